Background: an optimization exercise with open tools, aiming at small area. Do not read the settings as production practice. Where RTL was checked, it was by simulation tests only, not by an equivalence proof against the original. The runs stand in the order in which they began. Some may have run side by side, so a run need not build on the results above it, and the first need not be the original design. The series may have gaps, and a smaller design here may also do less where the tests do not look. Only the layout flow was run in run 1; the RTL was not checked for function there.

==> flow/design.v <==
typedef struct packed {
    logic          valid          ;
    logic          pending        ;
    logic          flushed        ;
    logic          valid_dest     ;
    logic [ 5 : 0] lreg           ;
    logic [ 5 : 0] preg           ;
    logic [ 5 : 0] ppreg          ;
    logic [ 4 : 0] microoperation ;
    logic          valid_exception;  
    logic [ 3 : 0] cause          ;  
    logic          is_store       ;
    logic [31 : 0] address        ;
} rob_entry;
typedef struct packed {
    logic         valid_request_1 ;
    logic         valid_dest_1    ;
    logic [5 : 0] lreg_1         ;
    logic [5 : 0] preg_1         ;
    logic [5 : 0] ppreg_1        ;
    logic [4 : 0] microoperation_1;
    logic         valid_request_2 ;
    logic         valid_dest_2    ;
    logic [5 : 0] lreg_2          ;
    logic [5 : 0] preg_2          ;
    logic [5 : 0] ppreg_2         ;
    logic [4 : 0] microoperation_2;
    } new_entries;
typedef struct packed {
    logic          valid_commit;
    logic          valid_write ;
    logic          flushed     ;
    logic [ 5 : 0] ldst        ;
    logic [ 5 : 0] pdst        ;
    logic [ 5 : 0] ppdst       ;
    logic [31 : 0] data        ;
    logic [ 2 : 0] ticket      ;
} writeback_toARF;
typedef struct packed {
    logic          valid          ;
    logic [ 5 : 0] destination    ;
    logic [ 2 : 0] ticket         ;
    logic [31 : 0] data           ;
    logic          valid_exception;
    logic [ 3 : 0] cause          ;
} ex_update;
typedef struct packed {
    logic         is_full  ;
    logic         two_empty;
    logic [2 : 0] ticket   ;
} to_issue;
typedef struct packed {
    logic [31 : 0] pc               ;
    logic [ 5 : 0] source1          ;
    logic          source1_pc       ;
    logic [ 5 : 0] source2          ;
    logic          source2_immediate;
    logic [31 : 0] immediate        ;
    logic [ 5 : 0] source3          ;
    logic [ 5 : 0] destination      ;
    logic [ 1 : 0] functional_unit  ;
    logic [ 4 : 0] microoperation   ;
    logic [ 2 : 0] rm               ;
    logic          is_branch        ;
    logic          is_valid         ;
} decoded_instr;
typedef struct packed {
    logic [31 : 0] pc               ;
    logic [ 5 : 0] source1          ;
    logic          source1_pc       ;
    logic [ 5 : 0] source2          ;
    logic          source2_immediate;
    logic [31 : 0] immediate        ;
    logic [ 5 : 0] source3          ;
    logic [ 5 : 0] destination      ;
    logic [ 1 : 0] functional_unit  ;
    logic [ 4 : 0] microoperation   ;
    logic [ 3 : 0] ticket           ;
    logic [ 2 : 0] rm               ;
    logic [ 1 : 0] rat_id           ;
    logic          is_valid         ;
} renamed_instr;
typedef struct packed {
    logic         pending;
    logic [1 : 0] fu     ;
    logic [2 : 0] ticket ;
    logic         in_rob ;
}scoreboard_entry;
typedef struct packed {
    logic busy;
}fu_entry;
typedef struct packed {
    logic          valid          ;
    logic [31 : 0] pc             ;
    logic [ 5 : 0] destination    ;
    logic [31 : 0] data1          ;
    logic [31 : 0] data2          ;
    logic [31 : 0] immediate      ;
    logic [ 1 : 0] functional_unit;
    logic [ 4 : 0] microoperation ;
    logic [ 2 : 0] rm             ;
    logic [ 1 : 0] rat_id         ;
    logic [ 2 : 0] ticket         ;
    }to_execution;
typedef struct packed {
    logic          valid_jump  ;
    logic          jump_taken  ;
    logic          is_comp     ;
    logic [ 1 : 0] rat_id      ;
    logic [31 : 0] orig_pc     ;
    logic [31 : 0] jump_address;
    logic [ 2 : 0] ticket      ;
} predictor_update;
module division #(
    parameter DATA_WIDTH  = 32,
    parameter CALC_CYCLES = 4
) (
    input  logic                    clk          ,
    input  logic                    rst_n        ,
    input  logic                    enable       ,
    input  logic                    sign         ,
    input  logic [  DATA_WIDTH-1:0] dividend     ,
    input  logic [  DATA_WIDTH-1:0] divider      ,
    output logic                    ready        ,
    output logic [2*DATA_WIDTH-1:0] result       ,
    output logic [  DATA_WIDTH-1:0] remainder_out
);
    localparam BIT_GROUPS = DATA_WIDTH/CALC_CYCLES;
    logic [$clog2(CALC_CYCLES)-1:0] counter        ;
    logic [         DATA_WIDTH-1:0] remainder_saved, quotient_saved;
    logic [         DATA_WIDTH-1:0] quotient,divider_copy, remainder;
    logic [           DATA_WIDTH:0] diff           ;
    logic                           result_sign, saved_sign;
    always_comb begin : Division
        remainder = {remainder_saved[DATA_WIDTH-2:0],quotient_saved[DATA_WIDTH-1]};
        quotient  = quotient_saved << 1 ;
        diff      = remainder - divider_copy;
        if(diff[DATA_WIDTH]) begin
            quotient[0] = 1'b0;
        end else begin
            quotient[0] = 1'b1;
            remainder   = remainder - divider_copy;
        end
        for(int i = 0; i < BIT_GROUPS-1; i++)    begin
            remainder = {remainder[DATA_WIDTH-2:0],quotient[DATA_WIDTH-1]};
            quotient  = quotient << 1 ;
            diff      = remainder - divider_copy;
            if(diff[DATA_WIDTH]) begin
                quotient[0] = 1'b0;
            end else begin
                quotient[0] = 1'b1;
                remainder   = remainder - divider_copy;
            end
        end
    end
    always_ff @(posedge clk or negedge rst_n) begin : CaptureData
        if(!rst_n) begin
            counter <= 0;
        end else begin
            if(enable && counter==0) begin
                counter        <= CALC_CYCLES-1;
                result_sign    <= sign & (dividend[31]^divider[31]);
                saved_sign     <= sign & dividend[31];
                quotient_saved <= (!sign || !dividend[31]) ? dividend : ~dividend + 1'b1;
                divider_copy   <= (!sign || !divider[31]) ? divider : ~divider + 1'b1;
                remainder_saved    <= 0;
            end else if(counter!=0) begin
                counter         <= counter -1;
                remainder_saved <= remainder;
                quotient_saved  <= quotient;
            end
        end
    end
    always_ff @(posedge clk or negedge rst_n) begin : Ready
        if(!rst_n) begin
            ready <= 0;
        end else begin
            if(counter==1 && !ready) begin
                ready <= 1;
            end else if(ready) begin
                ready <= 0;
            end
        end
    end
    assign remainder_out = (!saved_sign) ? remainder : ~remainder + 1'b1;
    assign result        = (!result_sign) ? quotient : ~quotient + 1'b1;
endmodule
module multiply #(parameter DATA_SIZE=32) (
    input  logic                   clk      ,
    input  logic                   rst_n    ,
    input  logic                   enable   ,
    input  logic                   sign     ,
    input  logic                   diff_type,
    input  logic [  DATA_SIZE-1:0] data_1   ,
    input  logic [  DATA_SIZE-1:0] data_2   ,
    output logic                   ready    ,
    output logic [2*DATA_SIZE-1:0] result
);
    logic [DATA_SIZE-1+8:0] part_1, part_2, part_3, part_4;
    logic [2*DATA_SIZE-1:0] extended_1,extended_2,extended_3,extended_4;
    logic [2*DATA_SIZE-1:0] result_i   ;
    logic [  DATA_SIZE-1:0] data_1_i, data_2_i;
    logic [            2:0] saved_ready, saved_sign;
    logic [  DATA_SIZE-1:0] saved_data_1, saved_data_2;
	assign ready = saved_ready[2];
	always_comb begin : data
		data_1_i = (!sign || !data_1[31]) ?  data_1 : ~data_1 + 1'b1;
        data_2_i = (!sign || diff_type || !data_2[31]) ?  data_2 : ~data_2 + 1'b1;
	end
	always_ff @(posedge clk) begin : Multiplication
        saved_data_1 <= data_1_i;
        saved_data_2 <= data_2_i;
		part_1 <= saved_data_1 * saved_data_2[7:0];
		part_2 <= saved_data_1 * saved_data_2[15:8];
		part_3 <= saved_data_1 * saved_data_2[23:16];
		part_4 <= saved_data_1 * saved_data_2[31:24];
		result_i <= extended_1+extended_2+extended_3+extended_4;
	end    
    assign extended_1 = {24'b0,part_1};
    assign extended_2 = {16'b0,part_2,8'b0};
    assign extended_3 = {8'b0,part_3,16'b0};
    assign extended_4 = {part_4,24'b0};
	assign result   = !saved_sign[2] ? result_i : ~result_i + 1'b1;
	always_ff @(posedge clk) begin : TempStorage
        saved_ready[2] <= saved_ready[1];
		saved_ready[1] <= saved_ready[0];
		saved_ready[0] <= enable;
        saved_sign[2]  <= saved_sign[1];
		saved_sign[1]  <= saved_sign[0];
		saved_sign[0]  <= diff_type? data_1[31] : sign && data_1[31]^data_2[31];
	end
endmodule
module int_alu #(
    parameter INSTR_BITS     = 32,
    parameter DATA_WIDTH     = 32,
    parameter R_ADDR         = 6 ,
    parameter ROB_INDEX_BITS = 3
) (
    input  logic        clk       ,
    input  logic        rst_n     ,
    input  logic        valid     ,
    input  to_execution input_data,
    output ex_update    fu_update ,
    output logic        busy_fu
);
    localparam DIV_CYCLES = 16;
    typedef enum logic[1:0] {NORMAL, MUL, DIV} alu_state;
    logic unsigned [DATA_WIDTH-1 : 0] data_1_u,data_2_u;
    logic signed [DATA_WIDTH-1 : 0]   data_1_s,data_2_s;
    logic [DIV_CYCLES-1:0][ROB_INDEX_BITS-1:0]  storage_ticket;
    logic [DATA_WIDTH-1 : 0]          result_comb;
    logic [DIV_CYCLES-1:0][R_ADDR-1:0]          storage_destination;
    logic [DIV_CYCLES-1:0][4 : 0]               storage_microop;
	logic [4 : 0]                     microoperation;
    logic [DIV_CYCLES:0]                      busy_vector;
    alu_state                         next_state;
    logic                             operation_enable;
    logic [2*DATA_WIDTH-1 : 0] result_div, result_mul;
    logic [DATA_WIDTH-1 : 0]   remainder;
    logic                      sign, diff_type, enable_div, enable_mul;
    logic                      div_ready, mul_ready, exc_valid;
    division #(DATA_WIDTH,DIV_CYCLES)
    division(.clk      (clk),
             .rst_n    (rst_n),
             .enable   (enable_div),
             .sign     (sign),
             .dividend (input_data.data1),
             .divider  (input_data.data2),
             .ready         (div_ready),
             .result        (result_div),
             .remainder_out (remainder));
    multiply #(DATA_WIDTH)
    multiply(.clk      (clk),
             .rst_n    (rst_n),
             .enable   (enable_mul),
             .sign     (sign),
             .diff_type(diff_type),
             .data_1   (input_data.data1),
             .data_2   (input_data.data2),
             .ready     (mul_ready),
             .result    (result_mul));
	assign microoperation = input_data.microoperation;
    assign data_1_u = $unsigned(input_data.data1);
    assign data_2_u = $unsigned(input_data.data2);
    assign data_1_s = $signed(input_data.data1);
    assign data_2_s = $signed(input_data.data2);
    assign operation_enable = valid & input_data.valid;
	assign fu_update.valid_exception = (mul_ready | div_ready)? 1'b0 : exc_valid;			 
	assign fu_update.cause           = 2;					 
    assign fu_update.valid           = (valid & input_data.valid & (next_state==NORMAL)) | mul_ready | div_ready;
    always_comb begin : Outputs
        if(mul_ready) begin
            fu_update.destination = storage_destination[2];
            fu_update.ticket      = storage_ticket[2];
            if(storage_microop[2]==5'b00010) begin
                fu_update.data        = result_mul[DATA_WIDTH-1:0];
            end else begin
                fu_update.data        = result_mul[2*DATA_WIDTH-1:DATA_WIDTH];
            end
        end else if(div_ready) begin
            fu_update.destination = storage_destination[DIV_CYCLES-1];
            fu_update.ticket      = storage_ticket[DIV_CYCLES-1];
            if(storage_microop[DIV_CYCLES-1]==5'b00110 || storage_microop[DIV_CYCLES-1]==5'b00111) begin
                fu_update.data        = result_div[DATA_WIDTH-1:0];
            end else if(storage_microop[DIV_CYCLES-1]==5'b01000 || storage_microop[DIV_CYCLES-1]==5'b01001) begin
                fu_update.data        = remainder[DATA_WIDTH-1:0];
            end else begin
                fu_update.data        = result_div[DATA_WIDTH-1:0];
            end
        end else begin
            fu_update.destination = input_data.destination;
            fu_update.ticket      = input_data.ticket;
            fu_update.data        = result_comb;
        end
    end
always_comb begin : Operations
    case (microoperation)
        5'b00000: begin
            enable_mul = 0;
            enable_div = 0;
            sign       = 0;
            diff_type  = 0;
            next_state = NORMAL;
            result_comb = data_1_u + data_2_u;
            exc_valid  = 0;
        end
        5'b00001: begin
            enable_mul = 0;
            enable_div = 0;
            sign       = 0;
            diff_type  = 0;
            next_state = NORMAL;
            result_comb = data_1_u - data_2_u;
            exc_valid  = 0;
        end
        5'b00010: begin
            sign       = 1;
            enable_mul = operation_enable;
            enable_div = 0;
            diff_type  = 0;
            next_state = MUL;
            result_comb = 0;
            exc_valid  = 0;
        end
        5'b00011: begin
            sign       = 1;
            enable_mul = operation_enable;
            enable_div = 0;
            diff_type  = 0;
            next_state = MUL;
            result_comb = 0;
            exc_valid  = 0;
        end
        5'b00100: begin
            sign       = 0;
            enable_mul = operation_enable;
            enable_div = 0;
            diff_type  = 0;
            next_state = MUL;
            result_comb = 0;
            exc_valid  = 0;
        end
        5'b00101: begin
            sign       = 1;
            enable_mul = operation_enable;
            enable_div = 0;
            diff_type  = 1;
            next_state = MUL;
            result_comb = 0;
            exc_valid  = 0;
        end
        5'b00110: begin
            if(input_data.data2==0) begin             
                next_state = NORMAL;
                result_comb = -1;
                enable_div = 0;
            end else if(input_data.data1==32'h80000000 && input_data.data2==32'hffffffff) begin  
                next_state = NORMAL;
                result_comb = input_data.data1;
                enable_div = 0;
            end else begin
                next_state = DIV;
                enable_div = operation_enable;
                result_comb = 0;
            end
            sign       = 1;
            enable_mul = 0;
            diff_type  = 0;
            exc_valid  = 0;
        end
        5'b00111: begin
            if(input_data.data2==0) begin             
                next_state = NORMAL;
                enable_div = 0;
                result_comb = '1;
            end else begin
                next_state = DIV;
                enable_div = operation_enable;
                result_comb = 0;
            end
            sign       = 0;
            enable_mul = 0;
            diff_type  = 0;
            exc_valid  = 0;
        end
        5'b01000: begin
            if(input_data.data2==0) begin             
                next_state = NORMAL;
                enable_div = 0;
                result_comb = input_data.data1;
            end else if(input_data.data1==32'h80000000 && input_data.data2==32'hffffffff) begin  
                next_state = NORMAL;
                result_comb = 'b0;
                enable_div = 0;
            end else begin
                next_state = DIV;
                enable_div = operation_enable;
                result_comb = 0;
            end
            sign       = 1;
            enable_mul = 0;
            diff_type  = 0;
            exc_valid  = 0;
        end
        5'b01001: begin
            if(input_data.data2==0) begin             
                next_state = NORMAL;
                enable_div = 0;
                result_comb = input_data.data1;
            end else begin
                next_state = DIV;
                enable_div = operation_enable;
                result_comb = 0;
            end
            sign       = 0;
            enable_mul = 0;
            diff_type  = 0;
            exc_valid  = 0;
        end
        5'b01010: begin
            enable_mul = 0;
            enable_div = 0;
            sign       = 0;
            diff_type  = 0;
            next_state = NORMAL;
            result_comb = data_1_u & data_2_u;
            exc_valid  = 0;
        end
        5'b01011: begin
            enable_mul = 0;
            enable_div = 0;
            sign       = 0;
            diff_type  = 0;
            next_state = NORMAL;
            result_comb = data_1_u | data_2_u;
            exc_valid  = 0;
        end
        5'b01100: begin
            enable_mul = 0;
            enable_div = 0;
            sign       = 0;
            diff_type  = 0;
            next_state = NORMAL;
            result_comb = data_1_u ^ data_2_u;
            exc_valid  = 0;
        end
        default: begin
            sign       = 0;
            enable_mul = 0;
            enable_div = 0;
            result_comb = 0;
            diff_type  = 0;
            next_state = NORMAL;
            exc_valid  = 1;
        end
    endcase
end
logic [DIV_CYCLES:0] busy_vector_shifted;
assign busy_vector_shifted = busy_vector <<1;
always_ff @(posedge clk or negedge rst_n) begin : BusyVector
    if(!rst_n) begin
        busy_vector <= 'b0;
    end else begin
        if(next_state==MUL & operation_enable) begin
            busy_vector <= busy_vector_shifted | 17'b00100000000000000;
        end else if(next_state==DIV & operation_enable) begin
            busy_vector <= busy_vector_shifted | 17'b01111111111111110;
        end else begin
            busy_vector <= busy_vector_shifted;
        end
    end
end
assign busy_fu = busy_vector[DIV_CYCLES-1] | (next_state == DIV & operation_enable);
always_ff @(posedge clk) begin : Storage
    for (int i = DIV_CYCLES-1; i > 0; i--) begin
        storage_destination[i] <= storage_destination[i-1];
        storage_ticket[i]      <= storage_ticket[i-1];
        storage_microop[i]     <= storage_microop[i-1];
    end
    storage_destination[0] <= input_data.destination;
    storage_ticket[0]      <= input_data.ticket;
    storage_microop[0]     <= input_data.microoperation;
end
endmodule
module int_alu_top (
    input  logic        clk          ,
    input  logic        rst_n        ,
    input  logic        in_valid     ,
    input  logic [ 4:0] in_microop   ,
    input  logic [31:0] in_data1     ,
    input  logic [31:0] in_data2     ,
    input  logic [ 5:0] in_dest      ,
    input  logic [ 2:0] in_ticket    ,
    output logic        out_valid    ,
    output logic [ 5:0] out_dest     ,
    output logic [ 2:0] out_ticket   ,
    output logic [31:0] out_data     ,
    output logic        out_exception,
    output logic [ 3:0] out_cause    ,
    output logic        busy
);
    logic [149:0] input_data;
    logic [ 46:0] fu_update;
    assign input_data = {in_valid, 32'b0, in_dest, in_data1, in_data2,
                         32'b0, 2'b10, in_microop, 3'b0, 2'b0, in_ticket};
    int_alu #(
        .INSTR_BITS    (32),
        .DATA_WIDTH    (32),
        .R_ADDR        (6 ),
        .ROB_INDEX_BITS(3 )
    ) int_alu (
        .clk       (clk       ),
        .rst_n     (rst_n     ),
        .valid     (in_valid  ),
        .input_data(input_data),
        .fu_update (fu_update ),
        .busy_fu   (busy      )
    );
    assign {out_valid, out_dest, out_ticket, out_data, out_exception, out_cause} = fu_update;
endmodule
==> flow/run.sh <==
#!/bin/bash
# synth_recipe.tcl (not shown) runs the flow's synth.tcl, then flattens the netlist and writes it again
# the make line also repeats each setting of config.mk as NAME=value (left out here)
make -C /OpenROAD-flow-scripts/flow DESIGN_CONFIG=/design/flow/config.mk WORK_HOME=/design/flow/orfs CLKGATE_MAP_FILE= SYNTH_SCRIPT=/design/flow/synth_recipe.tcl finish
==> flow/config.mk <==
export PLATFORM = sky130hd
export DESIGN_NAME = int_alu_top
export DESIGN_NICKNAME = int_alu_top
export VERILOG_FILES = /design/flow/design.v
export SDC_FILE = /design/flow/constraint.sdc
export NUM_CORES = 4
export LEC_CHECK = 0
export CAP_MARGIN = 20
export CORE_MARGIN = 2
export CORE_UTILIZATION = 40
export SLEW_MARGIN = 20
==> flow/constraint.sdc <==
create_clock -name core_clock -period 10.0 [get_ports {clk}]
set_input_delay 2.0000 -clock core_clock [delete_from_list [all_inputs] [get_ports {clk}]]
set_output_delay 2.0000 -clock core_clock [all_outputs]
set_load 0.01 [all_outputs]
==> flow_summary.yaml, run 1 <==
status:
  outcome: "timing/DRC/antenna clean"
floorplanning:
  ios: 129
  floorplan.rows: 145
  die_h_um: 401.5
  start_util: 0.4036
  dieArea_um2: 161200
  core_area_um2: 156600
  fp.dieW_um: 401.5
layout:
  area_delta_synth_final_pct: 12.93
  drive_above_1_share: 0.08941
  final_cell_mix: "nand2_1 (920), inv_1 (772), fa_1 (771), ha_1 (499), dfxtp_1 (484)"
  final_common_cell: "nand2_1"
  final_util: 0.4558
  nNetsFinal: 8567
  fillerInstances: 15100
setup_path:
  cp.required_ps: 8000
  crit_fanout: 4
  cp-start-kind: "input port"
  r2r_cells: 20
  rr_startpoint: "int_alu.multiply.saved_data_1[3]"
  crit_type: "in2out"
  r2r-end: "int_alu.multiply.part_2[39]"
  worst-r2r-setup-slack_ps: 2910
  cp.arrival_ps: 7780
  end_kind: "primary output"
synth:
  ys_types: 88
  yosysSeqAreaShare: 0.2140
  avgSynthCellArea_um2: 9.017
  synth-edff-count: 97
  synthArstFlopShare: 0.03215
  ys.flop_type: "dfxtp_1"
  synthTopCellsByArea: "fa_1 (24%), dfxtp_1 (16%), ha_1 (10%)"
  syn_inst: 7008
  yosysWarnings: 3
  netlist.area_leader.share: 0.2446
  ys_seq_elements: 622
  netlist_area_um2: 63190
  synth_top_area_cell: "fa_1"
clocking:
  postCtsHoldBufs: 0
  clkTransAtPathRegs_ps: 60
  htree_num_levels: 3
  cts_tree: "built"
  cts_buffers: 72
  clk_latency_ps: 710
  clockBufferDepth: 3
  cts_root_buf: "clkbuf_16"
  cts_num_sinks: 622
timing:
  min_period_ps: 9776
  rsz0062_at_grt: "false"
  tightest_slew_ps: 1151
  fin_skew_ps: 42.14
  period_share: 0.9776
  slew_headroom: 0.2297
  clock.fmax_mhz: 102.3
  setup_viol: 0
  hold_violations: 0
  report.final.slew_viol_count: 0
min_path:
  hp-class: "reg2reg"
  worstHoldStart: "int_alu.storage_microop[2]"
  min_path_cells: 0
  min_to: "int_alu.storage_microop[7]"
job:
  drv_cap: 0
routing:
  viasPerCell: 5.554
  first_iter_violations: 4647
  drc: 0
  drtAntennaViolNets: 0
  wl_um: 210400
  dr.pass1.iters: 6
  vias: 51820
  wl_per_cell_um: 22.55
global_routing:
  grt_pass1_vias: 52700
  grt_max_degree: 75
  grt_pass1_wl_um: 321400
  overflow: 0
  grt_usage: 0.2605
  antenna_found_initial: 12
placement:
  dp_hpwl_um: 161900
  gp_congestion: 1.018
  numPortBuffers: 124
-- final cells by class --
type / count / area [um2] / share of cell area
Multi-Input combinational cell: 5288 / 46020 / 0.6448
Sequential cell: 622 / 13550 / 0.1899
Timing Repair Buffer: 453 / 3775 / 0.05290
Inverter: 774 / 2905 / 0.04071
Tap cell: 2058 / 2575 / 0.03608
Clock buffer: 91 / 2016 / 0.02825
Clock inverter: 42 / 518.0 / 0.007259
Antenna cell: 3 / 7.507 / 0.0001052
-- per-layer routing --
layer / GRT usage / up-vias / part of all wire
met5: 0 / - / 0.00023
met3: 0.04186 / 431 / 0.072
li1: - / 23480 / -
met2: 0.4161 / 1933 / 0.45
met4: 0.1061 / 6 / 0.047
met1: 0.3512 / 25970 / 0.43
-- per-stage QoR --
stage          setup TNS [ps]  setup WS [ps]  hold WS, ps  instance area [um2]  instances
6_report                    0          223.9        305.2                71360       9331
5_1_grt                     0          4.157        298.1                71360       9329
4_1_cts                     0          2.985        286.0                71080       9324
3_5_place_dp            -4455         -821.9        312.1                68300       9187
3_3_place_gp            -4567         -844.1        309.5                68300       9187
2_1_floorplan               0          280.7        309.6                63200       7010
-- registers in the layout, indices dropped and copies added, names as in the netlist --
| register | count |
|---|---|
| int_alu.multiply.part_2 | 40 |
| int_alu.multiply.part_1 | 40 |
| int_alu.division.result_sign | 1 |
| int_alu.busy_vector | 15 |
| int_alu.division.saved_sign | 1 |
| int_alu.multiply.saved_data_2 | 32 |
| int_alu.multiply.part_3 | 40 |
| int_alu.division.remainder_saved | 31 |
| int_alu.storage_ticket | 48 |
| int_alu.division.counter | 4 |
| int_alu.division.ready | 1 |
| int_alu.multiply.saved_sign | 3 |
| int_alu.multiply.part_4 | 40 |
| int_alu.multiply.result_i | 64 |
| int_alu.multiply.saved_ready | 3 |
| int_alu.division.quotient_saved | 32 |
| int_alu.multiply.saved_data_1 | 32 |
| int_alu.division.divider_copy | 32 |
| int_alu.storage_microop | 67 |
| int_alu.storage_destination | 96 |
-- worst max-delay path by stage --
stage | end | start | depth (start not counted) | slack, ps
after detailed placement | out_data[29] | in_data2[0] | 25 | -820
after CTS | out_data[24] | int_alu.division.quotient_saved[31] | 30 | 3
after floorplan | out_data[30] | int_alu.division.quotient_saved[31] | 36 | 280
after global routing | out_data[8] | int_alu.division.quotient_saved[31] | 33 | 4
final | out_data[25] | in_data2[1] | 27 | 220
after global placement | out_data[29] | in_data2[0] | 25 | -840
-- Yosys cell counts (48+ instances only) --
cell	instances
nand2_1	922
fa_1	772
inv_1	772
dfxtp_1	505
ha_1	503
and2_1	458
nor2_1	352
xnor2_1	351
a21oi_1	326
clkbuf_1	304
o21ai_0	238
a21o_1	142
xor2_1	116
nor3_1	98
edfxtp_1	97
nand3_1	77
o31ai_1	59
nand2b_1	57
mux2_2	51
or3_1	50
mux2i_1	48
o21a_1	48
-- kinds of logic (layout without fill, tap and decap cells) --
group | after synthesis | after routing | synth area share
buffers and inverters | 1100 | 1360 | 0.06574
adder cells (fa/ha/maj) | 1275 | 1275 | 0.3442
AO/OA/AOI/OAI | 1192 | 1192 | 0.1234
flip-flops | 622 | 622 | 0.2140
XOR/XNOR | 467 | 467 | 0.06473
AND/OR/NAND/NOR | 2251 | 2251 | 0.1712
other | 2 | 7 | 0.0001188
multiplexers | 99 | 99 | 0.01669
-- worst max-delay path: stages --
cell and delay (ps):
clkdlybuf4s50_1 430, inv_1 90, ha_1 170, or3b_2 470
or4_4 470, nor4_4 190, buf_4 170, nand2_2 100
buf_6 200, nor2_2 100, nor2_1 60, xnor2_1 130
ha_1 330, nand4_1 150, nor4_2 230, buf_4 160
or4b_4 490, a31oi_4 260, buf_4 140, buf_4 90
nor2_1 40, xnor2_1 180, a221oi_2 90, nor2_1 190
a211oi_2 70, a32oi_2 450, clkdlybuf4s15_1 310
-- what timing repair did --
| item | 4_1_cts | 5_1_grt |
|---|---|---|
| pin swaps | 20 | 17 |
| setup buffers | 4 | 4 |
| setup endpoints to repair | 30 | 30 |
| gates cloned | 0 | 0 |
| resized for setup | 63 | 52 |
| hold endpoints to repair | 0 | 0 |
Power of run 1 is not shown: the default activity estimate is doubtful for this run.
==> run 2: too many edits to list; what changed since run 1 <==
flow/design.v: 540 -> 2666 lines; modules unchanged: 0
  div_unit: new, 60 lines
  mul_unit: new, 19 lines
  booth33: new, 2375 lines, shown in part
  int_alu_top: edited, 36 -> 99 lines
  removed: division, multiply, int_alu
==> module div_unit as of run 2 <==
module div_unit (
    input  logic        clk   ,
    input  logic        rst_n ,
    input  logic        start ,
    input  logic [ 4:0] op    ,
    input  logic [31:0] a     ,
    input  logic [31:0] b     ,
    input  logic [ 8:0] tag_in,
    output logic        done  ,
    output logic        busy  ,
    output logic [31:0] res   ,
    output logic [ 8:0] tag
);
    logic [ 3:0] cnt;
    logic        act;
    logic [31:0] rem_q, quo_q, dvs_q;
    logic        neg_q, sel_rem;
    logic        sgn;
    logic [31:0] r1, q1, r2, q2;
    logic [32:0] d1, d2;
    assign sgn  = ~op[0];
    assign done = act & (cnt == 4'd0);
    assign busy = act & (cnt != 4'd0);
    always_comb begin
        d1 = {rem_q, quo_q[31]} - {1'b0, dvs_q};
        r1 = d1[32] ? {rem_q[30:0], quo_q[31]} : d1[31:0];
        q1 = {quo_q[30:0], ~d1[32]};
        d2 = {r1, q1[31]} - {1'b0, dvs_q};
        r2 = d2[32] ? {r1[30:0], q1[31]} : d2[31:0];
        q2 = {q1[30:0], ~d2[32]};
    end
    logic [31:0] sel;
    assign sel = sel_rem ? r2 : q2;
    assign res = neg_q ? -sel : sel;
    always_ff @(posedge clk or negedge rst_n) begin
        if (!rst_n) begin
            act <= 1'b0;
            cnt <= 4'd0;
        end else if (start) begin
            act <= 1'b1;
            cnt <= 4'd15;
        end else if (act) begin
            act <= (cnt != 4'd0);
            cnt <= cnt - 4'd1;
        end
    end
    always_ff @(posedge clk) begin
        if (start) begin
            rem_q   <= 32'd0;
            quo_q   <= (sgn & a[31]) ? -a : a;
            dvs_q   <= (sgn & b[31]) ? -b : b;
            sel_rem <= op[3];
            neg_q   <= op[3] ? (sgn & a[31]) : (sgn & (a[31] ^ b[31]));
            tag     <= tag_in;
        end else begin
            rem_q   <= r2;
            quo_q   <= q2;
        end
    end
endmodule
==> module mul_unit as of run 2 <==
module mul_unit (
    input  logic [ 4:0] op ,
    input  logic [31:0] a  ,
    input  logic [31:0] b  ,
    output logic [31:0] res
);
    logic        sa, sb;
    logic [63:0] s, c, p;
    assign sa  = op[0];
    assign sb  = op[0] & op[1];
    booth33 booth33 (
        .a ({sa & a[31], a}),
        .b ({sb & b[31], b}),
        .s (s),
        .c (c)
    );
    assign p   = s + c;
    assign res = (op[2:0] == 3'b010) ? p[31:0] : p[63:32];
endmodule
==> module booth33 as of run 2, first 31 of 2375 lines <==
module booth33 (input logic [32:0] a, input logic [32:0] b,
    output logic [63:0] s, output logic [63:0] c);
    logic one0, two0, neg0;
    assign one0 = b[0] ^ 1'b0;
    assign two0 = (b[1] & ~b[0] & ~1'b0) | (~b[1] & b[0] & 1'b0);
    assign neg0 = b[1];
    logic [33:0] pp0;
    assign pp0[0] = ((a[0] & one0) | (1'b0 & two0)) ^ neg0;
    assign pp0[1] = ((a[1] & one0) | (a[0] & two0)) ^ neg0;
    assign pp0[2] = ((a[2] & one0) | (a[1] & two0)) ^ neg0;
    assign pp0[3] = ((a[3] & one0) | (a[2] & two0)) ^ neg0;
    assign pp0[4] = ((a[4] & one0) | (a[3] & two0)) ^ neg0;
    assign pp0[5] = ((a[5] & one0) | (a[4] & two0)) ^ neg0;
    assign pp0[6] = ((a[6] & one0) | (a[5] & two0)) ^ neg0;
    assign pp0[7] = ((a[7] & one0) | (a[6] & two0)) ^ neg0;
    assign pp0[8] = ((a[8] & one0) | (a[7] & two0)) ^ neg0;
    assign pp0[9] = ((a[9] & one0) | (a[8] & two0)) ^ neg0;
    assign pp0[10] = ((a[10] & one0) | (a[9] & two0)) ^ neg0;
    assign pp0[11] = ((a[11] & one0) | (a[10] & two0)) ^ neg0;
    assign pp0[12] = ((a[12] & one0) | (a[11] & two0)) ^ neg0;
    assign pp0[13] = ((a[13] & one0) | (a[12] & two0)) ^ neg0;
    assign pp0[14] = ((a[14] & one0) | (a[13] & two0)) ^ neg0;
    assign pp0[15] = ((a[15] & one0) | (a[14] & two0)) ^ neg0;
    assign pp0[16] = ((a[16] & one0) | (a[15] & two0)) ^ neg0;
    assign pp0[17] = ((a[17] & one0) | (a[16] & two0)) ^ neg0;
    assign pp0[18] = ((a[18] & one0) | (a[17] & two0)) ^ neg0;
    assign pp0[19] = ((a[19] & one0) | (a[18] & two0)) ^ neg0;
    assign pp0[20] = ((a[20] & one0) | (a[19] & two0)) ^ neg0;
    assign pp0[21] = ((a[21] & one0) | (a[20] & two0)) ^ neg0;
    assign pp0[22] = ((a[22] & one0) | (a[21] & two0)) ^ neg0;
    assign pp0[23] = ((a[23] & one0) | (a[22] & two0)) ^ neg0;
==> module int_alu_top as of run 2 <==
module int_alu_top (
    input  logic        clk          ,
    input  logic        rst_n        ,
    input  logic        in_valid     ,
    input  logic [ 4:0] in_microop   ,
    input  logic [31:0] in_data1     ,
    input  logic [31:0] in_data2     ,
    input  logic [ 5:0] in_dest      ,
    input  logic [ 2:0] in_ticket    ,
    output logic        out_valid    ,
    output logic [ 5:0] out_dest     ,
    output logic [ 2:0] out_ticket   ,
    output logic [31:0] out_data     ,
    output logic        out_exception,
    output logic [ 3:0] out_cause    ,
    output logic        busy
);
    logic [4:0] op;
    assign op = in_microop;
    logic is_mul, is_div, d2zero, ovf, div_triv, div_start, mul_start;
    assign is_mul    = (op == 5'd2) | (op == 5'd3) | (op == 5'd4) | (op == 5'd5);
    assign is_div    = (op == 5'd6) | (op == 5'd7) | (op == 5'd8) | (op == 5'd9);
    assign d2zero    = (in_data2 == 32'd0);
    assign ovf       = (in_data1 == 32'h8000_0000) & (in_data2 == 32'hffff_ffff) & ~op[0];
    assign div_triv  = d2zero | ovf;
    assign div_start = in_valid & is_div & ~div_triv;
    assign mul_start = in_valid & is_mul;
    logic [31:0] comb;
    always_comb begin
        case (op)
            5'd0:    comb = in_data1 + in_data2;
            5'd1:    comb = in_data1 - in_data2;
            5'd6:    comb = d2zero ? 32'hffff_ffff : 32'h8000_0000;
            5'd7:    comb = 32'hffff_ffff;
            5'd8:    comb = d2zero ? in_data1 : 32'd0;
            5'd9:    comb = in_data1;
            5'd10:   comb = in_data1 & in_data2;
            5'd11:   comb = in_data1 | in_data2;
            5'd12:   comb = in_data1 ^ in_data2;
            default: comb = 32'd0;
        endcase
    end
    logic        m_hi;
    logic [31:0] mres;
    mul_unit mul_unit (
        .op  (op      ),
        .a   (in_data1),
        .b   (in_data2),
        .res (mres    )
    );
    logic        mv1, mv2, mv3;
    logic [31:0] ms1, ms2, ms3;
    logic [ 8:0] mt1, mt2, mt3;
    always_ff @(posedge clk) begin
        mv1 <= mul_start;
        mv2 <= mv1;
        mv3 <= mv2;
        ms1 <= mres;
        ms2 <= ms1;
        ms3 <= ms2;
        mt1 <= {in_dest, in_ticket};
        mt2 <= mt1;
        mt3 <= mt2;
    end
    logic        d_done, d_busy;
    logic [31:0] dres;
    logic [ 8:0] dtag;
    div_unit div_unit (
        .clk    (clk      ),
        .rst_n  (rst_n    ),
        .start  (div_start),
        .op     (op       ),
        .a      (in_data1 ),
        .b      (in_data2 ),
        .tag_in ({in_dest, in_ticket}),
        .done   (d_done   ),
        .busy   (d_busy   ),
        .res    (dres     ),
        .tag    (dtag     )
    );
    assign busy      = mv2 | div_start | d_busy;
    assign out_valid = (in_valid & ~is_mul & ~(is_div & ~div_triv)) | mv3 | d_done;
    assign out_cause = 4'd2;
    always_comb begin
        if (mv3) begin
            {out_dest, out_ticket} = mt3;
            out_data               = ms3;
            out_exception          = 1'b0;
        end else if (d_done) begin
            {out_dest, out_ticket} = dtag;
            out_data               = dres;
            out_exception          = 1'b0;
        end else begin
            {out_dest, out_ticket} = {in_dest, in_ticket};
            out_data               = comb;
            out_exception          = (op > 5'd12);
        end
    end
endmodule
==> flow_summary.yaml, run 2 <==
routing:
  drtAntennaViolNets: 0
  vias: 42120
  dr.pass1.iters: 13
  drc: 0
  first_iter_violations: 5010
  viasPerCell: 6.074
  wl_um: 197100
  wl_per_cell_um: 28.42
global_routing:
  grt_usage: 0.3561
  antenna_found_initial: 14
  grt_pass1_wl_um: 285800
  grt_max_degree: 74
  overflow: 0
  grt_pass1_vias: 42350
timing:
  setup_viol: 1
  clock.fmax_mhz: 99.41
  setup_ws_ps: -59.77
  rsz0062_at_grt: "true"
  report.final.slew_viol_count: 0
  fin_skew_ps: 25.70
  tightest_slew_ps: 1158
  min_period_ps: 10060
  period_share: 1.006
  hold_violations: 0
  slew_headroom: 0.2280
setup_path:
  crit_type: "reg2out"
  cp-start-kind: "flip-flop"
  slowest_stage: "a221o_1"
  cp.arrival_ps: 8060
  slowest_delay_ps: 420
  crit_fanout: 6
  crit_top_cell: "buf_4"
  end_kind: "primary output"
  cp.required_ps: 8000
floorplanning:
  start_util: 0.4043
  fp.dieW_um: 330.4
  ios: 129
  floorplan.rows: 119
  die_h_um: 330.4
  core_area_um2: 105400
  dieArea_um2: 109200
placement:
  dpl_cell_area_um2: 50030
  gp_congestion: 1.029
  numPortBuffers: 124
  dp_hpwl_um: 154600
min_path:
  hp-class: "reg2reg"
synth:
  syn_inst: 4997
  ys_types: 96
  synthTopCellsByArea: "fa_1 (22%), xnor2_1 (15%), a22oi_1 (9.1%)"
  yosysSeqAreaShare: 0.1225
  netlist.area_leader.share: 0.2156
  synth_top_area_cell: "fa_1"
  yosysWarnings: 2
  synthArstFlopShare: 0.02101
  avgSynthCellArea_um2: 8.530
  ys_seq_elements: 238
  netlist_area_um2: 42620
  synth-edff-count: 43
  ys.flop_type: "dfxtp_1"
  synth_most_common_cell: "xnor2_1"
  yosys-top-cells-count: "xnor2_1 (734), a22oi_1 (516), fa_1 (459), inv_1 (406), clkbuf_1 (333)"
layout:
  final_cell_mix: "buf_4 (761), xnor2_1 (733), a22oi_1 (515), fa_1 (457), inv_1 (397)"
  final_common_cell: "buf_4"
  stdcell_area_um2: 51790
  nNetsFinal: 6362
  area_delta_synth_final_pct: 21.51
  fillerInstances: 10170
  drive_above_1_share: 0.1933
clocking:
  clkTransAtPathRegs_ps: 70
  clk_latency_ps: 590
  cts_tree: "built"
  cts_num_sinks: 238
  postCtsHoldBufs: 0
  cts_buffers: 28
  htree_num_levels: 1
  clockBufferDepth: 3
  cts_root_buf: "clkbuf_16"
status:
  so_faults: "negative setup slack"
  outcome: "failed layout checks"
job:
  drv_cap: 0
## run 2: kinds of logic after synthesis
family,after synthesis,share of synthesized area
flops,238,0.1225
buf+inv,850,0.07588
compound gates,1422,0.2257
fa+ha+maj,761,0.3042
other cells,2,0.0001762
mux,51,0.01256
simple gates,875,0.09497
xor+xnor,798,0.1640
## run 2: cell type report
class                   count  area [um2]  share of cell area
clock buffers              36       770.7             0.01488
repair buffers            925        7467              0.1442
flip-flops and latches    238        5223              0.1008
diodes                      2       5.005          0.00009663
clock inverters            16       147.6            0.002851
inverters                 416        1562             0.03015
multi-input cells        3911       34880              0.6734
well taps                1391        1740             0.03360
## run 2: worst paths after layout
kind | to | slack [ps] | start | cells past startpoint
max | out_data[27] | -60 | div_unit.dvs_q[25] | 32
min | ms3[23] | 320 | ms2[23] | 0
max reg2reg | div_unit.rem_q[27] | 3800 | div_unit.dvs_q[25] | 26
min reg2reg | ms3[23] | 320 | ms2[23] | 0
max in group asynchronous | div_unit.cnt[1] | 8160 | rst_n | 1
min in group asynchronous | div_unit.act | 1630 | rst_n | 1
## run 2: timing repair
| action | in CTS | in global routing |
|---|---|---|
| endpoints found under the setup margin | 31 | 30 |
| pin swaps | 44 | 59 |
| gates resized for setup | 129 | 97 |
| cloned | 0 | 0 |
| setup buffers | 20 | 15 |
## run 2: metal layers
layer  vias up  global-route usage  part of all wire
li1      18310                   -                 -
met2      2562              0.5607              0.44
met1     20630              0.4573              0.39
met5         -                   0           0.00060
met3       606             0.07270              0.10
met4        16              0.1962             0.068
## run 2: critical path: cells and delay by family, from the launching register on
family | cells | cell delay (ps)
DFF | 1 | 380
adders and majority gates | 2 | 540
xor gates and xnor gates | 1 | 110
AOI/OAI and AO/OA | 12 | 3180
and+or+nand+nor | 8 | 1450
buffers and inverters | 8 | 1410
muxes | 1 | 360
## run 2: through the flow
step / setup WS, ps / utilization / setup TNS [ps] / cells / hold slack, ps
after floorplan: 30.90 / - / 0 / 4999 / 309.6
after global placement: -729.0 / 0.4746 / -8568 / 6848 / 309.7
after detailed placement: -808.1 / 0.4746 / -8813 / 6848 / 312.1
after CTS: -22.41 / 0.4872 / -26.47 / 6919 / 325.3
after global routing: -358.8 / 0.4913 / -2598 / 6933 / 326.5
final: -59.77 / 0.4913 / -59.77 / 6935 / 322.3
Power of run 2 is left out: the tool's default activity adds up to more than one toggle a clock period on the data nets, which glitch-free logic cannot reach.
==> inputs of run 3 (changes only) <==
==> flow/design.v (replaced) <==
typedef struct packed {
    logic          valid          ;
    logic          pending        ;
    logic          flushed        ;
    logic          valid_dest     ;
    logic [ 5 : 0] lreg           ;
    logic [ 5 : 0] preg           ;
    logic [ 5 : 0] ppreg          ;
    logic [ 4 : 0] microoperation ;
    logic          valid_exception;  
    logic [ 3 : 0] cause          ;  
    logic          is_store       ;
    logic [31 : 0] address        ;
} rob_entry;
typedef struct packed {
    logic         valid_request_1 ;
    logic         valid_dest_1    ;
    logic [5 : 0] lreg_1         ;
    logic [5 : 0] preg_1         ;
    logic [5 : 0] ppreg_1        ;
    logic [4 : 0] microoperation_1;
    logic         valid_request_2 ;
    logic         valid_dest_2    ;
    logic [5 : 0] lreg_2          ;
    logic [5 : 0] preg_2          ;
    logic [5 : 0] ppreg_2         ;
    logic [4 : 0] microoperation_2;
    } new_entries;
typedef struct packed {
    logic          valid_commit;
    logic          valid_write ;
    logic          flushed     ;
    logic [ 5 : 0] ldst        ;
    logic [ 5 : 0] pdst        ;
    logic [ 5 : 0] ppdst       ;
    logic [31 : 0] data        ;
    logic [ 2 : 0] ticket      ;
} writeback_toARF;
typedef struct packed {
    logic          valid          ;
    logic [ 5 : 0] destination    ;
    logic [ 2 : 0] ticket         ;
    logic [31 : 0] data           ;
    logic          valid_exception;
    logic [ 3 : 0] cause          ;
} ex_update;
typedef struct packed {
    logic         is_full  ;
    logic         two_empty;
    logic [2 : 0] ticket   ;
} to_issue;
typedef struct packed {
    logic [31 : 0] pc               ;
    logic [ 5 : 0] source1          ;
    logic          source1_pc       ;
    logic [ 5 : 0] source2          ;
    logic          source2_immediate;
    logic [31 : 0] immediate        ;
    logic [ 5 : 0] source3          ;
    logic [ 5 : 0] destination      ;
    logic [ 1 : 0] functional_unit  ;
    logic [ 4 : 0] microoperation   ;
    logic [ 2 : 0] rm               ;
    logic          is_branch        ;
    logic          is_valid         ;
} decoded_instr;
typedef struct packed {
    logic [31 : 0] pc               ;
    logic [ 5 : 0] source1          ;
    logic          source1_pc       ;
    logic [ 5 : 0] source2          ;
    logic          source2_immediate;
    logic [31 : 0] immediate        ;
    logic [ 5 : 0] source3          ;
    logic [ 5 : 0] destination      ;
    logic [ 1 : 0] functional_unit  ;
    logic [ 4 : 0] microoperation   ;
    logic [ 3 : 0] ticket           ;
    logic [ 2 : 0] rm               ;
    logic [ 1 : 0] rat_id           ;
    logic          is_valid         ;
} renamed_instr;
typedef struct packed {
    logic         pending;
    logic [1 : 0] fu     ;
    logic [2 : 0] ticket ;
    logic         in_rob ;
}scoreboard_entry;
typedef struct packed {
    logic busy;
}fu_entry;
typedef struct packed {
    logic          valid          ;
    logic [31 : 0] pc             ;
    logic [ 5 : 0] destination    ;
    logic [31 : 0] data1          ;
    logic [31 : 0] data2          ;
    logic [31 : 0] immediate      ;
    logic [ 1 : 0] functional_unit;
    logic [ 4 : 0] microoperation ;
    logic [ 2 : 0] rm             ;
    logic [ 1 : 0] rat_id         ;
    logic [ 2 : 0] ticket         ;
    }to_execution;
typedef struct packed {
    logic          valid_jump  ;
    logic          jump_taken  ;
    logic          is_comp     ;
    logic [ 1 : 0] rat_id      ;
    logic [31 : 0] orig_pc     ;
    logic [31 : 0] jump_address;
    logic [ 2 : 0] ticket      ;
} predictor_update;
module div_unit (
    input  logic        clk   ,
    input  logic        rst_n ,
    input  logic        start ,
    input  logic [ 4:0] op    ,
    input  logic [31:0] a     ,
    input  logic [31:0] b     ,
    input  logic [ 8:0] tag_in,
    output logic        done  ,
    output logic        busy  ,
    output logic [31:0] res   ,
    output logic [ 8:0] tag
);
    logic [ 3:0] cnt;
    logic        act;
    logic [31:0] rem_q, quo_q, dvs_q;
    logic        neg_q, sel_rem;
    logic        sgn;
    logic [31:0] r1, q1, r2, q2;
    logic [32:0] d1, d2;
    assign sgn  = ~op[0];
    assign done = act & (cnt == 4'd0);
    assign busy = act & (cnt != 4'd0);
    always_comb begin
        d1 = {rem_q, quo_q[31]} - {1'b0, dvs_q};
        r1 = d1[32] ? {rem_q[30:0], quo_q[31]} : d1[31:0];
        q1 = {quo_q[30:0], ~d1[32]};
        d2 = {r1, q1[31]} - {1'b0, dvs_q};
        r2 = d2[32] ? {r1[30:0], q1[31]} : d2[31:0];
        q2 = {q1[30:0], ~d2[32]};
    end
    logic [31:0] sel;
    assign sel = sel_rem ? r2 : q2;
    assign res = neg_q ? -sel : sel;
    always_ff @(posedge clk or negedge rst_n) begin
        if (!rst_n) begin
            act <= 1'b0;
            cnt <= 4'd0;
        end else if (start) begin
            act <= 1'b1;
            cnt <= 4'd15;
        end else if (act) begin
            act <= (cnt != 4'd0);
            cnt <= cnt - 4'd1;
        end
    end
    always_ff @(posedge clk) begin
        if (start) begin
            rem_q   <= 32'd0;
            quo_q   <= (sgn & a[31]) ? -a : a;
            dvs_q   <= (sgn & b[31]) ? -b : b;
            sel_rem <= op[3];
            neg_q   <= op[3] ? (sgn & a[31]) : (sgn & (a[31] ^ b[31]));
            tag     <= tag_in;
        end else begin
            rem_q   <= r2;
            quo_q   <= q2;
        end
    end
endmodule
module mul_unit (
    input  logic        clk     ,
    input  logic        out_pass,    
    input  logic [ 4:0] op      ,
    input  logic [31:0] a       ,
    input  logic [31:0] b       ,
    output logic [31:0] res
);
    logic        sa, sb, lo;
    assign sa = op[0];
    assign sb = op[0] & op[1];
    assign lo = (op[2:0] == 3'b010);
    logic [32:0] w1, w2, w3;
    logic [32:0] x1, x2, x3;
    logic [16:0] y1, y2, y3;
    logic        l1, l2, l3;
    logic [32:0] xa, acc;
    logic [16:0] yb;
    logic [48:0] s, c, r;
    assign xa  = out_pass ? x3 : {sa & a[31], a};
    assign yb  = out_pass ? y3 : {1'b0, b[15:0]};
    assign acc = out_pass ? w3 : 33'd0;
    mulhalf mulhalf (
        .a   (xa ),
        .b   (yb ),
        .acc (acc),
        .s   (s  ),
        .c   (c  )
    );
    assign r = s + c;
    always_ff @(posedge clk) begin
        w1 <= {(lo ? {1'b0, r[15:0]} : r[48:32]), r[31:16]};
        x1 <= {sa & a[31], a};
        y1 <= {sb & b[31], b[31:16]};
        l1 <= lo;
        w2 <= w1; x2 <= x1; y2 <= y1; l2 <= l1;
        w3 <= w2; x3 <= x2; y3 <= y2; l3 <= l2;
    end
    assign res = l3 ? {r[15:0], w3[31:16]} : r[47:16];
endmodule
module mulhalf (input logic [32:0] a, input logic [16:0] b, input logic [32:0] acc,
    output logic [48:0] s, output logic [48:0] c);
    logic one0, two0, neg0;
    assign one0 = b[0] ^ 1'b0;
    assign two0 = (b[1] & ~b[0] & ~1'b0) | (~b[1] & b[0] & 1'b0);
    assign neg0 = b[1];
    logic [33:0] pp0;
    assign pp0[0] = ((a[0] & one0) | (1'b0 & two0)) ^ neg0;
    assign pp0[1] = ((a[1] & one0) | (a[0] & two0)) ^ neg0;
    assign pp0[2] = ((a[2] & one0) | (a[1] & two0)) ^ neg0;
    assign pp0[3] = ((a[3] & one0) | (a[2] & two0)) ^ neg0;
    assign pp0[4] = ((a[4] & one0) | (a[3] & two0)) ^ neg0;
    assign pp0[5] = ((a[5] & one0) | (a[4] & two0)) ^ neg0;
    assign pp0[6] = ((a[6] & one0) | (a[5] & two0)) ^ neg0;
    assign pp0[7] = ((a[7] & one0) | (a[6] & two0)) ^ neg0;
    assign pp0[8] = ((a[8] & one0) | (a[7] & two0)) ^ neg0;
    assign pp0[9] = ((a[9] & one0) | (a[8] & two0)) ^ neg0;
    assign pp0[10] = ((a[10] & one0) | (a[9] & two0)) ^ neg0;
    assign pp0[11] = ((a[11] & one0) | (a[10] & two0)) ^ neg0;
    assign pp0[12] = ((a[12] & one0) | (a[11] & two0)) ^ neg0;
    assign pp0[13] = ((a[13] & one0) | (a[12] & two0)) ^ neg0;
    assign pp0[14] = ((a[14] & one0) | (a[13] & two0)) ^ neg0;
    assign pp0[15] = ((a[15] & one0) | (a[14] & two0)) ^ neg0;
    assign pp0[16] = ((a[16] & one0) | (a[15] & two0)) ^ neg0;
    assign pp0[17] = ((a[17] & one0) | (a[16] & two0)) ^ neg0;
    assign pp0[18] = ((a[18] & one0) | (a[17] & two0)) ^ neg0;
    assign pp0[19] = ((a[19] & one0) | (a[18] & two0)) ^ neg0;
    assign pp0[20] = ((a[20] & one0) | (a[19] & two0)) ^ neg0;
    assign pp0[21] = ((a[21] & one0) | (a[20] & two0)) ^ neg0;
    assign pp0[22] = ((a[22] & one0) | (a[21] & two0)) ^ neg0;
    assign pp0[23] = ((a[23] & one0) | (a[22] & two0)) ^ neg0;
    assign pp0[24] = ((a[24] & one0) | (a[23] & two0)) ^ neg0;
    assign pp0[25] = ((a[25] & one0) | (a[24] & two0)) ^ neg0;
    assign pp0[26] = ((a[26] & one0) | (a[25] & two0)) ^ neg0;
    assign pp0[27] = ((a[27] & one0) | (a[26] & two0)) ^ neg0;
    assign pp0[28] = ((a[28] & one0) | (a[27] & two0)) ^ neg0;
    assign pp0[29] = ((a[29] & one0) | (a[28] & two0)) ^ neg0;
    assign pp0[30] = ((a[30] & one0) | (a[29] & two0)) ^ neg0;
    assign pp0[31] = ((a[31] & one0) | (a[30] & two0)) ^ neg0;
    assign pp0[32] = ((a[32] & one0) | (a[31] & two0)) ^ neg0;
    assign pp0[33] = ((a[32] & one0) | (a[32] & two0)) ^ neg0;
    logic one1, two1, neg1;
    assign one1 = b[2] ^ b[1];
    assign two1 = (b[3] & ~b[2] & ~b[1]) | (~b[3] & b[2] & b[1]);
    assign neg1 = b[3];
    logic [33:0] pp1;
    assign pp1[0] = ((a[0] & one1) | (1'b0 & two1)) ^ neg1;
    assign pp1[1] = ((a[1] & one1) | (a[0] & two1)) ^ neg1;
    assign pp1[2] = ((a[2] & one1) | (a[1] & two1)) ^ neg1;
    assign pp1[3] = ((a[3] & one1) | (a[2] & two1)) ^ neg1;
    assign pp1[4] = ((a[4] & one1) | (a[3] & two1)) ^ neg1;
    assign pp1[5] = ((a[5] & one1) | (a[4] & two1)) ^ neg1;
    assign pp1[6] = ((a[6] & one1) | (a[5] & two1)) ^ neg1;
    assign pp1[7] = ((a[7] & one1) | (a[6] & two1)) ^ neg1;
    assign pp1[8] = ((a[8] & one1) | (a[7] & two1)) ^ neg1;
    assign pp1[9] = ((a[9] & one1) | (a[8] & two1)) ^ neg1;
    assign pp1[10] = ((a[10] & one1) | (a[9] & two1)) ^ neg1;
    assign pp1[11] = ((a[11] & one1) | (a[10] & two1)) ^ neg1;
    assign pp1[12] = ((a[12] & one1) | (a[11] & two1)) ^ neg1;
    assign pp1[13] = ((a[13] & one1) | (a[12] & two1)) ^ neg1;
    assign pp1[14] = ((a[14] & one1) | (a[13] & two1)) ^ neg1;
    assign pp1[15] = ((a[15] & one1) | (a[14] & two1)) ^ neg1;
    assign pp1[16] = ((a[16] & one1) | (a[15] & two1)) ^ neg1;
    assign pp1[17] = ((a[17] & one1) | (a[16] & two1)) ^ neg1;
    assign pp1[18] = ((a[18] & one1) | (a[17] & two1)) ^ neg1;
    assign pp1[19] = ((a[19] & one1) | (a[18] & two1)) ^ neg1;
    assign pp1[20] = ((a[20] & one1) | (a[19] & two1)) ^ neg1;
    assign pp1[21] = ((a[21] & one1) | (a[20] & two1)) ^ neg1;
    assign pp1[22] = ((a[22] & one1) | (a[21] & two1)) ^ neg1;
    assign pp1[23] = ((a[23] & one1) | (a[22] & two1)) ^ neg1;
    assign pp1[24] = ((a[24] & one1) | (a[23] & two1)) ^ neg1;
    assign pp1[25] = ((a[25] & one1) | (a[24] & two1)) ^ neg1;
    assign pp1[26] = ((a[26] & one1) | (a[25] & two1)) ^ neg1;
    assign pp1[27] = ((a[27] & one1) | (a[26] & two1)) ^ neg1;
    assign pp1[28] = ((a[28] & one1) | (a[27] & two1)) ^ neg1;
    assign pp1[29] = ((a[29] & one1) | (a[28] & two1)) ^ neg1;
    assign pp1[30] = ((a[30] & one1) | (a[29] & two1)) ^ neg1;
    assign pp1[31] = ((a[31] & one1) | (a[30] & two1)) ^ neg1;
    assign pp1[32] = ((a[32] & one1) | (a[31] & two1)) ^ neg1;
    assign pp1[33] = ((a[32] & one1) | (a[32] & two1)) ^ neg1;
    logic one2, two2, neg2;
    assign one2 = b[4] ^ b[3];
    assign two2 = (b[5] & ~b[4] & ~b[3]) | (~b[5] & b[4] & b[3]);
    assign neg2 = b[5];
    logic [33:0] pp2;
    assign pp2[0] = ((a[0] & one2) | (1'b0 & two2)) ^ neg2;
    assign pp2[1] = ((a[1] & one2) | (a[0] & two2)) ^ neg2;
    assign pp2[2] = ((a[2] & one2) | (a[1] & two2)) ^ neg2;
    assign pp2[3] = ((a[3] & one2) | (a[2] & two2)) ^ neg2;
    assign pp2[4] = ((a[4] & one2) | (a[3] & two2)) ^ neg2;
    assign pp2[5] = ((a[5] & one2) | (a[4] & two2)) ^ neg2;
    assign pp2[6] = ((a[6] & one2) | (a[5] & two2)) ^ neg2;
    assign pp2[7] = ((a[7] & one2) | (a[6] & two2)) ^ neg2;
    assign pp2[8] = ((a[8] & one2) | (a[7] & two2)) ^ neg2;
    assign pp2[9] = ((a[9] & one2) | (a[8] & two2)) ^ neg2;
    assign pp2[10] = ((a[10] & one2) | (a[9] & two2)) ^ neg2;
    assign pp2[11] = ((a[11] & one2) | (a[10] & two2)) ^ neg2;
    assign pp2[12] = ((a[12] & one2) | (a[11] & two2)) ^ neg2;
    assign pp2[13] = ((a[13] & one2) | (a[12] & two2)) ^ neg2;
    assign pp2[14] = ((a[14] & one2) | (a[13] & two2)) ^ neg2;
    assign pp2[15] = ((a[15] & one2) | (a[14] & two2)) ^ neg2;
    assign pp2[16] = ((a[16] & one2) | (a[15] & two2)) ^ neg2;
    assign pp2[17] = ((a[17] & one2) | (a[16] & two2)) ^ neg2;
    assign pp2[18] = ((a[18] & one2) | (a[17] & two2)) ^ neg2;
    assign pp2[19] = ((a[19] & one2) | (a[18] & two2)) ^ neg2;
    assign pp2[20] = ((a[20] & one2) | (a[19] & two2)) ^ neg2;
    assign pp2[21] = ((a[21] & one2) | (a[20] & two2)) ^ neg2;
    assign pp2[22] = ((a[22] & one2) | (a[21] & two2)) ^ neg2;
    assign pp2[23] = ((a[23] & one2) | (a[22] & two2)) ^ neg2;
    assign pp2[24] = ((a[24] & one2) | (a[23] & two2)) ^ neg2;
    assign pp2[25] = ((a[25] & one2) | (a[24] & two2)) ^ neg2;
    assign pp2[26] = ((a[26] & one2) | (a[25] & two2)) ^ neg2;
    assign pp2[27] = ((a[27] & one2) | (a[26] & two2)) ^ neg2;
    assign pp2[28] = ((a[28] & one2) | (a[27] & two2)) ^ neg2;
    assign pp2[29] = ((a[29] & one2) | (a[28] & two2)) ^ neg2;
    assign pp2[30] = ((a[30] & one2) | (a[29] & two2)) ^ neg2;
    assign pp2[31] = ((a[31] & one2) | (a[30] & two2)) ^ neg2;
    assign pp2[32] = ((a[32] & one2) | (a[31] & two2)) ^ neg2;
    assign pp2[33] = ((a[32] & one2) | (a[32] & two2)) ^ neg2;
    logic one3, two3, neg3;
    assign one3 = b[6] ^ b[5];
    assign two3 = (b[7] & ~b[6] & ~b[5]) | (~b[7] & b[6] & b[5]);
    assign neg3 = b[7];
    logic [33:0] pp3;
    assign pp3[0] = ((a[0] & one3) | (1'b0 & two3)) ^ neg3;
    assign pp3[1] = ((a[1] & one3) | (a[0] & two3)) ^ neg3;
    assign pp3[2] = ((a[2] & one3) | (a[1] & two3)) ^ neg3;
    assign pp3[3] = ((a[3] & one3) | (a[2] & two3)) ^ neg3;
    assign pp3[4] = ((a[4] & one3) | (a[3] & two3)) ^ neg3;
    assign pp3[5] = ((a[5] & one3) | (a[4] & two3)) ^ neg3;
    assign pp3[6] = ((a[6] & one3) | (a[5] & two3)) ^ neg3;
    assign pp3[7] = ((a[7] & one3) | (a[6] & two3)) ^ neg3;
    assign pp3[8] = ((a[8] & one3) | (a[7] & two3)) ^ neg3;
    assign pp3[9] = ((a[9] & one3) | (a[8] & two3)) ^ neg3;
    assign pp3[10] = ((a[10] & one3) | (a[9] & two3)) ^ neg3;
    assign pp3[11] = ((a[11] & one3) | (a[10] & two3)) ^ neg3;
    assign pp3[12] = ((a[12] & one3) | (a[11] & two3)) ^ neg3;
    assign pp3[13] = ((a[13] & one3) | (a[12] & two3)) ^ neg3;
    assign pp3[14] = ((a[14] & one3) | (a[13] & two3)) ^ neg3;
    assign pp3[15] = ((a[15] & one3) | (a[14] & two3)) ^ neg3;
    assign pp3[16] = ((a[16] & one3) | (a[15] & two3)) ^ neg3;
    assign pp3[17] = ((a[17] & one3) | (a[16] & two3)) ^ neg3;
    assign pp3[18] = ((a[18] & one3) | (a[17] & two3)) ^ neg3;
    assign pp3[19] = ((a[19] & one3) | (a[18] & two3)) ^ neg3;
    assign pp3[20] = ((a[20] & one3) | (a[19] & two3)) ^ neg3;
    assign pp3[21] = ((a[21] & one3) | (a[20] & two3)) ^ neg3;
    assign pp3[22] = ((a[22] & one3) | (a[21] & two3)) ^ neg3;
    assign pp3[23] = ((a[23] & one3) | (a[22] & two3)) ^ neg3;
    assign pp3[24] = ((a[24] & one3) | (a[23] & two3)) ^ neg3;
    assign pp3[25] = ((a[25] & one3) | (a[24] & two3)) ^ neg3;
    assign pp3[26] = ((a[26] & one3) | (a[25] & two3)) ^ neg3;
    assign pp3[27] = ((a[27] & one3) | (a[26] & two3)) ^ neg3;
    assign pp3[28] = ((a[28] & one3) | (a[27] & two3)) ^ neg3;
    assign pp3[29] = ((a[29] & one3) | (a[28] & two3)) ^ neg3;
    assign pp3[30] = ((a[30] & one3) | (a[29] & two3)) ^ neg3;
    assign pp3[31] = ((a[31] & one3) | (a[30] & two3)) ^ neg3;
    assign pp3[32] = ((a[32] & one3) | (a[31] & two3)) ^ neg3;
    assign pp3[33] = ((a[32] & one3) | (a[32] & two3)) ^ neg3;
    logic one4, two4, neg4;
    assign one4 = b[8] ^ b[7];
    assign two4 = (b[9] & ~b[8] & ~b[7]) | (~b[9] & b[8] & b[7]);
    assign neg4 = b[9];
    logic [33:0] pp4;
    assign pp4[0] = ((a[0] & one4) | (1'b0 & two4)) ^ neg4;
    assign pp4[1] = ((a[1] & one4) | (a[0] & two4)) ^ neg4;
    assign pp4[2] = ((a[2] & one4) | (a[1] & two4)) ^ neg4;
    assign pp4[3] = ((a[3] & one4) | (a[2] & two4)) ^ neg4;
    assign pp4[4] = ((a[4] & one4) | (a[3] & two4)) ^ neg4;
    assign pp4[5] = ((a[5] & one4) | (a[4] & two4)) ^ neg4;
    assign pp4[6] = ((a[6] & one4) | (a[5] & two4)) ^ neg4;
    assign pp4[7] = ((a[7] & one4) | (a[6] & two4)) ^ neg4;
    assign pp4[8] = ((a[8] & one4) | (a[7] & two4)) ^ neg4;
    assign pp4[9] = ((a[9] & one4) | (a[8] & two4)) ^ neg4;
    assign pp4[10] = ((a[10] & one4) | (a[9] & two4)) ^ neg4;
    assign pp4[11] = ((a[11] & one4) | (a[10] & two4)) ^ neg4;
    assign pp4[12] = ((a[12] & one4) | (a[11] & two4)) ^ neg4;
    assign pp4[13] = ((a[13] & one4) | (a[12] & two4)) ^ neg4;
    assign pp4[14] = ((a[14] & one4) | (a[13] & two4)) ^ neg4;
    assign pp4[15] = ((a[15] & one4) | (a[14] & two4)) ^ neg4;
    assign pp4[16] = ((a[16] & one4) | (a[15] & two4)) ^ neg4;
    assign pp4[17] = ((a[17] & one4) | (a[16] & two4)) ^ neg4;
    assign pp4[18] = ((a[18] & one4) | (a[17] & two4)) ^ neg4;
    assign pp4[19] = ((a[19] & one4) | (a[18] & two4)) ^ neg4;
    assign pp4[20] = ((a[20] & one4) | (a[19] & two4)) ^ neg4;
    assign pp4[21] = ((a[21] & one4) | (a[20] & two4)) ^ neg4;
    assign pp4[22] = ((a[22] & one4) | (a[21] & two4)) ^ neg4;
    assign pp4[23] = ((a[23] & one4) | (a[22] & two4)) ^ neg4;
    assign pp4[24] = ((a[24] & one4) | (a[23] & two4)) ^ neg4;
    assign pp4[25] = ((a[25] & one4) | (a[24] & two4)) ^ neg4;
    assign pp4[26] = ((a[26] & one4) | (a[25] & two4)) ^ neg4;
    assign pp4[27] = ((a[27] & one4) | (a[26] & two4)) ^ neg4;
    assign pp4[28] = ((a[28] & one4) | (a[27] & two4)) ^ neg4;
    assign pp4[29] = ((a[29] & one4) | (a[28] & two4)) ^ neg4;
    assign pp4[30] = ((a[30] & one4) | (a[29] & two4)) ^ neg4;
    assign pp4[31] = ((a[31] & one4) | (a[30] & two4)) ^ neg4;
    assign pp4[32] = ((a[32] & one4) | (a[31] & two4)) ^ neg4;
    assign pp4[33] = ((a[32] & one4) | (a[32] & two4)) ^ neg4;
    logic one5, two5, neg5;
    assign one5 = b[10] ^ b[9];
    assign two5 = (b[11] & ~b[10] & ~b[9]) | (~b[11] & b[10] & b[9]);
    assign neg5 = b[11];
    logic [33:0] pp5;
    assign pp5[0] = ((a[0] & one5) | (1'b0 & two5)) ^ neg5;
    assign pp5[1] = ((a[1] & one5) | (a[0] & two5)) ^ neg5;
    assign pp5[2] = ((a[2] & one5) | (a[1] & two5)) ^ neg5;
    assign pp5[3] = ((a[3] & one5) | (a[2] & two5)) ^ neg5;
    assign pp5[4] = ((a[4] & one5) | (a[3] & two5)) ^ neg5;
    assign pp5[5] = ((a[5] & one5) | (a[4] & two5)) ^ neg5;
    assign pp5[6] = ((a[6] & one5) | (a[5] & two5)) ^ neg5;
    assign pp5[7] = ((a[7] & one5) | (a[6] & two5)) ^ neg5;
    assign pp5[8] = ((a[8] & one5) | (a[7] & two5)) ^ neg5;
    assign pp5[9] = ((a[9] & one5) | (a[8] & two5)) ^ neg5;
    assign pp5[10] = ((a[10] & one5) | (a[9] & two5)) ^ neg5;
    assign pp5[11] = ((a[11] & one5) | (a[10] & two5)) ^ neg5;
    assign pp5[12] = ((a[12] & one5) | (a[11] & two5)) ^ neg5;
    assign pp5[13] = ((a[13] & one5) | (a[12] & two5)) ^ neg5;
    assign pp5[14] = ((a[14] & one5) | (a[13] & two5)) ^ neg5;
    assign pp5[15] = ((a[15] & one5) | (a[14] & two5)) ^ neg5;
    assign pp5[16] = ((a[16] & one5) | (a[15] & two5)) ^ neg5;
    assign pp5[17] = ((a[17] & one5) | (a[16] & two5)) ^ neg5;
    assign pp5[18] = ((a[18] & one5) | (a[17] & two5)) ^ neg5;
    assign pp5[19] = ((a[19] & one5) | (a[18] & two5)) ^ neg5;
    assign pp5[20] = ((a[20] & one5) | (a[19] & two5)) ^ neg5;
    assign pp5[21] = ((a[21] & one5) | (a[20] & two5)) ^ neg5;
    assign pp5[22] = ((a[22] & one5) | (a[21] & two5)) ^ neg5;
    assign pp5[23] = ((a[23] & one5) | (a[22] & two5)) ^ neg5;
    assign pp5[24] = ((a[24] & one5) | (a[23] & two5)) ^ neg5;
    assign pp5[25] = ((a[25] & one5) | (a[24] & two5)) ^ neg5;
    assign pp5[26] = ((a[26] & one5) | (a[25] & two5)) ^ neg5;
    assign pp5[27] = ((a[27] & one5) | (a[26] & two5)) ^ neg5;
    assign pp5[28] = ((a[28] & one5) | (a[27] & two5)) ^ neg5;
    assign pp5[29] = ((a[29] & one5) | (a[28] & two5)) ^ neg5;
    assign pp5[30] = ((a[30] & one5) | (a[29] & two5)) ^ neg5;
    assign pp5[31] = ((a[31] & one5) | (a[30] & two5)) ^ neg5;
    assign pp5[32] = ((a[32] & one5) | (a[31] & two5)) ^ neg5;
    assign pp5[33] = ((a[32] & one5) | (a[32] & two5)) ^ neg5;
    logic one6, two6, neg6;
    assign one6 = b[12] ^ b[11];
    assign two6 = (b[13] & ~b[12] & ~b[11]) | (~b[13] & b[12] & b[11]);
    assign neg6 = b[13];
    logic [33:0] pp6;
    assign pp6[0] = ((a[0] & one6) | (1'b0 & two6)) ^ neg6;
    assign pp6[1] = ((a[1] & one6) | (a[0] & two6)) ^ neg6;
    assign pp6[2] = ((a[2] & one6) | (a[1] & two6)) ^ neg6;
    assign pp6[3] = ((a[3] & one6) | (a[2] & two6)) ^ neg6;
    assign pp6[4] = ((a[4] & one6) | (a[3] & two6)) ^ neg6;
    assign pp6[5] = ((a[5] & one6) | (a[4] & two6)) ^ neg6;
    assign pp6[6] = ((a[6] & one6) | (a[5] & two6)) ^ neg6;
    assign pp6[7] = ((a[7] & one6) | (a[6] & two6)) ^ neg6;
    assign pp6[8] = ((a[8] & one6) | (a[7] & two6)) ^ neg6;
    assign pp6[9] = ((a[9] & one6) | (a[8] & two6)) ^ neg6;
    assign pp6[10] = ((a[10] & one6) | (a[9] & two6)) ^ neg6;
    assign pp6[11] = ((a[11] & one6) | (a[10] & two6)) ^ neg6;
    assign pp6[12] = ((a[12] & one6) | (a[11] & two6)) ^ neg6;
    assign pp6[13] = ((a[13] & one6) | (a[12] & two6)) ^ neg6;
    assign pp6[14] = ((a[14] & one6) | (a[13] & two6)) ^ neg6;
    assign pp6[15] = ((a[15] & one6) | (a[14] & two6)) ^ neg6;
    assign pp6[16] = ((a[16] & one6) | (a[15] & two6)) ^ neg6;
    assign pp6[17] = ((a[17] & one6) | (a[16] & two6)) ^ neg6;
    assign pp6[18] = ((a[18] & one6) | (a[17] & two6)) ^ neg6;
    assign pp6[19] = ((a[19] & one6) | (a[18] & two6)) ^ neg6;
    assign pp6[20] = ((a[20] & one6) | (a[19] & two6)) ^ neg6;
    assign pp6[21] = ((a[21] & one6) | (a[20] & two6)) ^ neg6;
    assign pp6[22] = ((a[22] & one6) | (a[21] & two6)) ^ neg6;
    assign pp6[23] = ((a[23] & one6) | (a[22] & two6)) ^ neg6;
    assign pp6[24] = ((a[24] & one6) | (a[23] & two6)) ^ neg6;
    assign pp6[25] = ((a[25] & one6) | (a[24] & two6)) ^ neg6;
    assign pp6[26] = ((a[26] & one6) | (a[25] & two6)) ^ neg6;
    assign pp6[27] = ((a[27] & one6) | (a[26] & two6)) ^ neg6;
    assign pp6[28] = ((a[28] & one6) | (a[27] & two6)) ^ neg6;
    assign pp6[29] = ((a[29] & one6) | (a[28] & two6)) ^ neg6;
    assign pp6[30] = ((a[30] & one6) | (a[29] & two6)) ^ neg6;
    assign pp6[31] = ((a[31] & one6) | (a[30] & two6)) ^ neg6;
    assign pp6[32] = ((a[32] & one6) | (a[31] & two6)) ^ neg6;
    assign pp6[33] = ((a[32] & one6) | (a[32] & two6)) ^ neg6;
    logic one7, two7, neg7;
    assign one7 = b[14] ^ b[13];
    assign two7 = (b[15] & ~b[14] & ~b[13]) | (~b[15] & b[14] & b[13]);
    assign neg7 = b[15];
    logic [33:0] pp7;
    assign pp7[0] = ((a[0] & one7) | (1'b0 & two7)) ^ neg7;
    assign pp7[1] = ((a[1] & one7) | (a[0] & two7)) ^ neg7;
    assign pp7[2] = ((a[2] & one7) | (a[1] & two7)) ^ neg7;
    assign pp7[3] = ((a[3] & one7) | (a[2] & two7)) ^ neg7;
    assign pp7[4] = ((a[4] & one7) | (a[3] & two7)) ^ neg7;
    assign pp7[5] = ((a[5] & one7) | (a[4] & two7)) ^ neg7;
    assign pp7[6] = ((a[6] & one7) | (a[5] & two7)) ^ neg7;
    assign pp7[7] = ((a[7] & one7) | (a[6] & two7)) ^ neg7;
    assign pp7[8] = ((a[8] & one7) | (a[7] & two7)) ^ neg7;
    assign pp7[9] = ((a[9] & one7) | (a[8] & two7)) ^ neg7;
    assign pp7[10] = ((a[10] & one7) | (a[9] & two7)) ^ neg7;
    assign pp7[11] = ((a[11] & one7) | (a[10] & two7)) ^ neg7;
    assign pp7[12] = ((a[12] & one7) | (a[11] & two7)) ^ neg7;
    assign pp7[13] = ((a[13] & one7) | (a[12] & two7)) ^ neg7;
    assign pp7[14] = ((a[14] & one7) | (a[13] & two7)) ^ neg7;
    assign pp7[15] = ((a[15] & one7) | (a[14] & two7)) ^ neg7;
    assign pp7[16] = ((a[16] & one7) | (a[15] & two7)) ^ neg7;
    assign pp7[17] = ((a[17] & one7) | (a[16] & two7)) ^ neg7;
    assign pp7[18] = ((a[18] & one7) | (a[17] & two7)) ^ neg7;
    assign pp7[19] = ((a[19] & one7) | (a[18] & two7)) ^ neg7;
    assign pp7[20] = ((a[20] & one7) | (a[19] & two7)) ^ neg7;
    assign pp7[21] = ((a[21] & one7) | (a[20] & two7)) ^ neg7;
    assign pp7[22] = ((a[22] & one7) | (a[21] & two7)) ^ neg7;
    assign pp7[23] = ((a[23] & one7) | (a[22] & two7)) ^ neg7;
    assign pp7[24] = ((a[24] & one7) | (a[23] & two7)) ^ neg7;
    assign pp7[25] = ((a[25] & one7) | (a[24] & two7)) ^ neg7;
    assign pp7[26] = ((a[26] & one7) | (a[25] & two7)) ^ neg7;
    assign pp7[27] = ((a[27] & one7) | (a[26] & two7)) ^ neg7;
    assign pp7[28] = ((a[28] & one7) | (a[27] & two7)) ^ neg7;
    assign pp7[29] = ((a[29] & one7) | (a[28] & two7)) ^ neg7;
    assign pp7[30] = ((a[30] & one7) | (a[29] & two7)) ^ neg7;
    assign pp7[31] = ((a[31] & one7) | (a[30] & two7)) ^ neg7;
    assign pp7[32] = ((a[32] & one7) | (a[31] & two7)) ^ neg7;
    assign pp7[33] = ((a[32] & one7) | (a[32] & two7)) ^ neg7;
    logic one8, two8, neg8;
    assign one8 = b[16] ^ b[15];
    assign two8 = (b[16] & ~b[16] & ~b[15]) | (~b[16] & b[16] & b[15]);
    assign neg8 = b[16];
    logic [33:0] pp8;
    assign pp8[0] = ((a[0] & one8) | (1'b0 & two8)) ^ neg8;
    assign pp8[1] = ((a[1] & one8) | (a[0] & two8)) ^ neg8;
    assign pp8[2] = ((a[2] & one8) | (a[1] & two8)) ^ neg8;
    assign pp8[3] = ((a[3] & one8) | (a[2] & two8)) ^ neg8;
    assign pp8[4] = ((a[4] & one8) | (a[3] & two8)) ^ neg8;
    assign pp8[5] = ((a[5] & one8) | (a[4] & two8)) ^ neg8;
    assign pp8[6] = ((a[6] & one8) | (a[5] & two8)) ^ neg8;
    assign pp8[7] = ((a[7] & one8) | (a[6] & two8)) ^ neg8;
    assign pp8[8] = ((a[8] & one8) | (a[7] & two8)) ^ neg8;
    assign pp8[9] = ((a[9] & one8) | (a[8] & two8)) ^ neg8;
    assign pp8[10] = ((a[10] & one8) | (a[9] & two8)) ^ neg8;
    assign pp8[11] = ((a[11] & one8) | (a[10] & two8)) ^ neg8;
    assign pp8[12] = ((a[12] & one8) | (a[11] & two8)) ^ neg8;
    assign pp8[13] = ((a[13] & one8) | (a[12] & two8)) ^ neg8;
    assign pp8[14] = ((a[14] & one8) | (a[13] & two8)) ^ neg8;
    assign pp8[15] = ((a[15] & one8) | (a[14] & two8)) ^ neg8;
    assign pp8[16] = ((a[16] & one8) | (a[15] & two8)) ^ neg8;
    assign pp8[17] = ((a[17] & one8) | (a[16] & two8)) ^ neg8;
    assign pp8[18] = ((a[18] & one8) | (a[17] & two8)) ^ neg8;
    assign pp8[19] = ((a[19] & one8) | (a[18] & two8)) ^ neg8;
    assign pp8[20] = ((a[20] & one8) | (a[19] & two8)) ^ neg8;
    assign pp8[21] = ((a[21] & one8) | (a[20] & two8)) ^ neg8;
    assign pp8[22] = ((a[22] & one8) | (a[21] & two8)) ^ neg8;
    assign pp8[23] = ((a[23] & one8) | (a[22] & two8)) ^ neg8;
    assign pp8[24] = ((a[24] & one8) | (a[23] & two8)) ^ neg8;
    assign pp8[25] = ((a[25] & one8) | (a[24] & two8)) ^ neg8;
    assign pp8[26] = ((a[26] & one8) | (a[25] & two8)) ^ neg8;
    assign pp8[27] = ((a[27] & one8) | (a[26] & two8)) ^ neg8;
    assign pp8[28] = ((a[28] & one8) | (a[27] & two8)) ^ neg8;
    assign pp8[29] = ((a[29] & one8) | (a[28] & two8)) ^ neg8;
    assign pp8[30] = ((a[30] & one8) | (a[29] & two8)) ^ neg8;
    assign pp8[31] = ((a[31] & one8) | (a[30] & two8)) ^ neg8;
    assign pp8[32] = ((a[32] & one8) | (a[31] & two8)) ^ neg8;
    assign pp8[33] = ((a[32] & one8) | (a[32] & two8)) ^ neg8;
    logic hs0, hc0;
    assign hs0 = pp0[14] ^ pp1[12];
    assign hc0 = pp0[14] & pp1[12];
    logic hs1, hc1;
    assign hs1 = pp0[15] ^ pp1[13];
    assign hc1 = pp0[15] & pp1[13];
    logic fs2, fc2;
    logic ft2;
    assign ft2 = pp0[16] ^ pp1[14];
    assign fs2 = ft2 ^ pp2[12];
    assign fc2 = (pp0[16] & pp1[14]) | (ft2 & pp2[12]);
    logic hs3, hc3;
    assign hs3 = pp3[10] ^ pp4[8];
    assign hc3 = pp3[10] & pp4[8];
    logic fs4, fc4;
    logic ft4;
    assign ft4 = pp0[17] ^ pp1[15];
    assign fs4 = ft4 ^ pp2[13];
    assign fc4 = (pp0[17] & pp1[15]) | (ft4 & pp2[13]);
    logic hs5, hc5;
    assign hs5 = pp3[11] ^ pp4[9];
    assign hc5 = pp3[11] & pp4[9];
    logic fs6, fc6;
    logic ft6;
    assign ft6 = pp0[18] ^ pp1[16];
    assign fs6 = ft6 ^ pp2[14];
    assign fc6 = (pp0[18] & pp1[16]) | (ft6 & pp2[14]);
    logic hs7, hc7;
    assign hs7 = pp3[12] ^ pp4[10];
    assign hc7 = pp3[12] & pp4[10];
    logic fs8, fc8;
    logic ft8;
    assign ft8 = pp0[19] ^ pp1[17];
    assign fs8 = ft8 ^ pp2[15];
    assign fc8 = (pp0[19] & pp1[17]) | (ft8 & pp2[15]);
    logic hs9, hc9;
    assign hs9 = pp3[13] ^ pp4[11];
    assign hc9 = pp3[13] & pp4[11];
    logic fs10, fc10;
    logic ft10;
    assign ft10 = pp0[20] ^ pp1[18];
    assign fs10 = ft10 ^ pp2[16];
    assign fc10 = (pp0[20] & pp1[18]) | (ft10 & pp2[16]);
    logic hs11, hc11;
    assign hs11 = pp3[14] ^ pp4[12];
    assign hc11 = pp3[14] & pp4[12];
    logic fs12, fc12;
    logic ft12;
    assign ft12 = pp0[21] ^ pp1[19];
    assign fs12 = ft12 ^ pp2[17];
    assign fc12 = (pp0[21] & pp1[19]) | (ft12 & pp2[17]);
    logic hs13, hc13;
    assign hs13 = pp3[15] ^ pp4[13];
    assign hc13 = pp3[15] & pp4[13];
    logic fs14, fc14;
    logic ft14;
    assign ft14 = pp0[22] ^ pp1[20];
    assign fs14 = ft14 ^ pp2[18];
    assign fc14 = (pp0[22] & pp1[20]) | (ft14 & pp2[18]);
    logic hs15, hc15;
    assign hs15 = pp3[16] ^ pp4[14];
    assign hc15 = pp3[16] & pp4[14];
    logic fs16, fc16;
    logic ft16;
    assign ft16 = pp0[23] ^ pp1[21];
    assign fs16 = ft16 ^ pp2[19];
    assign fc16 = (pp0[23] & pp1[21]) | (ft16 & pp2[19]);
    logic hs17, hc17;
    assign hs17 = pp3[17] ^ pp4[15];
    assign hc17 = pp3[17] & pp4[15];
    logic fs18, fc18;
    logic ft18;
    assign ft18 = pp0[24] ^ pp1[22];
    assign fs18 = ft18 ^ pp2[20];
    assign fc18 = (pp0[24] & pp1[22]) | (ft18 & pp2[20]);
    logic hs19, hc19;
    assign hs19 = pp3[18] ^ pp4[16];
    assign hc19 = pp3[18] & pp4[16];
    logic fs20, fc20;
    logic ft20;
    assign ft20 = pp0[25] ^ pp1[23];
    assign fs20 = ft20 ^ pp2[21];
    assign fc20 = (pp0[25] & pp1[23]) | (ft20 & pp2[21]);
    logic hs21, hc21;
    assign hs21 = pp3[19] ^ pp4[17];
    assign hc21 = pp3[19] & pp4[17];
    logic fs22, fc22;
    logic ft22;
    assign ft22 = pp0[26] ^ pp1[24];
    assign fs22 = ft22 ^ pp2[22];
    assign fc22 = (pp0[26] & pp1[24]) | (ft22 & pp2[22]);
    logic hs23, hc23;
    assign hs23 = pp3[20] ^ pp4[18];
    assign hc23 = pp3[20] & pp4[18];
    logic fs24, fc24;
    logic ft24;
    assign ft24 = pp0[27] ^ pp1[25];
    assign fs24 = ft24 ^ pp2[23];
    assign fc24 = (pp0[27] & pp1[25]) | (ft24 & pp2[23]);
    logic hs25, hc25;
    assign hs25 = pp3[21] ^ pp4[19];
    assign hc25 = pp3[21] & pp4[19];
    logic fs26, fc26;
    logic ft26;
    assign ft26 = pp0[28] ^ pp1[26];
    assign fs26 = ft26 ^ pp2[24];
    assign fc26 = (pp0[28] & pp1[26]) | (ft26 & pp2[24]);
    logic hs27, hc27;
    assign hs27 = pp3[22] ^ pp4[20];
    assign hc27 = pp3[22] & pp4[20];
    logic fs28, fc28;
    logic ft28;
    assign ft28 = pp0[29] ^ pp1[27];
    assign fs28 = ft28 ^ pp2[25];
    assign fc28 = (pp0[29] & pp1[27]) | (ft28 & pp2[25]);
    logic hs29, hc29;
    assign hs29 = pp3[23] ^ pp4[21];
    assign hc29 = pp3[23] & pp4[21];
    logic fs30, fc30;
    logic ft30;
    assign ft30 = pp0[30] ^ pp1[28];
    assign fs30 = ft30 ^ pp2[26];
    assign fc30 = (pp0[30] & pp1[28]) | (ft30 & pp2[26]);
    logic hs31, hc31;
    assign hs31 = pp3[24] ^ pp4[22];
    assign hc31 = pp3[24] & pp4[22];
    logic fs32, fc32;
    logic ft32;
    assign ft32 = pp0[31] ^ pp1[29];
    assign fs32 = ft32 ^ pp2[27];
    assign fc32 = (pp0[31] & pp1[29]) | (ft32 & pp2[27]);
    logic hs33, hc33;
    assign hs33 = pp3[25] ^ pp4[23];
    assign hc33 = pp3[25] & pp4[23];
    logic fs34, fc34;
    logic ft34;
    assign ft34 = pp0[32] ^ pp1[30];
    assign fs34 = ft34 ^ pp2[28];
    assign fc34 = (pp0[32] & pp1[30]) | (ft34 & pp2[28]);
    logic fs35, fc35;
    logic ft35;
    assign ft35 = pp3[26] ^ pp4[24];
    assign fs35 = ft35 ^ pp5[22];
    assign fc35 = (pp3[26] & pp4[24]) | (ft35 & pp5[22]);
    logic fs36, fc36;
    logic ft36;
    assign ft36 = ~pp0[33] ^ pp1[31];
    assign fs36 = ft36 ^ pp2[29];
    assign fc36 = (~pp0[33] & pp1[31]) | (ft36 & pp2[29]);
    logic hs37, hc37;
    assign hs37 = pp1[32] ^ pp2[30];
    assign hc37 = pp1[32] & pp2[30];
    logic hs38, hc38;
    assign hs38 = pp0[8] ^ pp1[6];
    assign hc38 = pp0[8] & pp1[6];
    logic hs39, hc39;
    assign hs39 = pp0[9] ^ pp1[7];
    assign hc39 = pp0[9] & pp1[7];
    logic fs40, fc40;
    logic ft40;
    assign ft40 = pp0[10] ^ pp1[8];
    assign fs40 = ft40 ^ pp2[6];
    assign fc40 = (pp0[10] & pp1[8]) | (ft40 & pp2[6]);
    logic hs41, hc41;
    assign hs41 = pp3[4] ^ pp4[2];
    assign hc41 = pp3[4] & pp4[2];
    logic fs42, fc42;
    logic ft42;
    assign ft42 = pp0[11] ^ pp1[9];
    assign fs42 = ft42 ^ pp2[7];
    assign fc42 = (pp0[11] & pp1[9]) | (ft42 & pp2[7]);
    logic hs43, hc43;
    assign hs43 = pp3[5] ^ pp4[3];
    assign hc43 = pp3[5] & pp4[3];
    logic fs44, fc44;
    logic ft44;
    assign ft44 = pp0[12] ^ pp1[10];
    assign fs44 = ft44 ^ pp2[8];
    assign fc44 = (pp0[12] & pp1[10]) | (ft44 & pp2[8]);
    logic fs45, fc45;
    logic ft45;
    assign ft45 = pp3[6] ^ pp4[4];
    assign fs45 = ft45 ^ pp5[2];
    assign fc45 = (pp3[6] & pp4[4]) | (ft45 & pp5[2]);
    logic hs46, hc46;
    assign hs46 = pp6[0] ^ neg6;
    assign hc46 = pp6[0] & neg6;
    logic fs47, fc47;
    logic ft47;
    assign ft47 = pp0[13] ^ pp1[11];
    assign fs47 = ft47 ^ pp2[9];
    assign fc47 = (pp0[13] & pp1[11]) | (ft47 & pp2[9]);
    logic fs48, fc48;
    logic ft48;
    assign ft48 = pp3[7] ^ pp4[5];
    assign fs48 = ft48 ^ pp5[3];
    assign fc48 = (pp3[7] & pp4[5]) | (ft48 & pp5[3]);
    logic hs49, hc49;
    assign hs49 = pp6[1] ^ acc[13];
    assign hc49 = pp6[1] & acc[13];
    logic fs50, fc50;
    logic ft50;
    assign ft50 = pp2[10] ^ pp3[8];
    assign fs50 = ft50 ^ pp4[6];
    assign fc50 = (pp2[10] & pp3[8]) | (ft50 & pp4[6]);
    logic fs51, fc51;
    logic ft51;
    assign ft51 = pp5[4] ^ pp6[2];
    assign fs51 = ft51 ^ pp7[0];
    assign fc51 = (pp5[4] & pp6[2]) | (ft51 & pp7[0]);
    logic fs52, fc52;
    logic ft52;
    assign ft52 = neg7 ^ acc[14];
    assign fs52 = ft52 ^ hs0;
    assign fc52 = (neg7 & acc[14]) | (ft52 & hs0);
    logic fs53, fc53;
    logic ft53;
    assign ft53 = pp2[11] ^ pp3[9];
    assign fs53 = ft53 ^ pp4[7];
    assign fc53 = (pp2[11] & pp3[9]) | (ft53 & pp4[7]);
    logic fs54, fc54;
    logic ft54;
    assign ft54 = pp5[5] ^ pp6[3];
    assign fs54 = ft54 ^ pp7[1];
    assign fc54 = (pp5[5] & pp6[3]) | (ft54 & pp7[1]);
    logic fs55, fc55;
    logic ft55;
    assign ft55 = acc[15] ^ hc0;
    assign fs55 = ft55 ^ hs1;
    assign fc55 = (acc[15] & hc0) | (ft55 & hs1);
    logic fs56, fc56;
    logic ft56;
    assign ft56 = pp5[6] ^ pp6[4];
    assign fs56 = ft56 ^ pp7[2];
    assign fc56 = (pp5[6] & pp6[4]) | (ft56 & pp7[2]);
    logic fs57, fc57;
    logic ft57;
    assign ft57 = pp8[0] ^ neg8;
    assign fs57 = ft57 ^ acc[16];
    assign fc57 = (pp8[0] & neg8) | (ft57 & acc[16]);
    logic fs58, fc58;
    logic ft58;
    assign ft58 = hc1 ^ fs2;
    assign fs58 = ft58 ^ hs3;
    assign fc58 = (hc1 & fs2) | (ft58 & hs3);
    logic fs59, fc59;
    logic ft59;
    assign ft59 = pp5[7] ^ pp6[5];
    assign fs59 = ft59 ^ pp7[3];
    assign fc59 = (pp5[7] & pp6[5]) | (ft59 & pp7[3]);
    logic fs60, fc60;
    logic ft60;
    assign ft60 = pp8[1] ^ acc[17];
    assign fs60 = ft60 ^ fc2;
    assign fc60 = (pp8[1] & acc[17]) | (ft60 & fc2);
    logic fs61, fc61;
    logic ft61;
    assign ft61 = hc3 ^ fs4;
    assign fs61 = ft61 ^ hs5;
    assign fc61 = (hc3 & fs4) | (ft61 & hs5);
    logic fs62, fc62;
    logic ft62;
    assign ft62 = pp5[8] ^ pp6[6];
    assign fs62 = ft62 ^ pp7[4];
    assign fc62 = (pp5[8] & pp6[6]) | (ft62 & pp7[4]);
    logic fs63, fc63;
    logic ft63;
    assign ft63 = pp8[2] ^ acc[18];
    assign fs63 = ft63 ^ fc4;
    assign fc63 = (pp8[2] & acc[18]) | (ft63 & fc4);
    logic fs64, fc64;
    logic ft64;
    assign ft64 = hc5 ^ fs6;
    assign fs64 = ft64 ^ hs7;
    assign fc64 = (hc5 & fs6) | (ft64 & hs7);
    logic fs65, fc65;
    logic ft65;
    assign ft65 = pp5[9] ^ pp6[7];
    assign fs65 = ft65 ^ pp7[5];
    assign fc65 = (pp5[9] & pp6[7]) | (ft65 & pp7[5]);
    logic fs66, fc66;
    logic ft66;
    assign ft66 = pp8[3] ^ acc[19];
    assign fs66 = ft66 ^ fc6;
    assign fc66 = (pp8[3] & acc[19]) | (ft66 & fc6);
    logic fs67, fc67;
    logic ft67;
    assign ft67 = hc7 ^ fs8;
    assign fs67 = ft67 ^ hs9;
    assign fc67 = (hc7 & fs8) | (ft67 & hs9);
    logic fs68, fc68;
    logic ft68;
    assign ft68 = pp5[10] ^ pp6[8];
    assign fs68 = ft68 ^ pp7[6];
    assign fc68 = (pp5[10] & pp6[8]) | (ft68 & pp7[6]);
    logic fs69, fc69;
    logic ft69;
    assign ft69 = pp8[4] ^ acc[20];
    assign fs69 = ft69 ^ fc8;
    assign fc69 = (pp8[4] & acc[20]) | (ft69 & fc8);
    logic fs70, fc70;
    logic ft70;
    assign ft70 = hc9 ^ fs10;
    assign fs70 = ft70 ^ hs11;
    assign fc70 = (hc9 & fs10) | (ft70 & hs11);
    logic fs71, fc71;
    logic ft71;
    assign ft71 = pp5[11] ^ pp6[9];
    assign fs71 = ft71 ^ pp7[7];
    assign fc71 = (pp5[11] & pp6[9]) | (ft71 & pp7[7]);
    logic fs72, fc72;
    logic ft72;
    assign ft72 = pp8[5] ^ acc[21];
    assign fs72 = ft72 ^ fc10;
    assign fc72 = (pp8[5] & acc[21]) | (ft72 & fc10);
    logic fs73, fc73;
    logic ft73;
    assign ft73 = hc11 ^ fs12;
    assign fs73 = ft73 ^ hs13;
    assign fc73 = (hc11 & fs12) | (ft73 & hs13);
    logic fs74, fc74;
    logic ft74;
    assign ft74 = pp5[12] ^ pp6[10];
    assign fs74 = ft74 ^ pp7[8];
    assign fc74 = (pp5[12] & pp6[10]) | (ft74 & pp7[8]);
    logic fs75, fc75;
    logic ft75;
    assign ft75 = pp8[6] ^ acc[22];
    assign fs75 = ft75 ^ fc12;
    assign fc75 = (pp8[6] & acc[22]) | (ft75 & fc12);
    logic fs76, fc76;
    logic ft76;
    assign ft76 = hc13 ^ fs14;
    assign fs76 = ft76 ^ hs15;
    assign fc76 = (hc13 & fs14) | (ft76 & hs15);
    logic fs77, fc77;
    logic ft77;
    assign ft77 = pp5[13] ^ pp6[11];
    assign fs77 = ft77 ^ pp7[9];
    assign fc77 = (pp5[13] & pp6[11]) | (ft77 & pp7[9]);
    logic fs78, fc78;
    logic ft78;
    assign ft78 = pp8[7] ^ acc[23];
    assign fs78 = ft78 ^ fc14;
    assign fc78 = (pp8[7] & acc[23]) | (ft78 & fc14);
    logic fs79, fc79;
    logic ft79;
    assign ft79 = hc15 ^ fs16;
    assign fs79 = ft79 ^ hs17;
    assign fc79 = (hc15 & fs16) | (ft79 & hs17);
    logic fs80, fc80;
    logic ft80;
    assign ft80 = pp5[14] ^ pp6[12];
    assign fs80 = ft80 ^ pp7[10];
    assign fc80 = (pp5[14] & pp6[12]) | (ft80 & pp7[10]);
    logic fs81, fc81;
    logic ft81;
    assign ft81 = pp8[8] ^ acc[24];
    assign fs81 = ft81 ^ fc16;
    assign fc81 = (pp8[8] & acc[24]) | (ft81 & fc16);
    logic fs82, fc82;
    logic ft82;
    assign ft82 = hc17 ^ fs18;
    assign fs82 = ft82 ^ hs19;
    assign fc82 = (hc17 & fs18) | (ft82 & hs19);
    logic fs83, fc83;
    logic ft83;
    assign ft83 = pp5[15] ^ pp6[13];
    assign fs83 = ft83 ^ pp7[11];
    assign fc83 = (pp5[15] & pp6[13]) | (ft83 & pp7[11]);
    logic fs84, fc84;
    logic ft84;
    assign ft84 = pp8[9] ^ acc[25];
    assign fs84 = ft84 ^ fc18;
    assign fc84 = (pp8[9] & acc[25]) | (ft84 & fc18);
    logic fs85, fc85;
    logic ft85;
    assign ft85 = hc19 ^ fs20;
    assign fs85 = ft85 ^ hs21;
    assign fc85 = (hc19 & fs20) | (ft85 & hs21);
    logic fs86, fc86;
    logic ft86;
    assign ft86 = pp5[16] ^ pp6[14];
    assign fs86 = ft86 ^ pp7[12];
    assign fc86 = (pp5[16] & pp6[14]) | (ft86 & pp7[12]);
    logic fs87, fc87;
    logic ft87;
    assign ft87 = pp8[10] ^ acc[26];
    assign fs87 = ft87 ^ fc20;
    assign fc87 = (pp8[10] & acc[26]) | (ft87 & fc20);
    logic fs88, fc88;
    logic ft88;
    assign ft88 = hc21 ^ fs22;
    assign fs88 = ft88 ^ hs23;
    assign fc88 = (hc21 & fs22) | (ft88 & hs23);
    logic fs89, fc89;
    logic ft89;
    assign ft89 = pp5[17] ^ pp6[15];
    assign fs89 = ft89 ^ pp7[13];
    assign fc89 = (pp5[17] & pp6[15]) | (ft89 & pp7[13]);
    logic fs90, fc90;
    logic ft90;
    assign ft90 = pp8[11] ^ acc[27];
    assign fs90 = ft90 ^ fc22;
    assign fc90 = (pp8[11] & acc[27]) | (ft90 & fc22);
    logic fs91, fc91;
    logic ft91;
    assign ft91 = hc23 ^ fs24;
    assign fs91 = ft91 ^ hs25;
    assign fc91 = (hc23 & fs24) | (ft91 & hs25);
    logic fs92, fc92;
    logic ft92;
    assign ft92 = pp5[18] ^ pp6[16];
    assign fs92 = ft92 ^ pp7[14];
    assign fc92 = (pp5[18] & pp6[16]) | (ft92 & pp7[14]);
    logic fs93, fc93;
    logic ft93;
    assign ft93 = pp8[12] ^ acc[28];
    assign fs93 = ft93 ^ fc24;
    assign fc93 = (pp8[12] & acc[28]) | (ft93 & fc24);
    logic fs94, fc94;
    logic ft94;
    assign ft94 = hc25 ^ fs26;
    assign fs94 = ft94 ^ hs27;
    assign fc94 = (hc25 & fs26) | (ft94 & hs27);
    logic fs95, fc95;
    logic ft95;
    assign ft95 = pp5[19] ^ pp6[17];
    assign fs95 = ft95 ^ pp7[15];
    assign fc95 = (pp5[19] & pp6[17]) | (ft95 & pp7[15]);
    logic fs96, fc96;
    logic ft96;
    assign ft96 = pp8[13] ^ acc[29];
    assign fs96 = ft96 ^ fc26;
    assign fc96 = (pp8[13] & acc[29]) | (ft96 & fc26);
    logic fs97, fc97;
    logic ft97;
    assign ft97 = hc27 ^ fs28;
    assign fs97 = ft97 ^ hs29;
    assign fc97 = (hc27 & fs28) | (ft97 & hs29);
    logic fs98, fc98;
    logic ft98;
    assign ft98 = pp5[20] ^ pp6[18];
    assign fs98 = ft98 ^ pp7[16];
    assign fc98 = (pp5[20] & pp6[18]) | (ft98 & pp7[16]);
    logic fs99, fc99;
    logic ft99;
    assign ft99 = pp8[14] ^ acc[30];
    assign fs99 = ft99 ^ fc28;
    assign fc99 = (pp8[14] & acc[30]) | (ft99 & fc28);
    logic fs100, fc100;
    logic ft100;
    assign ft100 = hc29 ^ fs30;
    assign fs100 = ft100 ^ hs31;
    assign fc100 = (hc29 & fs30) | (ft100 & hs31);
    logic fs101, fc101;
    logic ft101;
    assign ft101 = pp5[21] ^ pp6[19];
    assign fs101 = ft101 ^ pp7[17];
    assign fc101 = (pp5[21] & pp6[19]) | (ft101 & pp7[17]);
    logic fs102, fc102;
    logic ft102;
    assign ft102 = pp8[15] ^ acc[31];
    assign fs102 = ft102 ^ fc30;
    assign fc102 = (pp8[15] & acc[31]) | (ft102 & fc30);
    logic fs103, fc103;
    logic ft103;
    assign ft103 = hc31 ^ fs32;
    assign fs103 = ft103 ^ hs33;
    assign fc103 = (hc31 & fs32) | (ft103 & hs33);
    logic fs104, fc104;
    logic ft104;
    assign ft104 = pp6[20] ^ pp7[18];
    assign fs104 = ft104 ^ pp8[16];
    assign fc104 = (pp6[20] & pp7[18]) | (ft104 & pp8[16]);
    logic fs105, fc105;
    logic ft105;
    assign ft105 = ~acc[32] ^ 1'b1;
    assign fs105 = ft105 ^ fc32;
    assign fc105 = (~acc[32] & 1'b1) | (ft105 & fc32);
    logic fs106, fc106;
    logic ft106;
    assign ft106 = hc33 ^ fs34;
    assign fs106 = ft106 ^ fs35;
    assign fc106 = (hc33 & fs34) | (ft106 & fs35);
    logic fs107, fc107;
    logic ft107;
    assign ft107 = pp3[27] ^ pp4[25];
    assign fs107 = ft107 ^ pp5[23];
    assign fc107 = (pp3[27] & pp4[25]) | (ft107 & pp5[23]);
    logic fs108, fc108;
    logic ft108;
    assign ft108 = pp6[21] ^ pp7[19];
    assign fs108 = ft108 ^ pp8[17];
    assign fc108 = (pp6[21] & pp7[19]) | (ft108 & pp8[17]);
    logic fs109, fc109;
    logic ft109;
    assign ft109 = fc34 ^ fc35;
    assign fs109 = ft109 ^ fs36;
    assign fc109 = (fc34 & fc35) | (ft109 & fs36);
    logic fs110, fc110;
    logic ft110;
    assign ft110 = pp3[28] ^ pp4[26];
    assign fs110 = ft110 ^ pp5[24];
    assign fc110 = (pp3[28] & pp4[26]) | (ft110 & pp5[24]);
    logic fs111, fc111;
    logic ft111;
    assign ft111 = pp6[22] ^ pp7[20];
    assign fs111 = ft111 ^ pp8[18];
    assign fc111 = (pp6[22] & pp7[20]) | (ft111 & pp8[18]);
    logic fs112, fc112;
    logic ft112;
    assign ft112 = 1'b1 ^ fc36;
    assign fs112 = ft112 ^ hs37;
    assign fc112 = (1'b1 & fc36) | (ft112 & hs37);
    logic fs113, fc113;
    logic ft113;
    assign ft113 = ~pp1[33] ^ pp2[31];
    assign fs113 = ft113 ^ pp3[29];
    assign fc113 = (~pp1[33] & pp2[31]) | (ft113 & pp3[29]);
    logic fs114, fc114;
    logic ft114;
    assign ft114 = pp4[27] ^ pp5[25];
    assign fs114 = ft114 ^ pp6[23];
    assign fc114 = (pp4[27] & pp5[25]) | (ft114 & pp6[23]);
    logic fs115, fc115;
    logic ft115;
    assign ft115 = pp7[21] ^ pp8[19];
    assign fs115 = ft115 ^ hc37;
    assign fc115 = (pp7[21] & pp8[19]) | (ft115 & hc37);
    logic fs116, fc116;
    logic ft116;
    assign ft116 = pp2[32] ^ pp3[30];
    assign fs116 = ft116 ^ pp4[28];
    assign fc116 = (pp2[32] & pp3[30]) | (ft116 & pp4[28]);
    logic fs117, fc117;
    logic ft117;
    assign ft117 = pp5[26] ^ pp6[24];
    assign fs117 = ft117 ^ pp7[22];
    assign fc117 = (pp5[26] & pp6[24]) | (ft117 & pp7[22]);
    logic hs118, hc118;
    assign hs118 = pp8[20] ^ 1'b1;
    assign hc118 = pp8[20] & 1'b1;
    logic fs119, fc119;
    logic ft119;
    assign ft119 = ~pp2[33] ^ pp3[31];
    assign fs119 = ft119 ^ pp4[29];
    assign fc119 = (~pp2[33] & pp3[31]) | (ft119 & pp4[29]);
    logic fs120, fc120;
    logic ft120;
    assign ft120 = pp5[27] ^ pp6[25];
    assign fs120 = ft120 ^ pp7[23];
    assign fc120 = (pp5[27] & pp6[25]) | (ft120 & pp7[23]);
    logic fs121, fc121;
    logic ft121;
    assign ft121 = pp3[32] ^ pp4[30];
    assign fs121 = ft121 ^ pp5[28];
    assign fc121 = (pp3[32] & pp4[30]) | (ft121 & pp5[28]);
    logic hs122, hc122;
    assign hs122 = pp6[26] ^ pp7[24];
    assign hc122 = pp6[26] & pp7[24];
    logic fs123, fc123;
    logic ft123;
    assign ft123 = ~pp3[33] ^ pp4[31];
    assign fs123 = ft123 ^ pp5[29];
    assign fc123 = (~pp3[33] & pp4[31]) | (ft123 & pp5[29]);
    logic hs124, hc124;
    assign hs124 = pp4[32] ^ pp5[30];
    assign hc124 = pp4[32] & pp5[30];
    logic hs125, hc125;
    assign hs125 = pp0[4] ^ pp1[2];
    assign hc125 = pp0[4] & pp1[2];
    logic hs126, hc126;
    assign hs126 = pp0[5] ^ pp1[3];
    assign hc126 = pp0[5] & pp1[3];
    logic fs127, fc127;
    logic ft127;
    assign ft127 = pp0[6] ^ pp1[4];
    assign fs127 = ft127 ^ pp2[2];
    assign fc127 = (pp0[6] & pp1[4]) | (ft127 & pp2[2]);
    logic hs128, hc128;
    assign hs128 = pp3[0] ^ neg3;
    assign hc128 = pp3[0] & neg3;
    logic fs129, fc129;
    logic ft129;
    assign ft129 = pp0[7] ^ pp1[5];
    assign fs129 = ft129 ^ pp2[3];
    assign fc129 = (pp0[7] & pp1[5]) | (ft129 & pp2[3]);
    logic hs130, hc130;
    assign hs130 = pp3[1] ^ acc[7];
    assign hc130 = pp3[1] & acc[7];
    logic fs131, fc131;
    logic ft131;
    assign ft131 = pp2[4] ^ pp3[2];
    assign fs131 = ft131 ^ pp4[0];
    assign fc131 = (pp2[4] & pp3[2]) | (ft131 & pp4[0]);
    logic fs132, fc132;
    logic ft132;
    assign ft132 = neg4 ^ acc[8];
    assign fs132 = ft132 ^ hs38;
    assign fc132 = (neg4 & acc[8]) | (ft132 & hs38);
    logic fs133, fc133;
    logic ft133;
    assign ft133 = pp2[5] ^ pp3[3];
    assign fs133 = ft133 ^ pp4[1];
    assign fc133 = (pp2[5] & pp3[3]) | (ft133 & pp4[1]);
    logic fs134, fc134;
    logic ft134;
    assign ft134 = acc[9] ^ hc38;
    assign fs134 = ft134 ^ hs39;
    assign fc134 = (acc[9] & hc38) | (ft134 & hs39);
    logic fs135, fc135;
    logic ft135;
    assign ft135 = pp5[0] ^ neg5;
    assign fs135 = ft135 ^ acc[10];
    assign fc135 = (pp5[0] & neg5) | (ft135 & acc[10]);
    logic fs136, fc136;
    logic ft136;
    assign ft136 = hc39 ^ fs40;
    assign fs136 = ft136 ^ hs41;
    assign fc136 = (hc39 & fs40) | (ft136 & hs41);
    logic fs137, fc137;
    logic ft137;
    assign ft137 = pp5[1] ^ acc[11];
    assign fs137 = ft137 ^ fc40;
    assign fc137 = (pp5[1] & acc[11]) | (ft137 & fc40);
    logic fs138, fc138;
    logic ft138;
    assign ft138 = hc41 ^ fs42;
    assign fs138 = ft138 ^ hs43;
    assign fc138 = (hc41 & fs42) | (ft138 & hs43);
    logic fs139, fc139;
    logic ft139;
    assign ft139 = acc[12] ^ fc42;
    assign fs139 = ft139 ^ hc43;
    assign fc139 = (acc[12] & fc42) | (ft139 & hc43);
    logic fs140, fc140;
    logic ft140;
    assign ft140 = fs44 ^ fs45;
    assign fs140 = ft140 ^ hs46;
    assign fc140 = (fs44 & fs45) | (ft140 & hs46);
    logic fs141, fc141;
    logic ft141;
    assign ft141 = fc44 ^ fc45;
    assign fs141 = ft141 ^ hc46;
    assign fc141 = (fc44 & fc45) | (ft141 & hc46);
    logic fs142, fc142;
    logic ft142;
    assign ft142 = fs47 ^ fs48;
    assign fs142 = ft142 ^ hs49;
    assign fc142 = (fs47 & fs48) | (ft142 & hs49);
    logic fs143, fc143;
    logic ft143;
    assign ft143 = fc47 ^ fc48;
    assign fs143 = ft143 ^ hc49;
    assign fc143 = (fc47 & fc48) | (ft143 & hc49);
    logic fs144, fc144;
    logic ft144;
    assign ft144 = fs50 ^ fs51;
    assign fs144 = ft144 ^ fs52;
    assign fc144 = (fs50 & fs51) | (ft144 & fs52);
    logic fs145, fc145;
    logic ft145;
    assign ft145 = fc50 ^ fc51;
    assign fs145 = ft145 ^ fc52;
    assign fc145 = (fc50 & fc51) | (ft145 & fc52);
    logic fs146, fc146;
    logic ft146;
    assign ft146 = fs53 ^ fs54;
    assign fs146 = ft146 ^ fs55;
    assign fc146 = (fs53 & fs54) | (ft146 & fs55);
    logic fs147, fc147;
    logic ft147;
    assign ft147 = fc53 ^ fc54;
    assign fs147 = ft147 ^ fc55;
    assign fc147 = (fc53 & fc54) | (ft147 & fc55);
    logic fs148, fc148;
    logic ft148;
    assign ft148 = fs56 ^ fs57;
    assign fs148 = ft148 ^ fs58;
    assign fc148 = (fs56 & fs57) | (ft148 & fs58);
    logic fs149, fc149;
    logic ft149;
    assign ft149 = fc56 ^ fc57;
    assign fs149 = ft149 ^ fc58;
    assign fc149 = (fc56 & fc57) | (ft149 & fc58);
    logic fs150, fc150;
    logic ft150;
    assign ft150 = fs59 ^ fs60;
    assign fs150 = ft150 ^ fs61;
    assign fc150 = (fs59 & fs60) | (ft150 & fs61);
    logic fs151, fc151;
    logic ft151;
    assign ft151 = fc59 ^ fc60;
    assign fs151 = ft151 ^ fc61;
    assign fc151 = (fc59 & fc60) | (ft151 & fc61);
    logic fs152, fc152;
    logic ft152;
    assign ft152 = fs62 ^ fs63;
    assign fs152 = ft152 ^ fs64;
    assign fc152 = (fs62 & fs63) | (ft152 & fs64);
    logic fs153, fc153;
    logic ft153;
    assign ft153 = fc62 ^ fc63;
    assign fs153 = ft153 ^ fc64;
    assign fc153 = (fc62 & fc63) | (ft153 & fc64);
    logic fs154, fc154;
    logic ft154;
    assign ft154 = fs65 ^ fs66;
    assign fs154 = ft154 ^ fs67;
    assign fc154 = (fs65 & fs66) | (ft154 & fs67);
    logic fs155, fc155;
    logic ft155;
    assign ft155 = fc65 ^ fc66;
    assign fs155 = ft155 ^ fc67;
    assign fc155 = (fc65 & fc66) | (ft155 & fc67);
    logic fs156, fc156;
    logic ft156;
    assign ft156 = fs68 ^ fs69;
    assign fs156 = ft156 ^ fs70;
    assign fc156 = (fs68 & fs69) | (ft156 & fs70);
    logic fs157, fc157;
    logic ft157;
    assign ft157 = fc68 ^ fc69;
    assign fs157 = ft157 ^ fc70;
    assign fc157 = (fc68 & fc69) | (ft157 & fc70);
    logic fs158, fc158;
    logic ft158;
    assign ft158 = fs71 ^ fs72;
    assign fs158 = ft158 ^ fs73;
    assign fc158 = (fs71 & fs72) | (ft158 & fs73);
    logic fs159, fc159;
    logic ft159;
    assign ft159 = fc71 ^ fc72;
    assign fs159 = ft159 ^ fc73;
    assign fc159 = (fc71 & fc72) | (ft159 & fc73);
    logic fs160, fc160;
    logic ft160;
    assign ft160 = fs74 ^ fs75;
    assign fs160 = ft160 ^ fs76;
    assign fc160 = (fs74 & fs75) | (ft160 & fs76);
    logic fs161, fc161;
    logic ft161;
    assign ft161 = fc74 ^ fc75;
    assign fs161 = ft161 ^ fc76;
    assign fc161 = (fc74 & fc75) | (ft161 & fc76);
    logic fs162, fc162;
    logic ft162;
    assign ft162 = fs77 ^ fs78;
    assign fs162 = ft162 ^ fs79;
    assign fc162 = (fs77 & fs78) | (ft162 & fs79);
    logic fs163, fc163;
    logic ft163;
    assign ft163 = fc77 ^ fc78;
    assign fs163 = ft163 ^ fc79;
    assign fc163 = (fc77 & fc78) | (ft163 & fc79);
    logic fs164, fc164;
    logic ft164;
    assign ft164 = fs80 ^ fs81;
    assign fs164 = ft164 ^ fs82;
    assign fc164 = (fs80 & fs81) | (ft164 & fs82);
    logic fs165, fc165;
    logic ft165;
    assign ft165 = fc80 ^ fc81;
    assign fs165 = ft165 ^ fc82;
    assign fc165 = (fc80 & fc81) | (ft165 & fc82);
    logic fs166, fc166;
    logic ft166;
    assign ft166 = fs83 ^ fs84;
    assign fs166 = ft166 ^ fs85;
    assign fc166 = (fs83 & fs84) | (ft166 & fs85);
    logic fs167, fc167;
    logic ft167;
    assign ft167 = fc83 ^ fc84;
    assign fs167 = ft167 ^ fc85;
    assign fc167 = (fc83 & fc84) | (ft167 & fc85);
    logic fs168, fc168;
    logic ft168;
    assign ft168 = fs86 ^ fs87;
    assign fs168 = ft168 ^ fs88;
    assign fc168 = (fs86 & fs87) | (ft168 & fs88);
    logic fs169, fc169;
    logic ft169;
    assign ft169 = fc86 ^ fc87;
    assign fs169 = ft169 ^ fc88;
    assign fc169 = (fc86 & fc87) | (ft169 & fc88);
    logic fs170, fc170;
    logic ft170;
    assign ft170 = fs89 ^ fs90;
    assign fs170 = ft170 ^ fs91;
    assign fc170 = (fs89 & fs90) | (ft170 & fs91);
    logic fs171, fc171;
    logic ft171;
    assign ft171 = fc89 ^ fc90;
    assign fs171 = ft171 ^ fc91;
    assign fc171 = (fc89 & fc90) | (ft171 & fc91);
    logic fs172, fc172;
    logic ft172;
    assign ft172 = fs92 ^ fs93;
    assign fs172 = ft172 ^ fs94;
    assign fc172 = (fs92 & fs93) | (ft172 & fs94);
    logic fs173, fc173;
    logic ft173;
    assign ft173 = fc92 ^ fc93;
    assign fs173 = ft173 ^ fc94;
    assign fc173 = (fc92 & fc93) | (ft173 & fc94);
    logic fs174, fc174;
    logic ft174;
    assign ft174 = fs95 ^ fs96;
    assign fs174 = ft174 ^ fs97;
    assign fc174 = (fs95 & fs96) | (ft174 & fs97);
    logic fs175, fc175;
    logic ft175;
    assign ft175 = fc95 ^ fc96;
    assign fs175 = ft175 ^ fc97;
    assign fc175 = (fc95 & fc96) | (ft175 & fc97);
    logic fs176, fc176;
    logic ft176;
    assign ft176 = fs98 ^ fs99;
    assign fs176 = ft176 ^ fs100;
    assign fc176 = (fs98 & fs99) | (ft176 & fs100);
    logic fs177, fc177;
    logic ft177;
    assign ft177 = fc98 ^ fc99;
    assign fs177 = ft177 ^ fc100;
    assign fc177 = (fc98 & fc99) | (ft177 & fc100);
    logic fs178, fc178;
    logic ft178;
    assign ft178 = fs101 ^ fs102;
    assign fs178 = ft178 ^ fs103;
    assign fc178 = (fs101 & fs102) | (ft178 & fs103);
    logic fs179, fc179;
    logic ft179;
    assign ft179 = fc101 ^ fc102;
    assign fs179 = ft179 ^ fc103;
    assign fc179 = (fc101 & fc102) | (ft179 & fc103);
    logic fs180, fc180;
    logic ft180;
    assign ft180 = fs104 ^ fs105;
    assign fs180 = ft180 ^ fs106;
    assign fc180 = (fs104 & fs105) | (ft180 & fs106);
    logic fs181, fc181;
    logic ft181;
    assign ft181 = fc104 ^ fc105;
    assign fs181 = ft181 ^ fc106;
    assign fc181 = (fc104 & fc105) | (ft181 & fc106);
    logic fs182, fc182;
    logic ft182;
    assign ft182 = fs107 ^ fs108;
    assign fs182 = ft182 ^ fs109;
    assign fc182 = (fs107 & fs108) | (ft182 & fs109);
    logic fs183, fc183;
    logic ft183;
    assign ft183 = fc107 ^ fc108;
    assign fs183 = ft183 ^ fc109;
    assign fc183 = (fc107 & fc108) | (ft183 & fc109);
    logic fs184, fc184;
    logic ft184;
    assign ft184 = fs110 ^ fs111;
    assign fs184 = ft184 ^ fs112;
    assign fc184 = (fs110 & fs111) | (ft184 & fs112);
    logic fs185, fc185;
    logic ft185;
    assign ft185 = fc110 ^ fc111;
    assign fs185 = ft185 ^ fc112;
    assign fc185 = (fc110 & fc111) | (ft185 & fc112);
    logic fs186, fc186;
    logic ft186;
    assign ft186 = fs113 ^ fs114;
    assign fs186 = ft186 ^ fs115;
    assign fc186 = (fs113 & fs114) | (ft186 & fs115);
    logic fs187, fc187;
    logic ft187;
    assign ft187 = fc113 ^ fc114;
    assign fs187 = ft187 ^ fc115;
    assign fc187 = (fc113 & fc114) | (ft187 & fc115);
    logic fs188, fc188;
    logic ft188;
    assign ft188 = fs116 ^ fs117;
    assign fs188 = ft188 ^ hs118;
    assign fc188 = (fs116 & fs117) | (ft188 & hs118);
    logic fs189, fc189;
    logic ft189;
    assign ft189 = pp8[21] ^ fc116;
    assign fs189 = ft189 ^ fc117;
    assign fc189 = (pp8[21] & fc116) | (ft189 & fc117);
    logic fs190, fc190;
    logic ft190;
    assign ft190 = hc118 ^ fs119;
    assign fs190 = ft190 ^ fs120;
    assign fc190 = (hc118 & fs119) | (ft190 & fs120);
    logic fs191, fc191;
    logic ft191;
    assign ft191 = pp8[22] ^ 1'b1;
    assign fs191 = ft191 ^ fc119;
    assign fc191 = (pp8[22] & 1'b1) | (ft191 & fc119);
    logic fs192, fc192;
    logic ft192;
    assign ft192 = fc120 ^ fs121;
    assign fs192 = ft192 ^ hs122;
    assign fc192 = (fc120 & fs121) | (ft192 & hs122);
    logic fs193, fc193;
    logic ft193;
    assign ft193 = pp6[27] ^ pp7[25];
    assign fs193 = ft193 ^ pp8[23];
    assign fc193 = (pp6[27] & pp7[25]) | (ft193 & pp8[23]);
    logic fs194, fc194;
    logic ft194;
    assign ft194 = fc121 ^ hc122;
    assign fs194 = ft194 ^ fs123;
    assign fc194 = (fc121 & hc122) | (ft194 & fs123);
    logic fs195, fc195;
    logic ft195;
    assign ft195 = pp6[28] ^ pp7[26];
    assign fs195 = ft195 ^ pp8[24];
    assign fc195 = (pp6[28] & pp7[26]) | (ft195 & pp8[24]);
    logic fs196, fc196;
    logic ft196;
    assign ft196 = 1'b1 ^ fc123;
    assign fs196 = ft196 ^ hs124;
    assign fc196 = (1'b1 & fc123) | (ft196 & hs124);
    logic fs197, fc197;
    logic ft197;
    assign ft197 = ~pp4[33] ^ pp5[31];
    assign fs197 = ft197 ^ pp6[29];
    assign fc197 = (~pp4[33] & pp5[31]) | (ft197 & pp6[29]);
    logic fs198, fc198;
    logic ft198;
    assign ft198 = pp7[27] ^ pp8[25];
    assign fs198 = ft198 ^ hc124;
    assign fc198 = (pp7[27] & pp8[25]) | (ft198 & hc124);
    logic fs199, fc199;
    logic ft199;
    assign ft199 = pp5[32] ^ pp6[30];
    assign fs199 = ft199 ^ pp7[28];
    assign fc199 = (pp5[32] & pp6[30]) | (ft199 & pp7[28]);
    logic hs200, hc200;
    assign hs200 = pp8[26] ^ 1'b1;
    assign hc200 = pp8[26] & 1'b1;
    logic fs201, fc201;
    logic ft201;
    assign ft201 = ~pp5[33] ^ pp6[31];
    assign fs201 = ft201 ^ pp7[29];
    assign fc201 = (~pp5[33] & pp6[31]) | (ft201 & pp7[29]);
    logic hs202, hc202;
    assign hs202 = pp6[32] ^ pp7[30];
    assign hc202 = pp6[32] & pp7[30];
    logic hs203, hc203;
    assign hs203 = pp0[2] ^ pp1[0];
    assign hc203 = pp0[2] & pp1[0];
    logic hs204, hc204;
    assign hs204 = pp0[3] ^ pp1[1];
    assign hc204 = pp0[3] & pp1[1];
    logic fs205, fc205;
    logic ft205;
    assign ft205 = pp2[0] ^ neg2;
    assign fs205 = ft205 ^ acc[4];
    assign fc205 = (pp2[0] & neg2) | (ft205 & acc[4]);
    logic fs206, fc206;
    logic ft206;
    assign ft206 = pp2[1] ^ acc[5];
    assign fs206 = ft206 ^ hc125;
    assign fc206 = (pp2[1] & acc[5]) | (ft206 & hc125);
    logic fs207, fc207;
    logic ft207;
    assign ft207 = acc[6] ^ hc126;
    assign fs207 = ft207 ^ fs127;
    assign fc207 = (acc[6] & hc126) | (ft207 & fs127);
    logic fs208, fc208;
    logic ft208;
    assign ft208 = fc127 ^ hc128;
    assign fs208 = ft208 ^ fs129;
    assign fc208 = (fc127 & hc128) | (ft208 & fs129);
    logic fs209, fc209;
    logic ft209;
    assign ft209 = fc129 ^ hc130;
    assign fs209 = ft209 ^ fs131;
    assign fc209 = (fc129 & hc130) | (ft209 & fs131);
    logic fs210, fc210;
    logic ft210;
    assign ft210 = fc131 ^ fc132;
    assign fs210 = ft210 ^ fs133;
    assign fc210 = (fc131 & fc132) | (ft210 & fs133);
    logic fs211, fc211;
    logic ft211;
    assign ft211 = fc133 ^ fc134;
    assign fs211 = ft211 ^ fs135;
    assign fc211 = (fc133 & fc134) | (ft211 & fs135);
    logic fs212, fc212;
    logic ft212;
    assign ft212 = fc135 ^ fc136;
    assign fs212 = ft212 ^ fs137;
    assign fc212 = (fc135 & fc136) | (ft212 & fs137);
    logic fs213, fc213;
    logic ft213;
    assign ft213 = fc137 ^ fc138;
    assign fs213 = ft213 ^ fs139;
    assign fc213 = (fc137 & fc138) | (ft213 & fs139);
    logic fs214, fc214;
    logic ft214;
    assign ft214 = fc139 ^ fc140;
    assign fs214 = ft214 ^ fs141;
    assign fc214 = (fc139 & fc140) | (ft214 & fs141);
    logic fs215, fc215;
    logic ft215;
    assign ft215 = fc141 ^ fc142;
    assign fs215 = ft215 ^ fs143;
    assign fc215 = (fc141 & fc142) | (ft215 & fs143);
    logic fs216, fc216;
    logic ft216;
    assign ft216 = fc143 ^ fc144;
    assign fs216 = ft216 ^ fs145;
    assign fc216 = (fc143 & fc144) | (ft216 & fs145);
    logic fs217, fc217;
    logic ft217;
    assign ft217 = fc145 ^ fc146;
    assign fs217 = ft217 ^ fs147;
    assign fc217 = (fc145 & fc146) | (ft217 & fs147);
    logic fs218, fc218;
    logic ft218;
    assign ft218 = fc147 ^ fc148;
    assign fs218 = ft218 ^ fs149;
    assign fc218 = (fc147 & fc148) | (ft218 & fs149);
    logic fs219, fc219;
    logic ft219;
    assign ft219 = fc149 ^ fc150;
    assign fs219 = ft219 ^ fs151;
    assign fc219 = (fc149 & fc150) | (ft219 & fs151);
    logic fs220, fc220;
    logic ft220;
    assign ft220 = fc151 ^ fc152;
    assign fs220 = ft220 ^ fs153;
    assign fc220 = (fc151 & fc152) | (ft220 & fs153);
    logic fs221, fc221;
    logic ft221;
    assign ft221 = fc153 ^ fc154;
    assign fs221 = ft221 ^ fs155;
    assign fc221 = (fc153 & fc154) | (ft221 & fs155);
    logic fs222, fc222;
    logic ft222;
    assign ft222 = fc155 ^ fc156;
    assign fs222 = ft222 ^ fs157;
    assign fc222 = (fc155 & fc156) | (ft222 & fs157);
    logic fs223, fc223;
    logic ft223;
    assign ft223 = fc157 ^ fc158;
    assign fs223 = ft223 ^ fs159;
    assign fc223 = (fc157 & fc158) | (ft223 & fs159);
    logic fs224, fc224;
    logic ft224;
    assign ft224 = fc159 ^ fc160;
    assign fs224 = ft224 ^ fs161;
    assign fc224 = (fc159 & fc160) | (ft224 & fs161);
    logic fs225, fc225;
    logic ft225;
    assign ft225 = fc161 ^ fc162;
    assign fs225 = ft225 ^ fs163;
    assign fc225 = (fc161 & fc162) | (ft225 & fs163);
    logic fs226, fc226;
    logic ft226;
    assign ft226 = fc163 ^ fc164;
    assign fs226 = ft226 ^ fs165;
    assign fc226 = (fc163 & fc164) | (ft226 & fs165);
    logic fs227, fc227;
    logic ft227;
    assign ft227 = fc165 ^ fc166;
    assign fs227 = ft227 ^ fs167;
    assign fc227 = (fc165 & fc166) | (ft227 & fs167);
    logic fs228, fc228;
    logic ft228;
    assign ft228 = fc167 ^ fc168;
    assign fs228 = ft228 ^ fs169;
    assign fc228 = (fc167 & fc168) | (ft228 & fs169);
    logic fs229, fc229;
    logic ft229;
    assign ft229 = fc169 ^ fc170;
    assign fs229 = ft229 ^ fs171;
    assign fc229 = (fc169 & fc170) | (ft229 & fs171);
    logic fs230, fc230;
    logic ft230;
    assign ft230 = fc171 ^ fc172;
    assign fs230 = ft230 ^ fs173;
    assign fc230 = (fc171 & fc172) | (ft230 & fs173);
    logic fs231, fc231;
    logic ft231;
    assign ft231 = fc173 ^ fc174;
    assign fs231 = ft231 ^ fs175;
    assign fc231 = (fc173 & fc174) | (ft231 & fs175);
    logic fs232, fc232;
    logic ft232;
    assign ft232 = fc175 ^ fc176;
    assign fs232 = ft232 ^ fs177;
    assign fc232 = (fc175 & fc176) | (ft232 & fs177);
    logic fs233, fc233;
    logic ft233;
    assign ft233 = fc177 ^ fc178;
    assign fs233 = ft233 ^ fs179;
    assign fc233 = (fc177 & fc178) | (ft233 & fs179);
    logic fs234, fc234;
    logic ft234;
    assign ft234 = fc179 ^ fc180;
    assign fs234 = ft234 ^ fs181;
    assign fc234 = (fc179 & fc180) | (ft234 & fs181);
    logic fs235, fc235;
    logic ft235;
    assign ft235 = fc181 ^ fc182;
    assign fs235 = ft235 ^ fs183;
    assign fc235 = (fc181 & fc182) | (ft235 & fs183);
    logic fs236, fc236;
    logic ft236;
    assign ft236 = fc183 ^ fc184;
    assign fs236 = ft236 ^ fs185;
    assign fc236 = (fc183 & fc184) | (ft236 & fs185);
    logic fs237, fc237;
    logic ft237;
    assign ft237 = fc185 ^ fc186;
    assign fs237 = ft237 ^ fs187;
    assign fc237 = (fc185 & fc186) | (ft237 & fs187);
    logic fs238, fc238;
    logic ft238;
    assign ft238 = fc187 ^ fc188;
    assign fs238 = ft238 ^ fs189;
    assign fc238 = (fc187 & fc188) | (ft238 & fs189);
    logic fs239, fc239;
    logic ft239;
    assign ft239 = fc189 ^ fc190;
    assign fs239 = ft239 ^ fs191;
    assign fc239 = (fc189 & fc190) | (ft239 & fs191);
    logic fs240, fc240;
    logic ft240;
    assign ft240 = fc191 ^ fc192;
    assign fs240 = ft240 ^ fs193;
    assign fc240 = (fc191 & fc192) | (ft240 & fs193);
    logic fs241, fc241;
    logic ft241;
    assign ft241 = fc193 ^ fc194;
    assign fs241 = ft241 ^ fs195;
    assign fc241 = (fc193 & fc194) | (ft241 & fs195);
    logic fs242, fc242;
    logic ft242;
    assign ft242 = fc195 ^ fc196;
    assign fs242 = ft242 ^ fs197;
    assign fc242 = (fc195 & fc196) | (ft242 & fs197);
    logic fs243, fc243;
    logic ft243;
    assign ft243 = fc197 ^ fc198;
    assign fs243 = ft243 ^ fs199;
    assign fc243 = (fc197 & fc198) | (ft243 & fs199);
    logic fs244, fc244;
    logic ft244;
    assign ft244 = pp8[27] ^ fc199;
    assign fs244 = ft244 ^ hc200;
    assign fc244 = (pp8[27] & fc199) | (ft244 & hc200);
    logic fs245, fc245;
    logic ft245;
    assign ft245 = pp8[28] ^ 1'b1;
    assign fs245 = ft245 ^ fc201;
    assign fc245 = (pp8[28] & 1'b1) | (ft245 & fc201);
    logic fs246, fc246;
    logic ft246;
    assign ft246 = ~pp6[33] ^ pp7[31];
    assign fs246 = ft246 ^ pp8[29];
    assign fc246 = (~pp6[33] & pp7[31]) | (ft246 & pp8[29]);
    logic hs247, hc247;
    assign hs247 = pp7[32] ^ pp8[30];
    assign hc247 = pp7[32] & pp8[30];
    logic hs248, hc248;
    assign hs248 = pp0[0] ^ neg0;
    assign hc248 = pp0[0] & neg0;
    logic hs249, hc249;
    assign hs249 = pp0[1] ^ acc[1];
    assign hc249 = pp0[1] & acc[1];
    logic fs250, fc250;
    logic ft250;
    assign ft250 = neg1 ^ acc[2];
    assign fs250 = ft250 ^ hs203;
    assign fc250 = (neg1 & acc[2]) | (ft250 & hs203);
    logic fs251, fc251;
    logic ft251;
    assign ft251 = acc[3] ^ hc203;
    assign fs251 = ft251 ^ hs204;
    assign fc251 = (acc[3] & hc203) | (ft251 & hs204);
    logic fs252, fc252;
    logic ft252;
    assign ft252 = hs125 ^ hc204;
    assign fs252 = ft252 ^ fs205;
    assign fc252 = (hs125 & hc204) | (ft252 & fs205);
    logic fs253, fc253;
    logic ft253;
    assign ft253 = hs126 ^ fc205;
    assign fs253 = ft253 ^ fs206;
    assign fc253 = (hs126 & fc205) | (ft253 & fs206);
    logic fs254, fc254;
    logic ft254;
    assign ft254 = hs128 ^ fc206;
    assign fs254 = ft254 ^ fs207;
    assign fc254 = (hs128 & fc206) | (ft254 & fs207);
    logic fs255, fc255;
    logic ft255;
    assign ft255 = hs130 ^ fc207;
    assign fs255 = ft255 ^ fs208;
    assign fc255 = (hs130 & fc207) | (ft255 & fs208);
    logic fs256, fc256;
    logic ft256;
    assign ft256 = fs132 ^ fc208;
    assign fs256 = ft256 ^ fs209;
    assign fc256 = (fs132 & fc208) | (ft256 & fs209);
    logic fs257, fc257;
    logic ft257;
    assign ft257 = fs134 ^ fc209;
    assign fs257 = ft257 ^ fs210;
    assign fc257 = (fs134 & fc209) | (ft257 & fs210);
    logic fs258, fc258;
    logic ft258;
    assign ft258 = fs136 ^ fc210;
    assign fs258 = ft258 ^ fs211;
    assign fc258 = (fs136 & fc210) | (ft258 & fs211);
    logic fs259, fc259;
    logic ft259;
    assign ft259 = fs138 ^ fc211;
    assign fs259 = ft259 ^ fs212;
    assign fc259 = (fs138 & fc211) | (ft259 & fs212);
    logic fs260, fc260;
    logic ft260;
    assign ft260 = fs140 ^ fc212;
    assign fs260 = ft260 ^ fs213;
    assign fc260 = (fs140 & fc212) | (ft260 & fs213);
    logic fs261, fc261;
    logic ft261;
    assign ft261 = fs142 ^ fc213;
    assign fs261 = ft261 ^ fs214;
    assign fc261 = (fs142 & fc213) | (ft261 & fs214);
    logic fs262, fc262;
    logic ft262;
    assign ft262 = fs144 ^ fc214;
    assign fs262 = ft262 ^ fs215;
    assign fc262 = (fs144 & fc214) | (ft262 & fs215);
    logic fs263, fc263;
    logic ft263;
    assign ft263 = fs146 ^ fc215;
    assign fs263 = ft263 ^ fs216;
    assign fc263 = (fs146 & fc215) | (ft263 & fs216);
    logic fs264, fc264;
    logic ft264;
    assign ft264 = fs148 ^ fc216;
    assign fs264 = ft264 ^ fs217;
    assign fc264 = (fs148 & fc216) | (ft264 & fs217);
    logic fs265, fc265;
    logic ft265;
    assign ft265 = fs150 ^ fc217;
    assign fs265 = ft265 ^ fs218;
    assign fc265 = (fs150 & fc217) | (ft265 & fs218);
    logic fs266, fc266;
    logic ft266;
    assign ft266 = fs152 ^ fc218;
    assign fs266 = ft266 ^ fs219;
    assign fc266 = (fs152 & fc218) | (ft266 & fs219);
    logic fs267, fc267;
    logic ft267;
    assign ft267 = fs154 ^ fc219;
    assign fs267 = ft267 ^ fs220;
    assign fc267 = (fs154 & fc219) | (ft267 & fs220);
    logic fs268, fc268;
    logic ft268;
    assign ft268 = fs156 ^ fc220;
    assign fs268 = ft268 ^ fs221;
    assign fc268 = (fs156 & fc220) | (ft268 & fs221);
    logic fs269, fc269;
    logic ft269;
    assign ft269 = fs158 ^ fc221;
    assign fs269 = ft269 ^ fs222;
    assign fc269 = (fs158 & fc221) | (ft269 & fs222);
    logic fs270, fc270;
    logic ft270;
    assign ft270 = fs160 ^ fc222;
    assign fs270 = ft270 ^ fs223;
    assign fc270 = (fs160 & fc222) | (ft270 & fs223);
    logic fs271, fc271;
    logic ft271;
    assign ft271 = fs162 ^ fc223;
    assign fs271 = ft271 ^ fs224;
    assign fc271 = (fs162 & fc223) | (ft271 & fs224);
    logic fs272, fc272;
    logic ft272;
    assign ft272 = fs164 ^ fc224;
    assign fs272 = ft272 ^ fs225;
    assign fc272 = (fs164 & fc224) | (ft272 & fs225);
    logic fs273, fc273;
    logic ft273;
    assign ft273 = fs166 ^ fc225;
    assign fs273 = ft273 ^ fs226;
    assign fc273 = (fs166 & fc225) | (ft273 & fs226);
    logic fs274, fc274;
    logic ft274;
    assign ft274 = fs168 ^ fc226;
    assign fs274 = ft274 ^ fs227;
    assign fc274 = (fs168 & fc226) | (ft274 & fs227);
    logic fs275, fc275;
    logic ft275;
    assign ft275 = fs170 ^ fc227;
    assign fs275 = ft275 ^ fs228;
    assign fc275 = (fs170 & fc227) | (ft275 & fs228);
    logic fs276, fc276;
    logic ft276;
    assign ft276 = fs172 ^ fc228;
    assign fs276 = ft276 ^ fs229;
    assign fc276 = (fs172 & fc228) | (ft276 & fs229);
    logic fs277, fc277;
    logic ft277;
    assign ft277 = fs174 ^ fc229;
    assign fs277 = ft277 ^ fs230;
    assign fc277 = (fs174 & fc229) | (ft277 & fs230);
    logic fs278, fc278;
    logic ft278;
    assign ft278 = fs176 ^ fc230;
    assign fs278 = ft278 ^ fs231;
    assign fc278 = (fs176 & fc230) | (ft278 & fs231);
    logic fs279, fc279;
    logic ft279;
    assign ft279 = fs178 ^ fc231;
    assign fs279 = ft279 ^ fs232;
    assign fc279 = (fs178 & fc231) | (ft279 & fs232);
    logic fs280, fc280;
    logic ft280;
    assign ft280 = fs180 ^ fc232;
    assign fs280 = ft280 ^ fs233;
    assign fc280 = (fs180 & fc232) | (ft280 & fs233);
    logic fs281, fc281;
    logic ft281;
    assign ft281 = fs182 ^ fc233;
    assign fs281 = ft281 ^ fs234;
    assign fc281 = (fs182 & fc233) | (ft281 & fs234);
    logic fs282, fc282;
    logic ft282;
    assign ft282 = fs184 ^ fc234;
    assign fs282 = ft282 ^ fs235;
    assign fc282 = (fs184 & fc234) | (ft282 & fs235);
    logic fs283, fc283;
    logic ft283;
    assign ft283 = fs186 ^ fc235;
    assign fs283 = ft283 ^ fs236;
    assign fc283 = (fs186 & fc235) | (ft283 & fs236);
    logic fs284, fc284;
    logic ft284;
    assign ft284 = fs188 ^ fc236;
    assign fs284 = ft284 ^ fs237;
    assign fc284 = (fs188 & fc236) | (ft284 & fs237);
    logic fs285, fc285;
    logic ft285;
    assign ft285 = fs190 ^ fc237;
    assign fs285 = ft285 ^ fs238;
    assign fc285 = (fs190 & fc237) | (ft285 & fs238);
    logic fs286, fc286;
    logic ft286;
    assign ft286 = fs192 ^ fc238;
    assign fs286 = ft286 ^ fs239;
    assign fc286 = (fs192 & fc238) | (ft286 & fs239);
    logic fs287, fc287;
    logic ft287;
    assign ft287 = fs194 ^ fc239;
    assign fs287 = ft287 ^ fs240;
    assign fc287 = (fs194 & fc239) | (ft287 & fs240);
    logic fs288, fc288;
    logic ft288;
    assign ft288 = fs196 ^ fc240;
    assign fs288 = ft288 ^ fs241;
    assign fc288 = (fs196 & fc240) | (ft288 & fs241);
    logic fs289, fc289;
    logic ft289;
    assign ft289 = fs198 ^ fc241;
    assign fs289 = ft289 ^ fs242;
    assign fc289 = (fs198 & fc241) | (ft289 & fs242);
    logic fs290, fc290;
    logic ft290;
    assign ft290 = hs200 ^ fc242;
    assign fs290 = ft290 ^ fs243;
    assign fc290 = (hs200 & fc242) | (ft290 & fs243);
    logic fs291, fc291;
    logic ft291;
    assign ft291 = fs201 ^ fc243;
    assign fs291 = ft291 ^ fs244;
    assign fc291 = (fs201 & fc243) | (ft291 & fs244);
    logic fs292, fc292;
    logic ft292;
    assign ft292 = hs202 ^ fc244;
    assign fs292 = ft292 ^ fs245;
    assign fc292 = (hs202 & fc244) | (ft292 & fs245);
    logic fs293, fc293;
    logic ft293;
    assign ft293 = hc202 ^ fc245;
    assign fs293 = ft293 ^ fs246;
    assign fc293 = (hc202 & fc245) | (ft293 & fs246);
    logic fs294, fc294;
    logic ft294;
    assign ft294 = 1'b1 ^ fc246;
    assign fs294 = ft294 ^ hs247;
    assign fc294 = (1'b1 & fc246) | (ft294 & hs247);
    logic fs295, fc295;
    logic ft295;
    assign ft295 = ~pp7[33] ^ pp8[31];
    assign fs295 = ft295 ^ hc247;
    assign fc295 = (~pp7[33] & pp8[31]) | (ft295 & hc247);
    logic hs296, hc296;
    assign hs296 = pp8[32] ^ 1'b1;
    assign hc296 = pp8[32] & 1'b1;
    assign s[0] = acc[0];
    assign c[0] = hs248;
    assign s[1] = hc248;
    assign c[1] = hs249;
    assign s[2] = hc249;
    assign c[2] = fs250;
    assign s[3] = fc250;
    assign c[3] = fs251;
    assign s[4] = fc251;
    assign c[4] = fs252;
    assign s[5] = fc252;
    assign c[5] = fs253;
    assign s[6] = fc253;
    assign c[6] = fs254;
    assign s[7] = fc254;
    assign c[7] = fs255;
    assign s[8] = fc255;
    assign c[8] = fs256;
    assign s[9] = fc256;
    assign c[9] = fs257;
    assign s[10] = fc257;
    assign c[10] = fs258;
    assign s[11] = fc258;
    assign c[11] = fs259;
    assign s[12] = fc259;
    assign c[12] = fs260;
    assign s[13] = fc260;
    assign c[13] = fs261;
    assign s[14] = fc261;
    assign c[14] = fs262;
    assign s[15] = fc262;
    assign c[15] = fs263;
    assign s[16] = fc263;
    assign c[16] = fs264;
    assign s[17] = fc264;
    assign c[17] = fs265;
    assign s[18] = fc265;
    assign c[18] = fs266;
    assign s[19] = fc266;
    assign c[19] = fs267;
    assign s[20] = fc267;
    assign c[20] = fs268;
    assign s[21] = fc268;
    assign c[21] = fs269;
    assign s[22] = fc269;
    assign c[22] = fs270;
    assign s[23] = fc270;
    assign c[23] = fs271;
    assign s[24] = fc271;
    assign c[24] = fs272;
    assign s[25] = fc272;
    assign c[25] = fs273;
    assign s[26] = fc273;
    assign c[26] = fs274;
    assign s[27] = fc274;
    assign c[27] = fs275;
    assign s[28] = fc275;
    assign c[28] = fs276;
    assign s[29] = fc276;
    assign c[29] = fs277;
    assign s[30] = fc277;
    assign c[30] = fs278;
    assign s[31] = fc278;
    assign c[31] = fs279;
    assign s[32] = fc279;
    assign c[32] = fs280;
    assign s[33] = fc280;
    assign c[33] = fs281;
    assign s[34] = fc281;
    assign c[34] = fs282;
    assign s[35] = fc282;
    assign c[35] = fs283;
    assign s[36] = fc283;
    assign c[36] = fs284;
    assign s[37] = fc284;
    assign c[37] = fs285;
    assign s[38] = fc285;
    assign c[38] = fs286;
    assign s[39] = fc286;
    assign c[39] = fs287;
    assign s[40] = fc287;
    assign c[40] = fs288;
    assign s[41] = fc288;
    assign c[41] = fs289;
    assign s[42] = fc289;
    assign c[42] = fs290;
    assign s[43] = fc290;
    assign c[43] = fs291;
    assign s[44] = fc291;
    assign c[44] = fs292;
    assign s[45] = fc292;
    assign c[45] = fs293;
    assign s[46] = fc293;
    assign c[46] = fs294;
    assign s[47] = fc294;
    assign c[47] = fs295;
    assign s[48] = fc295;
    assign c[48] = hs296;
endmodule
module int_alu_top (
    input  logic        clk          ,
    input  logic        rst_n        ,
    input  logic        in_valid     ,
    input  logic [ 4:0] in_microop   ,
    input  logic [31:0] in_data1     ,
    input  logic [31:0] in_data2     ,
    input  logic [ 5:0] in_dest      ,
    input  logic [ 2:0] in_ticket    ,
    output logic        out_valid    ,
    output logic [ 5:0] out_dest     ,
    output logic [ 2:0] out_ticket   ,
    output logic [31:0] out_data     ,
    output logic        out_exception,
    output logic [ 3:0] out_cause    ,
    output logic        busy
);
    logic [4:0] op;
    assign op = in_microop;
    logic is_mul, is_div, d2zero, ovf, div_triv, div_start, mul_start;
    assign is_mul    = (op == 5'd2) | (op == 5'd3) | (op == 5'd4) | (op == 5'd5);
    assign is_div    = (op == 5'd6) | (op == 5'd7) | (op == 5'd8) | (op == 5'd9);
    assign d2zero    = (in_data2 == 32'd0);
    assign ovf       = (in_data1 == 32'h8000_0000) & (in_data2 == 32'hffff_ffff) & ~op[0];
    assign div_triv  = d2zero | ovf;
    assign div_start = in_valid & is_div & ~div_triv;
    assign mul_start = in_valid & is_mul;
    logic [31:0] comb;
    always_comb begin
        case (op)
            5'd0:    comb = in_data1 + in_data2;
            5'd1:    comb = in_data1 - in_data2;
            5'd6:    comb = d2zero ? 32'hffff_ffff : 32'h8000_0000;
            5'd7:    comb = 32'hffff_ffff;
            5'd8:    comb = d2zero ? in_data1 : 32'd0;
            5'd9:    comb = in_data1;
            5'd10:   comb = in_data1 & in_data2;
            5'd11:   comb = in_data1 | in_data2;
            5'd12:   comb = in_data1 ^ in_data2;
            default: comb = 32'd0;
        endcase
    end
    logic        m_hi;
    logic [31:0] mres;
    mul_unit mul_unit (
        .clk      (clk     ),
        .out_pass (mv3     ),
        .op       (op      ),
        .a        (in_data1),
        .b        (in_data2),
        .res      (mres    )
    );
    logic        mv1, mv2, mv3;
    logic [ 8:0] mt1, mt2, mt3;
    always_ff @(posedge clk) begin
        mv1 <= mul_start;
        mv2 <= mv1;
        mv3 <= mv2;
        mt1 <= {in_dest, in_ticket};
        mt2 <= mt1;
        mt3 <= mt2;
    end
    logic        d_done, d_busy;
    logic [31:0] dres;
    logic [ 8:0] dtag;
    div_unit div_unit (
        .clk    (clk      ),
        .rst_n  (rst_n    ),
        .start  (div_start),
        .op     (op       ),
        .a      (in_data1 ),
        .b      (in_data2 ),
        .tag_in ({in_dest, in_ticket}),
        .done   (d_done   ),
        .busy   (d_busy   ),
        .res    (dres     ),
        .tag    (dtag     )
    );
    assign busy      = mv2 | div_start | d_busy;
    assign out_valid = (in_valid & ~is_mul & ~(is_div & ~div_triv)) | mv3 | d_done;
    assign out_cause = 4'd2;
    always_comb begin
        if (mv3) begin
            {out_dest, out_ticket} = mt3;
            out_data               = mres;
            out_exception          = 1'b0;
        end else if (d_done) begin
            {out_dest, out_ticket} = dtag;
            out_data               = dres;
            out_exception          = 1'b0;
        end else begin
            {out_dest, out_ticket} = {in_dest, in_ticket};
            out_data               = comb;
            out_exception          = (op > 5'd12);
        end
    end
endmodule
--- a/flow/config.mk
+++ b/flow/config.mk
@@ -7,2 +7,3 @@
 export LEC_CHECK = 0
+export ABC_AREA = 1
 export CAP_MARGIN = 20
==> flow_summary.yaml, run 3 <==
status:
  outcome: "failed layout checks"
  so_faults: "negative setup slack"
min_path:
  hp-class: "reg2reg"
setup_path:
  end_kind: "primary output"
  crit_family: "adder cells"
  crit_fanout: 6
  crit_type: "in2out"
  cp.arrival_ps: 8300
  critical_path_buf_inv_count: 11
  crit_top_cell: "buf_6"
  cp.required_ps: 8000
  slowest_delay_ps: 510
  slowest_stage: "fa_1"
  cp-start-kind: "input port"
timing:
  min_period_ps: 10300
  setup_viol: 9
  clock.fmax_mhz: 97.13
  period_share: 1.030
  rsz0062_at_grt: "true"
  slew_headroom: 0.1861
  fin_skew_ps: 39.12
  setup_ws_ps: -295.3
  report.final.slew_viol_count: 0
  hold_violations: 0
  tightest_slew_ps: 1208
  finalSetupTns_ps: -1238
routing:
  wl_per_cell_um: 23.68
  routed.top_layer: "met5"
  vias: 39090
  wl_met3_um: 19100
  viasPerCell: 5.503
  wl_um: 168200
  drtAntennaViolNets: 0
  wl_met1_um: 77830
  dr.pass1.iters: 8
  first_iter_violations: 4274
  dr_wl_met2_um: 65930
  drc: 0
floorplanning:
  core_area_um2: 93470
  dieArea_um2: 97060
  start_util: 0.4048
  ios: 129
  floorplan.rows: 112
  fp.dieW_um: 311.5
  die_h_um: 311.5
global_routing:
  grt_usage: 0.3359
  grt_pass1_wl_um: 244600
  grt_max_degree: 74
  overflow: 0
  grt_pass1_vias: 37250
  antenna_found_initial: 8
synth:
  yosysSeqAreaShare: 0.2205
  muxShareOfSynthArea: 0.0002646
  ys_seq_elements: 394
  netlist.area_leader.share: 0.1831
  synthAdderAreaFrac: 0.2185
  synth-edff-count: 43
  synth_top_area_cell: "dfxtp_1"
  ys_types: 76
  yosys-top-cells-count: "nand2_1 (1104), inv_1 (586), xor2_1 (359), dfxtp_1 (346), nor2_1 (339)"
  synthArstFlopShare: 0.01269
  avgSynthCellArea_um2: 7.409
  synth_compound_area_frac: 0.1664
  netlist_area_um2: 37830
  synth_most_common_cell: "nand2_1"
  synth_xor_area_frac: 0.09353
  yosysWarnings: 3
  ys.flop_type: "dfxtp_1"
  synth-simple-area-share: 0.2134
  synthTopCellsByArea: "dfxtp_1 (18%), fa_1 (13%), nand2_1 (11%)"
  synth_top_family_by_area: "adder cells"
  syn_inst: 5106
clocking:
  clockBufferDepth: 3
  cts_num_sinks: 394
  cts_tree: "built"
  cts_buffers: 46
  htree_num_levels: 2
  cts_root_buf: "clkbuf_16"
  clk_latency_ps: 620
  postCtsHoldBufs: 0
  clkTransAtPathRegs_ps: 60
layout:
  drive_above_1_share: 0.2624
  multi_input_area_um2: 28780
  final_cell_mix: "nand2_1 (1049), buf_4 (679), inv_1 (543), dfxtp_1 (345), xor2_1 (322)"
  register_area_um2: 8347
  area_delta_synth_final_pct: 32.72
  fillerInstances: 8956
  nNetsFinal: 6397
  final_common_cell: "nand2_1"
job:
  drv_cap: 0
placement:
  numPortBuffers: 124
  dp_hpwl_um: 135500
  gp_congestion: 1.019
run 3: worst reg2reg max path, delay by kind of cell (launching register included):
family | cells | cell delay [ps]
buffers and inverters | 33 | 4710
adders and majority gates | 6 | 2580
AOI/OAI and AO/OA | 11 | 1500
xor gates and xnor gates | 2 | 430
DFF | 1 | 370
and+or+nand+nor | 2 | 130
run 3: path summary, 6_finish.rpt:
| check | startpoint | endpoint | slack, ps | cells past startpoint |
|---|---|---|---|---|
| worst max-delay path | in_data2[2] | out_data[23] | -300 | 35 |
| worst min-delay path | mul_unit.x2[15] | mul_unit.x3[15] | 310 | 0 |
| worst max register to register | mv3 | mul_unit.w1[29] | 140 | 54 |
| worst min register to register | mul_unit.x2[15] | mul_unit.x3[15] | 310 | 0 |
| max in group asynchronous | rst_n | div_unit.cnt[0] | 8220 | 1 |
| min in group asynchronous | rst_n | div_unit.cnt[2] | 1600 | 1 |
run 3: through the flow:
stage | instance area [um2] | util | hold slack [ps] | std cells | setup WS, ps
CTS | 48110 | 0.5147 | 305.7 | 7057 | -386.3
detailed placement | 45060 | 0.4820 | 312.1 | 6917 | -1494
floorplan | 37840 | - | 309.6 | 5108 | 48.71
global route | 50210 | 0.5371 | 319.4 | 7101 | -476.0
finish | 50210 | 0.5372 | 311.8 | 7103 | -295.3
global placement | 45060 | 0.4820 | 309.6 | 6917 | -1592
run 3: area by class of cell:
class                      count  area share
sequential                   394      0.1662
timing repair buffer         884      0.1493
antenna                        4   0.0001993
tap                         1254     0.03125
clock buffer                  65     0.02826
multi-input combinational   3869      0.5731
inverter                     612     0.04667
clock inverter                21    0.004959
run 3: metal layers:
| layer | up-vias | global-route usage |
|---|---|---|
| met2 | 1922 | 0.4646 |
| met4 | 4 | 0.09014 |
| li1 | 18190 | - |
| met3 | 286 | 0.09177 |
| met1 | 18690 | 0.5051 |
| met5 | - | 0 |
run 3: timing repair:
| item | 4_1_cts | 5_1_grt |
|---|---|---|
| cloned | 1 | 2 |
| pin swaps | 89 | 199 |
| gates resized for setup | 390 | 474 |
| setup endpoints to repair | 32 | 33 |
| buffers inserted | 53 | 41 |
run 3: kinds of logic (layout without fill, tap and decap cells):
logic type | count (synthesis) | after routing
AND/OR/NAND/NOR | 1879 | 1879
AO/OA/AOI/OAI | 1072 | 1072
buffers and inverters | 845 | 1582
adder cells (fa/ha/maj) | 509 | 509
XOR/XNOR | 404 | 404
flip-flops | 394 | 394
other | 2 | 8
multiplexers | 1 | 1
Power of run 3 is left out for the same reason.
==> run 4: too many edits to list; what changed since run 3 <==
flow/design.v: 2167 -> 2683 lines; modules unchanged: 0
  div_unit: edited, 60 -> 77 lines
  mul_unit: edited, 40 -> 19 lines
  booth33: new, 2375 lines, shown in part
  int_alu_top: edited, 97 -> 99 lines
  removed: mulhalf
==> module div_unit as of run 4 <==
module div_unit (
    input  logic        clk   ,
    input  logic        rst_n ,
    input  logic        start ,
    input  logic [ 4:0] op    ,
    input  logic [31:0] a     ,
    input  logic [31:0] b     ,
    input  logic [ 8:0] tag_in,
    output logic        done  ,
    output logic        busy  ,
    output logic [31:0] res   ,
    output logic [ 8:0] tag
);
    logic [ 3:0] cnt;
    logic        act;
    logic [31:0] rem_q, quo_q, dx_q;
    logic        cin_q, neg_q, sel_rem;
    assign done = act & (cnt == 4'd0);
    assign busy = act & (cnt != 4'd0);
    logic        sgn, an, bn;
    logic [31:0] neg_in, neg_out, amag;
    assign sgn     = ~op[0];
    assign an      = sgn & a[31];
    assign bn      = sgn & b[31];
    assign neg_in  = done ? (sel_rem ? rem_q : quo_q) : a;
    assign neg_out = (done ? neg_q : an) ? (32'd0 - neg_in) : neg_in;
    assign amag    = neg_out;
    assign res     = neg_out;
    logic       dsmall;
    logic [1:0] dlow, r1, r2;
    logic       q1, q0;
    assign dsmall = bn ? ((&b[31:2]) & (b[1:0] != 2'd0)) : (b[31:2] == 30'd0);
    assign dlow  = bn ? (2'd0 - b[1:0]) : b[1:0];
    always_comb begin
        q1 = amag[31] & dsmall & (dlow == 2'd1);
        r1 = {1'b0, amag[31] & ~q1};
        r2 = {r1[0], amag[30]};
        q0 = dsmall & (dlow <= r2);
        if (q0) r2 = r2 - dlow;
    end
    logic [33:0] d1, d2;
    logic [31:0] r1s, q1s, r2s, q2s;
    always_comb begin
        d1  = {rem_q, quo_q[31], 1'b1} + {1'b1, dx_q, cin_q};
        r1s = d1[33] ? {rem_q[30:0], quo_q[31]} : d1[32:1];
        q1s = {quo_q[30:0], ~d1[33]};
        d2  = {r1s, q1s[31], 1'b1} + {1'b1, dx_q, cin_q};
        r2s = d2[33] ? {r1s[30:0], q1s[31]} : d2[32:1];
        q2s = {q1s[30:0], ~d2[33]};
    end
    always_ff @(posedge clk or negedge rst_n) begin
        if (!rst_n) begin
            act <= 1'b0;
            cnt <= 4'd0;
        end else if (start) begin
            act <= 1'b1;
            cnt <= 4'd15;
        end else if (act) begin
            act <= (cnt != 4'd0);
            cnt <= cnt - 4'd1;
        end
    end
    always_ff @(posedge clk) begin
        if (act) begin
            rem_q   <= r2s;
            quo_q   <= q2s;
        end else begin
            rem_q   <= {30'd0, r2};
            quo_q   <= {amag[29:0], q1, q0};
            dx_q    <= bn ? b : ~b;
            cin_q   <= ~bn;
            sel_rem <= op[3];
            neg_q   <= op[3] ? an : (an ^ bn);
            tag     <= tag_in;
        end
    end
endmodule
==> module mul_unit as of run 4 <==
module mul_unit (
    input  logic [ 4:0] op ,
    input  logic [31:0] a  ,
    input  logic [31:0] b  ,
    output logic [31:0] res
);
    logic        sa, sb;
    logic [63:0] s, c, p;
    assign sa  = op[0];
    assign sb  = op[0] & op[1];
    booth33 booth33 (
        .a ({sa & a[31], a}),
        .b ({sb & b[31], b}),
        .s (s),
        .c (c)
    );
    assign p   = s + c;
    assign res = (op[2:0] == 3'b010) ? p[31:0] : p[63:32];
endmodule
==> module booth33 as of run 4, first 31 of 2375 lines <==
module booth33 (input logic [32:0] a, input logic [32:0] b,
    output logic [63:0] s, output logic [63:0] c);
    logic one0, two0, neg0;
    assign one0 = b[0] ^ 1'b0;
    assign two0 = (b[1] & ~b[0] & ~1'b0) | (~b[1] & b[0] & 1'b0);
    assign neg0 = b[1];
    logic [33:0] pp0;
    assign pp0[0] = ((a[0] & one0) | (1'b0 & two0)) ^ neg0;
    assign pp0[1] = ((a[1] & one0) | (a[0] & two0)) ^ neg0;
    assign pp0[2] = ((a[2] & one0) | (a[1] & two0)) ^ neg0;
    assign pp0[3] = ((a[3] & one0) | (a[2] & two0)) ^ neg0;
    assign pp0[4] = ((a[4] & one0) | (a[3] & two0)) ^ neg0;
    assign pp0[5] = ((a[5] & one0) | (a[4] & two0)) ^ neg0;
    assign pp0[6] = ((a[6] & one0) | (a[5] & two0)) ^ neg0;
    assign pp0[7] = ((a[7] & one0) | (a[6] & two0)) ^ neg0;
    assign pp0[8] = ((a[8] & one0) | (a[7] & two0)) ^ neg0;
    assign pp0[9] = ((a[9] & one0) | (a[8] & two0)) ^ neg0;
    assign pp0[10] = ((a[10] & one0) | (a[9] & two0)) ^ neg0;
    assign pp0[11] = ((a[11] & one0) | (a[10] & two0)) ^ neg0;
    assign pp0[12] = ((a[12] & one0) | (a[11] & two0)) ^ neg0;
    assign pp0[13] = ((a[13] & one0) | (a[12] & two0)) ^ neg0;
    assign pp0[14] = ((a[14] & one0) | (a[13] & two0)) ^ neg0;
    assign pp0[15] = ((a[15] & one0) | (a[14] & two0)) ^ neg0;
    assign pp0[16] = ((a[16] & one0) | (a[15] & two0)) ^ neg0;
    assign pp0[17] = ((a[17] & one0) | (a[16] & two0)) ^ neg0;
    assign pp0[18] = ((a[18] & one0) | (a[17] & two0)) ^ neg0;
    assign pp0[19] = ((a[19] & one0) | (a[18] & two0)) ^ neg0;
    assign pp0[20] = ((a[20] & one0) | (a[19] & two0)) ^ neg0;
    assign pp0[21] = ((a[21] & one0) | (a[20] & two0)) ^ neg0;
    assign pp0[22] = ((a[22] & one0) | (a[21] & two0)) ^ neg0;
    assign pp0[23] = ((a[23] & one0) | (a[22] & two0)) ^ neg0;
==> module int_alu_top, changes in run 4 <==
@@ -45,10 +45,9 @@
     mul_unit mul_unit (
-        .clk      (clk     ),
-        .out_pass (mv3     ),
-        .op       (op      ),
-        .a        (in_data1),
-        .b        (in_data2),
-        .res      (mres    )
+        .op  (op      ),
+        .a   (in_data1),
+        .b   (in_data2),
+        .res (mres    )
     );
     logic        mv1, mv2, mv3;
+    logic [31:0] ms1, ms2, ms3;
     logic [ 8:0] mt1, mt2, mt3;
@@ -58,2 +57,5 @@
         mv3 <= mv2;
+        ms1 <= mres;
+        ms2 <= ms1;
+        ms3 <= ms2;
         mt1 <= {in_dest, in_ticket};
@@ -84,3 +86,3 @@
             {out_dest, out_ticket} = mt3;
-            out_data               = mres;
+            out_data               = ms3;
             out_exception          = 1'b0;
==> flow_summary.yaml, run 4 <==
status:
  outcome: "timing/DRC/antenna clean"
timing:
  min_period_ps: 9764
  report.final.slew_viol_count: 0
  finalSetupTns_ps: 0
  period_share: 0.9764
  fin_skew_ps: 33.03
  clock.fmax_mhz: 102.4
  hold_violations: 0
  rsz0062_at_grt: "false"
  slew_headroom: 0.2459
  setup_viol: 0
  tightest_slew_ps: 1119
placement:
  dp_hpwl_um: 165700
  numPortBuffers: 124
  gp_congestion: 1.042
clocking:
  cts_buffers: 29
  post_cts_buffers: 0
  cts_num_sinks: 239
  post_cts_resized: 0
  postCtsHoldBufs: 0
  cts_root_buf: "clkbuf_16"
  htree_num_levels: 1
  clk_latency_ps: 610
  clkTransAtPathRegs_ps: 60
  cts_tree: "built"
  clockBufferDepth: 3
routing:
  drc: 0
  dr.pass1.iters: 6
  wl_um: 211200
  drtAntennaViolNets: 0
  viasPerCell: 5.917
  vias: 45040
  wl_per_cell_um: 27.75
  first_iter_violations: 4994
synth:
  synthArstFlopShare: 0.02092
  synth-edff-count: 44
  yosysWarnings: 2
  synthTopCellsByArea: "fa_1 (21%), xor2_1 (13%), nand2_1 (10%)"
  avgSynthCellArea_um2: 7.264
  netlist_area_um2: 44360
  ys.flop_type: "dfxtp_1"
  synth_most_common_cell: "nand2_1"
  synth_top_area_cell: "fa_1"
  yosysSeqAreaShare: 0.1184
  ys_seq_elements: 239
  ys_types: 63
  yosys-top-cells-count: "nand2_1 (1227), inv_1 (704), xor2_1 (653), o22ai_1 (514), fa_1 (460)"
  syn_inst: 6106
  netlist.area_leader.share: 0.2076
global_routing:
  overflow: 0
  grt_pass1_wl_um: 305900
  grt_usage: 0.3674
  grt_pass1_vias: 44280
  antenna_found_initial: 6
  grt_max_degree: 82
layout:
  area_delta_synth_final_pct: 9.610
  final_common_cell: "nand2_1"
  multi_input_area_um2: 34850
  fillerInstances: 11540
  nNetsFinal: 6941
  final_cell_mix: "nand2_1 (1227), inv_1 (699), xor2_1 (653), o22ai_1 (514), fa_1 (460)"
  drive_above_1_share: 0.05376
  register_area_um2: 5250
min_path:
  hp-class: "reg2reg"
setup_path:
  end_kind: "primary output"
  cp-start-kind: "input port"
  crit_type: "in2out"
  cp.arrival_ps: 7760
  worst-r2r-setup-slack_ps: 3560
  cp.required_ps: 8000
  crit_fanout: 25
floorplanning:
  floorplan.rows: 122
  start_util: 0.4019
  fp.dieW_um: 337
  dieArea_um2: 113600
  die_h_um: 337
  ios: 129
  core_area_um2: 110400
job:
  drv_cap: 0
==> run 4: cell count changes after synthesis, moves of 118 or more <==
cell,before,now
o22ai_1,261,514
nand2_1,1104,1227
inv_1,586,704
dfxtp_1,346,190
xor2_1,359,653
fa_1,253,460
==> run 4: critical path, stage by stage <==
cell	delay, ps
clkdlybuf4s50_1	740
inv_2	180
nor2_1	290
inv_1	450
o21ai_0	620
inv_1	120
ha_1	300
nand2_1	60
o21ai_0	410
a21oi_1	180
o21ai_0	470
nand2_1	140
nand3b_1	120
nand3_1	160
nand2_1	420
nand2_1	140
nand2_1	150
nand2_1	80
nand2_1	150
clkdlybuf4s50_1	580
==> run 4: final timing paths <==
path                              startpoint                  to  cells past startpoint
hold / removal                        mt2[3]              mt3[3]                      0
max in group asynchronous              rst_n     div_unit.cnt[3]                      1
hold reg to reg                       mt2[3]              mt3[3]                      0
setup / recovery               in_microop[0]        out_data[21]                     20
min in group asynchronous              rst_n     div_unit.cnt[2]                      1
setup reg to reg           div_unit.dx_q[14]  div_unit.rem_q[18]                     26
==> run 4: logic make-up after synthesis <==
group                      count (synthesis)  share of synthesized area
and+or+nand+nor                         1988                     0.1839
AOI/OAI and AO/OA                       1316                     0.1730
buffers and inverters                   1114                    0.09661
adders and majority gates                761                     0.2925
xor gates and xnor gates                 685                     0.1353
DFF                                      239                     0.1184
other                                      2                  0.0001693
muxes                                      1                  0.0002539
==> run 4: area by class of cell <==
| cell class | instances | share of cell area |
|---|---|---|
| Timing Repair Buffer | 314 | 0.05667 |
| Clock buffer | 38 | 0.01740 |
| Sequential cell | 239 | 0.1080 |
| Multi-Input combinational cell | 4755 | 0.7167 |
| Inverter | 760 | 0.05870 |
| Tap cell | 1488 | 0.03829 |
| Clock inverter | 14 | 0.004092 |
| Antenna cell | 3 | 0.0001544 |
==> run 4: routing by layer <==
metal	routed length [um]	GRT usage
met5	37	0
met3	20160	0.07966
met4	15730	0.2273
met2	93530	0.5779
met1	81760	0.4588
==> run 4: stage by stage <==
stage | cells | utilization | hold slack, ps | worst slack [ps] | area (um2)
2_1_floorplan | 6108 | - | 309.6 | 1580 | 44360
3_3_place_gp | 7556 | 0.4310 | 310.2 | 243.1 | 47570
3_5_place_dp | 7556 | 0.4310 | 312.1 | 255.7 | 47570
4_1_cts | 7608 | 0.4405 | 324.4 | 443.5 | 48610
5_1_grt | 7609 | 0.4405 | 328.8 | 130.7 | 48610
6_report | 7611 | 0.4405 | 322.9 | 236.2 | 48620
Power of run 4 is left out for the same reason.
==> inputs of run 5 (changes only) <==
--- a/flow/design.v
+++ b/flow/design.v
@@ -138,3 +138,11 @@
     assign neg_in  = done ? (sel_rem ? rem_q : quo_q) : a;
-    assign neg_out = (done ? neg_q : an) ? (32'd0 - neg_in) : neg_in;
+    logic        ngate, nco;
+    assign ngate   = done ? neg_q : an;
+    add_bk32 negator (
+        .a    (neg_in ^ {32{ngate}}),
+        .b    (32'd0  ),
+        .cin  (ngate  ),
+        .s    (neg_out),
+        .cout (nco    )
+    );
     assign amag    = neg_out;
@@ -153,11 +161,24 @@
     end
-    logic [33:0] d1, d2;
+    logic [32:0] d1, d2;
+    logic        c1, c2;
+    add_bk33 step1 (
+        .a    ({rem_q, quo_q[31]}),
+        .b    ({1'b1, dx_q}),
+        .cin  (cin_q),
+        .s    (d1   ),
+        .cout (c1   )
+    );
+    add_bk33 step2 (
+        .a    ({r1s, q1s[31]}),
+        .b    ({1'b1, dx_q}),
+        .cin  (cin_q),
+        .s    (d2   ),
+        .cout (c2   )
+    );
     logic [31:0] r1s, q1s, r2s, q2s;
     always_comb begin
-        d1  = {rem_q, quo_q[31], 1'b1} + {1'b1, dx_q, cin_q};
-        r1s = d1[33] ? {rem_q[30:0], quo_q[31]} : d1[32:1];
-        q1s = {quo_q[30:0], ~d1[33]};
-        d2  = {r1s, q1s[31], 1'b1} + {1'b1, dx_q, cin_q};
-        r2s = d2[33] ? {r1s[30:0], q1s[31]} : d2[32:1];
-        q2s = {q1s[30:0], ~d2[33]};
+        r1s = d1[32] ? {rem_q[30:0], quo_q[31]} : d1[31:0];
+        q1s = {quo_q[30:0], ~d1[32]};
+        r2s = d2[32] ? {r1s[30:0], q1s[31]} : d2[31:0];
+        q2s = {q1s[30:0], ~d2[32]};
     end
@@ -190,2 +211,423 @@
 endmodule
+module add_bk32 (input logic [31:0] a, input logic [31:0] b, input logic cin,
+    output logic [31:0] s, output logic cout);
+    logic [31:0] p, g;
+    assign p = a ^ b;
+    assign g = a & b;
+    logic gg0;
+    assign gg0 = g[0] | (p[0] & cin);
+    logic gg1;
+    assign gg1 = g[2] | (p[2] & g[1]);
+    logic pp1;
+    assign pp1 = p[2] & p[1];
+    logic gg2;
+    assign gg2 = g[4] | (p[4] & g[3]);
+    logic pp2;
+    assign pp2 = p[4] & p[3];
+    logic gg3;
+    assign gg3 = g[6] | (p[6] & g[5]);
+    logic pp3;
+    assign pp3 = p[6] & p[5];
+    logic gg4;
+    assign gg4 = g[8] | (p[8] & g[7]);
+    logic pp4;
+    assign pp4 = p[8] & p[7];
+    logic gg5;
+    assign gg5 = g[10] | (p[10] & g[9]);
+    logic pp5;
+    assign pp5 = p[10] & p[9];
+    logic gg6;
+    assign gg6 = g[12] | (p[12] & g[11]);
+    logic pp6;
+    assign pp6 = p[12] & p[11];
+    logic gg7;
+    assign gg7 = g[14] | (p[14] & g[13]);
+    logic pp7;
+    assign pp7 = p[14] & p[13];
+    logic gg8;
+    assign gg8 = g[16] | (p[16] & g[15]);
+    logic pp8;
+    assign pp8 = p[16] & p[15];
+    logic gg9;
+    assign gg9 = g[18] | (p[18] & g[17]);
+    logic pp9;
+    assign pp9 = p[18] & p[17];
+    logic gg10;
+    assign gg10 = g[20] | (p[20] & g[19]);
+    logic pp10;
+    assign pp10 = p[20] & p[19];
+    logic gg11;
+    assign gg11 = g[22] | (p[22] & g[21]);
+    logic pp11;
+    assign pp11 = p[22] & p[21];
+    logic gg12;
+    assign gg12 = g[24] | (p[24] & g[23]);
+    logic pp12;
+    assign pp12 = p[24] & p[23];
+    logic gg13;
+    assign gg13 = g[26] | (p[26] & g[25]);
+    logic pp13;
+    assign pp13 = p[26] & p[25];
+    logic gg14;
+    assign gg14 = g[28] | (p[28] & g[27]);
+    logic pp14;
+    assign pp14 = p[28] & p[27];
+    logic gg15;
+    assign gg15 = g[30] | (p[30] & g[29]);
+    logic pp15;
+    assign pp15 = p[30] & p[29];
+    logic gg16;
+    assign gg16 = gg1 | (pp1 & gg0);
+    logic gg17;
+    assign gg17 = gg3 | (pp3 & gg2);
+    logic pp17;
+    assign pp17 = pp3 & pp2;
+    logic gg18;
+    assign gg18 = gg5 | (pp5 & gg4);
+    logic pp18;
+    assign pp18 = pp5 & pp4;
+    logic gg19;
+    assign gg19 = gg7 | (pp7 & gg6);
+    logic pp19;
+    assign pp19 = pp7 & pp6;
+    logic gg20;
+    assign gg20 = gg9 | (pp9 & gg8);
+    logic pp20;
+    assign pp20 = pp9 & pp8;
+    logic gg21;
+    assign gg21 = gg11 | (pp11 & gg10);
+    logic pp21;
+    assign pp21 = pp11 & pp10;
+    logic gg22;
+    assign gg22 = gg13 | (pp13 & gg12);
+    logic pp22;
+    assign pp22 = pp13 & pp12;
+    logic gg23;
+    assign gg23 = gg15 | (pp15 & gg14);
+    logic pp23;
+    assign pp23 = pp15 & pp14;
+    logic gg24;
+    assign gg24 = gg17 | (pp17 & gg16);
+    logic gg25;
+    assign gg25 = gg19 | (pp19 & gg18);
+    logic pp25;
+    assign pp25 = pp19 & pp18;
+    logic gg26;
+    assign gg26 = gg21 | (pp21 & gg20);
+    logic pp26;
+    assign pp26 = pp21 & pp20;
+    logic gg27;
+    assign gg27 = gg23 | (pp23 & gg22);
+    logic pp27;
+    assign pp27 = pp23 & pp22;
+    logic gg28;
+    assign gg28 = gg25 | (pp25 & gg24);
+    logic gg29;
+    assign gg29 = gg27 | (pp27 & gg26);
+    logic pp29;
+    assign pp29 = pp27 & pp26;
+    logic gg30;
+    assign gg30 = gg29 | (pp29 & gg28);
+    logic gg31;
+    assign gg31 = gg26 | (pp26 & gg28);
+    logic gg32;
+    assign gg32 = gg18 | (pp18 & gg24);
+    logic gg33;
+    assign gg33 = gg20 | (pp20 & gg28);
+    logic gg34;
+    assign gg34 = gg22 | (pp22 & gg31);
+    logic gg35;
+    assign gg35 = gg2 | (pp2 & gg16);
+    logic gg36;
+    assign gg36 = gg4 | (pp4 & gg24);
+    logic gg37;
+    assign gg37 = gg6 | (pp6 & gg32);
+    logic gg38;
+    assign gg38 = gg8 | (pp8 & gg28);
+    logic gg39;
+    assign gg39 = gg10 | (pp10 & gg33);
+    logic gg40;
+    assign gg40 = gg12 | (pp12 & gg31);
+    logic gg41;
+    assign gg41 = gg14 | (pp14 & gg34);
+    logic gg42;
+    assign gg42 = g[1] | (p[1] & gg0);
+    logic gg43;
+    assign gg43 = g[3] | (p[3] & gg16);
+    logic gg44;
+    assign gg44 = g[5] | (p[5] & gg35);
+    logic gg45;
+    assign gg45 = g[7] | (p[7] & gg24);
+    logic gg46;
+    assign gg46 = g[9] | (p[9] & gg36);
+    logic gg47;
+    assign gg47 = g[11] | (p[11] & gg32);
+    logic gg48;
+    assign gg48 = g[13] | (p[13] & gg37);
+    logic gg49;
+    assign gg49 = g[15] | (p[15] & gg28);
+    logic gg50;
+    assign gg50 = g[17] | (p[17] & gg38);
+    logic gg51;
+    assign gg51 = g[19] | (p[19] & gg33);
+    logic gg52;
+    assign gg52 = g[21] | (p[21] & gg39);
+    logic gg53;
+    assign gg53 = g[23] | (p[23] & gg31);
+    logic gg54;
+    assign gg54 = g[25] | (p[25] & gg40);
+    logic gg55;
+    assign gg55 = g[27] | (p[27] & gg34);
+    logic gg56;
+    assign gg56 = g[29] | (p[29] & gg41);
+    logic gg57;
+    assign gg57 = g[31] | (p[31] & gg30);
+    assign s[0] = p[0] ^ cin;
+    assign s[1] = p[1] ^ gg0;
+    assign s[2] = p[2] ^ gg42;
+    assign s[3] = p[3] ^ gg16;
+    assign s[4] = p[4] ^ gg43;
+    assign s[5] = p[5] ^ gg35;
+    assign s[6] = p[6] ^ gg44;
+    assign s[7] = p[7] ^ gg24;
+    assign s[8] = p[8] ^ gg45;
+    assign s[9] = p[9] ^ gg36;
+    assign s[10] = p[10] ^ gg46;
+    assign s[11] = p[11] ^ gg32;
+    assign s[12] = p[12] ^ gg47;
+    assign s[13] = p[13] ^ gg37;
+    assign s[14] = p[14] ^ gg48;
+    assign s[15] = p[15] ^ gg28;
+    assign s[16] = p[16] ^ gg49;
+    assign s[17] = p[17] ^ gg38;
+    assign s[18] = p[18] ^ gg50;
+    assign s[19] = p[19] ^ gg33;
+    assign s[20] = p[20] ^ gg51;
+    assign s[21] = p[21] ^ gg39;
+    assign s[22] = p[22] ^ gg52;
+    assign s[23] = p[23] ^ gg31;
+    assign s[24] = p[24] ^ gg53;
+    assign s[25] = p[25] ^ gg40;
+    assign s[26] = p[26] ^ gg54;
+    assign s[27] = p[27] ^ gg34;
+    assign s[28] = p[28] ^ gg55;
+    assign s[29] = p[29] ^ gg41;
+    assign s[30] = p[30] ^ gg56;
+    assign s[31] = p[31] ^ gg30;
+    assign cout = gg57;
+endmodule
+module add_bk33 (input logic [32:0] a, input logic [32:0] b, input logic cin,
+    output logic [32:0] s, output logic cout);
+    logic [32:0] p, g;
+    assign p = a ^ b;
+    assign g = a & b;
+    logic gg0;
+    assign gg0 = g[0] | (p[0] & cin);
+    logic gg1;
+    assign gg1 = g[2] | (p[2] & g[1]);
+    logic pp1;
+    assign pp1 = p[2] & p[1];
+    logic gg2;
+    assign gg2 = g[4] | (p[4] & g[3]);
+    logic pp2;
+    assign pp2 = p[4] & p[3];
+    logic gg3;
+    assign gg3 = g[6] | (p[6] & g[5]);
+    logic pp3;
+    assign pp3 = p[6] & p[5];
+    logic gg4;
+    assign gg4 = g[8] | (p[8] & g[7]);
+    logic pp4;
+    assign pp4 = p[8] & p[7];
+    logic gg5;
+    assign gg5 = g[10] | (p[10] & g[9]);
+    logic pp5;
+    assign pp5 = p[10] & p[9];
+    logic gg6;
+    assign gg6 = g[12] | (p[12] & g[11]);
+    logic pp6;
+    assign pp6 = p[12] & p[11];
+    logic gg7;
+    assign gg7 = g[14] | (p[14] & g[13]);
+    logic pp7;
+    assign pp7 = p[14] & p[13];
+    logic gg8;
+    assign gg8 = g[16] | (p[16] & g[15]);
+    logic pp8;
+    assign pp8 = p[16] & p[15];
+    logic gg9;
+    assign gg9 = g[18] | (p[18] & g[17]);
+    logic pp9;
+    assign pp9 = p[18] & p[17];
+    logic gg10;
+    assign gg10 = g[20] | (p[20] & g[19]);
+    logic pp10;
+    assign pp10 = p[20] & p[19];
+    logic gg11;
+    assign gg11 = g[22] | (p[22] & g[21]);
+    logic pp11;
+    assign pp11 = p[22] & p[21];
+    logic gg12;
+    assign gg12 = g[24] | (p[24] & g[23]);
+    logic pp12;
+    assign pp12 = p[24] & p[23];
+    logic gg13;
+    assign gg13 = g[26] | (p[26] & g[25]);
+    logic pp13;
+    assign pp13 = p[26] & p[25];
+    logic gg14;
+    assign gg14 = g[28] | (p[28] & g[27]);
+    logic pp14;
+    assign pp14 = p[28] & p[27];
+    logic gg15;
+    assign gg15 = g[30] | (p[30] & g[29]);
+    logic pp15;
+    assign pp15 = p[30] & p[29];
+    logic gg16;
+    assign gg16 = g[32] | (p[32] & g[31]);
+    logic pp16;
+    assign pp16 = p[32] & p[31];
+    logic gg17;
+    assign gg17 = gg1 | (pp1 & gg0);
+    logic gg18;
+    assign gg18 = gg3 | (pp3 & gg2);
+    logic pp18;
+    assign pp18 = pp3 & pp2;
+    logic gg19;
+    assign gg19 = gg5 | (pp5 & gg4);
+    logic pp19;
+    assign pp19 = pp5 & pp4;
+    logic gg20;
+    assign gg20 = gg7 | (pp7 & gg6);
+    logic pp20;
+    assign pp20 = pp7 & pp6;
+    logic gg21;
+    assign gg21 = gg9 | (pp9 & gg8);
+    logic pp21;
+    assign pp21 = pp9 & pp8;
+    logic gg22;
+    assign gg22 = gg11 | (pp11 & gg10);
+    logic pp22;
+    assign pp22 = pp11 & pp10;
+    logic gg23;
+    assign gg23 = gg13 | (pp13 & gg12);
+    logic pp23;
+    assign pp23 = pp13 & pp12;
+    logic gg24;
+    assign gg24 = gg15 | (pp15 & gg14);
+    logic pp24;
+    assign pp24 = pp15 & pp14;
+    logic gg25;
+    assign gg25 = gg18 | (pp18 & gg17);
+    logic gg26;
+    assign gg26 = gg20 | (pp20 & gg19);
+    logic pp26;
+    assign pp26 = pp20 & pp19;
+    logic gg27;
+    assign gg27 = gg22 | (pp22 & gg21);
+    logic pp27;
+    assign pp27 = pp22 & pp21;
+    logic gg28;
+    assign gg28 = gg24 | (pp24 & gg23);
+    logic pp28;
+    assign pp28 = pp24 & pp23;
+    logic gg29;
+    assign gg29 = gg26 | (pp26 & gg25);
+    logic gg30;
+    assign gg30 = gg28 | (pp28 & gg27);
+    logic pp30;
+    assign pp30 = pp28 & pp27;
+    logic gg31;
+    assign gg31 = gg30 | (pp30 & gg29);
+    logic gg32;
+    assign gg32 = gg27 | (pp27 & gg29);
+    logic gg33;
+    assign gg33 = gg19 | (pp19 & gg25);
+    logic gg34;
+    assign gg34 = gg21 | (pp21 & gg29);
+    logic gg35;
+    assign gg35 = gg23 | (pp23 & gg32);
+    logic gg36;
+    assign gg36 = gg2 | (pp2 & gg17);
+    logic gg37;
+    assign gg37 = gg4 | (pp4 & gg25);
+    logic gg38;
+    assign gg38 = gg6 | (pp6 & gg33);
+    logic gg39;
+    assign gg39 = gg8 | (pp8 & gg29);
+    logic gg40;
+    assign gg40 = gg10 | (pp10 & gg34);
+    logic gg41;
+    assign gg41 = gg12 | (pp12 & gg32);
+    logic gg42;
+    assign gg42 = gg14 | (pp14 & gg35);
+    logic gg43;
+    assign gg43 = gg16 | (pp16 & gg31);
+    logic gg44;
+    assign gg44 = g[1] | (p[1] & gg0);
+    logic gg45;
+    assign gg45 = g[3] | (p[3] & gg17);
+    logic gg46;
+    assign gg46 = g[5] | (p[5] & gg36);
+    logic gg47;
+    assign gg47 = g[7] | (p[7] & gg25);
+    logic gg48;
+    assign gg48 = g[9] | (p[9] & gg37);
+    logic gg49;
+    assign gg49 = g[11] | (p[11] & gg33);
+    logic gg50;
+    assign gg50 = g[13] | (p[13] & gg38);
+    logic gg51;
+    assign gg51 = g[15] | (p[15] & gg29);
+    logic gg52;
+    assign gg52 = g[17] | (p[17] & gg39);
+    logic gg53;
+    assign gg53 = g[19] | (p[19] & gg34);
+    logic gg54;
+    assign gg54 = g[21] | (p[21] & gg40);
+    logic gg55;
+    assign gg55 = g[23] | (p[23] & gg32);
+    logic gg56;
+    assign gg56 = g[25] | (p[25] & gg41);
+    logic gg57;
+    assign gg57 = g[27] | (p[27] & gg35);
+    logic gg58;
+    assign gg58 = g[29] | (p[29] & gg42);
+    logic gg59;
+    assign gg59 = g[31] | (p[31] & gg31);
+    assign s[0] = p[0] ^ cin;
+    assign s[1] = p[1] ^ gg0;
+    assign s[2] = p[2] ^ gg44;
+    assign s[3] = p[3] ^ gg17;
+    assign s[4] = p[4] ^ gg45;
+    assign s[5] = p[5] ^ gg36;
+    assign s[6] = p[6] ^ gg46;
+    assign s[7] = p[7] ^ gg25;
+    assign s[8] = p[8] ^ gg47;
+    assign s[9] = p[9] ^ gg37;
+    assign s[10] = p[10] ^ gg48;
+    assign s[11] = p[11] ^ gg33;
+    assign s[12] = p[12] ^ gg49;
+    assign s[13] = p[13] ^ gg38;
+    assign s[14] = p[14] ^ gg50;
+    assign s[15] = p[15] ^ gg29;
+    assign s[16] = p[16] ^ gg51;
+    assign s[17] = p[17] ^ gg39;
+    assign s[18] = p[18] ^ gg52;
+    assign s[19] = p[19] ^ gg34;
+    assign s[20] = p[20] ^ gg53;
+    assign s[21] = p[21] ^ gg40;
+    assign s[22] = p[22] ^ gg54;
+    assign s[23] = p[23] ^ gg32;
+    assign s[24] = p[24] ^ gg55;
+    assign s[25] = p[25] ^ gg41;
+    assign s[26] = p[26] ^ gg56;
+    assign s[27] = p[27] ^ gg35;
+    assign s[28] = p[28] ^ gg57;
+    assign s[29] = p[29] ^ gg42;
+    assign s[30] = p[30] ^ gg58;
+    assign s[31] = p[31] ^ gg31;
+    assign s[32] = p[32] ^ gg59;
+    assign cout = gg43;
+endmodule
 module mul_unit (
@@ -206,3 +648,10 @@
     );
-    assign p   = s + c;
+    logic pco;
+    add_bk64 cpa (
+        .a    (s   ),
+        .b    (c   ),
+        .cin  (1'b0),
+        .s    (p   ),
+        .cout (pco )
+    );
     assign res = (op[2:0] == 3'b010) ? p[31:0] : p[63:32];
@@ -2584,2 +3033,429 @@
 endmodule
+module add_bk64 (input logic [63:0] a, input logic [63:0] b, input logic cin,
+    output logic [63:0] s, output logic cout);
+    logic [63:0] p, g;
+    assign p = a ^ b;
+    assign g = a & b;
+    logic gg0;
+    assign gg0 = g[0] | (p[0] & cin);
+    logic gg1;
+    assign gg1 = g[2] | (p[2] & g[1]);
+    logic pp1;
+    assign pp1 = p[2] & p[1];
+    logic gg2;
+    assign gg2 = g[4] | (p[4] & g[3]);
+    logic pp2;
+    assign pp2 = p[4] & p[3];
+    logic gg3;
+    assign gg3 = g[6] | (p[6] & g[5]);
+    logic pp3;
+    assign pp3 = p[6] & p[5];
+    logic gg4;
+    assign gg4 = g[8] | (p[8] & g[7]);
+    logic pp4;
+    assign pp4 = p[8] & p[7];
+    logic gg5;
+    assign gg5 = g[10] | (p[10] & g[9]);
+    logic pp5;
+    assign pp5 = p[10] & p[9];
+    logic gg6;
+    assign gg6 = g[12] | (p[12] & g[11]);
+    logic pp6;
+    assign pp6 = p[12] & p[11];
+    logic gg7;
+    assign gg7 = g[14] | (p[14] & g[13]);
+    logic pp7;
+    assign pp7 = p[14] & p[13];
+    logic gg8;
+    assign gg8 = g[16] | (p[16] & g[15]);
+    logic pp8;
+    assign pp8 = p[16] & p[15];
+    logic gg9;
+    assign gg9 = g[18] | (p[18] & g[17]);
+    logic pp9;
+    assign pp9 = p[18] & p[17];
+    logic gg10;
+    assign gg10 = g[20] | (p[20] & g[19]);
+    logic pp10;
+    assign pp10 = p[20] & p[19];
+    logic gg11;
+    assign gg11 = g[22] | (p[22] & g[21]);
+    logic pp11;
+    assign pp11 = p[22] & p[21];
+    logic gg12;
+    assign gg12 = g[24] | (p[24] & g[23]);
+    logic pp12;
+    assign pp12 = p[24] & p[23];
+    logic gg13;
+    assign gg13 = g[26] | (p[26] & g[25]);
+    logic pp13;
+    assign pp13 = p[26] & p[25];
+    logic gg14;
+    assign gg14 = g[28] | (p[28] & g[27]);
+    logic pp14;
+    assign pp14 = p[28] & p[27];
+    logic gg15;
+    assign gg15 = g[30] | (p[30] & g[29]);
+    logic pp15;
+    assign pp15 = p[30] & p[29];
+    logic gg16;
+    assign gg16 = g[32] | (p[32] & g[31]);
+    logic pp16;
+    assign pp16 = p[32] & p[31];
+    logic gg17;
+    assign gg17 = g[34] | (p[34] & g[33]);
+    logic pp17;
+    assign pp17 = p[34] & p[33];
+    logic gg18;
+    assign gg18 = g[36] | (p[36] & g[35]);
+    logic pp18;
+    assign pp18 = p[36] & p[35];
+    logic gg19;
+    assign gg19 = g[38] | (p[38] & g[37]);
+    logic pp19;
+    assign pp19 = p[38] & p[37];
+    logic gg20;
+    assign gg20 = g[40] | (p[40] & g[39]);
+    logic pp20;
+    assign pp20 = p[40] & p[39];
+    logic gg21;
+    assign gg21 = g[42] | (p[42] & g[41]);
+    logic pp21;
+    assign pp21 = p[42] & p[41];
+    logic gg22;
+    assign gg22 = g[44] | (p[44] & g[43]);
+    logic pp22;
+    assign pp22 = p[44] & p[43];
+    logic gg23;
+    assign gg23 = g[46] | (p[46] & g[45]);
+    logic pp23;
+    assign pp23 = p[46] & p[45];
+    logic gg24;
+    assign gg24 = g[48] | (p[48] & g[47]);
+    logic pp24;
+    assign pp24 = p[48] & p[47];
+    logic gg25;
+    assign gg25 = g[50] | (p[50] & g[49]);
+    logic pp25;
+    assign pp25 = p[50] & p[49];
+    logic gg26;
+    assign gg26 = g[52] | (p[52] & g[51]);
+    logic pp26;
+    assign pp26 = p[52] & p[51];
+    logic gg27;
+    assign gg27 = g[54] | (p[54] & g[53]);
+    logic pp27;
+    assign pp27 = p[54] & p[53];
+    logic gg28;
+    assign gg28 = g[56] | (p[56] & g[55]);
+    logic pp28;
+    assign pp28 = p[56] & p[55];
+    logic gg29;
+    assign gg29 = g[58] | (p[58] & g[57]);
+    logic pp29;
+    assign pp29 = p[58] & p[57];
+    logic gg30;
+    assign gg30 = g[60] | (p[60] & g[59]);
+    logic pp30;
+    assign pp30 = p[60] & p[59];
+    logic gg31;
+    assign gg31 = g[62] | (p[62] & g[61]);
+    logic pp31;
+    assign pp31 = p[62] & p[61];
+    logic gg32;
+    assign gg32 = gg1 | (pp1 & gg0);
+    logic gg33;
+    assign gg33 = gg3 | (pp3 & gg2);
+    logic pp33;
+    assign pp33 = pp3 & pp2;
+    logic gg34;
+    assign gg34 = gg5 | (pp5 & gg4);
+    logic pp34;
+    assign pp34 = pp5 & pp4;
+    logic gg35;
+    assign gg35 = gg7 | (pp7 & gg6);
+    logic pp35;
+    assign pp35 = pp7 & pp6;
+    logic gg36;
+    assign gg36 = gg9 | (pp9 & gg8);
+    logic pp36;
+    assign pp36 = pp9 & pp8;
+    logic gg37;
+    assign gg37 = gg11 | (pp11 & gg10);
+    logic pp37;
+    assign pp37 = pp11 & pp10;
+    logic gg38;
+    assign gg38 = gg13 | (pp13 & gg12);
+    logic pp38;
+    assign pp38 = pp13 & pp12;
+    logic gg39;
+    assign gg39 = gg15 | (pp15 & gg14);
+    logic pp39;
+    assign pp39 = pp15 & pp14;
+    logic gg40;
+    assign gg40 = gg17 | (pp17 & gg16);
+    logic pp40;
+    assign pp40 = pp17 & pp16;
+    logic gg41;
+    assign gg41 = gg19 | (pp19 & gg18);
+    logic pp41;
+    assign pp41 = pp19 & pp18;
+    logic gg42;
+    assign gg42 = gg21 | (pp21 & gg20);
+    logic pp42;
+    assign pp42 = pp21 & pp20;
+    logic gg43;
+    assign gg43 = gg23 | (pp23 & gg22);
+    logic pp43;
+    assign pp43 = pp23 & pp22;
+    logic gg44;
+    assign gg44 = gg25 | (pp25 & gg24);
+    logic pp44;
+    assign pp44 = pp25 & pp24;
+    logic gg45;
+    assign gg45 = gg27 | (pp27 & gg26);
+    logic pp45;
+    assign pp45 = pp27 & pp26;
+    logic gg46;
+    assign gg46 = gg29 | (pp29 & gg28);
+    logic pp46;
+    assign pp46 = pp29 & pp28;
+    logic gg47;
+    assign gg47 = gg31 | (pp31 & gg30);
+    logic pp47;
+    assign pp47 = pp31 & pp30;
+    logic gg48;
+    assign gg48 = gg33 | (pp33 & gg32);
+    logic gg49;
+    assign gg49 = gg35 | (pp35 & gg34);
+    logic pp49;
+    assign pp49 = pp35 & pp34;
+    logic gg50;
+    assign gg50 = gg37 | (pp37 & gg36);
+    logic pp50;
+    assign pp50 = pp37 & pp36;
+    logic gg51;
+    assign gg51 = gg39 | (pp39 & gg38);
+    logic pp51;
+    assign pp51 = pp39 & pp38;
+    logic gg52;
+    assign gg52 = gg41 | (pp41 & gg40);
+    logic pp52;
+    assign pp52 = pp41 & pp40;
+    logic gg53;
+    assign gg53 = gg43 | (pp43 & gg42);
+    logic pp53;
+    assign pp53 = pp43 & pp42;
+    logic gg54;
+    assign gg54 = gg45 | (pp45 & gg44);
+    logic pp54;
+    assign pp54 = pp45 & pp44;
+    logic gg55;
+    assign gg55 = gg47 | (pp47 & gg46);
+    logic pp55;
+    assign pp55 = pp47 & pp46;
+    logic gg56;
+    assign gg56 = gg49 | (pp49 & gg48);
+    logic gg57;
+    assign gg57 = gg51 | (pp51 & gg50);
+    logic pp57;
+    assign pp57 = pp51 & pp50;
+    logic gg58;
+    assign gg58 = gg53 | (pp53 & gg52);
+    logic pp58;
+    assign pp58 = pp53 & pp52;
+    logic gg59;
+    assign gg59 = gg55 | (pp55 & gg54);
+    logic pp59;
+    assign pp59 = pp55 & pp54;
+    logic gg60;
+    assign gg60 = gg57 | (pp57 & gg56);
+    logic gg61;
+    assign gg61 = gg59 | (pp59 & gg58);
+    logic pp61;
+    assign pp61 = pp59 & pp58;
+    logic gg62;
+    assign gg62 = gg61 | (pp61 & gg60);
+    logic gg63;
+    assign gg63 = gg58 | (pp58 & gg60);
+    logic gg64;
+    assign gg64 = gg50 | (pp50 & gg56);
+    logic gg65;
+    assign gg65 = gg52 | (pp52 & gg60);
+    logic gg66;
+    assign gg66 = gg54 | (pp54 & gg63);
+    logic gg67;
+    assign gg67 = gg34 | (pp34 & gg48);
+    logic gg68;
+    assign gg68 = gg36 | (pp36 & gg56);
+    logic gg69;
+    assign gg69 = gg38 | (pp38 & gg64);
+    logic gg70;
+    assign gg70 = gg40 | (pp40 & gg60);
+    logic gg71;
+    assign gg71 = gg42 | (pp42 & gg65);
+    logic gg72;
+    assign gg72 = gg44 | (pp44 & gg63);
+    logic gg73;
+    assign gg73 = gg46 | (pp46 & gg66);
+    logic gg74;
+    assign gg74 = gg2 | (pp2 & gg32);
+    logic gg75;
+    assign gg75 = gg4 | (pp4 & gg48);
+    logic gg76;
+    assign gg76 = gg6 | (pp6 & gg67);
+    logic gg77;
+    assign gg77 = gg8 | (pp8 & gg56);
+    logic gg78;
+    assign gg78 = gg10 | (pp10 & gg68);
+    logic gg79;
+    assign gg79 = gg12 | (pp12 & gg64);
+    logic gg80;
+    assign gg80 = gg14 | (pp14 & gg69);
+    logic gg81;
+    assign gg81 = gg16 | (pp16 & gg60);
+    logic gg82;
+    assign gg82 = gg18 | (pp18 & gg70);
+    logic gg83;
+    assign gg83 = gg20 | (pp20 & gg65);
+    logic gg84;
+    assign gg84 = gg22 | (pp22 & gg71);
+    logic gg85;
+    assign gg85 = gg24 | (pp24 & gg63);
+    logic gg86;
+    assign gg86 = gg26 | (pp26 & gg72);
+    logic gg87;
+    assign gg87 = gg28 | (pp28 & gg66);
+    logic gg88;
+    assign gg88 = gg30 | (pp30 & gg73);
+    logic gg89;
+    assign gg89 = g[1] | (p[1] & gg0);
+    logic gg90;
+    assign gg90 = g[3] | (p[3] & gg32);
+    logic gg91;
+    assign gg91 = g[5] | (p[5] & gg74);
+    logic gg92;
+    assign gg92 = g[7] | (p[7] & gg48);
+    logic gg93;
+    assign gg93 = g[9] | (p[9] & gg75);
+    logic gg94;
+    assign gg94 = g[11] | (p[11] & gg67);
+    logic gg95;
+    assign gg95 = g[13] | (p[13] & gg76);
+    logic gg96;
+    assign gg96 = g[15] | (p[15] & gg56);
+    logic gg97;
+    assign gg97 = g[17] | (p[17] & gg77);
+    logic gg98;
+    assign gg98 = g[19] | (p[19] & gg68);
+    logic gg99;
+    assign gg99 = g[21] | (p[21] & gg78);
+    logic gg100;
+    assign gg100 = g[23] | (p[23] & gg64);
+    logic gg101;
+    assign gg101 = g[25] | (p[25] & gg79);
+    logic gg102;
+    assign gg102 = g[27] | (p[27] & gg69);
+    logic gg103;
+    assign gg103 = g[29] | (p[29] & gg80);
+    logic gg104;
+    assign gg104 = g[31] | (p[31] & gg60);
+    logic gg105;
+    assign gg105 = g[33] | (p[33] & gg81);
+    logic gg106;
+    assign gg106 = g[35] | (p[35] & gg70);
+    logic gg107;
+    assign gg107 = g[37] | (p[37] & gg82);
+    logic gg108;
+    assign gg108 = g[39] | (p[39] & gg65);
+    logic gg109;
+    assign gg109 = g[41] | (p[41] & gg83);
+    logic gg110;
+    assign gg110 = g[43] | (p[43] & gg71);
+    logic gg111;
+    assign gg111 = g[45] | (p[45] & gg84);
+    logic gg112;
+    assign gg112 = g[47] | (p[47] & gg63);
+    logic gg113;
+    assign gg113 = g[49] | (p[49] & gg85);
+    logic gg114;
+    assign gg114 = g[51] | (p[51] & gg72);
+    logic gg115;
+    assign gg115 = g[53] | (p[53] & gg86);
+    logic gg116;
+    assign gg116 = g[55] | (p[55] & gg66);
+    logic gg117;
+    assign gg117 = g[57] | (p[57] & gg87);
+    logic gg118;
+    assign gg118 = g[59] | (p[59] & gg73);
+    logic gg119;
+    assign gg119 = g[61] | (p[61] & gg88);
+    logic gg120;
+    assign gg120 = g[63] | (p[63] & gg62);
+    assign s[0] = p[0] ^ cin;
+    assign s[1] = p[1] ^ gg0;
+    assign s[2] = p[2] ^ gg89;
+    assign s[3] = p[3] ^ gg32;
+    assign s[4] = p[4] ^ gg90;
+    assign s[5] = p[5] ^ gg74;
+    assign s[6] = p[6] ^ gg91;
+    assign s[7] = p[7] ^ gg48;
+    assign s[8] = p[8] ^ gg92;
+    assign s[9] = p[9] ^ gg75;
+    assign s[10] = p[10] ^ gg93;
+    assign s[11] = p[11] ^ gg67;
+    assign s[12] = p[12] ^ gg94;
+    assign s[13] = p[13] ^ gg76;
+    assign s[14] = p[14] ^ gg95;
+    assign s[15] = p[15] ^ gg56;
+    assign s[16] = p[16] ^ gg96;
+    assign s[17] = p[17] ^ gg77;
+    assign s[18] = p[18] ^ gg97;
+    assign s[19] = p[19] ^ gg68;
+    assign s[20] = p[20] ^ gg98;
+    assign s[21] = p[21] ^ gg78;
+    assign s[22] = p[22] ^ gg99;
+    assign s[23] = p[23] ^ gg64;
+    assign s[24] = p[24] ^ gg100;
+    assign s[25] = p[25] ^ gg79;
+    assign s[26] = p[26] ^ gg101;
+    assign s[27] = p[27] ^ gg69;
+    assign s[28] = p[28] ^ gg102;
+    assign s[29] = p[29] ^ gg80;
+    assign s[30] = p[30] ^ gg103;
+    assign s[31] = p[31] ^ gg60;
+    assign s[32] = p[32] ^ gg104;
+    assign s[33] = p[33] ^ gg81;
+    assign s[34] = p[34] ^ gg105;
+    assign s[35] = p[35] ^ gg70;
+    assign s[36] = p[36] ^ gg106;
+    assign s[37] = p[37] ^ gg82;
+    assign s[38] = p[38] ^ gg107;
+    assign s[39] = p[39] ^ gg65;
+    assign s[40] = p[40] ^ gg108;
+    assign s[41] = p[41] ^ gg83;
+    assign s[42] = p[42] ^ gg109;
+    assign s[43] = p[43] ^ gg71;
+    assign s[44] = p[44] ^ gg110;
+    assign s[45] = p[45] ^ gg84;
+    assign s[46] = p[46] ^ gg111;
+    assign s[47] = p[47] ^ gg63;
+    assign s[48] = p[48] ^ gg112;
+    assign s[49] = p[49] ^ gg85;
+    assign s[50] = p[50] ^ gg113;
+    assign s[51] = p[51] ^ gg72;
+    assign s[52] = p[52] ^ gg114;
+    assign s[53] = p[53] ^ gg86;
+    assign s[54] = p[54] ^ gg115;
+    assign s[55] = p[55] ^ gg66;
+    assign s[56] = p[56] ^ gg116;
+    assign s[57] = p[57] ^ gg87;
+    assign s[58] = p[58] ^ gg117;
+    assign s[59] = p[59] ^ gg73;
+    assign s[60] = p[60] ^ gg118;
+    assign s[61] = p[61] ^ gg88;
+    assign s[62] = p[62] ^ gg119;
+    assign s[63] = p[63] ^ gg62;
+    assign cout = gg120;
+endmodule
 module int_alu_top (
@@ -2611,7 +3487,15 @@
     assign mul_start = in_valid & is_mul;
-    logic [31:0] comb;
+    logic [31:0] comb, addsub;
+    logic        asco;
+    add_bk32 alu_add (
+        .a    (in_data1),
+        .b    (in_data2 ^ {32{op[0]}}),
+        .cin  (op[0]   ),
+        .s    (addsub  ),
+        .cout (asco    )
+    );
     always_comb begin
         case (op)
-            5'd0:    comb = in_data1 + in_data2;
-            5'd1:    comb = in_data1 - in_data2;
+            5'd0:    comb = addsub;
+            5'd1:    comb = addsub;
             5'd6:    comb = d2zero ? 32'hffff_ffff : 32'h8000_0000;
==> flow_summary.yaml, run 5 <==
floorplanning:
  start_util: 0.4037
  fp.dieW_um: 321.7
  dieArea_um2: 103500
  ios: 129
  die_h_um: 321.7
  floorplan.rows: 116
  core_area_um2: 100000
synth:
  avgSynthCellArea_um2: 8.293
  yosysSeqAreaShare: 0.1300
  ys_types: 55
  netlist_area_um2: 40370
  syn_inst: 4868
  yosysWarnings: 2
  synth-edff-count: 44
  synth_most_common_cell: "nand2_1"
  netlist.area_leader.share: 0.2658
  synthArstFlopShare: 0.02092
  yosys-top-cells-count: "nand2_1 (664), xor2_1 (602), inv_1 (542), fa_1 (536), o22ai_1 (518)"
  synthTopCellsByArea: "fa_1 (27%), xor2_1 (13%), dfxtp_1 (9.4%)"
  ys_seq_elements: 239
  ys.flop_type: "dfxtp_1"
  synth_top_area_cell: "fa_1"
setup_path:
  end_kind: "flip-flop"
  worst-r2r-setup-slack_ps: 1240
  rr_startpoint: "div_unit.dx_q[2]"
  crit_type: "in2reg"
  cp.arrival_ps: 9830
  r2r_cells: 37
  crit_family: "adder cells"
  slowest_delay_ps: 580
  crit_top_cell: "fa_1"
  crit_fanout: 17
  cp-start-kind: "input port"
  cp.required_ps: 10480
  critical_path_buf_inv_count: 7
  r2r-end: "div_unit.rem_q[8]"
  slowest_stage: "clkdlybuf4s50_1"
clocking:
  htree_num_levels: 1
  cts_buffers: 31
  post_cts_resized: 0
  post_cts_buffers: 0
  clk_latency_ps: 640
  cts_root_buf: "clkbuf_16"
  cts_num_sinks: 239
  clockBufferDepth: 3
  clkTransAtPathRegs_ps: 60
  cts_tree: "built"
  postCtsHoldBufs: 0
layout:
  nNetsFinal: 5795
  area_delta_synth_final_pct: 11.00
  fillerInstances: 9971
  final_common_cell: "nand2_1"
  final_cell_mix: "nand2_1 (664), xor2_1 (602), inv_1 (539), fa_1 (536), o22ai_1 (518)"
  drive_above_1_share: 0.07951
  final_util: 0.4481
min_path:
  worstHoldStart: "ms2[30]"
  hp-class: "reg2reg"
  min_path_cells: 0
  min_to: "ms3[30]"
timing:
  clock.fmax_mhz: 106.9
  hold_violations: 0
  min_period_ps: 9351
  finalSetupTns_ps: 0
  rsz0062_at_grt: "false"
  setup_viol: 0
  fin_skew_ps: 15.31
  report.final.slew_viol_count: 0
  slew_headroom: 0.2568
  period_share: 0.9351
  tightest_slew_ps: 1103
placement:
  gp_congestion: 1.013
  dp_hpwl_um: 132100
  numPortBuffers: 124
routing:
  first_iter_violations: 4117
  wl_um: 168100
  dr.pass1.iters: 6
  drtAntennaViolNets: 0
  viasPerCell: 5.933
  vias: 36830
  wl_per_cell_um: 27.08
  drc: 0
global_routing:
  grt_usage: 0.3257
  overflow: 0
  antenna_found_initial: 10
  grt_pass1_wl_um: 249600
  grt_pass1_vias: 36570
  grt_max_degree: 75
job:
  drv_cap: 0
status:
  outcome: "timing/DRC/antenna clean"
-- run 5: cell count changes after synthesis, sizes merged, moves of 19 or more --
| cell | previous run | this run |
|---|---|---|
| a21oi | 297 | 169 |
| nand2 | 1236 | 672 |
| xor2 | 653 | 602 |
| nor3 | 50 | 24 |
| nor2 | 401 | 167 |
| fa | 460 | 536 |
| inv | 738 | 562 |
| o21ai | 352 | 244 |
| o21bai | 23 | 4 |
| nand3 | 189 | 96 |
| clkbuf | 216 | 265 |
| xnor2 | 32 | 82 |
-- run 5: layout make-up --
class	count	area, um2	area share
antenna	5	12.51	0.0002792
clock buffer	43	934.6	0.02086
clock inverter	15	148.9	0.003323
inverter	572	2151	0.04800
multi-input combinational	3662	31460	0.7020
sequential	239	5250	0.1172
tap	1298	1624	0.03624
timing repair buffer	374	3231	0.07210
-- run 5: per-layer routing --
layer / GRT usage / routed length (um) / vias to the layer above
li1: - / - / 16120
met1: 0.4283 / 66520 / 18150
met2: 0.5070 / 74210 / 2143
met3: 0.07313 / 18060 / 404
met4: 0.1540 / 9278 / 10
met5: 0 / 65 / -
-- run 5: worst max-delay path by stage --
stage | start | to | cells after the start
finish | in_data2[23] | ms1[12] | 28
global route | in_data2[14] | ms1[12] | 29
CTS | in_data2[1] | out_data[29] | 22
detailed placement | in_data2[23] | ms1[12] | 28
global placement | in_data2[23] | ms1[29] | 31
floorplan | in_data2[15] | ms1[30] | 33
-- run 5: logic make-up after synthesis --
kind of cell / count (synthesis) / synth area share
AND/OR/NAND/NOR: 1047 / 0.1095
other: 2 / 0.0001860
flip-flops: 239 / 0.1300
adder cells (fa/ha/maj): 834 / 0.3582
XOR/XNOR: 684 / 0.1484
buffers and inverters: 969 / 0.09230
multiplexers: 4 / 0.0009918
AO/OA/AOI/OAI: 1089 / 0.1605
-- run 5: stage by stage --
| stage | cells | setup WS (ps) | instance area [um2] | hold WS, ps |
|---|---|---|---|---|
| global route | 6205 | 415.7 | 44800 | 331.1 |
| CTS | 6203 | 659.6 | 44800 | 326.6 |
| finish | 6208 | 649.1 | 44810 | 316.8 |
| detailed placement | 6145 | 300.6 | 43710 | 312.1 |
| floorplan | 4870 | 1629 | 40380 | 309.6 |
| global placement | 6144 | 237.7 | 43710 | 309.9 |
Power of run 5 is left out for the same reason.
==> inputs of run 6 (changes only) <==
--- a/flow/config.mk
+++ b/flow/config.mk
@@ -10,3 +10,3 @@
 export CORE_MARGIN = 2
-export CORE_UTILIZATION = 40
+export CORE_UTILIZATION = 70
 export SLEW_MARGIN = 20
==> flow_summary.yaml, run 6 <==
clocking:
  clkTransAtPathRegs_ps: 60
  clk_latency_ps: 610
  clockBufferDepth: 3
  post_cts_buffers: 0
  postCtsHoldBufs: 0
  cts_buffers: 28
  cts_num_sinks: 239
  cts_root_buf: "clkbuf_16"
  post_cts_resized: 0
  cts_tree: "built"
  htree_num_levels: 1
synth:
  syn_inst: 4868
  synthArstFlopShare: 0.02092
  avgSynthCellArea_um2: 8.293
  synthTopCellsByArea: "fa_1 (27%), xor2_1 (13%), dfxtp_1 (9.4%)"
  muxShareOfSynthArea: 0.0009918
  synth_xor_area_frac: 0.1484
  synth-edff-count: 44
  yosysWarnings: 2
  synth_top_area_cell: "fa_1"
  synth_top_family_by_area: "adder cells"
  ys_types: 55
  ys.flop_type: "dfxtp_1"
  synth_compound_area_frac: 0.1605
  synthAdderAreaFrac: 0.3582
  netlist.area_leader.share: 0.2658
  yosys-top-cells-count: "nand2_1 (664), xor2_1 (602), inv_1 (542), fa_1 (536), o22ai_1 (518)"
  yosysSeqAreaShare: 0.1300
  synth_most_common_cell: "nand2_1"
  ys_seq_elements: 239
  synth-simple-area-share: 0.1095
  netlist_area_um2: 40370
setup_path:
  slowest_delay_ps: 670
  cp.arrival_ps: 10140
  critPathLaunch: "in_data2[10]"
  crit_type: "in2reg"
  crit_fanout: 18
  end_kind: "flip-flop"
  rr_startpoint: "div_unit.dx_q[2]"
  slowest_stage: "clkdlybuf4s50_1"
  cp-start-kind: "input port"
  crit_top_cell: "nand2_1"
  cp.required_ps: 10460
routing:
  dr.pass1.iters: 10
  drc: 0
  viasPerCell: 7.034
  wl_per_cell_um: 29.70
  wl_um: 167200
  drtAntennaViolNets: 0
  first_iter_violations: 6698
  vias: 39600
timing:
  min_period_ps: 9681
  setup_viol: 0
  period_share: 0.9681
  slew_headroom: 0.1717
  rsz0062_at_grt: "false"
  tightest_slew_ps: 1237
  fin_skew_ps: 15.15
  hold_violations: 0
  report.final.slew_viol_count: 0
  clock.fmax_mhz: 103.3
  finalSetupTns_ps: 0
layout:
  fillerInstances: 4070
  multi_input_area_um2: 31460
  drive_above_1_share: 0.07075
  final_common_cell: "nand2_1"
  final_cell_mix: "nand2_1 (664), xor2_1 (602), inv_1 (540), fa_1 (536), o22ai_1 (518)"
  register_area_um2: 5250
  area_delta_synth_final_pct: 8.275
  nNetsFinal: 5755
floorplanning:
  fp.dieW_um: 244.2
  core_area_um2: 57370
  die_h_um: 244.2
  floorplan.rows: 88
  dieArea_um2: 59610
  start_util: 0.7037
  ios: 129
placement:
  numPortBuffers: 124
  gp_congestion: 1.103
  dp_hpwl_um: 123500
global_routing:
  grt_pass1_vias: 40110
  grt_usage: 0.5619
  grt_pass1_wl_um: 248300
  grt_max_degree: 81
  antenna_found_initial: 6
  overflow: 0
min_path:
  hp-class: "reg2reg"
  worstHoldStart: "mt1[1]"
status:
  outcome: "timing/DRC/antenna clean"
job:
  drv_cap: 0
run 6: cell counts after synthesis:
No cell type changed its count.
run 6: per-stage QoR:
step	setup WS [ps]	area, um2	hold slack [ps]	utilization	std cells
2_1_floorplan	1629	40380	309.6	-	4870
3_3_place_gp	394.7	42720	309.5	0.7447	5574
3_5_place_dp	299.8	42720	312.1	0.7447	5574
4_1_cts	710.5	43700	323.7	0.7618	5626
5_1_grt	158.1	43710	325.9	0.7619	5627
6_report	319.4	43710	324.0	0.7620	5629
run 6: critical path: cells and delay by family:
family	cells	cell delay, ps
and+or+nand+nor	16	2080
adders and majority gates	7	3310
AOI/OAI and AO/OA	4	670
buffers and inverters	4	1690
xor gates and xnor gates	2	340
run 6: metal layers:
metal	global-route usage	part of all wire
met4	0.5082	0.13
met3	0.2135	0.16
met5	0	0.00016
met2	0.8061	0.40
met1	0.6518	0.32
run 6: worst paths after layout:
kind | to | cells past startpoint | slack (ps)
min in group asynchronous | div_unit.cnt[0] | 1 | 1630
max | ms1[30] | 33 | 320
max reg2reg | div_unit.rem_q[8] | 35 | 1090
min | mt2[1] | 0 | 320
min reg2reg | mt2[1] | 0 | 320
max in group asynchronous | div_unit.cnt[2] | 1 | 8170
run 6: cell type report:
type | instances | share of cell area
inverter | 572 | 0.04918
antenna | 2 | 0.0001145
multi-input combinational | 3662 | 0.7197
clock inverter | 14 | 0.004380
sequential | 239 | 0.1201
clock buffer | 38 | 0.01806
timing repair buffer | 337 | 0.06658
tap | 765 | 0.02190
run 6: logic make-up (layout without fill, tap and decap cells):
logic type               after synthesis  in the layout
AO/OA/AOI/OAI                       1089           1089
XOR/XNOR                             684            684
adder cells (fa/ha/maj)              834            834
buffers and inverters                969            961
flip-flops                           239            239
multiplexers                           4              4
other                                  2              6
AND/OR/NAND/NOR                     1047           1047
Power of run 6 is left out for the same reason.
==> inputs of run 7 (changes only) <==
--- a/flow/design.v
+++ b/flow/design.v
@@ -120,13 +120,14 @@
     input  logic [31:0] b     ,
-    input  logic [ 8:0] tag_in,
+    input  logic [31:0] dx_q  ,    
+    output logic        act   ,
+    output logic [31:0] dx_new,    
     output logic        done  ,
     output logic        busy  ,
-    output logic [31:0] res   ,
-    output logic [ 8:0] tag
+    output logic [31:0] res
 );
     logic [ 3:0] cnt;
-    logic        act;
-    logic [31:0] rem_q, quo_q, dx_q;
+    logic [31:0] rem_q, quo_q;
     logic        cin_q, neg_q, sel_rem;
-    assign done = act & (cnt == 4'd0);
+    assign done   = act & (cnt == 4'd0);
+    assign dx_new = bn ? b : ~b;
     assign busy = act & (cnt != 4'd0);
@@ -203,3 +204,2 @@
             quo_q   <= {amag[29:0], q1, q0};
-            dx_q    <= bn ? b : ~b;
             cin_q   <= ~bn;
@@ -207,3 +207,2 @@
             neg_q   <= op[3] ? an : (an ^ bn);
-            tag     <= tag_in;
         end
@@ -3510,3 +3509,4 @@
     end
-    logic        m_hi;
+    logic        d_act;
+    logic [31:0] dx_new;
     logic [31:0] mres;
@@ -3525,6 +3525,8 @@
         mv3 <= mv2;
-        ms1 <= mres;
+        if (!d_act) begin
+            ms1 <= is_mul ? mres : dx_new;
+            mt1 <= {in_dest, in_ticket};
+        end
         ms2 <= ms1;
         ms3 <= ms2;
-        mt1 <= {in_dest, in_ticket};
         mt2 <= mt1;
@@ -3534,3 +3536,2 @@
     logic [31:0] dres;
-    logic [ 8:0] dtag;
     div_unit div_unit (
@@ -3542,7 +3543,8 @@
         .b      (in_data2 ),
-        .tag_in ({in_dest, in_ticket}),
+        .dx_q   (ms1      ),
+        .act    (d_act    ),
+        .dx_new (dx_new   ),
         .done   (d_done   ),
         .busy   (d_busy   ),
-        .res    (dres     ),
-        .tag    (dtag     )
+        .res    (dres     )
     );
@@ -3557,3 +3559,3 @@
         end else if (d_done) begin
-            {out_dest, out_ticket} = dtag;
+            {out_dest, out_ticket} = mt1;
             out_data               = dres;
--- a/flow/config.mk
+++ b/flow/config.mk
@@ -10,3 +10,3 @@
 export CORE_MARGIN = 2
-export CORE_UTILIZATION = 70
+export CORE_UTILIZATION = 40
 export SLEW_MARGIN = 20
==> flow_summary.yaml, run 7 <==
placement:
  numPortBuffers: 124
  dp_hpwl_um: 131200
  gp_congestion: 1.016
floorplanning:
  floorplan.rows: 115
  ios: 129
  fp.dieW_um: 318.1
  core_area_um2: 98130
  dieArea_um2: 101200
  start_util: 0.4022
  die_h_um: 318.1
setup_path:
  cp-start-kind: "input port"
  cp.arrival_ps: 9730
  slowest_delay_ps: 600
  end_kind: "flip-flop"
  crit_fanout: 7
  slowest_stage: "clkdlybuf4s50_1"
  crit_top_cell: "nand2_1"
  cp.required_ps: 10220
  crit_type: "in2reg"
routing:
  drc: 0
  wl_um: 173800
  dr.pass1.iters: 6
  drtAntennaViolNets: 0
  vias: 37280
  wl_per_cell_um: 28.36
  viasPerCell: 6.084
  first_iter_violations: 4589
clocking:
  cts_buffers: 17
  clk_latency_ps: 510
  clockBufferDepth: 2
  cts_root_buf: "clkbuf_16"
  clkTransAtPathRegs_ps: 90
  post_cts_resized: 0
  cts_tree: "built"
  htree_num_levels: 4
  post_cts_buffers: 0
  cts_num_sinks: 198
  postCtsHoldBufs: 0
min_path:
  hp-class: "reg2reg"
job:
  drv_cap: 0
synth:
  ys_types: 54
  synth_top_area_cell: "fa_1"
  ys.flop_type: "dfxtp_1"
  avgSynthCellArea_um2: 8.253
  ys_seq_elements: 198
  yosys-top-cells-count: "xor2_1 (637), nand2_1 (626), inv_1 (540), fa_1 (536), o22ai_1 (524)"
  synth_most_common_cell: "xor2_1"
  syn_inst: 4783
  synthTopCellsByArea: "fa_1 (27%), xor2_1 (14%), ha_1 (9.5%)"
  synthArstFlopShare: 0.02525
  yosysWarnings: 2
  yosysSeqAreaShare: 0.1122
  synth-edff-count: 44
  netlist_area_um2: 39470
  netlist.area_leader.share: 0.2718
timing:
  slew_headroom: 0.1946
  holdWs_ps: 328.4
  fin_skew_ps: 23.04
  period_share: 0.9516
  clock.fmax_mhz: 105.1
  report.final.slew_viol_count: 0
  hold_violations: 0
  min_period_ps: 9516
  tightest_slew_ps: 1208
  rsz0062_at_grt: "false"
  setup_viol: 0
layout:
  drive_above_1_share: 0.08036
  diodes: 0
  area_delta_synth_final_pct: 11.40
  fillerInstances: 9803
  final_cell_mix: "xor2_1 (637), nand2_1 (626), fa_1 (536), inv_1 (532), o22ai_1 (524)"
  final_common_cell: "xor2_1"
  nNetsFinal: 5744
global_routing:
  antenna_found_initial: 2
  overflow: 0
  grt_pass1_wl_um: 253900
  grt_max_degree: 74
  grt_usage: 0.3393
  grt_pass1_vias: 37070
status:
  outcome: "timing/DRC/antenna clean"
[run 7: area by class of cell]
| cell class | count | area [um2] | area share |
|---|---|---|---|
| timing repair buffer | 396 | 3724 | 0.08468 |
| multi-input combinational | 3631 | 31440 | 0.7151 |
| inverter | 584 | 2193 | 0.04988 |
| sequential | 198 | 4431 | 0.1008 |
| clock inverter | 13 | 137.6 | 0.003130 |
| clock buffer | 19 | 432.9 | 0.009845 |
| tap | 1287 | 1610 | 0.03662 |
[run 7: through the flow]
| step | std cells | cell area [um2] | TNS (ps) | util | setup slack, ps |
|---|---|---|---|---|---|
| floorplan | 4785 | 39480 | 0 | - | 1400 |
| global placement | 6095 | 43370 | -1902 | 0.4419 | -240.7 |
| detailed placement | 6096 | 43400 | 0 | 0.4423 | 141.1 |
| CTS | 6128 | 43970 | 0 | 0.4481 | 656.8 |
| global route | 6128 | 43970 | 0 | 0.4481 | 212.0 |
| finish | 6128 | 43970 | 0 | 0.4481 | 484.3 |
[run 7: kinds of logic after synthesis]
group	after synthesis	share of synthesized area
multiplexers	8	0.002155
AO/OA/AOI/OAI	1101	0.1685
buffers and inverters	956	0.09300
adder cells (fa/ha/maj)	835	0.3666
flip-flops	198	0.1122
AND/OR/NAND/NOR	1007	0.1073
XOR/XNOR	676	0.1500
other	2	0.0001903
[run 7: critical path: cells and delay by family]
kind / cells / cell delay (ps)
adder cells (fa/ha/maj): 8 / 3480
AO/OA/AOI/OAI: 5 / 1370
AND/OR/NAND/NOR: 11 / 980
XOR/XNOR: 2 / 410
buffers and inverters: 7 / 1470
[run 7: worst paths after layout]
check / cells after the start / slack (ps) / startpoint / end
worst max-delay path: 33 / 480 / in_data2[18] / ms1[30]
max in group asynchronous: 1 / 8040 / rst_n / div_unit.act
worst min-delay path: 0 / 330 / mt2[1] / mt3[1]
worst min register to register: 0 / 330 / mt2[1] / mt3[1]
min in group asynchronous: 1 / 1740 / rst_n / div_unit.cnt[0]
worst max register to register: 32 / 1750 / ms1[2] / div_unit.rem_q[10]
[run 7: layer usage]
layer / GRT usage / share of wire
met5: 0 / 0.000086
met4: 0.1663 / 0.060
met3: 0.08528 / 0.12
met2: 0.5102 / 0.43
met1: 0.4545 / 0.40
Power of run 7 is left out for the same reason.
## Run 8: large edit since run 7, in outline
flow/design.v: 3569 -> 4528 lines; modules unchanged: 3
  div_unit: edited, 97 -> 88 lines
  mul_unit: edited, 26 -> 27 lines
  booth32t: new, 3325 lines, shown in part
  int_alu_top: edited, 110 -> 127 lines
  removed: booth33
==> module div_unit, changes in run 8 <==
@@ -12,3 +12,6 @@
     output logic        busy  ,
-    output logic [31:0] res
+    input  logic [31:0] amag  ,    
+    output logic        an    ,    
+    output logic [31:0] rsel  ,    
+    output logic        neg_q      
 );
@@ -16,3 +19,3 @@
     logic [31:0] rem_q, quo_q;
-    logic        cin_q, neg_q, sel_rem;
+    logic        cin_q, sel_rem;
     assign done   = act & (cnt == 4'd0);
@@ -20,4 +23,3 @@
     assign busy = act & (cnt != 4'd0);
-    logic        sgn, an, bn;
-    logic [31:0] neg_in, neg_out, amag;
+    logic        sgn, bn;
     assign sgn     = ~op[0];
@@ -25,14 +27,3 @@
     assign bn      = sgn & b[31];
-    assign neg_in  = done ? (sel_rem ? rem_q : quo_q) : a;
-    logic        ngate, nco;
-    assign ngate   = done ? neg_q : an;
-    add_bk32 negator (
-        .a    (neg_in ^ {32{ngate}}),
-        .b    (32'd0  ),
-        .cin  (ngate  ),
-        .s    (neg_out),
-        .cout (nco    )
-    );
-    assign amag    = neg_out;
-    assign res     = neg_out;
+    assign rsel    = sel_rem ? rem_q : quo_q;
     logic       dsmall;
==> module mul_unit, changes in run 8 <==
@@ -10,5 +10,6 @@
     assign sb  = op[0] & op[1];
-    booth33 booth33 (
-        .a ({sa & a[31], a}),
-        .b ({sb & b[31], b}),
+    booth32t booth32t (
+        .a  ({sa & a[31], a}),
+        .b  (b),
+        .bt (~sb & b[31]),
         .s (s),
==> module booth32t as of run 8, first 31 of 3325 lines <==
module booth32t (input logic [32:0] a, input logic [31:0] b, input logic bt,
    output logic [63:0] s, output logic [63:0] c);
    logic one0, two0, neg0;
    assign one0 = b[0] ^ 1'b0;
    assign two0 = (b[1] & ~b[0] & ~1'b0) | (~b[1] & b[0] & 1'b0);
    assign neg0 = b[1];
    logic [33:0] pp0;
    assign pp0[0] = ((a[0] & one0) | (1'b0 & two0)) ^ neg0;
    assign pp0[1] = ((a[1] & one0) | (a[0] & two0)) ^ neg0;
    assign pp0[2] = ((a[2] & one0) | (a[1] & two0)) ^ neg0;
    assign pp0[3] = ((a[3] & one0) | (a[2] & two0)) ^ neg0;
    assign pp0[4] = ((a[4] & one0) | (a[3] & two0)) ^ neg0;
    assign pp0[5] = ((a[5] & one0) | (a[4] & two0)) ^ neg0;
    assign pp0[6] = ((a[6] & one0) | (a[5] & two0)) ^ neg0;
    assign pp0[7] = ((a[7] & one0) | (a[6] & two0)) ^ neg0;
    assign pp0[8] = ((a[8] & one0) | (a[7] & two0)) ^ neg0;
    assign pp0[9] = ((a[9] & one0) | (a[8] & two0)) ^ neg0;
    assign pp0[10] = ((a[10] & one0) | (a[9] & two0)) ^ neg0;
    assign pp0[11] = ((a[11] & one0) | (a[10] & two0)) ^ neg0;
    assign pp0[12] = ((a[12] & one0) | (a[11] & two0)) ^ neg0;
    assign pp0[13] = ((a[13] & one0) | (a[12] & two0)) ^ neg0;
    assign pp0[14] = ((a[14] & one0) | (a[13] & two0)) ^ neg0;
    assign pp0[15] = ((a[15] & one0) | (a[14] & two0)) ^ neg0;
    assign pp0[16] = ((a[16] & one0) | (a[15] & two0)) ^ neg0;
    assign pp0[17] = ((a[17] & one0) | (a[16] & two0)) ^ neg0;
    assign pp0[18] = ((a[18] & one0) | (a[17] & two0)) ^ neg0;
    assign pp0[19] = ((a[19] & one0) | (a[18] & two0)) ^ neg0;
    assign pp0[20] = ((a[20] & one0) | (a[19] & two0)) ^ neg0;
    assign pp0[21] = ((a[21] & one0) | (a[20] & two0)) ^ neg0;
    assign pp0[22] = ((a[22] & one0) | (a[21] & two0)) ^ neg0;
    assign pp0[23] = ((a[23] & one0) | (a[22] & two0)) ^ neg0;
==> module int_alu_top, changes in run 8 <==
@@ -27,8 +27,23 @@
     assign mul_start = in_valid & is_mul;
-    logic [31:0] comb, addsub;
-    logic        asco;
+    logic [31:0] comb, addsub, add_a, add_b, d_rsel;
+    logic        asco, add_inv, d_an, d_neg;
+    always_comb begin
+        if (d_done) begin
+            add_a   = 32'd0;
+            add_b   = d_rsel;
+            add_inv = d_neg;
+        end else if (is_div) begin
+            add_a   = 32'd0;
+            add_b   = in_data1;
+            add_inv = d_an;
+        end else begin
+            add_a   = in_data1;
+            add_b   = in_data2;
+            add_inv = op[0];
+        end
+    end
     add_bk32 alu_add (
-        .a    (in_data1),
-        .b    (in_data2 ^ {32{op[0]}}),
-        .cin  (op[0]   ),
+        .a    (add_a   ),
+        .b    (add_b ^ {32{add_inv}}),
+        .cin  (add_inv ),
         .s    (addsub  ),
@@ -76,3 +91,2 @@
     logic        d_done, d_busy;
-    logic [31:0] dres;
     div_unit div_unit (
@@ -89,3 +103,6 @@
         .busy   (d_busy   ),
-        .res    (dres     )
+        .amag   (addsub   ),
+        .an     (d_an     ),
+        .rsel   (d_rsel   ),
+        .neg_q  (d_neg    )
     );
@@ -101,3 +118,3 @@
             {out_dest, out_ticket} = mt1;
-            out_data               = dres;
+            out_data               = addsub;
             out_exception          = 1'b0;
--- a/flow/config.mk
+++ b/flow/config.mk
@@ -10,3 +10,3 @@
 export CORE_MARGIN = 2
-export CORE_UTILIZATION = 40
+export CORE_UTILIZATION = 55
 export SLEW_MARGIN = 20
==> flow_summary.yaml, run 8 <==
layout:
  multi_input_area_um2: 30800
  stdcell_area_um2: 42770
  drive_above_1_share: 0.09421
  final_cell_mix: "xor2_1 (612), fa_1 (535), inv_1 (527), o22ai_1 (513), nand2_1 (458)"
  nNetsFinal: 5598
  fillerInstances: 6357
  register_area_um2: 4431
  area_delta_synth_final_pct: 10.44
  final_common_cell: "xor2_1"
clocking:
  clockBufferDepth: 2
  htree_num_levels: 4
  clkTransAtPathRegs_ps: 90
  cts_buffers: 17
  cts_root_buf: "clkbuf_16"
  postCtsHoldBufs: 0
  cts_tree: "built"
  clk_latency_ps: 480
  cts_num_sinks: 198
routing:
  drc: 0
  wl_per_cell_um: 30.10
  drtAntennaViolNets: 0
  first_iter_violations: 5072
  vias: 37090
  viasPerCell: 6.557
  dr.pass1.iters: 6
  wl_um: 170200
setup_path:
  crit_top_cell: "nand2_1"
  r2r_cells: 38
  end_kind: "primary output"
  crit_type: "in2out"
  crit_end: "out_data[29]"
  slowest_delay_ps: 640
  critPathLaunch: "in_microop[2]"
  slowest_stage: "clkdlybuf4s50_1"
  worst-r2r-setup-slack_ps: 1180
  r2r-end: "div_unit.rem_q[26]"
  crit_fanout: 8
  cp-start-kind: "input port"
  cp.arrival_ps: 7720
  cp.required_ps: 8000
  crit_cells: 31
  crit_family: "buffers and inverters"
  rr_startpoint: "ms1[2]"
  critical_path_buf_inv_count: 6
timing:
  report.final.slew_viol_count: 0
  clock.fmax_mhz: 102.9
  min_period_ps: 9723
  setup_viol: 0
  tightest_slew_ps: 1199
  slew_headroom: 0.1923
  period_share: 0.9723
  hold_violations: 0
  fin_skew_ps: 23.58
synth:
  yosys-top-cells-count: "xor2_1 (612), inv_1 (536), fa_1 (535), o22ai_1 (513), nand2_1 (459)"
  syn_inst: 4647
  synth_top_area_cell: "fa_1"
  ys_seq_elements: 198
  ys.flop_type: "dfxtp_1"
  ys_types: 65
  netlist_area_um2: 38730
  yosysWarnings: 2
  synth-edff-count: 44
  synth_most_common_cell: "xor2_1"
  avgSynthCellArea_um2: 8.334
  yosysSeqAreaShare: 0.1144
  netlist.area_leader.share: 0.2766
  synthTopCellsByArea: "fa_1 (28%), xor2_1 (14%), ha_1 (9.1%)"
  synthArstFlopShare: 0.02525
placement:
  gp_congestion: 1.058
  dp_hpwl_um: 131800
  numPortBuffers: 124
  dpl_cell_area_um2: 42030
floorplanning:
  fp.dieW_um: 269.4
  start_util: 0.5540
  dieArea_um2: 72550
  core_area_um2: 69910
  ios: 129
  floorplan.rows: 97
  die_h_um: 269.4
global_routing:
  grt_max_degree: 89
  overflow: 0
  antenna_found_initial: 7
  grt_pass1_wl_um: 247600
  grt_usage: 0.4627
  grt_pass1_vias: 36270
status:
  outcome: "timing/DRC/antenna clean"
job:
  drv_cap: 0
min_path:
  hp-class: "reg2reg"
==> run 8: cell count changes in the layout (fill, tap and decap cells not counted), moves of 19 or more <==
cell and delta:
a21oi_1 -19, o21ai_0 +49, nand2_1 -168, xor2_1 -25, buf_4 +44, nand3_1 -32, nor3_1 +40, nor2_1 +31
buf_12 -23
==> run 8: worst register-to-register path: cells and delay by family, from the launching register on <==
family	cells	cell delay, ps
adders and majority gates	4	1130
AOI/OAI and AO/OA	11	3090
and+or+nand+nor	16	2120
buffers and inverters	6	1610
xor gates and xnor gates	1	220
DFF	1	510
==> run 8: worst min path at each step <==
stage / start / end / slack, ps / cells after the start
after floorplan: ms2[0] / ms3[0] / 310 / 0
after global placement: ms2[29] / ms3[29] / 310 / 0
after detailed placement: ms2[23] / ms3[23] / 310 / 0
after CTS: ms2[14] / ms3[14] / 320 / 0
after global routing: ms2[23] / ms3[23] / 320 / 0
final: ms2[14] / ms3[14] / 320 / 0
==> run 8: cells by family (layout without fill, tap and decap cells) <==
| kind of cell | after synthesis | in the layout | synth area share |
|---|---|---|---|
| AOI/OAI and AO/OA | 1133 | 1133 | 0.1768 |
| and+or+nand+nor | 884 | 886 | 0.09799 |
| adders and majority gates | 817 | 817 | 0.3677 |
| buffers and inverters | 958 | 1020 | 0.09386 |
| xor gates and xnor gates | 641 | 641 | 0.1452 |
| muxes | 14 | 14 | 0.003942 |
| DFF | 198 | 198 | 0.1144 |
| other | 2 | 7 | 0.0001939 |
==> run 8: layout make-up <==
type,instances,share of cell area
flip-flops and latches,198,0.1036
well taps,940,0.02750
clock inverters,15,0.004447
multi-input cells,3495,0.7201
inverters,571,0.05026
repair buffers,417,0.08399
diodes,3,0.0001755
clock buffers,17,0.009947
==> run 8: stage by stage <==
stage	std cells	hold slack (ps)	utilization	setup WS, ps	setup TNS [ps]
floorplan	4649	309.6	-	1441	0
global placement	5612	309.7	0.6012	34.69	0
detailed placement	5612	312.1	0.6012	138.6	0
CTS	5644	318.6	0.6100	106.0	0
global route	5653	319.6	0.6117	-19.09	-19.09
finish	5656	320.2	0.6118	277.2	0
==> run 8: repair_timing <==
item / 4_1_cts / 5_1_grt
setup buffers: 0 / 7
endpoints found under the setup margin: 0 / 5
resized for setup: 0 / 15
==> run 8: metal layers <==
layer / wire (um) / share of wire / up-vias / track usage
met5: 203 / 0.0012 / - / 0.01382
met4: 13450 / 0.079 / 10 / 0.2982
met3: 23570 / 0.14 / 689 / 0.1496
met2: 70510 / 0.41 / 2809 / 0.6730
met1: 62510 / 0.37 / 17960 / 0.5911
li1: - / - / 15610 / -
Power of run 8 is left out for the same reason.
==> inputs of run 9 (changes only) <==
--- a/flow/config.mk
+++ b/flow/config.mk
@@ -8,5 +8,5 @@
 export ABC_AREA = 1
-export CAP_MARGIN = 20
+export CAP_MARGIN = 0
 export CORE_MARGIN = 2
 export CORE_UTILIZATION = 55
-export SLEW_MARGIN = 20
+export SLEW_MARGIN = 0
==> flow_summary.yaml, run 9 <==
job:
  drv_cap: 0
clocking:
  cts_num_sinks: 198
  cts_buffers: 17
  clockBufferDepth: 2
  htree_num_levels: 4
  clkTransAtPathRegs_ps: 90
  clk_latency_ps: 480
  cts_tree: "built"
  cts_root_buf: "clkbuf_16"
placement:
  numPortBuffers: 124
  dp_hpwl_um: 131800
  gp_congestion: 1.058
  pre_cts_ws_ps: 138.6
routing:
  dr.pass1.iters: 6
  routed.top_layer: "met5"
  wl_met1_um: 62510
  vias: 37090
  drc: 0
  wl_per_cell_um: 30.10
  first_iter_violations: 5072
  wl_met3_um: 23570
  viasPerCell: 6.557
  wl_um: 170200
  dr_wl_met2_um: 70510
  drtAntennaViolNets: 0
synth:
  synth_most_common_cell: "xor2_1"
  synthTopCellsByArea: "fa_1 (28%), xor2_1 (14%), ha_1 (9.1%)"
  netlist_area_um2: 38730
  netlist.area_leader.share: 0.2766
  yosysSeqAreaShare: 0.1144
  ys_seq_elements: 198
  yosys-top-cells-count: "xor2_1 (612), inv_1 (536), fa_1 (535), o22ai_1 (513), nand2_1 (459)"
  synth_top_area_cell: "fa_1"
  synth-edff-count: 44
  synthArstFlopShare: 0.02525
  ys_types: 65
  yosysWarnings: 2
  syn_inst: 4647
  ys.flop_type: "dfxtp_1"
  avgSynthCellArea_um2: 8.334
floorplanning:
  die_h_um: 269.4
  start_util: 0.5540
  core_area_um2: 69910
  fp.dieW_um: 269.4
  ios: 129
  floorplan.rows: 97
  dieArea_um2: 72550
timing:
  fin_skew_ps: 23.58
  report.final.slew_viol_count: 0
  slew_headroom: 0.1923
  min_period_ps: 9723
  setup_ws_ps: 277.2
  hold_violations: 0
  clock.fmax_mhz: 102.9
  setup_viol: 0
  period_share: 0.9723
  tightest_slew_ps: 1199
global_routing:
  grt_max_degree: 89
  grt_pass1_wl_um: 247600
  grt_usage: 0.4627
  grt_pass1_vias: 36270
  overflow: 0
  antenna_found_initial: 7
min_path:
  min_path_cells: 0
  min_to: "ms3[14]"
  hp-class: "reg2reg"
  worstHoldStart: "ms2[14]"
layout:
  final_common_cell: "xor2_1"
  drive_above_1_share: 0.09421
  area_delta_synth_final_pct: 10.44
  nNetsFinal: 5598
  fillerInstances: 6357
  final_cell_mix: "xor2_1 (612), fa_1 (535), inv_1 (527), o22ai_1 (513), nand2_1 (458)"
setup_path:
  cp.arrival_ps: 7720
  slowest_stage: "clkdlybuf4s50_1"
  crit_type: "in2out"
  crit_top_cell: "nand2_1"
  cp.required_ps: 8000
  cp-start-kind: "input port"
  worst-r2r-setup-slack_ps: 1180
  rr_startpoint: "ms1[2]"
  end_kind: "primary output"
  r2r_cells: 38
  r2r-end: "div_unit.rem_q[26]"
  slowest_delay_ps: 640
  crit_fanout: 8
  critical_path_buf_inv_count: 6
  crit_family: "buffers and inverters"
status:
  outcome: "timing/DRC/antenna clean"
## run 9: cell families (layout without fill, tap and decap cells)
group / after synthesis / count (layout) / synth area share
fa+ha+maj: 817 / 817 / 0.3677
mux: 14 / 14 / 0.003942
buf+inv: 958 / 1020 / 0.09386
other cells: 2 / 7 / 0.0001939
simple gates: 884 / 886 / 0.09799
xor+xnor: 641 / 641 / 0.1452
flops: 198 / 198 / 0.1144
compound gates: 1133 / 1133 / 0.1768
## run 9: final cells by class
cell class / count / area [um2] / area share
clock inverters: 15 / 190.2 / 0.004447
well taps: 940 / 1176 / 0.02750
repair buffers: 417 / 3592 / 0.08399
flip-flops and latches: 198 / 4431 / 0.1036
diodes: 3 / 7.507 / 0.0001755
clock buffers: 17 / 425.4 / 0.009947
multi-input cells: 3495 / 30800 / 0.7201
inverters: 571 / 2150 / 0.05026
## run 9: per-layer routing
layer  global-route usage  vias up
met2               0.6730     2809
met3               0.1496      689
met1               0.5911    17960
met4               0.2982       10
met5              0.01382        -
li1                     -    15610
## run 9: timing repair
item,in CTS,in global routing
gates resized for setup,0,15
hold buffers,0,0
setup buffers,0,7
endpoints found under the setup margin,0,5
## run 9: per-stage QoR
step,util,hold slack (ps),cells,TNS (ps),area (um2)
2_1_floorplan,-,309.6,4649,0,38730
3_3_place_gp,0.6012,309.7,5612,0,42030
3_5_place_dp,0.6012,312.1,5612,0,42030
4_1_cts,0.6100,318.6,5644,0,42650
5_1_grt,0.6117,319.6,5653,-19.09,42760
6_report,0.6118,320.2,5656,0,42770
## run 9: worst max path at each step
stage	startpoint	cells past startpoint	to	slack, ps
2_1_floorplan	in_data2[0]	27	ms1[13]	1440
3_3_place_gp	in_microop[1]	27	out_data[29]	30
3_5_place_dp	in_microop[1]	27	out_data[29]	140
4_1_cts	in_microop[1]	27	out_data[29]	110
5_1_grt	in_microop[4]	29	out_data[29]	-20
6_report	in_microop[2]	31	out_data[29]	280
## run 9: worst register-to-register path: cells and delay by family, from the launching register on
family	cells	cell delay, ps
buffers and inverters	6	1610
adder cells (fa/ha/maj)	4	1130
AO/OA/AOI/OAI	11	3090
XOR/XNOR	1	220
flip-flops	1	510
AND/OR/NAND/NOR	16	2120
Power of run 9 is left out for the same reason.
==> inputs of run 10 (changes only) <==
==> flow/flow/run.sh (new file) <==
#!/bin/bash
# The standard layout, with the port buffers (which the standard flow also
# inserts) taken from the smallest buffer cell instead of clkdlybuf4s50_1.
set -euo pipefail
bash standard.sh BUFFER_PORTS_ARGS="-buffer_cell sky130_fd_sc_hd__buf_1" finish > layout.log 2>&1
==> flow/standard.sh (new file) <==
#!/bin/bash
# synth_recipe.tcl (not shown) runs the flow's synth.tcl, then flattens the netlist and writes it again
# the make line also repeats each setting of config.mk as NAME=value (left out here)
make -C /OpenROAD-flow-scripts/flow DESIGN_CONFIG=/design/flow/config.mk WORK_HOME=/design/flow/orfs CLKGATE_MAP_FILE= SYNTH_SCRIPT=/design/flow/synth_recipe.tcl "${@:-finish}"
--- a/flow/config.mk
+++ b/flow/config.mk
@@ -8,5 +8,5 @@
 export ABC_AREA = 1
-export CAP_MARGIN = 0
+export CAP_MARGIN = 20
 export CORE_MARGIN = 2
 export CORE_UTILIZATION = 55
-export SLEW_MARGIN = 0
+export SLEW_MARGIN = 20
removed: flow/run.sh
==> flow_summary.yaml, run 10 <==
status:
  outcome: "timing/DRC/antenna clean"
global_routing:
  antenna_found_initial: 9
  grt_pass1_wl_um: 246200
  grt_pass1_vias: 35590
  overflow: 0
  grt_max_degree: 72
  grt_usage: 0.4601
clocking:
  clk_latency_ps: 480
  cts_root_buf: "clkbuf_16"
  cts_buffers: 17
  post_cts_resized: 0
  cts_num_sinks: 198
  postCtsHoldBufs: 0
  clockBufferDepth: 2
  htree_num_levels: 4
  post_cts_buffers: 0
  cts_tree: "built"
  clkTransAtPathRegs_ps: 90
floorplanning:
  die_h_um: 269.4
  floorplan.rows: 97
  start_util: 0.5540
  dieArea_um2: 72550
  core_area_um2: 69910
  ios: 129
  fp.dieW_um: 269.4
synth:
  yosysSeqAreaShare: 0.1144
  netlist_area_um2: 38730
  syn_inst: 4647
  ys.flop_type: "dfxtp_1"
  avgSynthCellArea_um2: 8.334
  muxShareOfSynthArea: 0.003942
  ys_types: 65
  synth_xor_area_frac: 0.1452
  synth_top_area_cell: "fa_1"
  synth-edff-count: 44
  ys_seq_elements: 198
  netlist.area_leader.share: 0.2766
  yosys-top-cells-count: "xor2_1 (612), inv_1 (536), fa_1 (535), o22ai_1 (513), nand2_1 (459)"
  synth_top_family_by_area: "adder cells"
  synthTopCellsByArea: "fa_1 (28%), xor2_1 (14%), ha_1 (9.1%)"
  synthArstFlopShare: 0.02525
  synth-simple-area-share: 0.09799
  synth_most_common_cell: "xor2_1"
  synthAdderAreaFrac: 0.3677
  yosysWarnings: 2
  synth_compound_area_frac: 0.1768
layout:
  nNetsFinal: 5519
  final_cell_mix: "xor2_1 (612), fa_1 (535), inv_1 (526), o22ai_1 (513), nand2_1 (458)"
  fillerInstances: 6597
  final_common_cell: "xor2_1"
  multi_input_area_um2: 30750
  register_area_um2: 4431
  area_delta_synth_final_pct: 6.643
  drive_above_1_share: 0.07877
setup_path:
  cp-start-kind: "input port"
  r2r_cells: 34
  worst-r2r-setup-slack_ps: 1520
  rr_startpoint: "ms1[2]"
  crit_type: "in2out"
  crit_fanout: 27
  cp.arrival_ps: 7560
  end_kind: "primary output"
  r2r-end: "div_unit.rem_q[26]"
  cp.required_ps: 8000
timing:
  min_period_ps: 9556
  finalSetupTns_ps: 0
  slew_headroom: 0.1734
  report.final.slew_viol_count: 0
  hold_violations: 0
  rsz0062_at_grt: "false"
  clock.fmax_mhz: 104.7
  tightest_slew_ps: 1240
  setup_viol: 0
  fin_skew_ps: 22.68
  period_share: 0.9556
min_path:
  min_path_cells: 0
  min_to: "ms3[21]"
  hp-class: "reg2reg"
  worstHoldStart: "ms2[21]"
routing:
  wl_um: 168700
  dr.pass1.iters: 7
  vias: 36630
  first_iter_violations: 4590
  wl_per_cell_um: 30.23
  drtAntennaViolNets: 0
  viasPerCell: 6.561
  drc: 0
placement:
  numPortBuffers: 124
  dp_hpwl_um: 128100
  gp_congestion: 1.044
job:
  drv_cap: 0
run 10: metrics by stage:
step | instances | hold slack [ps] | instance area (um2) | utilization | setup slack (ps)
2_1_floorplan | 4649 | 309.6 | 38730 | - | 1441
3_3_place_gp | 5542 | 310.0 | 40670 | 0.5818 | 490.8
3_5_place_dp | 5542 | 312.1 | 40670 | 0.5818 | 456.1
4_1_cts | 5574 | 324.9 | 41280 | 0.5905 | 630.0
5_1_grt | 5574 | 332.6 | 41280 | 0.5905 | 52.43
6_report | 5582 | 323.1 | 41300 | 0.5908 | 444.3
run 10: per-layer routing:
metal	GRT usage	wire length, um
met1	0.6100	65050
met2	0.6605	69340
met3	0.1408	22200
met4	0.2751	12030
met5	0	102
run 10: final cells by class:
type | count | area share
Antenna cell | 8 | 0.0004847
Multi-Input combinational cell | 3493 | 0.7446
Timing Repair Buffer | 340 | 0.05244
Inverter | 571 | 0.05199
Tap cell | 940 | 0.02848
Sequential cell | 198 | 0.1073
Clock inverter | 14 | 0.004332
Clock buffer | 18 | 0.01039
run 10: critical path, cell delays in order:
cell and delay [ps]:
buf_1 280, nor2_2 100, nand3_2 130, nand2_2 70, nor2_4 420, buf_4 370
a21oi_1 90, o21ai_0 180, o21ai_0 180, xor2_1 190, ha_1 340, a21oi_1 200
o21ai_0 100, inv_1 90, nor2_1 40, nor3_1 290, nand2_1 210, nand2_1 120
nand3_1 140, a31oi_1 210, fa_1 210, xor2_1 350, o21ai_0 180, a2111oi_0 390
o21ai_0 170, nand2_1 130, a21oi_1 110, buf_1 190
run 10: cells by family (layout without fill, tap and decap cells):
group | Yosys count | count (layout)
fa+ha+maj | 817 | 817
xor+xnor | 641 | 641
mux | 14 | 14
other cells | 2 | 12
flops | 198 | 198
buf+inv | 958 | 943
compound gates | 1133 | 1133
simple gates | 884 | 884
run 10: how the worst max path moves through the flow:
stage,endpoint,start,depth (start not counted)
detailed placement,ms1[13],in_data2[7],27
finish,out_data[30],in_microop[1],28
global placement,ms1[12],in_data2[7],28
global route,out_data[30],in_microop[2],29
CTS,out_data[30],in_microop[1],28
floorplan,ms1[13],in_data2[0],27
Power of run 10 is left out for the same reason.
==> inputs of run 11 (changes only) <==
==> flow/flow/run.sh (replaced) <==
#!/bin/bash
# The standard layout, except that the port buffers (which the standard
# flow inserts on every input and output) use the smallest buffer cell,
# sky130_fd_sc_hd__buf_1, instead of the one buffer_ports picks by default.
# Synthesis is the standard one, run unchanged. Each step's log is kept here;
# ORFS also keeps every tool's own log under orfs/logs/.
set -euo pipefail
bash standard.sh synth > synth.log 2>&1
bash standard.sh BUFFER_PORTS_ARGS="-buffer_cell sky130_fd_sc_hd__buf_1" finish > layout.log 2>&1
==> flow_summary.yaml, run 11 <==
placement:
  dp_hpwl_um: 128100
  numPortBuffers: 124
  gp_congestion: 1.044
  pre_cts_ws_ps: 456.1
global_routing:
  antenna_found_initial: 9
  overflow: 0
  grt_max_degree: 72
  grt_pass1_vias: 35590
  grt_usage: 0.4601
  grt_pass1_wl_um: 246200
routing:
  dr.pass1.iters: 7
  routed.top_layer: "met5"
  viasPerCell: 6.561
  wl_met1_um: 65050
  wl_met3_um: 22200
  drc: 0
  wl_per_cell_um: 30.23
  vias: 36630
  drtAntennaViolNets: 0
  dr_wl_met2_um: 69340
  wl_um: 168700
  first_iter_violations: 4590
synth:
  synthArstFlopShare: 0.02525
  netlist_area_um2: 38730
  synthTopCellsByArea: "fa_1 (28%), xor2_1 (14%), ha_1 (9.1%)"
  yosysSeqAreaShare: 0.1144
  yosys-top-cells-count: "xor2_1 (612), inv_1 (536), fa_1 (535), o22ai_1 (513), nand2_1 (459)"
  ys.flop_type: "dfxtp_1"
  ys_seq_elements: 198
  ys_types: 65
  netlist.area_leader.share: 0.2766
  yosysWarnings: 2
  synth_most_common_cell: "xor2_1"
  avgSynthCellArea_um2: 8.334
  syn_inst: 4647
  synth_top_area_cell: "fa_1"
  synth-edff-count: 44
clocking:
  postCtsHoldBufs: 0
  htree_num_levels: 4
  cts_tree: "built"
  clkTransAtPathRegs_ps: 90
  cts_num_sinks: 198
  cts_buffers: 17
  cts_root_buf: "clkbuf_16"
  post_cts_resized: 0
  post_cts_buffers: 0
  clockBufferDepth: 2
  clk_latency_ps: 480
floorplanning:
  start_util: 0.5540
  core_area_um2: 69910
  dieArea_um2: 72550
  ios: 129
  die_h_um: 269.4
  fp.dieW_um: 269.4
  floorplan.rows: 97
setup_path:
  cp.arrival_ps: 7560
  crit_type: "in2out"
  end_kind: "primary output"
  critical_path_buf_inv_count: 4
  cp-start-kind: "input port"
  slowest_stage: "nor2_4"
  crit_top_cell: "o21ai_0"
  crit_fanout: 27
  slowest_delay_ps: 420
  cp.required_ps: 8000
  crit_family: "compound AO/OA/AOI/OAI gates"
timing:
  setup_viol: 0
  clock.fmax_mhz: 104.7
  rsz0062_at_grt: "false"
  finalSetupTns_ps: 0
  tightest_slew_ps: 1240
  report.final.slew_viol_count: 0
  hold_violations: 0
  setup_ws_ps: 444.3
  period_share: 0.9556
  slew_headroom: 0.1734
  min_period_ps: 9556
  fin_skew_ps: 22.68
layout:
  final_common_cell: "xor2_1"
  final_cell_mix: "xor2_1 (612), fa_1 (535), inv_1 (526), o22ai_1 (513), nand2_1 (458)"
  drive_above_1_share: 0.07877
  area_delta_synth_final_pct: 6.643
  nNetsFinal: 5519
job:
  drv_cap: 0
status:
  outcome: "timing/DRC/antenna clean"
min_path:
  hp-class: "reg2reg"
-- run 11: cell families (layout without fill, tap and decap cells) --
family,after synthesis,count (layout),synth area share
mux,14,14,0.003942
flops,198,198,0.1144
compound gates,1133,1133,0.1768
buf+inv,958,943,0.09386
fa+ha+maj,817,817,0.3677
simple gates,884,884,0.09799
other cells,2,12,0.0001939
xor+xnor,641,641,0.1452
-- run 11: layer usage --
layer	GRT usage	vias up
met5	0	-
met4	0.2751	10
met3	0.1408	579
met2	0.6605	2688
met1	0.6100	17890
li1	-	15460
-- run 11: worst paths after layout --
| path | start | depth (start not counted) | end | slack, ps |
|---|---|---|---|---|
| worst max-delay path | in_microop[1] | 28 | out_data[30] | 440 |
| worst min-delay path | ms2[21] | 0 | ms3[21] | 320 |
| worst max register to register | ms1[2] | 34 | div_unit.rem_q[26] | 1520 |
| worst min register to register | ms2[21] | 0 | ms3[21] | 320 |
| max in group asynchronous | rst_n | 1 | div_unit.act | 8400 |
| min in group asynchronous | rst_n | 1 | div_unit.cnt[0] | 1360 |
-- run 11: area by class of cell --
cell class | count | area [um2]
antenna | 8 | 20.02
clock buffer | 18 | 429.2
clock inverter | 14 | 178.9
fill | 6597 | 28610
inverter | 571 | 2147
multi-input combinational | 3493 | 30750
sequential | 198 | 4431
tap | 940 | 1176
timing repair buffer | 340 | 2166
-- run 11: worst register-to-register path: cells and delay by family, from the launching register on --
| family | cells | cell delay [ps] |
|---|---|---|
| AO/OA/AOI/OAI | 10 | 3210 |
| flip-flops | 1 | 530 |
| XOR/XNOR | 1 | 110 |
| buffers and inverters | 5 | 1190 |
| AND/OR/NAND/NOR | 14 | 1880 |
| adder cells (fa/ha/maj) | 4 | 1370 |
-- run 11: metrics by stage --
step / area [um2] / instances / hold WS, ps / utilization
6_report: 41300 / 5582 / 323.1 / 0.5908
3_3_place_gp: 40670 / 5542 / 310.0 / 0.5818
5_1_grt: 41280 / 5574 / 332.6 / 0.5905
2_1_floorplan: 38730 / 4649 / 309.6 / -
3_5_place_dp: 40670 / 5542 / 312.1 / 0.5818
4_1_cts: 41280 / 5574 / 324.9 / 0.5905
Power of run 11 is left out for the same reason.
==> inputs of run 12 (changes only) <==
--- a/flow/config.mk
+++ b/flow/config.mk
@@ -11,2 +11,3 @@
 export CORE_UTILIZATION = 55
+export PLACE_DENSITY = 0.75
 export SLEW_MARGIN = 20
==> flow_summary.yaml, run 12 <==
setup_path:
  slowest_delay_ps: 680
  crit_family: "adder cells"
  cp-start-kind: "input port"
  r2r-end: "div_unit.rem_q[22]"
  slowest_stage: "fa_1"
  worst-r2r-setup-slack_ps: 1910
  crit_fanout: 14
  rr_startpoint: "ms1[2]"
  crit_top_cell: "fa_1"
  crit_type: "in2reg"
  end_kind: "flip-flop"
  critical_path_buf_inv_count: 6
  cp.arrival_ps: 9800
  r2r_cells: 35
  cp.required_ps: 10200
layout:
  area_delta_synth_final_pct: 6.433
  nNetsFinal: 5512
  stdcell_area_um2: 41220
  final_cell_mix: "xor2_1 (612), fa_1 (535), inv_1 (532), o22ai_1 (513), nand2_1 (458)"
  drive_above_1_share: 0.07694
  final_common_cell: "xor2_1"
timing:
  clock.fmax_mhz: 104.1
  finalSetupTns_ps: 0
  slew_headroom: 0.2213
  rsz0062_at_grt: "false"
  setup_viol: 0
  report.final.slew_viol_count: 0
  min_period_ps: 9605
  period_share: 0.9605
  tightest_slew_ps: 1156
  hold_violations: 0
  fin_skew_ps: 30.35
clocking:
  clkTransAtPathRegs_ps: 70
  clockBufferDepth: 2
  post_cts_buffers: 0
  cts_root_buf: "clkbuf_16"
  htree_num_levels: 4
  cts_num_sinks: 198
  clk_latency_ps: 490
  cts_tree: "built"
  postCtsHoldBufs: 0
  post_cts_resized: 0
  cts_buffers: 17
min_path:
  worstHoldStart: "mt2[7]"
  min_to: "mt3[7]"
  min_path_cells: 0
  hp-class: "reg2reg"
synth:
  synth_top_family_by_area: "adder cells"
  ys.flop_type: "dfxtp_1"
  yosysSeqAreaShare: 0.1144
  synthAdderAreaFrac: 0.3677
  avgSynthCellArea_um2: 8.334
  netlist.area_leader.share: 0.2766
  synthTopCellsByArea: "fa_1 (28%), xor2_1 (14%), ha_1 (9.1%)"
  muxShareOfSynthArea: 0.003942
  syn_inst: 4647
  synth_most_common_cell: "xor2_1"
  synthArstFlopShare: 0.02525
  synth_compound_area_frac: 0.1768
  netlist_area_um2: 38730
  synth-edff-count: 44
  ys_types: 65
  ys_seq_elements: 198
  synth_xor_area_frac: 0.1452
  synth_top_area_cell: "fa_1"
  yosysWarnings: 2
  synth-simple-area-share: 0.09799
  yosys-top-cells-count: "xor2_1 (612), inv_1 (536), fa_1 (535), o22ai_1 (513), nand2_1 (459)"
global_routing:
  grt_pass1_vias: 36210
  busiest_layer: "met2"
  grt_pass1_wl_um: 226800
  grt_usage: 0.4136
  grt_util_met2: 0.6167
  antenna_found_initial: 7
  grt_max_degree: 79
  use_met1: 0.5238
  gr-usage-met3: 0.1392
  overflow: 0
floorplanning:
  die_h_um: 269.4
  core_area_um2: 69910
  fp.dieW_um: 269.4
  ios: 129
  start_util: 0.5540
  dieArea_um2: 72550
  floorplan.rows: 97
status:
  outcome: "timing/DRC/antenna clean"
routing:
  wl_um: 152200
  drtAntennaViolNets: 0
  dr.pass1.iters: 8
  drc: 0
  vias: 36810
  wl_per_cell_um: 27.33
  viasPerCell: 6.609
  first_iter_violations: 5096
placement:
  dpl_cell_area_um2: 40620
  gp_congestion: 1.042
  dp_hpwl_um: 115300
  numPortBuffers: 124
job:
  drv_cap: 0
run 12: cell types whose count changed in the layout (fill, tap and decap cells not counted), sizes merged:
cell    previous run  this run
clkinv            18        14
diode              8         2
inv              566       569
buf              337       331
run 12: worst register-to-register path, delay by kind of cell (launching register included):
kind | cells | cell delay, ps
XOR/XNOR | 1 | 120
flip-flops | 1 | 520
AND/OR/NAND/NOR | 14 | 1620
buffers and inverters | 6 | 1440
adder cells (fa/ha/maj) | 4 | 1360
AO/OA/AOI/OAI | 10 | 2920
run 12: cells by family (layout without fill, tap and decap cells):
family,count (synthesis),after routing
fa+ha+maj,817,817
mux,14,14
simple gates,884,884
buf+inv,958,936
xor+xnor,641,641
flops,198,198
compound gates,1133,1133
other cells,2,6
run 12: through the flow:
step	setup slack, ps	util	hold WS [ps]	std cells
CTS	689.7	0.5892	321.6	5567
floorplan	1441	-	309.6	4649
detailed placement	281.2	0.5810	312.1	5535
finish	394.6	0.5896	320.5	5569
global route	49.08	0.5896	319.8	5568
global placement	330.9	0.5810	309.9	5535
run 12: cell type report:
cell class	instances	area [um2]
Tap cell	940	1176
Timing Repair Buffer	333	2112
Antenna cell	2	5.005
Sequential cell	198	4431
Clock inverter	13	133.9
Inverter	571	2148
Fill cell	6347	28690
Multi-Input combinational cell	3493	30770
Clock buffer	19	442.9
run 12: per-layer routing:
metal / vias to the layer above / share of wire
met4: 12 / 0.073
li1: 15450 / -
met1: 17670 / 0.36
met5: - / 0.0013
met2: 2901 / 0.42
met3: 780 / 0.14
run 12: how the worst max path moves through the flow:
stage	startpoint	to	cells after the start
floorplan	in_data2[0]	ms1[13]	27
global placement	in_data2[2]	ms1[13]	25
detailed placement	in_data2[7]	ms1[13]	23
CTS	in_microop[0]	out_data[30]	30
global route	in_microop[3]	out_data[30]	32
finish	in_data2[13]	ms1[24]	28
Power of run 12 is left out for the same reason.
==> inputs of run 13 (changes only) <==
--- a/flow/flow/run.sh
+++ b/flow/flow/run.sh
@@ -8,2 +8,2 @@
 bash standard.sh synth > synth.log 2>&1
-bash standard.sh BUFFER_PORTS_ARGS="-buffer_cell sky130_fd_sc_hd__buf_1" finish > layout.log 2>&1
+bash standard.sh BUFFER_PORTS_ARGS="-buffer_cell sky130_fd_sc_hd__buf_1" CTS_ARGS="-sink_clustering_enable -repair_clock_nets -dont_use_dummy_load" finish > layout.log 2>&1
--- a/flow/config.mk
+++ b/flow/config.mk
@@ -11,3 +11,2 @@
 export CORE_UTILIZATION = 55
-export PLACE_DENSITY = 0.75
 export SLEW_MARGIN = 20
==> flow_summary.yaml, run 13 <==
timing:
  period_share: 0.9561
  slew_headroom: 0.1935
  clock.fmax_mhz: 104.6
  tightest_slew_ps: 1210
  rsz0062_at_grt: "false"
  report.final.slew_viol_count: 0
  finalSetupTns_ps: 0
  min_period_ps: 9561
  setup_viol: 0
  fin_skew_ps: 26.14
  hold_violations: 0
setup_path:
  rr_startpoint: "ms1[2]"
  slowest_stage: "nor2_4"
  crit_fanout: 27
  cp.arrival_ps: 7560
  crit_top_cell: "o21ai_0"
  slowest_delay_ps: 420
  cp.required_ps: 8000
  critPathLaunch: "in_microop[1]"
  end_kind: "primary output"
  crit_type: "in2out"
  cp-start-kind: "input port"
  r2r_cells: 34
synth:
  yosys-top-cells-count: "xor2_1 (612), inv_1 (536), fa_1 (535), o22ai_1 (513), nand2_1 (459)"
  yosysWarnings: 2
  synth-edff-count: 44
  netlist.area_leader.share: 0.2766
  syn_inst: 4647
  synth_most_common_cell: "xor2_1"
  yosysSeqAreaShare: 0.1144
  avgSynthCellArea_um2: 8.334
  ys_types: 65
  netlist_area_um2: 38730
  ys_seq_elements: 198
  synthTopCellsByArea: "fa_1 (28%), xor2_1 (14%), ha_1 (9.1%)"
  synthArstFlopShare: 0.02525
  ys.flop_type: "dfxtp_1"
  synth_top_area_cell: "fa_1"
layout:
  drive_above_1_share: 0.07599
  final_cell_mix: "xor2_1 (612), fa_1 (535), inv_1 (526), o22ai_1 (513), nand2_1 (458)"
  nNetsFinal: 5519
  final_common_cell: "xor2_1"
  area_delta_synth_final_pct: 6.139
clocking:
  htree_num_levels: 4
  cts_num_sinks: 198
  postCtsHoldBufs: 0
  cts_root_buf: "clkbuf_16"
  cts_tree: "built"
  cts_buffers: 17
  clk_latency_ps: 460
  post_cts_buffers: 0
  post_cts_resized: 0
  clockBufferDepth: 2
  clkTransAtPathRegs_ps: 80
global_routing:
  overflow: 0
  antenna_found_initial: 9
  grt_usage: 0.4594
  grt_max_degree: 72
  grt_pass1_vias: 35550
  grt_pass1_wl_um: 245700
min_path:
  worstHoldStart: "mt2[8]"
  hp-class: "reg2reg"
  min_path_cells: 0
floorplanning:
  core_area_um2: 69910
  fp.dieW_um: 269.4
  die_h_um: 269.4
  ios: 129
  floorplan.rows: 97
  start_util: 0.5540
  dieArea_um2: 72550
routing:
  wl_per_cell_um: 30.26
  drc: 0
  dr.pass1.iters: 8
  vias: 36430
  wl_um: 168300
  drtAntennaViolNets: 0
  first_iter_violations: 4336
  viasPerCell: 6.550
job:
  drv_cap: 0
placement:
  numPortBuffers: 124
  gp_congestion: 1.044
  dp_hpwl_um: 128100
status:
  outcome: "timing/DRC/antenna clean"
run 13: cell counts after synthesis:
Identical to the previous run, type by type.
run 13: logic make-up after synthesis:
logic type | count (synthesis) | synth area share
other | 2 | 0.0001939
xor gates and xnor gates | 641 | 0.1452
and+or+nand+nor | 884 | 0.09799
muxes | 14 | 0.003942
DFF | 198 | 0.1144
AOI/OAI and AO/OA | 1133 | 0.1768
buffers and inverters | 958 | 0.09386
adders and majority gates | 817 | 0.3677
run 13: critical path, delay by kind of cell:
family / cells / cell delay (ps)
XOR/XNOR: 2 / 550
buffers and inverters: 4 / 930
AO/OA/AOI/OAI: 10 / 1840
AND/OR/NAND/NOR: 10 / 1650
adder cells (fa/ha/maj): 2 / 550
run 13: stage by stage:
| stage | area, um2 | cells | hold slack [ps] | utilization | setup WS (ps) |
|---|---|---|---|---|---|
| after floorplan | 38730 | 4649 | 309.6 | - | 1441 |
| after global placement | 40670 | 5542 | 310.0 | 0.5818 | 490.8 |
| after detailed placement | 40670 | 5542 | 312.1 | 0.5818 | 456.1 |
| after CTS | 41100 | 5559 | 319.2 | 0.5879 | 630.0 |
| after global routing | 41100 | 5559 | 323.7 | 0.5879 | 48.58 |
| final | 41100 | 5562 | 318.0 | 0.5880 | 439.2 |
run 13: final timing paths:
kind / to / slack (ps)
worst max register to register: div_unit.rem_q[26] / 1520
max in group asynchronous: div_unit.act / 8380
worst max-delay path: out_data[30] / 440
min in group asynchronous: div_unit.cnt[0] / 1380
worst min register to register: mt3[8] / 320
worst min-delay path: mt3[8] / 320
run 13: area by class of cell:
| class | instances | area (um2) |
|---|---|---|
| inverters | 571 | 2147 |
| flip-flops and latches | 198 | 4431 |
| repair buffers | 340 | 2166 |
| well taps | 940 | 1176 |
| clock buffers | 17 | 425.4 |
| multi-input cells | 3493 | 30750 |
| fillers | 6620 | 28800 |
| diodes | 3 | 7.507 |
run 13: layer usage:
| layer | global-route usage | vias up | routed length, um |
|---|---|---|---|
| met5 | 0 | - | 87 |
| met2 | 0.6577 | 2717 | 68570 |
| met3 | 0.1488 | 597 | 23370 |
| li1 | - | 15450 | - |
| met4 | 0.2794 | 14 | 12720 |
| met1 | 0.6034 | 17660 | 63580 |
Power of run 13 is left out for the same reason.
==> inputs of run 14 (changes only) <==
--- a/flow/config.mk
+++ b/flow/config.mk
@@ -11,2 +11,3 @@
 export CORE_UTILIZATION = 55
+export CTS_BUF_LIST = sky130_fd_sc_hd__clkbuf_8
 export SLEW_MARGIN = 20
==> flow_summary.yaml, run 14 <==
synth:
  ys.flop_type: "dfxtp_1"
  ys_seq_elements: 198
  netlist.area_leader.share: 0.2766
  netlist_area_um2: 38730
  ys_types: 65
  synthTopCellsByArea: "fa_1 (28%), xor2_1 (14%), ha_1 (9.1%)"
  syn_inst: 4647
  yosys-top-cells-count: "xor2_1 (612), inv_1 (536), fa_1 (535), o22ai_1 (513), nand2_1 (459)"
  synth_top_area_cell: "fa_1"
  yosysWarnings: 2
  synth-edff-count: 44
  synth_most_common_cell: "xor2_1"
  synthArstFlopShare: 0.02525
  yosysSeqAreaShare: 0.1144
  avgSynthCellArea_um2: 8.334
floorplanning:
  floorplan.rows: 97
  die_h_um: 269.4
  core_area_um2: 69910
  start_util: 0.5540
  dieArea_um2: 72550
  ios: 129
  fp.dieW_um: 269.4
clocking:
  post_cts_buffers: 0
  cts_root_buf: "clkbuf_16"
  cts_num_sinks: 198
  cts_tree: "built"
  postCtsHoldBufs: 0
  post_cts_resized: 0
  cts_buffers: 17
  clockBufferDepth: 2
  htree_num_levels: 4
  clk_latency_ps: 460
  clkTransAtPathRegs_ps: 80
global_routing:
  grt_pass1_wl_um: 245700
  gr-usage-met3: 0.1488
  antenna_found_initial: 9
  overflow: 0
  busiest_layer: "met2"
  grt_util_met2: 0.6577
  grt_pass1_vias: 35550
  grt_max_degree: 72
  use_met1: 0.6034
  grt_usage: 0.4594
status:
  outcome: "timing/DRC/antenna clean"
layout:
  final_common_cell: "xor2_1"
  stdcell_count: 5562
  area_delta_synth_final_pct: 6.139
  final_util: 0.5880
  final_cell_mix: "xor2_1 (612), fa_1 (535), inv_1 (526), o22ai_1 (513), nand2_1 (458)"
  drive_above_1_share: 0.07599
  fillerInstances: 6620
  nNetsFinal: 5519
setup_path:
  crit_fanout: 27
  r2r_cells: 34
  slowest_delay_ps: 420
  crit_type: "in2out"
  end_kind: "primary output"
  worst-r2r-setup-slack_ps: 1520
  cp-start-kind: "input port"
  r2r-end: "div_unit.rem_q[26]"
  critical_path_buf_inv_count: 4
  crit_family: "compound AO/OA/AOI/OAI gates"
  crit_top_cell: "o21ai_0"
  cp.required_ps: 8000
  slowest_stage: "nor2_4"
  cp.arrival_ps: 7560
  rr_startpoint: "ms1[2]"
placement:
  gp_congestion: 1.044
  dp_hpwl_um: 128100
  dpl.cell_count: 5542
  pre_cts_ws_ps: 456.1
  numPortBuffers: 124
routing:
  drtAntennaViolNets: 0
  viasPerCell: 6.550
  dr.pass1.iters: 8
  drc: 0
  wl_um: 168300
  vias: 36430
  wl_per_cell_um: 30.26
  first_iter_violations: 4336
timing:
  finalSetupTns_ps: 0
  min_period_ps: 9561
  setup_viol: 0
  fin_skew_ps: 26.14
  tightest_slew_ps: 1210
  slew_headroom: 0.1935
  period_share: 0.9561
  clock.fmax_mhz: 104.6
  setup_ws_ps: 439.2
  rsz0062_at_grt: "false"
  report.final.slew_viol_count: 0
  hold_violations: 0
min_path:
  min_path_cells: 0
  worstHoldStart: "mt2[8]"
  min_to: "mt3[8]"
  hp-class: "reg2reg"
job:
  drv_cap: 0
==> run 14: cell counts after synthesis <==
Identical to the previous run, type by type.
==> run 14: metrics by stage <==
stage | hold slack (ps) | cell area [um2]
finish | 318.0 | 41100
global route | 323.7 | 41100
CTS | 319.2 | 41100
detailed placement | 312.1 | 40670
global placement | 310.0 | 40670
floorplan | 309.6 | 38730
==> run 14: worst max path at each step <==
stage	startpoint	slack, ps	to	depth (start not counted)
after floorplan	in_data2[0]	1440	ms1[13]	27
after global placement	in_data2[7]	490	ms1[12]	28
after detailed placement	in_data2[7]	460	ms1[13]	27
after CTS	in_microop[1]	630	out_data[30]	28
after global routing	in_microop[2]	50	out_data[30]	28
final	in_microop[1]	440	out_data[30]	28
==> run 14: cell families (layout without fill, tap and decap cells) <==
| kind of cell | after synthesis | in the layout | synth area share |
|---|---|---|---|
| other cells | 2 | 7 | 0.0001939 |
| buf+inv | 958 | 928 | 0.09386 |
| mux | 14 | 14 | 0.003942 |
| fa+ha+maj | 817 | 817 | 0.3677 |
| flops | 198 | 198 | 0.1144 |
| compound gates | 1133 | 1133 | 0.1768 |
| xor+xnor | 641 | 641 | 0.1452 |
| simple gates | 884 | 884 | 0.09799 |
==> run 14: routing by layer <==
layer,routed length [um],part of all wire,vias up
met1,63580,0.38,17660
met3,23370,0.14,597
li1,-,-,15450
met2,68570,0.41,2717
met4,12720,0.076,14
met5,87,0.00052,-
==> run 14: final cells by class <==
class                      instances  area, um2  share of cell area
multi-input combinational       3493      30750              0.7481
sequential                       198       4431              0.1078
timing repair buffer             340       2166             0.05269
inverter                         571       2147             0.05224
tap                              940       1176             0.02861
clock buffer                      17      425.4             0.01035
antenna                            3      7.507           0.0001826
Power of run 14 is left out for the same reason.
==> inputs of run 15 (changes only) <==
==> flow/flow/run.sh (replaced) <==
#!/bin/bash
# The standard layout (standard synthesis, run unchanged), except:
# - the port buffers, which the standard flow inserts on every input and
#   output, use the smallest buffer cell, sky130_fd_sc_hd__buf_1, instead of
#   the one buffer_ports picks by default;
# - clock tree synthesis uses clkbuf_8 buffers and no dummy load cells.
# Each step's log is kept here; ORFS also keeps every tool's own log under
# orfs/logs/.
set -euo pipefail
bash standard.sh synth > synth.log 2>&1
bash standard.sh \
  BUFFER_PORTS_ARGS="-buffer_cell sky130_fd_sc_hd__buf_1" \
  CTS_ARGS="-sink_clustering_enable -repair_clock_nets -dont_use_dummy_load -buf_list sky130_fd_sc_hd__clkbuf_8" \
  finish > layout.log 2>&1
--- a/flow/config.mk
+++ b/flow/config.mk
@@ -11,3 +11,3 @@
 export CORE_UTILIZATION = 55
-export CTS_BUF_LIST = sky130_fd_sc_hd__clkbuf_8
+export PLACE_DENSITY = 0.75
 export SLEW_MARGIN = 20
==> flow_summary.yaml, run 15 <==
timing:
  tightest_slew_ps: 1208
  min_period_ps: 9525
  period_share: 0.9525
  rsz0062_at_grt: "false"
  slew_headroom: 0.1939
  report.final.slew_viol_count: 0
  hold_violations: 0
  holdWs_ps: 304.5
  setup_viol: 0
  finalSetupTns_ps: 0
  fin_skew_ps: 37.44
  clock.fmax_mhz: 105.0
layout:
  nNetsFinal: 5512
  drive_above_1_share: 0.07415
  area_delta_synth_final_pct: 5.554
  final_util: 0.5847
  final_common_cell: "xor2_1"
  stdcell_count: 5555
  final_cell_mix: "xor2_1 (612), fa_1 (535), inv_1 (532), o22ai_1 (513), nand2_1 (458)"
placement:
  numPortBuffers: 124
  dp_hpwl_um: 115300
  dpl.cell_count: 5535
  gp_congestion: 1.042
synth:
  yosysSeqAreaShare: 0.1144
  synth_most_common_cell: "xor2_1"
  synthTopCellsByArea: "fa_1 (28%), xor2_1 (14%), ha_1 (9.1%)"
  synthArstFlopShare: 0.02525
  ys_types: 65
  yosysWarnings: 2
  synth-edff-count: 44
  netlist_area_um2: 38730
  synth_top_area_cell: "fa_1"
  netlist.area_leader.share: 0.2766
  ys_seq_elements: 198
  yosys-top-cells-count: "xor2_1 (612), inv_1 (536), fa_1 (535), o22ai_1 (513), nand2_1 (459)"
  avgSynthCellArea_um2: 8.334
  ys.flop_type: "dfxtp_1"
  syn_inst: 4647
routing:
  dr.pass1.iters: 9
  drc: 0
  first_iter_violations: 5325
  viasPerCell: 6.624
  drtAntennaViolNets: 0
  vias: 36800
  wl_per_cell_um: 27.36
  wl_um: 152000
job:
  drv_cap: 0
clocking:
  htree_num_levels: 4
  clk_latency_ps: 550
  clockBufferDepth: 2
  cts_num_sinks: 198
  cts_root_buf: "clkbuf_8"
  cts_tree: "built"
  cts_buffers: 17
  clkTransAtPathRegs_ps: 100
setup_path:
  slowest_delay_ps: 690
  crit_fanout: 14
  crit_type: "in2reg"
  end_kind: "flip-flop"
  cp.required_ps: 10250
  slowest_stage: "fa_1"
  crit_top_cell: "fa_1"
  cp-start-kind: "input port"
  cp.arrival_ps: 9780
floorplanning:
  ios: 129
  dieArea_um2: 72550
  fp.dieW_um: 269.4
  start_util: 0.5540
  core_area_um2: 69910
  floorplan.rows: 97
  die_h_um: 269.4
min_path:
  hp-class: "reg2reg"
global_routing:
  grt_pass1_wl_um: 226400
  antenna_found_initial: 11
  grt_pass1_vias: 36090
  grt_usage: 0.4133
  grt_max_degree: 79
  overflow: 0
status:
  outcome: "timing/DRC/antenna clean"
## run 15: cell counts after synthesis
Identical to the previous run, type by type.
## run 15: logic make-up (layout without fill, tap and decap cells)
kind of cell,count (synthesis),after routing,synth area share
other,2,7,0.0001939
adders and majority gates,817,817,0.3677
AOI/OAI and AO/OA,1133,1133,0.1768
and+or+nand+nor,884,884,0.09799
buffers and inverters,958,921,0.09386
DFF,198,198,0.1144
muxes,14,14,0.003942
xor gates and xnor gates,641,641,0.1452
## run 15: repair_timing
action,CTS,global route
buffers inserted,0,0
setup endpoints to repair,0,1
resized for setup,0,3
endpoints found under the hold margin,0,0
hold buffers,0,0
## run 15: final timing paths
kind                         startpoint                 end  slack, ps  cells after the start
min                              mt2[7]              mt3[7]        300                      0
min reg2reg                      mt2[7]              mt3[7]        300                      0
max                        in_data2[13]             ms1[24]        470                     28
max in group asynchronous         rst_n        div_unit.act       8470                      1
min in group asynchronous         rst_n     div_unit.cnt[1]       1290                      1
max reg2reg                      ms1[2]  div_unit.rem_q[22]       1880                     35
## run 15: layout make-up
cell class	count	area [um2]
Multi-Input combinational cell	3493	30770
Fill cell	6382	29030
Sequential cell	198	4431
Inverter	571	2148
Timing Repair Buffer	333	2112
Tap cell	940	1176
Clock buffer	17	234.0
Antenna cell	3	7.507
## run 15: metal layers
metal | part of all wire | GRT usage | up-vias
li1 | - | - | 15440
met1 | 0.35 | 0.5208 | 17610
met2 | 0.42 | 0.6099 | 2952
met3 | 0.15 | 0.1432 | 790
met4 | 0.076 | 0.2519 | 12
met5 | 0.00051 | 0 | -
## run 15: per-stage QoR
step,instance area [um2],setup slack (ps)
2_1_floorplan,38730,1441
3_3_place_gp,40620,330.9
3_5_place_dp,40620,281.2
4_1_cts,40850,689.3
5_1_grt,40870,49.52
6_report,40880,475.0
## run 15: worst max-delay path: cells and delay by family
family | cells | cell delay [ps]
and+or+nand+nor | 7 | 930
buffers and inverters | 6 | 1560
adders and majority gates | 8 | 3710
AOI/OAI and AO/OA | 5 | 1170
xor gates and xnor gates | 2 | 390
Power of run 15 is left out for the same reason.
==> inputs of run 16 (changes only) <==
--- a/flow/design.v
+++ b/flow/design.v
@@ -121,2 +121,4 @@
     input  logic [31:0] dx_q  ,    
+    input  logic [27:0] rhi_q ,    
+    output logic [27:0] rhi_d ,    
     output logic        act   ,
@@ -132,2 +134,5 @@
     logic [31:0] rem_q, quo_q;
+    logic [ 3:0] rlo_q;
+    assign rem_q = {rhi_q & {28{cnt != 4'd15}}, rlo_q};
+    assign rhi_d = r2s[31:4];
     logic        cin_q, sel_rem;
@@ -190,6 +195,6 @@
         if (act) begin
-            rem_q   <= r2s;
+            rlo_q   <= r2s[3:0];
             quo_q   <= q2s;
         end else begin
-            rem_q   <= {30'd0, r2};
+            rlo_q   <= {2'd0, r2};
             quo_q   <= {amag[29:0], q1, q0};
@@ -4467,2 +4472,3 @@
     logic        d_act;
+    logic [27:0] d_rhi;
     logic [31:0] dx_new;
@@ -4486,3 +4492,3 @@
         end
-        ms2 <= ms1;
+        ms2 <= d_act ? {4'd0, d_rhi} : ms1;
         ms3 <= ms2;
@@ -4500,2 +4506,4 @@
         .dx_q   (ms1      ),
+        .rhi_q  (ms2[27:0]),
+        .rhi_d  (d_rhi    ),
         .act    (d_act    ),
--- a/flow/flow/run.sh
+++ b/flow/flow/run.sh
@@ -5,3 +5,3 @@
 #   the one buffer_ports picks by default;
-# - clock tree synthesis uses clkbuf_8 buffers and no dummy load cells.
+# - clock tree synthesis adds no dummy load cells.
 # Each step's log is kept here; ORFS also keeps every tool's own log under
@@ -12,3 +12,3 @@
   BUFFER_PORTS_ARGS="-buffer_cell sky130_fd_sc_hd__buf_1" \
-  CTS_ARGS="-sink_clustering_enable -repair_clock_nets -dont_use_dummy_load -buf_list sky130_fd_sc_hd__clkbuf_8" \
+  CTS_ARGS="-sink_clustering_enable -repair_clock_nets -dont_use_dummy_load" \
   finish > layout.log 2>&1
==> flow_summary.yaml, run 16 <==
layout:
  stdcell_count: 5652
  nNetsFinal: 5612
  final_common_cell: "xor2_1"
  final_cell_mix: "xor2_1 (620), nand2_1 (557), fa_1 (535), o22ai_1 (530), inv_1 (522)"
  drive_above_1_share: 0.07663
  fillerInstances: 6308
  area_delta_synth_final_pct: 7.419
clocking:
  post_cts_buffers: 0
  post_cts_resized: 0
  clockBufferDepth: 2
  htree_num_levels: 4
  clk_latency_ps: 470
  cts_tree: "built"
  postCtsHoldBufs: 0
  cts_buffers: 17
  clkTransAtPathRegs_ps: 60
  cts_num_sinks: 170
  cts_root_buf: "clkbuf_16"
routing:
  viasPerCell: 6.653
  dr.pass1.iters: 14
  first_iter_violations: 5692
  wl_um: 162900
  vias: 37600
  wl_per_cell_um: 28.83
  drc: 0
  drtAntennaViolNets: 0
timing:
  rsz0062_at_grt: "false"
  period_share: 0.9678
  min_period_ps: 9678
  report.final.slew_viol_count: 0
  fin_skew_ps: 37.58
  hold_violations: 0
  slew_headroom: 0.2552
  clock.fmax_mhz: 103.3
  setup_viol: 0
  tightest_slew_ps: 1105
  finalSetupTns_ps: 0
floorplanning:
  core_area_um2: 68830
  die_h_um: 268.1
  ios: 129
  fp.dieW_um: 268.1
  floorplan.rows: 96
  start_util: 0.5572
  dieArea_um2: 71860
synth:
  netlist_area_um2: 38350
  synthArstFlopShare: 0.02941
  yosysWarnings: 2
  synth-edff-count: 44
  netlist.area_leader.share: 0.2793
  synthTopCellsByArea: "fa_1 (28%), xor2_1 (14%), ha_1 (9.2%)"
  avgSynthCellArea_um2: 8.181
  yosysSeqAreaShare: 0.1009
  ys_types: 60
  synth_top_area_cell: "fa_1"
  ys_seq_elements: 170
  yosys-top-cells-count: "xor2_1 (620), nand2_1 (559), fa_1 (535), o22ai_1 (530), inv_1 (527)"
  synth_most_common_cell: "xor2_1"
  ys.flop_type: "dfxtp_1"
  syn_inst: 4688
global_routing:
  overflow: 0
  grt_pass1_wl_um: 237400
  antenna_found_initial: 10
  grt_usage: 0.4507
  grt_max_degree: 99
  grt_pass1_vias: 36720
placement:
  dp_hpwl_um: 123300
  dpl.cell_count: 5625
  gp_congestion: 1.130
  numPortBuffers: 124
setup_path:
  slowest_delay_ps: 540
  cp.required_ps: 8000
  critPathLaunch: "in_microop[0]"
  crit_type: "in2out"
  crit_fanout: 11
  slowest_stage: "inv_1"
  cp.arrival_ps: 7680
  rr_startpoint: "div_unit.cnt[0]"
  end_kind: "primary output"
  cp-start-kind: "input port"
min_path:
  hp-class: "reg2reg"
  worstHoldStart: "mv1"
job:
  drv_cap: 0
status:
  outcome: "timing/DRC/antenna clean"
[run 16: cell count changes after synthesis, moves of 11 or more]
cell | before | now
o22ai_1 | 513 | 530
a21oi_1 | 180 | 160
a22oi_1 | 7 | 27
dfxtp_1 | 149 | 121
a31oi_1 | 40 | 54
o21ai_0 | 234 | 176
nand2_1 | 459 | 559
a32oi_1 | 18 | 0
clkinv_1 | 8 | 30
o211ai_1 | 12 | 52
a221oi_1 | 7 | 21
o31ai_1 | 17 | 6
[run 16: cells by family (layout without fill, tap and decap cells)]
| family | Yosys count | in the layout | synth area share |
|---|---|---|---|
| compound gates | 1112 | 1112 | 0.1775 |
| simple gates | 973 | 973 | 0.1055 |
| buf+inv | 959 | 980 | 0.09481 |
| fa+ha+maj | 818 | 818 | 0.3716 |
| xor+xnor | 650 | 650 | 0.1484 |
| flops | 170 | 170 | 0.1009 |
| mux | 4 | 4 | 0.001044 |
| other cells | 2 | 14 | 0.0001958 |
[run 16: routing by layer]
metal,global-route usage,part of all wire,vias up
li1,-,-,15670
met1,0.5617,0.35,17890
met2,0.6429,0.41,3233
met3,0.1764,0.16,795
met4,0.3044,0.083,11
met5,0.002027,0.00054,-
[run 16: cell type report]
| cell class | count | area (um2) | area share |
|---|---|---|---|
| diodes | 10 | 25.02 | 0.0006074 |
| well taps | 931 | 1165 | 0.02828 |
| multi-input cells | 3561 | 30930 | 0.7509 |
| clock buffers | 17 | 425.4 | 0.01033 |
| flip-flops and latches | 170 | 3872 | 0.09400 |
| repair buffers | 384 | 2594 | 0.06296 |
| inverters | 579 | 2181 | 0.05294 |
[run 16: worst max-delay path, delay by kind of cell]
kind	cells	cell delay (ps)
adders and majority gates	2	530
xor gates and xnor gates	2	420
buffers and inverters	4	1130
AOI/OAI and AO/OA	9	2370
and+or+nand+nor	9	1200
[run 16: through the flow]
| step | utilization | setup WS, ps | instance area, um2 | hold WS (ps) |
|---|---|---|---|---|
| after detailed placement | 0.5918 | 324.8 | 40730 | 312.1 |
| after CTS | 0.5980 | 391.9 | 41160 | 330.9 |
| after global placement | 0.5918 | 410.9 | 40730 | 310.8 |
| after global routing | 0.5983 | 34.50 | 41180 | 335.5 |
| after floorplan | - | 1302 | 38360 | 309.6 |
| final | 0.5986 | 322.2 | 41200 | 329.3 |
[run 16: final timing paths]
kind | to | cells after the start | slack (ps)
worst min register to register | mv2 | 0 | 330
worst max register to register | ms2[0] | 45 | 470
worst min-delay path | mv2 | 0 | 330
worst max-delay path | out_data[30] | 26 | 320
min in group asynchronous | div_unit.cnt[0] | 1 | 1400
max in group asynchronous | div_unit.act | 1 | 8340
Power of run 16 is left out for the same reason.
==> inputs of run 17 (changes only) <==
--- a/flow/config.mk
+++ b/flow/config.mk
@@ -10,4 +10,4 @@
 export CORE_MARGIN = 2
-export CORE_UTILIZATION = 55
-export PLACE_DENSITY = 0.75
+export CORE_UTILIZATION = 65
+export PLACE_DENSITY = 0.8
 export SLEW_MARGIN = 20
==> flow_summary.yaml, run 17 <==
clocking:
  clk_latency_ps: 470
  clockBufferDepth: 2
  clkTransAtPathRegs_ps: 80
  cts_buffers: 17
  htree_num_levels: 4
  cts_root_buf: "clkbuf_16"
  cts_tree: "built"
  cts_num_sinks: 170
setup_path:
  r2r-end: "ms2[13]"
  slowest_delay_ps: 540
  cp.required_ps: 8000
  r2r_cells: 45
  rr_startpoint: "div_unit.cnt[0]"
  crit_fanout: 12
  slowest_stage: "inv_1"
  worst-r2r-setup-slack_ps: 830
  end_kind: "primary output"
  crit_top_cell: "a21oi_1"
  crit_type: "in2out"
  cp-start-kind: "input port"
  cp.arrival_ps: 7660
floorplanning:
  fp.dieW_um: 246.9
  core_area_um2: 58690
  floorplan.rows: 89
  dieArea_um2: 60960
  die_h_um: 246.9
  start_util: 0.6535
  ios: 129
global_routing:
  grt_max_degree: 67
  grt_pass1_wl_um: 239000
  grt_pass1_vias: 37150
  overflow: 0
  antenna_found_initial: 6
  grt_usage: 0.5384
layout:
  stdcell_count: 5474
  final_cell_mix: "xor2_1 (620), nand2_1 (557), fa_1 (535), o22ai_1 (530), inv_1 (521)"
  drive_above_1_share: 0.07389
  nNetsFinal: 5597
  final_common_cell: "xor2_1"
  area_delta_synth_final_pct: 6.433
  stdcell_area_um2: 40820
job:
  drv_cap: 0
synth:
  yosysWarnings: 2
  muxShareOfSynthArea: 0.001044
  ys.flop_type: "dfxtp_1"
  synthArstFlopShare: 0.02941
  yosys-top-cells-count: "xor2_1 (620), nand2_1 (559), fa_1 (535), o22ai_1 (530), inv_1 (527)"
  synth_xor_area_frac: 0.1484
  netlist.area_leader.share: 0.2793
  ys_seq_elements: 170
  netlist_area_um2: 38350
  synth_compound_area_frac: 0.1775
  synth-edff-count: 44
  synth_most_common_cell: "xor2_1"
  avgSynthCellArea_um2: 8.181
  synth_top_family_by_area: "adder cells"
  synthTopCellsByArea: "fa_1 (28%), xor2_1 (14%), ha_1 (9.2%)"
  syn_inst: 4688
  synth_top_area_cell: "fa_1"
  synth-simple-area-share: 0.1055
  ys_types: 60
  yosysSeqAreaShare: 0.1009
  synthAdderAreaFrac: 0.3716
routing:
  first_iter_violations: 5182
  drc: 0
  vias: 38150
  drtAntennaViolNets: 0
  wl_per_cell_um: 29.99
  viasPerCell: 6.969
  wl_um: 164100
  dr.pass1.iters: 9
placement:
  gp_congestion: 1.061
  dpl_cell_area_um2: 40370
  numPortBuffers: 124
  pre_cts_ws_ps: 321.8
  dp_hpwl_um: 123300
  dpl.cell_count: 5452
timing:
  rsz0062_at_grt: "false"
  hold_violations: 0
  setup_viol: 0
  min_period_ps: 9655
  period_share: 0.9655
  slew_headroom: 0.1998
  finalSetupTns_ps: 0
  fin_skew_ps: 42.26
  report.final.slew_viol_count: 0
  tightest_slew_ps: 1200
  setup_ws_ps: 344.7
  clock.fmax_mhz: 103.6
min_path:
  hp-class: "reg2reg"
  worstHoldStart: "mt2[4]"
  min_to: "mt3[4]"
  min_path_cells: 0
status:
  outcome: "timing/DRC/antenna clean"
-- run 17: cell counts after synthesis --
Identical to the previous run, type by type.
-- run 17: cells by family (layout without fill, tap and decap cells) --
family	after synthesis	in the layout
other	2	9
xor gates and xnor gates	650	650
muxes	4	4
buffers and inverters	959	965
DFF	170	170
AOI/OAI and AO/OA	1112	1112
and+or+nand+nor	973	973
adders and majority gates	818	818
-- run 17: routing by layer --
| layer | wire length, um | share of wire | GRT usage |
|---|---|---|---|
| met3 | 27890 | 0.17 | 0.2200 |
| met5 | 23 | 0.00014 | 0 |
| met4 | 14190 | 0.086 | 0.3607 |
| met1 | 56120 | 0.34 | 0.6760 |
| met2 | 65910 | 0.40 | 0.7567 |
-- run 17: cell type report --
cell class,count,area (um2)
clock buffers,17,425.4
multi-input cells,3561,30940
diodes,5,12.51
flip-flops and latches,170,3872
fillers,4713,17870
inverters,579,2181
repair buffers,369,2425
well taps,773,967.2
-- run 17: timing repair --
action	in CTS	in global routing
hold buffers	0	0
gates resized for setup	0	5
buffers inserted	0	0
setup endpoints to repair	0	26
-- run 17: stage by stage --
stage | utilization | hold WS (ps)
final | 0.6956 | 304.3
after global routing | 0.6954 | 308.4
after CTS | 0.6951 | 304.3
after detailed placement | 0.6878 | 312.1
after global placement | 0.6878 | 309.8
after floorplan | - | 309.6
-- run 17: how the worst max path moves through the flow --
stage,start,endpoint,slack (ps),cells after the start
detailed placement,in_data1[27],ms1[30],320,30
global placement,in_data1[27],ms1[30],390,29
finish,in_microop[0],out_data[22],340,27
floorplan,in_data2[21],ms1[30],1300,35
global route,div_unit.cnt[0],ms2[17],120,45
CTS,in_microop[0],out_data[29],480,29
-- run 17: worst max-delay path: cells and delay by family --
| kind | cells | cell delay (ps) |
|---|---|---|
| xor gates and xnor gates | 2 | 640 |
| and+or+nand+nor | 8 | 1000 |
| AOI/OAI and AO/OA | 10 | 2100 |
| buffers and inverters | 5 | 1210 |
| adders and majority gates | 2 | 670 |
Power of run 17 is left out for the same reason.
==> inputs of run 18 (changes only) <==
--- a/flow/design.v
+++ b/flow/design.v
@@ -121,4 +121,2 @@
     input  logic [31:0] dx_q  ,    
-    input  logic [27:0] rhi_q ,    
-    output logic [27:0] rhi_d ,    
     output logic        act   ,
@@ -134,5 +132,2 @@
     logic [31:0] rem_q, quo_q;
-    logic [ 3:0] rlo_q;
-    assign rem_q = {rhi_q & {28{cnt != 4'd15}}, rlo_q};
-    assign rhi_d = r2s[31:4];
     logic        cin_q, sel_rem;
@@ -195,6 +190,6 @@
         if (act) begin
-            rlo_q   <= r2s[3:0];
+            rem_q   <= r2s;
             quo_q   <= q2s;
         end else begin
-            rlo_q   <= {2'd0, r2};
+            rem_q   <= {30'd0, r2};
             quo_q   <= {amag[29:0], q1, q0};
@@ -4472,3 +4467,2 @@
     logic        d_act;
-    logic [27:0] d_rhi;
     logic [31:0] dx_new;
@@ -4492,3 +4486,3 @@
         end
-        ms2 <= d_act ? {4'd0, d_rhi} : ms1;
+        ms2 <= ms1;
         ms3 <= ms2;
@@ -4506,4 +4500,2 @@
         .dx_q   (ms1      ),
-        .rhi_q  (ms2[27:0]),
-        .rhi_d  (d_rhi    ),
         .act    (d_act    ),
--- a/flow/flow/run.sh
+++ b/flow/flow/run.sh
@@ -5,3 +5,3 @@
 #   the one buffer_ports picks by default;
-# - clock tree synthesis adds no dummy load cells.
+# - clock tree synthesis uses clkbuf_8 buffers and no dummy load cells.
 # Each step's log is kept here; ORFS also keeps every tool's own log under
@@ -12,3 +12,3 @@
   BUFFER_PORTS_ARGS="-buffer_cell sky130_fd_sc_hd__buf_1" \
-  CTS_ARGS="-sink_clustering_enable -repair_clock_nets -dont_use_dummy_load" \
+  CTS_ARGS="-sink_clustering_enable -repair_clock_nets -dont_use_dummy_load -buf_list sky130_fd_sc_hd__clkbuf_8" \
   finish > layout.log 2>&1
==> flow_summary.yaml, run 18 <==
clocking:
  clkTransAtPathRegs_ps: 100
  cts_tree: "built"
  post_cts_resized: 0
  post_cts_buffers: 0
  cts_buffers: 17
  clockBufferDepth: 2
  cts_num_sinks: 198
  clk_latency_ps: 540
  postCtsHoldBufs: 0
  cts_root_buf: "clkbuf_8"
  htree_num_levels: 4
min_path:
  worstHoldStart: "ms2[12]"
  min_to: "ms3[12]"
  min_path_cells: 0
  hp-class: "reg2reg"
setup_path:
  crit_fanout: 21
  slowest_delay_ps: 470
  slowest_stage: "xor2_1"
  r2r-end: "div_unit.rem_q[22]"
  cp-start-kind: "input port"
  cp.arrival_ps: 7750
  crit_top_cell: "nand2_1"
  r2r_cells: 35
  crit_type: "in2out"
  worst-r2r-setup-slack_ps: 1750
  cp.required_ps: 8000
  end_kind: "primary output"
  rr_startpoint: "ms1[2]"
placement:
  numPortBuffers: 124
  dp_hpwl_um: 118500
  dpl_cell_area_um2: 40550
  gp_congestion: 1.067
floorplanning:
  die_h_um: 248.1
  ios: 129
  dieArea_um2: 61550
  core_area_um2: 58910
  floorplan.rows: 89
  fp.dieW_um: 248.1
  start_util: 0.6574
timing:
  finalSetupTns_ps: 0
  slew_headroom: 0.2357
  clock.fmax_mhz: 102.5
  min_period_ps: 9752
  tightest_slew_ps: 1145
  report.final.slew_viol_count: 0
  setup_viol: 0
  rsz0062_at_grt: "false"
  period_share: 0.9752
  hold_violations: 0
  fin_skew_ps: 45.18
layout:
  nNetsFinal: 5531
  drive_above_1_share: 0.07709
  area_delta_synth_final_pct: 5.354
  fillerInstances: 4900
  final_cell_mix: "xor2_1 (612), fa_1 (535), inv_1 (532), o22ai_1 (513), nand2_1 (458)"
  final_common_cell: "xor2_1"
  stdcell_area_um2: 40800
synth:
  yosys-top-cells-count: "xor2_1 (612), inv_1 (536), fa_1 (535), o22ai_1 (513), nand2_1 (459)"
  netlist_area_um2: 38730
  syn_inst: 4647
  synthAdderAreaFrac: 0.3677
  synth_top_family_by_area: "adder cells"
  yosysSeqAreaShare: 0.1144
  synth_xor_area_frac: 0.1452
  ys_seq_elements: 198
  yosysWarnings: 2
  synth-simple-area-share: 0.09799
  avgSynthCellArea_um2: 8.334
  synth_most_common_cell: "xor2_1"
  synthArstFlopShare: 0.02525
  ys_types: 65
  synth_compound_area_frac: 0.1768
  muxShareOfSynthArea: 0.003942
  netlist.area_leader.share: 0.2766
  synth-edff-count: 44
  synth_top_area_cell: "fa_1"
  synthTopCellsByArea: "fa_1 (28%), xor2_1 (14%), ha_1 (9.1%)"
  ys.flop_type: "dfxtp_1"
global_routing:
  overflow: 0
  grt_pass1_wl_um: 229800
  grt_max_degree: 67
  antenna_found_initial: 5
  grt_usage: 0.5106
  grt_pass1_vias: 37190
routing:
  wl_met3_um: 23820
  first_iter_violations: 5504
  vias: 37460
  routed.top_layer: "met5"
  wl_um: 156700
  wl_met1_um: 53210
  viasPerCell: 6.925
  drtAntennaViolNets: 0
  drc: 0
  dr.pass1.iters: 9
  dr_wl_met2_um: 65040
  wl_per_cell_um: 28.96
status:
  outcome: "timing/DRC/antenna clean"
job:
  drv_cap: 0
==> run 18: cell types whose count changed after synthesis, sizes merged, moves of 19 or more <==
cell / before / now
a21oi: 161 / 180
a22oi: 27 / 7
clkinv: 30 / 8
dfxtp: 121 / 149
nand2: 571 / 477
o211ai: 52 / 12
o21ai: 194 / 254
==> run 18: per-stage QoR <==
stage	hold WS, ps	std cells	util	setup slack (ps)
after floorplan	309.6	4649	-	1441
after global placement	309.6	5387	0.6883	354.5
after detailed placement	312.1	5387	0.6883	365.5
after CTS	305.0	5404	0.6923	332.3
after global routing	309.4	5405	0.6924	10.18
final	304.3	5410	0.6926	247.6
==> run 18: worst max path at each step <==
stage	from	end	cells past startpoint
finish	in_microop[3]	out_data[30]	30
floorplan	in_data2[0]	ms1[13]	27
CTS	in_microop[0]	out_data[30]	29
detailed placement	in_microop[0]	out_data[30]	29
global placement	in_microop[0]	out_data[30]	29
global route	in_microop[3]	out_data[30]	30
==> run 18: cell families (layout without fill, tap and decap cells) <==
| family | after synthesis | count (layout) |
|---|---|---|
| DFF | 198 | 198 |
| adders and majority gates | 817 | 817 |
| muxes | 14 | 14 |
| AOI/OAI and AO/OA | 1133 | 1133 |
| and+or+nand+nor | 884 | 884 |
| xor gates and xnor gates | 641 | 641 |
| buffers and inverters | 958 | 940 |
| other | 2 | 10 |
==> run 18: critical path: cells and delay by family <==
| kind | cells | cell delay (ps) |
|---|---|---|
| AND/OR/NAND/NOR | 11 | 1500 |
| AO/OA/AOI/OAI | 11 | 2430 |
| adder cells (fa/ha/maj) | 2 | 520 |
| buffers and inverters | 4 | 650 |
| XOR/XNOR | 2 | 650 |
==> run 18: area by class of cell <==
cell class                 count  area [um2]  area share
inverter                     571        2150     0.05269
multi-input combinational   3493       30750      0.7537
sequential                   198        4429      0.1086
clock buffer                  17       234.0    0.005735
tap                          773       967.2     0.02371
timing repair buffer         352        2253     0.05523
antenna                        6       15.01   0.0003680
==> run 18: layer usage <==
| layer | track usage | vias up |
|---|---|---|
| met1 | 0.6243 | 17720 |
| met4 | 0.3700 | 2 |
| met5 | 0 | - |
| met2 | 0.7513 | 3295 |
| met3 | 0.1754 | 988 |
| li1 | - | 15460 |
Power of run 18 is left out for the same reason.

afterwards: timing with drivers on the ports:
The results above use ideal ports. As a check the final layouts listed here were re-extracted and re-timed, cells and wires unchanged.
Step 1 sets driving cells, clkbuf_16 on the clock port and buf_2 on the other inputs (assumed; they add their load-dependent delay and slew).
Step 2 times the ports against the registers' clock, not the clock port: input delays grow and output delays shrink by t, the midpoint of the rising clock arrivals with the driver on.
Three values: no drivers, after step 1, after step 2; two values: the first two.
run | t (ns) | setup WS [ns] | hold slack, ns | latest minus earliest clock arrival (ns)
run 1 | 0.766 | 0.224 / 0.202 / 0.202 | 0.305 / 0.305 / 0.305 | 0.046 / 0.047
run 2 | 0.643 | -0.060 / -0.126 / -0.278 | 0.322 / 0.322 / 0.322 | 0.029 / 0.029
run 3 | 0.671 | -0.295 / -0.356 / -0.920 | 0.312 / 0.312 / 0.312 | 0.042 / 0.042
run 4 | 0.659 | 0.236 / 0.083 / -0.130 | 0.323 / 0.323 / 0.323 | 0.034 / 0.033
run 5 | 0.704 | 0.649 / 0.688 / -0.016 | 0.317 / 0.317 / 0.317 | 0.019 / 0.019
run 6 | 0.671 | 0.319 / 0.316 / -0.356 | 0.324 / 0.324 / 0.324 | 0.019 / 0.019
run 7 | 0.551 | 0.484 / 0.516 / -0.035 | 0.328 / 0.328 / 0.328 | 0.031 / 0.031
run 8 | 0.520 | 0.277 / 0.241 / 0.005 | 0.320 / 0.320 / 0.320 | 0.025 / 0.025
run 9 | 0.520 | 0.277 / 0.241 / 0.005 | 0.320 / 0.320 / 0.320 | 0.025 / 0.025
run 10 | 0.520 | 0.444 / 0.406 / 0.141 | 0.323 / 0.323 / 0.323 | 0.025 / 0.025
run 11 | 0.520 | 0.444 / 0.406 / 0.141 | 0.323 / 0.323 / 0.323 | 0.025 / 0.025
run 12 | 0.534 | 0.395 / 0.422 / -0.112 | 0.321 / 0.321 / 0.321 | 0.030 / 0.031
run 13 | 0.501 | 0.439 / 0.400 / 0.222 | 0.318 / 0.318 / 0.318 | 0.026 / 0.026
run 14 | 0.501 | 0.439 / 0.400 / 0.222 | 0.318 / 0.318 / 0.318 | 0.026 / 0.026
run 15 | 0.584 | 0.475 / 0.457 / -0.087 | 0.305 / 0.305 / 0.305 | 0.037 / 0.038
run 16 | 0.503 | 0.322 / 0.294 / -0.154 | 0.329 / 0.329 / 0.329 | 0.038 / 0.038
run 17 | 0.502 | 0.345 / 0.306 / -0.170 | 0.304 / 0.304 / 0.304 | 0.042 / 0.043
run 18 | 0.577 | 0.248 / 0.224 / -0.053 | 0.304 / 0.304 / 0.304 | 0.045 / 0.045
Met with ideal ports but missed after step 2: setup timing in 9 of these runs. The setup slack of run 6, which loses most, moves by -0.003 ns with the drivers and by -0.675 ns with both steps.
